Context: an optimization exercise on an open-source flow, tuned for small area and a short achievable clock period. The choices shown serve that exercise and are no tape-out recipe.
Where RTL was checked, it was by simulation tests only, not by an equivalence proof against the original.
The runs stand in the order in which they began. Some may have run side by side, so a run need not build on the results above it, and the first need not be the original design.
Some runs may be left out. An edit can pass the tests and still lose a function that they never use.
For runs 2 to 8, only the layout was checked, not whether the RTL still works.
In runs 5 and 7 to 17 the design's own scripts or RTL, not TritonCTS, make the clock network.
The flow treats the clock pin as an ideal source. Dropping or thinning the clock tree relies on that and would not hold on a real chip.
No activity file was given, so power comes from the tool's default toggle rates.

==> flow/design.v <==
module Registers  (
    input clk,
    input rst,
    input [31:0] in,
    output reg [31:0]  out
);
always @(posedge clk)
    if (rst) out <= 32'd0;
    else     out <= in;
endmodule
module FPM (
    input [31:0] A,
    input [31:0] B,
    output [31:0] product
    );
wire [47:0] p = {1'b1, A[22:0]} * {1'b1, B[22:0]};
wire [7:0] e = A[30:23] + B[30:23] + 8'd129 + {7'd0, p[47]};
wire [22:0] m = p[47] ? p[46:24] : p[45:23];
wire za = (A[30:0] == 31'd0) | (B[30:0] == 31'd0);
wire z  = (A == 32'd0) | (B == 32'd0);
assign product = z ? 32'd0 : {A[31] ^ B[31], za ? 8'd0 : e, m};
endmodule
module FPM_final (
input clk,
input rst,
input [31 : 0] in1,
input [31 : 0] in2,
output [31 : 0] OUT
);
wire [31 : 0]A;
wire [31 : 0]B;
wire [31 : 0]product;
Registers operand1_reg (clk,rst, in1, A);
Registers operand2_reg (clk, rst, in2, B);
FPM B1 ( A, B, product);
Registers output_reg (clk,rst, product, OUT);
endmodule
==> flow/run.sh <==
#!/bin/bash
# synth_recipe.tcl (not shown) runs the flow's synth.tcl, then flattens the netlist and writes it again
# the make line also repeats each setting of config.mk as NAME=value (left out here)
make -C /OpenROAD-flow-scripts/flow DESIGN_CONFIG=/design/flow/config.mk WORK_HOME=/design/flow/orfs CLKGATE_MAP_FILE= SYNTH_SCRIPT=/design/flow/synth_recipe.tcl finish
==> flow/config.mk <==
export PLATFORM = sky130hd
export DESIGN_NAME = FPM_final
export DESIGN_NICKNAME = FPM_final
export VERILOG_FILES = /design/flow/design.v
export SDC_FILE = /design/flow/constraint.sdc
export NUM_CORES = 4
export LEC_CHECK = 0
export CAP_MARGIN = 20
export CORE_MARGIN = 2
export CORE_UTILIZATION = 40
export SLEW_MARGIN = 20
==> flow/constraint.sdc <==
create_clock -name core_clock -period 45.0 [get_ports {clk}]
set_input_delay 9.0000 -clock core_clock [delete_from_list [all_inputs] [get_ports {clk}]]
set_output_delay 9.0000 -clock core_clock [all_outputs]
set_load 0.01 [all_outputs]
==> qor.csv, run 1 <==
stage,metric,value,unit
status,outcome,"complete, no violations",
synth,avgSynthCellArea,9.038,um2
floorplan,ios,98,
clock_network,cts-root-buf,clkbuf_16,
sta,fmax,95.82,MHz
sta,hold_violations,0,
global_route,grt_first_pass_wirelength,98360,um
sta,period_share,23.19,%
worst_setup_path,path_common_cell,or3_1,
global_route,grt_max_degree,68,
synth,synth_top_area_share,44.92,%
synth,synthTopCellsByCount,"inv_1, fa_1, nand2_1, and2_1, ha_1",
synth,ys_seq_elements,96,
clock_network,cts_tree,done,
synth,synth_area_leader_cell,fa_1,
worst_setup_path,crit_fanout,67,
synth,synthXorXnorAreaFrac,1.264,%
synth,synth_top_family_by_area,adder cells,
finish,num-fill-cells,5076,
route,avgRoutedWirePerCell,19.36,um
finish,area_delta_synth_final,9.685,%
floorplan,coreArea,52870,um2
sta,setup_viol,0,
clock_network,cts-htree-levels,3,
worst_setup_path,worst-endpoint-arrival,10.73,ns
power_and_ir_drop,power.density,35.24,nW/um2
floorplan,die_width,235.8,um
clock_network,cts.repair.resized,0,
synth,postSynthCellCount,2377,
sta,rsz0062_at_grt,no,
worst_setup_path,cp_slowest_cell,or3_1,
clock_network,cts_buffers,9,
synth,synthMuxAreaShare,0.5591,%
synth,yosys-top-cells-area,"fa_1, ha_1, inv_1",
clock_network,clock_latency,0.38,ns
sta,tightest_slew,1.108,ns
synth,synth_fa_ha_area_share,55.52,%
global_route,grt_usage,22.93,%
synth,synth_edf_count,0,
route,highest_layer,met4,
sta,min_period,10.44,ns
clock_network,clockBufferDepth,2,
synth,ys_seq_area_share,8.946,%
clock_network,cts_sinks,96,
sta,timing.setup.tns,0,ns
sta,drv_slew,0,
placed_design,dp_hpwl,45020,um
global_route,antenna_found_initial,1,
route,wl_met2,30810,um
synth,synth_ff_type,dfxtp_1,
route,wl_met3,3351,um
global_route,grt_pass1_vias,18264,
synth,yosysMostFrequentCell,inv_1,
route,vias,15935,
synth,synth_area,21480,um2
synth,ys_types,55,
worst_hold_path,worstHoldPathType,reg -> reg,
placed_design,dp_slack,34.18,ns
sta,setup_slack,34.56,ns
route,first_pass_iters,5,
worst_setup_path,setup.worst_path.end_class,flip-flop,
clock_network,clk_pin_slew_worst_paths,0.08,ns
route,wl,60350,um
clock_network,postCtsSetupRepairBufs,0,
job,maxCapViolations,0,
floorplan,die_area,55580,um2
clock_network,ctsHoldBuffers,0,
placed_design,place_congestion,0.8840,
finish,fin_util,44.57,%
placed_design,place.port_buffers,97,
sta,slew_headroom,26.02,%
route,drc_errors,0,
floorplan,die-height,235.8,um
finish,stdcell_count,3118,
finish,nets,3155,
placed_design,post-place-cells,3102,
finish,diodes,0,
route,met1_length,23410,um
synth,ys_async_sr_fraction,0,%
floorplan,rows,84,
route,vias_per_cell,5.111,
floorplan,initial_core_util,40.64,%
worst_setup_path,start_kind,input pin,
finish,layout-drive-gt1-share,3.086,%
worst_setup_path,cpLargestDelayFamily,simple AND/OR/NAND/NOR gates,
worst_setup_path,crit_chain,buf_2 > buf_4 > or3_1 > or3_1 > mux2i_1,
route,first_iter_violations,815,
global_route,grt-ovfl-total,0,
power_and_ir_drop,power_leakage,11.70,nW
worst_setup_path,critPathMaxStageDelay,0.69,ns
synth,synth-warning-count,1,
power_and_ir_drop,worst_ir_drop_vdd,0.03904,mV
sta,finClkSkew,0.01531,ns
synth,yosys.area_share.simple,17.33,%
worst_setup_path,crit_type,in -> reg,
worst_setup_path,critPathBufInv,2,
worst_setup_path,cp.required,45.29,ns
route,ant_nets,0,
synth,synth_compound_area_share,4.438,%
[power breakdown]
group          switching [W]  internal, W
Combinational       0.000396     0.000251
Clock              0.0000397    0.0000392
Sequential        0.00000556    0.0000991
Total               0.000441     0.000389
[state kept, by name, indices dropped and copies added, names as in the netlist]
register and count:
operand1_reg.out 32, operand2_reg.out 32, output_reg.out 32
[kinds of logic (layout without fill, tap and decap cells)]
| group | after synthesis | after routing |
|---|---|---|
| compound gates | 144 | 144 |
| mux | 12 | 12 |
| fa+ha+maj | 664 | 664 |
| xor+xnor | 31 | 31 |
| simple gates | 749 | 749 |
| flops | 96 | 96 |
| buf+inv | 681 | 734 |
[placed cells by master, fill, tap and decap left out, drive strengths merged, types with 9 or more instances in the layout]
cell	instances
a21o	24
buf	48
xor2	11
or3	9
nor3	16
fa	482
nor4	17
nand3	20
nor2	59
o21ai	32
mux2i	12
a21oi	37
nor2b	69
inv	575
clkdlybuf4s50	96
ha	182
clkbuf	9
nand4	11
dfxtp	96
xnor2	20
and2	215
nand2	318
[stage by stage]
step / instance area (um2) / power, W / hold slack (ns)
2_1_floorplan: 21480 / 0.0005539 / 0.4769
3_3_place_gp: 23260 / 0.0007470 / 0.5724
3_5_place_dp: 23260 / 0.0007527 / 0.5798
4_1_cts: 23560 / 0.0008389 / 0.5833
5_1_grt: 23560 / 0.0009246 / 0.6288
6_report: 23560 / 0.0008304 / 0.5687
[worst paths after layout]
check | cells past startpoint | from | to | slack, ns
worst max register to register | 35 | operand2_reg.out[8] | output_reg.out[30] | 34.81
worst min-delay path | 2 | operand2_reg.out[31] | output_reg.out[31] | 0.57
worst min register to register | 2 | operand2_reg.out[31] | output_reg.out[31] | 0.57
worst max-delay path | 5 | rst | output_reg.out[13] | 34.56
[worst reg2reg max path: cells and delay by family, from the launching register on]
kind                     cells  cell delay, ns
AO/OA/AOI/OAI               10            2.33
XOR/XNOR                     1            0.13
adder cells (fa/ha/maj)      9            3.96
buffers and inverters        7            1.05
flip-flops                   1            0.87
AND/OR/NAND/NOR              8            1.71
[routing by layer]
layer  track usage (%)  vias up
met1             26.89     8188
met2             41.57      512
li1                  -     7077
met5                 0        -
met3             3.166      158
met4             10.40        0
[cell type report]
type	count	area, um2	share of cell area [%]
clock buffers	9	225.2	0.9558
clock inverters	7	76.32	0.3239
inverters	574	2155	9.144
multi-input cells	1600	17010	72.17
flip-flops and latches	96	1923	8.161
well taps	688	860.8	3.653
repair buffers	144	1319	5.597
## Run 2: large edit since run 1, in outline
flow/design.v: 37 -> 3345 lines; modules unchanged: 0
  mant_mul: new, 3307 lines, shown in part
  FPM: edited, 12 -> 18 lines
  FPM_final: edited, 15 -> 20 lines
  removed: Registers
==> module mant_mul as of run 2, first 152 of 3307 lines <==
module mant_mul (input [22:0] a, input [22:0] b, output [47:0] p);
wire [22:0] na = ~a;
wire [22:0] nb = ~b;
wire pp1;
wire pp2;
wire pp3;
wire pp4;
wire pp5;
wire pp6;
wire pp7;
wire pp8;
wire pp9;
wire pp10;
wire pp11;
wire pp12;
wire pp13;
wire pp14;
wire pp15;
wire pp16;
wire pp17;
wire pp18;
wire pp19;
wire pp20;
wire pp21;
wire pp22;
wire pp23;
wire pp24;
wire pp25;
wire pp26;
wire pp27;
wire pp28;
wire pp29;
wire pp30;
wire pp31;
wire pp32;
wire pp33;
wire pp34;
wire pp35;
wire pp36;
wire pp37;
wire pp38;
wire pp39;
wire pp40;
wire pp41;
wire pp42;
wire pp43;
wire pp44;
wire pp45;
wire pp46;
wire pp47;
wire pp48;
wire pp49;
wire pp50;
wire pp51;
wire pp52;
wire pp53;
wire pp54;
wire pp55;
wire pp56;
wire pp57;
wire pp58;
wire pp59;
wire pp60;
wire pp61;
wire pp62;
wire pp63;
wire pp64;
wire pp65;
wire pp66;
wire pp67;
wire pp68;
wire pp69;
wire pp70;
wire pp71;
wire pp72;
wire pp73;
wire pp74;
wire pp75;
wire pp76;
wire pp77;
wire pp78;
wire pp79;
wire pp80;
wire pp81;
wire pp82;
wire pp83;
wire pp84;
wire pp85;
wire pp86;
wire pp87;
wire pp88;
wire pp89;
wire pp90;
wire pp91;
wire pp92;
wire pp93;
wire pp94;
wire pp95;
wire pp96;
wire pp97;
wire pp98;
wire pp99;
wire pp100;
wire pp101;
wire pp102;
wire pp103;
wire pp104;
wire pp105;
wire pp106;
wire pp107;
wire pp108;
wire pp109;
wire pp110;
wire pp111;
wire pp112;
wire pp113;
wire pp114;
wire pp115;
wire pp116;
wire pp117;
wire pp118;
wire pp119;
wire pp120;
wire pp121;
wire pp122;
wire pp123;
wire pp124;
wire pp125;
wire pp126;
wire pp127;
wire pp128;
wire pp129;
wire pp130;
wire pp131;
wire pp132;
wire pp133;
wire pp134;
wire pp135;
wire pp136;
wire pp137;
wire pp138;
wire pp139;
wire pp140;
wire pp141;
wire pp142;
wire pp143;
wire pp144;
wire pp145;
wire pp146;
wire pp147;
wire pp148;
wire pp149;
==> module FPM as of run 2 <==
module FPM (
    input  [31:0] A,
    input  [31:0] B,
    input         kill,       
    output [31:0] product
    );
wire [47:0] p;
mant_mul mm (.a(A[22:0]), .b(B[22:0]), .p(p));
wire [7:0] e0 = A[30:23] + B[30:23] + 8'd129;
wire [7:0] e1 = A[30:23] + B[30:23] + 8'd130;
wire [7:0] e  = p[47] ? e1 : e0;
wire [22:0] m = p[47] ? p[46:24] : p[45:23];
wire za = (A[30:0] == 31'd0);
wire zb = (B[30:0] == 31'd0);
wire z  = kill | (za & ~A[31]) | (zb & ~B[31]);
wire ze = za | zb;
assign product = z ? 32'd0 : {A[31] ^ B[31], ze ? 8'd0 : e, m};
endmodule
==> module FPM_final as of run 2 <==
module FPM_final (
input clk,
input rst,
input [31 : 0] in1,
input [31 : 0] in2,
output [31 : 0] OUT
);
reg [31:0] A, B;
reg        rst_d;
reg [31:0] out_r;
wire [31:0] product;
FPM B1 (.A(A), .B(B), .kill(rst | rst_d), .product(product));
always @(posedge clk) begin
    A     <= in1;
    B     <= in2;
    rst_d <= rst;
    out_r <= product;
end
assign OUT = out_r;
endmodule
==> run 2 against run 1 <==
Net effect: still clean on timing, DRC and antenna; sequential cell count grew 1; sequential share of layout area grew 0.76 points; worst setup slack lost 0.077 ns; synthesized cell count shrank 11%; fmax shrank 0.73%.
==> qor.csv, run 2 <==
stage,metric,value,unit,change
route,ant_nets,0,,unchanged
synth,ys_seq_area_share,9.858,%,was 8.946%
global_route,grt_first_pass_wirelength,91980,um,was 98360 um
synth,synth_edf_count,0,,unchanged
finish,layout-drive-gt1-share,3.405,%,was 3.086%
worst_setup_path,cp.required,45.28,ns,was 45.29 ns
worst_setup_path,r2r_start,B[15],,was operand2_reg.out[8]
route,avgRoutedWirePerCell,20.04,um,was 19.36 um
worst_setup_path,crit_end,out_r[20],,was output_reg.out[13]
placed_design,dp_hpwl,41590,um,was 45020 um
clock_network,clk_pin_slew_worst_paths,0.08,ns,about the same
worst_setup_path,crit_fanout,23,,was 67
sta,timing.setup.tns,0,ns,unchanged
global_route,grt_pass1_vias,16110,,was 18.26k
floorplan,die_width,225.9,um,was 235.8 um
route,drc_errors,0,,unchanged
finish,final_common_cell,inv_1,,unchanged
worst_hold_path,worstHoldPathType,reg -> reg,,unchanged
synth,ys_async_sr_fraction,0,%,unchanged
floorplan,initial_core_util,40.41,%,was 40.64%
synth,synth_top_family_by_area,adder cells,,unchanged
route,vias_per_cell,4.959,,was 5.111
placed_design,place_congestion,0.8467,,was 0.8840
synth,yosysMostFrequentCell,inv_1,,unchanged
synth,ys_seq_elements,97,,was 96
clock_network,clockBufferDepth,2,,unchanged
sta,fmax,95.12,MHz,was 95.82 MHz
sta,slew_headroom,37.82,%,was 26.02%
route,first_pass_iters,5,,unchanged
sta,hold_violations,0,,unchanged
clock_network,cts-root-buf,clkbuf_16,,unchanged
synth,synthMuxAreaShare,0.2160,%,was 0.5591%
floorplan,die_area,51040,um2,was 55580 um2
global_route,grt_max_degree,40,,was 68
synth,synth_area,19700,um2,was 21480 um2
status,outcome,"complete, no violations",,unchanged
floorplan,rows,81,,was 84
worst_setup_path,startpoint,rst,,unchanged
worst_setup_path,worstRegToRegCells,23,,was 35
synth,synth_fa_ha_area_share,55.38,%,was 55.52%
clock_network,cts_tree,done,,unchanged
finish,nets,2808,,was 3155
clock_network,postCtsSetupRepairBufs,0,,unchanged
synth,yosys-top-cells-area,"fa_1, inv_1, and2_1",,"was fa_1, ha_1, inv_1"
global_route,grt_usage,24.23,%,was 22.93%
route,vias,14070,,was 15.94k
floorplan,coreArea,48750,um2,was 52870 um2
synth,postSynthCellCount,2108,,was 2377
synth,avgSynthCellArea,9.344,um2,was 9.038 um2
clock_network,cts.repair.resized,0,,unchanged
sta,drv_slew,0,,unchanged
sta,min_period,10.51,ns,was 10.44 ns
global_route,grt-ovfl-total,0,,unchanged
worst_setup_path,critPathMaxStageDelay,0.94,ns,was 0.69 ns
worst_setup_path,crit_type,in -> reg,,unchanged
finish,diodes,0,,unchanged
sta,tightest_slew,0.9315,ns,was 1.108 ns
sta,rsz0062_at_grt,no,,unchanged
synth,synth_area_leader_cell,fa_1,,unchanged
synth,synthTopCellsByCount,"inv_1, fa_1, and2_1, nand2_1, nor2_1",,"was inv_1, fa_1, nand2_1, and2_1, ha_1"
finish,final_cell_mix,"inv_1, fa_1, and2_1",,"was inv_1, fa_1, nand2_1"
worst_setup_path,start_kind,input pin,,unchanged
worst_setup_path,worst-endpoint-arrival,10.79,ns,was 10.73 ns
worst_setup_path,reg2reg_slack,36.72,ns,was 34.81 ns
sta,setup_viol,0,,unchanged
worst_hold_path,hold_depth,2,,unchanged
sta,finClkSkew,0.01062,ns,was 0.01531 ns
synth,synth_ff_type,dfxtp_1,,unchanged
route,wl,56860,um,was 60350 um
worst_setup_path,r2r_end,out_r[27],,was output_reg.out[30]
synth,synth_top_area_share,50.31,%,was 44.92%
clock_network,ctsHoldBuffers,0,,unchanged
worst_setup_path,cp_slowest_cell,or4_1,,was or3_1
synth,synthXorXnorAreaFrac,1.067,%,was 1.264%
route,first_iter_violations,769,,was 815
clock_network,cts-htree-levels,3,,unchanged
floorplan,die-height,225.9,um,was 235.8 um
job,maxCapViolations,0,,unchanged
floorplan,ios,98,,unchanged
finish,reg_top3,"A x32, B x32, out_r x32",,"was operand1_reg.out x32, operand2_reg.out x32, output_reg.out x32"
clock_network,cts_sinks,97,,was 96
sta,period_share,23.36,%,was 23.19%
placed_design,place.port_buffers,97,,unchanged
global_route,antenna_found_initial,1,,unchanged
clock_network,cts_buffers,9,,unchanged
synth,synth_compound_area_share,3.379,%,was 4.438%
finish,area_delta_synth_final,10.54,%,was 9.685%
clock_network,clock_latency,0.37,ns,was 0.38 ns
synth,yosys.area_share.simple,17.44,%,was 17.33%
worst_setup_path,crit_chain,clkdlybuf4s50_1 > or4_1 > a211oi_1,,was buf_2 > buf_4 > or3_1 > or3_1 > mux2i_1
worst_setup_path,setup.worst_path.end_class,flip-flop,,unchanged
synth,synth-warning-count,1,,unchanged
synth,ys_types,60,,was 55
run 2: cell count changes after synthesis, sizes merged, moves of 9 or more:
cell    before  now
nand2      318  160
and2       215  329
ha         182   79
nor2b       69    5
nor2        59  101
o21ai       32    6
a21o        24    1
nand3       20    1
clkbuf     102   88
fa         482  495
mux2i       12    2
nor3        16    7
run 2: worst min-delay path by stage:
stage           from         to  slack (ns)
3_5_place_dp   B[31]  out_r[31]        0.53
5_1_grt        A[31]  out_r[31]        0.60
2_1_floorplan  B[31]  out_r[31]        0.48
4_1_cts        A[31]  out_r[31]        0.55
6_report       A[31]  out_r[31]        0.54
3_3_place_gp   B[31]  out_r[31]        0.52
run 2: critical path, delay by kind of cell:
kind / cells / cell delay [ns]
AO/OA/AOI/OAI: 1 / 0.40
buffers and inverters: 1 / 0.44
AND/OR/NAND/NOR: 1 / 0.94
run 2: per-layer routing:
metal	up-vias	GRT usage, %	share of wire [%]
met5	-	0	0
met4	0	10.62	4.6
met3	121	3.331	6.7
met2	519	42.52	50
met1	7338	29.73	38
li1	6092	-	-
run 2: through the flow:
step,worst slack [ns],area (um2),hold slack [ns],instances,utilization (%)
3_3_place_gp,34.22,21470,0.5170,2821,44.05
4_1_cts,34.56,21770,0.5477,2837,44.67
3_5_place_dp,34.15,21470,0.5262,2821,44.05
6_report,34.49,21770,0.5372,2837,44.67
5_1_grt,34.43,21770,0.5961,2837,44.67
2_1_floorplan,34.90,19700,0.4769,2108,-
run 2: area by class of cell:
class | instances | area, um2
Multi-Input combinational cell | 1350 | 15260
Inverter | 568 | 2132
Sequential cell | 97 | 1942
Fill cell | 4766 | 26970
Timing Repair Buffer | 142 | 1309
Clock inverter | 6 | 60.06
Tap cell | 664 | 830.8
Clock buffer | 10 | 239.0
run 2: logic make-up after synthesis:
family                     Yosys count
buffers and inverters              661
and+or+nand+nor                    651
AOI/OAI and AO/OA                   96
muxes                                4
DFF                                 97
adders and majority gates          575
xor gates and xnor gates            24
Power of run 2 is not shown: default switching activity piles up to over one toggle a cycle in this logic, so the estimate is an artifact.
--- run 3: outline of the changes from run 2 ---
flow/design.v: 3345 -> 2151 lines; modules unchanged: 2
  mant_mul: edited, 3307 -> 2113 lines, shown in part
==> module mant_mul as of run 3, first 150 of 2113 lines <==
module mant_mul (input [22:0] a, input [22:0] b, output [47:0] p);
wire [22:0] na = ~a;
wire [22:0] nb = ~b;
wire one1;
wire two2;
wire neg3;
wire bp4;
wire bp5;
wire bp6;
wire bp7;
wire bp8;
wire bp9;
wire bp10;
wire bp11;
wire bp12;
wire bp13;
wire bp14;
wire bp15;
wire bp16;
wire bp17;
wire bp18;
wire bp19;
wire bp20;
wire bp21;
wire bp22;
wire bp23;
wire bp24;
wire bp25;
wire bp26;
wire bp27;
wire bp28;
wire nneg29;
wire one30;
wire two31;
wire neg32;
wire bp33;
wire bp34;
wire bp35;
wire bp36;
wire bp37;
wire bp38;
wire bp39;
wire bp40;
wire bp41;
wire bp42;
wire bp43;
wire bp44;
wire bp45;
wire bp46;
wire bp47;
wire bp48;
wire bp49;
wire bp50;
wire bp51;
wire bp52;
wire bp53;
wire bp54;
wire bp55;
wire bp56;
wire bp57;
wire nneg58;
wire one59;
wire two60;
wire neg61;
wire bp62;
wire bp63;
wire bp64;
wire bp65;
wire bp66;
wire bp67;
wire bp68;
wire bp69;
wire bp70;
wire bp71;
wire bp72;
wire bp73;
wire bp74;
wire bp75;
wire bp76;
wire bp77;
wire bp78;
wire bp79;
wire bp80;
wire bp81;
wire bp82;
wire bp83;
wire bp84;
wire bp85;
wire bp86;
wire nneg87;
wire one88;
wire two89;
wire neg90;
wire bp91;
wire bp92;
wire bp93;
wire bp94;
wire bp95;
wire bp96;
wire bp97;
wire bp98;
wire bp99;
wire bp100;
wire bp101;
wire bp102;
wire bp103;
wire bp104;
wire bp105;
wire bp106;
wire bp107;
wire bp108;
wire bp109;
wire bp110;
wire bp111;
wire bp112;
wire bp113;
wire bp114;
wire bp115;
wire nneg116;
wire one117;
wire two118;
wire neg119;
wire bp120;
wire bp121;
wire bp122;
wire bp123;
wire bp124;
wire bp125;
wire bp126;
wire bp127;
wire bp128;
wire bp129;
wire bp130;
wire bp131;
wire bp132;
wire bp133;
wire bp134;
wire bp135;
wire bp136;
wire bp137;
wire bp138;
wire bp139;
wire bp140;
wire bp141;
wire bp142;
wire bp143;
wire bp144;
wire nneg145;
wire one146;
wire two147;
--- a/flow/config.mk
+++ b/flow/config.mk
@@ -6,4 +6,5 @@
 export NUM_CORES = 4
 export LEC_CHECK = 0
+export ABC_AREA = 1
 export CAP_MARGIN = 20
 export CORE_MARGIN = 2
==> run 3 against run 2 <==
Net effect: sequential cell count unchanged; via count decreased by 2.4%; cell count decreased by 13%; critical path depth decreased by 2; area after synthesis decreased by 16%; non-clock buffer count decreased by 14; synthesized cell count decreased by 8.5%; first-iteration DRC count increased by 67%; count of clock-buffer cells in the layout unchanged; sequential share of layout area increased by 1.8 points; worst setup slack improved by 0.25 ns; register-to-register slack got worse by 0.42 ns; highest routed layer is now met5.
==> qor.csv, run 3 <==
stage,metric,value,unit,change
sta,rsz0062_at_grt,no,,unchanged
floorplan,die-height,206.9,um,was 225.9 um
synth,yosys-top-cells-area,"fa_1, xor2_1, dfxtp_1",,"was fa_1, inv_1, and2_1"
synth,synth-warning-count,1,,unchanged
floorplan,ios,98,,unchanged
worst_setup_path,critPathMaxStageDelay,0.56,ns,was 0.94 ns
route,avgRoutedWirePerCell,20.36,um,was 20.04 um
placed_design,dp_hpwl,36350,um,was 41590 um
route,vias_per_cell,5.545,,was 4.959
sta,timing.setup.tns,0,ns,unchanged
synth,ys_async_sr_fraction,0,%,unchanged
global_route,grt-ovfl-total,0,,unchanged
worst_setup_path,start_kind,flip-flop,,was input pin
placed_design,post-place-cells,2460,,was 2821
worst_setup_path,cp_slowest_cell,clkdlybuf4s50_1,,was or4_1
worst_setup_path,reg2reg_slack,36.30,ns,was 36.72 ns
route,drc_errors,0,,unchanged
finish,num-fill-cells,3997,,was 4766
global_route,antenna_found_initial,0,,was 1
route,first_pass_iters,7,,was 5
sta,slew_headroom,28.12,%,was 37.82%
synth,postSynthCellCount,1929,,was 2108
clock_network,cts.repair.resized,0,,unchanged
job,maxCapViolations,0,,unchanged
worst_hold_path,worstHoldPathType,reg -> reg,,unchanged
worst_setup_path,cp.required,36.00,ns,was 45.28 ns
finish,final_cell_mix,"inv_1, xor2_1, fa_1",,"was inv_1, fa_1, and2_1"
clock_network,cts_tree,done,,unchanged
synth,avgSynthCellArea,8.537,um2,was 9.344 um2
placed_design,place.port_buffers,97,,unchanged
sta,finClkSkew,0.01243,ns,was 0.01062 ns
worst_setup_path,setup.worst_path.end_class,output pin,,was flip-flop
finish,diodes,0,,unchanged
clock_network,postCtsSetupRepairBufs,0,,unchanged
synth,synthTopCellsByCount,"inv_1, xor2_1, fa_1, o22ai_1, nand2_1",,"was inv_1, fa_1, and2_1, nand2_1, nor2_1"
clock_network,cts-htree-levels,3,,unchanged
route,vias,13730,,was 14.07k
synth,ys_seq_area_share,11.79,%,was 9.858%
floorplan,rows,74,,was 81
synth,synth_ff_type,dfxtp_1,,unchanged
clock_network,cts-root-buf,clkbuf_16,,unchanged
synth,ys_seq_elements,97,,unchanged
sta,tightest_slew,1.076,ns,was 0.9315 ns
floorplan,coreArea,40740,um2,was 48750 um2
sta,setup_viol,0,,unchanged
floorplan,initial_core_util,40.42,%,was 40.41%
finish,nets,2365,,was 2808
sta,hold_violations,0,,unchanged
synth,yosysMostFrequentCell,inv_1,,unchanged
clock_network,clock_latency,0.39,ns,was 0.37 ns
global_route,grt_usage,24.83,%,was 24.23%
sta,drv_slew,0,,unchanged
route,ant_nets,0,,unchanged
sta,fmax,97.39,MHz,was 95.12 MHz
global_route,grt_max_degree,28,,was 40
synth,synth_area_leader_cell,fa_1,,unchanged
clock_network,clk_pin_slew_worst_paths,0.08,ns,about the same
worst_setup_path,crit_type,reg -> out,,was in -> reg
synth,synth_area,16470,um2,was 19700 um2
clock_network,ctsHoldBuffers,0,,unchanged
sta,period_share,22.82,%,was 23.36%
status,outcome,"complete, no violations",,unchanged
synth,synth_edf_count,0,,unchanged
route,wl,50410,um,was 56860 um
route,first_iter_violations,1282,,was 769
worst_setup_path,crit_chain,clkdlybuf4s50_1,,was clkdlybuf4s50_1 > or4_1 > a211oi_1
placed_design,place_congestion,0.8976,,was 0.8467
worst_setup_path,cpLargestDelayFamily,buffers and inverters,,was simple AND/OR/NAND/NOR gates
finish,area_delta_synth_final,10.30,%,was 10.54%
synth,synth_top_area_share,32.58,%,was 50.31%
placed_design,placed_area,17820,um2,was 21470 um2
finish,reg_top3,"A x32, B x32, out_r x32",,unchanged
finish,final_common_cell,inv_1,,unchanged
global_route,grt_first_pass_wirelength,80990,um,was 91980 um
finish,layout-drive-gt1-share,4.424,%,was 3.405%
worst_setup_path,critPathBufInv,1,,unchanged
floorplan,die_area,42810,um2,was 51040 um2
synth,ys_types,50,,was 60
floorplan,die_width,206.9,um,was 225.9 um
sta,min_period,10.27,ns,was 10.51 ns
clock_network,cts_sinks,97,,unchanged
clock_network,cts_buffers,9,,unchanged
finish,stdcell_count,2476,,was 2837
global_route,grt_pass1_vias,14759,,was 16.11k
finish,design_area,18160,um2,was 21770 um2
worst_setup_path,worst-endpoint-arrival,1.27,ns,was 10.79 ns
clock_network,clockBufferDepth,2,,unchanged
worst_setup_path,crit_fanout,1,,was 23
[run 3: layout make-up]
class / instances / area, um2 / share of cell area (%)
repair buffers: 128 / 1204 / 6.627
inverters: 419 / 1575 / 8.673
flip-flops and latches: 97 / 1942 / 10.69
clock buffers: 10 / 229.0 / 1.261
well taps: 532 / 665.6 / 3.665
multi-input cells: 1284 / 12430 / 68.43
clock inverters: 6 / 118.9 / 0.6544
[run 3: cell families after synthesis]
logic type / Yosys count / synth area share [%]
and+or+nand+nor: 279 / 7.484
xor gates and xnor gates: 280 / 14.89
AOI/OAI and AO/OA: 365 / 13.53
adders and majority gates: 360 / 39.57
DFF: 97 / 11.79
buffers and inverters: 548 / 12.73
[run 3: per-stage QoR]
stage | hold slack (ns) | util, % | worst slack (ns)
after global placement | 0.5256 | 43.73 | 34.56
after floorplan | 0.4907 | - | 35.42
after CTS | 0.5417 | 44.59 | 34.71
after global routing | 0.6242 | 44.59 | 34.68
after detailed placement | 0.5188 | 43.73 | 34.55
final | 0.5447 | 44.59 | 34.73
[run 3: per-layer routing]
metal	part of all wire, %	wire (um)	GRT usage [%]	vias to the layer above
met5	0.13	64	1.152	-
met4	5.6	2830	13.96	2
met3	8.2	4136	4.553	179
met2	47	23880	41.38	723
met1	39	19500	30.19	6741
li1	-	-	-	6085
[run 3: path summary, 6_finish.rpt]
check	start	cells past startpoint	end
worst max-delay path	out_r[28]	1	OUT[28]
worst min-delay path	B[31]	2	out_r[31]
worst max register to register	B[7]	40	out_r[29]
worst min register to register	B[31]	2	out_r[31]
Power of run 3 is left out for the same reason.
==> inputs of run 4 (changes only) <==
==> flow/flow/run.sh (new file) <==
#!/bin/bash
# The standard layout, with plain buffers (buf_2) as the port buffers instead of
# the delay buffers buffer_ports picks by default.
set -euo pipefail
export BUFFER_PORTS_ARGS="-buffer_cell sky130_fd_sc_hd__buf_2"
bash standard.sh > standard_flow.log 2>&1
==> flow/standard.sh (new file) <==
#!/bin/bash
# synth_recipe.tcl (not shown) runs the flow's synth.tcl, then flattens the netlist and writes it again
# the make line also repeats each setting of config.mk as NAME=value (left out here)
make -C /OpenROAD-flow-scripts/flow DESIGN_CONFIG=/design/flow/config.mk WORK_HOME=/design/flow/orfs CLKGATE_MAP_FILE= SYNTH_SCRIPT=/design/flow/synth_recipe.tcl "${@:-finish}"
removed: flow/run.sh
==> run 4 against run 3 <==
Net effect: clock skew increased by 0.0077 ns; area after synthesis unchanged; worst setup slack improved by 0.41 ns; die area is the same; cell count barely moved; register-to-register slack got worse by 0.05 ns; highest routed layer is now met4; count of clock-buffer cells in the layout is 1 lower; still clean; critical path depth unchanged.
==> qor.csv, run 4 <==
stage,metric,value,unit,change
worst_setup_path,cpLargestDelayFamily,flip-flops,,was buffers and inverters
sta,period_share,21.91,%,was 22.82%
clock_network,ctsHoldBuffers,0,,unchanged
placed_design,dp_hpwl,36200,um,was 36350 um
synth,synth_edf_count,0,,unchanged
worst_setup_path,crit_chain,buf_2,,was clkdlybuf4s50_1
route,first_iter_violations,1189,,was 1282
finish,final_common_cell,inv_1,,unchanged
synth,yosysMostFrequentCell,inv_1,,unchanged
synth,postSynthCellCount,1929,,unchanged
worst_hold_path,worstHoldPathType,reg -> reg,,unchanged
global_route,grt-ovfl-total,0,,unchanged
worst_setup_path,start_kind,flip-flop,,unchanged
global_route,grt_pass1_vias,14390,,was 14.76k
finish,num-fill-cells,4035,,was 3997
worst_setup_path,worst-endpoint-arrival,0.86,ns,was 1.27 ns
clock_network,cts_sinks,97,,unchanged
clock_network,postCtsSetupRepairBufs,0,,unchanged
worst_setup_path,critPathMaxStageDelay,0.34,ns,was 0.56 ns
sta,slew_headroom,30.41,%,was 28.12%
clock_network,cts.repair.resized,0,,unchanged
worst_setup_path,crit_fanout,1,,unchanged
synth,ys_seq_elements,97,,unchanged
sta,fmax,101.4,MHz,was 97.39 MHz
synth,synthTopCellsByCount,"inv_1, xor2_1, fa_1, o22ai_1, nand2_1",,unchanged
worst_setup_path,setup.worst_path.end_class,output pin,,unchanged
route,vias,13653,,was 13.73k
worst_setup_path,worstRegToRegCells,40,,unchanged
sta,tightest_slew,1.041,ns,was 1.076 ns
route,wl,50020,um,was 50410 um
synth,ys_async_sr_fraction,0,%,unchanged
route,vias_per_cell,5.510,,was 5.545
global_route,grt_first_pass_wirelength,79610,um,was 80990 um
synth,yosys-top-cells-area,"fa_1, xor2_1, dfxtp_1",,unchanged
clock_network,cts_tree,done,,unchanged
job,maxCapViolations,0,,unchanged
synth,avgSynthCellArea,8.537,um2,unchanged
clock_network,clockBufferDepth,2,,unchanged
placed_design,place_congestion,0.8896,,was 0.8976
worst_hold_path,hold_depth,2,,unchanged
synth,synth-warning-count,1,,unchanged
worst_setup_path,cp.required,36.00,ns,about the same
floorplan,initial_core_util,40.42,%,unchanged
finish,diodes,0,,unchanged
floorplan,die_area,42810,um2,unchanged
sta,setup_viol,0,,unchanged
clock_network,clk_pin_slew_worst_paths,0.06,ns,was 0.08 ns
floorplan,coreArea,40740,um2,unchanged
clock_network,cts-root-buf,clkbuf_16,,unchanged
clock_network,cts_buffers,9,,unchanged
floorplan,ios,98,,unchanged
floorplan,rows,74,,unchanged
route,first_pass_iters,7,,unchanged
global_route,antenna_found_initial,0,,unchanged
synth,synth_area_leader_cell,fa_1,,unchanged
sta,min_period,9.858,ns,was 10.27 ns
route,avgRoutedWirePerCell,20.18,um,was 20.36 um
placed_design,place.port_buffers,97,,unchanged
route,drc_errors,0,,unchanged
synth,synth_top_area_share,32.58,%,unchanged
sta,rsz0062_at_grt,no,,unchanged
worst_setup_path,crit_type,reg -> out,,unchanged
floorplan,die_width,206.9,um,unchanged
clock_network,cts-htree-levels,3,,unchanged
worst_setup_path,cp_slowest_cell,dfxtp_1,,was clkdlybuf4s50_1
finish,area_delta_synth_final,7.249,%,was 10.30%
synth,synth_ff_type,dfxtp_1,,unchanged
sta,timing.setup.tns,0,ns,unchanged
sta,hold_violations,0,,unchanged
sta,drv_slew,0,,unchanged
synth,ys_types,50,,unchanged
synth,synth_area,16470,um2,unchanged
synth,ys_seq_area_share,11.79,%,unchanged
worst_setup_path,critPathBufInv,1,,unchanged
finish,nets,2367,,was 2365
global_route,grt_usage,24.58,%,was 24.83%
worst_setup_path,path_depth,1,,unchanged
finish,layout-drive-gt1-share,9.507,%,was 4.424%
floorplan,die-height,206.9,um,unchanged
status,outcome,"complete, no violations",,unchanged
sta,finClkSkew,0.02016,ns,was 0.01243 ns
finish,reg_top3,"A x32, B x32, out_r x32",,unchanged
finish,final_cell_mix,"inv_1, xor2_1, fa_1",,unchanged
global_route,grt_max_degree,28,,unchanged
clock_network,clock_latency,0.39,ns,about the same
route,ant_nets,0,,unchanged
run 4: cell count changes in the layout (fill, tap and decap cells not counted), sizes merged, moves of 2 or more:
cell | before | now
clkdlybuf4s50 | 97 | 0
clkinv | 3 | 6
bufinv | 3 | 1
buf | 31 | 130
run 4: cell families after synthesis:
family                     synth area share (%)
adders and majority gates                 39.57
and+or+nand+nor                           7.484
AOI/OAI and AO/OA                         13.53
DFF                                       11.79
xor gates and xnor gates                  14.89
buffers and inverters                     12.73
run 4: area by class of cell:
type	instances	area (um2)	share of cell area [%]
clock buffers	9	225.2	1.275
clock inverters	7	90.09	0.5101
inverters	419	1575	8.920
multi-input cells	1284	12430	70.38
flip-flops and latches	97	1942	11.00
well taps	532	665.6	3.769
repair buffers	130	733.2	4.152
run 4: metrics by stage:
stage	util (%)	cells	area (um2)	hold slack (ns)	setup slack [ns]
floorplan	-	1929	16470	0.4907	35.42
global placement	42.58	2462	17350	0.5200	34.90
detailed placement	42.58	2462	17350	0.5102	34.90
CTS	43.35	2478	17660	0.5348	35.12
global route	43.35	2478	17660	0.5982	35.12
finish	43.35	2478	17660	0.5324	35.14
run 4: final timing paths:
check | start | endpoint | slack [ns]
max | out_r[26] | OUT[26] | 35.14
min | B[31] | out_r[31] | 0.53
max reg2reg | B[7] | out_r[29] | 36.25
min reg2reg | B[31] | out_r[31] | 0.53
run 4: layer usage:
metal / vias up / track usage [%] / part of all wire (%)
met5: - / 0 / 0
met4: 0 / 13.88 / 5.8
met3: 161 / 4.443 / 8.2
met2: 676 / 40.75 / 47
met1: 6742 / 30.19 / 39
li1: 6074 / - / -
Power of run 4 is left out for the same reason.
==> inputs of run 5 (changes only) <==
==> flow/design.v (replaced) <==
module fa_vec #(parameter N = 1) (input [N-1:0] a, input [N-1:0] b, input [N-1:0] c, output [N-1:0] s, output [N-1:0] co);
assign s = a ^ b ^ c;
assign co = (a & b) | (a & c) | (b & c);
endmodule
module ha_vec #(parameter N = 1) (input [N-1:0] a, input [N-1:0] b, output [N-1:0] s, output [N-1:0] co);
assign s = a ^ b;
assign co = a & b;
endmodule
module rst_gate (input rst, input [31:0] nr, output [31:0] d);
assign d = ~({32{rst}} | nr);
endmodule
module FPM (
    input  [31:0] A,
    input  [31:0] B,
    input         rst,        
    input         rst_d,      
    output [31:0] product
    );
wire [47:0] p;
wire [22:0] a = A[22:0];
wire [22:0] b = B[22:0];
wire [22:0] na = ~a;
wire none1;
wire ntwo2;
wire neg3;
wire bp4;
wire bp5;
wire bp6;
wire bp7;
wire bp8;
wire bp9;
wire bp10;
wire bp11;
wire bp12;
wire bp13;
wire bp14;
wire bp15;
wire bp16;
wire bp17;
wire bp18;
wire bp19;
wire bp20;
wire bp21;
wire bp22;
wire bp23;
wire bp24;
wire bp25;
wire bp26;
wire bp27;
wire bp28;
wire nneg29;
wire none30;
wire ntwo31;
wire neg32;
wire bp33;
wire bp34;
wire bp35;
wire bp36;
wire bp37;
wire bp38;
wire bp39;
wire bp40;
wire bp41;
wire bp42;
wire bp43;
wire bp44;
wire bp45;
wire bp46;
wire bp47;
wire bp48;
wire bp49;
wire bp50;
wire bp51;
wire bp52;
wire bp53;
wire bp54;
wire bp55;
wire bp56;
wire bp57;
wire nneg58;
wire none59;
wire ntwo60;
wire neg61;
wire bp62;
wire bp63;
wire bp64;
wire bp65;
wire bp66;
wire bp67;
wire bp68;
wire bp69;
wire bp70;
wire bp71;
wire bp72;
wire bp73;
wire bp74;
wire bp75;
wire bp76;
wire bp77;
wire bp78;
wire bp79;
wire bp80;
wire bp81;
wire bp82;
wire bp83;
wire bp84;
wire bp85;
wire bp86;
wire nneg87;
wire none88;
wire ntwo89;
wire neg90;
wire bp91;
wire bp92;
wire bp93;
wire bp94;
wire bp95;
wire bp96;
wire bp97;
wire bp98;
wire bp99;
wire bp100;
wire bp101;
wire bp102;
wire bp103;
wire bp104;
wire bp105;
wire bp106;
wire bp107;
wire bp108;
wire bp109;
wire bp110;
wire bp111;
wire bp112;
wire bp113;
wire bp114;
wire bp115;
wire nneg116;
wire none117;
wire ntwo118;
wire neg119;
wire bp120;
wire bp121;
wire bp122;
wire bp123;
wire bp124;
wire bp125;
wire bp126;
wire bp127;
wire bp128;
wire bp129;
wire bp130;
wire bp131;
wire bp132;
wire bp133;
wire bp134;
wire bp135;
wire bp136;
wire bp137;
wire bp138;
wire bp139;
wire bp140;
wire bp141;
wire bp142;
wire bp143;
wire bp144;
wire nneg145;
wire none146;
wire ntwo147;
wire neg148;
wire bp149;
wire bp150;
wire bp151;
wire bp152;
wire bp153;
wire bp154;
wire bp155;
wire bp156;
wire bp157;
wire bp158;
wire bp159;
wire bp160;
wire bp161;
wire bp162;
wire bp163;
wire bp164;
wire bp165;
wire bp166;
wire bp167;
wire bp168;
wire bp169;
wire bp170;
wire bp171;
wire bp172;
wire bp173;
wire nneg174;
wire none175;
wire ntwo176;
wire neg177;
wire bp178;
wire bp179;
wire bp180;
wire bp181;
wire bp182;
wire bp183;
wire bp184;
wire bp185;
wire bp186;
wire bp187;
wire bp188;
wire bp189;
wire bp190;
wire bp191;
wire bp192;
wire bp193;
wire bp194;
wire bp195;
wire bp196;
wire bp197;
wire bp198;
wire bp199;
wire bp200;
wire bp201;
wire bp202;
wire nneg203;
wire none204;
wire ntwo205;
wire neg206;
wire bp207;
wire bp208;
wire bp209;
wire bp210;
wire bp211;
wire bp212;
wire bp213;
wire bp214;
wire bp215;
wire bp216;
wire bp217;
wire bp218;
wire bp219;
wire bp220;
wire bp221;
wire bp222;
wire bp223;
wire bp224;
wire bp225;
wire bp226;
wire bp227;
wire bp228;
wire bp229;
wire bp230;
wire bp231;
wire nneg232;
wire none233;
wire ntwo234;
wire neg235;
wire bp236;
wire bp237;
wire bp238;
wire bp239;
wire bp240;
wire bp241;
wire bp242;
wire bp243;
wire bp244;
wire bp245;
wire bp246;
wire bp247;
wire bp248;
wire bp249;
wire bp250;
wire bp251;
wire bp252;
wire bp253;
wire bp254;
wire bp255;
wire bp256;
wire bp257;
wire bp258;
wire bp259;
wire bp260;
wire nneg261;
wire none262;
wire ntwo263;
wire neg264;
wire bp265;
wire bp266;
wire bp267;
wire bp268;
wire bp269;
wire bp270;
wire bp271;
wire bp272;
wire bp273;
wire bp274;
wire bp275;
wire bp276;
wire bp277;
wire bp278;
wire bp279;
wire bp280;
wire bp281;
wire bp282;
wire bp283;
wire bp284;
wire bp285;
wire bp286;
wire bp287;
wire bp288;
wire bp289;
wire nneg290;
wire none291;
wire ntwo292;
wire neg293;
wire bp294;
wire bp295;
wire bp296;
wire bp297;
wire bp298;
wire bp299;
wire bp300;
wire bp301;
wire bp302;
wire bp303;
wire bp304;
wire bp305;
wire bp306;
wire bp307;
wire bp308;
wire bp309;
wire bp310;
wire bp311;
wire bp312;
wire bp313;
wire bp314;
wire bp315;
wire bp316;
wire bp317;
wire bp318;
wire nneg319;
wire none320;
wire ntwo321;
wire neg322;
wire bp323;
wire bp324;
wire bp325;
wire bp326;
wire bp327;
wire bp328;
wire bp329;
wire bp330;
wire bp331;
wire bp332;
wire bp333;
wire bp334;
wire bp335;
wire bp336;
wire bp337;
wire bp338;
wire bp339;
wire bp340;
wire bp341;
wire bp342;
wire bp343;
wire bp344;
wire bp345;
wire bp346;
wire bp347;
wire nneg348;
wire hs349;
wire hc350;
wire hs351;
wire hc352;
wire hs353;
wire hc354;
wire hs355;
wire hc356;
wire s357;
wire c358;
wire hs359;
wire hc360;
wire s361;
wire c362;
wire hs363;
wire hc364;
wire s365;
wire c366;
wire s367;
wire c368;
wire hs369;
wire hc370;
wire s371;
wire c372;
wire s373;
wire c374;
wire hs375;
wire hc376;
wire s377;
wire c378;
wire s379;
wire c380;
wire s381;
wire c382;
wire hs383;
wire hc384;
wire s385;
wire c386;
wire s387;
wire c388;
wire s389;
wire c390;
wire hs391;
wire hc392;
wire s393;
wire c394;
wire s395;
wire c396;
wire s397;
wire c398;
wire s399;
wire c400;
wire s401;
wire c402;
wire s403;
wire c404;
wire s405;
wire c406;
wire s407;
wire c408;
wire s409;
wire c410;
wire s411;
wire c412;
wire s413;
wire c414;
wire s415;
wire c416;
wire s417;
wire c418;
wire s419;
wire c420;
wire s421;
wire c422;
wire s423;
wire c424;
wire s425;
wire c426;
wire s427;
wire c428;
wire s429;
wire c430;
wire hs431;
wire hc432;
wire s433;
wire c434;
wire s435;
wire c436;
wire s437;
wire c438;
wire s439;
wire c440;
wire s441;
wire c442;
wire hs443;
wire hc444;
wire s445;
wire c446;
wire s447;
wire c448;
wire s449;
wire c450;
wire hs451;
wire hc452;
wire s453;
wire c454;
wire hs455;
wire hc456;
wire hs457;
wire hc458;
wire hs459;
wire hc460;
wire s461;
wire c462;
wire hs463;
wire hc464;
wire s465;
wire c466;
wire hs467;
wire hc468;
wire s469;
wire c470;
wire s471;
wire c472;
wire hs473;
wire hc474;
wire s475;
wire c476;
wire s477;
wire c478;
wire hs479;
wire hc480;
wire s481;
wire c482;
wire s483;
wire c484;
wire s485;
wire c486;
wire s487;
wire c488;
wire s489;
wire c490;
wire s491;
wire c492;
wire s493;
wire c494;
wire s495;
wire c496;
wire s497;
wire c498;
wire s499;
wire c500;
wire s501;
wire c502;
wire s503;
wire c504;
wire s505;
wire c506;
wire s507;
wire c508;
wire s509;
wire c510;
wire s511;
wire c512;
wire s513;
wire c514;
wire s515;
wire c516;
wire s517;
wire c518;
wire s519;
wire c520;
wire s521;
wire c522;
wire s523;
wire c524;
wire s525;
wire c526;
wire s527;
wire c528;
wire s529;
wire c530;
wire s531;
wire c532;
wire s533;
wire c534;
wire s535;
wire c536;
wire s537;
wire c538;
wire s539;
wire c540;
wire s541;
wire c542;
wire s543;
wire c544;
wire s545;
wire c546;
wire s547;
wire c548;
wire s549;
wire c550;
wire s551;
wire c552;
wire s553;
wire c554;
wire s555;
wire c556;
wire s557;
wire c558;
wire s559;
wire c560;
wire s561;
wire c562;
wire s563;
wire c564;
wire s565;
wire c566;
wire s567;
wire c568;
wire s569;
wire c570;
wire s571;
wire c572;
wire s573;
wire c574;
wire s575;
wire c576;
wire s577;
wire c578;
wire s579;
wire c580;
wire s581;
wire c582;
wire s583;
wire c584;
wire s585;
wire c586;
wire s587;
wire c588;
wire s589;
wire c590;
wire s591;
wire c592;
wire s593;
wire c594;
wire s595;
wire c596;
wire s597;
wire c598;
wire s599;
wire c600;
wire s601;
wire c602;
wire s603;
wire c604;
wire hs605;
wire hc606;
wire s607;
wire c608;
wire s609;
wire c610;
wire s611;
wire c612;
wire hs613;
wire hc614;
wire s615;
wire c616;
wire hs617;
wire hc618;
wire hs619;
wire hc620;
wire hs621;
wire hc622;
wire s623;
wire c624;
wire hs625;
wire hc626;
wire s627;
wire c628;
wire hs629;
wire hc630;
wire s631;
wire c632;
wire s633;
wire c634;
wire s635;
wire c636;
wire s637;
wire c638;
wire s639;
wire c640;
wire s641;
wire c642;
wire s643;
wire c644;
wire s645;
wire c646;
wire s647;
wire c648;
wire s649;
wire c650;
wire s651;
wire c652;
wire s653;
wire c654;
wire s655;
wire c656;
wire s657;
wire c658;
wire s659;
wire c660;
wire s661;
wire c662;
wire s663;
wire c664;
wire s665;
wire c666;
wire s667;
wire c668;
wire s669;
wire c670;
wire s671;
wire c672;
wire s673;
wire c674;
wire s675;
wire c676;
wire s677;
wire c678;
wire s679;
wire c680;
wire s681;
wire c682;
wire s683;
wire c684;
wire s685;
wire c686;
wire s687;
wire c688;
wire s689;
wire c690;
wire s691;
wire c692;
wire s693;
wire c694;
wire s695;
wire c696;
wire s697;
wire c698;
wire s699;
wire c700;
wire s701;
wire c702;
wire s703;
wire c704;
wire s705;
wire c706;
wire s707;
wire c708;
wire s709;
wire c710;
wire s711;
wire c712;
wire s713;
wire c714;
wire s715;
wire c716;
wire s717;
wire c718;
wire s719;
wire c720;
wire s721;
wire c722;
wire s723;
wire c724;
wire s725;
wire c726;
wire s727;
wire c728;
wire s729;
wire c730;
wire s731;
wire c732;
wire s733;
wire c734;
wire s735;
wire c736;
wire s737;
wire c738;
wire s739;
wire c740;
wire s741;
wire c742;
wire s743;
wire c744;
wire s745;
wire c746;
wire s747;
wire c748;
wire s749;
wire c750;
wire s751;
wire c752;
wire s753;
wire c754;
wire s755;
wire c756;
wire s757;
wire c758;
wire s759;
wire c760;
wire hs761;
wire hc762;
wire s763;
wire c764;
wire hs765;
wire hc766;
wire hs767;
wire hc768;
wire hs769;
wire hc770;
wire s771;
wire c772;
wire s773;
wire c774;
wire s775;
wire c776;
wire s777;
wire c778;
wire s779;
wire c780;
wire s781;
wire c782;
wire s783;
wire c784;
wire s785;
wire c786;
wire s787;
wire c788;
wire s789;
wire c790;
wire s791;
wire c792;
wire s793;
wire c794;
wire s795;
wire c796;
wire s797;
wire c798;
wire s799;
wire c800;
wire s801;
wire c802;
wire s803;
wire c804;
wire s805;
wire c806;
wire s807;
wire c808;
wire s809;
wire c810;
wire s811;
wire c812;
wire s813;
wire c814;
wire s815;
wire c816;
wire s817;
wire c818;
wire s819;
wire c820;
wire s821;
wire c822;
wire s823;
wire c824;
wire s825;
wire c826;
wire s827;
wire c828;
wire s829;
wire c830;
wire s831;
wire c832;
wire s833;
wire c834;
wire s835;
wire c836;
wire s837;
wire c838;
wire s839;
wire c840;
wire s841;
wire c842;
wire s843;
wire c844;
wire s845;
wire c846;
wire s847;
wire c848;
wire s849;
wire c850;
wire hs851;
wire hc852;
wire hs853;
wire hc854;
wire hs855;
wire hc856;
wire s857;
wire c858;
wire s859;
wire c860;
wire s861;
wire c862;
wire s863;
wire c864;
wire s865;
wire c866;
wire s867;
wire c868;
wire s869;
wire c870;
wire s871;
wire c872;
wire s873;
wire c874;
wire s875;
wire c876;
wire s877;
wire c878;
wire s879;
wire c880;
wire s881;
wire c882;
wire s883;
wire c884;
wire s885;
wire c886;
wire s887;
wire c888;
wire s889;
wire c890;
wire s891;
wire c892;
wire s893;
wire c894;
wire s895;
wire c896;
wire s897;
wire c898;
wire s899;
wire c900;
wire s901;
wire c902;
wire s903;
wire c904;
wire s905;
wire c906;
wire s907;
wire c908;
wire s909;
wire c910;
wire s911;
wire c912;
wire s913;
wire c914;
wire s915;
wire c916;
wire s917;
wire c918;
wire s919;
wire c920;
wire s921;
wire c922;
wire s923;
wire c924;
wire s925;
wire c926;
wire s927;
wire c928;
wire s929;
wire c930;
wire s931;
wire c932;
wire s933;
wire c934;
wire s935;
wire c936;
wire s937;
wire c938;
wire s939;
wire c940;
wire s941;
wire c942;
wire s943;
wire c944;
assign none1 = ~b[0];
assign ntwo2 = ~(b[1] & ~b[0]);
assign neg3 = b[1];
assign bp4 = ~(none1 | na[0]) ^ neg3;
assign bp5 = ~((none1 | na[1]) & (ntwo2 | na[0])) ^ neg3;
assign bp6 = ~((none1 | na[2]) & (ntwo2 | na[1])) ^ neg3;
assign bp7 = ~((none1 | na[3]) & (ntwo2 | na[2])) ^ neg3;
assign bp8 = ~((none1 | na[4]) & (ntwo2 | na[3])) ^ neg3;
assign bp9 = ~((none1 | na[5]) & (ntwo2 | na[4])) ^ neg3;
assign bp10 = ~((none1 | na[6]) & (ntwo2 | na[5])) ^ neg3;
assign bp11 = ~((none1 | na[7]) & (ntwo2 | na[6])) ^ neg3;
assign bp12 = ~((none1 | na[8]) & (ntwo2 | na[7])) ^ neg3;
assign bp13 = ~((none1 | na[9]) & (ntwo2 | na[8])) ^ neg3;
assign bp14 = ~((none1 | na[10]) & (ntwo2 | na[9])) ^ neg3;
assign bp15 = ~((none1 | na[11]) & (ntwo2 | na[10])) ^ neg3;
assign bp16 = ~((none1 | na[12]) & (ntwo2 | na[11])) ^ neg3;
assign bp17 = ~((none1 | na[13]) & (ntwo2 | na[12])) ^ neg3;
assign bp18 = ~((none1 | na[14]) & (ntwo2 | na[13])) ^ neg3;
assign bp19 = ~((none1 | na[15]) & (ntwo2 | na[14])) ^ neg3;
assign bp20 = ~((none1 | na[16]) & (ntwo2 | na[15])) ^ neg3;
assign bp21 = ~((none1 | na[17]) & (ntwo2 | na[16])) ^ neg3;
assign bp22 = ~((none1 | na[18]) & (ntwo2 | na[17])) ^ neg3;
assign bp23 = ~((none1 | na[19]) & (ntwo2 | na[18])) ^ neg3;
assign bp24 = ~((none1 | na[20]) & (ntwo2 | na[19])) ^ neg3;
assign bp25 = ~((none1 | na[21]) & (ntwo2 | na[20])) ^ neg3;
assign bp26 = ~((none1 | na[22]) & (ntwo2 | na[21])) ^ neg3;
assign bp27 = ~(none1 & (ntwo2 | na[22])) ^ neg3;
assign bp28 = ~ntwo2 ^ neg3;
assign nneg29 = ~neg3;
assign none30 = ~(b[2] ^ b[1]);
assign ntwo31 = ~((b[3] & ~b[2] & ~b[1]) | (~b[3] & b[2] & b[1]));
assign neg32 = b[3];
assign bp33 = ~(none30 | na[0]) ^ neg32;
assign bp34 = ~((none30 | na[1]) & (ntwo31 | na[0])) ^ neg32;
assign bp35 = ~((none30 | na[2]) & (ntwo31 | na[1])) ^ neg32;
assign bp36 = ~((none30 | na[3]) & (ntwo31 | na[2])) ^ neg32;
assign bp37 = ~((none30 | na[4]) & (ntwo31 | na[3])) ^ neg32;
assign bp38 = ~((none30 | na[5]) & (ntwo31 | na[4])) ^ neg32;
assign bp39 = ~((none30 | na[6]) & (ntwo31 | na[5])) ^ neg32;
assign bp40 = ~((none30 | na[7]) & (ntwo31 | na[6])) ^ neg32;
assign bp41 = ~((none30 | na[8]) & (ntwo31 | na[7])) ^ neg32;
assign bp42 = ~((none30 | na[9]) & (ntwo31 | na[8])) ^ neg32;
assign bp43 = ~((none30 | na[10]) & (ntwo31 | na[9])) ^ neg32;
assign bp44 = ~((none30 | na[11]) & (ntwo31 | na[10])) ^ neg32;
assign bp45 = ~((none30 | na[12]) & (ntwo31 | na[11])) ^ neg32;
assign bp46 = ~((none30 | na[13]) & (ntwo31 | na[12])) ^ neg32;
assign bp47 = ~((none30 | na[14]) & (ntwo31 | na[13])) ^ neg32;
assign bp48 = ~((none30 | na[15]) & (ntwo31 | na[14])) ^ neg32;
assign bp49 = ~((none30 | na[16]) & (ntwo31 | na[15])) ^ neg32;
assign bp50 = ~((none30 | na[17]) & (ntwo31 | na[16])) ^ neg32;
assign bp51 = ~((none30 | na[18]) & (ntwo31 | na[17])) ^ neg32;
assign bp52 = ~((none30 | na[19]) & (ntwo31 | na[18])) ^ neg32;
assign bp53 = ~((none30 | na[20]) & (ntwo31 | na[19])) ^ neg32;
assign bp54 = ~((none30 | na[21]) & (ntwo31 | na[20])) ^ neg32;
assign bp55 = ~((none30 | na[22]) & (ntwo31 | na[21])) ^ neg32;
assign bp56 = ~(none30 & (ntwo31 | na[22])) ^ neg32;
assign bp57 = ~ntwo31 ^ neg32;
assign nneg58 = ~neg32;
assign none59 = ~(b[4] ^ b[3]);
assign ntwo60 = ~((b[5] & ~b[4] & ~b[3]) | (~b[5] & b[4] & b[3]));
assign neg61 = b[5];
assign bp62 = ~(none59 | na[0]) ^ neg61;
assign bp63 = ~((none59 | na[1]) & (ntwo60 | na[0])) ^ neg61;
assign bp64 = ~((none59 | na[2]) & (ntwo60 | na[1])) ^ neg61;
assign bp65 = ~((none59 | na[3]) & (ntwo60 | na[2])) ^ neg61;
assign bp66 = ~((none59 | na[4]) & (ntwo60 | na[3])) ^ neg61;
assign bp67 = ~((none59 | na[5]) & (ntwo60 | na[4])) ^ neg61;
assign bp68 = ~((none59 | na[6]) & (ntwo60 | na[5])) ^ neg61;
assign bp69 = ~((none59 | na[7]) & (ntwo60 | na[6])) ^ neg61;
assign bp70 = ~((none59 | na[8]) & (ntwo60 | na[7])) ^ neg61;
assign bp71 = ~((none59 | na[9]) & (ntwo60 | na[8])) ^ neg61;
assign bp72 = ~((none59 | na[10]) & (ntwo60 | na[9])) ^ neg61;
assign bp73 = ~((none59 | na[11]) & (ntwo60 | na[10])) ^ neg61;
assign bp74 = ~((none59 | na[12]) & (ntwo60 | na[11])) ^ neg61;
assign bp75 = ~((none59 | na[13]) & (ntwo60 | na[12])) ^ neg61;
assign bp76 = ~((none59 | na[14]) & (ntwo60 | na[13])) ^ neg61;
assign bp77 = ~((none59 | na[15]) & (ntwo60 | na[14])) ^ neg61;
assign bp78 = ~((none59 | na[16]) & (ntwo60 | na[15])) ^ neg61;
assign bp79 = ~((none59 | na[17]) & (ntwo60 | na[16])) ^ neg61;
assign bp80 = ~((none59 | na[18]) & (ntwo60 | na[17])) ^ neg61;
assign bp81 = ~((none59 | na[19]) & (ntwo60 | na[18])) ^ neg61;
assign bp82 = ~((none59 | na[20]) & (ntwo60 | na[19])) ^ neg61;
assign bp83 = ~((none59 | na[21]) & (ntwo60 | na[20])) ^ neg61;
assign bp84 = ~((none59 | na[22]) & (ntwo60 | na[21])) ^ neg61;
assign bp85 = ~(none59 & (ntwo60 | na[22])) ^ neg61;
assign bp86 = ~ntwo60 ^ neg61;
assign nneg87 = ~neg61;
assign none88 = ~(b[6] ^ b[5]);
assign ntwo89 = ~((b[7] & ~b[6] & ~b[5]) | (~b[7] & b[6] & b[5]));
assign neg90 = b[7];
assign bp91 = ~(none88 | na[0]) ^ neg90;
assign bp92 = ~((none88 | na[1]) & (ntwo89 | na[0])) ^ neg90;
assign bp93 = ~((none88 | na[2]) & (ntwo89 | na[1])) ^ neg90;
assign bp94 = ~((none88 | na[3]) & (ntwo89 | na[2])) ^ neg90;
assign bp95 = ~((none88 | na[4]) & (ntwo89 | na[3])) ^ neg90;
assign bp96 = ~((none88 | na[5]) & (ntwo89 | na[4])) ^ neg90;
assign bp97 = ~((none88 | na[6]) & (ntwo89 | na[5])) ^ neg90;
assign bp98 = ~((none88 | na[7]) & (ntwo89 | na[6])) ^ neg90;
assign bp99 = ~((none88 | na[8]) & (ntwo89 | na[7])) ^ neg90;
assign bp100 = ~((none88 | na[9]) & (ntwo89 | na[8])) ^ neg90;
assign bp101 = ~((none88 | na[10]) & (ntwo89 | na[9])) ^ neg90;
assign bp102 = ~((none88 | na[11]) & (ntwo89 | na[10])) ^ neg90;
assign bp103 = ~((none88 | na[12]) & (ntwo89 | na[11])) ^ neg90;
assign bp104 = ~((none88 | na[13]) & (ntwo89 | na[12])) ^ neg90;
assign bp105 = ~((none88 | na[14]) & (ntwo89 | na[13])) ^ neg90;
assign bp106 = ~((none88 | na[15]) & (ntwo89 | na[14])) ^ neg90;
assign bp107 = ~((none88 | na[16]) & (ntwo89 | na[15])) ^ neg90;
assign bp108 = ~((none88 | na[17]) & (ntwo89 | na[16])) ^ neg90;
assign bp109 = ~((none88 | na[18]) & (ntwo89 | na[17])) ^ neg90;
assign bp110 = ~((none88 | na[19]) & (ntwo89 | na[18])) ^ neg90;
assign bp111 = ~((none88 | na[20]) & (ntwo89 | na[19])) ^ neg90;
assign bp112 = ~((none88 | na[21]) & (ntwo89 | na[20])) ^ neg90;
assign bp113 = ~((none88 | na[22]) & (ntwo89 | na[21])) ^ neg90;
assign bp114 = ~(none88 & (ntwo89 | na[22])) ^ neg90;
assign bp115 = ~ntwo89 ^ neg90;
assign nneg116 = ~neg90;
assign none117 = ~(b[8] ^ b[7]);
assign ntwo118 = ~((b[9] & ~b[8] & ~b[7]) | (~b[9] & b[8] & b[7]));
assign neg119 = b[9];
assign bp120 = ~(none117 | na[0]) ^ neg119;
assign bp121 = ~((none117 | na[1]) & (ntwo118 | na[0])) ^ neg119;
assign bp122 = ~((none117 | na[2]) & (ntwo118 | na[1])) ^ neg119;
assign bp123 = ~((none117 | na[3]) & (ntwo118 | na[2])) ^ neg119;
assign bp124 = ~((none117 | na[4]) & (ntwo118 | na[3])) ^ neg119;
assign bp125 = ~((none117 | na[5]) & (ntwo118 | na[4])) ^ neg119;
assign bp126 = ~((none117 | na[6]) & (ntwo118 | na[5])) ^ neg119;
assign bp127 = ~((none117 | na[7]) & (ntwo118 | na[6])) ^ neg119;
assign bp128 = ~((none117 | na[8]) & (ntwo118 | na[7])) ^ neg119;
assign bp129 = ~((none117 | na[9]) & (ntwo118 | na[8])) ^ neg119;
assign bp130 = ~((none117 | na[10]) & (ntwo118 | na[9])) ^ neg119;
assign bp131 = ~((none117 | na[11]) & (ntwo118 | na[10])) ^ neg119;
assign bp132 = ~((none117 | na[12]) & (ntwo118 | na[11])) ^ neg119;
assign bp133 = ~((none117 | na[13]) & (ntwo118 | na[12])) ^ neg119;
assign bp134 = ~((none117 | na[14]) & (ntwo118 | na[13])) ^ neg119;
assign bp135 = ~((none117 | na[15]) & (ntwo118 | na[14])) ^ neg119;
assign bp136 = ~((none117 | na[16]) & (ntwo118 | na[15])) ^ neg119;
assign bp137 = ~((none117 | na[17]) & (ntwo118 | na[16])) ^ neg119;
assign bp138 = ~((none117 | na[18]) & (ntwo118 | na[17])) ^ neg119;
assign bp139 = ~((none117 | na[19]) & (ntwo118 | na[18])) ^ neg119;
assign bp140 = ~((none117 | na[20]) & (ntwo118 | na[19])) ^ neg119;
assign bp141 = ~((none117 | na[21]) & (ntwo118 | na[20])) ^ neg119;
assign bp142 = ~((none117 | na[22]) & (ntwo118 | na[21])) ^ neg119;
assign bp143 = ~(none117 & (ntwo118 | na[22])) ^ neg119;
assign bp144 = ~ntwo118 ^ neg119;
assign nneg145 = ~neg119;
assign none146 = ~(b[10] ^ b[9]);
assign ntwo147 = ~((b[11] & ~b[10] & ~b[9]) | (~b[11] & b[10] & b[9]));
assign neg148 = b[11];
assign bp149 = ~(none146 | na[0]) ^ neg148;
assign bp150 = ~((none146 | na[1]) & (ntwo147 | na[0])) ^ neg148;
assign bp151 = ~((none146 | na[2]) & (ntwo147 | na[1])) ^ neg148;
assign bp152 = ~((none146 | na[3]) & (ntwo147 | na[2])) ^ neg148;
assign bp153 = ~((none146 | na[4]) & (ntwo147 | na[3])) ^ neg148;
assign bp154 = ~((none146 | na[5]) & (ntwo147 | na[4])) ^ neg148;
assign bp155 = ~((none146 | na[6]) & (ntwo147 | na[5])) ^ neg148;
assign bp156 = ~((none146 | na[7]) & (ntwo147 | na[6])) ^ neg148;
assign bp157 = ~((none146 | na[8]) & (ntwo147 | na[7])) ^ neg148;
assign bp158 = ~((none146 | na[9]) & (ntwo147 | na[8])) ^ neg148;
assign bp159 = ~((none146 | na[10]) & (ntwo147 | na[9])) ^ neg148;
assign bp160 = ~((none146 | na[11]) & (ntwo147 | na[10])) ^ neg148;
assign bp161 = ~((none146 | na[12]) & (ntwo147 | na[11])) ^ neg148;
assign bp162 = ~((none146 | na[13]) & (ntwo147 | na[12])) ^ neg148;
assign bp163 = ~((none146 | na[14]) & (ntwo147 | na[13])) ^ neg148;
assign bp164 = ~((none146 | na[15]) & (ntwo147 | na[14])) ^ neg148;
assign bp165 = ~((none146 | na[16]) & (ntwo147 | na[15])) ^ neg148;
assign bp166 = ~((none146 | na[17]) & (ntwo147 | na[16])) ^ neg148;
assign bp167 = ~((none146 | na[18]) & (ntwo147 | na[17])) ^ neg148;
assign bp168 = ~((none146 | na[19]) & (ntwo147 | na[18])) ^ neg148;
assign bp169 = ~((none146 | na[20]) & (ntwo147 | na[19])) ^ neg148;
assign bp170 = ~((none146 | na[21]) & (ntwo147 | na[20])) ^ neg148;
assign bp171 = ~((none146 | na[22]) & (ntwo147 | na[21])) ^ neg148;
assign bp172 = ~(none146 & (ntwo147 | na[22])) ^ neg148;
assign bp173 = ~ntwo147 ^ neg148;
assign nneg174 = ~neg148;
assign none175 = ~(b[12] ^ b[11]);
assign ntwo176 = ~((b[13] & ~b[12] & ~b[11]) | (~b[13] & b[12] & b[11]));
assign neg177 = b[13];
assign bp178 = ~(none175 | na[0]) ^ neg177;
assign bp179 = ~((none175 | na[1]) & (ntwo176 | na[0])) ^ neg177;
assign bp180 = ~((none175 | na[2]) & (ntwo176 | na[1])) ^ neg177;
assign bp181 = ~((none175 | na[3]) & (ntwo176 | na[2])) ^ neg177;
assign bp182 = ~((none175 | na[4]) & (ntwo176 | na[3])) ^ neg177;
assign bp183 = ~((none175 | na[5]) & (ntwo176 | na[4])) ^ neg177;
assign bp184 = ~((none175 | na[6]) & (ntwo176 | na[5])) ^ neg177;
assign bp185 = ~((none175 | na[7]) & (ntwo176 | na[6])) ^ neg177;
assign bp186 = ~((none175 | na[8]) & (ntwo176 | na[7])) ^ neg177;
assign bp187 = ~((none175 | na[9]) & (ntwo176 | na[8])) ^ neg177;
assign bp188 = ~((none175 | na[10]) & (ntwo176 | na[9])) ^ neg177;
assign bp189 = ~((none175 | na[11]) & (ntwo176 | na[10])) ^ neg177;
assign bp190 = ~((none175 | na[12]) & (ntwo176 | na[11])) ^ neg177;
assign bp191 = ~((none175 | na[13]) & (ntwo176 | na[12])) ^ neg177;
assign bp192 = ~((none175 | na[14]) & (ntwo176 | na[13])) ^ neg177;
assign bp193 = ~((none175 | na[15]) & (ntwo176 | na[14])) ^ neg177;
assign bp194 = ~((none175 | na[16]) & (ntwo176 | na[15])) ^ neg177;
assign bp195 = ~((none175 | na[17]) & (ntwo176 | na[16])) ^ neg177;
assign bp196 = ~((none175 | na[18]) & (ntwo176 | na[17])) ^ neg177;
assign bp197 = ~((none175 | na[19]) & (ntwo176 | na[18])) ^ neg177;
assign bp198 = ~((none175 | na[20]) & (ntwo176 | na[19])) ^ neg177;
assign bp199 = ~((none175 | na[21]) & (ntwo176 | na[20])) ^ neg177;
assign bp200 = ~((none175 | na[22]) & (ntwo176 | na[21])) ^ neg177;
assign bp201 = ~(none175 & (ntwo176 | na[22])) ^ neg177;
assign bp202 = ~ntwo176 ^ neg177;
assign nneg203 = ~neg177;
assign none204 = ~(b[14] ^ b[13]);
assign ntwo205 = ~((b[15] & ~b[14] & ~b[13]) | (~b[15] & b[14] & b[13]));
assign neg206 = b[15];
assign bp207 = ~(none204 | na[0]) ^ neg206;
assign bp208 = ~((none204 | na[1]) & (ntwo205 | na[0])) ^ neg206;
assign bp209 = ~((none204 | na[2]) & (ntwo205 | na[1])) ^ neg206;
assign bp210 = ~((none204 | na[3]) & (ntwo205 | na[2])) ^ neg206;
assign bp211 = ~((none204 | na[4]) & (ntwo205 | na[3])) ^ neg206;
assign bp212 = ~((none204 | na[5]) & (ntwo205 | na[4])) ^ neg206;
assign bp213 = ~((none204 | na[6]) & (ntwo205 | na[5])) ^ neg206;
assign bp214 = ~((none204 | na[7]) & (ntwo205 | na[6])) ^ neg206;
assign bp215 = ~((none204 | na[8]) & (ntwo205 | na[7])) ^ neg206;
assign bp216 = ~((none204 | na[9]) & (ntwo205 | na[8])) ^ neg206;
assign bp217 = ~((none204 | na[10]) & (ntwo205 | na[9])) ^ neg206;
assign bp218 = ~((none204 | na[11]) & (ntwo205 | na[10])) ^ neg206;
assign bp219 = ~((none204 | na[12]) & (ntwo205 | na[11])) ^ neg206;
assign bp220 = ~((none204 | na[13]) & (ntwo205 | na[12])) ^ neg206;
assign bp221 = ~((none204 | na[14]) & (ntwo205 | na[13])) ^ neg206;
assign bp222 = ~((none204 | na[15]) & (ntwo205 | na[14])) ^ neg206;
assign bp223 = ~((none204 | na[16]) & (ntwo205 | na[15])) ^ neg206;
assign bp224 = ~((none204 | na[17]) & (ntwo205 | na[16])) ^ neg206;
assign bp225 = ~((none204 | na[18]) & (ntwo205 | na[17])) ^ neg206;
assign bp226 = ~((none204 | na[19]) & (ntwo205 | na[18])) ^ neg206;
assign bp227 = ~((none204 | na[20]) & (ntwo205 | na[19])) ^ neg206;
assign bp228 = ~((none204 | na[21]) & (ntwo205 | na[20])) ^ neg206;
assign bp229 = ~((none204 | na[22]) & (ntwo205 | na[21])) ^ neg206;
assign bp230 = ~(none204 & (ntwo205 | na[22])) ^ neg206;
assign bp231 = ~ntwo205 ^ neg206;
assign nneg232 = ~neg206;
assign none233 = ~(b[16] ^ b[15]);
assign ntwo234 = ~((b[17] & ~b[16] & ~b[15]) | (~b[17] & b[16] & b[15]));
assign neg235 = b[17];
assign bp236 = ~(none233 | na[0]) ^ neg235;
assign bp237 = ~((none233 | na[1]) & (ntwo234 | na[0])) ^ neg235;
assign bp238 = ~((none233 | na[2]) & (ntwo234 | na[1])) ^ neg235;
assign bp239 = ~((none233 | na[3]) & (ntwo234 | na[2])) ^ neg235;
assign bp240 = ~((none233 | na[4]) & (ntwo234 | na[3])) ^ neg235;
assign bp241 = ~((none233 | na[5]) & (ntwo234 | na[4])) ^ neg235;
assign bp242 = ~((none233 | na[6]) & (ntwo234 | na[5])) ^ neg235;
assign bp243 = ~((none233 | na[7]) & (ntwo234 | na[6])) ^ neg235;
assign bp244 = ~((none233 | na[8]) & (ntwo234 | na[7])) ^ neg235;
assign bp245 = ~((none233 | na[9]) & (ntwo234 | na[8])) ^ neg235;
assign bp246 = ~((none233 | na[10]) & (ntwo234 | na[9])) ^ neg235;
assign bp247 = ~((none233 | na[11]) & (ntwo234 | na[10])) ^ neg235;
assign bp248 = ~((none233 | na[12]) & (ntwo234 | na[11])) ^ neg235;
assign bp249 = ~((none233 | na[13]) & (ntwo234 | na[12])) ^ neg235;
assign bp250 = ~((none233 | na[14]) & (ntwo234 | na[13])) ^ neg235;
assign bp251 = ~((none233 | na[15]) & (ntwo234 | na[14])) ^ neg235;
assign bp252 = ~((none233 | na[16]) & (ntwo234 | na[15])) ^ neg235;
assign bp253 = ~((none233 | na[17]) & (ntwo234 | na[16])) ^ neg235;
assign bp254 = ~((none233 | na[18]) & (ntwo234 | na[17])) ^ neg235;
assign bp255 = ~((none233 | na[19]) & (ntwo234 | na[18])) ^ neg235;
assign bp256 = ~((none233 | na[20]) & (ntwo234 | na[19])) ^ neg235;
assign bp257 = ~((none233 | na[21]) & (ntwo234 | na[20])) ^ neg235;
assign bp258 = ~((none233 | na[22]) & (ntwo234 | na[21])) ^ neg235;
assign bp259 = ~(none233 & (ntwo234 | na[22])) ^ neg235;
assign bp260 = ~ntwo234 ^ neg235;
assign nneg261 = ~neg235;
assign none262 = ~(b[18] ^ b[17]);
assign ntwo263 = ~((b[19] & ~b[18] & ~b[17]) | (~b[19] & b[18] & b[17]));
assign neg264 = b[19];
assign bp265 = ~(none262 | na[0]) ^ neg264;
assign bp266 = ~((none262 | na[1]) & (ntwo263 | na[0])) ^ neg264;
assign bp267 = ~((none262 | na[2]) & (ntwo263 | na[1])) ^ neg264;
assign bp268 = ~((none262 | na[3]) & (ntwo263 | na[2])) ^ neg264;
assign bp269 = ~((none262 | na[4]) & (ntwo263 | na[3])) ^ neg264;
assign bp270 = ~((none262 | na[5]) & (ntwo263 | na[4])) ^ neg264;
assign bp271 = ~((none262 | na[6]) & (ntwo263 | na[5])) ^ neg264;
assign bp272 = ~((none262 | na[7]) & (ntwo263 | na[6])) ^ neg264;
assign bp273 = ~((none262 | na[8]) & (ntwo263 | na[7])) ^ neg264;
assign bp274 = ~((none262 | na[9]) & (ntwo263 | na[8])) ^ neg264;
assign bp275 = ~((none262 | na[10]) & (ntwo263 | na[9])) ^ neg264;
assign bp276 = ~((none262 | na[11]) & (ntwo263 | na[10])) ^ neg264;
assign bp277 = ~((none262 | na[12]) & (ntwo263 | na[11])) ^ neg264;
assign bp278 = ~((none262 | na[13]) & (ntwo263 | na[12])) ^ neg264;
assign bp279 = ~((none262 | na[14]) & (ntwo263 | na[13])) ^ neg264;
assign bp280 = ~((none262 | na[15]) & (ntwo263 | na[14])) ^ neg264;
assign bp281 = ~((none262 | na[16]) & (ntwo263 | na[15])) ^ neg264;
assign bp282 = ~((none262 | na[17]) & (ntwo263 | na[16])) ^ neg264;
assign bp283 = ~((none262 | na[18]) & (ntwo263 | na[17])) ^ neg264;
assign bp284 = ~((none262 | na[19]) & (ntwo263 | na[18])) ^ neg264;
assign bp285 = ~((none262 | na[20]) & (ntwo263 | na[19])) ^ neg264;
assign bp286 = ~((none262 | na[21]) & (ntwo263 | na[20])) ^ neg264;
assign bp287 = ~((none262 | na[22]) & (ntwo263 | na[21])) ^ neg264;
assign bp288 = ~(none262 & (ntwo263 | na[22])) ^ neg264;
assign bp289 = ~ntwo263 ^ neg264;
assign nneg290 = ~neg264;
assign none291 = ~(b[20] ^ b[19]);
assign ntwo292 = ~((b[21] & ~b[20] & ~b[19]) | (~b[21] & b[20] & b[19]));
assign neg293 = b[21];
assign bp294 = ~(none291 | na[0]) ^ neg293;
assign bp295 = ~((none291 | na[1]) & (ntwo292 | na[0])) ^ neg293;
assign bp296 = ~((none291 | na[2]) & (ntwo292 | na[1])) ^ neg293;
assign bp297 = ~((none291 | na[3]) & (ntwo292 | na[2])) ^ neg293;
assign bp298 = ~((none291 | na[4]) & (ntwo292 | na[3])) ^ neg293;
assign bp299 = ~((none291 | na[5]) & (ntwo292 | na[4])) ^ neg293;
assign bp300 = ~((none291 | na[6]) & (ntwo292 | na[5])) ^ neg293;
assign bp301 = ~((none291 | na[7]) & (ntwo292 | na[6])) ^ neg293;
assign bp302 = ~((none291 | na[8]) & (ntwo292 | na[7])) ^ neg293;
assign bp303 = ~((none291 | na[9]) & (ntwo292 | na[8])) ^ neg293;
assign bp304 = ~((none291 | na[10]) & (ntwo292 | na[9])) ^ neg293;
assign bp305 = ~((none291 | na[11]) & (ntwo292 | na[10])) ^ neg293;
assign bp306 = ~((none291 | na[12]) & (ntwo292 | na[11])) ^ neg293;
assign bp307 = ~((none291 | na[13]) & (ntwo292 | na[12])) ^ neg293;
assign bp308 = ~((none291 | na[14]) & (ntwo292 | na[13])) ^ neg293;
assign bp309 = ~((none291 | na[15]) & (ntwo292 | na[14])) ^ neg293;
assign bp310 = ~((none291 | na[16]) & (ntwo292 | na[15])) ^ neg293;
assign bp311 = ~((none291 | na[17]) & (ntwo292 | na[16])) ^ neg293;
assign bp312 = ~((none291 | na[18]) & (ntwo292 | na[17])) ^ neg293;
assign bp313 = ~((none291 | na[19]) & (ntwo292 | na[18])) ^ neg293;
assign bp314 = ~((none291 | na[20]) & (ntwo292 | na[19])) ^ neg293;
assign bp315 = ~((none291 | na[21]) & (ntwo292 | na[20])) ^ neg293;
assign bp316 = ~((none291 | na[22]) & (ntwo292 | na[21])) ^ neg293;
assign bp317 = ~(none291 & (ntwo292 | na[22])) ^ neg293;
assign bp318 = ~ntwo292 ^ neg293;
assign nneg319 = ~neg293;
assign none320 = ~(b[22] ^ b[21]);
assign ntwo321 = ~((1'b1 & ~b[22] & ~b[21]) | (~1'b1 & b[22] & b[21]));
assign neg322 = 1'b1;
assign bp323 = ~(none320 | na[0]) ^ neg322;
assign bp324 = ~((none320 | na[1]) & (ntwo321 | na[0])) ^ neg322;
assign bp325 = ~((none320 | na[2]) & (ntwo321 | na[1])) ^ neg322;
assign bp326 = ~((none320 | na[3]) & (ntwo321 | na[2])) ^ neg322;
assign bp327 = ~((none320 | na[4]) & (ntwo321 | na[3])) ^ neg322;
assign bp328 = ~((none320 | na[5]) & (ntwo321 | na[4])) ^ neg322;
assign bp329 = ~((none320 | na[6]) & (ntwo321 | na[5])) ^ neg322;
assign bp330 = ~((none320 | na[7]) & (ntwo321 | na[6])) ^ neg322;
assign bp331 = ~((none320 | na[8]) & (ntwo321 | na[7])) ^ neg322;
assign bp332 = ~((none320 | na[9]) & (ntwo321 | na[8])) ^ neg322;
assign bp333 = ~((none320 | na[10]) & (ntwo321 | na[9])) ^ neg322;
assign bp334 = ~((none320 | na[11]) & (ntwo321 | na[10])) ^ neg322;
assign bp335 = ~((none320 | na[12]) & (ntwo321 | na[11])) ^ neg322;
assign bp336 = ~((none320 | na[13]) & (ntwo321 | na[12])) ^ neg322;
assign bp337 = ~((none320 | na[14]) & (ntwo321 | na[13])) ^ neg322;
assign bp338 = ~((none320 | na[15]) & (ntwo321 | na[14])) ^ neg322;
assign bp339 = ~((none320 | na[16]) & (ntwo321 | na[15])) ^ neg322;
assign bp340 = ~((none320 | na[17]) & (ntwo321 | na[16])) ^ neg322;
assign bp341 = ~((none320 | na[18]) & (ntwo321 | na[17])) ^ neg322;
assign bp342 = ~((none320 | na[19]) & (ntwo321 | na[18])) ^ neg322;
assign bp343 = ~((none320 | na[20]) & (ntwo321 | na[19])) ^ neg322;
assign bp344 = ~((none320 | na[21]) & (ntwo321 | na[20])) ^ neg322;
assign bp345 = ~((none320 | na[22]) & (ntwo321 | na[21])) ^ neg322;
assign bp346 = ~(none320 & (ntwo321 | na[22])) ^ neg322;
assign bp347 = ~ntwo321 ^ neg322;
assign nneg348 = ~neg322;
assign hs349 = ~a[1];
assign hc350 = a[1];
assign hs351 = ~a[2];
assign hc352 = a[2];
assign hs455 = ~a[10];
assign hc456 = a[10];
fa_vec #(.N(40)) fas1 (.a({neg264, bp23, neg293, bp78, bp25, bp106, neg322, bp80, bp161, bp27, bp108, bp189, a[0], bp82, bp163, bp244, nneg29, bp83, bp164, bp245, hc350, bp84, bp165, bp246, a[3], bp85, bp166, bp247, a[4], bp113, bp194, a[5], bp141, bp222, a[6], bp142, a[7], bp170, a[8], a[9]}), .b({bp22, bp50, bp24, bp105, bp52, bp133, bp26, bp107, bp188, bp54, bp135, bp216, bp28, bp109, bp190, bp271, hs349, bp110, bp191, bp272, hs351, bp111, bp192, bp273, nneg58, bp112, bp193, bp274, bp86, bp140, bp221, nneg87, bp168, bp249, bp115, bp169, nneg116, bp197, bp144, nneg145}), .c({bp49, bp77, bp51, bp132, bp79, bp160, bp53, bp134, bp215, bp81, bp162, bp243, bp55, bp136, bp217, bp298, bp56, bp137, bp218, bp299, bp57, bp138, bp219, bp300, hc352, bp139, bp220, bp301, 1'b1, bp167, bp248, bp114, bp195, bp276, 1'b1, bp196, bp143, bp224, 1'b1, bp172}), .s({s357, s361, s365, s367, s371, s373, s377, s379, s381, s385, s387, s389, s393, s395, s397, s399, s401, s403, s405, s407, s409, s411, s413, s415, s417, s419, s421, s423, s425, s427, s429, s433, s435, s437, s439, s441, s445, s447, s449, s453}), .co({c358, c362, c366, c368, c372, c374, c378, c380, c382, c386, c388, c390, c394, c396, c398, c400, c402, c404, c406, c408, c410, c412, c414, c416, c418, c420, c422, c424, c426, c428, c430, c434, c436, c438, c440, c442, c446, c448, c450, c454}));
ha_vec #(.N(11)) has1 (.a({neg235, bp21, bp76, bp104, bp159, bp187, bp242, bp270, bp275, bp223, bp171}), .b({bp20, bp48, bp103, bp131, bp186, bp214, bp269, bp297, bp302, bp250, bp198}), .s({hs353, hs355, hs359, hs363, hs369, hs375, hs383, hs391, hs431, hs443, hs451}), .co({hc354, hc356, hc360, hc364, hc370, hc376, hc384, hc392, hc432, hc444, hc452}));
assign hs617 = ~a[16];
assign hc618 = a[16];
fa_vec #(.N(72)) fas2 (.a({neg177, bp17, neg206, bp72, bp19, bp100, bp47, bp128, bp209, bp75, bp156, bp237, bp130, bp211, hc356, bp158, bp239, hs363, bp213, bp294, c362, bp241, hc370, c368, bp296, hs383, s377, bp324, c378, s385, bp325, c388, s395, bp326, c398, s403, bp327, c406, s411, s417, c412, s419, c418, c420, s425, bp303, c426, s433, bp277, hs443, c438, bp251, bp332, c442, bp225, bp306, c446, bp199, bp280, hc452, hs455, bp227, bp308, a[11], bp201, bp282, a[12], bp229, a[13], bp257, a[14], a[15]}), .b({bp16, bp44, bp18, bp99, bp46, bp127, bp74, bp155, bp236, bp102, bp183, hc354, bp157, bp238, hs359, bp185, bp266, c358, bp240, hc364, s365, bp268, hs375, s371, bp323, c372, s379, hc384, c380, s387, hc392, c390, s397, c394, c400, s405, c402, c408, s413, bp328, c414, s421, bp329, c422, s427, bp330, c428, s435, bp304, c434, s439, bp278, hc444, s445, bp252, bp333, c448, bp226, bp307, c450, bp173, bp254, bp335, nneg174, bp228, bp309, bp202, bp256, nneg203, bp284, bp231, nneg232}), .c({bp43, bp71, bp45, bp126, bp73, bp154, bp101, bp182, hs353, bp129, bp210, hs355, bp184, bp265, s357, bp212, hc360, s361, bp267, hs369, s367, bp295, c366, s373, hc376, c374, s381, hs391, c382, s389, c386, s393, s399, c396, s401, s407, c404, s409, s415, c410, c416, s423, hs431, c424, s429, hc432, c430, s437, bp331, c436, s441, bp305, c440, s447, bp279, hs451, s449, bp253, bp334, s453, bp200, bp281, c454, hc456, bp255, bp336, 1'b1, bp283, bp230, bp311, 1'b1, bp259}), .s({s461, s465, s469, s471, s475, s477, s481, s483, s485, s487, s489, s491, s493, s495, s497, s499, s501, s503, s505, s507, s509, s511, s513, s515, s517, s519, s521, s523, s525, s527, s529, s531, s533, s535, s537, s539, s541, s543, s545, s547, s549, s551, s553, s555, s557, s559, s561, s563, s565, s567, s569, s571, s573, s575, s577, s579, s581, s583, s585, s587, s589, s591, s593, s595, s597, s599, s601, s603, s607, s609, s611, s615}), .co({c462, c466, c470, c472, c476, c478, c482, c484, c486, c488, c490, c492, c494, c496, c498, c500, c502, c504, c506, c508, c510, c512, c514, c516, c518, c520, c522, c524, c526, c528, c530, c532, c534, c536, c538, c540, c542, c544, c546, c548, c550, c552, c554, c556, c558, c560, c562, c564, c566, c568, c570, c572, c574, c576, c578, c580, c582, c584, c586, c588, c590, c592, c594, c596, c598, c600, c602, c604, c608, c610, c612, c616}));
ha_vec #(.N(8)) has2 (.a({neg148, bp15, bp70, bp98, bp153, bp181, bp310, bp258}), .b({bp14, bp42, bp97, bp125, bp180, bp208, bp337, bp285}), .s({hs457, hs459, hs463, hs467, hs473, hs479, hs605, hs613}), .co({hc458, hc460, hc464, hc468, hc474, hc480, hc606, hc614}));
assign hs765 = ~a[20];
assign hc766 = a[20];
fa_vec #(.N(68)) fas3 (.a({neg119, bp13, bp41, bp122, bp69, bp150, bp124, hc460, bp152, hs467, bp207, c466, hc474, c472, hc480, s481, c482, s489, c488, s495, c494, s501, c500, s507, c506, c510, c512, c516, c518, c522, c524, s529, c530, s535, c536, s541, c542, s547, s553, c552, c554, c558, s565, c564, c566, c570, c572, c574, c578, c580, c584, s591, s595, s597, c596, c600, bp338, c604, bp312, c608, bp286, hc614, hs617, bp314, a[17], bp288, a[18], a[19]}), .b({bp12, bp40, bp68, bp149, bp96, hc458, bp151, hs463, bp179, c462, hc468, s469, hs479, s475, c476, s483, c484, c486, c490, c492, c496, c498, s505, c504, s511, s513, s517, s519, s523, s525, c526, s531, c532, s537, c538, s543, c544, s549, c548, s555, s559, s561, c560, s567, s571, s573, s577, c576, s583, c582, c586, c588, c590, s599, hs605, s601, hc606, s607, bp339, c610, bp313, c612, bp260, bp341, nneg261, bp315, bp289, nneg290}), .c({bp39, bp67, bp95, hs457, bp123, hs459, bp178, s461, hc464, s465, hs473, s471, c470, s477, c478, s485, s487, s491, s493, s497, s499, s503, c502, s509, c508, s515, c514, s521, c520, s527, c528, s533, c534, s539, c540, s545, c546, s551, c550, s557, c556, s563, c562, s569, c568, s575, s579, s581, s585, s587, s589, s593, c592, c594, c598, s603, c602, s609, hs613, s611, bp340, s615, bp287, c616, hc618, bp342, 1'b1, bp317}), .s({s623, s627, s631, s633, s635, s637, s639, s641, s643, s645, s647, s649, s651, s653, s655, s657, s659, s661, s663, s665, s667, s669, s671, s673, s675, s677, s679, s681, s683, s685, s687, s689, s691, s693, s695, s697, s699, s701, s703, s705, s707, s709, s711, s713, s715, s717, s719, s721, s723, s725, s727, s729, s731, s733, s735, s737, s739, s741, s743, s745, s747, s749, s751, s753, s755, s757, s759, s763}), .co({c624, c628, c632, c634, c636, c638, c640, c642, c644, c646, c648, c650, c652, c654, c656, c658, c660, c662, c664, c666, c668, c670, c672, c674, c676, c678, c680, c682, c684, c686, c688, c690, c692, c694, c696, c698, c700, c702, c704, c706, c708, c710, c712, c714, c716, c718, c720, c722, c724, c726, c728, c730, c732, c734, c736, c738, c740, c742, c744, c746, c748, c750, c752, c754, c756, c758, c760, c764}));
ha_vec #(.N(5)) has3 (.a({neg90, bp11, bp66, bp94, bp316}), .b({bp10, bp38, bp93, bp121, bp343}), .s({hs619, hs621, hs625, hs629, hs761}), .co({hc620, hc622, hc626, hc630, hc762}));
assign hs851 = ~a[22];
assign hc852 = a[22];
fa_vec #(.N(40)) fas4 (.a({bp37, bp65, bp120, hc626, hc630, c632, c636, c640, c644, c648, c652, c656, c660, c664, c668, c672, c676, c680, c684, c688, c692, c696, c700, c704, c708, c712, s719, s723, c724, c728, c732, c736, s743, s747, c748, s755, c756, bp344, hs765, a[21]}), .b({bp64, bp92, hc622, hs629, c628, s635, s639, s643, s647, c650, c654, s659, s663, s667, s671, s675, s679, s683, c686, c690, c694, c698, s703, s707, s711, s715, c716, c720, s727, s731, s735, c738, c740, c744, s751, c752, hs761, hc762, bp318, nneg319}), .c({bp91, hc620, hs625, c624, s631, c634, c638, c642, c646, s651, s655, c658, c662, c666, c670, c674, c678, c682, s687, s691, s695, s699, c702, c706, c710, c714, c718, c722, c726, c730, s737, s739, c742, c746, c750, s757, c758, c760, bp345, hc766}), .s({s771, s773, s775, s777, s779, s781, s783, s785, s787, s789, s791, s793, s795, s797, s799, s801, s803, s805, s807, s809, s811, s813, s815, s817, s819, s821, s823, s825, s827, s829, s831, s833, s835, s837, s839, s841, s843, s845, s847, s849}), .co({c772, c774, c776, c778, c780, c782, c784, c786, c788, c790, c792, c794, c796, c798, c800, c802, c804, c806, c808, c810, c812, c814, c816, c818, c820, c822, c824, c826, c828, c830, c832, c834, c836, c838, c840, c842, c844, c846, c848, c850}));
ha_vec #(.N(2)) has4 (.a({neg61, bp9}), .b({bp8, bp36}), .s({hs767, hs769}), .co({hc768, hc770}));
fa_vec #(.N(44)) fas5 (.a({bp35, bp63, hc770, hs621, s623, s627, s633, s637, s641, s645, s649, s653, s657, s661, s665, s669, s673, s677, s681, s685, s689, s693, s697, s701, s705, s709, s713, s717, s721, s725, s729, s733, c734, s741, s745, s749, s753, c754, s759, s763, c764, s849, hs851, nneg348}), .b({bp62, hc768, hs619, c772, c774, c776, c778, c780, c782, c784, c786, c788, c790, c792, c794, c796, c798, c800, c802, c804, c806, c808, c810, c812, c814, c816, c818, c820, c822, c824, c826, c828, s831, c832, c834, c836, c838, s841, c842, c844, s847, bp346, c850, hc852}), .c({hs767, hs769, s771, s773, s775, s777, s779, s781, s783, s785, s787, s789, s791, s793, s795, s797, s799, s801, s803, s805, s807, s809, s811, s813, s815, s817, s819, s821, s823, s825, s827, s829, c830, s833, s835, s837, s839, c840, s843, s845, c846, c848, bp347, 1'b1}), .s({s857, s859, s861, s863, s865, s867, s869, s871, s873, s875, s877, s879, s881, s883, s885, s887, s889, s891, s893, s895, s897, s899, s901, s903, s905, s907, s909, s911, s913, s915, s917, s919, s921, s923, s925, s927, s929, s931, s933, s935, s937, s939, s941, s943}), .co({c858, c860, c862, c864, c866, c868, c870, c872, c874, c876, c878, c880, c882, c884, c886, c888, c890, c892, c894, c896, c898, c900, c902, c904, c906, c908, c910, c912, c914, c916, c918, c920, c922, c924, c926, c928, c930, c932, c934, c936, c938, c940, c942, c944}));
ha_vec #(.N(2)) has5 (.a({neg32, bp7}), .b({bp6, bp34}), .s({hs853, hs855}), .co({hc854, hc856}));
wire [47:0] x = {c942, c940, c938, c936, c934, c932, c930, c928, c926, c924, c922, c920, c918, c916, c914, c912, c910, c908, c906, c904, c902, c900, c898, c896, c894, c892, c890, c888, c886, c884, c882, c880, c878, c876, c874, c872, c870, c868, c866, c864, c862, c860, c858, hc856, hc854, hs853, bp5, neg3};
wire [47:0] y = {s943, s941, s939, s937, s935, s933, s931, s929, s927, s925, s923, s921, s919, s917, s915, s913, s911, s909, s907, s905, s903, s901, s899, s897, s895, s893, s891, s889, s887, s885, s883, s881, s879, s877, s875, s873, s871, s869, s867, s865, s863, s861, s859, s857, hs855, bp33, 1'b0, bp4};
wire [47:0] g, t;
wire [48:0] cy;
assign cy[0] = 1'b0;
assign g[1] = 1'b0; assign t[1] = x[1];
ha_vec #(.N(47)) hcpa (.a({x[0], x[2], x[3], x[4], x[5], x[6], x[7], x[8], x[9], x[10], x[11], x[12], x[13], x[14], x[15], x[16], x[17], x[18], x[19], x[20], x[21], x[22], x[23], x[24], x[25], x[26], x[27], x[28], x[29], x[30], x[31], x[32], x[33], x[34], x[35], x[36], x[37], x[38], x[39], x[40], x[41], x[42], x[43], x[44], x[45], x[46], x[47]}), .b({y[0], y[2], y[3], y[4], y[5], y[6], y[7], y[8], y[9], y[10], y[11], y[12], y[13], y[14], y[15], y[16], y[17], y[18], y[19], y[20], y[21], y[22], y[23], y[24], y[25], y[26], y[27], y[28], y[29], y[30], y[31], y[32], y[33], y[34], y[35], y[36], y[37], y[38], y[39], y[40], y[41], y[42], y[43], y[44], y[45], y[46], y[47]}), .s({t[0], t[2], t[3], t[4], t[5], t[6], t[7], t[8], t[9], t[10], t[11], t[12], t[13], t[14], t[15], t[16], t[17], t[18], t[19], t[20], t[21], t[22], t[23], t[24], t[25], t[26], t[27], t[28], t[29], t[30], t[31], t[32], t[33], t[34], t[35], t[36], t[37], t[38], t[39], t[40], t[41], t[42], t[43], t[44], t[45], t[46], t[47]}), .co({g[0], g[2], g[3], g[4], g[5], g[6], g[7], g[8], g[9], g[10], g[11], g[12], g[13], g[14], g[15], g[16], g[17], g[18], g[19], g[20], g[21], g[22], g[23], g[24], g[25], g[26], g[27], g[28], g[29], g[30], g[31], g[32], g[33], g[34], g[35], g[36], g[37], g[38], g[39], g[40], g[41], g[42], g[43], g[44], g[45], g[46], g[47]}));
wire G1 = g[1] | (t[1] & g[0]);
wire P1 = t[1] & t[0];
wire G2 = g[3] | (t[3] & g[2]);
wire P2 = t[3] & t[2];
wire G3 = g[5] | (t[5] & g[4]);
wire P3 = t[5] & t[4];
wire G4 = g[7] | (t[7] & g[6]);
wire P4 = t[7] & t[6];
wire G5 = g[9] | (t[9] & g[8]);
wire P5 = t[9] & t[8];
wire G6 = g[11] | (t[11] & g[10]);
wire P6 = t[11] & t[10];
wire G7 = g[13] | (t[13] & g[12]);
wire P7 = t[13] & t[12];
wire G8 = g[15] | (t[15] & g[14]);
wire P8 = t[15] & t[14];
wire G9 = g[17] | (t[17] & g[16]);
wire P9 = t[17] & t[16];
wire G10 = g[19] | (t[19] & g[18]);
wire P10 = t[19] & t[18];
wire G11 = g[21] | (t[21] & g[20]);
wire P11 = t[21] & t[20];
wire G12 = g[23] | (t[23] & g[22]);
wire P12 = t[23] & t[22];
wire G13 = g[25] | (t[25] & g[24]);
wire P13 = t[25] & t[24];
wire G14 = g[27] | (t[27] & g[26]);
wire P14 = t[27] & t[26];
wire G15 = g[29] | (t[29] & g[28]);
wire P15 = t[29] & t[28];
wire G16 = g[31] | (t[31] & g[30]);
wire P16 = t[31] & t[30];
wire G17 = g[33] | (t[33] & g[32]);
wire P17 = t[33] & t[32];
wire G18 = g[35] | (t[35] & g[34]);
wire P18 = t[35] & t[34];
wire G19 = g[37] | (t[37] & g[36]);
wire P19 = t[37] & t[36];
wire G20 = g[39] | (t[39] & g[38]);
wire P20 = t[39] & t[38];
wire G21 = g[41] | (t[41] & g[40]);
wire P21 = t[41] & t[40];
wire G22 = g[43] | (t[43] & g[42]);
wire P22 = t[43] & t[42];
wire G23 = g[45] | (t[45] & g[44]);
wire P23 = t[45] & t[44];
wire G24 = G2 | (P2 & G1);
wire P24 = P2 & P1;
wire G25 = G4 | (P4 & G3);
wire P25 = P4 & P3;
wire G26 = G6 | (P6 & G5);
wire P26 = P6 & P5;
wire G27 = G8 | (P8 & G7);
wire P27 = P8 & P7;
wire G28 = G10 | (P10 & G9);
wire P28 = P10 & P9;
wire G29 = G12 | (P12 & G11);
wire P29 = P12 & P11;
wire G30 = G14 | (P14 & G13);
wire P30 = P14 & P13;
wire G31 = G16 | (P16 & G15);
wire P31 = P16 & P15;
wire G32 = G18 | (P18 & G17);
wire P32 = P18 & P17;
wire G33 = G20 | (P20 & G19);
wire P33 = P20 & P19;
wire G34 = G22 | (P22 & G21);
wire P34 = P22 & P21;
wire G35 = G25 | (P25 & G24);
wire P35 = P25 & P24;
wire G36 = G27 | (P27 & G26);
wire P36 = P27 & P26;
wire G37 = G29 | (P29 & G28);
wire P37 = P29 & P28;
wire G38 = G31 | (P31 & G30);
wire P38 = P31 & P30;
wire G39 = G33 | (P33 & G32);
wire P39 = P33 & P32;
wire G40 = G36 | (P36 & G35);
wire P40 = P36 & P35;
wire G41 = G38 | (P38 & G37);
wire P41 = P38 & P37;
wire G42 = G41 | (P41 & G40);
wire P42 = P41 & P40;
wire G43 = G37 | (P37 & G40);
wire P43 = P37 & P40;
wire G44 = G39 | (P39 & G42);
wire P44 = P39 & P42;
wire G45 = G26 | (P26 & G35);
wire P45 = P26 & P35;
wire G46 = G28 | (P28 & G40);
wire P46 = P28 & P40;
wire G47 = G30 | (P30 & G43);
wire P47 = P30 & P43;
wire G48 = G32 | (P32 & G42);
wire P48 = P32 & P42;
wire G49 = G34 | (P34 & G44);
wire P49 = P34 & P44;
wire G50 = G3 | (P3 & G24);
wire P50 = P3 & P24;
wire G51 = G5 | (P5 & G35);
wire P51 = P5 & P35;
wire G52 = G7 | (P7 & G45);
wire P52 = P7 & P45;
wire G53 = G9 | (P9 & G40);
wire P53 = P9 & P40;
wire G54 = G11 | (P11 & G46);
wire P54 = P11 & P46;
wire G55 = G13 | (P13 & G43);
wire P55 = P13 & P43;
wire G56 = G15 | (P15 & G47);
wire P56 = P15 & P47;
wire G57 = G17 | (P17 & G42);
wire P57 = P17 & P42;
wire G58 = G19 | (P19 & G48);
wire P58 = P19 & P48;
wire G59 = G21 | (P21 & G44);
wire P59 = P21 & P44;
wire G60 = G23 | (P23 & G49);
wire P60 = P23 & P49;
wire G61 = g[2] | (t[2] & G1);
wire P61 = t[2] & P1;
wire G62 = g[4] | (t[4] & G24);
wire P62 = t[4] & P24;
wire G63 = g[6] | (t[6] & G50);
wire P63 = t[6] & P50;
wire G64 = g[8] | (t[8] & G35);
wire P64 = t[8] & P35;
wire G65 = g[10] | (t[10] & G51);
wire P65 = t[10] & P51;
wire G66 = g[12] | (t[12] & G45);
wire P66 = t[12] & P45;
wire G67 = g[14] | (t[14] & G52);
wire P67 = t[14] & P52;
wire G68 = g[16] | (t[16] & G40);
wire P68 = t[16] & P40;
wire G69 = g[18] | (t[18] & G53);
wire P69 = t[18] & P53;
wire G70 = g[20] | (t[20] & G46);
wire P70 = t[20] & P46;
wire G71 = g[22] | (t[22] & G54);
wire P71 = t[22] & P54;
wire G72 = g[24] | (t[24] & G43);
wire P72 = t[24] & P43;
wire G73 = g[26] | (t[26] & G55);
wire P73 = t[26] & P55;
wire G74 = g[28] | (t[28] & G47);
wire P74 = t[28] & P47;
wire G75 = g[30] | (t[30] & G56);
wire P75 = t[30] & P56;
wire G76 = g[32] | (t[32] & G42);
wire P76 = t[32] & P42;
wire G77 = g[34] | (t[34] & G57);
wire P77 = t[34] & P57;
wire G78 = g[36] | (t[36] & G48);
wire P78 = t[36] & P48;
wire G79 = g[38] | (t[38] & G58);
wire P79 = t[38] & P58;
wire G80 = g[40] | (t[40] & G44);
wire P80 = t[40] & P44;
wire G81 = g[42] | (t[42] & G59);
wire P81 = t[42] & P59;
wire G82 = g[44] | (t[44] & G49);
wire P82 = t[44] & P49;
wire G83 = g[46] | (t[46] & G60);
wire P83 = t[46] & P60;
assign cy[1] = g[0];
assign cy[2] = G1;
assign cy[3] = G61;
assign cy[4] = G24;
assign cy[5] = G62;
assign cy[6] = G50;
assign cy[7] = G63;
assign cy[8] = G35;
assign cy[9] = G64;
assign cy[10] = G51;
assign cy[11] = G65;
assign cy[12] = G45;
assign cy[13] = G66;
assign cy[14] = G52;
assign cy[15] = G67;
assign cy[16] = G40;
assign cy[17] = G68;
assign cy[18] = G53;
assign cy[19] = G69;
assign cy[20] = G46;
assign cy[21] = G70;
assign cy[22] = G54;
assign cy[23] = G71;
assign cy[24] = G43;
assign cy[25] = G72;
assign cy[26] = G55;
assign cy[27] = G73;
assign cy[28] = G47;
assign cy[29] = G74;
assign cy[30] = G56;
assign cy[31] = G75;
assign cy[32] = G42;
assign cy[33] = G76;
assign cy[34] = G57;
assign cy[35] = G77;
assign cy[36] = G48;
assign cy[37] = G78;
assign cy[38] = G58;
assign cy[39] = G79;
assign cy[40] = G44;
assign cy[41] = G80;
assign cy[42] = G59;
assign cy[43] = G81;
assign cy[44] = G49;
assign cy[45] = G82;
assign cy[46] = G60;
assign cy[47] = G83;
assign p = t ^ cy[47:0];
wire [7:0] e0 = A[30:23] + B[30:23] + 8'd129;
wire [7:0] e1 = A[30:23] + B[30:23] + 8'd130;
wire [7:0] e  = p[47] ? e1 : e0;
wire [22:0] m = p[47] ? p[46:24] : p[45:23];
wire za = (A[30:0] == 31'd0);
wire zb = (B[30:0] == 31'd0);
wire z  = rst_d | (za & ~A[31]) | (zb & ~B[31]);
wire ze = za | zb;
wire [31:0] nr = z ? 32'hffffffff : ~{A[31] ^ B[31], ze ? 8'd0 : e, m};
rst_gate rg (.rst(rst), .nr(nr), .d(product));
endmodule
module FPM_final (
input clk,
input rst,
input [31 : 0] in1,
input [31 : 0] in2,
output [31 : 0] OUT
);
reg [31:0] A, B;
reg        rst_d;
reg [31:0] out_r;
wire [31:0] product;
FPM B1 (.A(A), .B(B), .rst(rst), .rst_d(rst_d), .product(product));
always @(posedge clk) begin
    A     <= in1;
    B     <= in2;
    rst_d <= rst;
    out_r <= product;
end
assign OUT = out_r;
endmodule
==> flow/flow/run.sh (replaced) <==
#!/bin/bash
# The standard layout, with two changes:
#  * plain buffers (buf_2) as the port buffers instead of the delay buffers
#    buffer_ports picks by default;
#  * after CTS, flow/post_cts.tcl replaces the clock tree with a one-level tree
#    of four clkbuf_16, each driving a quarter of the flip-flops.
set -euo pipefail
export BUFFER_PORTS_ARGS="-buffer_cell sky130_fd_sc_hd__buf_2"
export POST_CTS_TCL="$PWD/flow/post_cts.tcl"
bash standard.sh > standard_flow.log 2>&1
==> flow/flow/post_cts.tcl (new file) <==
# Replace the clock tree CTS built with a shallow balanced tree: the clk port
# drives NL1 clock buffers; each drives NL2 leaf clock buffers, and each leaf
# buffer drives the clock pins of one cluster of nearby flip-flops (clusters
# of about equal size, found by k-means on the flip-flop positions).
if {![info exists l1_master_name]} { set l1_master_name sky130_fd_sc_hd__clkbuf_16 }
if {![info exists l2_master_name]} { set l2_master_name sky130_fd_sc_hd__clkbuf_16 }
set block [ord::get_db_block]
set db [ord::get_db]
set clk_net [$block findNet clk]

# balanced k-means: returns (assignment list, centre list)
proc bal_kmeans {pts k} {
  set n [llength $pts]
  set cap [expr {int(ceil(double($n) / $k))}]
  set cx 0; set cy 0
  foreach p $pts { set cx [expr {$cx + [lindex $p 0]}]; set cy [expr {$cy + [lindex $p 1]}] }
  set cx [expr {$cx / $n}]; set cy [expr {$cy / $n}]
  set centres {}
  for {set c 0} {$c < $k} {incr c} {
    set a [expr {2 * 3.14159265 * ($c + 0.5) / $k}]
    lappend centres [list [expr {$cx + 20000 * cos($a)}] [expr {$cy + 20000 * sin($a)}]]
  }
  for {set iter 0} {$iter < 40} {incr iter} {
    set pairs {}
    for {set i 0} {$i < $n} {incr i} {
      for {set c 0} {$c < $k} {incr c} {
        set p [lindex $pts $i]; set q [lindex $centres $c]
        lappend pairs [list [expr {hypot([lindex $p 0] - [lindex $q 0], [lindex $p 1] - [lindex $q 1])}] $i $c]
      }
    }
    set assign [lrepeat $n -1]
    set count [lrepeat $k 0]
    foreach pr [lsort -real -index 0 $pairs] {
      lassign $pr d i c
      if {[lindex $assign $i] >= 0 || [lindex $count $c] >= $cap} { continue }
      lset assign $i $c
      lset count $c [expr {[lindex $count $c] + 1}]
    }
    set newc {}
    for {set c 0} {$c < $k} {incr c} {
      set sx 0; set sy 0; set m 0
      for {set i 0} {$i < $n} {incr i} {
        if {[lindex $assign $i] == $c} {
          set sx [expr {$sx + [lindex $pts $i 0]}]; set sy [expr {$sy + [lindex $pts $i 1]}]; incr m
        }
      }
      if {$m} { lappend newc [list [expr {$sx / $m}] [expr {$sy / $m}]] } else { lappend newc [lindex $centres $c] }
    }
    set centres $newc
  }
  return [list $assign $centres]
}

proc add_buf {block master name x y in_net} {
  set inst [odb::dbInst_create $block $master $name]
  $inst setLocation [expr {int($x)}] [expr {int($y)}]
  $inst setPlacementStatus PLACED
  set net [odb::dbNet_create $block "${name}_net"]
  $net setSigType CLOCK
  foreach it [$inst getITerms] {
    set mn [[$it getMTerm] getName]
    if {$mn eq "A"} { $it connect $in_net }
    if {$mn eq "X"} { $it connect $net }
  }
  return $net
}

# estimated load of a cluster in fF: clock pins plus a star of wires to its centre
proc cluster_cost {pts assign k} {
  set worst 0
  for {set c 0} {$c < $k} {incr c} {
    set sx 0; set sy 0; set m 0
    foreach p $pts a $assign { if {$a == $c} { set sx [expr {$sx + [lindex $p 0]}]; set sy [expr {$sy + [lindex $p 1]}]; incr m } }
    if {!$m} { continue }
    set sx [expr {$sx / $m}]; set sy [expr {$sy / $m}]
    set w 0
    foreach p $pts a $assign { if {$a == $c} { set w [expr {$w + abs([lindex $p 0] - $sx) + abs([lindex $p 1] - $sy)}] } }
    set load [expr {1.8 * $m + 0.215 * 0.5 * $w / 1000.0}]
    if {$load > $worst} { set worst $load }
  }
  return $worst
}

proc lloyd {pts k seed} {
  expr {srand($seed)}
  set n [llength $pts]
  set centres {}
  for {set c 0} {$c < $k} {incr c} { lappend centres [lindex $pts [expr {int(rand() * $n)}]] }
  for {set iter 0} {$iter < 50} {incr iter} {
    set assign {}
    foreach p $pts {
      set best -1; set bd 1e18
      for {set c 0} {$c < $k} {incr c} {
        set q [lindex $centres $c]
        set d [expr {hypot([lindex $p 0] - [lindex $q 0], [lindex $p 1] - [lindex $q 1])}]
        if {$d < $bd} { set bd $d; set best $c }
      }
      lappend assign $best
    }
    set newc {}
    for {set c 0} {$c < $k} {incr c} {
      set sx 0; set sy 0; set m 0
      foreach p $pts a $assign { if {$a == $c} { set sx [expr {$sx + [lindex $p 0]}]; set sy [expr {$sy + [lindex $p 1]}]; incr m } }
      if {$m} { lappend newc [list [expr {$sx / $m}] [expr {$sy / $m}]] } else { lappend newc [lindex $centres $c] }
    }
    set centres $newc
  }
  return [list $assign $centres]
}

proc build_tree {nl1 nl2 l1_master_name l2_master_name} {
set block [ord::get_db_block]
set db [ord::get_db]
set clk_net [$block findNet clk]
set sinks {}
foreach inst [$block getInsts] {
  if {![[$inst getMaster] isSequential]} { continue }
  foreach it [$inst getITerms] {
    if {[[$it getMTerm] getName] eq "CLK"} { lappend sinks $it }
  }
}
puts "post_cts: [llength $sinks] flip-flop clock pins"

# remove the CTS tree: every cell reached from clk before the flip-flops
set old_insts {}
set old_nets {}
set frontier [list $clk_net]
while {[llength $frontier]} {
  set next {}
  foreach net $frontier {
    foreach it [$net getITerms] {
      set inst [$it getInst]
      if {[[$inst getMaster] isSequential]} { continue }
      if {[$it isOutputSignal]} { continue }
      if {[lsearch -exact $old_insts $inst] >= 0} { continue }
      lappend old_insts $inst
      foreach ot [$inst getITerms] {
        if {[$ot isOutputSignal] && [$ot getNet] ne "NULL"} {
          lappend next [$ot getNet]
          lappend old_nets [$ot getNet]
        }
      }
    }
  }
  set frontier $next
}
puts "post_cts: removing [llength $old_insts] clock-tree cells"
foreach it $sinks { $it disconnect }
foreach inst $old_insts { odb::dbInst_destroy $inst }
foreach net [lsort -unique $old_nets] {
  if {[llength [$net getITerms]] == 0} { odb::dbNet_destroy $net }
}



set pts {}
foreach it $sinks {
  set box [[$it getInst] getBBox]
  lappend pts [list [expr {([$box xMin] + [$box xMax]) / 2.0}] [expr {([$box yMin] + [$box yMax]) / 2.0}]]
}
set nleaf [expr {$nl1 > 0 ? $nl1 * $nl2 : $nl2}]
lassign [bal_kmeans $pts $nleaf] leaf_of leaf_centres
set best_cost [cluster_cost $pts $leaf_of $nleaf]
puts "post_cts: balanced clustering, worst load [format %.1f $best_cost] fF"
for {set seed 1} {$seed <= 200} {incr seed} {
  lassign [lloyd $pts $nleaf $seed] a c
  set cost [cluster_cost $pts $a $nleaf]
  if {$cost < $best_cost} { set best_cost $cost; set leaf_of $a; set leaf_centres $c }
}
puts "post_cts: chosen clustering, worst load [format %.1f $best_cost] fF"
set l1m [$db findMaster $l1_master_name]
set l2m [$db findMaster $l2_master_name]
if {$nl1 > 0} {
  lassign [bal_kmeans $leaf_centres $nl1] top_of top_centres
} else {
  set top_of [lrepeat $nleaf 0]
}
for {set t 0} {$t < max($nl1, 1)} {incr t} {
  if {$nl1 > 0} {
    set c [lindex $top_centres $t]
    set tnet [add_buf $block $l1m "clkbuf_t$t" [lindex $c 0] [lindex $c 1] $clk_net]
  } else {
    set tnet $clk_net
  }
  for {set l 0} {$l < $nleaf} {incr l} {
    if {[lindex $top_of $l] != $t} { continue }
    set c [lindex $leaf_centres $l]
    set lnet [add_buf $block $l2m "clkbuf_t${t}_l$l" [lindex $c 0] [lindex $c 1] $tnet]
    set m 0
    for {set i 0} {$i < [llength $sinks]} {incr i} {
      if {[lindex $leaf_of $i] == $l} { [lindex $sinks $i] connect $lnet; incr m }
    }
    puts "post_cts: clkbuf_t${t}_l$l drives $m flip-flops"
  }
}
}

proc max_clk_slew {} {
  set mx 0
  foreach pin [get_pins -of_objects [all_registers] -filter "name==CLK"] {
    foreach e {rise fall} { foreach a {min max} {
      set s [get_property $pin slew_${a}_$e]
      if {$s > $mx} { set mx $s }
    } }
  }
  return $mx
}

set_propagated_clock [all_clocks]
build_tree 0 4 $l1_master_name $l2_master_name
detailed_placement
estimate_parasitics -placement
set s [max_clk_slew]
puts "post_cts: one-level tree, worst clock-pin slew $s"
if {$s > 0.115} {
  build_tree 4 2 $l1_master_name $l2_master_name
  detailed_placement
  estimate_parasitics -placement
  puts "post_cts: two-level tree, worst clock-pin slew [max_clk_slew]"
}
check_placement -verbose
report_clock_latency
--- a/flow/config.mk
+++ b/flow/config.mk
@@ -9,4 +9,6 @@
 export CAP_MARGIN = 20
 export CORE_MARGIN = 2
-export CORE_UTILIZATION = 40
+export CORE_UTILIZATION = 60
 export SLEW_MARGIN = 20
+export SYNTH_HIERARCHICAL = 1
+export SYNTH_MINIMUM_KEEP_SIZE = 0
==> run 5 against run 4 <==
Net effect: still clean; die area is 37% lower; wire length is 10% lower; synthesized cell count is 17% lower; sequential share of layout area is 1.2 points higher; worst hold slack better by 0.053 ns; cell count is 22% lower; clock skew is 0.0067 ns higher; highest routed layer unchanged.
==> qor.csv, run 5 <==
stage,metric,value,unit,change
clock_network,clk_pin_slew_worst_paths,0.10,ns,was 0.06 ns
global_route,grt-ovfl-total,0,,unchanged
placed_design,place_congestion,0.9186,,was 0.8896
worst_setup_path,cp.required,36.00,ns,about the same
sta,timing.setup.tns,0,ns,unchanged
sta,tightest_slew,1.206,ns,was 1.041 ns
route,wl,44780,um,was 50020 um
route,first_iter_violations,1182,,was 1189
worst_setup_path,crit_chain,buf_2,,unchanged
finish,reg_top3,"A x32, B x32, out_r x32",,unchanged
finish,final_cell_mix,"xor2_1, fa_1, o22ai_1",,"was inv_1, xor2_1, fa_1"
floorplan,ios,98,,unchanged
sta,period_share,21.36,%,was 21.91%
floorplan,initial_core_util,60.90,%,was 40.42%
worst_setup_path,critPathMaxStageDelay,0.33,ns,was 0.34 ns
finish,diodes,0,,unchanged
synth,yosys-top-cells-area,"fa_1, xor2_1, dfxtp_1",,unchanged
synth,synth_top_area_share,34.69,%,was 32.58%
sta,hold_violations,0,,unchanged
floorplan,die-height,163.6,um,was 206.9 um
finish,area_delta_synth_final,4.173,%,was 7.249%
global_route,grt_max_degree,34,,was 28
placed_design,placed_area,15830,um2,was 17350 um2
worst_setup_path,setup.worst_path.end_class,output pin,,unchanged
synth,synth_area,15290,um2,was 16470 um2
global_route,grt_use_met3,6.171,%,was 4.443%
synth,synth_ff_type,dfxtp_1,,unchanged
worst_setup_path,start_kind,flip-flop,,unchanged
route,ant_nets,0,,unchanged
sta,drv_slew,0,,unchanged
global_route,grt_first_pass_wirelength,71150,um,was 79610 um
global_route,grt_util_met2,57.89,%,was 40.75%
route,avgRoutedWirePerCell,23.08,um,was 20.18 um
synth,synth-warning-count,7,,was 1
status,outcome,"complete, no violations",,unchanged
finish,layout-drive-gt1-share,9.565,%,was 9.507%
route,vias_per_cell,6.349,,was 5.510
global_route,busiest_layer,met2,,unchanged
synth,ys_async_sr_fraction,0,%,unchanged
placed_design,dp_hpwl,31940,um,was 36200 um
sta,fmax,104.1,MHz,was 101.4 MHz
clock_network,clock_latency,0.17,ns,was 0.39 ns
synth,synthTopCellsByCount,"xor2_1, fa_1, o22ai_1, nand2_1",,"was inv_1, xor2_1, fa_1, o22ai_1, nand2_1"
finish,final_common_cell,xor2_1,,was inv_1
synth,postSynthCellCount,1607,,was 1929
synth,synth_area_leader_cell,fa_1,,unchanged
worst_hold_path,worstHoldPathType,reg -> reg,,unchanged
worst_setup_path,crit_type,reg -> out,,unchanged
placed_design,place.port_buffers,97,,unchanged
global_route,grt_usage,35.15,%,was 24.58%
finish,nets,2040,,was 2367
floorplan,rows,58,,was 74
sta,slew_headroom,19.43,%,was 30.41%
job,maxCapViolations,0,,unchanged
worst_setup_path,critPathBufInv,1,,unchanged
synth,ys_seq_area_share,12.70,%,was 11.79%
worst_setup_path,cpLargestDelayFamily,flip-flops,,unchanged
floorplan,die_area,26780,um2,was 42810 um2
synth,avgSynthCellArea,9.515,um2,was 8.537 um2
global_route,grt_pass1_vias,12996,,was 14.39k
synth,ys_seq_elements,97,,unchanged
worst_setup_path,cp_slowest_cell,dfxtp_1,,unchanged
worst_setup_path,crit_fanout,1,,unchanged
global_route,antenna_found_initial,0,,unchanged
sta,min_period,9.610,ns,was 9.858 ns
sta,finClkSkew,0.02690,ns,was 0.02016 ns
synth,yosysMostFrequentCell,xor2_1,,was inv_1
synth,ys_types,45,,was 50
clock_network,cts_sinks,97,,unchanged
route,drc_errors,0,,unchanged
synth,synth_edf_count,0,,unchanged
sta,rsz0062_at_grt,no,,unchanged
finish,design_area,15930,um2,was 17660 um2
sta,setup_viol,0,,unchanged
floorplan,die_width,163.6,um,was 206.9 um
global_route,grt_use_met1,43.25,%,was 30.19%
worst_setup_path,worst-endpoint-arrival,0.61,ns,was 0.86 ns
route,vias,12318,,was 13.65k
route,first_pass_iters,5,,was 7
floorplan,coreArea,25110,um2,was 40740 um2
[run 5: changes by cell type in the layout (fill, tap and decap cells not counted), sizes merged, moves of 4 or more]
| cell | delta |
|---|---|
| inv | -324 |
| nor2 | +24 |
| nor4 | -4 |
| or2 | -5 |
| o21ai | -10 |
| nand3 | +7 |
| a21oi | -22 |
| ha | +5 |
| nand2 | -11 |
| conb | +9 |
| clkbuf | -5 |
| o211ai | +23 |
| clkinv | -6 |
[run 5: cells by family (layout without fill, tap and decap cells)]
family | Yosys count | after routing | share of synthesized area, %
AOI/OAI and AO/OA | 345 | 345 | 14.09
xor gates and xnor gates | 281 | 281 | 16.10
adders and majority gates | 362 | 362 | 42.63
buffers and inverters | 230 | 226 | 6.358
DFF | 97 | 97 | 12.70
other | 2 | 9 | 0.04911
and+or+nand+nor | 290 | 290 | 8.076
[run 5: routing by layer]
metal  share of wire (%)  wire [um]
met1                  37      16760
met2                  47      21140
met3                 8.4       3746
met4                 7.0       3134
met5                   0          0
[run 5: modules after synthesis, one instance, submodules excluded, excerpt]
module     flip-flops and latches  cell area, um2  times used  cells inside
rst_gate                        0           153.9           1            35
FPM                             0            6972           1          1136
FPM_final                      97            1942           1            97
[run 5: area by class of cell]
cell class,count,area (um2)
multi-input cells,1287,12400
fillers,2207,9180
flip-flops and latches,97,1942
repair buffers,128,718.2
well taps,330,412.9
inverters,94,352.8
plain buffers,4,100.1
[run 5: path summary, 6_finish.rpt]
| check | startpoint | end | slack (ns) | cells after the start |
|---|---|---|---|---|
| min reg2reg | B[31] | out_r[31] | 0.58 | 3 |
| min | B[31] | out_r[31] | 0.58 | 3 |
| max | out_r[22] | OUT[22] | 35.39 | 1 |
| max reg2reg | B[13] | out_r[30] | 36.41 | 35 |
[run 5: per-stage QoR]
| step | setup slack (ns) | instances | util [%] | hold WS [ns] |
|---|---|---|---|---|
| floorplan | 35.67 | 1614 | - | 0.5344 |
| global placement | 35.31 | 1936 | 63.04 | 0.5627 |
| detailed placement | 35.26 | 1936 | 63.04 | 0.5653 |
| global route | 35.34 | 1940 | 63.44 | 0.6767 |
| finish | 35.39 | 1940 | 63.44 | 0.5849 |
Power of run 5 is left out for the same reason.
==> inputs of run 6 (changes only) <==
==> flow/flow/run.sh (replaced) <==
#!/bin/bash
# The standard layout, with plain buffers (buf_2) as the port buffers instead of
# the delay buffers buffer_ports picks by default.
set -euo pipefail
export BUFFER_PORTS_ARGS="-buffer_cell sky130_fd_sc_hd__buf_2"
bash standard.sh > standard_flow.log 2>&1
removed: flow/flow/post_cts.tcl
==> run 6 against run 5 <==
Net effect: still clean; utilization grew 0.83 points; wire length grew 1.5%; first-iteration DRC count decreased by 4.7%; via count increased by 0.53%; cell area is 1.3% higher; synthesized cell count stayed put; worst setup slack worse by 0.20 ns; fmax fell by 2.0%; largest cell class unchanged; highest routed layer unchanged.
==> qor.csv, run 6 <==
stage,metric,value,unit,change
status,outcome,"complete, no violations",,unchanged
worst_setup_path,cp_slowest_cell,dfxtp_1,,unchanged
route,vias_per_cell,6.344,,was 6.349
synth,synth-warning-count,7,,unchanged
route,first_pass_iters,6,,was 5
clock_network,clock_latency,0.37,ns,was 0.17 ns
finish,final_common_cell,xor2_1,,unchanged
sta,timing.setup.tns,0,ns,unchanged
floorplan,coreArea,25110,um2,unchanged
global_route,grt_usage,35.68,%,was 35.15%
floorplan,ios,98,,unchanged
global_route,antenna_found_initial,0,,unchanged
finish,diodes,0,,unchanged
synth,synth_compound_area_share,14.09,%,unchanged
clock_network,clockBufferDepth,2,,
route,first_iter_violations,1127,,was 1182
finish,nets,2045,,was 2040
finish,layout-drive-gt1-share,10.23,%,was 9.565%
clock_network,postCtsSetupRepairBufs,0,,
finish,seqCellArea,1942,um2,unchanged
synth,synth_area_leader_cell,fa_1,,unchanged
route,ant_nets,0,,unchanged
clock_network,cts_buffers,9,,
worst_setup_path,crit_type,reg -> out,,unchanged
worst_setup_path,crit_chain,buf_2,,unchanged
synth,yosys-top-cells-area,"fa_1, xor2_1, dfxtp_1",,unchanged
synth,ys_async_sr_fraction,0,%,unchanged
placed_design,dp_hpwl,31940,um,unchanged
sta,slew_headroom,17.98,%,was 19.43%
synth,synth_ff_type,dfxtp_1,,unchanged
sta,hold_violations,0,,unchanged
synth,synth_top_area_share,34.69,%,unchanged
route,drc_errors,0,,unchanged
sta,fmax,102.0,MHz,was 104.1 MHz
finish,num-fill-cells,2196,,was 2207
worst_setup_path,cpLargestDelayFamily,flip-flops,,unchanged
synth,synth_area,15290,um2,unchanged
synth,ys_types,45,,unchanged
clock_network,ctsHoldBuffers,0,,
worst_setup_path,cp.required,36.00,ns,about the same
global_route,grt_first_pass_wirelength,71970,um,was 71150 um
route,wl,45430,um,was 44780 um
floorplan,rows,58,,unchanged
clock_network,cts-htree-levels,3,,
floorplan,die_area,26780,um2,unchanged
sta,rsz0062_at_grt,no,,unchanged
sta,setup_viol,0,,unchanged
worst_setup_path,critPathBufInv,1,,unchanged
worst_hold_path,worstHoldPathType,reg -> reg,,unchanged
clock_network,clk_pin_slew_worst_paths,0.09,ns,was 0.10 ns
sta,drv_slew,0,,unchanged
global_route,grt-ovfl-total,0,,unchanged
worst_setup_path,critPathMaxStageDelay,0.32,ns,was 0.33 ns
sta,finClkSkew,0.01076,ns,was 0.02690 ns
synth,ys_seq_area_share,12.70,%,unchanged
clock_network,cts_tree,done,,
synth,synthMuxAreaShare,0,%,unchanged
sta,whs,0.5832,ns,was 0.5849 ns
synth,synth_edf_count,0,,unchanged
clock_network,cts.repair.resized,0,,
worst_setup_path,start_kind,flip-flop,,unchanged
finish,area_delta_synth_final,5.540,%,was 4.173%
global_route,grt_max_degree,34,,unchanged
clock_network,cts-root-buf,clkbuf_16,,
placed_design,place.port_buffers,97,,unchanged
synth,ys_seq_elements,97,,unchanged
finish,final_cell_mix,"xor2_1, fa_1, o22ai_1",,unchanged
worst_setup_path,crit_fanout,1,,unchanged
synth,yosysMostFrequentCell,xor2_1,,unchanged
synth,synth_fa_ha_area_share,42.63,%,unchanged
synth,synth_top_family_by_area,adder cells,,unchanged
route,avgRoutedWirePerCell,23.28,um,was 23.08 um
global_route,grt_pass1_vias,13086,,was 13.00k
floorplan,die-height,163.6,um,unchanged
floorplan,die_width,163.6,um,unchanged
synth,postSynthCellCount,1607,,unchanged
placed_design,place_congestion,0.9186,,unchanged
worst_setup_path,worst-endpoint-arrival,0.81,ns,was 0.61 ns
sta,min_period,9.808,ns,was 9.610 ns
job,maxCapViolations,0,,unchanged
finish,fin_util,64.27,%,was 63.44%
synth,synthXorXnorAreaFrac,16.10,%,unchanged
route,vias,12383,,was 12.32k
clock_network,cts_sinks,97,,unchanged
sta,period_share,21.80,%,was 21.36%
sta,tightest_slew,1.227,ns,was 1.206 ns
synth,avgSynthCellArea,9.515,um2,unchanged
finish,reg_top3,"A x32, B x32, out_r x32",,unchanged
finish,multi_input_area,12400,um2,unchanged
floorplan,initial_core_util,60.90,%,unchanged
synth,yosys.area_share.simple,8.076,%,unchanged
synth,synthTopCellsByCount,"xor2_1, fa_1, o22ai_1, nand2_1",,unchanged
worst_setup_path,setup.worst_path.end_class,output pin,,unchanged
## run 6: cell count changes in the layout (fill, tap and decap cells not counted), sizes merged
cell | before | now
clkinv | 0 | 5
clkbuf | 4 | 9
inv | 94 | 96
## run 6: metrics by stage
stage	instances	area [um2]	worst slack, ns
2_1_floorplan	1614	15320	35.67
3_3_place_gp	1936	15830	35.31
3_5_place_dp	1936	15830	35.26
4_1_cts	1952	16140	35.18
5_1_grt	1952	16140	35.16
6_report	1952	16140	35.19
## run 6: modules after synthesis, one instance, submodules excluded, excerpt
module,flip-flops and latches,cell area [um2],copies in the design,cells inside
rst_gate,0,153.9,1,35
FPM_final,97,1942,1,97
FPM,0,6972,1,1136
## run 6: worst min-delay path, stage by stage, from the launching register on
cell and delay [ns]:
dfxtp_1 0.31, nor2_1 0.09, o21ai_0 0.08, nor2_1 0.07
## run 6: layout make-up
class	count	share of cell area, %
Timing Repair Buffer	128	4.450
Clock buffer	9	1.396
Tap cell	330	2.559
Clock inverter	7	0.5195
Multi-Input combinational cell	1287	76.86
Sequential cell	97	12.03
Inverter	94	2.186
## run 6: kinds of logic after synthesis
| logic type | count (synthesis) |
|---|---|
| xor+xnor | 281 |
| flops | 97 |
| fa+ha+maj | 362 |
| other cells | 2 |
| simple gates | 290 |
| compound gates | 345 |
| buf+inv | 230 |
## run 6: worst paths after layout
| check | slack (ns) | cells past startpoint | end | from |
|---|---|---|---|---|
| worst min-delay path | 0.58 | 3 | out_r[31] | B[31] |
| worst min register to register | 0.58 | 3 | out_r[31] | B[31] |
| worst max-delay path | 35.19 | 1 | OUT[30] | out_r[30] |
| worst max register to register | 36.36 | 34 | out_r[30] | B[15] |
## run 6: routing by layer
metal / up-vias / GRT usage (%) / part of all wire, %
met3: 168 / 6.526 / 8.5
li1: 5447 / - / -
met2: 677 / 58.16 / 47
met1: 6091 / 43.65 / 37
met5: - / 0 / 0
met4: 0 / 22.89 / 7.6
Power of run 6 is left out for the same reason.
==> inputs of run 7 (changes only) <==
--- a/flow/design.v
+++ b/flow/design.v
@@ -1340,6 +1340,28 @@
 wire [48:0] cy;
 assign cy[0] = 1'b0;
+assign g[0] = x[0] & y[0]; assign t[0] = x[0] | y[0];
 assign g[1] = 1'b0; assign t[1] = x[1];
-ha_vec #(.N(47)) hcpa (.a({x[0], x[2], x[3], x[4], x[5], x[6], x[7], x[8], x[9], x[10], x[11], x[12], x[13], x[14], x[15], x[16], x[17], x[18], x[19], x[20], x[21], x[22], x[23], x[24], x[25], x[26], x[27], x[28], x[29], x[30], x[31], x[32], x[33], x[34], x[35], x[36], x[37], x[38], x[39], x[40], x[41], x[42], x[43], x[44], x[45], x[46], x[47]}), .b({y[0], y[2], y[3], y[4], y[5], y[6], y[7], y[8], y[9], y[10], y[11], y[12], y[13], y[14], y[15], y[16], y[17], y[18], y[19], y[20], y[21], y[22], y[23], y[24], y[25], y[26], y[27], y[28], y[29], y[30], y[31], y[32], y[33], y[34], y[35], y[36], y[37], y[38], y[39], y[40], y[41], y[42], y[43], y[44], y[45], y[46], y[47]}), .s({t[0], t[2], t[3], t[4], t[5], t[6], t[7], t[8], t[9], t[10], t[11], t[12], t[13], t[14], t[15], t[16], t[17], t[18], t[19], t[20], t[21], t[22], t[23], t[24], t[25], t[26], t[27], t[28], t[29], t[30], t[31], t[32], t[33], t[34], t[35], t[36], t[37], t[38], t[39], t[40], t[41], t[42], t[43], t[44], t[45], t[46], t[47]}), .co({g[0], g[2], g[3], g[4], g[5], g[6], g[7], g[8], g[9], g[10], g[11], g[12], g[13], g[14], g[15], g[16], g[17], g[18], g[19], g[20], g[21], g[22], g[23], g[24], g[25], g[26], g[27], g[28], g[29], g[30], g[31], g[32], g[33], g[34], g[35], g[36], g[37], g[38], g[39], g[40], g[41], g[42], g[43], g[44], g[45], g[46], g[47]}));
+assign g[2] = x[2] & y[2]; assign t[2] = x[2] | y[2];
+assign g[3] = x[3] & y[3]; assign t[3] = x[3] | y[3];
+assign g[4] = x[4] & y[4]; assign t[4] = x[4] | y[4];
+assign g[5] = x[5] & y[5]; assign t[5] = x[5] | y[5];
+assign g[6] = x[6] & y[6]; assign t[6] = x[6] | y[6];
+assign g[7] = x[7] & y[7]; assign t[7] = x[7] | y[7];
+assign g[8] = x[8] & y[8]; assign t[8] = x[8] | y[8];
+assign g[9] = x[9] & y[9]; assign t[9] = x[9] | y[9];
+assign g[10] = x[10] & y[10]; assign t[10] = x[10] | y[10];
+assign g[11] = x[11] & y[11]; assign t[11] = x[11] | y[11];
+assign g[12] = x[12] & y[12]; assign t[12] = x[12] | y[12];
+assign g[13] = x[13] & y[13]; assign t[13] = x[13] | y[13];
+assign g[14] = x[14] & y[14]; assign t[14] = x[14] | y[14];
+assign g[15] = x[15] & y[15]; assign t[15] = x[15] | y[15];
+assign g[16] = x[16] & y[16]; assign t[16] = x[16] | y[16];
+assign g[17] = x[17] & y[17]; assign t[17] = x[17] | y[17];
+assign g[18] = x[18] & y[18]; assign t[18] = x[18] | y[18];
+assign g[19] = x[19] & y[19]; assign t[19] = x[19] | y[19];
+assign g[20] = x[20] & y[20]; assign t[20] = x[20] | y[20];
+assign g[21] = x[21] & y[21]; assign t[21] = x[21] | y[21];
+assign g[22] = x[22] & y[22]; assign t[22] = x[22] | y[22];
+ha_vec #(.N(25)) hcpa (.a({x[23], x[24], x[25], x[26], x[27], x[28], x[29], x[30], x[31], x[32], x[33], x[34], x[35], x[36], x[37], x[38], x[39], x[40], x[41], x[42], x[43], x[44], x[45], x[46], x[47]}), .b({y[23], y[24], y[25], y[26], y[27], y[28], y[29], y[30], y[31], y[32], y[33], y[34], y[35], y[36], y[37], y[38], y[39], y[40], y[41], y[42], y[43], y[44], y[45], y[46], y[47]}), .s({t[23], t[24], t[25], t[26], t[27], t[28], t[29], t[30], t[31], t[32], t[33], t[34], t[35], t[36], t[37], t[38], t[39], t[40], t[41], t[42], t[43], t[44], t[45], t[46], t[47]}), .co({g[23], g[24], g[25], g[26], g[27], g[28], g[29], g[30], g[31], g[32], g[33], g[34], g[35], g[36], g[37], g[38], g[39], g[40], g[41], g[42], g[43], g[44], g[45], g[46], g[47]}));
 wire G1 = g[1] | (t[1] & g[0]);
 wire P1 = t[1] & t[0];
@@ -1557,5 +1579,5 @@
 assign p = t ^ cy[47:0];
 wire [7:0] e0 = A[30:23] + B[30:23] + 8'd129;
-wire [7:0] e1 = A[30:23] + B[30:23] + 8'd130;
+wire [7:0] e1 = e0 + 8'd1;
 wire [7:0] e  = p[47] ? e1 : e0;
 wire [22:0] m = p[47] ? p[46:24] : p[45:23];
==> flow/flow/run.sh (replaced) <==
#!/bin/bash
# The standard layout, with two changes:
#  * buffer_ports uses buf_1 as the port buffer (not the delay buffer it picks
#    by default); flow/post_cts.tcl later makes the output buffers buf_2 and
#    the rst buffer buf_4;
#  * after CTS, flow/post_cts.tcl replaces the clock tree with a shallow
#    balanced tree of clkbuf_16 (one level of four buffers when the clock-pin
#    slew allows it, else two levels).
set -euo pipefail
export BUFFER_PORTS_ARGS="-buffer_cell sky130_fd_sc_hd__buf_1"
export POST_CTS_TCL="$PWD/flow/post_cts.tcl"
bash standard.sh > standard_flow.log 2>&1
==> flow/flow/post_cts.tcl (new file) <==
# Replace the clock tree CTS built with a shallow balanced tree: the clk port
# drives NL1 clock buffers; each drives NL2 leaf clock buffers, and each leaf
# buffer drives the clock pins of one cluster of nearby flip-flops (clusters
# of about equal size, found by k-means on the flip-flop positions).
if {![info exists l1_master_name]} { set l1_master_name sky130_fd_sc_hd__clkbuf_16 }
if {![info exists l2_master_name]} { set l2_master_name sky130_fd_sc_hd__clkbuf_16 }
set block [ord::get_db_block]
set db [ord::get_db]
set clk_net [$block findNet clk]

# balanced k-means: returns (assignment list, centre list)
proc bal_kmeans {pts k} {
  set n [llength $pts]
  set cap [expr {int(ceil(double($n) / $k))}]
  set cx 0; set cy 0
  foreach p $pts { set cx [expr {$cx + [lindex $p 0]}]; set cy [expr {$cy + [lindex $p 1]}] }
  set cx [expr {$cx / $n}]; set cy [expr {$cy / $n}]
  set centres {}
  for {set c 0} {$c < $k} {incr c} {
    set a [expr {2 * 3.14159265 * ($c + 0.5) / $k}]
    lappend centres [list [expr {$cx + 20000 * cos($a)}] [expr {$cy + 20000 * sin($a)}]]
  }
  for {set iter 0} {$iter < 40} {incr iter} {
    set pairs {}
    for {set i 0} {$i < $n} {incr i} {
      for {set c 0} {$c < $k} {incr c} {
        set p [lindex $pts $i]; set q [lindex $centres $c]
        lappend pairs [list [expr {hypot([lindex $p 0] - [lindex $q 0], [lindex $p 1] - [lindex $q 1])}] $i $c]
      }
    }
    set assign [lrepeat $n -1]
    set count [lrepeat $k 0]
    foreach pr [lsort -real -index 0 $pairs] {
      lassign $pr d i c
      if {[lindex $assign $i] >= 0 || [lindex $count $c] >= $cap} { continue }
      lset assign $i $c
      lset count $c [expr {[lindex $count $c] + 1}]
    }
    set newc {}
    for {set c 0} {$c < $k} {incr c} {
      set sx 0; set sy 0; set m 0
      for {set i 0} {$i < $n} {incr i} {
        if {[lindex $assign $i] == $c} {
          set sx [expr {$sx + [lindex $pts $i 0]}]; set sy [expr {$sy + [lindex $pts $i 1]}]; incr m
        }
      }
      if {$m} { lappend newc [list [expr {$sx / $m}] [expr {$sy / $m}]] } else { lappend newc [lindex $centres $c] }
    }
    set centres $newc
  }
  return [list $assign $centres]
}

proc add_buf {block master name x y in_net} {
  set inst [odb::dbInst_create $block $master $name]
  $inst setLocation [expr {int($x)}] [expr {int($y)}]
  $inst setPlacementStatus PLACED
  set net [odb::dbNet_create $block "${name}_net"]
  $net setSigType CLOCK
  foreach it [$inst getITerms] {
    set mn [[$it getMTerm] getName]
    if {$mn eq "A"} { $it connect $in_net }
    if {$mn eq "X"} { $it connect $net }
  }
  return $net
}

# estimated load of a cluster in fF: clock pins plus a star of wires to its centre
proc cluster_cost {pts assign k} {
  set worst 0
  for {set c 0} {$c < $k} {incr c} {
    set sx 0; set sy 0; set m 0
    foreach p $pts a $assign { if {$a == $c} { set sx [expr {$sx + [lindex $p 0]}]; set sy [expr {$sy + [lindex $p 1]}]; incr m } }
    if {!$m} { continue }
    set sx [expr {$sx / $m}]; set sy [expr {$sy / $m}]
    set w 0
    foreach p $pts a $assign { if {$a == $c} { set w [expr {$w + abs([lindex $p 0] - $sx) + abs([lindex $p 1] - $sy)}] } }
    set load [expr {1.8 * $m + 0.215 * 0.5 * $w / 1000.0}]
    if {$load > $worst} { set worst $load }
  }
  return $worst
}

proc lloyd {pts k seed} {
  expr {srand($seed)}
  set n [llength $pts]
  set centres {}
  for {set c 0} {$c < $k} {incr c} { lappend centres [lindex $pts [expr {int(rand() * $n)}]] }
  for {set iter 0} {$iter < 50} {incr iter} {
    set assign {}
    foreach p $pts {
      set best -1; set bd 1e18
      for {set c 0} {$c < $k} {incr c} {
        set q [lindex $centres $c]
        set d [expr {hypot([lindex $p 0] - [lindex $q 0], [lindex $p 1] - [lindex $q 1])}]
        if {$d < $bd} { set bd $d; set best $c }
      }
      lappend assign $best
    }
    set newc {}
    for {set c 0} {$c < $k} {incr c} {
      set sx 0; set sy 0; set m 0
      foreach p $pts a $assign { if {$a == $c} { set sx [expr {$sx + [lindex $p 0]}]; set sy [expr {$sy + [lindex $p 1]}]; incr m } }
      if {$m} { lappend newc [list [expr {$sx / $m}] [expr {$sy / $m}]] } else { lappend newc [lindex $centres $c] }
    }
    set centres $newc
  }
  return [list $assign $centres]
}

proc build_tree {nl1 nl2 l1_master_name l2_master_name} {
set block [ord::get_db_block]
set db [ord::get_db]
set clk_net [$block findNet clk]
set sinks {}
foreach inst [$block getInsts] {
  if {![[$inst getMaster] isSequential]} { continue }
  foreach it [$inst getITerms] {
    if {[[$it getMTerm] getName] eq "CLK"} { lappend sinks $it }
  }
}
puts "post_cts: [llength $sinks] flip-flop clock pins"

# remove the CTS tree: every cell reached from clk before the flip-flops
set old_insts {}
set old_nets {}
set frontier [list $clk_net]
while {[llength $frontier]} {
  set next {}
  foreach net $frontier {
    foreach it [$net getITerms] {
      set inst [$it getInst]
      if {[[$inst getMaster] isSequential]} { continue }
      if {[$it isOutputSignal]} { continue }
      if {[lsearch -exact $old_insts $inst] >= 0} { continue }
      lappend old_insts $inst
      foreach ot [$inst getITerms] {
        if {[$ot isOutputSignal] && [$ot getNet] ne "NULL"} {
          lappend next [$ot getNet]
          lappend old_nets [$ot getNet]
        }
      }
    }
  }
  set frontier $next
}
puts "post_cts: removing [llength $old_insts] clock-tree cells"
foreach it $sinks { $it disconnect }
foreach inst $old_insts { odb::dbInst_destroy $inst }
foreach net [lsort -unique $old_nets] {
  if {[llength [$net getITerms]] == 0} { odb::dbNet_destroy $net }
}



set pts {}
foreach it $sinks {
  set box [[$it getInst] getBBox]
  lappend pts [list [expr {([$box xMin] + [$box xMax]) / 2.0}] [expr {([$box yMin] + [$box yMax]) / 2.0}]]
}
set nleaf [expr {$nl1 > 0 ? $nl1 * $nl2 : $nl2}]
lassign [bal_kmeans $pts $nleaf] leaf_of leaf_centres
set best_cost [cluster_cost $pts $leaf_of $nleaf]
puts "post_cts: balanced clustering, worst load [format %.1f $best_cost] fF"
for {set seed 1} {$seed <= 200} {incr seed} {
  lassign [lloyd $pts $nleaf $seed] a c
  set cost [cluster_cost $pts $a $nleaf]
  if {$cost < $best_cost} { set best_cost $cost; set leaf_of $a; set leaf_centres $c }
}
puts "post_cts: chosen clustering, worst load [format %.1f $best_cost] fF"
set l1m [$db findMaster $l1_master_name]
set l2m [$db findMaster $l2_master_name]
if {$nl1 > 0} {
  lassign [bal_kmeans $leaf_centres $nl1] top_of top_centres
} else {
  set top_of [lrepeat $nleaf 0]
}
for {set t 0} {$t < max($nl1, 1)} {incr t} {
  if {$nl1 > 0} {
    set c [lindex $top_centres $t]
    set tnet [add_buf $block $l1m "clkbuf_t$t" [lindex $c 0] [lindex $c 1] $clk_net]
  } else {
    set tnet $clk_net
  }
  for {set l 0} {$l < $nleaf} {incr l} {
    if {[lindex $top_of $l] != $t} { continue }
    set c [lindex $leaf_centres $l]
    set lnet [add_buf $block $l2m "clkbuf_t${t}_l$l" [lindex $c 0] [lindex $c 1] $tnet]
    set m 0
    for {set i 0} {$i < [llength $sinks]} {incr i} {
      if {[lindex $leaf_of $i] == $l} { [lindex $sinks $i] connect $lnet; incr m }
    }
    puts "post_cts: clkbuf_t${t}_l$l drives $m flip-flops"
  }
}
}

proc max_clk_slew {} {
  set mx 0
  foreach pin [get_pins -of_objects [all_registers] -filter "name==CLK"] {
    foreach e {rise fall} { foreach a {min max} {
      set s [get_property $pin slew_${a}_$e]
      if {$s > $mx} { set mx $s }
    } }
  }
  return $mx
}

set_propagated_clock [all_clocks]
build_tree 0 4 $l1_master_name $l2_master_name
detailed_placement
estimate_parasitics -placement
set s [max_clk_slew]
puts "post_cts: one-level tree, worst clock-pin slew $s"
if {$s > 0.115} {
  build_tree 4 2 $l1_master_name $l2_master_name
  detailed_placement
  estimate_parasitics -placement
  puts "post_cts: two-level tree, worst clock-pin slew [max_clk_slew]"
}
check_placement -verbose
report_clock_latency

# Port buffers: buffer_ports made every port buffer a buf_1; the output
# buffers drive the pins' load better as buf_2, and the rst buffer fans out to
# the whole output register.
proc port_buffer {bt} {
  foreach it [[$bt getNet] getITerms] {
    set inst [$it getInst]
    if {[$bt getIoType] eq "OUTPUT" && [$it isOutputSignal]} { return $inst }
    if {[$bt getIoType] eq "INPUT" && [$it isInputSignal] && [string match "*buf*" [[$inst getMaster] getName]]} { return $inst }
  }
  return ""
}
foreach bt [[ord::get_db_block] getBTerms] {
  set name [$bt getName]
  if {$name eq "clk"} { continue }
  set inst [port_buffer $bt]
  if {$inst eq ""} { continue }
  if {[$bt getIoType] eq "OUTPUT"} {
    replace_cell [get_cells [$inst getName]] sky130_fd_sc_hd__buf_2
  } elseif {$name eq "rst"} {
    replace_cell [get_cells [$inst getName]] sky130_fd_sc_hd__buf_4
  }
}
detailed_placement
check_placement -verbose
estimate_parasitics -placement
report_checks -from [all_inputs] -to [all_registers -data_pins] -format end -group_path_count 2
report_checks -from [all_registers -clock_pins] -to [all_outputs] -format end -group_path_count 2
--- a/flow/config.mk
+++ b/flow/config.mk
@@ -7,8 +7,8 @@
 export LEC_CHECK = 0
 export ABC_AREA = 1
-export CAP_MARGIN = 20
+export CAP_MARGIN = 0
 export CORE_MARGIN = 2
 export CORE_UTILIZATION = 60
-export SLEW_MARGIN = 20
+export SLEW_MARGIN = 0
 export SYNTH_HIERARCHICAL = 1
 export SYNTH_MINIMUM_KEEP_SIZE = 0
==> run 7 against run 6 <==
Net effect: wire length down 0.46%; worst hold slack lost 0.038 ns; sequential share of layout area grew 0.25 points; largest cell class unchanged.
==> qor.csv, run 7 <==
stage,metric,value,unit,change
synth,synth_area_leader_cell,fa_1,,unchanged
finish,final_cell_mix,"xor2_1, fa_1, o22ai_1",,unchanged
route,wl,45230,um,was 45430 um
sta,finClkSkew,0.02783,ns,was 0.01076 ns
finish,layout-drive-gt1-share,5.778,%,was 10.23%
worst_setup_path,cp_slowest_cell,dfxtp_1,,unchanged
synth,synth-warning-count,7,,unchanged
job,maxCapViolations,0,,unchanged
worst_setup_path,setup.worst_path.end_class,output pin,,unchanged
sta,slew_headroom,23.47,%,was 17.98%
synth,ys_seq_elements,97,,unchanged
finish,diodes,0,,unchanged
worst_setup_path,critPathBufInv,1,,unchanged
floorplan,coreArea,25040,um2,was 25110 um2
finish,reg_top3,"A x32, B x32, out_r x32",,unchanged
clock_network,cts_sinks,97,,unchanged
floorplan,die_width,163.1,um,was 163.6 um
route,ant_nets,0,,unchanged
worst_setup_path,worstRegToRegCells,36,,was 34
floorplan,ios,98,,unchanged
synth,synth_edf_count,0,,unchanged
finish,num-fill-cells,2241,,was 2196
global_route,grt_max_degree,32,,was 34
sta,period_share,21.37,%,was 21.80%
synth,yosys-top-cells-area,"fa_1, xor2_1, dfxtp_1",,unchanged
worst_setup_path,crit_type,reg -> out,,unchanged
floorplan,rows,58,,unchanged
clock_network,clk_pin_slew_worst_paths,0.10,ns,was 0.09 ns
synth,postSynthCellCount,1621,,was 1607
sta,min_period,9.618,ns,was 9.808 ns
synth,avgSynthCellArea,9.372,um2,was 9.515 um2
sta,rsz0062_at_grt,no,,unchanged
route,first_pass_iters,7,,was 6
worst_setup_path,crit_chain,buf_2,,unchanged
global_route,grt_first_pass_wirelength,72320,um,was 71970 um
worst_hold_path,hold_depth,3,,unchanged
global_route,grt-ovfl-total,0,,unchanged
synth,yosysMostFrequentCell,xor2_1,,unchanged
global_route,grt_pass1_vias,13203,,was 13.09k
floorplan,die-height,163.1,um,was 163.6 um
finish,design_area,15810,um2,was 16140 um2
route,vias_per_cell,6.344,,about the same
synth,ys_seq_area_share,12.78,%,was 12.70%
finish,fin_util,63.13,%,was 64.27%
worst_setup_path,worst-endpoint-arrival,0.62,ns,was 0.81 ns
worst_setup_path,cpLargestDelayFamily,flip-flops,,unchanged
synth,synthTopCellsByCount,"xor2_1, fa_1, o22ai_1, nand2_1, inv_1",,"was xor2_1, fa_1, o22ai_1, nand2_1"
sta,timing.setup.tns,0,ns,unchanged
status,outcome,"complete, no violations",,unchanged
synth,ys_types,42,,was 45
finish,multi_input_area,12250,um2,was 12400 um2
sta,fmax,104.0,MHz,was 102.0 MHz
global_route,antenna_found_initial,0,,unchanged
placed_design,placed_area,15660,um2,was 15830 um2
finish,seqCellArea,1942,um2,unchanged
clock_network,clock_latency,0.17,ns,was 0.37 ns
synth,ys_async_sr_fraction,0,%,unchanged
floorplan,die_area,26610,um2,was 26780 um2
worst_setup_path,path_depth,1,,unchanged
synth,synth_ff_type,dfxtp_1,,unchanged
finish,final_common_cell,xor2_1,,unchanged
worst_setup_path,cp.required,36.00,ns,about the same
worst_setup_path,crit_fanout,1,,unchanged
route,vias,12415,,was 12.38k
global_route,grt_usage,35.83,%,was 35.68%
placed_design,dp_hpwl,32010,um,was 31940 um
route,first_iter_violations,1072,,was 1127
placed_design,place.port_buffers,97,,unchanged
floorplan,initial_core_util,60.68,%,was 60.90%
worst_setup_path,critPathMaxStageDelay,0.33,ns,was 0.32 ns
sta,hold_violations,0,,unchanged
synth,synth_top_area_share,34.92,%,was 34.69%
sta,tightest_slew,1.145,ns,was 1.227 ns
synth,synth_area,15190,um2,was 15290 um2
worst_hold_path,worstHoldPathType,reg -> reg,,unchanged
worst_setup_path,start_kind,flip-flop,,unchanged
sta,setup_viol,0,,unchanged
sta,drv_slew,0,,unchanged
route,drc_errors,0,,unchanged
finish,area_delta_synth_final,4.036,%,was 5.540%
finish,nets,2040,,was 2045
route,avgRoutedWirePerCell,23.11,um,was 23.28 um
placed_design,place_congestion,0.9377,,was 0.9186
run 7: cell types whose count changed in the layout (fill, tap and decap cells not counted), moves of 5 or more:
cell / before / now
a21oi_1: 29 / 21
buf_1: 0 / 64
buf_2: 97 / 32
clkbuf_16: 9 / 4
ha_1: 97 / 80
inv_1: 87 / 108
nand2_1: 149 / 143
nor2_1: 77 / 92
run 7: path summary, 6_finish.rpt:
path / to / slack, ns / from
setup / recovery: OUT[28] / 35.38 / out_r[28]
hold / removal: out_r[31] / 0.54 / A[31]
setup reg to reg: out_r[29] / 36.37 / B[11]
hold reg to reg: out_r[31] / 0.54 / A[31]
run 7: final cells by class:
type	count	area share, %
Sequential cell	97	12.29
Multi-Input combinational cell	1280	77.53
Inverter	115	2.747
Timing Repair Buffer	131	4.196
Buffer	4	0.6333
Tap cell	330	2.612
run 7: worst register-to-register path, delay by kind of cell, from the launching register on:
family                     cells  cell delay (ns)
and+or+nand+nor               18             2.69
adders and majority gates      7             3.02
AOI/OAI and AO/OA              4             0.64
DFF                            1             0.32
xor gates and xnor gates       2             0.52
buffers and inverters          5             1.35
run 7: metal layers:
| layer | GRT usage (%) | up-vias | part of all wire, % |
|---|---|---|---|
| met4 | 17.38 | 0 | 5.2 |
| met5 | 0 | - | 0 |
| met3 | 6.044 | 164 | 8.4 |
| li1 | - | 5466 | - |
| met1 | 46.58 | 6084 | 40 |
| met2 | 58.47 | 701 | 47 |
run 7: cell families (layout without fill, tap and decap cells):
group,after synthesis,in the layout,share of synthesized area [%]
simple gates,300,300,8.425
buf+inv,251,250,6.737
xor+xnor,281,281,16.20
fa+ha+maj,345,345,41.51
other cells,2,9,0.04943
compound gates,345,345,14.30
flops,97,97,12.78
run 7: per-module statistics from Yosys (local to each module, per instance), excerpt:
module     cells inside  times used
FPM                1172           1
FPM_final            97           1
rst_gate             35           1
run 7: stage by stage:
stage               hold WS, ns  std cells  setup slack (ns)
detailed placement       0.5315       1953             34.84
global placement         0.5367       1953             34.87
floorplan                0.4992       1628             35.67
global route             0.6075       1957             35.36
finish                   0.5448       1957             35.38
Power of run 7 is left out for the same reason.
==> inputs of run 8 (changes only) <==
--- a/flow/config.mk
+++ b/flow/config.mk
@@ -7,8 +7,8 @@
 export LEC_CHECK = 0
 export ABC_AREA = 1
-export CAP_MARGIN = 0
+export CAP_MARGIN = 20
 export CORE_MARGIN = 2
 export CORE_UTILIZATION = 60
-export SLEW_MARGIN = 0
+export SLEW_MARGIN = 20
 export SYNTH_HIERARCHICAL = 1
 export SYNTH_MINIMUM_KEEP_SIZE = 0
==> run 8 against run 7 <==
Net effect: critical endpoint unchanged; worst hold slack lost 0.0021 ns; register-to-register slack lost 0.08 ns; sequential cell count is the same; synthesized cell count is the same; still clean on timing, DRC and antenna; first-iteration DRC count grew 4.6%.
==> qor.csv, run 8 <==
stage,metric,value,unit,change
status,outcome,"complete, no violations",,unchanged
worst_setup_path,crit_type,reg -> out,,unchanged
placed_design,dp_hpwl,32010,um,unchanged
worst_setup_path,worstRegToRegCells,36,,unchanged
global_route,antenna_found_initial,0,,unchanged
finish,multi_input_area,12250,um2,unchanged
sta,finClkSkew,0.02819,ns,was 0.02783 ns
clock_network,cts_sinks,97,,unchanged
sta,timing.setup.tns,0,ns,unchanged
synth,synth_ff_type,dfxtp_1,,unchanged
worst_setup_path,cpLargestDelayFamily,flip-flops,,unchanged
synth,synth_area,15190,um2,unchanged
sta,rsz0062_at_grt,no,,unchanged
worst_setup_path,r2r_end,out_r[29],,unchanged
worst_setup_path,cp.required,36.00,ns,about the same
worst_setup_path,critPathMaxStageDelay,0.33,ns,about the same
sta,hold_violations,0,,unchanged
route,vias,12441,,was 12.42k
route,wl,45180,um,was 45230 um
floorplan,rows,58,,unchanged
worst_hold_path,min_from,B[31],,was A[31]
worst_hold_path,hold_depth,3,,unchanged
floorplan,initial_core_util,60.68,%,unchanged
sta,setup_viol,0,,unchanged
worst_setup_path,crit_chain,buf_2,,unchanged
global_route,grt_first_pass_wirelength,72320,um,unchanged
worst_setup_path,setup.worst_path.end_class,output pin,,unchanged
route,first_iter_violations,1121,,was 1072
worst_setup_path,path_depth,1,,unchanged
finish,diodes,0,,unchanged
placed_design,place_congestion,0.9377,,unchanged
floorplan,coreArea,25040,um2,unchanged
sta,slew_headroom,23.38,%,was 23.47%
synth,yosys-top-cells-area,"fa_1, xor2_1, dfxtp_1",,unchanged
sta,drv_slew,0,,unchanged
finish,final_common_cell,xor2_1,,unchanged
finish,nets,2040,,unchanged
finish,num-fill-cells,2241,,unchanged
floorplan,ios,98,,unchanged
worst_setup_path,reg2reg_slack,36.29,ns,was 36.37 ns
worst_hold_path,worstHoldPathType,reg -> reg,,unchanged
finish,reg_top3,"A x32, B x32, out_r x32",,unchanged
floorplan,die-height,163.1,um,unchanged
synth,synthTopCellsByCount,"xor2_1, fa_1, o22ai_1, nand2_1, inv_1",,unchanged
synth,synth_edf_count,0,,unchanged
global_route,grt_max_degree,32,,unchanged
placed_design,place.port_buffers,97,,unchanged
finish,layout-drive-gt1-share,5.778,%,unchanged
synth,synth-warning-count,7,,unchanged
job,maxCapViolations,0,,unchanged
route,vias_per_cell,6.357,,was 6.344
clock_network,clock_latency,0.17,ns,about the same
worst_setup_path,crit_end,OUT[28],,unchanged
route,ant_nets,0,,unchanged
synth,postSynthCellCount,1621,,unchanged
worst_setup_path,worst-endpoint-arrival,0.62,ns,about the same
route,avgRoutedWirePerCell,23.08,um,was 23.11 um
floorplan,die_width,163.1,um,unchanged
worst_setup_path,startpoint,out_r[28],,unchanged
route,first_pass_iters,7,,unchanged
worst_setup_path,r2r_start,B[11],,unchanged
clock_network,clk_pin_slew_worst_paths,0.10,ns,about the same
worst_setup_path,crit_fanout,1,,unchanged
worst_setup_path,cp_slowest_cell,dfxtp_1,,unchanged
finish,final_cell_mix,"xor2_1, fa_1, o22ai_1",,unchanged
sta,fmax,104.0,MHz,unchanged
sta,tightest_slew,1.147,ns,was 1.145 ns
sta,min_period,9.618,ns,about the same
worst_setup_path,critPathBufInv,1,,unchanged
global_route,grt_pass1_vias,13203,,unchanged
synth,yosysMostFrequentCell,xor2_1,,unchanged
synth,ys_types,42,,unchanged
finish,stdcell_count,1957,,unchanged
synth,ys_seq_elements,97,,unchanged
synth,synth_area_leader_cell,fa_1,,unchanged
route,drc_errors,0,,unchanged
global_route,grt_usage,35.83,%,unchanged
synth,avgSynthCellArea,9.372,um2,unchanged
finish,seqCellArea,1942,um2,unchanged
synth,ys_async_sr_fraction,0,%,unchanged
floorplan,die_area,26610,um2,unchanged
global_route,grt-ovfl-total,0,,unchanged
placed_design,post-place-cells,1953,,unchanged
worst_setup_path,start_kind,flip-flop,,unchanged
finish,area_delta_synth_final,4.036,%,unchanged
synth,synth_top_area_share,34.92,%,unchanged
sta,period_share,21.37,%,about the same
synth,ys_seq_area_share,12.78,%,unchanged
## run 8: cell counts after synthesis
No cell type changed its count.
## run 8: layout make-up
cell class,count,area share (%)
well taps,330,2.612
inverters,115,2.747
multi-input cells,1280,77.53
repair buffers,131,4.196
plain buffers,4,0.6333
flip-flops and latches,97,12.29
## run 8: worst register-to-register path: cells and delay by family (launching register included)
kind / cells / cell delay (ns)
adder cells (fa/ha/maj): 7 / 3.02
AND/OR/NAND/NOR: 18 / 2.70
buffers and inverters: 5 / 1.36
AO/OA/AOI/OAI: 4 / 0.64
XOR/XNOR: 2 / 0.56
flip-flops: 1 / 0.32
## run 8: worst min path at each step
stage | to
after floorplan | out_r[31]
after global placement | out_r[31]
after detailed placement | out_r[31]
after global routing | out_r[31]
final | out_r[31]
## run 8: per-module statistics from Yosys, one instance, submodules excluded, excerpt
module     flops+latches  cells inside  times used
rst_gate               0            35           1
FPM                    0          1172           1
FPM_final             97            97           1
## run 8: cells by family after synthesis
logic type	after synthesis	share of synthesized area [%]
buf+inv	251	6.737
xor+xnor	281	16.20
compound gates	345	14.30
simple gates	300	8.425
other cells	2	0.04943
fa+ha+maj	345	41.51
flops	97	12.78
## run 8: per-stage QoR
stage	hold WS (ns)	setup WS (ns)	area, um2	utilization, %
after floorplan	0.4992	35.67	15220	-
after global placement	0.5367	34.87	15660	62.55
after detailed placement	0.5315	34.84	15660	62.55
after global routing	0.6075	35.36	15810	63.13
final	0.5427	35.38	15810	63.13
## run 8: routing by layer
layer / track usage (%) / routed length (um) / vias to the layer above
li1: - / - / 5464
met1: 46.58 / 18070 / 6100
met2: 58.47 / 21030 / 710
met3: 6.044 / 3757 / 167
met4: 17.38 / 2318 / 0
met5: 0 / 0 / -
Power of run 8 is left out for the same reason.
==> inputs of run 9 (changes only) <==
--- a/flow/design.v
+++ b/flow/design.v
@@ -342,5 +342,5 @@
 wire none320;
 wire ntwo321;
-wire neg322;
+wire bp322;
 wire bp323;
 wire bp324;
@@ -367,6 +367,6 @@
 wire bp345;
 wire bp346;
-wire bp347;
-wire nneg348;
+wire hs347;
+wire hc348;
 wire hs349;
 wire hc350;
@@ -375,26 +375,26 @@
 wire hs353;
 wire hc354;
-wire hs355;
-wire hc356;
-wire s357;
-wire c358;
-wire hs359;
-wire hc360;
-wire s361;
-wire c362;
-wire hs363;
-wire hc364;
+wire s355;
+wire c356;
+wire hs357;
+wire hc358;
+wire s359;
+wire c360;
+wire hs361;
+wire hc362;
+wire s363;
+wire c364;
 wire s365;
 wire c366;
-wire s367;
-wire c368;
-wire hs369;
-wire hc370;
+wire hs367;
+wire hc368;
+wire s369;
+wire c370;
 wire s371;
 wire c372;
-wire s373;
-wire c374;
-wire hs375;
-wire hc376;
+wire hs373;
+wire hc374;
+wire s375;
+wire c376;
 wire s377;
 wire c378;
@@ -403,14 +403,14 @@
 wire s381;
 wire c382;
-wire hs383;
-wire hc384;
+wire s383;
+wire c384;
 wire s385;
 wire c386;
-wire s387;
-wire c388;
+wire hs387;
+wire hc388;
 wire s389;
 wire c390;
-wire hs391;
-wire hc392;
+wire s391;
+wire c392;
 wire s393;
 wire c394;
@@ -447,10 +447,10 @@
 wire s425;
 wire c426;
-wire s427;
-wire c428;
+wire hs427;
+wire hc428;
 wire s429;
 wire c430;
-wire hs431;
-wire hc432;
+wire s431;
+wire c432;
 wire s433;
 wire c434;
@@ -459,24 +459,24 @@
 wire s437;
 wire c438;
-wire s439;
-wire c440;
+wire hs439;
+wire hc440;
 wire s441;
 wire c442;
-wire hs443;
-wire hc444;
+wire s443;
+wire c444;
 wire s445;
 wire c446;
-wire s447;
-wire c448;
+wire hs447;
+wire hc448;
 wire s449;
 wire c450;
 wire hs451;
 wire hc452;
-wire s453;
-wire c454;
+wire hs453;
+wire hc454;
 wire hs455;
 wire hc456;
-wire hs457;
-wire hc458;
+wire s457;
+wire c458;
 wire hs459;
 wire hc460;
@@ -487,18 +487,18 @@
 wire s465;
 wire c466;
-wire hs467;
-wire hc468;
-wire s469;
-wire c470;
+wire s467;
+wire c468;
+wire hs469;
+wire hc470;
 wire s471;
 wire c472;
-wire hs473;
-wire hc474;
-wire s475;
-wire c476;
+wire s473;
+wire c474;
+wire hs475;
+wire hc476;
 wire s477;
 wire c478;
-wire hs479;
-wire hc480;
+wire s479;
+wire c480;
 wire s481;
 wire c482;
@@ -621,24 +621,24 @@
 wire s599;
 wire c600;
-wire s601;
-wire c602;
+wire hs601;
+wire hc602;
 wire s603;
 wire c604;
-wire hs605;
-wire hc606;
+wire s605;
+wire c606;
 wire s607;
 wire c608;
-wire s609;
-wire c610;
+wire hs609;
+wire hc610;
 wire s611;
 wire c612;
 wire hs613;
 wire hc614;
-wire s615;
-wire c616;
+wire hs615;
+wire hc616;
 wire hs617;
 wire hc618;
-wire hs619;
-wire hc620;
+wire s619;
+wire c620;
 wire hs621;
 wire hc622;
@@ -649,6 +649,6 @@
 wire s627;
 wire c628;
-wire hs629;
-wire hc630;
+wire s629;
+wire c630;
 wire s631;
 wire c632;
@@ -777,18 +777,18 @@
 wire s755;
 wire c756;
-wire s757;
-wire c758;
+wire hs757;
+wire hc758;
 wire s759;
 wire c760;
 wire hs761;
 wire hc762;
-wire s763;
-wire c764;
+wire hs763;
+wire hc764;
 wire hs765;
 wire hc766;
-wire hs767;
-wire hc768;
-wire hs769;
-wire hc770;
+wire s767;
+wire c768;
+wire s769;
+wire c770;
 wire s771;
 wire c772;
@@ -867,14 +867,14 @@
 wire s845;
 wire c846;
-wire s847;
-wire c848;
-wire s849;
-wire c850;
-wire hs851;
-wire hc852;
-wire hs853;
-wire hc854;
-wire hs855;
-wire hc856;
+wire hs847;
+wire hc848;
+wire hs849;
+wire hc850;
+wire s851;
+wire c852;
+wire s853;
+wire c854;
+wire s855;
+wire c856;
 wire s857;
 wire c858;
@@ -955,14 +955,6 @@
 wire s933;
 wire c934;
-wire s935;
-wire c936;
-wire s937;
-wire c938;
-wire s939;
-wire c940;
-wire s941;
-wire c942;
-wire s943;
-wire c944;
+wire hs935;
+wire hc936;
 assign none1 = ~b[0];
 assign ntwo2 = ~(b[1] & ~b[0]);
@@ -1285,56 +1277,52 @@
 assign nneg319 = ~neg293;
 assign none320 = ~(b[22] ^ b[21]);
-assign ntwo321 = ~((1'b1 & ~b[22] & ~b[21]) | (~1'b1 & b[22] & b[21]));
-assign neg322 = 1'b1;
-assign bp323 = ~(none320 | na[0]) ^ neg322;
-assign bp324 = ~((none320 | na[1]) & (ntwo321 | na[0])) ^ neg322;
-assign bp325 = ~((none320 | na[2]) & (ntwo321 | na[1])) ^ neg322;
-assign bp326 = ~((none320 | na[3]) & (ntwo321 | na[2])) ^ neg322;
-assign bp327 = ~((none320 | na[4]) & (ntwo321 | na[3])) ^ neg322;
-assign bp328 = ~((none320 | na[5]) & (ntwo321 | na[4])) ^ neg322;
-assign bp329 = ~((none320 | na[6]) & (ntwo321 | na[5])) ^ neg322;
-assign bp330 = ~((none320 | na[7]) & (ntwo321 | na[6])) ^ neg322;
-assign bp331 = ~((none320 | na[8]) & (ntwo321 | na[7])) ^ neg322;
-assign bp332 = ~((none320 | na[9]) & (ntwo321 | na[8])) ^ neg322;
-assign bp333 = ~((none320 | na[10]) & (ntwo321 | na[9])) ^ neg322;
-assign bp334 = ~((none320 | na[11]) & (ntwo321 | na[10])) ^ neg322;
-assign bp335 = ~((none320 | na[12]) & (ntwo321 | na[11])) ^ neg322;
-assign bp336 = ~((none320 | na[13]) & (ntwo321 | na[12])) ^ neg322;
-assign bp337 = ~((none320 | na[14]) & (ntwo321 | na[13])) ^ neg322;
-assign bp338 = ~((none320 | na[15]) & (ntwo321 | na[14])) ^ neg322;
-assign bp339 = ~((none320 | na[16]) & (ntwo321 | na[15])) ^ neg322;
-assign bp340 = ~((none320 | na[17]) & (ntwo321 | na[16])) ^ neg322;
-assign bp341 = ~((none320 | na[18]) & (ntwo321 | na[17])) ^ neg322;
-assign bp342 = ~((none320 | na[19]) & (ntwo321 | na[18])) ^ neg322;
-assign bp343 = ~((none320 | na[20]) & (ntwo321 | na[19])) ^ neg322;
-assign bp344 = ~((none320 | na[21]) & (ntwo321 | na[20])) ^ neg322;
-assign bp345 = ~((none320 | na[22]) & (ntwo321 | na[21])) ^ neg322;
-assign bp346 = ~(none320 & (ntwo321 | na[22])) ^ neg322;
-assign bp347 = ~ntwo321 ^ neg322;
-assign nneg348 = ~neg322;
-assign hs349 = ~a[1];
-assign hc350 = a[1];
-assign hs351 = ~a[2];
-assign hc352 = a[2];
-assign hs455 = ~a[10];
-assign hc456 = a[10];
-fa_vec #(.N(40)) fas1 (.a({neg264, bp23, neg293, bp78, bp25, bp106, neg322, bp80, bp161, bp27, bp108, bp189, a[0], bp82, bp163, bp244, nneg29, bp83, bp164, bp245, hc350, bp84, bp165, bp246, a[3], bp85, bp166, bp247, a[4], bp113, bp194, a[5], bp141, bp222, a[6], bp142, a[7], bp170, a[8], a[9]}), .b({bp22, bp50, bp24, bp105, bp52, bp133, bp26, bp107, bp188, bp54, bp135, bp216, bp28, bp109, bp190, bp271, hs349, bp110, bp191, bp272, hs351, bp111, bp192, bp273, nneg58, bp112, bp193, bp274, bp86, bp140, bp221, nneg87, bp168, bp249, bp115, bp169, nneg116, bp197, bp144, nneg145}), .c({bp49, bp77, bp51, bp132, bp79, bp160, bp53, bp134, bp215, bp81, bp162, bp243, bp55, bp136, bp217, bp298, bp56, bp137, bp218, bp299, bp57, bp138, bp219, bp300, hc352, bp139, bp220, bp301, 1'b1, bp167, bp248, bp114, bp195, bp276, 1'b1, bp196, bp143, bp224, 1'b1, bp172}), .s({s357, s361, s365, s367, s371, s373, s377, s379, s381, s385, s387, s389, s393, s395, s397, s399, s401, s403, s405, s407, s409, s411, s413, s415, s417, s419, s421, s423, s425, s427, s429, s433, s435, s437, s439, s441, s445, s447, s449, s453}), .co({c358, c362, c366, c368, c372, c374, c378, c380, c382, c386, c388, c390, c394, c396, c398, c400, c402, c404, c406, c408, c410, c412, c414, c416, c418, c420, c422, c424, c426, c428, c430, c434, c436, c438, c440, c442, c446, c448, c450, c454}));
-ha_vec #(.N(11)) has1 (.a({neg235, bp21, bp76, bp104, bp159, bp187, bp242, bp270, bp275, bp223, bp171}), .b({bp20, bp48, bp103, bp131, bp186, bp214, bp269, bp297, bp302, bp250, bp198}), .s({hs353, hs355, hs359, hs363, hs369, hs375, hs383, hs391, hs431, hs443, hs451}), .co({hc354, hc356, hc360, hc364, hc370, hc376, hc384, hc392, hc432, hc444, hc452}));
-assign hs617 = ~a[16];
-assign hc618 = a[16];
-fa_vec #(.N(72)) fas2 (.a({neg177, bp17, neg206, bp72, bp19, bp100, bp47, bp128, bp209, bp75, bp156, bp237, bp130, bp211, hc356, bp158, bp239, hs363, bp213, bp294, c362, bp241, hc370, c368, bp296, hs383, s377, bp324, c378, s385, bp325, c388, s395, bp326, c398, s403, bp327, c406, s411, s417, c412, s419, c418, c420, s425, bp303, c426, s433, bp277, hs443, c438, bp251, bp332, c442, bp225, bp306, c446, bp199, bp280, hc452, hs455, bp227, bp308, a[11], bp201, bp282, a[12], bp229, a[13], bp257, a[14], a[15]}), .b({bp16, bp44, bp18, bp99, bp46, bp127, bp74, bp155, bp236, bp102, bp183, hc354, bp157, bp238, hs359, bp185, bp266, c358, bp240, hc364, s365, bp268, hs375, s371, bp323, c372, s379, hc384, c380, s387, hc392, c390, s397, c394, c400, s405, c402, c408, s413, bp328, c414, s421, bp329, c422, s427, bp330, c428, s435, bp304, c434, s439, bp278, hc444, s445, bp252, bp333, c448, bp226, bp307, c450, bp173, bp254, bp335, nneg174, bp228, bp309, bp202, bp256, nneg203, bp284, bp231, nneg232}), .c({bp43, bp71, bp45, bp126, bp73, bp154, bp101, bp182, hs353, bp129, bp210, hs355, bp184, bp265, s357, bp212, hc360, s361, bp267, hs369, s367, bp295, c366, s373, hc376, c374, s381, hs391, c382, s389, c386, s393, s399, c396, s401, s407, c404, s409, s415, c410, c416, s423, hs431, c424, s429, hc432, c430, s437, bp331, c436, s441, bp305, c440, s447, bp279, hs451, s449, bp253, bp334, s453, bp200, bp281, c454, hc456, bp255, bp336, 1'b1, bp283, bp230, bp311, 1'b1, bp259}), .s({s461, s465, s469, s471, s475, s477, s481, s483, s485, s487, s489, s491, s493, s495, s497, s499, s501, s503, s505, s507, s509, s511, s513, s515, s517, s519, s521, s523, s525, s527, s529, s531, s533, s535, s537, s539, s541, s543, s545, s547, s549, s551, s553, s555, s557, s559, s561, s563, s565, s567, s569, s571, s573, s575, s577, s579, s581, s583, s585, s587, s589, s591, s593, s595, s597, s599, s601, s603, s607, s609, s611, s615}), .co({c462, c466, c470, c472, c476, c478, c482, c484, c486, c488, c490, c492, c494, c496, c498, c500, c502, c504, c506, c508, c510, c512, c514, c516, c518, c520, c522, c524, c526, c528, c530, c532, c534, c536, c538, c540, c542, c544, c546, c548, c550, c552, c554, c556, c558, c560, c562, c564, c566, c568, c570, c572, c574, c576, c578, c580, c582, c584, c586, c588, c590, c592, c594, c596, c598, c600, c602, c604, c608, c610, c612, c616}));
-ha_vec #(.N(8)) has2 (.a({neg148, bp15, bp70, bp98, bp153, bp181, bp310, bp258}), .b({bp14, bp42, bp97, bp125, bp180, bp208, bp337, bp285}), .s({hs457, hs459, hs463, hs467, hs473, hs479, hs605, hs613}), .co({hc458, hc460, hc464, hc468, hc474, hc480, hc606, hc614}));
-assign hs765 = ~a[20];
-assign hc766 = a[20];
-fa_vec #(.N(68)) fas3 (.a({neg119, bp13, bp41, bp122, bp69, bp150, bp124, hc460, bp152, hs467, bp207, c466, hc474, c472, hc480, s481, c482, s489, c488, s495, c494, s501, c500, s507, c506, c510, c512, c516, c518, c522, c524, s529, c530, s535, c536, s541, c542, s547, s553, c552, c554, c558, s565, c564, c566, c570, c572, c574, c578, c580, c584, s591, s595, s597, c596, c600, bp338, c604, bp312, c608, bp286, hc614, hs617, bp314, a[17], bp288, a[18], a[19]}), .b({bp12, bp40, bp68, bp149, bp96, hc458, bp151, hs463, bp179, c462, hc468, s469, hs479, s475, c476, s483, c484, c486, c490, c492, c496, c498, s505, c504, s511, s513, s517, s519, s523, s525, c526, s531, c532, s537, c538, s543, c544, s549, c548, s555, s559, s561, c560, s567, s571, s573, s577, c576, s583, c582, c586, c588, c590, s599, hs605, s601, hc606, s607, bp339, c610, bp313, c612, bp260, bp341, nneg261, bp315, bp289, nneg290}), .c({bp39, bp67, bp95, hs457, bp123, hs459, bp178, s461, hc464, s465, hs473, s471, c470, s477, c478, s485, s487, s491, s493, s497, s499, s503, c502, s509, c508, s515, c514, s521, c520, s527, c528, s533, c534, s539, c540, s545, c546, s551, c550, s557, c556, s563, c562, s569, c568, s575, s579, s581, s585, s587, s589, s593, c592, c594, c598, s603, c602, s609, hs613, s611, bp340, s615, bp287, c616, hc618, bp342, 1'b1, bp317}), .s({s623, s627, s631, s633, s635, s637, s639, s641, s643, s645, s647, s649, s651, s653, s655, s657, s659, s661, s663, s665, s667, s669, s671, s673, s675, s677, s679, s681, s683, s685, s687, s689, s691, s693, s695, s697, s699, s701, s703, s705, s707, s709, s711, s713, s715, s717, s719, s721, s723, s725, s727, s729, s731, s733, s735, s737, s739, s741, s743, s745, s747, s749, s751, s753, s755, s757, s759, s763}), .co({c624, c628, c632, c634, c636, c638, c640, c642, c644, c646, c648, c650, c652, c654, c656, c658, c660, c662, c664, c666, c668, c670, c672, c674, c676, c678, c680, c682, c684, c686, c688, c690, c692, c694, c696, c698, c700, c702, c704, c706, c708, c710, c712, c714, c716, c718, c720, c722, c724, c726, c728, c730, c732, c734, c736, c738, c740, c742, c744, c746, c748, c750, c752, c754, c756, c758, c760, c764}));
-ha_vec #(.N(5)) has3 (.a({neg90, bp11, bp66, bp94, bp316}), .b({bp10, bp38, bp93, bp121, bp343}), .s({hs619, hs621, hs625, hs629, hs761}), .co({hc620, hc622, hc626, hc630, hc762}));
-assign hs851 = ~a[22];
-assign hc852 = a[22];
-fa_vec #(.N(40)) fas4 (.a({bp37, bp65, bp120, hc626, hc630, c632, c636, c640, c644, c648, c652, c656, c660, c664, c668, c672, c676, c680, c684, c688, c692, c696, c700, c704, c708, c712, s719, s723, c724, c728, c732, c736, s743, s747, c748, s755, c756, bp344, hs765, a[21]}), .b({bp64, bp92, hc622, hs629, c628, s635, s639, s643, s647, c650, c654, s659, s663, s667, s671, s675, s679, s683, c686, c690, c694, c698, s703, s707, s711, s715, c716, c720, s727, s731, s735, c738, c740, c744, s751, c752, hs761, hc762, bp318, nneg319}), .c({bp91, hc620, hs625, c624, s631, c634, c638, c642, c646, s651, s655, c658, c662, c666, c670, c674, c678, c682, s687, s691, s695, s699, c702, c706, c710, c714, c718, c722, c726, c730, s737, s739, c742, c746, c750, s757, c758, c760, bp345, hc766}), .s({s771, s773, s775, s777, s779, s781, s783, s785, s787, s789, s791, s793, s795, s797, s799, s801, s803, s805, s807, s809, s811, s813, s815, s817, s819, s821, s823, s825, s827, s829, s831, s833, s835, s837, s839, s841, s843, s845, s847, s849}), .co({c772, c774, c776, c778, c780, c782, c784, c786, c788, c790, c792, c794, c796, c798, c800, c802, c804, c806, c808, c810, c812, c814, c816, c818, c820, c822, c824, c826, c828, c830, c832, c834, c836, c838, c840, c842, c844, c846, c848, c850}));
-ha_vec #(.N(2)) has4 (.a({neg61, bp9}), .b({bp8, bp36}), .s({hs767, hs769}), .co({hc768, hc770}));
-fa_vec #(.N(44)) fas5 (.a({bp35, bp63, hc770, hs621, s623, s627, s633, s637, s641, s645, s649, s653, s657, s661, s665, s669, s673, s677, s681, s685, s689, s693, s697, s701, s705, s709, s713, s717, s721, s725, s729, s733, c734, s741, s745, s749, s753, c754, s759, s763, c764, s849, hs851, nneg348}), .b({bp62, hc768, hs619, c772, c774, c776, c778, c780, c782, c784, c786, c788, c790, c792, c794, c796, c798, c800, c802, c804, c806, c808, c810, c812, c814, c816, c818, c820, c822, c824, c826, c828, s831, c832, c834, c836, c838, s841, c842, c844, s847, bp346, c850, hc852}), .c({hs767, hs769, s771, s773, s775, s777, s779, s781, s783, s785, s787, s789, s791, s793, s795, s797, s799, s801, s803, s805, s807, s809, s811, s813, s815, s817, s819, s821, s823, s825, s827, s829, c830, s833, s835, s837, s839, c840, s843, s845, c846, c848, bp347, 1'b1}), .s({s857, s859, s861, s863, s865, s867, s869, s871, s873, s875, s877, s879, s881, s883, s885, s887, s889, s891, s893, s895, s897, s899, s901, s903, s905, s907, s909, s911, s913, s915, s917, s919, s921, s923, s925, s927, s929, s931, s933, s935, s937, s939, s941, s943}), .co({c858, c860, c862, c864, c866, c868, c870, c872, c874, c876, c878, c880, c882, c884, c886, c888, c890, c892, c894, c896, c898, c900, c902, c904, c906, c908, c910, c912, c914, c916, c918, c920, c922, c924, c926, c928, c930, c932, c934, c936, c938, c940, c942, c944}));
-ha_vec #(.N(2)) has5 (.a({neg32, bp7}), .b({bp6, bp34}), .s({hs853, hs855}), .co({hc854, hc856}));
-wire [47:0] x = {c942, c940, c938, c936, c934, c932, c930, c928, c926, c924, c922, c920, c918, c916, c914, c912, c910, c908, c906, c904, c902, c900, c898, c896, c894, c892, c890, c888, c886, c884, c882, c880, c878, c876, c874, c872, c870, c868, c866, c864, c862, c860, c858, hc856, hc854, hs853, bp5, neg3};
-wire [47:0] y = {s943, s941, s939, s937, s935, s933, s931, s929, s927, s925, s923, s921, s919, s917, s915, s913, s911, s909, s907, s905, s903, s901, s899, s897, s895, s893, s891, s889, s887, s885, s883, s881, s879, s877, s875, s873, s871, s869, s867, s865, s863, s861, s859, s857, hs855, bp33, 1'b0, bp4};
+assign ntwo321 = ~(b[22] & b[21]);
+assign bp322 = ~(none320 | na[0]);
+assign bp323 = ~((none320 | na[1]) & (ntwo321 | na[0]));
+assign bp324 = ~((none320 | na[2]) & (ntwo321 | na[1]));
+assign bp325 = ~((none320 | na[3]) & (ntwo321 | na[2]));
+assign bp326 = ~((none320 | na[4]) & (ntwo321 | na[3]));
+assign bp327 = ~((none320 | na[5]) & (ntwo321 | na[4]));
+assign bp328 = ~((none320 | na[6]) & (ntwo321 | na[5]));
+assign bp329 = ~((none320 | na[7]) & (ntwo321 | na[6]));
+assign bp330 = ~((none320 | na[8]) & (ntwo321 | na[7]));
+assign bp331 = ~((none320 | na[9]) & (ntwo321 | na[8]));
+assign bp332 = ~((none320 | na[10]) & (ntwo321 | na[9]));
+assign bp333 = ~((none320 | na[11]) & (ntwo321 | na[10]));
+assign bp334 = ~((none320 | na[12]) & (ntwo321 | na[11]));
+assign bp335 = ~((none320 | na[13]) & (ntwo321 | na[12]));
+assign bp336 = ~((none320 | na[14]) & (ntwo321 | na[13]));
+assign bp337 = ~((none320 | na[15]) & (ntwo321 | na[14]));
+assign bp338 = ~((none320 | na[16]) & (ntwo321 | na[15]));
+assign bp339 = ~((none320 | na[17]) & (ntwo321 | na[16]));
+assign bp340 = ~((none320 | na[18]) & (ntwo321 | na[17]));
+assign bp341 = ~((none320 | na[19]) & (ntwo321 | na[18]));
+assign bp342 = ~((none320 | na[20]) & (ntwo321 | na[19]));
+assign bp343 = ~((none320 | na[21]) & (ntwo321 | na[20]));
+assign bp344 = ~((none320 | na[22]) & (ntwo321 | na[21]));
+assign bp345 = ~(none320 & (ntwo321 | na[22]));
+assign bp346 = ~ntwo321;
+assign hs347 = ~a[2];
+assign hc348 = a[2];
+assign hs349 = ~a[3];
+assign hc350 = a[3];
+assign hs451 = ~a[11];
+assign hc452 = a[11];
+fa_vec #(.N(40)) fas1 (.a({neg264, bp23, neg293, bp78, bp25, bp106, bp26, bp107, bp188, a[0], bp81, bp162, a[1], bp82, bp163, bp244, nneg29, bp83, bp164, bp245, hc348, bp84, bp165, bp246, a[4], bp85, bp166, bp247, a[5], bp113, bp194, a[6], bp141, bp222, a[7], bp142, a[8], bp170, a[9], a[10]}), .b({bp22, bp50, bp24, bp105, bp52, bp133, bp53, bp134, bp215, bp27, bp108, bp189, bp28, bp109, bp190, bp271, hs347, bp110, bp191, bp272, hs349, bp111, bp192, bp273, nneg58, bp112, bp193, bp274, bp86, bp140, bp221, nneg87, bp168, bp249, bp115, bp169, nneg116, bp197, bp144, nneg145}), .c({bp49, bp77, bp51, bp132, bp79, bp160, bp80, bp161, bp242, bp54, bp135, bp216, bp55, bp136, bp217, bp298, bp56, bp137, bp218, bp299, bp57, bp138, bp219, bp300, hc350, bp139, bp220, bp301, 1'b1, bp167, bp248, bp114, bp195, bp276, 1'b1, bp196, bp143, bp224, 1'b1, bp172}), .s({s355, s359, s363, s365, s369, s371, s375, s377, s379, s381, s383, s385, s389, s391, s393, s395, s397, s399, s401, s403, s405, s407, s409, s411, s413, s415, s417, s419, s421, s423, s425, s429, s431, s433, s435, s437, s441, s443, s445, s449}), .co({c356, c360, c364, c366, c370, c372, c376, c378, c380, c382, c384, c386, c390, c392, c394, c396, c398, c400, c402, c404, c406, c408, c410, c412, c414, c416, c418, c420, c422, c424, c426, c430, c432, c434, c436, c438, c442, c444, c446, c450}));
+ha_vec #(.N(10)) has1 (.a({neg235, bp21, bp76, bp104, bp159, bp187, bp243, bp275, bp223, bp171}), .b({bp20, bp48, bp103, bp131, bp186, bp214, bp270, bp302, bp250, bp198}), .s({hs351, hs353, hs357, hs361, hs367, hs373, hs387, hs427, hs439, hs447}), .co({hc352, hc354, hc358, hc362, hc368, hc374, hc388, hc428, hc440, hc448}));
+assign hs613 = ~a[17];
+assign hc614 = a[17];
+fa_vec #(.N(72)) fas2 (.a({neg177, bp17, neg206, bp72, bp19, bp100, bp47, bp128, bp209, bp75, bp156, bp237, bp130, bp211, hc354, bp158, bp239, hs361, bp213, bp294, c360, bp241, hc368, c366, bp269, hc374, s375, bp297, c376, s381, bp324, c384, s391, bp325, c394, s399, bp326, c402, s407, s413, c408, s415, c414, c416, s421, bp303, c422, s429, bp277, hs439, c434, bp251, bp331, c438, bp225, bp306, c442, bp199, bp280, hc448, hs451, bp227, bp308, a[12], bp201, bp282, a[13], bp229, a[14], bp257, a[15], a[16]}), .b({bp16, bp44, bp18, bp99, bp46, bp127, bp74, bp155, bp236, bp102, bp183, hc352, bp157, bp238, hs357, bp185, bp266, c356, bp240, hc362, s363, bp268, hs373, s369, bp296, c370, s377, bp323, c378, s383, hc388, c386, s393, c390, c396, s401, c398, c404, s409, bp327, c410, s417, bp328, c418, s423, bp329, c424, s431, bp304, c430, s435, bp278, hc440, s441, bp252, bp332, c444, bp226, bp307, c446, bp173, bp254, bp334, nneg174, bp228, bp309, bp202, bp256, nneg203, bp284, bp231, nneg232}), .c({bp43, bp71, bp45, bp126, bp73, bp154, bp101, bp182, hs351, bp129, bp210, hs353, bp184, bp265, s355, bp212, hc358, s359, bp267, hs367, s365, bp295, c364, s371, bp322, c372, s379, hs387, c380, s385, c382, s389, s395, c392, s397, s403, c400, s405, s411, c406, c412, s419, hs427, c420, s425, hc428, c426, s433, bp330, c432, s437, bp305, c436, s443, bp279, hs447, s445, bp253, bp333, s449, bp200, bp281, c450, hc452, bp255, bp335, 1'b1, bp283, bp230, bp311, 1'b1, bp259}), .s({s457, s461, s465, s467, s471, s473, s477, s479, s481, s483, s485, s487, s489, s491, s493, s495, s497, s499, s501, s503, s505, s507, s509, s511, s513, s515, s517, s519, s521, s523, s525, s527, s529, s531, s533, s535, s537, s539, s541, s543, s545, s547, s549, s551, s553, s555, s557, s559, s561, s563, s565, s567, s569, s571, s573, s575, s577, s579, s581, s583, s585, s587, s589, s591, s593, s595, s597, s599, s603, s605, s607, s611}), .co({c458, c462, c466, c468, c472, c474, c478, c480, c482, c484, c486, c488, c490, c492, c494, c496, c498, c500, c502, c504, c506, c508, c510, c512, c514, c516, c518, c520, c522, c524, c526, c528, c530, c532, c534, c536, c538, c540, c542, c544, c546, c548, c550, c552, c554, c556, c558, c560, c562, c564, c566, c568, c570, c572, c574, c576, c578, c580, c582, c584, c586, c588, c590, c592, c594, c596, c598, c600, c604, c606, c608, c612}));
+ha_vec #(.N(8)) has2 (.a({neg148, bp15, bp70, bp98, bp153, bp181, bp310, bp258}), .b({bp14, bp42, bp97, bp125, bp180, bp208, bp336, bp285}), .s({hs453, hs455, hs459, hs463, hs469, hs475, hs601, hs609}), .co({hc454, hc456, hc460, hc464, hc470, hc476, hc602, hc610}));
+assign hs761 = ~a[21];
+assign hc762 = a[21];
+fa_vec #(.N(68)) fas3 (.a({neg119, bp13, bp41, bp122, bp69, bp150, bp124, hc456, bp152, hs463, bp207, c462, hc470, c468, hc476, s477, c478, s485, c484, s491, c490, s497, c496, s503, c502, c506, c508, c512, c514, c518, c520, s525, c526, s531, c532, s537, c538, s543, s549, c548, c550, c554, s561, c560, c562, c566, c568, c570, c574, c576, c580, s587, s591, s593, c592, c596, bp337, c600, bp312, c604, bp286, hc610, hs613, bp314, a[18], bp288, a[19], a[20]}), .b({bp12, bp40, bp68, bp149, bp96, hc454, bp151, hs459, bp179, c458, hc464, s465, hs475, s471, c472, s479, c480, c482, c486, c488, c492, c494, s501, c500, s507, s509, s513, s515, s519, s521, c522, s527, c528, s533, c534, s539, c540, s545, c544, s551, s555, s557, c556, s563, s567, s569, s573, c572, s579, c578, c582, c584, c586, s595, hs601, s597, hc602, s603, bp338, c606, bp313, c608, bp260, bp340, nneg261, bp315, bp289, nneg290}), .c({bp39, bp67, bp95, hs453, bp123, hs455, bp178, s457, hc460, s461, hs469, s467, c466, s473, c474, s481, s483, s487, s489, s493, s495, s499, c498, s505, c504, s511, c510, s517, c516, s523, c524, s529, c530, s535, c536, s541, c542, s547, c546, s553, c552, s559, c558, s565, c564, s571, s575, s577, s581, s583, s585, s589, c588, c590, c594, s599, c598, s605, hs609, s607, bp339, s611, bp287, c612, hc614, bp341, 1'b1, bp317}), .s({s619, s623, s627, s629, s631, s633, s635, s637, s639, s641, s643, s645, s647, s649, s651, s653, s655, s657, s659, s661, s663, s665, s667, s669, s671, s673, s675, s677, s679, s681, s683, s685, s687, s689, s691, s693, s695, s697, s699, s701, s703, s705, s707, s709, s711, s713, s715, s717, s719, s721, s723, s725, s727, s729, s731, s733, s735, s737, s739, s741, s743, s745, s747, s749, s751, s753, s755, s759}), .co({c620, c624, c628, c630, c632, c634, c636, c638, c640, c642, c644, c646, c648, c650, c652, c654, c656, c658, c660, c662, c664, c666, c668, c670, c672, c674, c676, c678, c680, c682, c684, c686, c688, c690, c692, c694, c696, c698, c700, c702, c704, c706, c708, c710, c712, c714, c716, c718, c720, c722, c724, c726, c728, c730, c732, c734, c736, c738, c740, c742, c744, c746, c748, c750, c752, c754, c756, c760}));
+ha_vec #(.N(5)) has3 (.a({neg90, bp11, bp66, bp94, bp316}), .b({bp10, bp38, bp93, bp121, bp342}), .s({hs615, hs617, hs621, hs625, hs757}), .co({hc616, hc618, hc622, hc626, hc758}));
+fa_vec #(.N(40)) fas4 (.a({bp37, bp65, bp120, hc622, hc626, c628, c632, c636, c640, c644, c648, c652, c656, c660, c664, c668, c672, c676, c680, c684, c688, c692, c696, c700, c704, c708, s715, s719, c720, c724, c728, c732, s739, s743, c744, s751, c752, bp343, hs761, a[22]}), .b({bp64, bp92, hc618, hs625, c624, s631, s635, s639, s643, c646, c650, s655, s659, s663, s667, s671, s675, s679, c682, c686, c690, c694, s699, s703, s707, s711, c712, c716, s723, s727, s731, c734, c736, c740, s747, c748, hs757, hc758, bp318, nneg319}), .c({bp91, hc616, hs621, c620, s627, c630, c634, c638, c642, s647, s651, c654, c658, c662, c666, c670, c674, c678, s683, s687, s691, s695, c698, c702, c706, c710, c714, c718, c722, c726, s733, s735, c738, c742, c746, s753, c754, c756, bp344, hc762}), .s({s767, s769, s771, s773, s775, s777, s779, s781, s783, s785, s787, s789, s791, s793, s795, s797, s799, s801, s803, s805, s807, s809, s811, s813, s815, s817, s819, s821, s823, s825, s827, s829, s831, s833, s835, s837, s839, s841, s843, s845}), .co({c768, c770, c772, c774, c776, c778, c780, c782, c784, c786, c788, c790, c792, c794, c796, c798, c800, c802, c804, c806, c808, c810, c812, c814, c816, c818, c820, c822, c824, c826, c828, c830, c832, c834, c836, c838, c840, c842, c844, c846}));
+ha_vec #(.N(2)) has4 (.a({neg61, bp9}), .b({bp8, bp36}), .s({hs763, hs765}), .co({hc764, hc766}));
+fa_vec #(.N(42)) fas5 (.a({bp35, bp63, hc766, hs617, s619, s623, s629, s633, s637, s641, s645, s649, s653, s657, s661, s665, s669, s673, s677, s681, s685, s689, s693, s697, s701, s705, s709, s713, s717, s721, s725, s729, c730, s737, s741, s745, s749, c750, s755, s759, c760, s845}), .b({bp62, hc764, hs615, c768, c770, c772, c774, c776, c778, c780, c782, c784, c786, c788, c790, c792, c794, c796, c798, c800, c802, c804, c806, c808, c810, c812, c814, c816, c818, c820, c822, c824, s827, c828, c830, c832, c834, s837, c838, c840, s843, bp345}), .c({hs763, hs765, s767, s769, s771, s773, s775, s777, s779, s781, s783, s785, s787, s789, s791, s793, s795, s797, s799, s801, s803, s805, s807, s809, s811, s813, s815, s817, s819, s821, s823, s825, c826, s829, s831, s833, s835, c836, s839, s841, c842, c844}), .s({s851, s853, s855, s857, s859, s861, s863, s865, s867, s869, s871, s873, s875, s877, s879, s881, s883, s885, s887, s889, s891, s893, s895, s897, s899, s901, s903, s905, s907, s909, s911, s913, s915, s917, s919, s921, s923, s925, s927, s929, s931, s933}), .co({c852, c854, c856, c858, c860, c862, c864, c866, c868, c870, c872, c874, c876, c878, c880, c882, c884, c886, c888, c890, c892, c894, c896, c898, c900, c902, c904, c906, c908, c910, c912, c914, c916, c918, c920, c922, c924, c926, c928, c930, c932, c934}));
+ha_vec #(.N(3)) has5 (.a({neg32, bp7, c846}), .b({bp6, bp34, bp346}), .s({hs847, hs849, hs935}), .co({hc848, hc850, hc936}));
+wire [47:0] x = {hc936, c934, c932, c930, c928, c926, c924, c922, c920, c918, c916, c914, c912, c910, c908, c906, c904, c902, c900, c898, c896, c894, c892, c890, c888, c886, c884, c882, c880, c878, c876, c874, c872, c870, c868, c866, c864, c862, c860, c858, c856, c854, c852, hc850, hc848, hs847, bp5, neg3};
+wire [47:0] y = {1'b0, hs935, s933, s931, s929, s927, s925, s923, s921, s919, s917, s915, s913, s911, s909, s907, s905, s903, s901, s899, s897, s895, s893, s891, s889, s887, s885, s883, s881, s879, s877, s875, s873, s871, s869, s867, s865, s863, s861, s859, s857, s855, s853, s851, hs849, bp33, 1'b0, bp4};
 wire [47:0] g, t;
 wire [48:0] cy;
@@ -1363,5 +1351,6 @@
 assign g[21] = x[21] & y[21]; assign t[21] = x[21] | y[21];
 assign g[22] = x[22] & y[22]; assign t[22] = x[22] | y[22];
-ha_vec #(.N(25)) hcpa (.a({x[23], x[24], x[25], x[26], x[27], x[28], x[29], x[30], x[31], x[32], x[33], x[34], x[35], x[36], x[37], x[38], x[39], x[40], x[41], x[42], x[43], x[44], x[45], x[46], x[47]}), .b({y[23], y[24], y[25], y[26], y[27], y[28], y[29], y[30], y[31], y[32], y[33], y[34], y[35], y[36], y[37], y[38], y[39], y[40], y[41], y[42], y[43], y[44], y[45], y[46], y[47]}), .s({t[23], t[24], t[25], t[26], t[27], t[28], t[29], t[30], t[31], t[32], t[33], t[34], t[35], t[36], t[37], t[38], t[39], t[40], t[41], t[42], t[43], t[44], t[45], t[46], t[47]}), .co({g[23], g[24], g[25], g[26], g[27], g[28], g[29], g[30], g[31], g[32], g[33], g[34], g[35], g[36], g[37], g[38], g[39], g[40], g[41], g[42], g[43], g[44], g[45], g[46], g[47]}));
+assign g[47] = 1'b0; assign t[47] = x[47];
+ha_vec #(.N(24)) hcpa (.a({x[23], x[24], x[25], x[26], x[27], x[28], x[29], x[30], x[31], x[32], x[33], x[34], x[35], x[36], x[37], x[38], x[39], x[40], x[41], x[42], x[43], x[44], x[45], x[46]}), .b({y[23], y[24], y[25], y[26], y[27], y[28], y[29], y[30], y[31], y[32], y[33], y[34], y[35], y[36], y[37], y[38], y[39], y[40], y[41], y[42], y[43], y[44], y[45], y[46]}), .s({t[23], t[24], t[25], t[26], t[27], t[28], t[29], t[30], t[31], t[32], t[33], t[34], t[35], t[36], t[37], t[38], t[39], t[40], t[41], t[42], t[43], t[44], t[45], t[46]}), .co({g[23], g[24], g[25], g[26], g[27], g[28], g[29], g[30], g[31], g[32], g[33], g[34], g[35], g[36], g[37], g[38], g[39], g[40], g[41], g[42], g[43], g[44], g[45], g[46]}));
 wire G1 = g[1] | (t[1] & g[0]);
 wire P1 = t[1] & t[0];
==> run 9 against run 8 <==
Net effect: synthesized cell count is 1.5% lower; sequential cell count did not move; worst hold slack got worse by 0.021 ns; critical path depth did not move; area after synthesis decreased by 1.2%; wire length grew 1.6%; global-route usage rose by 0.23 points; register-to-register slack improved by 0.43 ns; utilization grew 1.9 points; critical endpoint is now OUT[26]; largest cell class unchanged.
==> qor.csv, run 9 <==
stage,metric,value,unit,change
status,outcome,"complete, no violations",,unchanged
route,drc_errors,0,,unchanged
finish,reg_top3,"A x32, B x32, out_r x32",,unchanged
floorplan,ios,98,,unchanged
worst_setup_path,setup.worst_path.end_class,output pin,,unchanged
worst_setup_path,cp_slowest_cell,dfxtp_1,,unchanged
finish,final_common_cell,xor2_1,,unchanged
floorplan,die-height,162.2,um,was 163.1 um
route,first_iter_violations,1166,,was 1121
worst_setup_path,crit_type,reg -> out,,unchanged
route,vias_per_cell,6.370,,was 6.357
worst_setup_path,start_kind,flip-flop,,unchanged
placed_design,place.port_buffers,97,,unchanged
finish,num-fill-cells,2047,,was 2241
synth,ys_types,40,,was 42
worst_setup_path,cp.required,36.00,ns,about the same
synth,ys_async_sr_fraction,0,%,unchanged
floorplan,coreArea,24460,um2,was 25040 um2
worst_setup_path,cpLargestDelayFamily,flip-flops,,unchanged
sta,slew_headroom,27.24,%,was 23.38%
finish,diodes,0,,unchanged
worst_setup_path,worst-endpoint-arrival,0.71,ns,was 0.62 ns
synth,synth-warning-count,7,,unchanged
finish,area_delta_synth_final,6.044,%,was 4.036%
synth,synthTopCellsByCount,"xor2_1, o22ai_1, fa_1, nand2_1",,"was xor2_1, fa_1, o22ai_1, nand2_1, inv_1"
clock_network,clock_latency,0.28,ns,was 0.17 ns
finish,nets,2029,,was 2040
route,first_pass_iters,5,,was 7
global_route,antenna_found_initial,0,,unchanged
global_route,grt-ovfl-total,0,,unchanged
clock_network,cts_sinks,97,,unchanged
synth,yosysMostFrequentCell,xor2_1,,unchanged
placed_design,dp_hpwl,32340,um,was 32010 um
global_route,grt_usage,36.06,%,was 35.83%
worst_hold_path,worstHoldPathType,reg -> reg,,unchanged
sta,min_period,9.707,ns,was 9.618 ns
job,maxCapViolations,0,,unchanged
global_route,grt_max_degree,34,,was 32
sta,setup_viol,0,,unchanged
synth,yosys-top-cells-area,"fa_1, xor2_1, dfxtp_1",,unchanged
sta,period_share,21.57,%,was 21.37%
worst_setup_path,critPathBufInv,1,,unchanged
global_route,grt_pass1_vias,12926,,was 13.20k
clock_network,clk_pin_slew_worst_paths,0.06,ns,was 0.10 ns
floorplan,rows,57,,was 58
route,ant_nets,0,,unchanged
sta,fmax,103.0,MHz,was 104.0 MHz
route,avgRoutedWirePerCell,23.61,um,was 23.08 um
synth,synth_ff_type,dfxtp_1,,unchanged
sta,hold_violations,0,,unchanged
worst_setup_path,crit_fanout,1,,unchanged
global_route,grt_first_pass_wirelength,72150,um,was 72320 um
synth,avgSynthCellArea,9.398,um2,was 9.372 um2
route,wl,45880,um,was 45180 um
floorplan,die_width,162.2,um,was 163.1 um
sta,tightest_slew,1.090,ns,was 1.147 ns
synth,synth_area,15010,um2,was 15190 um2
sta,rsz0062_at_grt,no,,unchanged
floorplan,die_area,26300,um2,was 26610 um2
placed_design,place_congestion,0.9191,,was 0.9377
route,vias,12376,,was 12.44k
synth,synth_area_leader_cell,fa_1,,unchanged
synth,synth_edf_count,0,,unchanged
sta,drv_slew,0,,unchanged
finish,layout-drive-gt1-share,6.856,%,was 5.778%
worst_setup_path,crit_chain,buf_2,,unchanged
sta,finClkSkew,0.02655,ns,was 0.02819 ns
finish,final_cell_mix,"xor2_1, o22ai_1, fa_1",,"was xor2_1, fa_1, o22ai_1"
worst_setup_path,critPathMaxStageDelay,0.31,ns,was 0.33 ns
synth,synth_top_area_share,35.08,%,was 34.92%
sta,timing.setup.tns,0,ns,unchanged
synth,ys_seq_area_share,12.94,%,was 12.78%
floorplan,initial_core_util,61.36,%,was 60.68%
synth,postSynthCellCount,1597,,was 1621
synth,ys_seq_elements,97,,unchanged
## run 9: cell types whose count changed after synthesis, moves of 3 or more
cell	previous run	this run
clkbuf_1	61	68
nand3_1	20	16
nor2_1	92	97
buf_6	9	4
buf_1	59	52
buf_2	6	9
nand2_1	143	149
inv_1	108	81
o21ai_0	18	23
## run 9: final timing paths
path	from	slack, ns	to	depth (start not counted)
min	A[31]	0.52	out_r[31]	3
max reg2reg	B[0]	36.72	out_r[30]	37
max	out_r[26]	35.29	OUT[26]	1
min reg2reg	A[31]	0.52	out_r[31]	3
## run 9: logic make-up (layout without fill, tap and decap cells)
logic type / Yosys count / after routing / share of synthesized area, %
simple gates: 306 / 306 / 8.620
buf+inv: 225 / 242 / 5.994
xor+xnor: 281 / 281 / 16.40
other cells: 1 / 6 / 0.02498
fa+ha+maj: 342 / 342 / 41.66
flops: 97 / 97 / 12.94
compound gates: 345 / 345 / 14.36
## run 9: per-module statistics from Yosys (local to each module, per instance), a selection
module,flip-flops and latches,cells inside,cell area [um2],times used
FPM,0,1151,7018,1
rst_gate,0,35,153.9,1
FPM_final,97,97,1942,1
## run 9: final cells by class
cell class	count	area, um2	share of cell area, %
Multi-Input combinational cell	1280	12190	76.57
Sequential cell	97	1942	12.20
Timing Repair Buffer	141	745.7	4.685
Tap cell	324	405.4	2.547
Inverter	89	336.6	2.115
Buffer	12	300.3	1.887
## run 9: stage by stage
| stage | utilization, % | std cells | worst slack, ns | area [um2] | hold WS (ns) |
|---|---|---|---|---|---|
| 5_1_grt | 65.07 | 1943 | 35.26 | 15920 | 0.5567 |
| 2_1_floorplan | - | 1602 | 35.67 | 15030 | 0.5005 |
| 3_5_place_dp | 63.60 | 1930 | 35.38 | 15560 | 0.5248 |
| 6_report | 65.07 | 1943 | 35.29 | 15920 | 0.5213 |
| 3_3_place_gp | 63.60 | 1930 | 35.40 | 15560 | 0.5271 |
## run 9: metal layers
metal | up-vias | part of all wire, % | global-route usage (%)
li1 | 5440 | - | -
met5 | - | 0 | 0
met4 | 0 | 7.6 | 23.81
met2 | 729 | 45 | 56.42
met1 | 6018 | 38 | 46.46
met3 | 189 | 9.2 | 6.001
Power of run 9 is left out for the same reason.
==> inputs of run 10 (changes only) <==
--- a/flow/flow/post_cts.tcl
+++ b/flow/flow/post_cts.tcl
@@ -160,13 +160,23 @@
 }
 set nleaf [expr {$nl1 > 0 ? $nl1 * $nl2 : $nl2}]
-lassign [bal_kmeans $pts $nleaf] leaf_of leaf_centres
-set best_cost [cluster_cost $pts $leaf_of $nleaf]
-puts "post_cts: balanced clustering, worst load [format %.1f $best_cost] fF"
+set cands {}
+lassign [bal_kmeans $pts $nleaf] a c
+lappend cands [list [cluster_cost $pts $a $nleaf] $a $c]
 for {set seed 1} {$seed <= 200} {incr seed} {
   lassign [lloyd $pts $nleaf $seed] a c
-  set cost [cluster_cost $pts $a $nleaf]
-  if {$cost < $best_cost} { set best_cost $cost; set leaf_of $a; set leaf_centres $c }
-}
-puts "post_cts: chosen clustering, worst load [format %.1f $best_cost] fF"
+  lappend cands [list [cluster_cost $pts $a $nleaf] $a $c]
+}
+set cands [lsort -real -index 0 $cands]
+set uniq {}
+set seen {}
+foreach cd $cands {
+  set key [lindex $cd 0]
+  if {[lsearch -exact $seen $key] >= 0} { continue }
+  lappend seen $key
+  lappend uniq $cd
+}
+set pick [expr {min($::pick, [llength $uniq] - 1)}]
+lassign [lindex $uniq $pick] best_cost leaf_of leaf_centres
+puts "post_cts: clustering rank $pick, worst load [format %.1f $best_cost] fF"
 set l1m [$db findMaster $l1_master_name]
 set l2m [$db findMaster $l2_master_name]
@@ -208,4 +218,14 @@
 
 set_propagated_clock [all_clocks]
+set best_pick 0
+set best_slew 1e9
+for {set ::pick 0} {$::pick < 8} {incr ::pick} {
+  build_tree 0 4 $l1_master_name $l2_master_name
+  estimate_parasitics -placement
+  set s [max_clk_slew]
+  puts "post_cts: candidate $::pick, worst clock-pin slew $s"
+  if {$s < $best_slew} { set best_slew $s; set best_pick $::pick }
+}
+set ::pick $best_pick
 build_tree 0 4 $l1_master_name $l2_master_name
 detailed_placement
@@ -213,5 +233,6 @@
 set s [max_clk_slew]
 puts "post_cts: one-level tree, worst clock-pin slew $s"
-if {$s > 0.115} {
+if {$s > 0.12} {
+  set ::pick 0
   build_tree 4 2 $l1_master_name $l2_master_name
   detailed_placement
--- a/flow/config.mk
+++ b/flow/config.mk
@@ -9,5 +9,5 @@
 export CAP_MARGIN = 20
 export CORE_MARGIN = 2
-export CORE_UTILIZATION = 60
+export CORE_UTILIZATION = 72
 export SLEW_MARGIN = 20
 export SYNTH_HIERARCHICAL = 1
==> run 10 against run 9 <==
Net effect: first-iteration DRC count grew 37%; synthesized cell count is the same; sequential share of layout area increased by 0.25 points; critical path type unchanged.
==> qor.csv, run 10 <==
stage,metric,value,unit,change
worst_setup_path,critPathBufInv,1,,unchanged
worst_hold_path,worstHoldPathType,reg -> reg,,unchanged
sta,hold_violations,0,,unchanged
sta,rsz0062_at_grt,no,,unchanged
floorplan,rows,52,,was 57
finish,layout-drive-gt1-share,6.044,%,was 6.856%
worst_setup_path,cp_slowest_cell,dfxtp_1,,unchanged
global_route,antenna_found_initial,0,,unchanged
worst_setup_path,worst-endpoint-arrival,0.68,ns,was 0.71 ns
finish,reg_top3,"A x32, B x32, out_r x32",,unchanged
floorplan,coreArea,20360,um2,was 24460 um2
clock_network,cts_sinks,97,,unchanged
route,vias,12835,,was 12.38k
global_route,grt_usage,42.58,%,was 36.06%
synth,synth_fa_ha_area_share,41.66,%,unchanged
route,drc_errors,0,,unchanged
finish,area_delta_synth_final,3.910,%,was 6.044%
route,first_pass_iters,6,,was 5
floorplan,ios,98,,unchanged
worst_setup_path,cp.required,36.00,ns,about the same
worst_setup_path,setup.worst_path.end_class,output pin,,unchanged
synth,ys_async_sr_fraction,0,%,unchanged
route,avgRoutedWirePerCell,24.03,um,was 23.61 um
placed_design,dp_hpwl,31130,um,was 32340 um
synth,synthXorXnorAreaFrac,16.40,%,unchanged
worst_setup_path,crit_type,reg -> out,,unchanged
synth,synth_ff_type,dfxtp_1,,unchanged
status,outcome,"complete, no violations",,unchanged
placed_design,place.port_buffers,97,,unchanged
floorplan,die_width,148.4,um,was 162.2 um
route,first_iter_violations,1595,,was 1166
sta,setup_viol,0,,unchanged
worst_setup_path,critPathMaxStageDelay,0.36,ns,was 0.31 ns
global_route,grt_pass1_vias,13316,,was 12.93k
sta,fmax,103.3,MHz,was 103.0 MHz
synth,synth_compound_area_share,14.36,%,unchanged
job,maxCapViolations,0,,unchanged
placed_design,place_congestion,0.9189,,was 0.9191
finish,nets,2015,,was 2029
synth,ys_seq_area_share,12.94,%,unchanged
synth,synthTopCellsByCount,"xor2_1, o22ai_1, fa_1, nand2_1",,unchanged
floorplan,die-height,148.4,um,was 162.2 um
sta,finClkSkew,0.03107,ns,was 0.02655 ns
finish,num-fill-cells,1458,,was 2047
clock_network,clk_pin_slew_worst_paths,0.11,ns,was 0.06 ns
sta,min_period,9.679,ns,was 9.707 ns
worst_setup_path,cpLargestDelayFamily,flip-flops,,unchanged
floorplan,die_area,22020,um2,was 26300 um2
synth,ys_types,40,,unchanged
synth,synth_top_family_by_area,adder cells,,unchanged
synth,synth-warning-count,7,,unchanged
sta,drv_slew,0,,unchanged
sta,slew_headroom,22.94,%,was 27.24%
synth,avgSynthCellArea,9.398,um2,unchanged
worst_setup_path,crit_chain,buf_2,,unchanged
sta,period_share,21.51,%,was 21.57%
synth,yosys-top-cells-area,"fa_1, xor2_1, dfxtp_1",,unchanged
clock_network,clock_latency,0.17,ns,was 0.28 ns
global_route,grt_first_pass_wirelength,71630,um,was 72150 um
worst_setup_path,start_kind,flip-flop,,unchanged
global_route,grt_max_degree,34,,unchanged
sta,timing.setup.tns,0,ns,unchanged
route,wl,45050,um,was 45880 um
floorplan,initial_core_util,73.70,%,was 61.36%
synth,postSynthCellCount,1597,,unchanged
finish,final_cell_mix,"xor2_1, o22ai_1, fa_1",,unchanged
worst_setup_path,crit_fanout,1,,unchanged
synth,ys_seq_elements,97,,unchanged
route,ant_nets,0,,unchanged
sta,tightest_slew,1.153,ns,was 1.090 ns
synth,yosys.area_share.simple,8.620,%,unchanged
route,vias_per_cell,6.845,,was 6.370
synth,yosysMostFrequentCell,xor2_1,,unchanged
synth,synth_area_leader_cell,fa_1,,unchanged
synth,synthMuxAreaShare,0,%,unchanged
synth,synth_top_area_share,35.08,%,unchanged
synth,synth_edf_count,0,,unchanged
global_route,grt-ovfl-total,0,,unchanged
finish,diodes,0,,unchanged
synth,synth_area,15010,um2,unchanged
finish,final_common_cell,xor2_1,,unchanged
[run 10: cell counts after synthesis]
No cell type changed its count.
[run 10: logic make-up (layout without fill, tap and decap cells)]
family	after synthesis	count (layout)
DFF	97	97
adders and majority gates	342	342
AOI/OAI and AO/OA	345	345
xor gates and xnor gates	281	281
other	1	6
and+or+nand+nor	306	306
buffers and inverters	225	228
[run 10: worst min-delay path, stage by stage, from the launching register on]
cell and delay, ns:
dfxtp_1 0.34, xor2_1 0.06, nand2_1 0.06, nor2_1 0.04
[run 10: worst paths after layout]
path | from | endpoint | slack (ns) | cells past startpoint
min reg2reg | B[31] | out_r[31] | 0.53 | 3
min | B[31] | out_r[31] | 0.53 | 3
max | out_r[17] | OUT[17] | 35.32 | 1
max reg2reg | B[15] | out_r[30] | 36.53 | 39
[run 10: stage by stage]
stage	util, %	hold slack, ns	cell area, um2	instances	setup slack [ns]
after floorplan	-	0.5005	15030	1602	35.67
after global placement	75.88	0.5209	15450	1871	35.41
after detailed placement	75.88	0.5273	15450	1871	35.37
after global routing	76.59	0.5951	15600	1875	35.31
final	76.59	0.5346	15600	1875	35.32
[run 10: cell type report]
class                   instances  area [um2]  share of cell area, %
plain buffers                   4       100.1                 0.6418
flip-flops and latches         97        1942                  12.45
repair buffers                135       693.2                  4.444
well taps                     270       337.8                  2.166
multi-input cells            1280       12190                  78.14
inverters                      89       336.6                  2.158
[run 10: layer usage]
metal  part of all wire (%)  wire length, um  track usage, %
met3                     11             5031           9.755
met5                      0                0               0
met1                     36            16420           54.64
met4                    7.1             3178           24.90
met2                     45            20420           66.76
[run 10: per-module statistics from Yosys, one instance, submodules excluded, excerpt]
module	times used	cells
FPM	1	1151
rst_gate	1	35
FPM_final	1	97
Power of run 10 is left out for the same reason.
==> inputs of run 11 (changes only) <==
--- a/flow/config.mk
+++ b/flow/config.mk
@@ -9,5 +9,5 @@
 export CAP_MARGIN = 20
 export CORE_MARGIN = 2
-export CORE_UTILIZATION = 72
+export CORE_UTILIZATION = 60
 export SLEW_MARGIN = 20
 export SYNTH_HIERARCHICAL = 1
==> run 11 against run 10 <==
Net effect: die area rose by 19%; wire length increased by 0.85%; still clean; utilization fell by 12 points; worst hold slack better by 0.0021 ns; critical path depth unchanged; register-to-register slack improved by 0.17 ns; sequential share of layout area down 0.095 points.
==> qor.csv, run 11 <==
stage,metric,value,unit,change
route,avgRoutedWirePerCell,23.48,um,was 24.03 um
synth,postSynthCellCount,1597,,unchanged
worst_setup_path,cpLargestDelayFamily,flip-flops,,unchanged
synth,yosysMostFrequentCell,xor2_1,,unchanged
sta,setup_slack,35.40,ns,was 35.32 ns
worst_setup_path,crit_chain,buf_2,,unchanged
clock_network,cts_sinks,97,,unchanged
worst_setup_path,critPathBufInv,1,,unchanged
finish,area_delta_synth_final,4.710,%,was 3.910%
floorplan,ios,98,,unchanged
floorplan,initial_core_util,61.36,%,was 73.70%
route,first_iter_violations,1323,,was 1595
route,wl,45440,um,was 45050 um
synth,synth_area_leader_cell,fa_1,,unchanged
sta,timing.setup.tns,0,ns,unchanged
placed_design,place_congestion,0.9191,,was 0.9189
worst_setup_path,cp_slowest_cell,dfxtp_1,,unchanged
synth,synth_top_area_share,35.08,%,unchanged
synth,synthTopCellsByCount,"xor2_1, o22ai_1, fa_1, nand2_1",,unchanged
synth,ys_async_sr_fraction,0,%,unchanged
clock_network,clock_latency,0.18,ns,was 0.17 ns
global_route,antenna_found_initial,0,,unchanged
synth,synth_area,15010,um2,unchanged
worst_setup_path,critPathMaxStageDelay,0.33,ns,was 0.36 ns
global_route,grt_util_met2,55.96,%,was 66.76%
finish,stdcell_count,1935,,was 1875
sta,min_period,9.603,ns,was 9.679 ns
synth,synth_edf_count,0,,unchanged
synth,ys_seq_elements,97,,unchanged
finish,layout-drive-gt1-share,6.394,%,was 6.044%
finish,final_common_cell,xor2_1,,unchanged
sta,tightest_slew,1.072,ns,was 1.153 ns
sta,fmax,104.1,MHz,was 103.3 MHz
synth,yosys-top-cells-area,"fa_1, xor2_1, dfxtp_1",,unchanged
placed_design,place.port_buffers,97,,unchanged
global_route,grt_max_degree,34,,unchanged
synth,synth-warning-count,7,,unchanged
floorplan,rows,57,,was 52
finish,diodes,0,,unchanged
synth,avgSynthCellArea,9.398,um2,unchanged
job,maxCapViolations,0,,unchanged
global_route,grt-ovfl-total,0,,unchanged
finish,reg_top3,"A x32, B x32, out_r x32",,unchanged
synth,ys_types,40,,unchanged
worst_setup_path,start_kind,flip-flop,,unchanged
finish,final_cell_mix,"xor2_1, o22ai_1, fa_1",,unchanged
worst_setup_path,cp.required,36.00,ns,about the same
global_route,grt_pass1_vias,12886,,was 13.32k
sta,rsz0062_at_grt,no,,unchanged
clock_network,clk_pin_slew_worst_paths,0.09,ns,was 0.11 ns
floorplan,die-height,162.2,um,was 148.4 um
sta,finClkSkew,0.02506,ns,was 0.03107 ns
sta,period_share,21.34,%,was 21.51%
placed_design,post-place-cells,1930,,was 1871
global_route,grt_usage,35.62,%,was 42.58%
status,outcome,"complete, no violations",,unchanged
global_route,grt_use_met3,5.363,%,was 9.755%
worst_setup_path,setup.worst_path.end_class,output pin,,unchanged
synth,synth_ff_type,dfxtp_1,,unchanged
route,ant_nets,0,,unchanged
sta,setup_viol,0,,unchanged
global_route,grt_first_pass_wirelength,71620,um,was 71630 um
floorplan,coreArea,24460,um2,was 20360 um2
route,vias_per_cell,6.402,,was 6.845
route,vias,12388,,was 12.84k
floorplan,die_width,162.2,um,was 148.4 um
global_route,grt_use_met1,46.33,%,was 54.64%
finish,fin_util,64.25,%,was 76.59%
sta,slew_headroom,28.48,%,was 22.94%
placed_design,dp_hpwl,32340,um,was 31130 um
worst_setup_path,crit_type,reg -> out,,unchanged
synth,ys_seq_area_share,12.94,%,unchanged
global_route,busiest_layer,met2,,unchanged
finish,nets,2021,,was 2015
sta,hold_violations,0,,unchanged
route,first_pass_iters,7,,was 6
worst_setup_path,worst-endpoint-arrival,0.60,ns,was 0.68 ns
worst_hold_path,worstHoldPathType,reg -> reg,,unchanged
route,drc_errors,0,,unchanged
floorplan,die_area,26300,um2,was 22020 um2
worst_setup_path,crit_fanout,1,,unchanged
sta,drv_slew,0,,unchanged
placed_design,dp_slack,35.38,ns,was 35.37 ns
==> run 11: per-stage QoR <==
stage	hold WS [ns]	cell area [um2]
2_1_floorplan	0.5005	15030
3_3_place_gp	0.5271	15560
3_5_place_dp	0.5248	15560
5_1_grt	0.5770	15720
6_report	0.5367	15720
==> run 11: kinds of logic after synthesis <==
kind of cell	share of synthesized area, %
compound gates	14.36
fa+ha+maj	41.66
xor+xnor	16.40
flops	12.94
other cells	0.02498
simple gates	8.620
buf+inv	5.994
==> run 11: modules after synthesis, one instance, submodules excluded, excerpt <==
| module | times used | area [um2] |
|---|---|---|
| FPM_final | 1 | 1942 |
| rst_gate | 1 | 153.9 |
| FPM | 1 | 7018 |
==> run 11: path summary, 6_finish.rpt <==
| check | startpoint | endpoint | slack (ns) | depth (start not counted) |
|---|---|---|---|---|
| hold reg to reg | A[31] | out_r[31] | 0.54 | 3 |
| setup / recovery | out_r[27] | OUT[27] | 35.40 | 1 |
| setup reg to reg | B[0] | out_r[30] | 36.70 | 37 |
| hold / removal | A[31] | out_r[31] | 0.54 | 3 |
==> run 11: cell type report <==
cell class                 instances  area, um2
sequential                        97       1942
buffer                             4      100.1
inverter                          89      336.6
timing repair buffer             141      745.7
tap                              324      405.4
multi-input combinational       1280      12190
fill                            2070       8746
==> run 11: layer usage <==
layer | part of all wire (%) | vias to the layer above
met2 | 45 | 746
li1 | - | 5407
met1 | 38 | 6056
met5 | 0 | -
met4 | 7.4 | 0
met3 | 8.8 | 179
Power of run 11 is left out for the same reason.
==> inputs of run 12 (changes only) <==
--- a/flow/config.mk
+++ b/flow/config.mk
@@ -10,4 +10,5 @@
 export CORE_MARGIN = 2
 export CORE_UTILIZATION = 60
+export GPL_TIMING_DRIVEN = 0
 export SLEW_MARGIN = 20
 export SYNTH_HIERARCHICAL = 1
==> run 12 against run 11 <==
Net effect: worst hold slack got worse by 0.0038 ns; area after synthesis unchanged; wire length increased by 20%; via count increased by 8.8%; sequential share of layout area decreased by 0.17 points; die area unchanged; cell count increased by 4.8%; synthesized cell count unchanged; first-iteration DRC count increased by 37%; fmax decreased by 0.44%; critical path depth unchanged.
==> qor.csv, run 12 <==
stage,metric,value,unit,change
synth,ys_seq_area_share,12.94,%,unchanged
route,first_iter_violations,1818,,was 1323
sta,hold_violations,0,,unchanged
finish,nets,2113,,was 2021
worst_setup_path,setup.worst_path.end_class,output pin,,unchanged
route,vias,13476,,was 12.39k
sta,period_share,21.43,%,was 21.34%
global_route,antenna_found_initial,0,,unchanged
worst_setup_path,cp.required,36.00,ns,about the same
sta,whs,0.5329,ns,was 0.5367 ns
route,first_pass_iters,6,,was 7
placed_design,dp_slack,35.30,ns,was 35.38 ns
synth,synth_area_leader_cell,fa_1,,unchanged
floorplan,ios,98,,unchanged
route,drc_errors,0,,unchanged
placed_design,place_congestion,1.110,,was 0.9191
global_route,grt_usage,42.95,%,was 35.62%
floorplan,die-height,162.2,um,unchanged
sta,slew_headroom,37.32,%,was 28.48%
clock_network,cts_sinks,97,,unchanged
global_route,grt-ovfl-total,0,,unchanged
synth,ys_types,40,,unchanged
floorplan,rows,57,,unchanged
synth,ys_seq_elements,97,,unchanged
synth,synth_area,15010,um2,unchanged
worst_setup_path,critPathBufInv,1,,unchanged
synth,yosysMostFrequentCell,xor2_1,,unchanged
clock_network,clk_pin_slew_worst_paths,0.11,ns,was 0.09 ns
worst_setup_path,worst-endpoint-arrival,0.65,ns,was 0.60 ns
floorplan,die_area,26300,um2,unchanged
synth,synth_top_area_share,35.08,%,unchanged
route,vias_per_cell,6.648,,was 6.402
worst_setup_path,crit_fanout,1,,unchanged
sta,rsz0062_at_grt,no,,unchanged
synth,postSynthCellCount,1597,,unchanged
route,ant_nets,0,,unchanged
finish,final_cell_mix,"xor2_1, o22ai_1, fa_1",,unchanged
finish,diodes,0,,unchanged
worst_setup_path,crit_type,reg -> out,,unchanged
sta,setup_slack,35.35,ns,was 35.40 ns
global_route,grt_max_degree,36,,was 34
sta,timing.setup.tns,0,ns,unchanged
placed_design,dp_hpwl,44060,um,was 32340 um
route,avgRoutedWirePerCell,26.94,um,was 23.48 um
synth,yosys-top-cells-area,"fa_1, xor2_1, dfxtp_1",,unchanged
job,maxCapViolations,0,,unchanged
sta,setup_viol,0,,unchanged
sta,min_period,9.645,ns,was 9.603 ns
global_route,grt_pass1_vias,13719,,was 12.89k
sta,finClkSkew,0.03643,ns,was 0.02506 ns
sta,fmax,103.7,MHz,was 104.1 MHz
floorplan,coreArea,24460,um2,unchanged
status,outcome,"complete, no violations",,unchanged
synth,synthTopCellsByCount,"xor2_1, o22ai_1, fa_1, nand2_1",,unchanged
route,wl,54600,um,was 45440 um
finish,final_common_cell,xor2_1,,unchanged
finish,area_delta_synth_final,6.210,%,was 4.710%
finish,reg_top3,"A x32, B x32, out_r x32",,unchanged
synth,synth_ff_type,dfxtp_1,,unchanged
synth,synth_edf_count,0,,unchanged
placed_design,place.port_buffers,97,,unchanged
sta,tightest_slew,0.9403,ns,was 1.072 ns
clock_network,clock_latency,0.18,ns,about the same
synth,synth-warning-count,7,,unchanged
worst_setup_path,cpLargestDelayFamily,flip-flops,,unchanged
worst_setup_path,start_kind,flip-flop,,unchanged
floorplan,die_width,162.2,um,unchanged
global_route,grt_first_pass_wirelength,82710,um,was 71620 um
worst_setup_path,crit_chain,buf_2,,unchanged
synth,avgSynthCellArea,9.398,um2,unchanged
floorplan,initial_core_util,61.36,%,unchanged
worst_setup_path,critPathMaxStageDelay,0.35,ns,was 0.33 ns
sta,drv_slew,0,,unchanged
synth,ys_async_sr_fraction,0,%,unchanged
worst_hold_path,worstHoldPathType,reg -> reg,,unchanged
worst_setup_path,cp_slowest_cell,dfxtp_1,,unchanged
finish,layout-drive-gt1-share,4.404,%,was 6.394%
run 12: cell counts after synthesis:
No cell type changed its count.
run 12: cells by family (layout without fill, tap and decap cells):
kind of cell	after synthesis	in the layout	synth area share (%)
AO/OA/AOI/OAI	345	345	14.36
XOR/XNOR	281	281	16.40
adder cells (fa/ha/maj)	342	342	41.66
buffers and inverters	225	326	5.994
flip-flops	97	97	12.94
other	1	6	0.02498
AND/OR/NAND/NOR	306	306	8.620
run 12: worst min-delay path: stages (launching register included):
cell,delay [ns]
dfxtp_1,0.34
xor2_1,0.07
nand2_1,0.06
nor2_1,0.03
run 12: worst paths after layout:
path	startpoint	slack, ns	cells after the start	endpoint
setup / recovery	out_r[18]	35.35	1	OUT[18]
hold / removal	B[31]	0.53	3	out_r[31]
setup reg to reg	B[7]	36.42	38	out_r[30]
hold reg to reg	B[31]	0.53	3	out_r[31]
run 12: per-module statistics from Yosys, one instance, submodules excluded, excerpt:
module | cell area [um2] | times used | cells inside
FPM | 7018 | 1 | 1151
FPM_final | 1942 | 1 | 97
rst_gate | 153.9 | 1 | 35
run 12: routing by layer:
layer  track usage [%]  part of all wire, %  vias up
met4             27.59                  8.7        0
met2             63.93                   42     1063
met5                 0                    0        -
met1             54.87                   36     6524
met3             12.61                   13      283
li1                  -                    -     5606
run 12: layout make-up:
cell class,instances,area [um2]
timing repair buffer,97,407.9
inverter,89,336.6
fill,2072,8521
buffer,140,663.1
tap,324,405.4
multi-input combinational,1280,12190
sequential,97,1942
run 12: metrics by stage:
stage	instance area [um2]	utilization [%]	instances
floorplan	15030	-	1602
global placement	15800	64.58	2023
detailed placement	15800	64.58	2023
global route	15940	65.17	2027
finish	15940	65.17	2027
Power of run 12 is left out for the same reason.
==> inputs of run 13 (changes only) <==
--- a/flow/flow/run.sh
+++ b/flow/flow/run.sh
@@ -9,4 +9,5 @@
 set -euo pipefail
 export BUFFER_PORTS_ARGS="-buffer_cell sky130_fd_sc_hd__buf_1"
+export MATCH_CELL_FOOTPRINT=0
 export POST_CTS_TCL="$PWD/flow/post_cts.tcl"
 bash standard.sh > standard_flow.log 2>&1
--- a/flow/config.mk
+++ b/flow/config.mk
@@ -10,5 +10,4 @@
 export CORE_MARGIN = 2
 export CORE_UTILIZATION = 60
-export GPL_TIMING_DRIVEN = 0
 export SLEW_MARGIN = 20
 export SYNTH_HIERARCHICAL = 1
==> run 13 against run 12 <==
Net effect: synthesized cell count is the same; sequential share of layout area grew 0.17 points; wire length shrank 17%; worst hold slack gained 0.0075 ns; critical path depth is the same; cell area shrank 1.4%; critical endpoint is now OUT[27].
==> qor.csv, run 13 <==
stage,metric,value,unit,change
status,outcome,"complete, no violations",,unchanged
worst_setup_path,setup.worst_path.end_class,output pin,,unchanged
synth,ys_seq_elements,97,,unchanged
sta,hold_violations,0,,unchanged
finish,nets,2021,,was 2113
floorplan,ios,98,,unchanged
floorplan,die-height,162.2,um,unchanged
synth,synth_area,15010,um2,unchanged
global_route,grt-ovfl-total,0,,unchanged
sta,setup_viol,0,,unchanged
finish,num-fill-cells,2070,,was 2072
worst_setup_path,cp_slowest_cell,dfxtp_1,,unchanged
worst_hold_path,holdPathEnd,out_r[31],,unchanged
synth,synth_top_area_share,35.08,%,unchanged
finish,fin_util,64.25,%,was 65.17%
floorplan,initial_core_util,61.36,%,unchanged
worst_setup_path,cp.required,36.00,ns,about the same
worst_setup_path,crit_fanout,1,,unchanged
finish,final_cell_mix,"xor2_1, o22ai_1, fa_1",,unchanged
synth,yosysMostFrequentCell,xor2_1,,unchanged
clock_network,clk_pin_slew_worst_paths,0.09,ns,was 0.11 ns
synth,ys_types,40,,unchanged
worst_setup_path,reg2reg_slack,36.75,ns,was 36.42 ns
finish,design_area,15720,um2,was 15940 um2
worst_setup_path,r2r_start,B[0],,was B[7]
sta,period_share,21.34,%,was 21.43%
sta,fmax,104.1,MHz,was 103.7 MHz
route,vias,12338,,was 13.48k
sta,drv_slew,0,,unchanged
route,wl,45260,um,was 54600 um
synth,yosys-top-cells-area,"fa_1, xor2_1, dfxtp_1",,unchanged
worst_setup_path,critPathBufInv,1,,unchanged
sta,slew_headroom,30.21,%,was 37.32%
finish,diodes,0,,unchanged
job,maxCapViolations,0,,unchanged
finish,area_delta_synth_final,4.710,%,was 6.210%
synth,ys_async_sr_fraction,0,%,unchanged
sta,rsz0062_at_grt,no,,unchanged
worst_hold_path,worstHoldPathType,reg -> reg,,unchanged
synth,synth_area_leader_cell,fa_1,,unchanged
route,vias_per_cell,6.376,,was 6.648
sta,timing.setup.tns,0,ns,unchanged
floorplan,coreArea,24460,um2,unchanged
finish,final_common_cell,xor2_1,,unchanged
sta,min_period,9.603,ns,was 9.645 ns
floorplan,rows,57,,unchanged
placed_design,place_congestion,0.9191,,was 1.110
sta,setup_slack,35.40,ns,was 35.35 ns
worst_setup_path,critPathMaxStageDelay,0.33,ns,was 0.35 ns
route,avgRoutedWirePerCell,23.39,um,was 26.94 um
route,drc_errors,0,,unchanged
worst_hold_path,hold_depth,3,,unchanged
global_route,grt_usage,35.62,%,was 42.95%
placed_design,dp_slack,35.38,ns,was 35.30 ns
worst_setup_path,path_depth,1,,unchanged
synth,synth-warning-count,7,,unchanged
route,first_pass_iters,5,,was 6
worst_setup_path,worstRegToRegCells,37,,was 38
worst_setup_path,cpLargestDelayFamily,flip-flops,,unchanged
global_route,grt_first_pass_wirelength,71620,um,was 82710 um
global_route,grt_pass1_vias,12886,,was 13.72k
global_route,grt_max_degree,34,,was 36
sta,tightest_slew,1.046,ns,was 0.9403 ns
synth,synthTopCellsByCount,"xor2_1, o22ai_1, fa_1, nand2_1",,unchanged
synth,avgSynthCellArea,9.398,um2,unchanged
synth,synth_ff_type,dfxtp_1,,unchanged
worst_setup_path,crit_type,reg -> out,,unchanged
floorplan,die_area,26300,um2,unchanged
worst_setup_path,start_kind,flip-flop,,unchanged
global_route,antenna_found_initial,0,,unchanged
route,first_iter_violations,1265,,was 1818
finish,layout-drive-gt1-share,6.394,%,was 4.404%
clock_network,clock_latency,0.18,ns,about the same
finish,reg_top3,"A x32, B x32, out_r x32",,unchanged
clock_network,cts_sinks,97,,unchanged
worst_setup_path,r2r_end,out_r[30],,unchanged
worst_setup_path,worst-endpoint-arrival,0.60,ns,was 0.65 ns
placed_design,placed_area,15560,um2,was 15800 um2
worst_hold_path,min_from,A[31],,was B[31]
floorplan,die_width,162.2,um,unchanged
route,ant_nets,0,,unchanged
sta,finClkSkew,0.02479,ns,was 0.03643 ns
worst_setup_path,crit_chain,buf_2,,unchanged
synth,synth_edf_count,0,,unchanged
placed_design,dp_hpwl,32340,um,was 44060 um
synth,ys_seq_area_share,12.94,%,unchanged
synth,postSynthCellCount,1597,,unchanged
placed_design,place.port_buffers,97,,unchanged
## run 13: cell counts after synthesis
Identical to the previous run, type by type.
## run 13: cell type report
class                           count  area [um2]  share of cell area, %
Tap cell                          324       405.4                  2.579
Buffer                              4       100.1                 0.6369
Sequential cell                    97        1942                  12.36
Timing Repair Buffer              141       745.7                  4.745
Inverter                           89       336.6                  2.142
Multi-Input combinational cell   1280       12190                  77.54
## run 13: worst max path at each step
stage	from	to	slack [ns]
3_5_place_dp	rst	out_r[22]	35.38
3_3_place_gp	rst	out_r[21]	35.40
2_1_floorplan	out_r[0]	OUT[0]	35.67
6_report	out_r[27]	OUT[27]	35.40
5_1_grt	out_r[14]	OUT[14]	35.36
## run 13: metrics by stage
| stage | hold WS (ns) | cells |
|---|---|---|
| floorplan | 0.5005 | 1602 |
| global placement | 0.5271 | 1930 |
| detailed placement | 0.5248 | 1930 |
| global route | 0.5770 | 1935 |
| finish | 0.5404 | 1935 |
## run 13: metal layers
metal	global-route usage, %	part of all wire [%]	vias to the layer above
met5	0	0	-
met1	46.33	39	6049
met4	22.89	7.5	0
met2	55.96	45	700
li1	-	-	5407
met3	5.363	8.5	182
## run 13: cells by family (layout without fill, tap and decap cells)
group,Yosys count,in the layout,share of synthesized area [%]
xor gates and xnor gates,281,281,16.40
other,1,6,0.02498
adders and majority gates,342,342,41.66
DFF,97,97,12.94
and+or+nand+nor,306,306,8.620
AOI/OAI and AO/OA,345,345,14.36
buffers and inverters,225,234,5.994
## run 13: modules after synthesis, one instance, submodules excluded, a selection
module	cell area, um2	cells inside	flops+latches	copies in the design
FPM_final	1942	97	97	1
FPM	7018	1151	0	1
rst_gate	153.9	35	0	1
Power of run 13 is left out for the same reason.
==> inputs of run 14 (changes only) <==
--- a/flow/flow/run.sh
+++ b/flow/flow/run.sh
@@ -9,5 +9,4 @@
 set -euo pipefail
 export BUFFER_PORTS_ARGS="-buffer_cell sky130_fd_sc_hd__buf_1"
-export MATCH_CELL_FOOTPRINT=0
 export POST_CTS_TCL="$PWD/flow/post_cts.tcl"
 bash standard.sh > standard_flow.log 2>&1
--- a/flow/flow/post_cts.tcl
+++ b/flow/flow/post_cts.tcl
@@ -270,2 +270,52 @@
 report_checks -from [all_inputs] -to [all_registers -data_pins] -format end -group_path_count 2
 report_checks -from [all_registers -clock_pins] -to [all_outputs] -format end -group_path_count 2
+
+# Fold fanout buffers into their drivers: where a buf_4 inserted by the
+# resizer is the only load of a small cell, drop the buffer and give the
+# driver more drive strength instead (a smaller total area); repair_design then
+# re-buffers any net that still breaks a slew or capacitance limit.
+set upsize {
+  sky130_fd_sc_hd__inv_1 sky130_fd_sc_hd__inv_4
+  sky130_fd_sc_hd__inv_2 sky130_fd_sc_hd__inv_4
+  sky130_fd_sc_hd__nand2_1 sky130_fd_sc_hd__nand2_2
+  sky130_fd_sc_hd__nor2_1 sky130_fd_sc_hd__nor2_2
+  sky130_fd_sc_hd__dfxtp_1 sky130_fd_sc_hd__dfxtp_2
+}
+set block [ord::get_db_block]
+set db [ord::get_db]
+set merged 0
+foreach inst [$block getInsts] {
+  if {[[$inst getMaster] getName] ne "sky130_fd_sc_hd__buf_4"} { continue }
+  set in_it ""; set out_it ""
+  foreach it [$inst getITerms] {
+    if {[$it isInputSignal]} { set in_it $it }
+    if {[$it isOutputSignal]} { set out_it $it }
+  }
+  if {$in_it eq "" || $out_it eq ""} { continue }
+  set in [$in_it getNet]; set out [$out_it getNet]
+  if {$in eq "NULL" || $out eq "NULL"} { continue }
+  if {[llength [$in getBTerms]] || [llength [$out getBTerms]]} { continue }
+  if {[$in getSigType] ne "SIGNAL" || [$out getSigType] ne "SIGNAL"} { continue }
+  set its [$in getITerms]
+  if {[llength $its] != 2} { continue }
+  set drv ""
+  foreach it $its { if {[$it isOutputSignal]} { set drv [$it getInst] } }
+  if {$drv eq ""} { continue }
+  set dm [[$drv getMaster] getName]
+  if {![dict exists $upsize $dm]} { continue }
+  # move the buffer's loads onto the driver's net
+  set loads {}
+  foreach it [$out getITerms] { if {$it ne $out_it} { lappend loads $it } }
+  foreach it $loads { $it disconnect; $it connect $in }
+  $in_it disconnect
+  $out_it disconnect
+  odb::dbInst_destroy $inst
+  odb::dbNet_destroy $out
+  replace_cell [get_cells [$drv getName]] [dict get $upsize $dm]
+  incr merged
+}
+puts "merge_bufs: folded $merged buffers into their drivers"
+estimate_parasitics -placement
+repair_design -slew_margin 20 -cap_margin 20
+detailed_placement
+estimate_parasitics -placement
==> run 14 against run 13 <==
Net effect: still clean; die area is the same; critical path depth is the same; clock skew shrank 0.0035 ns; synthesized cell count is the same; first-iteration DRC count shrank 3.4%; worst setup slack gained 0.0016 ns; largest cell class unchanged; highest routed layer unchanged.
==> qor.csv, run 14 <==
stage,metric,value,unit,change
floorplan,initial_core_util,61.36,%,unchanged
global_route,grt-ovfl-total,0,,unchanged
finish,reg_top3,"A x32, B x32, out_r x32",,unchanged
status,outcome,"complete, no violations",,unchanged
synth,synth_area_leader_cell,fa_1,,unchanged
clock_network,clock_latency,0.17,ns,was 0.18 ns
clock_network,clk_pin_slew_worst_paths,0.09,ns,about the same
worst_setup_path,critPathBufInv,1,,unchanged
synth,postSynthCellCount,1597,,unchanged
synth,synth_area,15010,um2,unchanged
floorplan,die-height,162.2,um,unchanged
placed_design,placed_area,15560,um2,unchanged
finish,stdcell_count,1897,,was 1935
synth,ys_seq_elements,97,,unchanged
route,vias_per_cell,6.493,,was 6.376
floorplan,ios,98,,unchanged
floorplan,die_width,162.2,um,unchanged
finish,area_delta_synth_final,3.351,%,was 4.710%
synth,ys_types,40,,unchanged
floorplan,rows,57,,unchanged
sta,hold_violations,0,,unchanged
synth,avgSynthCellArea,9.398,um2,unchanged
synth,synth_top_area_share,35.08,%,unchanged
sta,min_period,9.601,ns,was 9.603 ns
worst_setup_path,crit_type,reg -> out,,unchanged
synth,yosys-top-cells-area,"fa_1, xor2_1, dfxtp_1",,unchanged
finish,fin_util,63.41,%,was 64.25%
global_route,antenna_found_initial,0,,unchanged
worst_setup_path,crit_fanout,1,,unchanged
finish,layout-drive-gt1-share,6.548,%,was 6.394%
sta,drv_slew,0,,unchanged
sta,timing.setup.tns,0,ns,unchanged
placed_design,place.port_buffers,97,,unchanged
finish,design_area,15510,um2,was 15720 um2
global_route,grt_usage,35.61,%,was 35.62%
placed_design,place_congestion,0.9191,,unchanged
sta,setup_viol,0,,unchanged
finish,num-fill-cells,2085,,was 2070
route,avgRoutedWirePerCell,23.86,um,was 23.39 um
synth,ys_seq_area_share,12.94,%,unchanged
route,wl,45260,um,about the same
sta,period_share,21.34,%,about the same
floorplan,die_area,26300,um2,unchanged
route,drc_errors,0,,unchanged
finish,final_cell_mix,"xor2_1, o22ai_1, fa_1",,unchanged
worst_setup_path,cp.required,36.00,ns,about the same
synth,synth-warning-count,7,,unchanged
sta,fmax,104.2,MHz,was 104.1 MHz
worst_setup_path,crit_chain,buf_2,,unchanged
route,first_pass_iters,5,,unchanged
synth,ys_async_sr_fraction,0,%,unchanged
worst_setup_path,start_kind,flip-flop,,unchanged
finish,final_common_cell,xor2_1,,unchanged
synth,synthTopCellsByCount,"xor2_1, o22ai_1, fa_1, nand2_1",,unchanged
placed_design,post-place-cells,1930,,unchanged
job,maxCapViolations,0,,unchanged
sta,slew_headroom,25.16,%,was 30.21%
sta,tightest_slew,1.123,ns,was 1.046 ns
global_route,grt_first_pass_wirelength,71570,um,was 71620 um
route,first_iter_violations,1222,,was 1265
synth,synth_edf_count,0,,unchanged
route,ant_nets,0,,unchanged
clock_network,cts_sinks,97,,unchanged
worst_hold_path,worstHoldPathType,reg -> reg,,unchanged
worst_setup_path,cpLargestDelayFamily,flip-flops,,unchanged
worst_setup_path,setup.worst_path.end_class,output pin,,unchanged
synth,yosysMostFrequentCell,xor2_1,,unchanged
sta,finClkSkew,0.02126,ns,was 0.02479 ns
route,vias,12318,,was 12.34k
placed_design,dp_hpwl,32340,um,unchanged
global_route,grt_max_degree,34,,unchanged
finish,nets,1983,,was 2021
worst_setup_path,cp_slowest_cell,dfxtp_1,,unchanged
floorplan,coreArea,24460,um2,unchanged
finish,diodes,0,,unchanged
worst_setup_path,critPathMaxStageDelay,0.33,ns,about the same
sta,rsz0062_at_grt,no,,unchanged
global_route,grt_pass1_vias,12675,,was 12.89k
worst_setup_path,worst-endpoint-arrival,0.60,ns,about the same
synth,synth_ff_type,dfxtp_1,,unchanged
[run 14: cell count changes in the layout (fill, tap and decap cells not counted), sizes merged]
cell  delta
buf     -38
[run 14: worst paths after layout]
path	startpoint	endpoint	slack, ns	depth (start not counted)
setup / recovery	out_r[27]	OUT[27]	35.40	1
hold / removal	A[31]	out_r[31]	0.54	3
setup reg to reg	B[15]	out_r[30]	36.24	38
hold reg to reg	A[31]	out_r[31]	0.54	3
[run 14: kinds of logic (layout without fill, tap and decap cells)]
kind of cell    after synthesis  after routing  share of synthesized area (%)
other cells                   1              6                        0.02498
compound gates              345            345                          14.36
fa+ha+maj                   342            342                          41.66
xor+xnor                    281            281                          16.40
flops                        97             97                          12.94
buf+inv                     225            196                          5.994
simple gates                306            306                          8.620
[run 14: layer usage]
metal	up-vias	wire (um)	GRT usage, %
li1	5323	-	-
met3	176	3831	5.618
met2	746	20800	56.21
met4	0	3161	22.20
met1	6073	17470	46.20
met5	-	0	0
[run 14: Yosys stat by module, one instance, submodules excluded, a selection]
module / cells inside / times used / cell area, um2
FPM: 1151 / 1 / 7018
rst_gate: 35 / 1 / 153.9
FPM_final: 97 / 1 / 1942
[run 14: cell type report]
| class | instances | area, um2 | share of cell area [%] |
|---|---|---|---|
| multi-input combinational | 1280 | 12230 | 78.85 |
| timing repair buffer | 103 | 460.4 | 2.968 |
| tap | 324 | 405.4 | 2.613 |
| buffer | 4 | 100.1 | 0.6453 |
| inverter | 89 | 359.1 | 2.315 |
| sequential | 97 | 1956 | 12.61 |
[run 14: worst register-to-register path, delay by kind of cell, from the launching register on]
family / cells / cell delay (ns)
buffers and inverters: 4 / 0.83
adder cells (fa/ha/maj): 7 / 2.91
AO/OA/AOI/OAI: 5 / 0.88
flip-flops: 1 / 1.08
XOR/XNOR: 2 / 0.35
AND/OR/NAND/NOR: 20 / 2.62
[run 14: stage by stage]
stage	hold slack (ns)	setup WS (ns)
final	0.5385	35.40
after global routing	0.5770	35.36
after global placement	0.5271	35.40
after detailed placement	0.5248	35.38
after floorplan	0.5005	35.67
Power of run 14 is left out for the same reason.
==> inputs of run 15 (changes only) <==
--- a/flow/flow/run.sh
+++ b/flow/flow/run.sh
@@ -6,5 +6,6 @@
 #  * after CTS, flow/post_cts.tcl replaces the clock tree with a shallow
 #    balanced tree of clkbuf_16 (one level of four buffers when the clock-pin
-#    slew allows it, else two levels).
+#    slew allows it, else two levels), and folds the resizer's fanout buffers
+#    into their drivers where a stronger driver alone suffices.
 set -euo pipefail
 export BUFFER_PORTS_ARGS="-buffer_cell sky130_fd_sc_hd__buf_1"
==> run 15 against run 14 <==
Net effect: still clean on timing, DRC and antenna; first-iteration DRC count is the same; clock skew is the same; via count stayed put; sequential cell count unchanged; worst setup slack is the same; die area is the same; cell area unchanged; critical path depth is the same; register-to-register slack about the same; worst hold slack unchanged; wire length unchanged; fmax is the same; critical path type unchanged.
==> qor.csv, run 15 <==
stage,metric,value,unit,change
clock_network,clock_latency,0.17,ns,about the same
route,ant_nets,0,,unchanged
worst_hold_path,worstHoldPathType,reg -> reg,,unchanged
worst_setup_path,crit_chain,buf_2,,unchanged
clock_network,clk_pin_slew_worst_paths,0.09,ns,about the same
sta,rsz0062_at_grt,no,,unchanged
floorplan,initial_core_util,61.36,%,unchanged
synth,synth_top_area_share,35.08,%,unchanged
finish,final_common_cell,xor2_1,,unchanged
global_route,grt_max_degree,34,,unchanged
synth,synth-warning-count,7,,unchanged
finish,diodes,0,,unchanged
sta,fmax,104.2,MHz,unchanged
worst_setup_path,setup.worst_path.end_class,output pin,,unchanged
floorplan,coreArea,24460,um2,unchanged
global_route,busiest_layer,met2,,unchanged
status,outcome,"complete, no violations",,unchanged
worst_setup_path,crit_end,OUT[27],,unchanged
sta,min_period,9.601,ns,unchanged
placed_design,place_congestion,0.9191,,unchanged
sta,timing.setup.tns,0,ns,unchanged
route,vias,12318,,unchanged
global_route,grt_util_met2,56.21,%,unchanged
synth,avgSynthCellArea,9.398,um2,unchanged
synth,postSynthCellCount,1597,,unchanged
finish,layout-drive-gt1-share,6.548,%,unchanged
route,first_iter_violations,1222,,unchanged
sta,setup_viol,0,,unchanged
floorplan,die_width,162.2,um,unchanged
finish,final_cell_mix,"xor2_1, o22ai_1, fa_1",,unchanged
sta,period_share,21.34,%,unchanged
worst_setup_path,cp.required,36.00,ns,about the same
global_route,grt_use_met3,5.618,%,unchanged
worst_setup_path,worstRegToRegCells,38,,unchanged
route,first_pass_iters,5,,unchanged
route,drc_errors,0,,unchanged
worst_setup_path,startpoint,out_r[27],,unchanged
floorplan,ios,98,,unchanged
floorplan,die-height,162.2,um,unchanged
global_route,grt_first_pass_wirelength,71570,um,unchanged
worst_setup_path,worst-endpoint-arrival,0.60,ns,about the same
finish,fin_util,63.41,%,unchanged
synth,synth_area_leader_cell,fa_1,,unchanged
finish,reg_top3,"A x32, B x32, out_r x32",,unchanged
synth,ys_seq_area_share,12.94,%,unchanged
global_route,grt_use_met1,46.20,%,unchanged
synth,synth_area,15010,um2,unchanged
sta,drv_slew,0,,unchanged
route,avgRoutedWirePerCell,23.86,um,unchanged
synth,ys_types,40,,unchanged
synth,ys_seq_elements,97,,unchanged
worst_setup_path,critPathMaxStageDelay,0.33,ns,about the same
worst_setup_path,r2r_start,B[15],,unchanged
worst_setup_path,r2r_end,out_r[30],,unchanged
finish,area_delta_synth_final,3.351,%,unchanged
worst_setup_path,path_depth,1,,unchanged
global_route,antenna_found_initial,0,,unchanged
synth,ys_async_sr_fraction,0,%,unchanged
placed_design,place.port_buffers,97,,unchanged
synth,synthTopCellsByCount,"xor2_1, o22ai_1, fa_1, nand2_1",,unchanged
worst_setup_path,start_kind,flip-flop,,unchanged
worst_setup_path,critPathBufInv,1,,unchanged
floorplan,die_area,26300,um2,unchanged
global_route,grt_usage,35.61,%,unchanged
placed_design,dp_hpwl,32340,um,unchanged
worst_setup_path,cp_slowest_cell,dfxtp_1,,unchanged
synth,yosysMostFrequentCell,xor2_1,,unchanged
job,maxCapViolations,0,,unchanged
synth,synth_ff_type,dfxtp_1,,unchanged
finish,nets,1983,,unchanged
sta,whs,0.5385,ns,unchanged
route,wl,45260,um,unchanged
synth,synth_edf_count,0,,unchanged
sta,slew_headroom,25.16,%,unchanged
route,vias_per_cell,6.493,,unchanged
global_route,grt-ovfl-total,0,,unchanged
worst_setup_path,crit_fanout,1,,unchanged
sta,hold_violations,0,,unchanged
floorplan,rows,57,,unchanged
clock_network,cts_sinks,97,,unchanged
sta,finClkSkew,0.02126,ns,unchanged
sta,tightest_slew,1.123,ns,unchanged
global_route,grt_pass1_vias,12675,,unchanged
worst_setup_path,crit_type,reg -> out,,unchanged
worst_setup_path,reg2reg_slack,36.24,ns,about the same
synth,yosys-top-cells-area,"fa_1, xor2_1, dfxtp_1",,unchanged
worst_setup_path,cpLargestDelayFamily,flip-flops,,unchanged
[run 15: cell type report]
type,instances,area (um2)
multi-input combinational,1280,12230
buffer,4,100.1
fill,2085,8950
inverter,89,359.1
tap,324,405.4
timing repair buffer,103,460.4
sequential,97,1956
[run 15: worst min-delay path by stage]
stage / startpoint / end / slack, ns / cells after the start
finish: A[31] / out_r[31] / 0.54 / 3
global route: A[31] / out_r[31] / 0.58 / 3
detailed placement: A[31] / out_r[31] / 0.52 / 3
global placement: B[31] / out_r[31] / 0.53 / 3
floorplan: B[31] / out_r[31] / 0.50 / 3
[run 15: per-stage QoR]
| step | instances | instance area (um2) | setup slack, ns |
|---|---|---|---|
| 2_1_floorplan | 1602 | 15030 | 35.67 |
| 3_3_place_gp | 1930 | 15560 | 35.40 |
| 3_5_place_dp | 1930 | 15560 | 35.38 |
| 5_1_grt | 1897 | 15510 | 35.36 |
| 6_report | 1897 | 15510 | 35.40 |
[run 15: per-layer routing]
metal	vias up	wire length (um)
li1	5323	-
met1	6073	17470
met2	746	20800
met3	176	3831
met4	0	3161
met5	-	0
[run 15: Yosys stat by module (local to each module, per instance), a selection]
module | flops+latches | area, um2 | times used | cells
rst_gate | 0 | 153.9 | 1 | 35
FPM_final | 97 | 1942 | 1 | 97
FPM | 0 | 7018 | 1 | 1151
[run 15: cells by family after synthesis]
| kind of cell | after synthesis | share of synthesized area (%) |
|---|---|---|
| adders and majority gates | 342 | 41.66 |
| and+or+nand+nor | 306 | 8.620 |
| other | 1 | 0.02498 |
| xor gates and xnor gates | 281 | 16.40 |
| DFF | 97 | 12.94 |
| buffers and inverters | 225 | 5.994 |
| AOI/OAI and AO/OA | 345 | 14.36 |
Power of run 15 is left out for the same reason.
==> inputs of run 16 (changes only) <==
--- a/flow/flow/post_cts.tcl
+++ b/flow/flow/post_cts.tcl
@@ -276,5 +276,5 @@
 # re-buffers any net that still breaks a slew or capacitance limit.
 set upsize {
-  sky130_fd_sc_hd__inv_1 sky130_fd_sc_hd__inv_4
+  sky130_fd_sc_hd__inv_1 sky130_fd_sc_hd__inv_2
   sky130_fd_sc_hd__inv_2 sky130_fd_sc_hd__inv_4
   sky130_fd_sc_hd__nand2_1 sky130_fd_sc_hd__nand2_2
==> run 16 against run 15 <==
Net effect: sequential share of layout area hardly changed; still clean; via count rose by 0.37%; critical path type unchanged; wire length about the same.
==> qor.csv, run 16 <==
stage,metric,value,unit,change
status,outcome,"complete, no violations",,unchanged
sta,tightest_slew,1.142,ns,was 1.123 ns
sta,min_period,9.601,ns,about the same
sta,setup_slack,35.40,ns,about the same
worst_setup_path,r2r_start,B[15],,unchanged
synth,synthMuxAreaShare,0,%,unchanged
route,first_pass_iters,5,,unchanged
worst_setup_path,cp_slowest_cell,dfxtp_1,,unchanged
worst_hold_path,min_from,A[31],,unchanged
sta,period_share,21.34,%,about the same
synth,yosys-top-cells-area,"fa_1, xor2_1, dfxtp_1",,unchanged
global_route,grt_pass1_vias,12700,,was 12.68k
sta,rsz0062_at_grt,no,,unchanged
finish,num-fill-cells,2092,,was 2085
sta,timing.setup.tns,0,ns,unchanged
synth,synth_top_family_by_area,adder cells,,unchanged
floorplan,rows,57,,unchanged
worst_setup_path,critPathMaxStageDelay,0.33,ns,about the same
floorplan,die-height,162.2,um,unchanged
floorplan,initial_core_util,61.36,%,unchanged
route,drc_errors,0,,unchanged
worst_setup_path,critPathBufInv,1,,unchanged
route,ant_nets,0,,unchanged
placed_design,post-place-cells,1930,,unchanged
route,avgRoutedWirePerCell,23.86,um,about the same
worst_setup_path,crit_type,reg -> out,,unchanged
placed_design,placed_area,15560,um2,unchanged
synth,synth_area_leader_cell,fa_1,,unchanged
synth,synth_edf_count,0,,unchanged
finish,layout-drive-gt1-share,6.548,%,unchanged
finish,stdcell_count,1897,,unchanged
finish,final_cell_mix,"xor2_1, o22ai_1, fa_1",,unchanged
global_route,grt_first_pass_wirelength,71530,um,was 71570 um
route,wl,45260,um,about the same
finish,final_common_cell,xor2_1,,unchanged
worst_setup_path,r2r_end,out_r[30],,unchanged
sta,finClkSkew,0.02473,ns,was 0.02126 ns
floorplan,coreArea,24460,um2,unchanged
worst_setup_path,reg2reg_slack,36.22,ns,was 36.24 ns
placed_design,dp_hpwl,32340,um,unchanged
placed_design,place.port_buffers,97,,unchanged
synth,ys_seq_elements,97,,unchanged
synth,avgSynthCellArea,9.398,um2,unchanged
job,maxCapViolations,0,,unchanged
worst_setup_path,startpoint,out_r[27],,unchanged
synth,synth_area,15010,um2,unchanged
worst_setup_path,worstRegToRegCells,38,,unchanged
clock_network,clock_latency,0.18,ns,was 0.17 ns
synth,ys_async_sr_fraction,0,%,unchanged
global_route,grt_usage,35.57,%,was 35.61%
worst_setup_path,cp.required,36.00,ns,about the same
worst_setup_path,path_depth,1,,unchanged
floorplan,die_area,26300,um2,unchanged
synth,synth_compound_area_share,14.36,%,unchanged
worst_hold_path,hold_depth,3,,unchanged
finish,area_delta_synth_final,3.201,%,was 3.351%
synth,postSynthCellCount,1597,,unchanged
sta,setup_viol,0,,unchanged
worst_setup_path,setup.worst_path.end_class,output pin,,unchanged
global_route,grt_max_degree,34,,unchanged
synth,synthXorXnorAreaFrac,16.40,%,unchanged
floorplan,die_width,162.2,um,unchanged
global_route,antenna_found_initial,0,,unchanged
synth,ys_types,40,,unchanged
synth,synthTopCellsByCount,"xor2_1, o22ai_1, fa_1, nand2_1",,unchanged
route,vias,12363,,was 12.32k
finish,nets,1983,,unchanged
route,first_iter_violations,1303,,was 1222
worst_setup_path,crit_chain,buf_2,,unchanged
finish,design_area,15490,um2,was 15510 um2
synth,synth_ff_type,dfxtp_1,,unchanged
worst_setup_path,crit_fanout,1,,unchanged
clock_network,cts_sinks,97,,unchanged
worst_setup_path,worst-endpoint-arrival,0.60,ns,about the same
synth,synth_fa_ha_area_share,41.66,%,unchanged
sta,fmax,104.2,MHz,about the same
clock_network,clk_pin_slew_worst_paths,0.09,ns,about the same
sta,hold_violations,0,,unchanged
sta,drv_slew,0,,unchanged
sta,slew_headroom,23.88,%,was 25.16%
synth,ys_seq_area_share,12.94,%,unchanged
synth,yosysMostFrequentCell,xor2_1,,unchanged
placed_design,place_congestion,0.9191,,unchanged
finish,diodes,0,,unchanged
placed_design,dp_slack,35.38,ns,unchanged
route,vias_per_cell,6.517,,was 6.493
worst_setup_path,start_kind,flip-flop,,unchanged
worst_hold_path,worstHoldPathType,reg -> reg,,unchanged
synth,synth_top_area_share,35.08,%,unchanged
worst_setup_path,crit_end,OUT[27],,unchanged
synth,yosys.area_share.simple,8.620,%,unchanged
synth,synth-warning-count,7,,unchanged
worst_setup_path,cpLargestDelayFamily,flip-flops,,unchanged
global_route,grt-ovfl-total,0,,unchanged
floorplan,ios,98,,unchanged
finish,reg_top3,"A x32, B x32, out_r x32",,unchanged
-- run 16: cell counts after synthesis --
Identical to the previous run, type by type.
-- run 16: worst min path at each step --
stage | to | slack (ns)
3_3_place_gp | out_r[31] | 0.53
2_1_floorplan | out_r[31] | 0.50
5_1_grt | out_r[31] | 0.58
3_5_place_dp | out_r[31] | 0.52
6_report | out_r[31] | 0.54
-- run 16: per-module statistics from Yosys, one instance, submodules excluded, a selection --
module / copies in the design / cells inside / cell area [um2] / flops+latches
rst_gate: 1 / 35 / 153.9 / 0
FPM_final: 1 / 97 / 1942 / 97
FPM: 1 / 1151 / 7018 / 0
-- run 16: cell families (layout without fill, tap and decap cells) --
logic type / count (synthesis) / after routing
AO/OA/AOI/OAI: 345 / 345
XOR/XNOR: 281 / 281
adder cells (fa/ha/maj): 342 / 342
buffers and inverters: 225 / 196
flip-flops: 97 / 97
other: 1 / 6
AND/OR/NAND/NOR: 306 / 306
-- run 16: layout make-up --
| cell class | instances | area [um2] | area share, % |
|---|---|---|---|
| sequential | 97 | 1956 | 12.63 |
| timing repair buffer | 103 | 460.4 | 2.973 |
| tap | 324 | 405.4 | 2.617 |
| multi-input combinational | 1280 | 12230 | 78.97 |
| inverter | 89 | 336.6 | 2.173 |
| buffer | 4 | 100.1 | 0.6462 |
-- run 16: stage by stage --
stage	utilization (%)	hold WS, ns
after global routing	63.32	0.5770
final	63.32	0.5380
after global placement	63.60	0.5271
after detailed placement	63.60	0.5248
after floorplan	-	0.5005
-- run 16: routing by layer --
layer  GRT usage [%]  vias to the layer above  routed length (um)
li1                -                     5327                   -
met1           45.99                     6103               17340
met2           56.36                      746               20730
met3           5.592                      187                3977
met4           22.16                        0                3213
met5               0                        -                   0
Power of run 16 is left out for the same reason.
==> inputs of run 17 (changes only) <==
==> flow/design.v (replaced) <==
module fa_vec #(parameter N = 1) (input [N-1:0] a, input [N-1:0] b, input [N-1:0] c, output [N-1:0] s, output [N-1:0] co);
assign s = a ^ b ^ c;
assign co = (a & b) | (a & c) | (b & c);
endmodule
module ha_vec #(parameter N = 1) (input [N-1:0] a, input [N-1:0] b, output [N-1:0] s, output [N-1:0] co);
assign s = a ^ b;
assign co = a & b;
endmodule
module rst_gate (input rst, input [31:0] nr, output [31:0] d);
assign d = ~({32{rst}} | nr);
endmodule
module FPM (
    input  [31:0] A,
    input  [31:0] B,
    input         rst,        
    input         rst_d,      
    output [31:0] product
    );
wire [47:0] p;
wire [22:0] a = A[22:0];
wire [22:0] b = B[22:0];
wire [22:0] na = ~a;
wire none1;
wire ntwo2;
wire neg3;
wire bp4;
wire nc5;
wire bp6;
wire bp7;
wire bp8;
wire bp9;
wire bp10;
wire bp11;
wire bp12;
wire bp13;
wire bp14;
wire bp15;
wire bp16;
wire bp17;
wire bp18;
wire bp19;
wire bp20;
wire bp21;
wire bp22;
wire bp23;
wire bp24;
wire bp25;
wire bp26;
wire bp27;
wire bp28;
wire bp29;
wire nneg30;
wire none31;
wire ntwo32;
wire neg33;
wire bp34;
wire nc35;
wire bp36;
wire bp37;
wire bp38;
wire bp39;
wire bp40;
wire bp41;
wire bp42;
wire bp43;
wire bp44;
wire bp45;
wire bp46;
wire bp47;
wire bp48;
wire bp49;
wire bp50;
wire bp51;
wire bp52;
wire bp53;
wire bp54;
wire bp55;
wire bp56;
wire bp57;
wire bp58;
wire bp59;
wire nneg60;
wire none61;
wire ntwo62;
wire neg63;
wire bp64;
wire nc65;
wire bp66;
wire bp67;
wire bp68;
wire bp69;
wire bp70;
wire bp71;
wire bp72;
wire bp73;
wire bp74;
wire bp75;
wire bp76;
wire bp77;
wire bp78;
wire bp79;
wire bp80;
wire bp81;
wire bp82;
wire bp83;
wire bp84;
wire bp85;
wire bp86;
wire bp87;
wire bp88;
wire bp89;
wire nneg90;
wire none91;
wire ntwo92;
wire neg93;
wire bp94;
wire nc95;
wire bp96;
wire bp97;
wire bp98;
wire bp99;
wire bp100;
wire bp101;
wire bp102;
wire bp103;
wire bp104;
wire bp105;
wire bp106;
wire bp107;
wire bp108;
wire bp109;
wire bp110;
wire bp111;
wire bp112;
wire bp113;
wire bp114;
wire bp115;
wire bp116;
wire bp117;
wire bp118;
wire bp119;
wire nneg120;
wire none121;
wire ntwo122;
wire neg123;
wire bp124;
wire nc125;
wire bp126;
wire bp127;
wire bp128;
wire bp129;
wire bp130;
wire bp131;
wire bp132;
wire bp133;
wire bp134;
wire bp135;
wire bp136;
wire bp137;
wire bp138;
wire bp139;
wire bp140;
wire bp141;
wire bp142;
wire bp143;
wire bp144;
wire bp145;
wire bp146;
wire bp147;
wire bp148;
wire bp149;
wire nneg150;
wire none151;
wire ntwo152;
wire neg153;
wire bp154;
wire nc155;
wire bp156;
wire bp157;
wire bp158;
wire bp159;
wire bp160;
wire bp161;
wire bp162;
wire bp163;
wire bp164;
wire bp165;
wire bp166;
wire bp167;
wire bp168;
wire bp169;
wire bp170;
wire bp171;
wire bp172;
wire bp173;
wire bp174;
wire bp175;
wire bp176;
wire bp177;
wire bp178;
wire bp179;
wire nneg180;
wire none181;
wire ntwo182;
wire neg183;
wire bp184;
wire nc185;
wire bp186;
wire bp187;
wire bp188;
wire bp189;
wire bp190;
wire bp191;
wire bp192;
wire bp193;
wire bp194;
wire bp195;
wire bp196;
wire bp197;
wire bp198;
wire bp199;
wire bp200;
wire bp201;
wire bp202;
wire bp203;
wire bp204;
wire bp205;
wire bp206;
wire bp207;
wire bp208;
wire bp209;
wire nneg210;
wire none211;
wire ntwo212;
wire neg213;
wire bp214;
wire nc215;
wire bp216;
wire bp217;
wire bp218;
wire bp219;
wire bp220;
wire bp221;
wire bp222;
wire bp223;
wire bp224;
wire bp225;
wire bp226;
wire bp227;
wire bp228;
wire bp229;
wire bp230;
wire bp231;
wire bp232;
wire bp233;
wire bp234;
wire bp235;
wire bp236;
wire bp237;
wire bp238;
wire bp239;
wire nneg240;
wire none241;
wire ntwo242;
wire neg243;
wire bp244;
wire nc245;
wire bp246;
wire bp247;
wire bp248;
wire bp249;
wire bp250;
wire bp251;
wire bp252;
wire bp253;
wire bp254;
wire bp255;
wire bp256;
wire bp257;
wire bp258;
wire bp259;
wire bp260;
wire bp261;
wire bp262;
wire bp263;
wire bp264;
wire bp265;
wire bp266;
wire bp267;
wire bp268;
wire bp269;
wire nneg270;
wire none271;
wire ntwo272;
wire neg273;
wire bp274;
wire nc275;
wire bp276;
wire bp277;
wire bp278;
wire bp279;
wire bp280;
wire bp281;
wire bp282;
wire bp283;
wire bp284;
wire bp285;
wire bp286;
wire bp287;
wire bp288;
wire bp289;
wire bp290;
wire bp291;
wire bp292;
wire bp293;
wire bp294;
wire bp295;
wire bp296;
wire bp297;
wire bp298;
wire bp299;
wire nneg300;
wire none301;
wire ntwo302;
wire neg303;
wire bp304;
wire nc305;
wire bp306;
wire bp307;
wire bp308;
wire bp309;
wire bp310;
wire bp311;
wire bp312;
wire bp313;
wire bp314;
wire bp315;
wire bp316;
wire bp317;
wire bp318;
wire bp319;
wire bp320;
wire bp321;
wire bp322;
wire bp323;
wire bp324;
wire bp325;
wire bp326;
wire bp327;
wire bp328;
wire bp329;
wire nneg330;
wire none331;
wire ntwo332;
wire bp333;
wire bp334;
wire bp335;
wire bp336;
wire bp337;
wire bp338;
wire bp339;
wire bp340;
wire bp341;
wire bp342;
wire bp343;
wire bp344;
wire bp345;
wire bp346;
wire bp347;
wire bp348;
wire bp349;
wire bp350;
wire bp351;
wire bp352;
wire bp353;
wire bp354;
wire bp355;
wire bp356;
wire bp357;
wire hs358;
wire hc359;
wire hs360;
wire hc361;
wire hs362;
wire hc363;
wire s364;
wire c365;
wire s366;
wire c367;
wire hs368;
wire hc369;
wire s370;
wire c371;
wire s372;
wire c373;
wire s374;
wire c375;
wire s376;
wire c377;
wire hs378;
wire hc379;
wire s380;
wire c381;
wire s382;
wire c383;
wire s384;
wire c385;
wire s386;
wire c387;
wire s388;
wire c389;
wire s390;
wire c391;
wire hs392;
wire hc393;
wire s394;
wire c395;
wire s396;
wire c397;
wire s398;
wire c399;
wire s400;
wire c401;
wire s402;
wire c403;
wire s404;
wire c405;
wire s406;
wire c407;
wire s408;
wire c409;
wire s410;
wire c411;
wire s412;
wire c413;
wire s414;
wire c415;
wire s416;
wire c417;
wire s418;
wire c419;
wire s420;
wire c421;
wire s422;
wire c423;
wire s424;
wire c425;
wire s426;
wire c427;
wire s428;
wire c429;
wire s430;
wire c431;
wire hs432;
wire hc433;
wire s434;
wire c435;
wire s436;
wire c437;
wire s438;
wire c439;
wire s440;
wire c441;
wire s442;
wire c443;
wire hs444;
wire hc445;
wire s446;
wire c447;
wire s448;
wire c449;
wire s450;
wire c451;
wire hs452;
wire hc453;
wire s454;
wire c455;
wire hs456;
wire hc457;
wire hs458;
wire hc459;
wire s460;
wire c461;
wire s462;
wire c463;
wire hs464;
wire hc465;
wire s466;
wire c467;
wire s468;
wire c469;
wire s470;
wire c471;
wire s472;
wire c473;
wire hs474;
wire hc475;
wire s476;
wire c477;
wire s478;
wire c479;
wire s480;
wire c481;
wire s482;
wire c483;
wire s484;
wire c485;
wire s486;
wire c487;
wire s488;
wire c489;
wire s490;
wire c491;
wire s492;
wire c493;
wire s494;
wire c495;
wire s496;
wire c497;
wire s498;
wire c499;
wire s500;
wire c501;
wire s502;
wire c503;
wire s504;
wire c505;
wire s506;
wire c507;
wire s508;
wire c509;
wire s510;
wire c511;
wire s512;
wire c513;
wire s514;
wire c515;
wire s516;
wire c517;
wire s518;
wire c519;
wire s520;
wire c521;
wire s522;
wire c523;
wire s524;
wire c525;
wire s526;
wire c527;
wire s528;
wire c529;
wire s530;
wire c531;
wire s532;
wire c533;
wire s534;
wire c535;
wire s536;
wire c537;
wire s538;
wire c539;
wire s540;
wire c541;
wire s542;
wire c543;
wire s544;
wire c545;
wire s546;
wire c547;
wire s548;
wire c549;
wire s550;
wire c551;
wire s552;
wire c553;
wire s554;
wire c555;
wire s556;
wire c557;
wire s558;
wire c559;
wire s560;
wire c561;
wire s562;
wire c563;
wire s564;
wire c565;
wire s566;
wire c567;
wire s568;
wire c569;
wire s570;
wire c571;
wire s572;
wire c573;
wire s574;
wire c575;
wire s576;
wire c577;
wire s578;
wire c579;
wire s580;
wire c581;
wire s582;
wire c583;
wire s584;
wire c585;
wire s586;
wire c587;
wire s588;
wire c589;
wire s590;
wire c591;
wire s592;
wire c593;
wire s594;
wire c595;
wire s596;
wire c597;
wire s598;
wire c599;
wire hs600;
wire hc601;
wire s602;
wire c603;
wire s604;
wire c605;
wire s606;
wire c607;
wire hs608;
wire hc609;
wire s610;
wire c611;
wire hs612;
wire hc613;
wire hs614;
wire hc615;
wire s616;
wire c617;
wire s618;
wire c619;
wire hs620;
wire hc621;
wire s622;
wire c623;
wire s624;
wire c625;
wire s626;
wire c627;
wire s628;
wire c629;
wire s630;
wire c631;
wire s632;
wire c633;
wire s634;
wire c635;
wire s636;
wire c637;
wire s638;
wire c639;
wire s640;
wire c641;
wire s642;
wire c643;
wire s644;
wire c645;
wire s646;
wire c647;
wire s648;
wire c649;
wire s650;
wire c651;
wire s652;
wire c653;
wire s654;
wire c655;
wire s656;
wire c657;
wire s658;
wire c659;
wire s660;
wire c661;
wire s662;
wire c663;
wire s664;
wire c665;
wire s666;
wire c667;
wire s668;
wire c669;
wire s670;
wire c671;
wire s672;
wire c673;
wire s674;
wire c675;
wire s676;
wire c677;
wire s678;
wire c679;
wire s680;
wire c681;
wire s682;
wire c683;
wire s684;
wire c685;
wire s686;
wire c687;
wire s688;
wire c689;
wire s690;
wire c691;
wire s692;
wire c693;
wire s694;
wire c695;
wire s696;
wire c697;
wire s698;
wire c699;
wire s700;
wire c701;
wire s702;
wire c703;
wire s704;
wire c705;
wire s706;
wire c707;
wire s708;
wire c709;
wire s710;
wire c711;
wire s712;
wire c713;
wire s714;
wire c715;
wire s716;
wire c717;
wire s718;
wire c719;
wire s720;
wire c721;
wire s722;
wire c723;
wire s724;
wire c725;
wire s726;
wire c727;
wire s728;
wire c729;
wire s730;
wire c731;
wire s732;
wire c733;
wire s734;
wire c735;
wire s736;
wire c737;
wire s738;
wire c739;
wire s740;
wire c741;
wire s742;
wire c743;
wire s744;
wire c745;
wire s746;
wire c747;
wire s748;
wire c749;
wire s750;
wire c751;
wire hs752;
wire hc753;
wire s754;
wire c755;
wire hs756;
wire hc757;
wire hs758;
wire hc759;
wire s760;
wire c761;
wire s762;
wire c763;
wire s764;
wire c765;
wire s766;
wire c767;
wire s768;
wire c769;
wire s770;
wire c771;
wire s772;
wire c773;
wire s774;
wire c775;
wire s776;
wire c777;
wire s778;
wire c779;
wire s780;
wire c781;
wire s782;
wire c783;
wire s784;
wire c785;
wire s786;
wire c787;
wire s788;
wire c789;
wire s790;
wire c791;
wire s792;
wire c793;
wire s794;
wire c795;
wire s796;
wire c797;
wire s798;
wire c799;
wire s800;
wire c801;
wire s802;
wire c803;
wire s804;
wire c805;
wire s806;
wire c807;
wire s808;
wire c809;
wire s810;
wire c811;
wire s812;
wire c813;
wire s814;
wire c815;
wire s816;
wire c817;
wire s818;
wire c819;
wire s820;
wire c821;
wire s822;
wire c823;
wire s824;
wire c825;
wire s826;
wire c827;
wire s828;
wire c829;
wire s830;
wire c831;
wire s832;
wire c833;
wire s834;
wire c835;
wire s836;
wire c837;
wire s838;
wire c839;
wire hs840;
wire hc841;
wire s842;
wire c843;
wire s844;
wire c845;
wire s846;
wire c847;
wire s848;
wire c849;
wire s850;
wire c851;
wire s852;
wire c853;
wire s854;
wire c855;
wire s856;
wire c857;
wire s858;
wire c859;
wire s860;
wire c861;
wire s862;
wire c863;
wire s864;
wire c865;
wire s866;
wire c867;
wire s868;
wire c869;
wire s870;
wire c871;
wire s872;
wire c873;
wire s874;
wire c875;
wire s876;
wire c877;
wire s878;
wire c879;
wire s880;
wire c881;
wire s882;
wire c883;
wire s884;
wire c885;
wire s886;
wire c887;
wire s888;
wire c889;
wire s890;
wire c891;
wire s892;
wire c893;
wire s894;
wire c895;
wire s896;
wire c897;
wire s898;
wire c899;
wire s900;
wire c901;
wire s902;
wire c903;
wire s904;
wire c905;
wire s906;
wire c907;
wire s908;
wire c909;
wire s910;
wire c911;
wire s912;
wire c913;
wire s914;
wire c915;
wire s916;
wire c917;
wire s918;
wire c919;
wire s920;
wire c921;
wire s922;
wire c923;
wire s924;
wire c925;
wire hs926;
wire hc927;
assign none1 = ~b[0];
assign ntwo2 = ~(b[1] & ~b[0]);
assign neg3 = b[1];
assign bp4 = ~(none1 | na[0]);
assign nc5 = neg3 & (none1 | na[0]);
assign bp6 = ~((none1 | na[1]) & (ntwo2 | na[0])) ^ neg3;
assign bp7 = ~((none1 | na[2]) & (ntwo2 | na[1])) ^ neg3;
assign bp8 = ~((none1 | na[3]) & (ntwo2 | na[2])) ^ neg3;
assign bp9 = ~((none1 | na[4]) & (ntwo2 | na[3])) ^ neg3;
assign bp10 = ~((none1 | na[5]) & (ntwo2 | na[4])) ^ neg3;
assign bp11 = ~((none1 | na[6]) & (ntwo2 | na[5])) ^ neg3;
assign bp12 = ~((none1 | na[7]) & (ntwo2 | na[6])) ^ neg3;
assign bp13 = ~((none1 | na[8]) & (ntwo2 | na[7])) ^ neg3;
assign bp14 = ~((none1 | na[9]) & (ntwo2 | na[8])) ^ neg3;
assign bp15 = ~((none1 | na[10]) & (ntwo2 | na[9])) ^ neg3;
assign bp16 = ~((none1 | na[11]) & (ntwo2 | na[10])) ^ neg3;
assign bp17 = ~((none1 | na[12]) & (ntwo2 | na[11])) ^ neg3;
assign bp18 = ~((none1 | na[13]) & (ntwo2 | na[12])) ^ neg3;
assign bp19 = ~((none1 | na[14]) & (ntwo2 | na[13])) ^ neg3;
assign bp20 = ~((none1 | na[15]) & (ntwo2 | na[14])) ^ neg3;
assign bp21 = ~((none1 | na[16]) & (ntwo2 | na[15])) ^ neg3;
assign bp22 = ~((none1 | na[17]) & (ntwo2 | na[16])) ^ neg3;
assign bp23 = ~((none1 | na[18]) & (ntwo2 | na[17])) ^ neg3;
assign bp24 = ~((none1 | na[19]) & (ntwo2 | na[18])) ^ neg3;
assign bp25 = ~((none1 | na[20]) & (ntwo2 | na[19])) ^ neg3;
assign bp26 = ~((none1 | na[21]) & (ntwo2 | na[20])) ^ neg3;
assign bp27 = ~((none1 | na[22]) & (ntwo2 | na[21])) ^ neg3;
assign bp28 = ~(none1 & (ntwo2 | na[22])) ^ neg3;
assign bp29 = ~ntwo2 ^ neg3;
assign nneg30 = ~neg3;
assign none31 = ~(b[2] ^ b[1]);
assign ntwo32 = ~((b[3] & ~b[2] & ~b[1]) | (~b[3] & b[2] & b[1]));
assign neg33 = b[3];
assign bp34 = ~(none31 | na[0]);
assign nc35 = neg33 & (none31 | na[0]);
assign bp36 = ~((none31 | na[1]) & (ntwo32 | na[0])) ^ neg33;
assign bp37 = ~((none31 | na[2]) & (ntwo32 | na[1])) ^ neg33;
assign bp38 = ~((none31 | na[3]) & (ntwo32 | na[2])) ^ neg33;
assign bp39 = ~((none31 | na[4]) & (ntwo32 | na[3])) ^ neg33;
assign bp40 = ~((none31 | na[5]) & (ntwo32 | na[4])) ^ neg33;
assign bp41 = ~((none31 | na[6]) & (ntwo32 | na[5])) ^ neg33;
assign bp42 = ~((none31 | na[7]) & (ntwo32 | na[6])) ^ neg33;
assign bp43 = ~((none31 | na[8]) & (ntwo32 | na[7])) ^ neg33;
assign bp44 = ~((none31 | na[9]) & (ntwo32 | na[8])) ^ neg33;
assign bp45 = ~((none31 | na[10]) & (ntwo32 | na[9])) ^ neg33;
assign bp46 = ~((none31 | na[11]) & (ntwo32 | na[10])) ^ neg33;
assign bp47 = ~((none31 | na[12]) & (ntwo32 | na[11])) ^ neg33;
assign bp48 = ~((none31 | na[13]) & (ntwo32 | na[12])) ^ neg33;
assign bp49 = ~((none31 | na[14]) & (ntwo32 | na[13])) ^ neg33;
assign bp50 = ~((none31 | na[15]) & (ntwo32 | na[14])) ^ neg33;
assign bp51 = ~((none31 | na[16]) & (ntwo32 | na[15])) ^ neg33;
assign bp52 = ~((none31 | na[17]) & (ntwo32 | na[16])) ^ neg33;
assign bp53 = ~((none31 | na[18]) & (ntwo32 | na[17])) ^ neg33;
assign bp54 = ~((none31 | na[19]) & (ntwo32 | na[18])) ^ neg33;
assign bp55 = ~((none31 | na[20]) & (ntwo32 | na[19])) ^ neg33;
assign bp56 = ~((none31 | na[21]) & (ntwo32 | na[20])) ^ neg33;
assign bp57 = ~((none31 | na[22]) & (ntwo32 | na[21])) ^ neg33;
assign bp58 = ~(none31 & (ntwo32 | na[22])) ^ neg33;
assign bp59 = ~ntwo32 ^ neg33;
assign nneg60 = ~neg33;
assign none61 = ~(b[4] ^ b[3]);
assign ntwo62 = ~((b[5] & ~b[4] & ~b[3]) | (~b[5] & b[4] & b[3]));
assign neg63 = b[5];
assign bp64 = ~(none61 | na[0]);
assign nc65 = neg63 & (none61 | na[0]);
assign bp66 = ~((none61 | na[1]) & (ntwo62 | na[0])) ^ neg63;
assign bp67 = ~((none61 | na[2]) & (ntwo62 | na[1])) ^ neg63;
assign bp68 = ~((none61 | na[3]) & (ntwo62 | na[2])) ^ neg63;
assign bp69 = ~((none61 | na[4]) & (ntwo62 | na[3])) ^ neg63;
assign bp70 = ~((none61 | na[5]) & (ntwo62 | na[4])) ^ neg63;
assign bp71 = ~((none61 | na[6]) & (ntwo62 | na[5])) ^ neg63;
assign bp72 = ~((none61 | na[7]) & (ntwo62 | na[6])) ^ neg63;
assign bp73 = ~((none61 | na[8]) & (ntwo62 | na[7])) ^ neg63;
assign bp74 = ~((none61 | na[9]) & (ntwo62 | na[8])) ^ neg63;
assign bp75 = ~((none61 | na[10]) & (ntwo62 | na[9])) ^ neg63;
assign bp76 = ~((none61 | na[11]) & (ntwo62 | na[10])) ^ neg63;
assign bp77 = ~((none61 | na[12]) & (ntwo62 | na[11])) ^ neg63;
assign bp78 = ~((none61 | na[13]) & (ntwo62 | na[12])) ^ neg63;
assign bp79 = ~((none61 | na[14]) & (ntwo62 | na[13])) ^ neg63;
assign bp80 = ~((none61 | na[15]) & (ntwo62 | na[14])) ^ neg63;
assign bp81 = ~((none61 | na[16]) & (ntwo62 | na[15])) ^ neg63;
assign bp82 = ~((none61 | na[17]) & (ntwo62 | na[16])) ^ neg63;
assign bp83 = ~((none61 | na[18]) & (ntwo62 | na[17])) ^ neg63;
assign bp84 = ~((none61 | na[19]) & (ntwo62 | na[18])) ^ neg63;
assign bp85 = ~((none61 | na[20]) & (ntwo62 | na[19])) ^ neg63;
assign bp86 = ~((none61 | na[21]) & (ntwo62 | na[20])) ^ neg63;
assign bp87 = ~((none61 | na[22]) & (ntwo62 | na[21])) ^ neg63;
assign bp88 = ~(none61 & (ntwo62 | na[22])) ^ neg63;
assign bp89 = ~ntwo62 ^ neg63;
assign nneg90 = ~neg63;
assign none91 = ~(b[6] ^ b[5]);
assign ntwo92 = ~((b[7] & ~b[6] & ~b[5]) | (~b[7] & b[6] & b[5]));
assign neg93 = b[7];
assign bp94 = ~(none91 | na[0]);
assign nc95 = neg93 & (none91 | na[0]);
assign bp96 = ~((none91 | na[1]) & (ntwo92 | na[0])) ^ neg93;
assign bp97 = ~((none91 | na[2]) & (ntwo92 | na[1])) ^ neg93;
assign bp98 = ~((none91 | na[3]) & (ntwo92 | na[2])) ^ neg93;
assign bp99 = ~((none91 | na[4]) & (ntwo92 | na[3])) ^ neg93;
assign bp100 = ~((none91 | na[5]) & (ntwo92 | na[4])) ^ neg93;
assign bp101 = ~((none91 | na[6]) & (ntwo92 | na[5])) ^ neg93;
assign bp102 = ~((none91 | na[7]) & (ntwo92 | na[6])) ^ neg93;
assign bp103 = ~((none91 | na[8]) & (ntwo92 | na[7])) ^ neg93;
assign bp104 = ~((none91 | na[9]) & (ntwo92 | na[8])) ^ neg93;
assign bp105 = ~((none91 | na[10]) & (ntwo92 | na[9])) ^ neg93;
assign bp106 = ~((none91 | na[11]) & (ntwo92 | na[10])) ^ neg93;
assign bp107 = ~((none91 | na[12]) & (ntwo92 | na[11])) ^ neg93;
assign bp108 = ~((none91 | na[13]) & (ntwo92 | na[12])) ^ neg93;
assign bp109 = ~((none91 | na[14]) & (ntwo92 | na[13])) ^ neg93;
assign bp110 = ~((none91 | na[15]) & (ntwo92 | na[14])) ^ neg93;
assign bp111 = ~((none91 | na[16]) & (ntwo92 | na[15])) ^ neg93;
assign bp112 = ~((none91 | na[17]) & (ntwo92 | na[16])) ^ neg93;
assign bp113 = ~((none91 | na[18]) & (ntwo92 | na[17])) ^ neg93;
assign bp114 = ~((none91 | na[19]) & (ntwo92 | na[18])) ^ neg93;
assign bp115 = ~((none91 | na[20]) & (ntwo92 | na[19])) ^ neg93;
assign bp116 = ~((none91 | na[21]) & (ntwo92 | na[20])) ^ neg93;
assign bp117 = ~((none91 | na[22]) & (ntwo92 | na[21])) ^ neg93;
assign bp118 = ~(none91 & (ntwo92 | na[22])) ^ neg93;
assign bp119 = ~ntwo92 ^ neg93;
assign nneg120 = ~neg93;
assign none121 = ~(b[8] ^ b[7]);
assign ntwo122 = ~((b[9] & ~b[8] & ~b[7]) | (~b[9] & b[8] & b[7]));
assign neg123 = b[9];
assign bp124 = ~(none121 | na[0]);
assign nc125 = neg123 & (none121 | na[0]);
assign bp126 = ~((none121 | na[1]) & (ntwo122 | na[0])) ^ neg123;
assign bp127 = ~((none121 | na[2]) & (ntwo122 | na[1])) ^ neg123;
assign bp128 = ~((none121 | na[3]) & (ntwo122 | na[2])) ^ neg123;
assign bp129 = ~((none121 | na[4]) & (ntwo122 | na[3])) ^ neg123;
assign bp130 = ~((none121 | na[5]) & (ntwo122 | na[4])) ^ neg123;
assign bp131 = ~((none121 | na[6]) & (ntwo122 | na[5])) ^ neg123;
assign bp132 = ~((none121 | na[7]) & (ntwo122 | na[6])) ^ neg123;
assign bp133 = ~((none121 | na[8]) & (ntwo122 | na[7])) ^ neg123;
assign bp134 = ~((none121 | na[9]) & (ntwo122 | na[8])) ^ neg123;
assign bp135 = ~((none121 | na[10]) & (ntwo122 | na[9])) ^ neg123;
assign bp136 = ~((none121 | na[11]) & (ntwo122 | na[10])) ^ neg123;
assign bp137 = ~((none121 | na[12]) & (ntwo122 | na[11])) ^ neg123;
assign bp138 = ~((none121 | na[13]) & (ntwo122 | na[12])) ^ neg123;
assign bp139 = ~((none121 | na[14]) & (ntwo122 | na[13])) ^ neg123;
assign bp140 = ~((none121 | na[15]) & (ntwo122 | na[14])) ^ neg123;
assign bp141 = ~((none121 | na[16]) & (ntwo122 | na[15])) ^ neg123;
assign bp142 = ~((none121 | na[17]) & (ntwo122 | na[16])) ^ neg123;
assign bp143 = ~((none121 | na[18]) & (ntwo122 | na[17])) ^ neg123;
assign bp144 = ~((none121 | na[19]) & (ntwo122 | na[18])) ^ neg123;
assign bp145 = ~((none121 | na[20]) & (ntwo122 | na[19])) ^ neg123;
assign bp146 = ~((none121 | na[21]) & (ntwo122 | na[20])) ^ neg123;
assign bp147 = ~((none121 | na[22]) & (ntwo122 | na[21])) ^ neg123;
assign bp148 = ~(none121 & (ntwo122 | na[22])) ^ neg123;
assign bp149 = ~ntwo122 ^ neg123;
assign nneg150 = ~neg123;
assign none151 = ~(b[10] ^ b[9]);
assign ntwo152 = ~((b[11] & ~b[10] & ~b[9]) | (~b[11] & b[10] & b[9]));
assign neg153 = b[11];
assign bp154 = ~(none151 | na[0]);
assign nc155 = neg153 & (none151 | na[0]);
assign bp156 = ~((none151 | na[1]) & (ntwo152 | na[0])) ^ neg153;
assign bp157 = ~((none151 | na[2]) & (ntwo152 | na[1])) ^ neg153;
assign bp158 = ~((none151 | na[3]) & (ntwo152 | na[2])) ^ neg153;
assign bp159 = ~((none151 | na[4]) & (ntwo152 | na[3])) ^ neg153;
assign bp160 = ~((none151 | na[5]) & (ntwo152 | na[4])) ^ neg153;
assign bp161 = ~((none151 | na[6]) & (ntwo152 | na[5])) ^ neg153;
assign bp162 = ~((none151 | na[7]) & (ntwo152 | na[6])) ^ neg153;
assign bp163 = ~((none151 | na[8]) & (ntwo152 | na[7])) ^ neg153;
assign bp164 = ~((none151 | na[9]) & (ntwo152 | na[8])) ^ neg153;
assign bp165 = ~((none151 | na[10]) & (ntwo152 | na[9])) ^ neg153;
assign bp166 = ~((none151 | na[11]) & (ntwo152 | na[10])) ^ neg153;
assign bp167 = ~((none151 | na[12]) & (ntwo152 | na[11])) ^ neg153;
assign bp168 = ~((none151 | na[13]) & (ntwo152 | na[12])) ^ neg153;
assign bp169 = ~((none151 | na[14]) & (ntwo152 | na[13])) ^ neg153;
assign bp170 = ~((none151 | na[15]) & (ntwo152 | na[14])) ^ neg153;
assign bp171 = ~((none151 | na[16]) & (ntwo152 | na[15])) ^ neg153;
assign bp172 = ~((none151 | na[17]) & (ntwo152 | na[16])) ^ neg153;
assign bp173 = ~((none151 | na[18]) & (ntwo152 | na[17])) ^ neg153;
assign bp174 = ~((none151 | na[19]) & (ntwo152 | na[18])) ^ neg153;
assign bp175 = ~((none151 | na[20]) & (ntwo152 | na[19])) ^ neg153;
assign bp176 = ~((none151 | na[21]) & (ntwo152 | na[20])) ^ neg153;
assign bp177 = ~((none151 | na[22]) & (ntwo152 | na[21])) ^ neg153;
assign bp178 = ~(none151 & (ntwo152 | na[22])) ^ neg153;
assign bp179 = ~ntwo152 ^ neg153;
assign nneg180 = ~neg153;
assign none181 = ~(b[12] ^ b[11]);
assign ntwo182 = ~((b[13] & ~b[12] & ~b[11]) | (~b[13] & b[12] & b[11]));
assign neg183 = b[13];
assign bp184 = ~(none181 | na[0]);
assign nc185 = neg183 & (none181 | na[0]);
assign bp186 = ~((none181 | na[1]) & (ntwo182 | na[0])) ^ neg183;
assign bp187 = ~((none181 | na[2]) & (ntwo182 | na[1])) ^ neg183;
assign bp188 = ~((none181 | na[3]) & (ntwo182 | na[2])) ^ neg183;
assign bp189 = ~((none181 | na[4]) & (ntwo182 | na[3])) ^ neg183;
assign bp190 = ~((none181 | na[5]) & (ntwo182 | na[4])) ^ neg183;
assign bp191 = ~((none181 | na[6]) & (ntwo182 | na[5])) ^ neg183;
assign bp192 = ~((none181 | na[7]) & (ntwo182 | na[6])) ^ neg183;
assign bp193 = ~((none181 | na[8]) & (ntwo182 | na[7])) ^ neg183;
assign bp194 = ~((none181 | na[9]) & (ntwo182 | na[8])) ^ neg183;
assign bp195 = ~((none181 | na[10]) & (ntwo182 | na[9])) ^ neg183;
assign bp196 = ~((none181 | na[11]) & (ntwo182 | na[10])) ^ neg183;
assign bp197 = ~((none181 | na[12]) & (ntwo182 | na[11])) ^ neg183;
assign bp198 = ~((none181 | na[13]) & (ntwo182 | na[12])) ^ neg183;
assign bp199 = ~((none181 | na[14]) & (ntwo182 | na[13])) ^ neg183;
assign bp200 = ~((none181 | na[15]) & (ntwo182 | na[14])) ^ neg183;
assign bp201 = ~((none181 | na[16]) & (ntwo182 | na[15])) ^ neg183;
assign bp202 = ~((none181 | na[17]) & (ntwo182 | na[16])) ^ neg183;
assign bp203 = ~((none181 | na[18]) & (ntwo182 | na[17])) ^ neg183;
assign bp204 = ~((none181 | na[19]) & (ntwo182 | na[18])) ^ neg183;
assign bp205 = ~((none181 | na[20]) & (ntwo182 | na[19])) ^ neg183;
assign bp206 = ~((none181 | na[21]) & (ntwo182 | na[20])) ^ neg183;
assign bp207 = ~((none181 | na[22]) & (ntwo182 | na[21])) ^ neg183;
assign bp208 = ~(none181 & (ntwo182 | na[22])) ^ neg183;
assign bp209 = ~ntwo182 ^ neg183;
assign nneg210 = ~neg183;
assign none211 = ~(b[14] ^ b[13]);
assign ntwo212 = ~((b[15] & ~b[14] & ~b[13]) | (~b[15] & b[14] & b[13]));
assign neg213 = b[15];
assign bp214 = ~(none211 | na[0]);
assign nc215 = neg213 & (none211 | na[0]);
assign bp216 = ~((none211 | na[1]) & (ntwo212 | na[0])) ^ neg213;
assign bp217 = ~((none211 | na[2]) & (ntwo212 | na[1])) ^ neg213;
assign bp218 = ~((none211 | na[3]) & (ntwo212 | na[2])) ^ neg213;
assign bp219 = ~((none211 | na[4]) & (ntwo212 | na[3])) ^ neg213;
assign bp220 = ~((none211 | na[5]) & (ntwo212 | na[4])) ^ neg213;
assign bp221 = ~((none211 | na[6]) & (ntwo212 | na[5])) ^ neg213;
assign bp222 = ~((none211 | na[7]) & (ntwo212 | na[6])) ^ neg213;
assign bp223 = ~((none211 | na[8]) & (ntwo212 | na[7])) ^ neg213;
assign bp224 = ~((none211 | na[9]) & (ntwo212 | na[8])) ^ neg213;
assign bp225 = ~((none211 | na[10]) & (ntwo212 | na[9])) ^ neg213;
assign bp226 = ~((none211 | na[11]) & (ntwo212 | na[10])) ^ neg213;
assign bp227 = ~((none211 | na[12]) & (ntwo212 | na[11])) ^ neg213;
assign bp228 = ~((none211 | na[13]) & (ntwo212 | na[12])) ^ neg213;
assign bp229 = ~((none211 | na[14]) & (ntwo212 | na[13])) ^ neg213;
assign bp230 = ~((none211 | na[15]) & (ntwo212 | na[14])) ^ neg213;
assign bp231 = ~((none211 | na[16]) & (ntwo212 | na[15])) ^ neg213;
assign bp232 = ~((none211 | na[17]) & (ntwo212 | na[16])) ^ neg213;
assign bp233 = ~((none211 | na[18]) & (ntwo212 | na[17])) ^ neg213;
assign bp234 = ~((none211 | na[19]) & (ntwo212 | na[18])) ^ neg213;
assign bp235 = ~((none211 | na[20]) & (ntwo212 | na[19])) ^ neg213;
assign bp236 = ~((none211 | na[21]) & (ntwo212 | na[20])) ^ neg213;
assign bp237 = ~((none211 | na[22]) & (ntwo212 | na[21])) ^ neg213;
assign bp238 = ~(none211 & (ntwo212 | na[22])) ^ neg213;
assign bp239 = ~ntwo212 ^ neg213;
assign nneg240 = ~neg213;
assign none241 = ~(b[16] ^ b[15]);
assign ntwo242 = ~((b[17] & ~b[16] & ~b[15]) | (~b[17] & b[16] & b[15]));
assign neg243 = b[17];
assign bp244 = ~(none241 | na[0]);
assign nc245 = neg243 & (none241 | na[0]);
assign bp246 = ~((none241 | na[1]) & (ntwo242 | na[0])) ^ neg243;
assign bp247 = ~((none241 | na[2]) & (ntwo242 | na[1])) ^ neg243;
assign bp248 = ~((none241 | na[3]) & (ntwo242 | na[2])) ^ neg243;
assign bp249 = ~((none241 | na[4]) & (ntwo242 | na[3])) ^ neg243;
assign bp250 = ~((none241 | na[5]) & (ntwo242 | na[4])) ^ neg243;
assign bp251 = ~((none241 | na[6]) & (ntwo242 | na[5])) ^ neg243;
assign bp252 = ~((none241 | na[7]) & (ntwo242 | na[6])) ^ neg243;
assign bp253 = ~((none241 | na[8]) & (ntwo242 | na[7])) ^ neg243;
assign bp254 = ~((none241 | na[9]) & (ntwo242 | na[8])) ^ neg243;
assign bp255 = ~((none241 | na[10]) & (ntwo242 | na[9])) ^ neg243;
assign bp256 = ~((none241 | na[11]) & (ntwo242 | na[10])) ^ neg243;
assign bp257 = ~((none241 | na[12]) & (ntwo242 | na[11])) ^ neg243;
assign bp258 = ~((none241 | na[13]) & (ntwo242 | na[12])) ^ neg243;
assign bp259 = ~((none241 | na[14]) & (ntwo242 | na[13])) ^ neg243;
assign bp260 = ~((none241 | na[15]) & (ntwo242 | na[14])) ^ neg243;
assign bp261 = ~((none241 | na[16]) & (ntwo242 | na[15])) ^ neg243;
assign bp262 = ~((none241 | na[17]) & (ntwo242 | na[16])) ^ neg243;
assign bp263 = ~((none241 | na[18]) & (ntwo242 | na[17])) ^ neg243;
assign bp264 = ~((none241 | na[19]) & (ntwo242 | na[18])) ^ neg243;
assign bp265 = ~((none241 | na[20]) & (ntwo242 | na[19])) ^ neg243;
assign bp266 = ~((none241 | na[21]) & (ntwo242 | na[20])) ^ neg243;
assign bp267 = ~((none241 | na[22]) & (ntwo242 | na[21])) ^ neg243;
assign bp268 = ~(none241 & (ntwo242 | na[22])) ^ neg243;
assign bp269 = ~ntwo242 ^ neg243;
assign nneg270 = ~neg243;
assign none271 = ~(b[18] ^ b[17]);
assign ntwo272 = ~((b[19] & ~b[18] & ~b[17]) | (~b[19] & b[18] & b[17]));
assign neg273 = b[19];
assign bp274 = ~(none271 | na[0]);
assign nc275 = neg273 & (none271 | na[0]);
assign bp276 = ~((none271 | na[1]) & (ntwo272 | na[0])) ^ neg273;
assign bp277 = ~((none271 | na[2]) & (ntwo272 | na[1])) ^ neg273;
assign bp278 = ~((none271 | na[3]) & (ntwo272 | na[2])) ^ neg273;
assign bp279 = ~((none271 | na[4]) & (ntwo272 | na[3])) ^ neg273;
assign bp280 = ~((none271 | na[5]) & (ntwo272 | na[4])) ^ neg273;
assign bp281 = ~((none271 | na[6]) & (ntwo272 | na[5])) ^ neg273;
assign bp282 = ~((none271 | na[7]) & (ntwo272 | na[6])) ^ neg273;
assign bp283 = ~((none271 | na[8]) & (ntwo272 | na[7])) ^ neg273;
assign bp284 = ~((none271 | na[9]) & (ntwo272 | na[8])) ^ neg273;
assign bp285 = ~((none271 | na[10]) & (ntwo272 | na[9])) ^ neg273;
assign bp286 = ~((none271 | na[11]) & (ntwo272 | na[10])) ^ neg273;
assign bp287 = ~((none271 | na[12]) & (ntwo272 | na[11])) ^ neg273;
assign bp288 = ~((none271 | na[13]) & (ntwo272 | na[12])) ^ neg273;
assign bp289 = ~((none271 | na[14]) & (ntwo272 | na[13])) ^ neg273;
assign bp290 = ~((none271 | na[15]) & (ntwo272 | na[14])) ^ neg273;
assign bp291 = ~((none271 | na[16]) & (ntwo272 | na[15])) ^ neg273;
assign bp292 = ~((none271 | na[17]) & (ntwo272 | na[16])) ^ neg273;
assign bp293 = ~((none271 | na[18]) & (ntwo272 | na[17])) ^ neg273;
assign bp294 = ~((none271 | na[19]) & (ntwo272 | na[18])) ^ neg273;
assign bp295 = ~((none271 | na[20]) & (ntwo272 | na[19])) ^ neg273;
assign bp296 = ~((none271 | na[21]) & (ntwo272 | na[20])) ^ neg273;
assign bp297 = ~((none271 | na[22]) & (ntwo272 | na[21])) ^ neg273;
assign bp298 = ~(none271 & (ntwo272 | na[22])) ^ neg273;
assign bp299 = ~ntwo272 ^ neg273;
assign nneg300 = ~neg273;
assign none301 = ~(b[20] ^ b[19]);
assign ntwo302 = ~((b[21] & ~b[20] & ~b[19]) | (~b[21] & b[20] & b[19]));
assign neg303 = b[21];
assign bp304 = ~(none301 | na[0]);
assign nc305 = neg303 & (none301 | na[0]);
assign bp306 = ~((none301 | na[1]) & (ntwo302 | na[0])) ^ neg303;
assign bp307 = ~((none301 | na[2]) & (ntwo302 | na[1])) ^ neg303;
assign bp308 = ~((none301 | na[3]) & (ntwo302 | na[2])) ^ neg303;
assign bp309 = ~((none301 | na[4]) & (ntwo302 | na[3])) ^ neg303;
assign bp310 = ~((none301 | na[5]) & (ntwo302 | na[4])) ^ neg303;
assign bp311 = ~((none301 | na[6]) & (ntwo302 | na[5])) ^ neg303;
assign bp312 = ~((none301 | na[7]) & (ntwo302 | na[6])) ^ neg303;
assign bp313 = ~((none301 | na[8]) & (ntwo302 | na[7])) ^ neg303;
assign bp314 = ~((none301 | na[9]) & (ntwo302 | na[8])) ^ neg303;
assign bp315 = ~((none301 | na[10]) & (ntwo302 | na[9])) ^ neg303;
assign bp316 = ~((none301 | na[11]) & (ntwo302 | na[10])) ^ neg303;
assign bp317 = ~((none301 | na[12]) & (ntwo302 | na[11])) ^ neg303;
assign bp318 = ~((none301 | na[13]) & (ntwo302 | na[12])) ^ neg303;
assign bp319 = ~((none301 | na[14]) & (ntwo302 | na[13])) ^ neg303;
assign bp320 = ~((none301 | na[15]) & (ntwo302 | na[14])) ^ neg303;
assign bp321 = ~((none301 | na[16]) & (ntwo302 | na[15])) ^ neg303;
assign bp322 = ~((none301 | na[17]) & (ntwo302 | na[16])) ^ neg303;
assign bp323 = ~((none301 | na[18]) & (ntwo302 | na[17])) ^ neg303;
assign bp324 = ~((none301 | na[19]) & (ntwo302 | na[18])) ^ neg303;
assign bp325 = ~((none301 | na[20]) & (ntwo302 | na[19])) ^ neg303;
assign bp326 = ~((none301 | na[21]) & (ntwo302 | na[20])) ^ neg303;
assign bp327 = ~((none301 | na[22]) & (ntwo302 | na[21])) ^ neg303;
assign bp328 = ~(none301 & (ntwo302 | na[22])) ^ neg303;
assign bp329 = ~ntwo302 ^ neg303;
assign nneg330 = ~neg303;
assign none331 = ~(b[22] ^ b[21]);
assign ntwo332 = ~(b[22] & b[21]);
assign bp333 = ~(none331 | na[0]);
assign bp334 = ~((none331 | na[1]) & (ntwo332 | na[0]));
assign bp335 = ~((none331 | na[2]) & (ntwo332 | na[1]));
assign bp336 = ~((none331 | na[3]) & (ntwo332 | na[2]));
assign bp337 = ~((none331 | na[4]) & (ntwo332 | na[3]));
assign bp338 = ~((none331 | na[5]) & (ntwo332 | na[4]));
assign bp339 = ~((none331 | na[6]) & (ntwo332 | na[5]));
assign bp340 = ~((none331 | na[7]) & (ntwo332 | na[6]));
assign bp341 = ~((none331 | na[8]) & (ntwo332 | na[7]));
assign bp342 = ~((none331 | na[9]) & (ntwo332 | na[8]));
assign bp343 = ~((none331 | na[10]) & (ntwo332 | na[9]));
assign bp344 = ~((none331 | na[11]) & (ntwo332 | na[10]));
assign bp345 = ~((none331 | na[12]) & (ntwo332 | na[11]));
assign bp346 = ~((none331 | na[13]) & (ntwo332 | na[12]));
assign bp347 = ~((none331 | na[14]) & (ntwo332 | na[13]));
assign bp348 = ~((none331 | na[15]) & (ntwo332 | na[14]));
assign bp349 = ~((none331 | na[16]) & (ntwo332 | na[15]));
assign bp350 = ~((none331 | na[17]) & (ntwo332 | na[16]));
assign bp351 = ~((none331 | na[18]) & (ntwo332 | na[17]));
assign bp352 = ~((none331 | na[19]) & (ntwo332 | na[18]));
assign bp353 = ~((none331 | na[20]) & (ntwo332 | na[19]));
assign bp354 = ~((none331 | na[21]) & (ntwo332 | na[20]));
assign bp355 = ~((none331 | na[22]) & (ntwo332 | na[21]));
assign bp356 = ~(none331 & (ntwo332 | na[22]));
assign bp357 = ~ntwo332;
assign hs358 = ~a[2];
assign hc359 = a[2];
assign hs360 = ~a[3];
assign hc361 = a[3];
assign hs456 = ~a[11];
assign hc457 = a[11];
fa_vec #(.N(40)) fas1 (.a({bp23, nc275, bp25, bp109, nc305, bp82, bp27, bp111, bp195, a[0], bp84, bp168, a[1], bp85, bp169, bp253, nneg30, bp86, bp170, bp254, hc359, bp87, bp171, bp255, a[4], bp88, bp172, bp256, a[5], bp117, bp201, a[6], bp146, bp230, a[7], bp147, a[8], bp176, a[9], a[10]}), .b({bp51, bp24, bp53, bp137, bp26, bp110, bp55, bp139, bp223, bp28, bp112, bp196, bp29, bp113, bp197, bp281, hs358, bp114, bp198, bp282, hs360, bp115, bp199, bp283, nneg60, bp116, bp200, bp284, bp89, bp145, bp229, nneg90, bp174, bp258, bp119, bp175, nneg120, bp204, bp149, nneg150}), .c({bp79, bp52, bp81, bp165, bp54, bp138, bp83, bp167, bp251, bp56, bp140, bp224, bp57, bp141, bp225, bp309, bp58, bp142, bp226, bp310, bp59, bp143, bp227, bp311, hc361, bp144, bp228, bp312, 1'b1, bp173, bp257, bp118, bp202, bp286, 1'b1, bp203, bp148, bp232, 1'b1, bp178}), .s({s364, s366, s370, s372, s374, s376, s380, s382, s384, s386, s388, s390, s394, s396, s398, s400, s402, s404, s406, s408, s410, s412, s414, s416, s418, s420, s422, s424, s426, s428, s430, s434, s436, s438, s440, s442, s446, s448, s450, s454}), .co({c365, c367, c371, c373, c375, c377, c381, c383, c385, c387, c389, c391, c395, c397, c399, c401, c403, c405, c407, c409, c411, c413, c415, c417, c419, c421, c423, c425, c427, c429, c431, c435, c437, c439, c441, c443, c447, c449, c451, c455}));
ha_vec #(.N(7)) has1 (.a({nc245, bp80, bp166, bp252, bp285, bp231, bp177}), .b({bp22, bp108, bp194, bp280, bp313, bp259, bp205}), .s({hs362, hs368, hs378, hs392, hs432, hs444, hs452}), .co({hc363, hc369, hc379, hc393, hc433, hc445, hc453}));
assign hs612 = ~a[17];
assign hc613 = a[17];
fa_vec #(.N(72)) fas2 (.a({bp17, nc185, bp19, bp103, nc215, bp76, bp21, bp105, bp189, bp50, bp134, bp218, bp107, bp191, bp274, bp136, bp220, hs368, bp193, bp277, c367, bp222, bp306, c373, bp279, hc379, s380, bp308, c381, s386, bp335, c389, s396, bp336, c399, s404, bp337, c407, s412, s418, c413, s420, c419, c421, s426, bp314, c427, s434, bp287, hs444, c439, bp260, bp342, c443, bp233, bp317, c447, bp206, bp290, hc453, hs456, bp235, bp319, a[12], bp208, bp292, a[13], bp237, a[14], bp266, a[15], a[16]}), .b({bp45, bp18, bp47, bp131, bp20, bp104, bp49, bp133, bp217, bp78, bp162, bp246, bp135, bp219, hc363, bp164, bp248, c365, bp221, bp304, s370, bp250, hs378, s374, bp307, c375, s382, bp334, c383, s388, hc393, c391, s398, c395, c401, s406, c403, c409, s414, bp338, c415, s422, bp339, c423, s428, bp340, c429, s436, bp315, c435, s440, bp288, hc445, s446, bp261, bp343, c449, bp234, bp318, c451, bp179, bp263, bp345, nneg180, bp236, bp320, bp209, bp265, nneg210, bp294, bp239, nneg240}), .c({bp73, bp46, bp75, bp159, bp48, bp132, bp77, bp161, bp244, bp106, bp190, hs362, bp163, bp247, s364, bp192, bp276, s366, bp249, hc369, s372, bp278, c371, s376, bp333, c377, s384, hs392, c385, s390, c387, s394, s400, c397, s402, s408, c405, s410, s416, c411, c417, s424, hs432, c425, s430, hc433, c431, s438, bp341, c437, s442, bp316, c441, s448, bp289, hs452, s450, bp262, bp344, s454, bp207, bp291, c455, hc457, bp264, bp346, 1'b1, bp293, bp238, bp322, 1'b1, bp268}), .s({s460, s462, s466, s468, s470, s472, s476, s478, s480, s482, s484, s486, s488, s490, s492, s494, s496, s498, s500, s502, s504, s506, s508, s510, s512, s514, s516, s518, s520, s522, s524, s526, s528, s530, s532, s534, s536, s538, s540, s542, s544, s546, s548, s550, s552, s554, s556, s558, s560, s562, s564, s566, s568, s570, s572, s574, s576, s578, s580, s582, s584, s586, s588, s590, s592, s594, s596, s598, s602, s604, s606, s610}), .co({c461, c463, c467, c469, c471, c473, c477, c479, c481, c483, c485, c487, c489, c491, c493, c495, c497, c499, c501, c503, c505, c507, c509, c511, c513, c515, c517, c519, c521, c523, c525, c527, c529, c531, c533, c535, c537, c539, c541, c543, c545, c547, c549, c551, c553, c555, c557, c559, c561, c563, c565, c567, c569, c571, c573, c575, c577, c579, c581, c583, c585, c587, c589, c591, c593, c595, c597, c599, c603, c605, c607, c611}));
ha_vec #(.N(5)) has2 (.a({nc155, bp74, bp160, bp321, bp267}), .b({bp16, bp102, bp188, bp347, bp295}), .s({hs458, hs464, hs474, hs600, hs608}), .co({hc459, hc465, hc475, hc601, hc609}));
assign hs756 = ~a[21];
assign hc757 = a[21];
fa_vec #(.N(68)) fas3 (.a({bp13, nc125, bp15, bp99, bp44, bp128, bp101, bp184, bp130, hs464, bp187, c463, bp216, c469, hc475, s476, c477, s482, c483, s490, c489, s496, c495, s502, c501, c505, c507, c511, c513, c517, c519, s524, c525, s530, c531, s536, c537, s542, s548, c547, c549, c553, s560, c559, c561, c565, c567, c569, c573, c575, c579, s586, s590, s592, c591, c595, bp348, c599, bp323, c603, bp296, hc609, hs612, bp325, a[18], bp298, a[19], a[20]}), .b({bp41, bp14, bp43, bp127, bp72, bp156, bp129, hc459, bp158, c461, bp214, s466, hs474, s470, c471, s478, c479, s484, c485, c487, c491, c493, c497, c499, s506, s508, s512, s514, s518, s520, c521, s526, c527, s532, c533, s538, c539, s544, c543, s550, s554, s556, c555, s562, s566, s568, s572, c571, s578, c577, c581, c583, c585, s594, hs600, s596, hc601, s602, bp349, c605, bp324, c607, bp269, bp351, nneg270, bp326, bp299, nneg300}), .c({bp69, bp42, bp71, bp154, bp100, hs458, bp157, s460, bp186, s462, hc465, s468, c467, s472, c473, s480, c481, s486, s488, s492, s494, s498, s500, s504, c503, s510, c509, s516, c515, s522, c523, s528, c529, s534, c535, s540, c541, s546, c545, s552, c551, s558, c557, s564, c563, s570, s574, s576, s580, s582, s584, s588, c587, c589, c593, s598, c597, s604, hs608, s606, bp350, s610, bp297, c611, hc613, bp352, 1'b1, bp328}), .s({s616, s618, s622, s624, s626, s628, s630, s632, s634, s636, s638, s640, s642, s644, s646, s648, s650, s652, s654, s656, s658, s660, s662, s664, s666, s668, s670, s672, s674, s676, s678, s680, s682, s684, s686, s688, s690, s692, s694, s696, s698, s700, s702, s704, s706, s708, s710, s712, s714, s716, s718, s720, s722, s724, s726, s728, s730, s732, s734, s736, s738, s740, s742, s744, s746, s748, s750, s754}), .co({c617, c619, c623, c625, c627, c629, c631, c633, c635, c637, c639, c641, c643, c645, c647, c649, c651, c653, c655, c657, c659, c661, c663, c665, c667, c669, c671, c673, c675, c677, c679, c681, c683, c685, c687, c689, c691, c693, c695, c697, c699, c701, c703, c705, c707, c709, c711, c713, c715, c717, c719, c721, c723, c725, c727, c729, c731, c733, c735, c737, c739, c741, c743, c745, c747, c749, c751, c755}));
ha_vec #(.N(3)) has3 (.a({nc95, bp70, bp327}), .b({bp12, bp98, bp353}), .s({hs614, hs620, hs752}), .co({hc615, hc621, hc753}));
fa_vec #(.N(40)) fas4 (.a({bp11, bp40, bp97, bp126, hc621, c623, c627, c631, c635, c639, c643, c647, c651, c655, c659, c663, c667, c671, c675, c679, c683, c687, c691, c695, c699, c703, s710, s714, c715, c719, c723, c727, s734, s738, c739, s746, c747, bp354, hs756, a[22]}), .b({bp39, bp68, bp124, hs620, c619, c625, s630, s634, s638, c641, c645, c649, s654, s658, s662, s666, s670, s674, c677, c681, c685, c689, s694, s698, s702, s706, c707, c711, s718, s722, s726, c729, c731, c735, s742, c743, hs752, hc753, bp329, nneg330}), .c({bp67, bp96, hc615, c617, s622, s626, c629, c633, c637, s642, s646, s650, c653, c657, c661, c665, c669, c673, s678, s682, s686, s690, c693, c697, c701, c705, c709, c713, c717, c721, s728, s730, c733, c737, c741, s748, c749, c751, bp355, hc757}), .s({s760, s762, s764, s766, s768, s770, s772, s774, s776, s778, s780, s782, s784, s786, s788, s790, s792, s794, s796, s798, s800, s802, s804, s806, s808, s810, s812, s814, s816, s818, s820, s822, s824, s826, s828, s830, s832, s834, s836, s838}), .co({c761, c763, c765, c767, c769, c771, c773, c775, c777, c779, c781, c783, c785, c787, c789, c791, c793, c795, c797, c799, c801, c803, c805, c807, c809, c811, c813, c815, c817, c819, c821, c823, c825, c827, c829, c831, c833, c835, c837, c839}));
ha_vec #(.N(1)) has4 (.a({nc65}), .b({bp10}), .s({hs758}), .co({hc759}));
fa_vec #(.N(42)) fas5 (.a({bp9, bp38, bp94, hs614, c763, s618, s624, s628, c771, s636, s640, s644, s648, s652, c783, s660, s664, s668, s672, s676, s680, s684, s688, s692, s696, s700, s704, s708, s712, s716, s720, s724, c725, s732, s736, s740, s744, c745, s750, s754, c755, s838}), .b({bp37, bp66, hc759, c761, s616, c765, c767, c769, s632, c773, c775, c777, c779, c781, s656, c785, c787, c789, c791, c793, c795, c797, c799, c801, c803, c805, c807, c809, c811, c813, c815, c817, s820, c821, c823, c825, c827, s830, c831, c833, s836, bp356}), .c({bp64, hs758, s760, s762, s764, s766, s768, s770, s772, s774, s776, s778, s780, s782, s784, s786, s788, s790, s792, s794, s796, s798, s800, s802, s804, s806, s808, s810, s812, s814, s816, s818, c819, s822, s824, s826, s828, c829, s832, s834, c835, c837}), .s({s842, s844, s846, s848, s850, s852, s854, s856, s858, s860, s862, s864, s866, s868, s870, s872, s874, s876, s878, s880, s882, s884, s886, s888, s890, s892, s894, s896, s898, s900, s902, s904, s906, s908, s910, s912, s914, s916, s918, s920, s922, s924}), .co({c843, c845, c847, c849, c851, c853, c855, c857, c859, c861, c863, c865, c867, c869, c871, c873, c875, c877, c879, c881, c883, c885, c887, c889, c891, c893, c895, c897, c899, c901, c903, c905, c907, c909, c911, c913, c915, c917, c919, c921, c923, c925}));
ha_vec #(.N(2)) has5 (.a({nc35, c839}), .b({bp8, bp357}), .s({hs840, hs926}), .co({hc841, hc927}));
wire [47:0] x = {hc927, c925, c923, c921, c919, c917, c915, c913, c911, c909, c907, c905, c903, c901, c899, c897, c895, c893, c891, c889, c887, c885, c883, c881, c879, c877, c875, c873, c871, c869, c867, c865, c863, c861, c859, c857, c855, c853, c851, c849, c847, c845, c843, hc841, hs840, bp7, nc5, bp4};
wire [47:0] y = {1'b0, hs926, s924, s922, s920, s918, s916, s914, s912, s910, s908, s906, s904, s902, s900, s898, s896, s894, s892, s890, s888, s886, s884, s882, s880, s878, s876, s874, s872, s870, s868, s866, s864, s862, s860, s858, s856, s854, s852, s850, s848, s846, s844, s842, bp36, bp34, bp6, 1'b0};
wire [47:0] g, t;
wire [48:0] cy;
assign cy[0] = 1'b0;
assign g[0] = 1'b0; assign t[0] = x[0];
assign g[1] = x[1] & y[1]; assign t[1] = x[1] | y[1];
assign g[2] = x[2] & y[2]; assign t[2] = x[2] | y[2];
assign g[3] = x[3] & y[3]; assign t[3] = x[3] | y[3];
assign g[4] = x[4] & y[4]; assign t[4] = x[4] | y[4];
assign g[5] = x[5] & y[5]; assign t[5] = x[5] | y[5];
assign g[6] = x[6] & y[6]; assign t[6] = x[6] | y[6];
assign g[7] = x[7] & y[7]; assign t[7] = x[7] | y[7];
assign g[8] = x[8] & y[8]; assign t[8] = x[8] | y[8];
assign g[9] = x[9] & y[9]; assign t[9] = x[9] | y[9];
assign g[10] = x[10] & y[10]; assign t[10] = x[10] | y[10];
assign g[11] = x[11] & y[11]; assign t[11] = x[11] | y[11];
assign g[12] = x[12] & y[12]; assign t[12] = x[12] | y[12];
assign g[13] = x[13] & y[13]; assign t[13] = x[13] | y[13];
assign g[14] = x[14] & y[14]; assign t[14] = x[14] | y[14];
assign g[15] = x[15] & y[15]; assign t[15] = x[15] | y[15];
assign g[16] = x[16] & y[16]; assign t[16] = x[16] | y[16];
assign g[17] = x[17] & y[17]; assign t[17] = x[17] | y[17];
assign g[18] = x[18] & y[18]; assign t[18] = x[18] | y[18];
assign g[19] = x[19] & y[19]; assign t[19] = x[19] | y[19];
assign g[20] = x[20] & y[20]; assign t[20] = x[20] | y[20];
assign g[21] = x[21] & y[21]; assign t[21] = x[21] | y[21];
assign g[22] = x[22] & y[22]; assign t[22] = x[22] | y[22];
assign g[47] = 1'b0; assign t[47] = x[47];
ha_vec #(.N(24)) hcpa (.a({x[23], x[24], x[25], x[26], x[27], x[28], x[29], x[30], x[31], x[32], x[33], x[34], x[35], x[36], x[37], x[38], x[39], x[40], x[41], x[42], x[43], x[44], x[45], x[46]}), .b({y[23], y[24], y[25], y[26], y[27], y[28], y[29], y[30], y[31], y[32], y[33], y[34], y[35], y[36], y[37], y[38], y[39], y[40], y[41], y[42], y[43], y[44], y[45], y[46]}), .s({t[23], t[24], t[25], t[26], t[27], t[28], t[29], t[30], t[31], t[32], t[33], t[34], t[35], t[36], t[37], t[38], t[39], t[40], t[41], t[42], t[43], t[44], t[45], t[46]}), .co({g[23], g[24], g[25], g[26], g[27], g[28], g[29], g[30], g[31], g[32], g[33], g[34], g[35], g[36], g[37], g[38], g[39], g[40], g[41], g[42], g[43], g[44], g[45], g[46]}));
wire G1 = g[1] | (t[1] & g[0]);
wire P1 = t[1] & t[0];
wire G2 = g[3] | (t[3] & g[2]);
wire P2 = t[3] & t[2];
wire G3 = g[5] | (t[5] & g[4]);
wire P3 = t[5] & t[4];
wire G4 = g[7] | (t[7] & g[6]);
wire P4 = t[7] & t[6];
wire G5 = g[9] | (t[9] & g[8]);
wire P5 = t[9] & t[8];
wire G6 = g[11] | (t[11] & g[10]);
wire P6 = t[11] & t[10];
wire G7 = g[13] | (t[13] & g[12]);
wire P7 = t[13] & t[12];
wire G8 = g[15] | (t[15] & g[14]);
wire P8 = t[15] & t[14];
wire G9 = g[17] | (t[17] & g[16]);
wire P9 = t[17] & t[16];
wire G10 = g[19] | (t[19] & g[18]);
wire P10 = t[19] & t[18];
wire G11 = g[21] | (t[21] & g[20]);
wire P11 = t[21] & t[20];
wire G12 = g[23] | (t[23] & g[22]);
wire P12 = t[23] & t[22];
wire G13 = g[25] | (t[25] & g[24]);
wire P13 = t[25] & t[24];
wire G14 = g[27] | (t[27] & g[26]);
wire P14 = t[27] & t[26];
wire G15 = g[29] | (t[29] & g[28]);
wire P15 = t[29] & t[28];
wire G16 = g[31] | (t[31] & g[30]);
wire P16 = t[31] & t[30];
wire G17 = g[33] | (t[33] & g[32]);
wire P17 = t[33] & t[32];
wire G18 = g[35] | (t[35] & g[34]);
wire P18 = t[35] & t[34];
wire G19 = g[37] | (t[37] & g[36]);
wire P19 = t[37] & t[36];
wire G20 = g[39] | (t[39] & g[38]);
wire P20 = t[39] & t[38];
wire G21 = g[41] | (t[41] & g[40]);
wire P21 = t[41] & t[40];
wire G22 = g[43] | (t[43] & g[42]);
wire P22 = t[43] & t[42];
wire G23 = g[45] | (t[45] & g[44]);
wire P23 = t[45] & t[44];
wire G24 = G2 | (P2 & G1);
wire P24 = P2 & P1;
wire G25 = G4 | (P4 & G3);
wire P25 = P4 & P3;
wire G26 = G6 | (P6 & G5);
wire P26 = P6 & P5;
wire G27 = G8 | (P8 & G7);
wire P27 = P8 & P7;
wire G28 = G10 | (P10 & G9);
wire P28 = P10 & P9;
wire G29 = G12 | (P12 & G11);
wire P29 = P12 & P11;
wire G30 = G14 | (P14 & G13);
wire P30 = P14 & P13;
wire G31 = G16 | (P16 & G15);
wire P31 = P16 & P15;
wire G32 = G18 | (P18 & G17);
wire P32 = P18 & P17;
wire G33 = G20 | (P20 & G19);
wire P33 = P20 & P19;
wire G34 = G22 | (P22 & G21);
wire P34 = P22 & P21;
wire G35 = G25 | (P25 & G24);
wire P35 = P25 & P24;
wire G36 = G27 | (P27 & G26);
wire P36 = P27 & P26;
wire G37 = G29 | (P29 & G28);
wire P37 = P29 & P28;
wire G38 = G31 | (P31 & G30);
wire P38 = P31 & P30;
wire G39 = G33 | (P33 & G32);
wire P39 = P33 & P32;
wire G40 = G36 | (P36 & G35);
wire P40 = P36 & P35;
wire G41 = G38 | (P38 & G37);
wire P41 = P38 & P37;
wire G42 = G41 | (P41 & G40);
wire P42 = P41 & P40;
wire G43 = G37 | (P37 & G40);
wire P43 = P37 & P40;
wire G44 = G39 | (P39 & G42);
wire P44 = P39 & P42;
wire G45 = G26 | (P26 & G35);
wire P45 = P26 & P35;
wire G46 = G28 | (P28 & G40);
wire P46 = P28 & P40;
wire G47 = G30 | (P30 & G43);
wire P47 = P30 & P43;
wire G48 = G32 | (P32 & G42);
wire P48 = P32 & P42;
wire G49 = G34 | (P34 & G44);
wire P49 = P34 & P44;
wire G50 = G3 | (P3 & G24);
wire P50 = P3 & P24;
wire G51 = G5 | (P5 & G35);
wire P51 = P5 & P35;
wire G52 = G7 | (P7 & G45);
wire P52 = P7 & P45;
wire G53 = G9 | (P9 & G40);
wire P53 = P9 & P40;
wire G54 = G11 | (P11 & G46);
wire P54 = P11 & P46;
wire G55 = G13 | (P13 & G43);
wire P55 = P13 & P43;
wire G56 = G15 | (P15 & G47);
wire P56 = P15 & P47;
wire G57 = G17 | (P17 & G42);
wire P57 = P17 & P42;
wire G58 = G19 | (P19 & G48);
wire P58 = P19 & P48;
wire G59 = G21 | (P21 & G44);
wire P59 = P21 & P44;
wire G60 = G23 | (P23 & G49);
wire P60 = P23 & P49;
wire G61 = g[2] | (t[2] & G1);
wire P61 = t[2] & P1;
wire G62 = g[4] | (t[4] & G24);
wire P62 = t[4] & P24;
wire G63 = g[6] | (t[6] & G50);
wire P63 = t[6] & P50;
wire G64 = g[8] | (t[8] & G35);
wire P64 = t[8] & P35;
wire G65 = g[10] | (t[10] & G51);
wire P65 = t[10] & P51;
wire G66 = g[12] | (t[12] & G45);
wire P66 = t[12] & P45;
wire G67 = g[14] | (t[14] & G52);
wire P67 = t[14] & P52;
wire G68 = g[16] | (t[16] & G40);
wire P68 = t[16] & P40;
wire G69 = g[18] | (t[18] & G53);
wire P69 = t[18] & P53;
wire G70 = g[20] | (t[20] & G46);
wire P70 = t[20] & P46;
wire G71 = g[22] | (t[22] & G54);
wire P71 = t[22] & P54;
wire G72 = g[24] | (t[24] & G43);
wire P72 = t[24] & P43;
wire G73 = g[26] | (t[26] & G55);
wire P73 = t[26] & P55;
wire G74 = g[28] | (t[28] & G47);
wire P74 = t[28] & P47;
wire G75 = g[30] | (t[30] & G56);
wire P75 = t[30] & P56;
wire G76 = g[32] | (t[32] & G42);
wire P76 = t[32] & P42;
wire G77 = g[34] | (t[34] & G57);
wire P77 = t[34] & P57;
wire G78 = g[36] | (t[36] & G48);
wire P78 = t[36] & P48;
wire G79 = g[38] | (t[38] & G58);
wire P79 = t[38] & P58;
wire G80 = g[40] | (t[40] & G44);
wire P80 = t[40] & P44;
wire G81 = g[42] | (t[42] & G59);
wire P81 = t[42] & P59;
wire G82 = g[44] | (t[44] & G49);
wire P82 = t[44] & P49;
wire G83 = g[46] | (t[46] & G60);
wire P83 = t[46] & P60;
assign cy[1] = g[0];
assign cy[2] = G1;
assign cy[3] = G61;
assign cy[4] = G24;
assign cy[5] = G62;
assign cy[6] = G50;
assign cy[7] = G63;
assign cy[8] = G35;
assign cy[9] = G64;
assign cy[10] = G51;
assign cy[11] = G65;
assign cy[12] = G45;
assign cy[13] = G66;
assign cy[14] = G52;
assign cy[15] = G67;
assign cy[16] = G40;
assign cy[17] = G68;
assign cy[18] = G53;
assign cy[19] = G69;
assign cy[20] = G46;
assign cy[21] = G70;
assign cy[22] = G54;
assign cy[23] = G71;
assign cy[24] = G43;
assign cy[25] = G72;
assign cy[26] = G55;
assign cy[27] = G73;
assign cy[28] = G47;
assign cy[29] = G74;
assign cy[30] = G56;
assign cy[31] = G75;
assign cy[32] = G42;
assign cy[33] = G76;
assign cy[34] = G57;
assign cy[35] = G77;
assign cy[36] = G48;
assign cy[37] = G78;
assign cy[38] = G58;
assign cy[39] = G79;
assign cy[40] = G44;
assign cy[41] = G80;
assign cy[42] = G59;
assign cy[43] = G81;
assign cy[44] = G49;
assign cy[45] = G82;
assign cy[46] = G60;
assign cy[47] = G83;
assign p = t ^ cy[47:0];
wire [7:0] e0 = A[30:23] + B[30:23] + 8'd129;
wire [7:0] e1 = e0 + 8'd1;
wire [7:0] e  = p[47] ? e1 : e0;
wire [22:0] m = p[47] ? p[46:24] : p[45:23];
wire za = (A[30:0] == 31'd0);
wire zb = (B[30:0] == 31'd0);
wire z  = rst_d | (za & ~A[31]) | (zb & ~B[31]);
wire ze = za | zb;
wire [31:0] nr = z ? 32'hffffffff : ~{A[31] ^ B[31], ze ? 8'd0 : e, m};
rst_gate rg (.rst(rst), .nr(nr), .d(product));
endmodule
module FPM_final (
input clk,
input rst,
input [31 : 0] in1,
input [31 : 0] in2,
output [31 : 0] OUT
);
reg [31:0] A, B;
reg        rst_d;
reg [31:0] out_r;
wire [31:0] product;
FPM B1 (.A(A), .B(B), .rst(rst), .rst_d(rst_d), .product(product));
always @(posedge clk) begin
    A     <= in1;
    B     <= in2;
    rst_d <= rst;
    out_r <= product;
end
assign OUT = out_r;
endmodule
==> run 17 against run 16 <==
Net effect: still clean; critical path depth did not move; cell count fell by 0.21%; die area fell by 0.47%; global-route usage fell by 1.2 points; cell area fell by 0.65%; critical endpoint is now OUT[19]; highest routed layer unchanged.
==> qor.csv, run 17 <==
stage,metric,value,unit,change
status,outcome,"complete, no violations",,unchanged
placed_design,dp_hpwl,30820,um,was 32340 um
placed_design,post-place-cells,1922,,was 1930
worst_setup_path,cpLargestDelayFamily,flip-flops,,unchanged
synth,ys_types,46,,was 40
worst_setup_path,critPathBufInv,1,,unchanged
sta,timing.setup.tns,0,ns,unchanged
synth,postSynthCellCount,1591,,was 1597
worst_setup_path,cp.required,36.00,ns,about the same
finish,area_delta_synth_final,3.024,%,was 3.201%
sta,hold_violations,0,,unchanged
route,vias_per_cell,6.442,,was 6.517
floorplan,coreArea,24390,um2,was 24460 um2
sta,fmax,103.9,MHz,was 104.2 MHz
global_route,grt_pass1_vias,12634,,was 12.70k
floorplan,initial_core_util,61.24,%,was 61.36%
worst_setup_path,reg2reg_slack,36.13,ns,was 36.22 ns
route,first_iter_violations,1164,,was 1303
synth,synth_ff_type,dfxtp_1,,unchanged
worst_setup_path,worst-endpoint-arrival,0.63,ns,was 0.60 ns
worst_setup_path,r2r_start,B[3],,was B[15]
synth,ys_async_sr_fraction,0,%,unchanged
synth,synth-warning-count,7,,unchanged
synth,synth_area_leader_cell,fa_1,,unchanged
floorplan,ios,98,,unchanged
route,wl,43570,um,was 45260 um
sta,rsz0062_at_grt,no,,unchanged
sta,period_share,21.40,%,was 21.34%
global_route,antenna_found_initial,0,,unchanged
worst_setup_path,crit_fanout,1,,unchanged
global_route,grt_max_degree,34,,unchanged
floorplan,die_area,26170,um2,was 26300 um2
worst_hold_path,worstHoldPathType,reg -> reg,,unchanged
floorplan,die-height,161.8,um,was 162.2 um
worst_hold_path,hold_depth,3,,unchanged
worst_setup_path,start_kind,flip-flop,,unchanged
placed_design,place_congestion,0.8918,,was 0.9191
finish,final_cell_mix,"xor2_1, fa_1, o22ai_1",,"was xor2_1, o22ai_1, fa_1"
clock_network,clk_pin_slew_worst_paths,0.10,ns,was 0.09 ns
route,vias,12194,,was 12.36k
worst_setup_path,crit_chain,buf_2,,unchanged
sta,min_period,9.629,ns,was 9.601 ns
route,drc_errors,0,,unchanged
worst_setup_path,critPathMaxStageDelay,0.34,ns,was 0.33 ns
floorplan,die_width,161.8,um,was 162.2 um
worst_setup_path,setup.worst_path.end_class,output pin,,unchanged
worst_hold_path,min_from,B[31],,was A[31]
floorplan,rows,57,,unchanged
synth,synth_top_area_share,35.25,%,was 35.08%
worst_setup_path,cp_slowest_cell,dfxtp_1,,unchanged
global_route,grt-ovfl-total,0,,unchanged
sta,finClkSkew,0.02800,ns,was 0.02473 ns
global_route,grt_first_pass_wirelength,69280,um,was 71530 um
synth,ys_seq_area_share,13.00,%,was 12.94%
worst_setup_path,worstRegToRegCells,37,,was 38
clock_network,clock_latency,0.17,ns,was 0.18 ns
synth,synthTopCellsByCount,"xor2_1, fa_1, o22ai_1, nand2_1",,"was xor2_1, o22ai_1, fa_1, nand2_1"
job,maxCapViolations,0,,unchanged
synth,ys_seq_elements,97,,unchanged
worst_setup_path,crit_type,reg -> out,,unchanged
placed_design,place.port_buffers,97,,unchanged
sta,drv_slew,0,,unchanged
clock_network,cts_sinks,97,,unchanged
worst_setup_path,r2r_end,out_r[30],,unchanged
sta,whs,0.5328,ns,was 0.5380 ns
sta,setup_viol,0,,unchanged
synth,synth_edf_count,0,,unchanged
sta,tightest_slew,1.060,ns,was 1.142 ns
finish,nets,1969,,was 1983
finish,layout-drive-gt1-share,7.330,%,was 6.548%
synth,synth_area,14940,um2,was 15010 um2
synth,yosys-top-cells-area,"fa_1, xor2_1, dfxtp_1",,unchanged
route,first_pass_iters,6,,was 5
finish,diodes,0,,unchanged
worst_hold_path,holdPathEnd,out_r[31],,unchanged
finish,reg_top3,"A x32, B x32, out_r x32",,unchanged
global_route,grt_usage,34.39,%,was 35.57%
sta,slew_headroom,29.19,%,was 23.88%
synth,avgSynthCellArea,9.388,um2,was 9.398 um2
route,avgRoutedWirePerCell,23.02,um,was 23.86 um
synth,yosysMostFrequentCell,xor2_1,,unchanged
route,ant_nets,0,,unchanged
finish,final_common_cell,xor2_1,,unchanged
finish,stdcell_count,1893,,was 1897
-- run 17: worst max-delay path by stage --
stage / cells past startpoint / to / slack [ns] / from
after global placement: 3 / out_r[22] / 35.39 / rst
final: 1 / OUT[19] / 35.37 / out_r[19]
after global routing: 1 / OUT[16] / 35.34 / out_r[16]
after detailed placement: 3 / out_r[23] / 35.37 / rst
after floorplan: 0 / OUT[0] / 35.67 / out_r[0]
-- run 17: kinds of logic after synthesis --
| kind of cell | count (synthesis) | share of synthesized area (%) |
|---|---|---|
| compound gates | 351 | 14.62 |
| fa+ha+maj | 332 | 41.03 |
| simple gates | 312 | 9.181 |
| xor+xnor | 270 | 15.83 |
| buf+inv | 228 | 6.316 |
| flops | 97 | 13.00 |
| other cells | 1 | 0.02511 |
-- run 17: metrics by stage --
step                      utilization, %  worst slack, ns  cell area [um2]
final                              63.09            35.37            15390
after global routing               63.09            35.34            15390
after detailed placement           63.31            35.37            15440
after global placement             63.31            35.39            15440
after floorplan                        -            35.67            14960
-- run 17: per-module statistics from Yosys (local to each module, per instance), a selection --
module / copies in the design / cells
FPM: 1 / 1155
FPM_final: 1 / 97
rst_gate: 1 / 35
-- run 17: area by class of cell --
cell class	count	area [um2]
Sequential cell	97	1956
Buffer	4	100.1
Inverter	91	344.1
Multi-Input combinational cell	1271	12110
Timing Repair Buffer	106	475.5
Fill cell	2173	9002
Tap cell	324	405.4
-- run 17: layer usage --
layer  track usage [%]  part of all wire [%]  wire [um]  vias up
met2             57.91                    48      20960      670
li1                  -                     -          -     5329
met5            0.1894                     0          0        -
met1             42.83                    38      16460     6053
met4             16.69                   5.1       2224        0
met3             6.384                   9.0       3923      142
Power of run 17 is left out for the same reason.

[what the ideal ports hide]
In the flow no input, the clock included, has a driving cell. The finished layouts below were timed again as built, in two steps.
Step 1 assumes that a clkbuf_16 drives the clock port and a buf_2 every other input.
Step 2 times the ports against the registers' clock, not the clock port: input delays grow and output delays shrink by t, the midpoint of the rising clock arrivals with the driver on.
Slacks: no drivers / after step 1 / after step 2; pairs: no drivers / after step 1.
run | shift t [ns] | setup slack, ns | hold slack, ns | slew at the worst register clock pin (ns) | pins driven straight from the clock port
run 1 | 0.420 | 34.563 / 34.592 / 34.172 | 0.569 / 0.569 / 0.569 | 0.08 / 0.08 | 1
run 2 | 0.420 | 34.487 / 34.503 / 34.083 | 0.537 / 0.537 / 0.537 | 0.08 / 0.08 | 1
run 3 | 0.432 | 34.732 / 34.679 / 34.601 | 0.545 / 0.545 / 0.545 | 0.08 / 0.08 | 1
run 4 | 0.437 | 35.142 / 35.089 / 34.931 | 0.532 / 0.532 / 0.532 | 0.09 / 0.09 | 1
run 5 | 0.255 | 35.390 / 35.288 / 35.258 | 0.585 / 0.585 / 0.585 | 0.10 / 0.10 | 4
run 6 | 0.415 | 35.192 / 35.139 / 35.253 | 0.583 / 0.583 / 0.583 | 0.09 / 0.09 | 1
run 7 | 0.264 | 35.382 / 35.274 / 35.322 | 0.545 / 0.545 / 0.545 | 0.11 / 0.11 | 4
run 8 | 0.264 | 35.382 / 35.274 / 35.320 | 0.543 / 0.543 / 0.543 | 0.11 / 0.11 | 4
run 9 | 0.367 | 35.293 / 35.194 / 35.335 | 0.521 / 0.521 / 0.521 | 0.08 / 0.08 | 4
run 10 | 0.258 | 35.321 / 35.220 / 35.365 | 0.535 / 0.535 / 0.535 | 0.11 / 0.11 | 4
run 11 | 0.259 | 35.397 / 35.302 / 35.348 | 0.537 / 0.537 / 0.537 | 0.12 / 0.12 | 4
run 12 | 0.265 | 35.355 / 35.247 / 35.491 | 0.533 / 0.533 / 0.533 | 0.12 / 0.12 | 4
run 13 | 0.259 | 35.397 / 35.301 / 35.347 | 0.540 / 0.540 / 0.540 | 0.11 / 0.11 | 4
run 14 | 0.257 | 35.399 / 35.303 / 35.351 | 0.538 / 0.539 / 0.539 | 0.11 / 0.11 | 4
run 15 | 0.257 | 35.399 / 35.303 / 35.351 | 0.538 / 0.539 / 0.539 | 0.11 / 0.11 | 4
run 16 | 0.258 | 35.399 / 35.303 / 35.350 | 0.538 / 0.538 / 0.538 | 0.11 / 0.11 | 4
run 17 | 0.249 | 35.371 / 35.274 / 35.355 | 0.533 / 0.533 / 0.533 | 0.10 / 0.11 | 4
After both steps setup and hold are still met in every run listed. The setup slack of run 2, which loses most, moves by +0.016 ns with the drivers and by -0.404 ns with both steps.
